Source: an optimization exercise on an open RTL-to-GDS flow (aim: small area, a short achievable clock period and few clock cycles). Production flows keep margins and buffers that such runs may drop. Where RTL was checked, it was by simulation tests only, not by an equivalence proof against the original. Order is by start time. A run may have started before the one above it ended, and the first run may already hold edits. The series may have gaps, and a smaller design here may also do less where the tests do not look. The RTL of runs 3 to 5, 10, 11, 13, 15, 17, 19, 21, 22 and 29 was laid out without a check of its function. Power is estimated from default activity; no workload was simulated.

==> design.v <==
`timescale 1ns/1ns
module ALU(input[7:0] A, B, input[1:0] ALUOP, output[7:0] out);
    assign out = ALUOP == 2'b00 ? A + B :
          ALUOP == 2'b01 ? A - B :
          ALUOP == 2'b10 ? A & B : 
          ~A;
endmodule
`timescale 1ns/1ns
module ALUReg(input[7:0] inp, input clk, rst, output reg[7:0] out);
    always @(posedge rst, posedge clk) begin
        if (rst)
            out <= 8'b0;
        else 
            out <= inp;
    end
endmodule
`timescale 1ns/1ns
module AReg(input[7:0] inp, input ldA, clk, rst, output reg[7:0] out);
    always @(posedge rst, posedge clk) begin
        if (rst)
            out <= 8'b0;
        else if (ldA)
            out <= inp;
        else
            out <= out;
    end
endmodule
`timescale 1ns/1ns
module BReg(input[7:0] inp, input ldB, clk, rst, output reg[7:0] out);
    always @(posedge rst, posedge clk) begin
        if (rst)
            out <= 8'b0;
        else if (ldB)
            out <= inp;
        else
            out <= out;
    end
endmodule
`timescale 1ns/1ns
module IR(input[7:0] inp, input IRWrite, clk, rst, output reg[7:0] out);
    always @(posedge rst, posedge clk) begin
        if (rst)
            out <= 8'b0;
        else if (IRWrite)
            out <= inp;
        else
            out <= out;
    end
endmodule
`timescale 1ns/1ns
module MDR(input[7:0] inp, input clk, rst, output reg[7:0] out);
    always @(posedge rst, posedge clk) begin
        if (rst)
            out <= 8'b0;
        else
            out <= inp;
    end
endmodule
`timescale 1ns/1ns
module ZReg(input[7:0] inp, input clk, rst, output out);
    assign out = (inp == 8'b0) ? 1'b1 : 1'b0;
endmodule
`timescale 1ns/1ns
module mem(input[4:0] address, input[7:0] writeData, input memRead, memWrite, clk, rst,
           input ld_we, input[4:0] ld_addr, input[7:0] ld_data, output[7:0] out);
    reg[7:0] mem [0:31];
    assign out = mem[address];
    always @(posedge clk) begin
        if (ld_we)
            mem[ld_addr] <= ld_data;
        else if (memWrite)
            mem[address] <= writeData;
    end
endmodule
`timescale 1ns/1ns
module pcReg(input[4:0] in, input write, clk, rst, output reg[4:0] out);
    always @(posedge clk, posedge rst) begin
        if (rst)
            out <= 0;
        else if (write)
            out <= in;
        else
            out <= out;
    end
endmodule
`timescale 1ns/1ns
module stack(input[7:0] din, input push, pop, tos, clk, rst, output reg[7:0] dout);
    reg[7:0] mem [0:31];
    reg[4:0] top;
    always @(posedge clk, posedge rst) begin
        if (rst) begin
            integer i;
            for (i = 0 ; i < 32 ; i = i + 1) begin
              mem[i] <= 0;
            end
            top <= 0;
            dout <= 0;
        end
        else begin
            if (push) begin
                top <= top + 1;
                mem[top] <= din;
            end
            else if (pop) begin
                top <= top - 1;
                dout <= mem[top - 1];
            end
            else if (tos) begin
                dout <= mem[top - 1];
            end
            else begin
              dout <= dout;
            end
        end
    end
endmodule
`timescale 1ns/1ns
module controller (input clk, rst, input [2:0] opcode,  output reg IorD, srcA, srcB, lda, ldb,
                  output reg PCsrc, PCwrite, memRead, IRwrite, tos, pop, push, MtoS, PCwriteCond, memWrite, output reg [1:0] ALUop);
      parameter If = 0, getTop = 1, readFromMem = 2, pushFromMem = 3, popStage = 4, secOprndPop = 5, loadB = 6, jump = 7,
                loadA = 8, branch = 9, ALUfuncNot = 10, ALUfunc = 11, pushRes = 12, writeToMem = 13;
      reg[3:0] ps, ns;
      always @ (posedge rst, posedge clk) begin
        if (rst) ps <= If;
        else ps <= ns;
      end
      always @ (ps, opcode) begin : State_changing_block
        case (ps)
          If: ns <= getTop;
          getTop: ns <= (opcode == 3'b100) ? readFromMem :
                        (opcode == 3'b110) ? jump :
                        (opcode == 3'b111) ? branch :
                        popStage;
          readFromMem: ns <= pushFromMem;
          pushFromMem: ns <= If;
          jump: ns <= If;
          branch: ns <= If;
          popStage: ns <= loadA;
          loadA: ns <= (opcode == 3'b101) ? writeToMem :
                       (opcode == 3'b011) ? ALUfuncNot :
                       secOprndPop;
          writeToMem: ns <= If;
          ALUfuncNot: ns <= pushRes;
          secOprndPop: ns <= loadB;
          loadB: ns <= ALUfunc;
          ALUfunc: ns <= pushRes;
          pushRes: ns <= If;
          default: ns <= If;
        endcase
      end
      always @ (ps) begin
        {IorD, srcA, srcB, lda, ldb, PCsrc, PCwrite, memRead, IRwrite, tos, pop, push, MtoS, PCwriteCond, memWrite, ALUop} = 16'b0;
        case (ps)
          If: begin
            IorD = 0;
            srcA = 1;
            srcB = 1;
            ALUop = 0;
            PCsrc = 0;
            PCwrite = 1;
            memRead = 1;
            IRwrite = 1;
          end
          getTop: begin
            tos = 1;
          end
          readFromMem: begin
            IorD = 1;
            memRead = 1;
          end
          pushFromMem: begin
            MtoS = 1;
            push = 1;
          end
          popStage: begin
            pop = 1;
          end
          secOprndPop: begin
            pop = 1;
          end
          loadB: begin
            ldb = 1;
          end
          jump: begin
            PCsrc = 1;
            PCwrite = 1;
          end
          loadA: begin
            lda = 1;
          end
          branch: begin
            PCwriteCond = 1;
            PCsrc = 1;
          end
          ALUfuncNot: begin
            ALUop = 3;
          end
          ALUfunc: begin
            ALUop = opcode[1:0];
          end
          pushRes: begin
            push = 1;
          end
          writeToMem: begin
            IorD = 1;
            memWrite = 1;
          end
        endcase
      end
endmodule
`timescale 1ns/1ns
module dataPath(input [1:0] ALUOP, input pcWriteUnCond, pcWriteCond, IorD, memRead, memWrite, IRWrite, MtoS, push, pop, tos, ldA, ldB, srcA, srcB, pcSrc, clk, rst,
                input ld_we, input[4:0] ld_addr, input[7:0] ld_data, output[2:0] opc, output[4:0] st_addr, output[7:0] st_data);
    wire pcWrite, zero;
    wire[4:0] pcIn, pcOut, address;
    wire[7:0] AOut, BOut, memOut, MDROut, stackOut, din, ALURegOut, ALUA, ALUB, ALUOut, IROut;
    assign pcWrite = pcWriteUnCond || (pcWriteCond && zero);
    assign pcIn = pcSrc == 1'b0 ? ALUOut[4:0] : IROut[4:0];
    pcReg pcModule(pcIn, pcWrite, clk, rst, pcOut);
    assign address = IorD == 1'b0 ? pcOut : IROut[4:0];
    mem memoryModule(address, AOut, memRead, memWrite, clk, rst, ld_we, ld_addr, ld_data, memOut);
    IR IRModule(memOut, IRWrite, clk, rst, IROut);
    MDR MDRModule(memOut, clk, rst, MDROut);
    assign din = MtoS == 1'b0 ? ALURegOut : MDROut;
    stack stackModule(din, push, pop, tos, clk, rst, stackOut);
    AReg ARegModule(stackOut, ldA, clk, rst, AOut);
    BReg BRegModule(stackOut, ldB, clk, rst, BOut);
    ZReg ZRegModule(stackOut, clk, rst, zero);
    assign ALUA = srcA == 1'b0 ? AOut : {3'b0, pcOut};
    assign ALUB = srcB == 1'b0 ? BOut : 8'b00000001;
    ALU ALUModule(ALUA, ALUB, ALUOP, ALUOut);
    ALUReg ALURegModule(ALUOut, clk, rst, ALURegOut);
    assign opc = IROut[7:5];
    assign st_addr = address;
    assign st_data = AOut;
endmodule
`timescale 1ns/1ns
module CPU (input clk, rst,
            input ld_we, input [4:0] ld_addr, input [7:0] ld_data,
            output st_valid, output [4:0] st_addr, output [7:0] st_data);
  wire [2:0] opc;
  wire [1:0] ALUop;
  wire IorD, srcA, srcB, lda, ldb, PCsrc, PCwrite, memRead, IRwrite, tos, pop, push, MtoS, PCwriteCond, memWrite;
  controller ctrl (clk, rst, opc, IorD, srcA, srcB, lda, ldb, PCsrc, PCwrite, memRead, IRwrite, tos, pop, push, MtoS, PCwriteCond, memWrite, ALUop);
  dataPath DP (ALUop, PCwrite, PCwriteCond, IorD, memRead, memWrite, IRwrite, MtoS, push, pop, tos, lda, ldb, srcA, srcB, PCsrc, clk, rst,
               ld_we, ld_addr, ld_data, opc, st_addr, st_data);
  assign st_valid = memWrite;
endmodule
==> run.sh <==
#!/bin/bash
# synth_recipe.tcl (not shown) runs the flow's synth.tcl, then flattens the netlist and writes it again
# the make line also repeats each setting of config.mk as NAME=value (left out here)
make -C /OpenROAD-flow-scripts/flow DESIGN_CONFIG=/design/flow/config.mk WORK_HOME=/design/flow/orfs CLKGATE_MAP_FILE= SYNTH_SCRIPT=/design/flow/synth_recipe.tcl finish
==> config.mk <==
export PLATFORM = sky130hd
export DESIGN_NAME = CPU
export DESIGN_NICKNAME = CPU
export VERILOG_FILES = /design/flow/design.v
export SDC_FILE = /design/flow/constraint.sdc
export NUM_CORES = 4
export LEC_CHECK = 0
export CAP_MARGIN = 20
export CORE_MARGIN = 2
export CORE_UTILIZATION = 40
export SLEW_MARGIN = 20
==> constraint.sdc <==
create_clock -name core_clock -period 10.0 [get_ports {clk}]
set_input_delay 2.0000 -clock core_clock [delete_from_list [all_inputs] [get_ports {clk}]]
set_output_delay 2.0000 -clock core_clock [all_outputs]
set_load 0.01 [all_outputs]
==> results of run 1 <==
==> metal layers <==
metal / part of all wire / vias to the layer above / GRT usage
met5: 0.00020 / - / 0
met2: 0.45 / 694 / 0.3340
met1: 0.44 / 8960 / 0.3098
li1: - / 8024 / -
met3: 0.082 / 135 / 0.04310
met4: 0.028 / 2 / 0.06202
==> cells by family (layout without fill, tap and decap cells) <==
group | after synthesis | after routing
DFF | 574 | 574
buffers and inverters | 170 | 198
AOI/OAI and AO/OA | 546 | 546
adders and majority gates | 26 | 26
muxes | 270 | 270
and+or+nand+nor | 610 | 610
xor gates and xnor gates | 5 | 5
==> sequential cells by signal (all words and copies together) (netlist names) <==
register,cells
DP.memoryModule.mem,256
DP.stackModule.mem,256
DP.ALURegModule.out,8
DP.ARegModule.out,8
DP.BRegModule.out,8
DP.IRModule.out,8
DP.MDRModule.out,8
DP.stackModule.dout,8
DP.pcModule.out,5
DP.stackModule.top,5
ctrl.ps,4
==> final timing paths <==
| kind | start | to | slack, ps | cells after the start |
|---|---|---|---|---|
| worst max-delay path | ctrl.ps[1] | st_addr[0] | 4550 | 7 |
| worst min-delay path | DP.stackModule.mem[24][1] | DP.stackModule.mem[24][1] | 480 | 2 |
| worst max register to register | ctrl.ps[1] | DP.IRModule.out[5] | 5440 | 11 |
| worst min register to register | DP.stackModule.mem[24][1] | DP.stackModule.mem[24][1] | 480 | 2 |
| max in group asynchronous | rst | DP.stackModule.mem[29][4] | 7240 | 3 |
| min in group asynchronous | rst | DP.stackModule.mem[25][0] | 1960 | 3 |
==> area by class of cell <==
type | instances | area share
Multi-Input combinational cell | 1457 | 0.3261
Tap cell | 846 | 0.03708
Clock buffer | 80 | 0.05619
Inverter | 31 | 0.004207
Clock inverter | 24 | 0.007012
Sequential cell | 574 | 0.5480
Timing Repair Buffer | 63 | 0.02139
==> synthesized netlist by cell type, drive strengths merged, types with 4 or more instances <==
cell type / n / area (sq um)
nand4: 8 / 56.30
dfrtp: 318 / 7958
xnor2: 4 / 35.03
inv: 31 / 116.4
a221oi: 16 / 140.1
a22oi: 33 / 247.7
a222oi: 9 / 90.09
nor3b: 4 / 30.03
a31oi: 25 / 156.4
nand3: 60 / 300.3
nor3: 12 / 70.07
a21oi: 78 / 401.6
o221ai: 4 / 35.03
clkbuf: 100 / 375.4
edfxtp: 256 / 7687
nand3b: 4 / 30.03
mux2i: 224 / 2242
or3: 4 / 25.02
a22o: 14 / 122.6
a211oi: 5 / 37.54
buf: 39 / 230.2
o21ai: 259 / 1296
mux2: 46 / 521.8
nand2b: 7 / 43.79
a32o: 4 / 40.04
nand2: 331 / 1242
o22ai: 52 / 325.3
o211ai: 4 / 30.03
or2: 5 / 31.28
nor4: 16 / 156.4
and2: 6 / 37.54
nor2: 128 / 483.0
nor2b: 11 / 68.82
ha: 24 / 300.3
a32oi: 6 / 52.55
and3: 10 / 62.56
o22a: 5 / 43.79
a21o: 4 / 30.03
==> power by group through the flow <==
stage               Combinational, uW  Sequential, uW  Clock [uW]
floorplan                        2520            3210           0
CTS                              3670            3360        2120
global route                     3980            3420        2210
global placement                 3570            3370           0
finish                           3710            3360        2090
detailed placement               3670            3400           0
==> through the flow <==
step	area (sq um)	worst slack [ps]	power, uW	cells	hold WS [ps]
after CTS	28510	4591	9146	3074	480.6
after floorplan	25480	3761	5725	2201	441.8
after global routing	28550	4414	9615	3075	496.5
after detailed placement	26710	4667	7062	2970	466.9
final	28550	4548	9163	3075	475.8
after global placement	26660	4766	6939	2968	459.3
==> worst reg2reg max path, stage by stage (launching register included) <==
cell	delay (ps)
dfrtp_1	680
inv_2	210
nand4_2	180
inv_2	80
a21oi_4	280
mux2_8	650
buf_4	960
mux2i_1	370
mux2i_1	120
o22ai_1	480
nor4_2	140
mux2_2	290
==> results.toml, run 1 <==
[finish]
mostFrequentLayoutCells = "331 x nand2_1, 318 x dfrtp_1, 258 x o21ai_0, 256 x edfxtp_1, 215 x mux2i_1"
postLayoutCoreUtil = 0.4526
nNetsFinal = 2227
fillCellCount = 5790
drive_above_1_share = 0.09332
multi_input_area_sq_um = 9310
n_antenna_cell = 0
ff_latch_area_sq_um = 15650
syn_to_final_growth_pct = 12.05
final_common_cell = "nand2_1"

[route]
drc = 0
vias = 17820
vias_per_cell = 5.793
dr.first_iter.drc_count = 1924
wire_per_inst_microns = 23.17
ant_nets = 0
routed_wirelength_mm = 71.26
dr.pass1.iters = 6

[worst_setup_path]
cp-start-kind = "flip-flop"
crit_top_cell = "inv_2"
worstSetupPathType = "flip-flop to primary output"
cp_cell_sequence = "inv_2 -> nand4_2 -> inv_2 -> a21oi_4 -> mux2i_1 -> inv_1 -> clkdlybuf4s50_1"
path_buf_inv = 4
cp_top_family = "buffers and inverters"
crit_slowest_cell = "dfrtp_1"
cp.required_ps = 8000
crit_fanout = 13
crit_path_end_kind = "primary output"
cpPeakStageDelay_ps = 680
critPathArrivalTime_ps = 3450

[clock_tree]
cts_setup_buffers = 0
worst_skew_pair.late_latency_ps = 620
numCtsBuffers = 58
cts_max_path_buffers = 3
cts_tree = "built"
cts_resized = 0
ctsHtreeMaxLevel = 2
root_buffer = "clkbuf_16"
cts.hold.buffers_added = 0
cts.sinks = 574
path_clk_slew_ps = 60

[power]
pwr-share-seq = 0.367
power.leakage_uw = 0.01134
clkPwrFrac = 0.228
p_per_area_nw_per_um2 = 321.0
switching_share = 0.4067
p_int_uw = 5436
p_switching_uw = 3727
pwr-share-comb = 0.405
peakVddDrop_uv = 245.4

[placed_design]
hpwl_mm = 46.63
place_congestion = 0.8725
io_buffers = 29

[timing]
clock_skew_ps = 21.01
fmax_mhz = 183.4
maxSlewHeadroom = 0.2110
slew_violations = 0
setup-tns-final_ps = 0
final.period_utilization = 0.5452
worstMarginPinSlew_ps = 1181
setup_viol = 0
period_minus_slack_ps = 5452
hold_viol = 0
rsz0062_at_grt = "false"

[floorplanning]
die-width_microns = 256.4
core_area_sq_um = 63080
pin_count = 30
num_rows = 92
initial_core_util = 0.4039
dieArea_sq_um = 65730
die_h_microns = 256.4

[grt]
overflow = 0
grt_max_degree = 164
antenna_found_initial = 1
grt_pass1_vias = 17440
track_usage = 0.2162
grt_pass1_wl_mm = 109.4

[yosys]
syn_area_sq_um = 25480
yosysWarningCount = 10
yosys.area_share.adder = 0.01336
synthXorXnorAreaFrac = 0.001719
muxShareOfSynthArea = 0.1085
synth_fp_nets = 2243
async_flop_share = 0.5540
synth_cell_types = 70
synth_top_family_by_area = "compound AO/OA/AOI/OAI gates"
synth-seq-cells = 574
synth_compound_area_frac = 0.1292
syn_inst = 2201
synth_simple_gate_area_frac = 0.1049
yosysSeqAreaShare = 0.6141
avgSynthCellArea_sq_um = 11.58
ys.flop_type = "dfrtp_1"
synth_edf_count = 256

[outcome]
status = "finished clean"

[min_path]
holdCritPathClass = "flip-flop to flip-flop"

[job]
cap_violations = 0
Testbench counts, summed over its fixed seeds: cycles 96,597.
==> run 2, diff against run 1 <==
==> design.v (replaced) <==
`timescale 1ns/1ns
module CPU (input clk, rst,
            input ld_we, input [4:0] ld_addr, input [7:0] ld_data,
            output st_valid, output [4:0] st_addr, output [7:0] st_data);
  reg [7:0] mem [0:31];
  reg [7:0] stk [0:31];
  reg [4:0] pc;
  reg [7:0] ir;
  reg       iv;
  wire [2:0] op = ir[7:5];
  wire [4:0] a  = ir[4:0];
  wire e_push = iv & (op == 3'b100);
  wire e_pop  = iv & (op == 3'b101);
  wire e_alu  = iv & ~op[2] & (op[1:0] != 2'b11);
  wire e_not  = iv & (op == 3'b011);
  wire e_jz   = iv & (op == 3'b111);
  wire taken  = e_jz & (stk[0] == 8'd0);
  assign st_valid = e_pop;
  assign st_addr  = a;
  assign st_data  = stk[0];
  always @(posedge clk) begin
    if (ld_we)
      mem[ld_addr] <= ld_data;
    else if (e_pop)
      mem[a] <= stk[0];
  end
  wire [7:0] fm = mem[pc];
  wire [7:0] f  = (e_pop && a == pc) ? stk[0] : fm;
  always @(posedge clk, posedge rst) begin
    if (rst) begin
      pc <= 5'd0;
      ir <= 8'd0;
      iv <= 1'b0;
    end else if (taken) begin
      pc <= a;
      iv <= 1'b0;
    end else begin
      ir <= f;
      iv <= 1'b1;
      pc <= (f[7:5] == 3'b110) ? f[4:0] : pc + 5'd1;
    end
  end
  reg [7:0] top_n;
  always @* begin
    case (op[1:0])
      2'b00:   top_n = stk[0] + stk[1];
      2'b01:   top_n = stk[0] - stk[1];
      default: top_n = stk[0] & stk[1];
    endcase
    if (e_push)     top_n = mem[a];
    else if (e_pop) top_n = stk[1];
    else if (e_not) top_n = ~stk[0];
    else if (!e_alu) top_n = stk[0];
  end
  wire down = e_push;             
  wire up   = e_pop | e_alu;      
  integer k;
  always @(posedge clk, posedge rst) begin
    if (rst) begin
      for (k = 0; k < 32; k = k + 1)
        stk[k] <= 8'd0;
    end else begin
      stk[0] <= top_n;
      for (k = 1; k < 32; k = k + 1)
        if (down)
          stk[k] <= stk[k-1];
        else if (up)
          stk[k] <= stk[(k+1) % 32];
    end
  end
endmodule
==> results.toml, run 2 <==
[yosys]
syn_inst = 1899
yosysWarningCount = 2
synth_cell_types = 61
yosys-top-cells-count = "290 x nand2_1, 270 x dfrtp_1, 257 x mux2i_1, 256 x edfxtp_1, 256 x o21ai_0"
synth_top_cell_area_share = 0.3050
avgSynthCellArea_sq_um = 13.27
yosys.area.top_type = "edfxtp_1"
synth_area_leaders = "edfxtp_1 31%, dfrtp_1 27%, mux4_2 12%"
syn_area_sq_um = 25200
async_flop_share = 0.5133
synth_most_common_cell = "nand2_1"
synth_edf_count = 256
yosysSeqAreaShare = 0.5731
ys.flop_type = "dfrtp_1"
synth-seq-cells = 526
synth_fp_nets = 1926

[worst_setup_path]
cp.required_ps = 8000
crit_path_end_kind = "primary output"
endpoint = "st_valid"
path_buf_inv = 2
crit_slowest_cell = "clkdlybuf4s50_1"
cp_top_family = "buffers and inverters"
ff2ff_setup_slack_ps = 5960
cp_cell_sequence = "nand4b_1 -> inv_1 -> clkdlybuf4s50_1"
cp-start-kind = "flip-flop"
r2r-start = "pc[0]"
worstSetupPathType = "flip-flop to primary output"
startpoint = "ir[6]"
cpPeakStageDelay_ps = 740
r2r_end = "pc[2]"
cp.depth = 3
critPathArrivalTime_ps = 3130
reg2reg_depth = 8
crit_fanout = 21

[timing]
hold_viol = 0
setup-tns-final_ps = 0
maxSlewHeadroom = 0.2698
fin_hold_ws_ps = 484.8
worstMarginPinSlew_ps = 1095
slew_violations = 0
setup_slack_ps = 4869
final.period_utilization = 0.5131
setup_viol = 0
clock_skew_ps = 26.23
fmax_mhz = 194.9
period_minus_slack_ps = 5131
rsz0062_at_grt = "false"

[clock_tree]
cts_resized = 0
root_buffer = "clkbuf_16"
cts.sinks = 526
path_clk_slew_ps = 60
cts_setup_buffers = 0
cts.hold.buffers_added = 0
ctsHtreeMaxLevel = 2
cts_tree = "built"
numCtsBuffers = 55
cts_max_path_buffers = 3
worst_skew_pair.late_latency_ps = 620

[finish]
postLayoutCoreUtil = 0.4474
drive_above_1_share = 0.1512
mostFrequentLayoutCells = "289 x nand2_1, 266 x dfrtp_1, 257 x mux2i_1, 256 x o21ai_0, 256 x edfxtp_1"
nNetsFinal = 1890
final_common_cell = "nand2_1"
n_antenna_cell = 0
fin_cells = 2751
syn_to_final_growth_pct = 11.37
top_regs = "mem (256), stk (256), ir (8)"

[floorplanning]
pin_count = 30
die_h_microns = 255.0
core_area_sq_um = 62740
initial_core_util = 0.4018
die-width_microns = 255.0
dieArea_sq_um = 65040
num_rows = 92

[grt]
antenna_found_initial = 1
grt_max_degree = 155
grt_pass1_wl_mm = 88.96
overflow = 0
grt_pass1_vias = 15000
track_usage = 0.1786

[placed_design]
dp_cells = 2652
hpwl_mm = 36.77
dp_slack_ps = 4847
place_congestion = 0.8598
io_buffers = 29

[power]
p_per_area_nw_per_um2 = 324.0
power.leakage_uw = 0.01151
peakVddDrop_uv = 168.3

[route]
dr.first_iter.drc_count = 1590
ant_nets = 0
vias = 15410
drc = 0
dr.pass1.iters = 8
vias_per_cell = 5.602
wire_per_inst_microns = 20.85
routed_wirelength_mm = 57.35

[job]
cap_violations = 0

[min_path]
holdCritPathClass = "flip-flop to flip-flop"

[outcome]
status = "finished clean"
## run 2: cell types whose count changed in the layout (fill, tap and decap cells not counted), sizes merged, moves of 17 or more
| cell | delta |
|---|---|
| a21oi | -56 |
| a22oi | -22 |
| a31oi | -17 |
| dfrtp | -48 |
| mux2 | -28 |
| mux2i | +35 |
| mux4 | +146 |
| nand2 | -41 |
| nand3 | -46 |
| nor2 | -66 |
| o22ai | -52 |
## run 2: power by group
group	switching, uW	total, uW	internal, uW
Clock	856	2120	1260
Combinational	2010	3650	1640
Sequential	571	3330	2760
## run 2: worst reg2reg max path, delay by kind of cell, from the launching register on
kind	cells	cell delay (ps)
multiplexers	4	1810
flip-flops	1	880
buffers and inverters	1	700
AND/OR/NAND/NOR	3	580
## run 2: layout make-up
cell class / count / area [sq um]
clock buffer: 69 / 1520
inverter: 17 / 71.32
timing repair buffer: 52 / 474.2
sequential: 526 / 14450
multi-input combinational: 1211 / 10120
tap: 846 / 1059
fill: 5528 / 34660
clock inverter: 30 / 374.1
## run 2: metrics by stage
| stage | instance area (sq um) | total power, uW |
|---|---|---|
| after floorplan | 25200 | 6031 |
| after global placement | 26150 | 6916 |
| after detailed placement | 26150 | 7015 |
| after CTS | 28040 | 9150 |
| after global routing | 28070 | 9654 |
| final | 28070 | 9094 |
## run 2: worst min path at each step
| stage | to | cells after the start | startpoint | slack, ps |
|---|---|---|---|---|
| floorplan | stk[31][0] | 2 | stk[31][0] | 450 |
| global placement | stk[31][6] | 2 | stk[31][6] | 460 |
| detailed placement | stk[31][7] | 2 | stk[31][7] | 470 |
| CTS | stk[31][7] | 2 | stk[31][7] | 490 |
| global route | stk[31][6] | 2 | stk[31][6] | 530 |
| finish | stk[31][7] | 2 | stk[31][7] | 480 |
## run 2: logic make-up after synthesis
| logic type | after synthesis | synth area share |
|---|---|---|
| buffers and inverters | 162 | 0.02701 |
| AND/OR/NAND/NOR | 405 | 0.06588 |
| flip-flops | 526 | 0.5731 |
| adder cells (fa/ha/maj) | 11 | 0.005759 |
| multiplexers | 423 | 0.2430 |
| XOR/XNOR | 18 | 0.006255 |
| AO/OA/AOI/OAI | 354 | 0.07903 |
## run 2: metal layers
metal / wire length [microns] / global-route usage / share of wire
met1: 24750 / 0.2515 / 0.43
met2: 26590 / 0.2749 / 0.46
met3: 4005 / 0.03478 / 0.070
met4: 1995 / 0.06800 / 0.035
met5: 9 / 0 / 0.00016
Testbench counts for the RTL of run 2, summed over its fixed seeds: cycles 20,287.
==> run 3, diff against run 2 <==
==> design.v (replaced) <==
`timescale 1ns/1ns
module CPU (input clk, rst,
            input ld_we, input [4:0] ld_addr, input [7:0] ld_data,
            output st_valid, output [4:0] st_addr, output [7:0] st_data);
  reg [7:0] mem [0:31];
  reg [7:0] stk [0:31];
  reg [4:0] pc;
  reg [4:0] a;                  
  reg [1:0] aop;                
  reg       e_push, e_pop, e_alu, e_not, e_jz;
  reg [7:0] sd;                 
  wire taken = e_jz & (stk[0] == 8'd0);
  assign st_valid = e_pop;
  assign st_addr  = a;
  assign st_data  = sd;
  always @(posedge clk) begin
    if (ld_we)
      mem[ld_addr] <= ld_data;
    else if (e_pop)
      mem[a] <= sd;
  end
  wire [7:0] fm = mem[pc];
  wire [7:0] f  = (e_pop && a == pc) ? sd : fm;
  always @(posedge clk, posedge rst) begin
    if (rst) begin
      pc <= 5'd0;
      a <= 5'd0;
      aop <= 2'd0;
      {e_push, e_pop, e_alu, e_not, e_jz} <= 5'd0;
    end else if (taken) begin
      pc <= a;
      {e_push, e_pop, e_alu, e_not, e_jz} <= 5'd0;
    end else begin
      a <= f[4:0];
      aop <= f[6:5];
      e_push <= f[7:5] == 3'b100;
      e_pop  <= f[7:5] == 3'b101;
      e_alu  <= ~f[7] & (f[6:5] != 2'b11);
      e_not  <= f[7:5] == 3'b011;
      e_jz   <= f[7:5] == 3'b111;
      pc <= (f[7:5] == 3'b110) ? f[4:0] : pc + 5'd1;
    end
  end
  reg [7:0] top_n;
  always @* begin
    case (aop)
      2'b00:   top_n = stk[0] + stk[1];
      2'b01:   top_n = stk[0] - stk[1];
      default: top_n = stk[0] & stk[1];
    endcase
    if (e_push)      top_n = mem[a];
    else if (e_pop)  top_n = stk[1];
    else if (e_not)  top_n = ~stk[0];
    else if (!e_alu) top_n = stk[0];
  end
  always @(posedge clk) begin
    if (!taken && f[7:5] == 3'b101)
      sd <= top_n;
  end
  wire down = e_push;             
  wire up   = e_pop | e_alu;      
  integer k;
  always @(posedge clk, posedge rst) begin
    if (rst) begin
      for (k = 0; k < 32; k = k + 1)
        stk[k] <= 8'd0;
    end else begin
      stk[0] <= top_n;
      for (k = 1; k < 32; k = k + 1)
        if (down)
          stk[k] <= stk[k-1];
        else if (up)
          stk[k] <= stk[(k+1) % 32];
    end
  end
endmodule
==> flow/run.sh (new file) <==
#!/bin/bash
# Standard ORFS layout, with repair_timing aiming for a tighter setup slack.
set -e
cp standard.sh logs_standard_sh.txt 2>/dev/null || true
echo "export SETUP_SLACK_MARGIN = ${MARGIN:-7.0}" >> config.mk
bash standard.sh > standard.log 2>&1
==> standard.sh (new file) <==
#!/bin/bash
# synth_recipe.tcl (not shown) runs the flow's synth.tcl, then flattens the netlist and writes it again
# the make line also repeats each setting of config.mk as NAME=value (left out here)
make -C /OpenROAD-flow-scripts/flow DESIGN_CONFIG=/design/flow/config.mk WORK_HOME=/design/flow/orfs CLKGATE_MAP_FILE= SYNTH_SCRIPT=/design/flow/synth_recipe.tcl "${@:-finish}"
--- a/config.mk
+++ b/config.mk
@@ -5,7 +5,9 @@
 export SDC_FILE = /design/flow/constraint.sdc
 export NUM_CORES = 4
 export LEC_CHECK = 0
+export ABC_CLOCK_PERIOD_IN_PS = 2800
 export CAP_MARGIN = 20
 export CORE_MARGIN = 2
 export CORE_UTILIZATION = 40
 export SLEW_MARGIN = 20
+export SETUP_SLACK_MARGIN = 7.0
removed: run.sh
==> results.toml, run 3 <==
[outcome]
status = "finished clean"

[yosys]
synth_top_cell_area_share = 0.3087
syn_inst = 1931
synth_edf_count = 264
yosysWarningCount = 2
yosys-top-cells-count = "317 x nor2_1, 274 x mux2i_1, 273 x a21oi_1, 273 x dfrtp_1, 264 x edfxtp_1"
synth-seq-cells = 537
synth_cell_types = 65
synth_most_common_cell = "nor2_1"
yosys.area.top_type = "edfxtp_1"
synth_area_leaders = "edfxtp_1 31%, dfrtp_1 27%, mux4_2 12%"
async_flop_share = 0.5084
synth_fp_nets = 1958
avgSynthCellArea_sq_um = 13.30
ys.flop_type = "dfrtp_1"
yosysSeqAreaShare = 0.5746
syn_area_sq_um = 25680

[finish]
drive_above_1_share = 0.2277
mostFrequentLayoutCells = "283 x nor2_1, 272 x mux2i_1, 268 x a21oi_1, 264 x edfxtp_1, 259 x dfrtp_1"
n_antenna_cell = 0
fin_cells = 2849
final_common_cell = "nor2_1"
syn_to_final_growth_pct = 17.32
nNetsFinal = 1985
top_regs = "mem (256), stk (256), sd (8)"
postLayoutCoreUtil = 0.4760

[power]
switching_share = 0.3723
pwr-share-seq = 0.340
power.leakage_uw = 0.01012
clkPwrFrac = 0.228
p_per_area_nw_per_um2 = 319.6
p_int_uw = 6045
pwr-share-comb = 0.432
peakVddDrop_uv = 175.9
p_switching_uw = 3586

[worst_setup_path]
r2r_end = "sd[2]"
cp_cell_sequence = "buf_16 -> buf_6"
path_buf_inv = 2
worstSetupPathType = "flip-flop to primary output"
crit_fanout = 2
cp.required_ps = 8000
ff2ff_setup_slack_ps = 7050
r2r-start = "a[1]"
cp-start-kind = "flip-flop"
cpPeakStageDelay_ps = 510
reg2reg_depth = 8
cp.depth = 2
cp_top_family = "flip-flops"
crit_slowest_cell = "dfrtp_4"
critPathArrivalTime_ps = 1390
crit_path_end_kind = "primary output"

[placed_design]
hpwl_mm = 36.19
io_buffers = 29
place_congestion = 0.8417
dp_cells = 2678

[route]
vias_per_cell = 5.670
drc = 0
ant_nets = 0
dr.first_iter.drc_count = 1373
wire_per_inst_microns = 21.62
vias = 16150
dr.pass1.iters = 6
routed_wirelength_mm = 61.58

[clock_tree]
root_buffer = "clkbuf_16"
worst_skew_pair.late_latency_ps = 620
path_clk_slew_ps = 60
cts_max_path_buffers = 3
cts.sinks = 537
cts_tree = "built"
ctsHtreeMaxLevel = 2
numCtsBuffers = 57

[timing]
period_minus_slack_ps = 3386
hold_viol = 0
rsz0062_at_grt = "true"
maxSlewHeadroom = 0.2380
worstMarginPinSlew_ps = 1143
slew_violations = 0
setup-tns-final_ps = 0
final.period_utilization = 0.3386
setup_viol = 0
fmax_mhz = 295.3
clock_skew_ps = 16.02

[floorplanning]
pin_count = 30
die_h_microns = 257.4
initial_core_util = 0.4057
core_area_sq_um = 63310
dieArea_sq_um = 66250
num_rows = 92
die-width_microns = 257.4

[grt]
overflow = 0
grt_pass1_vias = 15670
antenna_found_initial = 0
grt_pass1_wl_mm = 95.25
track_usage = 0.1858
grt_max_degree = 281

[min_path]
hp-start = "stk[31][5]"
holdCritPathClass = "flip-flop to flip-flop"
hold-path-cell-count = 2
min_to = "stk[31][5]"

[job]
cap_violations = 0
[run 3: changes by cell type in the layout (fill, tap and decap cells not counted), sizes merged, moves of 10 or more]
| cell | change |
|---|---|
| clkdlybuf4s50 | -20 |
| mux2i | +15 |
| o21ai | -239 |
| nand2 | -247 |
| a21oi | +253 |
| buf | +70 |
| nor2 | +255 |
| a211oi | +10 |
[run 3: cell families (layout without fill, tap and decap cells)]
logic type	after synthesis	in the layout	synth area share
AOI/OAI and AO/OA	349	349	0.07487
adders and majority gates	11	11	0.005651
and+or+nand+nor	424	425	0.06864
DFF	537	537	0.5746
muxes	435	435	0.2416
xor gates and xnor gates	18	18	0.006138
buffers and inverters	157	228	0.02850
[run 3: tightest hold or removal path, stage by stage (launching register included)]
cell     delay (ps)
dfrtp_1         340
nor2_1           50
a21oi_1         100
[run 3: area by class of cell]
type                    count  area [sq um]
inverters                  10         41.29
flip-flops and latches    537         14790
repair buffers            114          1460
well taps                 846          1059
clock inverters            28         330.3
clock buffers              76          1639
fillers                  5483         33180
multi-input cells        1238         10810
[run 3: per-layer routing]
layer | track usage | vias up | share of wire
met5 | 0 | - | 0
met4 | 0.06856 | 0 | 0.037
met3 | 0.03851 | 128 | 0.076
met2 | 0.2753 | 578 | 0.44
met1 | 0.2702 | 8122 | 0.44
li1 | - | 7326 | -
[run 3: how the worst max path moves through the flow]
stage | start | end | slack (ps)
final | a[1] | st_addr[1] | 6610
after global routing | a[1] | st_addr[1] | 6580
after CTS | a[1] | st_addr[1] | 6570
after detailed placement | ld_we | mem[10][2] | 5400
after global placement | ld_we | mem[6][0] | 5480
after floorplan | rst | a[0] | 4390
[run 3: stage by stage]
step	instance area [sq um]	hold WS [ps]	setup WS, ps	total power, uW
after detailed placement	27010	525.3	5401	6877
after CTS	29810	538.4	6571	9523
after floorplan	26240	494.6	4391	6011
final	30130	529.1	6614	9631
after global routing	30130	567.3	6582	10130
after global placement	27010	512.8	5476	6782
[run 3: repair_timing]
item	4_1_cts	5_1_grt
hold buffers	0	0
pin swaps	10	14
setup buffers	41	17
resized for setup	141	26
gates cloned	7	1
setup endpoints to repair	992	335
[run 3: power groups by stage]
stage | Sequential (uW) | Clock (uW) | Combinational (uW)
4_1_cts | 3270 | 2240 | 4020
3_3_place_gp | 3420 | 0 | 3370
3_5_place_dp | 3430 | 0 | 3440
2_1_floorplan | 3130 | 0 | 2880
6_report | 3270 | 2200 | 4160
5_1_grt | 3330 | 2330 | 4480
==> run 4, diff against run 3 <==
--- a/design.v
+++ b/design.v
@@ -9,18 +9,28 @@
   reg [1:0] aop;                
   reg       e_push, e_pop, e_alu, e_not, e_jz;
   reg [7:0] sd;                 
+  reg [4:0] sa;                 
+  reg       lw;                 
+  reg [4:0] la;
+  reg [7:0] ldv;
   wire taken = e_jz & (stk[0] == 8'd0);
   assign st_valid = e_pop;
-  assign st_addr  = a;
+  assign st_addr  = sa;
   assign st_data  = sd;
   always @(posedge clk) begin
-    if (ld_we)
-      mem[ld_addr] <= ld_data;
-    else if (e_pop)
-      mem[a] <= sd;
+    lw  <= ld_we;
+    la  <= ld_addr;
+    ldv <= ld_data;
+  end
+  wire       wen   = lw | e_pop;
+  wire [4:0] waddr = lw ? la : sa;
+  wire [7:0] wdata = lw ? ldv : sd;
+  always @(posedge clk) begin
+    if (wen)
+      mem[waddr] <= wdata;
   end
   wire [7:0] fm = mem[pc];
-  wire [7:0] f  = (e_pop && a == pc) ? sd : fm;
+  wire [7:0] f  = (wen && waddr == pc) ? wdata : fm;
   always @(posedge clk, posedge rst) begin
     if (rst) begin
       pc <= 5'd0;
@@ -54,8 +64,10 @@
     else if (!e_alu) top_n = stk[0];
   end
   always @(posedge clk) begin
-    if (!taken && f[7:5] == 3'b101)
+    if (!taken && f[7:5] == 3'b101) begin
       sd <= top_n;
+      sa <= f[4:0];
+    end
   end
   wire down = e_push;             
   wire up   = e_pop | e_alu;      
==> results.toml, run 4 <==
[outcome]
status = "finished clean"

[timing]
maxSlewHeadroom = 0.2217
slew_violations = 0
period_minus_slack_ps = 3349
clock_skew_ps = 32.14
hold_viol = 0
setup_slack_ps = 6651
final.period_utilization = 0.3349
setup_viol = 0
setup-tns-final_ps = 0
worstMarginPinSlew_ps = 1163
fmax_mhz = 298.6
fin_hold_ws_ps = 529.6
rsz0062_at_grt = "true"

[floorplanning]
dieArea_sq_um = 67340
die-width_microns = 259.5
num_rows = 93
initial_core_util = 0.4050
core_area_sq_um = 64460
die_h_microns = 259.5
pin_count = 30

[worst_setup_path]
crit_fanout = 2
worstSetupPathType = "flip-flop to primary output"
cp_top_family = "flip-flops"
cp_cell_sequence = "buf_2"
cpPeakStageDelay_ps = 540
ff2ff_setup_slack_ps = 7010
cp-start-kind = "flip-flop"
cp.required_ps = 8000
path_buf_inv = 1
crit_path_end_kind = "primary output"
crit_slowest_cell = "edfxtp_1"
critPathArrivalTime_ps = 1350

[yosys]
synth_top_cell_area_share = 0.3094
yosys.area.top_type = "edfxtp_1"
synth_edf_count = 269
ys.flop_type = "dfrtp_1"
synth_fp_nets = 2008
avgSynthCellArea_sq_um = 13.18
yosysSeqAreaShare = 0.5818
synth-seq-cells = 556
yosys-top-cells-count = "322 x nor2_1, 314 x mux2i_1, 280 x a21oi_1, 273 x dfrtp_1, 269 x edfxtp_1"
syn_area_sq_um = 26110
synth_area_leaders = "edfxtp_1 31%, dfrtp_1 26%, mux2i_1 12%"
yosysWarningCount = 2
synth_most_common_cell = "nor2_1"
async_flop_share = 0.4910
syn_inst = 1981
synth_cell_types = 65

[finish]
final_area_sq_um = 29750
mostFrequentLayoutCells = "318 x nor2_1, 310 x mux2i_1, 277 x a21oi_1, 269 x edfxtp_1, 261 x dfrtp_1"
nNetsFinal = 2019
syn_to_final_growth_pct = 13.94
fin_cells = 2895
top_regs = "mem (256), stk (256)"
final_common_cell = "nor2_1"
drive_above_1_share = 0.1839

[placed_design]
io_buffers = 29
hpwl_mm = 34.66
dp_slack_ps = 5458
place_congestion = 0.8389
dp_cells = 2731
place_area_sq_um = 27000

[route]
ant_nets = 0
drc = 0
wire_per_inst_microns = 20.87
dr.pass1.iters = 6
vias = 16130
routed_wirelength_mm = 60.43
vias_per_cell = 5.572
dr.first_iter.drc_count = 1439

[clock_tree]
worst_skew_pair.late_latency_ps = 630
path_clk_slew_ps = 60
cts_max_path_buffers = 3
cts_tree = "built"
root_buffer = "clkbuf_16"
ctsHtreeMaxLevel = 2
cts.hold.buffers_added = 0
cts.sinks = 556
numCtsBuffers = 58

[power]
power.leakage_uw = 0.01011
peakVddDrop_uv = 328.4
p_per_area_nw_per_um2 = 323.9

[grt]
grt_pass1_vias = 15940
track_usage = 0.1806
antenna_found_initial = 1
grt_pass1_wl_mm = 94.29
overflow = 0
grt_max_degree = 267

[job]
cap_violations = 0

[min_path]
holdCritPathClass = "flip-flop to flip-flop"
==> run 4: cell count changes after synthesis, sizes merged, moves of 6 or more <==
| cell | delta |
|---|---|
| nor3 | -7 |
| inv | +11 |
| nand2b | -7 |
| nand2 | -10 |
| mux4 | -21 |
| a21oi | +6 |
| dfxtp | +14 |
| nor2b | +7 |
| a211oi | -7 |
| mux2i | +43 |
==> run 4: final timing paths <==
check,cells after the start,startpoint,end
max,1,sa[1],st_addr[1]
min,2,stk[31][3],stk[31][3]
max reg2reg,13,aop[0],sd[7]
min reg2reg,2,stk[31][3],stk[31][3]
max in group asynchronous,4,rst,stk[18][6]
min in group asynchronous,3,rst,stk[21][3]
==> run 4: timing repair <==
action | CTS | global route
cloned | 4 | 1
setup endpoints to repair | 329 | 239
buffers inserted | 42 | 8
pin swaps | 9 | 16
gates resized for setup | 102 | 35
==> run 4: per-stage QoR <==
stage | power, uW | util
4_1_cts | 9574 | 0.4578
3_5_place_dp | 7068 | 0.4188
3_3_place_gp | 6969 | 0.4188
5_1_grt | 10180 | 0.4615
2_1_floorplan | 6122 | -
6_report | 9635 | 0.4615
==> run 4: kinds of logic (layout without fill, tap and decap cells) <==
| logic type | count (synthesis) | after routing | synth area share |
|---|---|---|---|
| simple gates | 399 | 400 | 0.06263 |
| other cells | 0 | 1 | 0 |
| buf+inv | 170 | 227 | 0.02789 |
| xor+xnor | 19 | 19 | 0.006373 |
| flops | 556 | 556 | 0.5818 |
| compound gates | 368 | 368 | 0.07840 |
| mux | 458 | 458 | 0.2374 |
| fa+ha+maj | 11 | 11 | 0.005559 |
==> run 4: area by class of cell <==
| type | instances | area [sq um] |
|---|---|---|
| diodes | 1 | 2.502 |
| clock buffers | 76 | 1549 |
| clock inverters | 31 | 366.6 |
| fillers | 5636 | 34710 |
| inverters | 21 | 82.58 |
| multi-input cells | 1256 | 10390 |
| flip-flops and latches | 556 | 15220 |
| well taps | 855 | 1070 |
| repair buffers | 99 | 1065 |
==> run 4: per-layer routing <==
| layer | global-route usage | wire, microns | share of wire | up-vias |
|---|---|---|---|---|
| li1 | - | - | - | 7419 |
| met1 | 0.2520 | 26400 | 0.44 | 8111 |
| met2 | 0.2832 | 28160 | 0.47 | 476 |
| met3 | 0.03144 | 3775 | 0.062 | 125 |
| met4 | 0.06785 | 2095 | 0.035 | 0 |
| met5 | 0 | 0 | 0 | - |
==> run 4: power breakdown <==
group	total, uW	switching (uW)	internal (uW)
logic	3970	2200	1770
registers	3480	475	3010
clock network	2180	906	1270
==> run 5, diff against run 4 <==
--- a/config.mk
+++ b/config.mk
@@ -9,5 +9,8 @@
 export CAP_MARGIN = 20
 export CORE_MARGIN = 2
 export CORE_UTILIZATION = 40
+export CTS_BUF_LIST = sky130_fd_sc_hd__clkbuf_8 sky130_fd_sc_hd__clkbuf_16
+export CTS_CLUSTER_DIAMETER = 60
+export CTS_CLUSTER_SIZE = 30
 export SLEW_MARGIN = 20
 export SETUP_SLACK_MARGIN = 7.0
==> results.toml, run 5 <==
[outcome]
status = "finished clean"

[placed_design]
hpwl_mm = 34.66
io_buffers = 29
place_congestion = 0.8389
dp_cells = 2731
dp_slack_ps = 5458

[grt]
grt_pass1_vias = 15830
overflow = 0
grt_pass1_wl_mm = 93.38
antenna_found_initial = 2
grt_max_degree = 267
track_usage = 0.1791

[yosys]
synth_cell_types = 65
yosys.area.top_type = "edfxtp_1"
yosysWarningCount = 2
ys.flop_type = "dfrtp_1"
syn_inst = 1981
yosysSeqAreaShare = 0.5818
syn_area_sq_um = 26110
yosys-top-cells-count = "322 x nor2_1, 314 x mux2i_1, 280 x a21oi_1, 273 x dfrtp_1, 269 x edfxtp_1"
synth_most_common_cell = "nor2_1"
synth_fp_nets = 2008
avgSynthCellArea_sq_um = 13.18
synth_area_leaders = "edfxtp_1 31%, dfrtp_1 26%, mux2i_1 12%"
synth-seq-cells = 556
synth_edf_count = 269
async_flop_share = 0.4910
synth_top_cell_area_share = 0.3094

[clock_tree]
cts_max_path_buffers = 3
ctsHtreeMaxLevel = 2
worst_skew_pair.late_latency_ps = 610
root_buffer = "clkbuf_16"
cts_tree = "built"
path_clk_slew_ps = 100
cts.sinks = 556
numCtsBuffers = 42

[worst_setup_path]
cp-start-kind = "flip-flop"
crit_fanout = 2
path_buf_inv = 1
crit_path_end_kind = "primary output"
cp.required_ps = 8000
worstSetupPathType = "flip-flop to primary output"
cpPeakStageDelay_ps = 550
startpoint = "sa[3]"
ff2ff_setup_slack_ps = 6950
r2r-start = "aop[0]"
critPathArrivalTime_ps = 1370
crit_slowest_cell = "edfxtp_1"
cp_cell_sequence = "buf_2"
cp_top_family = "flip-flops"

[floorplanning]
num_rows = 93
die-width_microns = 259.5
core_area_sq_um = 64460
dieArea_sq_um = 67340
pin_count = 30
initial_core_util = 0.4050
die_h_microns = 259.5

[power]
pwr-share-seq = 0.373
switching_share = 0.3902
pwr-share-comb = 0.427
p_switching_uw = 3633
power.total_uw = 9308
p_int_uw = 5676
p_per_area_nw_per_um2 = 317.3
peakVddDrop_uv = 296.1
clkPwrFrac = 0.199
power.leakage_uw = 0.009922

[route]
vias_per_cell = 5.565
drc = 0
vias = 15930
dr.pass1.iters = 5
wire_per_inst_microns = 20.85
dr.first_iter.drc_count = 1396
routed_wirelength_mm = 59.68
ant_nets = 0

[timing]
setup_viol = 0
slew_violations = 0
fin_hold_ws_ps = 533.3
fmax_mhz = 296.9
setup_slack_ps = 6632
final.period_utilization = 0.3368
clock_skew_ps = 42.13
setup-tns-final_ps = 0
rsz0062_at_grt = "true"
maxSlewHeadroom = 0.2181
worstMarginPinSlew_ps = 1173
hold_viol = 0
period_minus_slack_ps = 3368

[finish]
drive_above_1_share = 0.1770
syn_to_final_growth_pct = 12.37
ff_latch_area_sq_um = 15220
top_regs = "mem (256), stk (256)"
multi_input_area_sq_um = 10400
fillCellCount = 5677
nNetsFinal = 2000
mostFrequentLayoutCells = "318 x nor2_1, 311 x mux2i_1, 277 x a21oi_1, 269 x edfxtp_1, 261 x dfrtp_1"
fin_cells = 2862
final_common_cell = "nor2_1"

[min_path]
hp-start = "stk[31][3]"
holdCritPathClass = "flip-flop to flip-flop"

[job]
cap_violations = 0
[run 5: cell families (layout without fill, tap and decap cells)]
| family | after synthesis | in the layout | share of synthesized area |
|---|---|---|---|
| flip-flops | 556 | 556 | 0.5818 |
| multiplexers | 458 | 458 | 0.2374 |
| buffers and inverters | 170 | 194 | 0.02789 |
| adder cells (fa/ha/maj) | 11 | 11 | 0.005559 |
| AO/OA/AOI/OAI | 368 | 368 | 0.07840 |
| AND/OR/NAND/NOR | 399 | 400 | 0.06263 |
| XOR/XNOR | 19 | 19 | 0.006373 |
| other | 0 | 1 | 0 |
[run 5: path summary, 6_finish.rpt]
check | cells past startpoint | end
worst max-delay path | 1 | st_addr[3]
worst min-delay path | 2 | stk[31][3]
worst max register to register | 12 | sd[7]
worst min register to register | 2 | stk[31][3]
max in group asynchronous | 4 | stk[18][4]
min in group asynchronous | 3 | stk[27][3]
[run 5: metrics by stage]
stage          instance area (sq um)    util
5_1_grt                        29340  0.4551
3_5_place_dp                   27000  0.4188
6_report                       29340  0.4551
4_1_cts                        29060  0.4509
3_3_place_gp                   27000  0.4188
2_1_floorplan                  26120       -
[run 5: timing repair]
| item | in CTS | in global routing |
|---|---|---|
| gates cloned | 4 | 0 |
| setup endpoints to repair | 340 | 227 |
| hold buffers | 0 | 0 |
| pin swaps | 9 | 19 |
| gates resized for setup | 103 | 43 |
| buffers inserted | 36 | 12 |
[run 5: final cells by class]
| type | count | area share |
|---|---|---|
| sequential | 556 | 0.5187 |
| multi-input combinational | 1256 | 0.3546 |
| clock buffer | 44 | 0.03714 |
| tap | 855 | 0.03646 |
| timing repair buffer | 96 | 0.03569 |
| clock inverter | 33 | 0.01450 |
| inverter | 21 | 0.002815 |
| antenna | 1 | 0.00008529 |
[run 5: layer usage]
metal  global-route usage  routed length (microns)
met1               0.2518                    26210
met2               0.2831                    27730
met3              0.02548                     3555
met4              0.06737                     2184
met5                    0                        0
[run 5: power groups by stage]
stage                     Sequential (uW)  Clock (uW)  Combinational [uW]
after floorplan                      3300           0                2820
after global placement               3610           0                3360
after detailed placement             3630           0                3440
after CTS                            3470        1900                3830
after global routing                 3540        1990                4320
final                                3480        1860                3980
==> run 6, diff against run 5 <==
==> design.v (replaced) <==
`timescale 1ns/1ns
module CPU (input clk, rst,
            input ld_we, input [4:0] ld_addr, input [7:0] ld_data,
            output st_valid, output [4:0] st_addr, output [7:0] st_data);
  reg [7:0] mem [0:31];
  reg [7:0] stk [0:31];
  reg [4:0] pc;
  reg [4:0] a;                  
  reg       e_push, e_pop, e_add, e_sub, e_and, e_not, e_jz;
  reg       e_up;               
  reg       e_keep;             
  reg [7:0] sd;                 
  reg [4:0] sa;                 
  reg       lw;                 
  reg [4:0] la;
  reg [7:0] ldv;
  wire [7:0] s0 = stk[0];
  wire [7:0] s1 = stk[1];
  wire taken = e_jz & (s0 == 8'd0);
  assign st_valid = e_pop;
  assign st_addr  = sa;
  assign st_data  = sd;
  always @(posedge clk) begin
    lw  <= ld_we;
    la  <= ld_addr;
    ldv <= ld_data;
  end
  wire       wen   = lw | e_pop;
  wire [4:0] waddr = lw ? la : a;
  wire [7:0] wdata = lw ? ldv : s0;
  always @(posedge clk) begin
    if (wen)
      mem[waddr] <= wdata;
  end
  wire [7:0] fm = mem[pc];
  wire [7:0] f  = (wen && waddr == pc) ? wdata : fm;
  wire [2:0] fo = f[7:5];
  always @(posedge clk, posedge rst) begin
    if (rst) begin
      pc <= 5'd0;
      a  <= 5'd0;
      {e_push, e_pop, e_add, e_sub, e_and, e_not, e_jz, e_up} <= 8'd0;
      e_keep <= 1'b1;
    end else begin
      a <= f[4:0];
      if (taken) begin
        pc <= a;
        {e_push, e_pop, e_add, e_sub, e_and, e_not, e_jz, e_up} <= 8'd0;
        e_keep <= 1'b1;
      end else begin
        pc <= (fo == 3'b110) ? f[4:0] : pc + 5'd1;
        e_push <= fo == 3'b100;
        e_pop  <= fo == 3'b101;
        e_add  <= fo == 3'b000;
        e_sub  <= fo == 3'b001;
        e_and  <= fo == 3'b010;
        e_not  <= fo == 3'b011;
        e_jz   <= fo == 3'b111;
        e_up   <= (fo == 3'b101) | (~fo[2] & (fo[1:0] != 2'b11));
        e_keep <= fo[2] & fo[1];
      end
    end
  end
  always @(posedge clk) begin
    sa <= f[4:0];
  end
  wire [7:0] md   = mem[a];
  wire [7:0] sum  = s0 + s1;
  wire [7:0] diff = ~(~s0 + s1);           
  wire [7:0] top_n = ({8{e_push}} & md)
                   | ({8{e_pop}}  & s1)
                   | ({8{e_add}}  & sum)
                   | ({8{e_sub}}  & diff)
                   | ({8{e_and}}  & (s0 & s1))
                   | ({8{e_not}}  & ~s0)
                   | ({8{e_keep}} & s0);
  always @(posedge clk) begin
    sd <= top_n;
  end
  integer k;
  always @(posedge clk, posedge rst) begin
    if (rst) begin
      for (k = 0; k < 32; k = k + 1)
        stk[k] <= 8'd0;
    end else begin
      stk[0] <= top_n;
      for (k = 1; k < 32; k = k + 1)
        if (e_push)
          stk[k] <= stk[k-1];
        else if (e_up)
          stk[k] <= stk[(k+1) % 32];
    end
  end
endmodule
==> flow/run.sh (replaced) <==
#!/bin/bash
# Standard ORFS layout (standard.sh, unchanged synthesis), with extra
# settings appended to config.mk: repair_timing aims for a tighter setup slack,
# and the port buffers are plain buffers.
set -e
cat flow/extra.mk >> config.mk
bash standard.sh > standard.log 2>&1
==> flow/extra.mk (new file) <==
export SETUP_SLACK_MARGIN = 7.0
export BUFFER_PORTS_ARGS = -buffer_cell sky130_fd_sc_hd__buf_4
--- a/config.mk
+++ b/config.mk
@@ -14,3 +14,4 @@
 export CTS_CLUSTER_SIZE = 30
 export SLEW_MARGIN = 20
 export SETUP_SLACK_MARGIN = 7.0
+export BUFFER_PORTS_ARGS = -buffer_cell sky130_fd_sc_hd__buf_4
==> results.toml, run 6 <==
[outcome]
status = "finished clean"

[clock_tree]
cts_max_path_buffers = 3
cts_tree = "built"
worst_skew_pair.late_latency_ps = 600
cts.hold.buffers_added = 0
ctsHtreeMaxLevel = 2
root_buffer = "clkbuf_16"
path_clk_slew_ps = 100
cts.sinks = 558
numCtsBuffers = 41

[placed_design]
place_congestion = 0.8279
place_area_sq_um = 26820
hpwl_mm = 36.31
dp_slack_ps = 5815
io_buffers = 29

[yosys]
yosys-top-cells-count = "303 x nand2_1, 283 x mux2i_1, 274 x dfrtp_1, 259 x o21ai_0, 256 x edfxtp_1"
async_flop_share = 0.4928
syn_inst = 1930
synth_edf_count = 256
synth-seq-cells = 558
synth_area_leaders = "edfxtp_1 30%, dfrtp_1 27%, mux4_2 12%"
yosysWarningCount = 2
synth_most_common_cell = "nand2_1"
synth_cell_types = 61
yosysSeqAreaShare = 0.5843
ys.flop_type = "dfrtp_1"
yosys.area.top_type = "edfxtp_1"
avgSynthCellArea_sq_um = 13.40
synth_fp_nets = 1964
synth_top_cell_area_share = 0.2973
syn_area_sq_um = 25860

[timing]
setup_slack_ps = 6765
hold_viol = 0
setup-tns-final_ps = 0
clock_skew_ps = 21.41
worstMarginPinSlew_ps = 1262
fmax_mhz = 309.1
slew_violations = 0
rsz0062_at_grt = "true"
maxSlewHeadroom = 0.1583
final.period_utilization = 0.3235
setup_viol = 0
period_minus_slack_ps = 3235

[floorplanning]
dieArea_sq_um = 66700
num_rows = 93
die-width_microns = 258.3
die_h_microns = 258.3
core_area_sq_um = 64230
initial_core_util = 0.4026
pin_count = 30

[worst_setup_path]
reg2reg_depth = 7
cp.depth = 1
startpoint = "e_pop"
critPathArrivalTime_ps = 1240
cpPeakStageDelay_ps = 500
cp.required_ps = 8000
r2r_end = "stk[0][1]"
worstSetupPathType = "flip-flop to primary output"
cp-start-kind = "flip-flop"
endpoint = "st_valid"
path_buf_inv = 1
r2r-start = "a[0]"
crit_path_end_kind = "primary output"
cp_cell_sequence = "buf_6"
crit_slowest_cell = "dfrtp_4"
crit_fanout = 2
cp_top_family = "flip-flops"
ff2ff_setup_slack_ps = 7090

[min_path]
hold-path-cell-count = 2
holdCritPathClass = "flip-flop to flip-flop"

[grt]
grt_max_degree = 153
antenna_found_initial = 0
overflow = 0
track_usage = 0.1781
grt_pass1_wl_mm = 91.45
grt_pass1_vias = 15040

[finish]
mostFrequentLayoutCells = "303 x nand2_1, 280 x mux2i_1, 266 x dfrtp_1, 256 x edfxtp_1, 255 x o21ai_0"
fillCellCount = 5741
n_antenna_cell = 0
top_regs = "mem (256), stk (256)"
syn_to_final_growth_pct = 11.71
drive_above_1_share = 0.1849
final_common_cell = "nand2_1"
final_area_sq_um = 28890
nNetsFinal = 1953

[route]
vias = 15560
dr.pass1.iters = 6
dr.first_iter.drc_count = 1626
routed_wirelength_mm = 59.53
vias_per_cell = 5.542
drc = 0
ant_nets = 0
wire_per_inst_microns = 21.21

[power]
peakVddDrop_uv = 239.9
power.leakage_uw = 0.01136
p_per_area_nw_per_um2 = 300.3

[job]
cap_violations = 0
[run 6: cells by family after synthesis]
group                      after synthesis  synth area share
buffers and inverters                  160           0.02685
AOI/OAI and AO/OA                      346           0.07456
and+or+nand+nor                        394           0.06130
DFF                                    558            0.5843
adders and majority gates               18          0.009289
xor gates and xnor gates                11          0.003726
muxes                                  443            0.2400
[run 6: layout make-up]
type,count,area (sq um),area share
inverter,23,92.59,0.003205
timing repair buffer,83,907.1,0.03140
tap,855,1070,0.03703
clock inverter,34,481.7,0.01667
multi-input combinational,1212,10120,0.3503
sequential,558,15170,0.5250
clock buffer,42,1051,0.03638
[run 6: through the flow]
step | power (uW) | util | hold WS [ps] | std cells
3_3_place_gp | 6571 | 0.4173 | 487.8 | 2704
2_1_floorplan | 5774 | - | 470.4 | 1930
5_1_grt | 9158 | 0.4498 | 535.5 | 2807
6_report | 8676 | 0.4498 | 499.2 | 2807
4_1_cts | 8657 | 0.4463 | 492.3 | 2790
3_5_place_dp | 6656 | 0.4175 | 493.8 | 2704
[run 6: worst min path at each step]
stage,start,endpoint
final,stk[16][0],stk[17][0]
after global routing,stk[18][2],stk[19][2]
after CTS,stk[16][0],stk[17][0]
after detailed placement,stk[4][5],stk[5][5]
after global placement,stk[15][6],stk[16][6]
after floorplan,stk[22][0],stk[23][0]
[run 6: repair_timing]
item                                   in CTS  in global routing
pin swaps                                   1                  2
gates cloned                                2                  2
resized for setup                          53                 16
buffers inserted                            8                 14
setup endpoints to repair                 494                117
endpoints found under the hold margin       0                  0
[run 6: worst min-delay path: cells and delay by family, from the launching register on]
| family | cells | cell delay, ps |
|---|---|---|
| compound gates | 1 | 60 |
| flops | 1 | 370 |
| simple gates | 1 | 60 |
[run 6: power breakdown]
part	switching, uW	internal [uW]
sequential	487	2980
clock	954	897
combinational	1780	1580
[run 6: layer usage]
layer / vias to the layer above / track usage / routed length (microns)
met5: - / 0 / 0
met2: 501 / 0.2674 / 26460
met4: 0 / 0.05186 / 1725
li1: 7162 / - / -
met3: 91 / 0.04137 / 4675
met1: 7801 / 0.2594 / 26670
Testbench counts for the RTL of run 6, summed over its fixed seeds: cycles 20,287.
==> run 7, diff against run 6 <==
==> flow/extra.mk (replaced) <==
export SETUP_SLACK_MARGIN = 7.2
export TNS_END_PERCENT = 20
export BUFFER_PORTS_ARGS = -buffer_cell sky130_fd_sc_hd__buf_4
--- a/config.mk
+++ b/config.mk
@@ -13,5 +13,6 @@
 export CTS_CLUSTER_DIAMETER = 60
 export CTS_CLUSTER_SIZE = 30
 export SLEW_MARGIN = 20
-export SETUP_SLACK_MARGIN = 7.0
+export SETUP_SLACK_MARGIN = 7.2
+export TNS_END_PERCENT = 20
 export BUFFER_PORTS_ARGS = -buffer_cell sky130_fd_sc_hd__buf_4
==> results.toml, run 7 <==
[outcome]
status = "finished clean"

[timing]
maxSlewHeadroom = 0.2157
fmax_mhz = 309.0
worstMarginPinSlew_ps = 1172
clock_skew_ps = 20.75
slew_violations = 0
final.period_utilization = 0.3237
rsz0062_at_grt = "true"
hold_viol = 0
setup_viol = 0
period_minus_slack_ps = 3237
setup-tns-final_ps = 0

[min_path]
holdCritPathClass = "flip-flop to flip-flop"

[yosys]
yosys-top-cells-count = "303 x nand2_1, 283 x mux2i_1, 274 x dfrtp_1, 259 x o21ai_0, 256 x edfxtp_1"
yosysSeqAreaShare = 0.5843
synth_fp_nets = 1964
yosys.area.top_type = "edfxtp_1"
synth_cell_types = 61
avgSynthCellArea_sq_um = 13.40
ys.flop_type = "dfrtp_1"
yosysWarningCount = 2
syn_area_sq_um = 25860
synth_top_cell_area_share = 0.2973
synth_most_common_cell = "nand2_1"
synth_simple_gate_area_frac = 0.06130
muxShareOfSynthArea = 0.2400
syn_inst = 1930
async_flop_share = 0.4928
yosys.area_share.adder = 0.009289
synth-seq-cells = 558
synth_compound_area_frac = 0.07456
synthXorXnorAreaFrac = 0.003725
synth_edf_count = 256
synth_top_family_by_area = "multiplexers"
synth_area_leaders = "edfxtp_1 30%, dfrtp_1 27%, mux4_2 12%"

[finish]
drive_above_1_share = 0.1896
final_common_cell = "nand2_1"
n_antenna_cell = 0
nNetsFinal = 1958
syn_to_final_growth_pct = 12.50
fillCellCount = 5714
top_regs = "mem (256), stk (256)"
mostFrequentLayoutCells = "303 x nand2_1, 279 x mux2i_1, 265 x dfrtp_1, 256 x edfxtp_1, 255 x o21ai_0"

[clock_tree]
ctsHtreeMaxLevel = 2
cts_tree = "built"
numCtsBuffers = 41
worst_skew_pair.late_latency_ps = 600
path_clk_slew_ps = 90
cts_max_path_buffers = 3
cts.sinks = 558
root_buffer = "clkbuf_16"

[floorplanning]
num_rows = 93
pin_count = 30
core_area_sq_um = 64230
die-width_microns = 258.3
dieArea_sq_um = 66700
initial_core_util = 0.4026
die_h_microns = 258.3

[route]
vias = 15520
wire_per_inst_microns = 21.42
dr.pass1.iters = 5
routed_wirelength_mm = 60.23
vias_per_cell = 5.520
ant_nets = 0
drt-met1-wl_mm = 26.54
wl_met2_mm = 26.51
dr.first_iter.drc_count = 1748
wl_met3_mm = 5.139
drc = 0
highest_layer = "met4"

[grt]
overflow = 0
antenna_found_initial = 0
grt_max_degree = 153
grt_pass1_vias = 15120
track_usage = 0.1794
grt_pass1_wl_mm = 91.90

[job]
cap_violations = 0

[worst_setup_path]
crit_fanout = 2
cp_top_family = "flip-flops"
crit_slowest_cell = "dfrtp_4"
crit_path_end_kind = "primary output"
cp-start-kind = "flip-flop"
cp.required_ps = 8000
cpPeakStageDelay_ps = 500
path_buf_inv = 1
critPathArrivalTime_ps = 1240
worstSetupPathType = "flip-flop to primary output"
cp_cell_sequence = "buf_6"

[power]
p_per_area_nw_per_um2 = 301.4
power.leakage_uw = 0.01143
power.total_uw = 8769
peakVddDrop_uv = 239.5

[placed_design]
hpwl_mm = 36.31
io_buffers = 29
place_congestion = 0.8279
run 7: path summary, 6_finish.rpt:
kind / startpoint / endpoint / slack (ps) / cells after the start
setup reg to reg: stk[0][0] / stk[0][6] / 7260 / 11
min in group asynchronous: rst / e_pop / 1340 / 2
setup / recovery: e_pop / st_valid / 6760 / 1
hold / removal: stk[16][0] / stk[17][0] / 500 / 2
hold reg to reg: stk[16][0] / stk[17][0] / 500 / 2
max in group asynchronous: rst / stk[22][0] / 7320 / 4
run 7: layout make-up:
type / count / area, sq um / area share
inverter: 23 / 95.09 / 0.003268
sequential: 558 / 15170 / 0.5214
clock inverter: 34 / 481.7 / 0.01656
timing repair buffer: 88 / 1085 / 0.03729
multi-input combinational: 1212 / 10140 / 0.3486
clock buffer: 42 / 1051 / 0.03612
tap: 855 / 1070 / 0.03677
run 7: metrics by stage:
step           cell area (sq um)  hold slack (ps)  utilization  cells  worst slack, ps
3_5_place_dp               26820            493.8       0.4175   2704             5815
6_report                   29090            501.4       0.4530   2812             6763
3_3_place_gp               26810            487.8       0.4173   2704             5840
5_1_grt                    29090            535.5       0.4530   2812             6702
4_1_cts                    28730            492.3       0.4473   2795             6710
2_1_floorplan              25860            470.4            -   1930             4363
run 7: metal layers:
metal	GRT usage	vias to the layer above
li1	-	7174
met1	0.2609	7743
met2	0.2659	507
met3	0.04362	97
met4	0.05700	0
met5	0	-
run 7: kinds of logic after synthesis:
family	count (synthesis)
buffers and inverters	160
XOR/XNOR	11
AND/OR/NAND/NOR	394
flip-flops	558
AO/OA/AOI/OAI	346
adder cells (fa/ha/maj)	18
multiplexers	443
run 7: worst register-to-register path, stage by stage (launching register included):
cell and delay [ps]:
dfrtp_1 570, inv_1 130, ha_1 260, fa_1 430
a21oi_1 220, nor2_1 60, nor2_1 190, o21bai_1 100
a21oi_1 220, nor2_1 60, o21ai_0 170, o2111ai_1 180
run 7: timing repair:
item | CTS | global route
pin swaps | 3 | 4
buffers inserted | 11 | 13
endpoints found under the hold margin | 0 | 0
endpoints found under the setup margin | 635 | 299
resized for setup | 38 | 52
cloned | 4 | 3
hold buffers | 0 | 0
run 7: report_power, final:
group          switching (uW)  leakage, uW  internal (uW)  total [uW]
clock network             954     0.000733            897        1850
registers                 492      0.00622           2980        3470
logic                    1820      0.00448           1630        3450
==> run 8, diff against run 7 <==
--- a/design.v
+++ b/design.v
@@ -11,9 +11,9 @@
   reg       e_keep;             
   reg [7:0] sd;                 
   reg [4:0] sa;                 
-  reg       lw;                 
-  reg [4:0] la;
-  reg [7:0] ldv;
+  reg       wen;                
+  reg [4:0] wa;                 
+  reg [7:0] wd;
   wire [7:0] s0 = stk[0];
   wire [7:0] s1 = stk[1];
   wire taken = e_jz & (s0 == 8'd0);
@@ -21,19 +21,11 @@
   assign st_addr  = sa;
   assign st_data  = sd;
   always @(posedge clk) begin
-    lw  <= ld_we;
-    la  <= ld_addr;
-    ldv <= ld_data;
-  end
-  wire       wen   = lw | e_pop;
-  wire [4:0] waddr = lw ? la : a;
-  wire [7:0] wdata = lw ? ldv : s0;
-  always @(posedge clk) begin
     if (wen)
-      mem[waddr] <= wdata;
+      mem[wa] <= wd;
   end
   wire [7:0] fm = mem[pc];
-  wire [7:0] f  = (wen && waddr == pc) ? wdata : fm;
+  wire [7:0] f  = (wen && wa == pc) ? wd : fm;
   wire [2:0] fo = f[7:5];
   always @(posedge clk, posedge rst) begin
     if (rst) begin
@@ -68,7 +60,7 @@
   wire [7:0] sum  = s0 + s1;
   wire [7:0] diff = ~(~s0 + s1);           
   wire [7:0] top_n = ({8{e_push}} & md)
-                   | ({8{e_pop}}  & s1)
+                   | ({8{e_up & ~(e_add | e_sub | e_and)}} & s1)
                    | ({8{e_add}}  & sum)
                    | ({8{e_sub}}  & diff)
                    | ({8{e_and}}  & (s0 & s1))
@@ -76,6 +68,11 @@
                    | ({8{e_keep}} & s0);
   always @(posedge clk) begin
     sd <= top_n;
+  end
+  always @(posedge clk) begin
+    wen <= ld_we | (~rst & ~taken & (fo == 3'b101));
+    wa  <= ld_we ? ld_addr : f[4:0];
+    wd  <= ld_we ? ld_data : top_n;
   end
   integer k;
   always @(posedge clk, posedge rst) begin
--- a/config.mk
+++ b/config.mk
@@ -8,10 +8,11 @@
 export ABC_CLOCK_PERIOD_IN_PS = 2800
 export CAP_MARGIN = 20
 export CORE_MARGIN = 2
-export CORE_UTILIZATION = 40
-export CTS_BUF_LIST = sky130_fd_sc_hd__clkbuf_8 sky130_fd_sc_hd__clkbuf_16
-export CTS_CLUSTER_DIAMETER = 60
-export CTS_CLUSTER_SIZE = 30
+export CORE_UTILIZATION = 60
+export CTS_BUF_LIST = sky130_fd_sc_hd__clkbuf_4 sky130_fd_sc_hd__clkbuf_8
+export CTS_CLUSTER_DIAMETER = 50
+export CTS_CLUSTER_SIZE = 20
+export PLACE_DENSITY = 0.7
 export SLEW_MARGIN = 20
 export SETUP_SLACK_MARGIN = 7.2
 export TNS_END_PERCENT = 20
==> results.toml, run 8 <==
[worst_setup_path]
cp_cell_sequence = "buf_6"
crit_fanout = 1
cpPeakStageDelay_ps = 440
path_buf_inv = 1
crit_path_end_kind = "primary output"
cp.required_ps = 8000
critPathArrivalTime_ps = 1270
cp-start-kind = "flip-flop"
cp_top_family = "flip-flops"
crit_slowest_cell = "dfrtp_1"
worstSetupPathType = "flip-flop to primary output"

[yosys]
synth_most_common_cell = "mux2i_1"
yosysWarningCount = 2
synth_fp_nets = 2011
ys.flop_type = "dfrtp_1"
yosysSeqAreaShare = 0.5828
async_flop_share = 0.4928
avgSynthCellArea_sq_um = 13.12
synth_top_cell_area_share = 0.2965
yosys.area.top_type = "edfxtp_1"
synth_edf_count = 256
synth-seq-cells = 558
synth_area_leaders = "edfxtp_1 30%, dfrtp_1 26%, mux2i_1 12%"
syn_area_sq_um = 25930
synth_cell_types = 58
syn_inst = 1977
yosys-top-cells-count = "316 x mux2i_1, 284 x nand2_1, 274 x dfrtp_1, 264 x o21ai_0, 256 x edfxtp_1"

[placed_design]
place_congestion = 0.8542
hpwl_mm = 34.94
io_buffers = 29
dp_slack_ps = 5735

[finish]
top_regs = "mem (256), stk (256)"
n_antenna_cell = 0
nNetsFinal = 1999
mostFrequentLayoutCells = "315 x mux2i_1, 284 x nand2_1, 266 x dfrtp_1, 263 x o21ai_0, 256 x edfxtp_1"
postLayoutCoreUtil = 0.6620
final_common_cell = "mux2i_1"
drive_above_1_share = 0.1721
syn_to_final_growth_pct = 9.496

[route]
vias_per_cell = 6.190
dr.pass1.iters = 6
ant_nets = 0
routed_wirelength_mm = 58.82
wire_per_inst_microns = 22.71
dr.first_iter.drc_count = 1721
drc = 0
vias = 16030

[floorplanning]
initial_core_util = 0.6046
die-width_microns = 211.9
num_rows = 76
core_area_sq_um = 42890
dieArea_sq_um = 44900
die_h_microns = 211.9
pin_count = 30

[grt]
antenna_found_initial = 1
overflow = 0
grt_pass1_wl_mm = 92.40
grt_pass1_vias = 15950
grt_max_degree = 244
track_usage = 0.2709

[timing]
period_minus_slack_ps = 3270
rsz0062_at_grt = "true"
setup_viol = 0
setup_slack_ps = 6730
fmax_mhz = 305.8
setup-tns-final_ps = 0
worstMarginPinSlew_ps = 1117
clock_skew_ps = 63.62
hold_viol = 0
slew_violations = 0
maxSlewHeadroom = 0.2528
final.period_utilization = 0.3270

[clock_tree]
ctsHtreeMaxLevel = 2
worst_skew_pair.late_latency_ps = 680
path_clk_slew_ps = 120
numCtsBuffers = 48
root_buffer = "clkbuf_8"
cts_tree = "built"
cts.sinks = 558
cts_max_path_buffers = 3

[job]
cap_violations = 0

[power]
peakVddDrop_uv = 187.2
power.leakage_uw = 0.01132
p_per_area_nw_per_um2 = 310.3
power.total_uw = 8811

[outcome]
status = "finished clean"

[min_path]
holdCritPathClass = "flip-flop to flip-flop"
==> run 8: timing repair <==
action                                  4_1_cts  5_1_grt
hold buffers                                  0        0
resized for setup                            52        1
buffers inserted                             25        0
endpoints found under the setup margin      375      171
pin swaps                                     4        0
gates cloned                                  8        1
==> run 8: area by class of cell <==
type | instances | area, sq um
clock buffer | 56 | 739.5
tap | 585 | 732.0
inverter | 17 | 67.56
sequential | 558 | 15140
timing repair inverter | 1 | 7.507
fill | 3114 | 14490
multi-input combinational | 1257 | 10230
clock inverter | 34 | 392.9
timing repair buffer | 82 | 1089
==> run 8: per-layer routing <==
metal / GRT usage / share of wire / up-vias
met5: 0 / 0.00014 / -
met4: 0.1241 / 0.047 / 2
met3: 0.05044 / 0.071 / 146
met2: 0.4280 / 0.47 / 646
met1: 0.3694 / 0.41 / 7914
li1: - / - / 7325
==> run 8: metrics by stage <==
step	std cells	hold WS, ps	cell area, sq um
6_report	2590	489.6	28390
3_3_place_gp	2466	481.0	26490
3_5_place_dp	2466	494.4	26490
4_1_cts	2589	496.9	28360
5_1_grt	2590	529.1	28390
2_1_floorplan	1977	470.4	25930
==> run 8: worst paths after layout <==
check,from,end,slack (ps),cells past startpoint
min in group asynchronous,rst,stk[22][7],1390,2
max,e_pop,st_valid,6730,1
max in group asynchronous,rst,stk[6][6],7330,4
min,stk[2][3],stk[3][3],490,2
max reg2reg,a[0],wd[4],7020,7
min reg2reg,stk[2][3],stk[3][3],490,2
==> run 8: cell families (layout without fill, tap and decap cells) <==
kind of cell / after synthesis / after routing / share of synthesized area
adder cells (fa/ha/maj): 18 / 18 / 0.009265
AO/OA/AOI/OAI: 362 / 362 / 0.07996
flip-flops: 558 / 558 / 0.5828
multiplexers: 456 / 456 / 0.2319
buffers and inverters: 162 / 190 / 0.02572
XOR/XNOR: 17 / 17 / 0.005742
AND/OR/NAND/NOR: 404 / 404 / 0.06471
==> run 8: power by group <==
group	leakage (uW)	internal, uW	total [uW]	switching, uW
sequential	0.00624	3080	3660	578
clock	0.000573	642	1480	843
combinational	0.00451	1720	3670	1950
==> run 8: worst reg2reg max path: stages (launching register included) <==
cell and delay, ps:
dfrtp_4 460, buf_12 160, bufbuf_16 300, mux4_2 490, mux4_2 530, mux2_2 310, a221o_1 360, mux2_2 280
Testbench counts for the RTL of run 8, summed over its fixed seeds: cycles 20,287.
==> run 9, diff against run 8 <==
==> config.mk (replaced) <==
export PLATFORM = sky130hd
export DESIGN_NAME = CPU
export DESIGN_NICKNAME = CPU
export VERILOG_FILES = /design/flow/design.v
export SDC_FILE = /design/flow/constraint.sdc
export NUM_CORES = 4
export LEC_CHECK = 0
export CAP_MARGIN = 20
export CORE_MARGIN = 2
export CORE_UTILIZATION = 60
export CTS_BUF_LIST = sky130_fd_sc_hd__clkbuf_8 sky130_fd_sc_hd__clkbuf_16
export CTS_CLUSTER_DIAMETER = 60
export CTS_CLUSTER_SIZE = 30
export PLACE_DENSITY = 0.7
export SLEW_MARGIN = 20
export SETUP_SLACK_MARGIN = 7.2
export TNS_END_PERCENT = 20
export BUFFER_PORTS_ARGS = -buffer_cell sky130_fd_sc_hd__buf_4
==> results.toml, run 9 <==
[worst_setup_path]
cp_cell_sequence = "buf_6"
cp-start-kind = "flip-flop"
crit_fanout = 1
critPathArrivalTime_ps = 1150
worstSetupPathType = "flip-flop to primary output"
path_buf_inv = 1
cp_top_family = "flip-flops"
cpPeakStageDelay_ps = 430
cp.required_ps = 8000
crit_path_end_kind = "primary output"
crit_slowest_cell = "dfrtp_1"

[grt]
grt_max_degree = 244
antenna_found_initial = 0
overflow = 0
grt_pass1_wl_mm = 92.95
grt_pass1_vias = 15980
track_usage = 0.2725

[timing]
rsz0062_at_grt = "true"
clock_skew_ps = 29.75
maxSlewHeadroom = 0.2372
slew_violations = 0
setup_slack_ps = 6850
final.period_utilization = 0.3150
hold_viol = 0
fmax_mhz = 317.4
worstMarginPinSlew_ps = 1140
setup-tns-final_ps = 0
setup_viol = 0
period_minus_slack_ps = 3150

[floorplanning]
pin_count = 30
initial_core_util = 0.6046
die_h_microns = 211.9
num_rows = 76
die-width_microns = 211.9
dieArea_sq_um = 44900
core_area_sq_um = 42890

[yosys]
async_flop_share = 0.4928
synth_edf_count = 256
yosysSeqAreaShare = 0.5828
syn_inst = 1977
ys.flop_type = "dfrtp_1"
synth_fp_nets = 2011
synth-seq-cells = 558
synth_most_common_cell = "mux2i_1"
syn_area_sq_um = 25930
avgSynthCellArea_sq_um = 13.12
yosysWarningCount = 2
synth_top_cell_area_share = 0.2965
yosys.area.top_type = "edfxtp_1"
synth_area_leaders = "edfxtp_1 30%, dfrtp_1 26%, mux2i_1 12%"
yosys-top-cells-count = "316 x mux2i_1, 284 x nand2_1, 274 x dfrtp_1, 264 x o21ai_0, 256 x edfxtp_1"
synth_cell_types = 58

[placed_design]
dp_slack_ps = 5735
io_buffers = 29
hpwl_mm = 34.94
place_area_sq_um = 26490
place_congestion = 0.8542

[finish]
nNetsFinal = 1995
top_regs = "mem (256), stk (256)"
postLayoutCoreUtil = 0.6734
mostFrequentLayoutCells = "315 x mux2i_1, 283 x nand2_1, 266 x dfrtp_1, 263 x o21ai_0, 256 x edfxtp_1"
final_area_sq_um = 28880
drive_above_1_share = 0.1745
n_antenna_cell = 0
fillCellCount = 3038
syn_to_final_growth_pct = 11.37
final_common_cell = "mux2i_1"

[route]
dr.first_iter.drc_count = 1817
vias = 16120
routed_wirelength_mm = 59.52
vias_per_cell = 6.263
drc = 0
ant_nets = 0
dr.pass1.iters = 6
wire_per_inst_microns = 23.12

[outcome]
status = "finished clean"

[clock_tree]
numCtsBuffers = 39
worst_skew_pair.late_latency_ps = 580
path_clk_slew_ps = 90
cts.sinks = 558
root_buffer = "clkbuf_16"
cts_tree = "built"
ctsHtreeMaxLevel = 2
cts_max_path_buffers = 3

[power]
p_per_area_nw_per_um2 = 318.0
power.leakage_uw = 0.01151
peakVddDrop_uv = 232.6

[min_path]
holdCritPathClass = "flip-flop to flip-flop"

[job]
cap_violations = 0
-- run 9: layout make-up --
type | count | area [sq um] | area share
Timing Repair inverter | 1 | 7.507 | 0.0002600
Inverter | 17 | 67.56 | 0.002340
Sequential cell | 558 | 15160 | 0.5250
Clock inverter | 26 | 306.5 | 0.01062
Timing Repair Buffer | 87 | 1234 | 0.04272
Clock buffer | 43 | 1065 | 0.03687
Multi-Input combinational cell | 1257 | 10310 | 0.3569
Tap cell | 585 | 732.0 | 0.02535
-- run 9: cell families (layout without fill, tap and decap cells) --
group,count (synthesis),count (layout),share of synthesized area
xor+xnor,17,17,0.005742
buf+inv,162,174,0.02572
flops,558,558,0.5828
fa+ha+maj,18,18,0.009265
simple gates,404,404,0.06471
mux,456,456,0.2319
compound gates,362,362,0.07996
-- run 9: worst paths after layout --
kind / start / to / slack (ps) / cells past startpoint
hold / removal: stk[23][3] / stk[24][3] / 500 / 2
min in group asynchronous: rst / stk[22][2] / 1470 / 2
hold reg to reg: stk[23][3] / stk[24][3] / 500 / 2
setup / recovery: e_pop / st_valid / 6850 / 1
setup reg to reg: a[0] / wd[4] / 7000 / 8
max in group asynchronous: rst / stk[30][5] / 7230 / 4
-- run 9: repair_timing --
item,CTS,global route
buffers inserted,24,4
endpoints found under the setup margin,433,104
hold buffers,0,0
resized for setup,56,51
gates cloned,9,2
pin swaps,4,4
-- run 9: per-layer routing --
layer,track usage,vias up,part of all wire
li1,-,7322,-
met1,0.3739,8001,0.41
met2,0.4351,650,0.48
met3,0.04762,148,0.071
met4,0.1144,0,0.044
met5,0,-,0
-- run 9: metrics by stage --
stage / power [uW] / hold WS (ps) / cells
floorplan: 5987 / 470.4 / 1977
global placement: 6837 / 481.0 / 2466
detailed placement: 6927 / 494.4 / 2466
CTS: 9040 / 510.0 / 2568
global route: 9627 / 536.5 / 2574
finish: 9183 / 503.5 / 2574
-- run 9: power by group --
group	total [uW]	switching, uW	leakage, uW	internal [uW]
logic	3800	2000	0.00462	1800
registers	3670	585	0.00624	3090
clock network	1710	851	0.000650	859
total	9180	3440	0.0115	5750
-- run 9: worst register-to-register path, delay by kind of cell (launching register included) --
kind,cells,cell delay (ps)
AOI/OAI and AO/OA,1,390
muxes,4,1580
buffers and inverters,3,430
DFF,1,510
==> run 10, diff against run 9 <==
--- a/design.v
+++ b/design.v
@@ -5,21 +5,18 @@
   reg [7:0] mem [0:31];
   reg [7:0] stk [0:31];
   reg [4:0] pc;
-  reg [4:0] a;                  
   reg       e_push, e_pop, e_add, e_sub, e_and, e_not, e_jz;
   reg       e_up;               
   reg       e_keep;             
-  reg [7:0] sd;                 
-  reg [4:0] sa;                 
   reg       wen;                
   reg [4:0] wa;                 
-  reg [7:0] wd;
+  reg [7:0] wd;                 
   wire [7:0] s0 = stk[0];
   wire [7:0] s1 = stk[1];
   wire taken = e_jz & (s0 == 8'd0);
   assign st_valid = e_pop;
-  assign st_addr  = sa;
-  assign st_data  = sd;
+  assign st_addr  = wa;
+  assign st_data  = wd;
   always @(posedge clk) begin
     if (wen)
       mem[wa] <= wd;
@@ -30,13 +27,11 @@
   always @(posedge clk, posedge rst) begin
     if (rst) begin
       pc <= 5'd0;
-      a  <= 5'd0;
       {e_push, e_pop, e_add, e_sub, e_and, e_not, e_jz, e_up} <= 8'd0;
       e_keep <= 1'b1;
     end else begin
-      a <= f[4:0];
       if (taken) begin
-        pc <= a;
+        pc <= wa;
         {e_push, e_pop, e_add, e_sub, e_and, e_not, e_jz, e_up} <= 8'd0;
         e_keep <= 1'b1;
       end else begin
@@ -53,10 +48,7 @@
       end
     end
   end
-  always @(posedge clk) begin
-    sa <= f[4:0];
-  end
-  wire [7:0] md   = mem[a];
+  wire [7:0] md   = mem[wa];
   wire [7:0] sum  = s0 + s1;
   wire [7:0] diff = ~(~s0 + s1);           
   wire [7:0] top_n = ({8{e_push}} & md)
@@ -66,9 +58,6 @@
                    | ({8{e_and}}  & (s0 & s1))
                    | ({8{e_not}}  & ~s0)
                    | ({8{e_keep}} & s0);
-  always @(posedge clk) begin
-    sd <= top_n;
-  end
   always @(posedge clk) begin
     wen <= ld_we | (~rst & ~taken & (fo == 3'b101));
     wa  <= ld_we ? ld_addr : f[4:0];
--- a/config.mk
+++ b/config.mk
@@ -5,6 +5,7 @@
 export SDC_FILE = /design/flow/constraint.sdc
 export NUM_CORES = 4
 export LEC_CHECK = 0
+export ABC_CLOCK_PERIOD_IN_PS = 2800
 export CAP_MARGIN = 20
 export CORE_MARGIN = 2
 export CORE_UTILIZATION = 60
==> results.toml, run 10 <==
[worst_setup_path]
path_buf_inv = 2
cp_cell_sequence = "buf_16 -> buf_6"
cp.required_ps = 8000
crit_slowest_cell = "dfxtp_4"
r2r-start = "wa[0]"
critPathArrivalTime_ps = 1220
cp-start-kind = "flip-flop"
startpoint = "wa[1]"
crit_fanout = 2
crit_path_end_kind = "primary output"
cp_top_family = "flip-flops"
cpPeakStageDelay_ps = 380
worstSetupPathType = "flip-flop to primary output"

[grt]
track_usage = 0.2818
overflow = 0
grt_pass1_wl_mm = 94.25
use_met2 = 0.4370
use_met3 = 0.05796
grt_util_met1 = 0.3764
antenna_found_initial = 1
busiest_layer = "met2"
grt_max_degree = 147
grt_pass1_vias = 15940

[route]
drc = 0
vias_per_cell = 6.491
ant_nets = 0
dr.pass1.iters = 5
dr.first_iter.drc_count = 1964
wire_per_inst_microns = 24.34
vias = 16380
routed_wirelength_mm = 61.41

[floorplanning]
die_h_microns = 210.4
core_area_sq_um = 41950
initial_core_util = 0.6091
num_rows = 75
die-width_microns = 210.4
dieArea_sq_um = 44250
pin_count = 30

[timing]
hold_viol = 0
maxSlewHeadroom = 0.3015
period_minus_slack_ps = 3215
setup_viol = 0
fin_hold_ws_ps = 505.7
final.period_utilization = 0.3215
setup-tns-final_ps = 0
clock_skew_ps = 29.32
slew_violations = 0
fmax_mhz = 311.0
rsz0062_at_grt = "true"
worstMarginPinSlew_ps = 1048

[finish]
ff_latch_area_sq_um = 14790
final_area_sq_um = 28860
final_common_cell = "mux2i_1"
postLayoutCoreUtil = 0.6880
nNetsFinal = 1987
multi_input_area_sq_um = 10240
top_regs = "mem (256), stk (256), wd (8)"
drive_above_1_share = 0.1947
mostFrequentLayoutCells = "278 x mux2i_1, 271 x nand2_1, 261 x dfrtp_1, 258 x o21ai_0, 256 x edfxtp_1"
syn_to_final_growth_pct = 12.94
fillCellCount = 2862

[yosys]
ys.flop_type = "dfrtp_1"
yosys.area.top_type = "edfxtp_1"
yosysWarningCount = 2
syn_inst = 1925
synth_fp_nets = 1959
yosysSeqAreaShare = 0.5763
yosys-top-cells-count = "278 x mux2i_1, 271 x nand2_1, 269 x dfrtp_1, 264 x o21ai_0, 256 x edfxtp_1"
synth_top_cell_area_share = 0.3009
synth-seq-cells = 540
syn_area_sq_um = 25550
synth_cell_types = 74
synth_most_common_cell = "mux2i_1"
synth_edf_count = 256
async_flop_share = 0.5000
synth_area_leaders = "edfxtp_1 30%, dfrtp_1 26%, mux2i_1 11%"
avgSynthCellArea_sq_um = 13.27

[power]
peakVddDrop_uv = 247.5
power.total_uw = 9231
power.leakage_uw = 0.01157
p_per_area_nw_per_um2 = 319.9

[clock_tree]
cts_tree = "built"
numCtsBuffers = 40
path_clk_slew_ps = 80
cts_max_path_buffers = 3
root_buffer = "clkbuf_16"
worst_skew_pair.late_latency_ps = 600
cts.sinks = 540
cts.hold.buffers_added = 0
ctsHtreeMaxLevel = 2

[min_path]
hp-start = "stk[26][4]"
holdCritPathClass = "flip-flop to flip-flop"

[placed_design]
io_buffers = 29
place_congestion = 0.9624
hpwl_mm = 34.55
place_area_sq_um = 26000

[job]
cap_violations = 0

[outcome]
status = "finished clean"
-- run 10: changes by cell type after synthesis, sizes merged, moves of 6 or more --
| cell | before | now |
|---|---|---|
| nand2 | 284 | 271 |
| a22oi | 16 | 38 |
| mux2 | 27 | 16 |
| dfxtp | 27 | 14 |
| nand4 | 2 | 11 |
| mux4 | 113 | 126 |
| mux2i | 316 | 278 |
| nor2b | 14 | 4 |
| o21ai | 270 | 264 |
| nor2 | 56 | 65 |
| a221o | 13 | 4 |
-- run 10: cell families after synthesis --
| logic type | count (synthesis) | synth area share |
|---|---|---|
| flops | 540 | 0.5763 |
| simple gates | 405 | 0.06763 |
| mux | 420 | 0.2294 |
| compound gates | 368 | 0.08320 |
| buf+inv | 159 | 0.02894 |
| fa+ha+maj | 18 | 0.009402 |
| xor+xnor | 15 | 0.005142 |
-- run 10: routing by layer --
metal | up-vias | part of all wire
met2 | 727 | 0.46
met3 | 199 | 0.084
met4 | 0 | 0.065
li1 | 7285 | -
met1 | 8167 | 0.39
met5 | - | 0
-- run 10: final timing paths --
kind | cells after the start | slack (ps) | endpoint
max | 2 | 6780 | st_addr[1]
min | 2 | 510 | stk[27][4]
max reg2reg | 10 | 7070 | wd[3]
min reg2reg | 2 | 510 | stk[27][4]
max in group asynchronous | 3 | 7360 | stk[14][6]
min in group asynchronous | 2 | 1510 | stk[6][3]
-- run 10: cell type report --
cell class	instances	share of cell area
Sequential cell	540	0.5127
Multi-Input combinational cell	1226	0.3550
Timing Repair Buffer	123	0.05832
Clock buffer	42	0.03603
Tap cell	539	0.02337
Clock inverter	30	0.01106
Inverter	22	0.003512
Antenna cell	1	0.00008672
-- run 10: worst register-to-register path, stage by stage (launching register included) --
cell and delay, ps:
dfxtp_4 390, buf_4 130, buf_8 100, buf_12 140, buf_12 120, mux4_2 480, a22oi_1 540, nand4_1 250
nand2_1 150, o2111ai_1 220, mux2_2 320
-- run 10: power by group --
part	internal [uW]	leakage, uW	switching (uW)
clock network	831	0.000678	871
logic	1940	0.00481	2140
registers	2960	0.00609	485
total	5730	0.0116	3500
-- run 10: repair_timing --
item                                   in CTS  in global routing
setup buffers                              44                 12
gates cloned                               16                  0
pin swaps                                   7                 10
setup endpoints to repair                 606                353
endpoints found under the hold margin       0                  0
resized for setup                          98                 48
-- run 10: stage by stage --
stage	setup slack [ps]	cells
after floorplan	4433	1925
after global placement	6011	2378
after detailed placement	5971	2378
after CTS	6769	2510
after global routing	6767	2522
final	6785	2523
==> run 11, diff against run 10 <==
==> design.v (replaced) <==
`timescale 1ns/1ns
module CPU (input clk, rst,
            input ld_we, input [4:0] ld_addr, input [7:0] ld_data,
            output st_valid, output [4:0] st_addr, output [7:0] st_data);
  reg [7:0] mem [0:31];
  reg [7:0] stk [0:31];
  reg [4:0] pc, pc1;            
  reg       e_pop;              
  reg       e_jz;               
  reg       e_add, e_sub, e_and;
  reg       r_dn, r_up;         
  reg       t_md, t_nmd, t_s1, t_ns1, t_alu, t_nalu, t_ns0, t_s0;   
  reg       u_ns0, u_alu;       
  reg [4:0] ra;                 
  reg       wen;
  reg [4:0] wa;
  reg [7:0] wd;
  wire [7:0] s0 = stk[0];
  wire [7:0] s1 = stk[1];
  wire [7:0] s2 = stk[2];
  wire taken = e_jz & (s0 == 8'd0);
  assign st_valid = e_pop;
  assign st_addr  = wa;
  assign st_data  = wd;
  always @(posedge clk) begin
    if (wen)
      mem[wa] <= wd;
  end
  wire [7:0] f0 = (wen && wa == pc)  ? wd : mem[pc];
  wire [7:0] f1 = (wen && wa == pc1) ? wd : mem[pc1];
  wire [2:0] o0 = f0[7:5];
  wire [2:0] o1 = f1[7:5];
  wire [4:0] a0 = f0[4:0];
  wire [4:0] a1 = f1[4:0];
  wire i0_push = o0 == 3'b100;
  wire i0_pop  = o0 == 3'b101;
  wire i0_not  = o0 == 3'b011;
  wire i0_alu  = ~o0[2] & ~(o0[1] & o0[0]);
  wire i0_jmp  = o0 == 3'b110;
  wire i0_jz   = o0 == 3'b111;
  wire i1_push = o1 == 3'b100;
  wire i1_not  = o1 == 3'b011;
  wire i1_jmp  = o1 == 3'b110;
  wire hz   = i0_pop & (a0 == pc1);           
  wire x0   = i0_pop | i0_alu | i0_not;
  wire p_j  = ~i0_jmp & i1_jmp & ~hz;          
  wire p_p  = x0 & i1_push & ~hz;              
  wire p_n  = (x0 | i0_push) & i1_not & ~hz;   
  wire same = a0 == a1;                        
  always @(posedge clk, posedge rst) begin
    if (rst) begin
      pc  <= 5'd0;
      pc1 <= 5'd1;
      {e_pop, e_jz, r_dn, r_up, u_ns0, u_alu} <= 6'd0;
      {t_md, t_nmd, t_s1, t_ns1, t_alu, t_nalu, t_ns0} <= 7'd0;
      t_s0 <= 1'b1;
    end else if (taken) begin
      pc  <= wa;
      pc1 <= wa + 5'd1;
      {e_pop, e_jz, r_dn, r_up, u_ns0, u_alu} <= 6'd0;
      {t_md, t_nmd, t_s1, t_ns1, t_alu, t_nalu, t_ns0} <= 7'd0;
      t_s0 <= 1'b1;
    end else begin
      if (i0_jmp) begin
        pc  <= a0;
        pc1 <= a0 + 5'd1;
      end else if (p_j) begin
        pc  <= a1;
        pc1 <= a1 + 5'd1;
      end else if (p_p | p_n) begin
        pc  <= pc1 + 5'd1;
        pc1 <= pc1 + 5'd2;
      end else begin
        pc  <= pc1;
        pc1 <= pc1 + 5'd1;
      end
      e_pop  <= i0_pop;
      e_jz   <= i0_jz;
      r_dn   <= i0_push | (i0_not & p_p);
      r_up   <= (i0_pop | i0_alu) & ~p_p;
      u_ns0  <= i0_not & p_p;
      u_alu  <= i0_alu & p_p;
      t_md   <= (i0_push & ~p_n) | (p_p & ~(i0_pop & same));
      t_nmd  <= i0_push & p_n;
      t_s1   <= i0_pop & ~p_p & ~p_n;
      t_ns1  <= i0_pop & p_n;
      t_alu  <= i0_alu & ~p_p & ~p_n;
      t_nalu <= i0_alu & p_n;
      t_ns0  <= i0_not & ~p_p & ~p_n;
      t_s0   <= i0_jmp | i0_jz | (i0_not & p_n) | (p_p & i0_pop & same);
    end
  end
  always @(posedge clk) begin
    e_add <= o0[1:0] == 2'b00;
    e_sub <= o0[1:0] == 2'b01;
    e_and <= o0[1:0] == 2'b10;
    ra    <= p_p ? a1 : a0;
  end
  wire [7:0] md   = mem[ra];
  wire [7:0] sum  = s0 + s1;
  wire [7:0] diff = ~(~s0 + s1);           
  wire [7:0] alu  = ({8{e_add}} & sum) | ({8{e_sub}} & diff) | ({8{e_and}} & (s0 & s1));
  wire [7:0] top_n = ({8{t_md}}   & md)
                   | ({8{t_nmd}}  & ~md)
                   | ({8{t_s1}}   & s1)
                   | ({8{t_ns1}}  & ~s1)
                   | ({8{t_alu}}  & alu)
                   | ({8{t_nalu}} & ~alu)
                   | ({8{t_ns0}}  & ~s0)
                   | ({8{t_s0}}   & s0);
  always @(posedge clk) begin
    wen <= ld_we | (~rst & ~taken & i0_pop);
    wa  <= ld_we ? ld_addr : a0;
    wd  <= ld_we ? ld_data : top_n;
  end
  integer k;
  always @(posedge clk, posedge rst) begin
    if (rst) begin
      for (k = 0; k < 32; k = k + 1)
        stk[k] <= 8'd0;
    end else begin
      stk[0] <= top_n;
      if (r_dn)
        stk[1] <= u_ns0 ? ~s0 : s0;
      else if (r_up)
        stk[1] <= s2;
      else if (u_alu)
        stk[1] <= alu;
      for (k = 2; k < 32; k = k + 1)
        if (r_dn)
          stk[k] <= stk[k-1];
        else if (r_up)
          stk[k] <= stk[(k+1) % 32];
    end
  end
endmodule
==> results.toml, run 11 <==
[yosys]
syn_area_sq_um = 29790
yosys.area.top_type = "edfxtp_1"
synth-seq-cells = 558
yosysWarningCount = 2
syn_inst = 2398
synth_most_common_cell = "mux2i_1"
synth_fp_nets = 2440
synth_area_leaders = "edfxtp_1 26%, dfrtp_1 23%, mux2i_1 14%"
async_flop_share = 0.5018
synth_cell_types = 88
ys.flop_type = "dfrtp_1"
synth_top_cell_area_share = 0.2581
avgSynthCellArea_sq_um = 12.42
yosysSeqAreaShare = 0.5082
synth_edf_count = 256
yosys-top-cells-count = "414 x mux2i_1, 284 x nand2_1, 278 x dfrtp_1, 261 x o21ai_0, 256 x edfxtp_1"

[route]
routed_wirelength_mm = 84.27
ant_nets = 0
wire_per_inst_microns = 26.60
dr.first_iter.drc_count = 2720
vias_per_cell = 6.699
vias = 21220
drc = 0
dr.pass1.iters = 9

[grt]
overflow = 0
antenna_found_initial = 1
track_usage = 0.3245
grt_pass1_wl_mm = 124.0
use_met3 = 0.08578
use_met2 = 0.5019
grt_max_degree = 335
busiest_layer = "met2"
grt_pass1_vias = 20810
grt_util_met1 = 0.4151

[worst_setup_path]
cp-start-kind = "flip-flop"
crit_fanout = 7
worstSetupPathType = "flip-flop to flip-flop"
critPathArrivalTime_ps = 4100
crit_path_end_kind = "flip-flop"
cp.required_ps = 10480

[floorplanning]
initial_core_util = 0.6085
die-width_microns = 226.8
pin_count = 30
core_area_sq_um = 48950
dieArea_sq_um = 51440
num_rows = 81
die_h_microns = 226.8

[timing]
slew_violations = 0
fmax_mhz = 276.3
worstMarginPinSlew_ps = 1308
clock_skew_ps = 17.02
period_minus_slack_ps = 3620
hold_viol = 0
setup-tns-final_ps = 0
setup_viol = 0
final.period_utilization = 0.3620
maxSlewHeadroom = 0.1277
rsz0062_at_grt = "true"

[placed_design]
io_buffers = 29
place_congestion = 0.9752
hpwl_mm = 49.29

[clock_tree]
ctsHtreeMaxLevel = 2
cts_tree = "built"
cts.sinks = 558
cts.hold.buffers_added = 0
cts_max_path_buffers = 3
path_clk_slew_ps = 90
worst_skew_pair.late_latency_ps = 590
root_buffer = "clkbuf_16"
numCtsBuffers = 41

[min_path]
holdCritPathClass = "flip-flop to flip-flop"

[finish]
nNetsFinal = 2515
final_common_cell = "mux2i_1"
fillCellCount = 3256
top_regs = "mem (256), stk (256), wd (8)"
syn_to_final_growth_pct = 16.45
mostFrequentLayoutCells = "396 x mux2i_1, 283 x nand2_1, 264 x dfrtp_1, 257 x o21ai_0, 256 x edfxtp_1"
drive_above_1_share = 0.2517

[outcome]
status = "finished clean"

[job]
cap_violations = 0
-- run 11: cell types whose count changed after synthesis, sizes merged, moves of 10 or more --
| cell | delta |
|---|---|
| mux2i | +136 |
| buf | +47 |
| a21oi | +35 |
| mux4 | +26 |
| nor2 | +26 |
| inv | +25 |
| xnor2 | +22 |
| nand2 | +13 |
| a22oi | +12 |
| o221ai | +11 |
| nor2b | +10 |
| nor3 | +10 |
-- run 11: layer usage --
layer  up-vias  wire [microns]
met5         -              16
met4         2            5951
met3       399            9516
met2      1241           38480
met1     10410           30300
li1       9170               -
-- run 11: final timing paths --
| kind | startpoint | to | slack, ps | depth (start not counted) |
|---|---|---|---|---|
| max reg2reg | pc[0] | pc[2] | 6380 | 12 |
| max in group asynchronous | rst | stk[20][4] | 7380 | 4 |
| min reg2reg | stk[2][4] | stk[3][4] | 510 | 2 |
| min in group asynchronous | rst | pc[0] | 1460 | 2 |
| min | stk[2][4] | stk[3][4] | 510 | 2 |
| max | pc[0] | pc[2] | 6380 | 12 |
-- run 11: cell families (layout without fill, tap and decap cells) --
kind of cell,Yosys count,count (layout),share of synthesized area
adder cells (fa/ha/maj),26,26,0.01143
flip-flops,558,558,0.5082
multiplexers,588,588,0.2624
AO/OA/AOI/OAI,474,474,0.09598
other,0,1,0
AND/OR/NAND/NOR,478,478,0.07053
buffers and inverters,228,333,0.03797
XOR/XNOR,46,46,0.01353
-- run 11: through the flow --
step                hold slack (ps)  instances  instance area, sq um  worst slack [ps]    util
floorplan                     465.2       2398                 29790              4294       -
global route                  528.8       3167                 34680              6355  0.7085
global placement              488.8       2944                 30190              5164  0.6167
CTS                           507.9       3115                 33790              6501  0.6904
detailed placement            495.8       2944                 30200              5155  0.6169
finish                        506.7       3168                 34680              6380  0.7086
-- run 11: worst max-delay path, stage by stage (launching register included) --
cell,delay [ps]
dfrtp_4,580
buf_16,190
mux4_2,550
nor3b_2,180
nor4_1,340
o211ai_1,210
xnor2_1,180
a41o_1,320
and3_4,220
buf_4,150
o21ai_1,230
inv_1,130
a221oi_2,230
-- run 11: layout make-up --
class                   instances  area, sq um  area share
inverters                      47        180.2    0.005195
clock inverters                32        435.4     0.01255
multi-input cells            1612        14320      0.4128
repair inverters                1        5.005   0.0001443
clock buffers                  41         1026     0.02958
well taps                     664        830.8     0.02395
diodes                          1        2.502  0.00007215
repair buffers                212         2684     0.07738
flip-flops and latches        558        15200      0.4383
-- run 11: what timing repair did --
item                       4_1_cts  5_1_grt
pin swaps                       50       30
gates resized for setup        213       83
buffers inserted                82       44
cloned                          16        6
setup endpoints to repair      297      123
Power of run 11 is not shown: the default activity estimate is doubtful for this run.
==> run 12, diff against run 11 <==
==> design.v: back to that of run 8 <==
==> results.toml, run 12 <==
[outcome]
status = "finished clean"

[timing]
clock_skew_ps = 29.75
setup_slack_ps = 6850
fmax_mhz = 317.4
period_minus_slack_ps = 3150
worstMarginPinSlew_ps = 1140
slew_violations = 0
maxSlewHeadroom = 0.2372
hold_viol = 0
setup_viol = 0
rsz0062_at_grt = "true"
fin_hold_ws_ps = 503.5
setup-tns-final_ps = 0
final.period_utilization = 0.3150

[placed_design]
dp_cells = 2466
dp_slack_ps = 5735
place_congestion = 0.8542
io_buffers = 29
hpwl_mm = 34.94

[yosys]
synth_most_common_cell = "mux2i_1"
yosysWarningCount = 2
syn_area_sq_um = 25930
synth_top_cell_area_share = 0.2965
ys.flop_type = "dfrtp_1"
syn_inst = 1977
synth_area_leaders = "edfxtp_1 30%, dfrtp_1 26%, mux2i_1 12%"
yosys-top-cells-count = "316 x mux2i_1, 284 x nand2_1, 274 x dfrtp_1, 264 x o21ai_0, 256 x edfxtp_1"
yosysSeqAreaShare = 0.5828
async_flop_share = 0.4928
synth_edf_count = 256
synth-seq-cells = 558
synth_fp_nets = 2011
synth_cell_types = 58
avgSynthCellArea_sq_um = 13.12
yosys.area.top_type = "edfxtp_1"

[power]
p_per_area_nw_per_um2 = 318.0
p_int_uw = 5748
peakVddDrop_uv = 232.6
p_switching_uw = 3435
switching_share = 0.3741
pwr-share-comb = 0.414
clkPwrFrac = 0.186
pwr-share-seq = 0.400
power.leakage_uw = 0.01151

[worst_setup_path]
cp.required_ps = 8000
cpPeakStageDelay_ps = 430
path_buf_inv = 1
cp_top_family = "flip-flops"
crit_path_end_kind = "primary output"
crit_fanout = 1
cp_cell_sequence = "buf_6"
cp-start-kind = "flip-flop"
worstSetupPathType = "flip-flop to primary output"
ff2ff_setup_slack_ps = 7000
crit_slowest_cell = "dfrtp_1"
critPathArrivalTime_ps = 1150

[route]
vias = 16120
routed_wirelength_mm = 59.52
wire_per_inst_microns = 23.12
dr.pass1.iters = 6
drc = 0
dr.first_iter.drc_count = 1817
ant_nets = 0
vias_per_cell = 6.263

[finish]
nNetsFinal = 1995
fin_cells = 2574
drive_above_1_share = 0.1745
n_antenna_cell = 0
mostFrequentLayoutCells = "315 x mux2i_1, 283 x nand2_1, 266 x dfrtp_1, 263 x o21ai_0, 256 x edfxtp_1"
final_common_cell = "mux2i_1"
postLayoutCoreUtil = 0.6734
syn_to_final_growth_pct = 11.37
top_regs = "mem (256), stk (256)"
fillCellCount = 3038

[floorplanning]
die_h_microns = 211.9
pin_count = 30
die-width_microns = 211.9
dieArea_sq_um = 44900
num_rows = 76
core_area_sq_um = 42890
initial_core_util = 0.6046

[clock_tree]
ctsHtreeMaxLevel = 2
cts.sinks = 558
cts_max_path_buffers = 3
cts_tree = "built"
numCtsBuffers = 39
worst_skew_pair.late_latency_ps = 580
root_buffer = "clkbuf_16"
path_clk_slew_ps = 90

[grt]
overflow = 0
antenna_found_initial = 0
grt_pass1_wl_mm = 92.95
grt_max_degree = 244
grt_pass1_vias = 15980
track_usage = 0.2725

[job]
cap_violations = 0

[min_path]
holdCritPathClass = "flip-flop to flip-flop"
run 12: cell types whose count changed after synthesis, sizes merged, moves of 9 or more:
| cell | before | now |
|---|---|---|
| xnor2 | 31 | 7 |
| nor2 | 91 | 56 |
| o221ai | 11 | 0 |
| a22oi | 50 | 16 |
| mux2i | 414 | 316 |
| mux4 | 152 | 113 |
| a21oi | 58 | 20 |
| buf | 80 | 38 |
| and2 | 11 | 1 |
| a221o | 1 | 13 |
| nor3 | 16 | 7 |
| inv | 46 | 17 |
run 12: path summary, 6_finish.rpt:
path | start | end | depth (start not counted)
max | e_pop | st_valid | 1
min | stk[23][3] | stk[24][3] | 2
max reg2reg | a[0] | wd[4] | 8
min reg2reg | stk[23][3] | stk[24][3] | 2
max in group asynchronous | rst | stk[30][5] | 4
min in group asynchronous | rst | stk[22][2] | 2
run 12: cells by family after synthesis:
| group | synth area share |
|---|---|
| buffers and inverters | 0.02572 |
| AND/OR/NAND/NOR | 0.06471 |
| multiplexers | 0.2319 |
| adder cells (fa/ha/maj) | 0.009265 |
| AO/OA/AOI/OAI | 0.07996 |
| flip-flops | 0.5828 |
| XOR/XNOR | 0.005742 |
run 12: power groups by stage:
stage          sequential [uW]  clock [uW]  combinational, uW
6_report                  3670        1710               3800
5_1_grt                   3740        1830               4060
4_1_cts                   3650        1750               3640
3_5_place_dp              3830           0               3100
3_3_place_gp              3800           0               3040
2_1_floorplan             3450           0               2540
run 12: layout make-up:
cell class              instances  area (sq um)  share of cell area
repair buffers                 87          1234             0.04272
inverters                      17         67.56            0.002340
clock inverters                26         306.5             0.01062
clock buffers                  43          1065             0.03687
multi-input cells            1257         10310              0.3569
repair inverters                1         7.507           0.0002600
flip-flops and latches        558         15160              0.5250
well taps                     585         732.0             0.02535
run 12: repair_timing:
| item | in CTS | in global routing |
|---|---|---|
| cloned | 9 | 2 |
| pin swaps | 4 | 4 |
| endpoints found under the setup margin | 433 | 104 |
| resized for setup | 56 | 51 |
| buffers inserted | 24 | 4 |
| hold buffers | 0 | 0 |
run 12: stage by stage:
stage	power (uW)	area [sq um]
after floorplan	5987	25930
after global placement	6837	26490
after detailed placement	6927	26490
after CTS	9040	28620
after global routing	9627	28880
final	9183	28880
run 12: per-layer routing:
metal  routed length, microns  vias to the layer above  share of wire  global-route usage
met5                        0                        -              0                   0
met4                     2643                        0          0.044              0.1144
met3                     4233                      148          0.071             0.04762
met2                    28520                      650           0.48              0.4351
met1                    24120                     8001           0.41              0.3739
li1                         -                     7322              -                   -
Testbench counts for the RTL of run 12, summed over its fixed seeds: cycles 20,287.
==> run 13, diff against run 12 <==
==> design.v (replaced) <==
`timescale 1ns/1ns
module CPU (input clk, rst,
            input ld_we, input [4:0] ld_addr, input [7:0] ld_data,
            output st_valid, output [4:0] st_addr, output [7:0] st_data);
  reg [7:0] mem [0:31];
  reg [7:0] stk [0:31];
  reg [4:0] pc, pc1;            
  reg       e_pop;              
  reg       e_jz;               
  reg       e_add, e_sub, e_and;
  reg       r_dn, r_up;         
  reg       t_md, t_nmd, t_s1, t_ns1, t_alu, t_nalu, t_ns0, t_s0;   
  reg       u_ns0, u_alu;       
  reg [4:0] ra;                 
  reg       wen;
  reg [4:0] wa;
  reg [7:0] wd;
  wire [7:0] s0 = stk[0];
  wire [7:0] s1 = stk[1];
  wire [7:0] s2 = stk[2];
  wire taken = e_jz & (s0 == 8'd0);
  assign st_valid = e_pop;
  assign st_addr  = wa;
  assign st_data  = wd;
  always @(posedge clk) begin
    if (wen)
      mem[wa] <= wd;
  end
  wire [7:0] f0 = (wen && wa == pc)  ? wd : mem[pc];
  wire [7:0] f1 = (wen && wa == pc1) ? wd : mem[pc1];
  wire [2:0] o0 = f0[7:5];
  wire [2:0] o1 = f1[7:5];
  wire [4:0] a0 = f0[4:0];
  wire [4:0] a1 = f1[4:0];
  wire i0_push = o0 == 3'b100;
  wire i0_pop  = o0 == 3'b101;
  wire i0_not  = o0 == 3'b011;
  wire i0_alu  = ~o0[2] & ~(o0[1] & o0[0]);
  wire i0_jmp  = o0 == 3'b110;
  wire i0_jz   = o0 == 3'b111;
  wire i1_push = o1 == 3'b100;
  wire i1_not  = o1 == 3'b011;
  wire i1_jmp  = o1 == 3'b110;
  wire hz   = i0_pop & (a0[4:3] == pc1[4:3]);
  wire x0   = i0_pop | i0_alu | i0_not;
  wire p_j  = ~i0_jmp & i1_jmp & ~hz;          
  wire p_p  = x0 & i1_push & ~hz;              
  wire p_n  = (x0 | i0_push) & i1_not & ~hz;   
  wire same = a0 == a1;                        
  wire n_a0 = i0_jmp;
  wire n_a1 = p_j;
  wire n_p2 = p_p | p_n;
  wire n_p1 = ~i0_jmp & ~p_j & ~p_p & ~p_n;
  wire [4:0] pc2 = pc1 + 5'd1;
  wire [4:0] pc3 = pc1 + 5'd2;
  wire [4:0] a0i = a0 + 5'd1;
  wire [4:0] a1i = a1 + 5'd1;
  always @(posedge clk, posedge rst) begin
    if (rst) begin
      pc  <= 5'd0;
      pc1 <= 5'd1;
      {e_pop, e_jz, r_dn, r_up, u_ns0, u_alu} <= 6'd0;
      {t_md, t_nmd, t_s1, t_ns1, t_alu, t_nalu, t_ns0} <= 7'd0;
      t_s0 <= 1'b1;
    end else if (taken) begin
      pc  <= wa;
      pc1 <= wa + 5'd1;
      {e_pop, e_jz, r_dn, r_up, u_ns0, u_alu} <= 6'd0;
      {t_md, t_nmd, t_s1, t_ns1, t_alu, t_nalu, t_ns0} <= 7'd0;
      t_s0 <= 1'b1;
    end else begin
      pc  <= ({5{n_a0}} & a0) | ({5{n_a1}} & a1) | ({5{n_p2}} & pc2) | ({5{n_p1}} & pc1);
      pc1 <= ({5{n_a0}} & a0i) | ({5{n_a1}} & a1i) | ({5{n_p2}} & pc3) | ({5{n_p1}} & pc2);
      e_pop  <= i0_pop;
      e_jz   <= i0_jz;
      r_dn   <= i0_push | (i0_not & p_p);
      r_up   <= (i0_pop | i0_alu) & ~p_p;
      u_ns0  <= i0_not & p_p;
      u_alu  <= i0_alu & p_p;
      t_md   <= (i0_push & ~p_n) | (p_p & ~(i0_pop & same));
      t_nmd  <= i0_push & p_n;
      t_s1   <= i0_pop & ~p_p & ~p_n;
      t_ns1  <= i0_pop & p_n;
      t_alu  <= i0_alu & ~p_p & ~p_n;
      t_nalu <= i0_alu & p_n;
      t_ns0  <= i0_not & ~p_p & ~p_n;
      t_s0   <= i0_jmp | i0_jz | (i0_not & p_n) | (p_p & i0_pop & same);
    end
  end
  always @(posedge clk) begin
    e_add <= o0[1:0] == 2'b00;
    e_sub <= o0[1:0] == 2'b01;
    e_and <= o0[1:0] == 2'b10;
    ra    <= p_p ? a1 : a0;
  end
  wire [7:0] md   = mem[ra];
  wire [7:0] sum  = s0 + s1;
  wire [7:0] diff = ~(~s0 + s1);           
  wire [7:0] alu  = ({8{e_add}} & sum) | ({8{e_sub}} & diff) | ({8{e_and}} & (s0 & s1));
  wire [7:0] top_n = ({8{t_md}}   & md)
                   | ({8{t_nmd}}  & ~md)
                   | ({8{t_s1}}   & s1)
                   | ({8{t_ns1}}  & ~s1)
                   | ({8{t_alu}}  & alu)
                   | ({8{t_nalu}} & ~alu)
                   | ({8{t_ns0}}  & ~s0)
                   | ({8{t_s0}}   & s0);
  always @(posedge clk) begin
    wen <= ld_we | (~rst & ~taken & i0_pop);
    wa  <= ld_we ? ld_addr : a0;
    wd  <= ld_we ? ld_data : top_n;
  end
  integer k;
  always @(posedge clk, posedge rst) begin
    if (rst) begin
      for (k = 0; k < 32; k = k + 1)
        stk[k] <= 8'd0;
    end else begin
      stk[0] <= top_n;
      if (r_dn)
        stk[1] <= u_ns0 ? ~s0 : s0;
      else if (r_up)
        stk[1] <= s2;
      else if (u_alu)
        stk[1] <= alu;
      for (k = 2; k < 32; k = k + 1)
        if (r_dn)
          stk[k] <= stk[k-1];
        else if (r_up)
          stk[k] <= stk[(k+1) % 32];
    end
  end
endmodule
==> results.toml, run 13 <==
[finish]
top_regs = "mem (256), stk (256), wd (8)"
nNetsFinal = 2394
mostFrequentLayoutCells = "305 x mux2i_1, 297 x nand2_1, 267 x dfrtp_1, 266 x o21ai_0, 256 x edfxtp_1"
fillCellCount = 3104
final_common_cell = "mux2i_1"
ff_latch_area_sq_um = 15220
multi_input_area_sq_um = 13880
drive_above_1_share = 0.2613
final_area_sq_um = 34190
syn_to_final_growth_pct = 16.97

[timing]
maxSlewHeadroom = 0.2196
clock_skew_ps = 15.69
final.period_utilization = 0.3609
rsz0062_at_grt = "true"
setup-tns-final_ps = 0
setup_viol = 0
fmax_mhz = 277.1
worstMarginPinSlew_ps = 1166
slew_violations = 0
period_minus_slack_ps = 3609
hold_viol = 0

[route]
drc = 0
dr.pass1.iters = 7
vias_per_cell = 6.972
dr.first_iter.drc_count = 3341
wire_per_inst_microns = 28.93
ant_nets = 0
routed_wirelength_mm = 86.89
vias = 20940

[clock_tree]
worst_skew_pair.late_latency_ps = 610
cts.sinks = 558
path_clk_slew_ps = 80
cts_tree = "built"
cts_max_path_buffers = 3
numCtsBuffers = 39
ctsHtreeMaxLevel = 2
root_buffer = "clkbuf_16"

[grt]
grt_util_met1 = 0.4056
use_met2 = 0.5146
use_met3 = 0.1172
antenna_found_initial = 9
grt_pass1_wl_mm = 125.1
track_usage = 0.3402
grt_max_degree = 360
grt_pass1_vias = 19830
overflow = 0
busiest_layer = "met2"

[yosys]
synth-seq-cells = 558
yosys-top-cells-count = "322 x mux2i_1, 299 x nand2_1, 278 x dfrtp_1, 271 x o21ai_0, 256 x edfxtp_1"
synth_top_cell_area_share = 0.2630
synth_area_leaders = "edfxtp_1 26%, dfrtp_1 24%, mux4_2 15%"
synth_top_family_by_area = "multiplexers"
synth_simple_gate_area_frac = 0.07132
synth_edf_count = 256
syn_inst = 2281
ys.flop_type = "dfrtp_1"
synth_fp_nets = 2322
async_flop_share = 0.5018
synthXorXnorAreaFrac = 0.01318
yosysWarningCount = 2
syn_area_sq_um = 29230
muxShareOfSynthArea = 0.2696
synth_compound_area_frac = 0.08514
synth_most_common_cell = "mux2i_1"
synth_cell_types = 80
yosys.area.top_type = "edfxtp_1"
yosysSeqAreaShare = 0.5179
avgSynthCellArea_sq_um = 12.81
yosys.area_share.adder = 0.01122

[worst_setup_path]
critPathArrivalTime_ps = 4100
cp.required_ps = 10490
worstSetupPathType = "flip-flop to flip-flop"
crit_path_end_kind = "flip-flop"
cp-start-kind = "flip-flop"
crit_fanout = 21

[floorplanning]
num_rows = 80
core_area_sq_um = 47950
dieArea_sq_um = 50500
die_h_microns = 224.7
die-width_microns = 224.7
pin_count = 30
initial_core_util = 0.6096

[placed_design]
hpwl_mm = 45.53
io_buffers = 29
place_congestion = 0.9771
place_area_sq_um = 29720

[job]
cap_violations = 0

[outcome]
status = "finished clean"

[min_path]
holdCritPathClass = "flip-flop to flip-flop"
-- run 13: changes by cell type after synthesis, sizes merged, moves of 10 or more --
cell and delta:
nor2 +29, a21oi +22, xnor2 +22, nand4 +11, buf +23, mux2 -13, a221o -11, nand2 +15
nor3 +10, a22oi +14, mux4 +85, inv +15
-- run 13: per-layer routing --
layer,vias to the layer above,share of wire
li1,8773,-
met1,10170,0.33
met2,1464,0.44
met3,525,0.12
met4,4,0.099
met5,-,0.00035
-- run 13: repair_timing --
item	in CTS	in global routing
resized for setup	204	86
setup buffers	76	38
setup endpoints to repair	322	318
pin swaps	27	38
hold buffers	0	0
gates cloned	22	6
-- run 13: cells by family (layout without fill, tap and decap cells) --
family | Yosys count | count (layout)
flops | 558 | 558
mux | 535 | 535
simple gates | 485 | 486
compound gates | 428 | 428
buf+inv | 206 | 308
xor+xnor | 44 | 44
fa+ha+maj | 25 | 25
other cells | 0 | 4
-- run 13: path summary, 6_finish.rpt --
| kind | from | to | slack (ps) | depth (start not counted) |
|---|---|---|---|---|
| worst max-delay path | pc[3] | pc[0] | 6390 | 10 |
| worst min-delay path | stk[21][3] | stk[22][3] | 510 | 2 |
| worst max register to register | pc[3] | pc[0] | 6390 | 10 |
| worst min register to register | stk[21][3] | stk[22][3] | 510 | 2 |
| max in group asynchronous | rst | stk[30][2] | 7280 | 3 |
| min in group asynchronous | rst | stk[10][6] | 1560 | 2 |
-- run 13: layout make-up --
cell class	instances	share of cell area
Antenna cell	4	0.0002928
Clock inverter	31	0.01102
Timing Repair Buffer	203	0.08161
Inverter	33	0.003879
Clock buffer	41	0.02968
Tap cell	615	0.02251
Multi-Input combinational cell	1518	0.4059
Sequential cell	558	0.4451
-- run 13: through the flow --
stage	cells	util	worst slack [ps]	hold slack, ps
6_report	3003	0.7131	6391	508.3
5_1_grt	2999	0.7129	6331	540.7
4_1_cts	2954	0.6948	6593	510.2
3_5_place_dp	2784	0.6199	4966	494.2
3_3_place_gp	2784	0.6199	5003	483.5
2_1_floorplan	2281	-	4294	465.2
-- run 13: worst max-delay path, stage by stage (launching register included) --
cell,delay (ps)
dfrtp_2,810
xnor2_1,200
nand4_1,280
or2_4,380
buf_12,160
nor3_2,420
a211oi_1,120
or2_1,270
nor2b_4,170
a221o_1,320
o32a_1,350
Power of run 13 is not shown: the default activity estimate is doubtful for this run.
==> run 14, diff against run 13 <==
==> design.v: back to that of run 8 <==
--- a/config.mk
+++ b/config.mk
@@ -5,14 +5,13 @@
 export SDC_FILE = /design/flow/constraint.sdc
 export NUM_CORES = 4
 export LEC_CHECK = 0
-export ABC_CLOCK_PERIOD_IN_PS = 2800
 export CAP_MARGIN = 20
 export CORE_MARGIN = 2
-export CORE_UTILIZATION = 60
+export CORE_UTILIZATION = 70
 export CTS_BUF_LIST = sky130_fd_sc_hd__clkbuf_8 sky130_fd_sc_hd__clkbuf_16
 export CTS_CLUSTER_DIAMETER = 60
 export CTS_CLUSTER_SIZE = 30
-export PLACE_DENSITY = 0.7
+export PLACE_DENSITY = 0.8
 export SLEW_MARGIN = 20
 export SETUP_SLACK_MARGIN = 7.2
 export TNS_END_PERCENT = 20
==> results.toml, run 14 <==
[min_path]
min_to = "stk[9][4]"
hold-path-cell-count = 2
holdCritPathClass = "flip-flop to flip-flop"
hp-start = "stk[8][4]"

[clock_tree]
cts_max_path_buffers = 3
root_buffer = "clkbuf_16"
numCtsBuffers = 37
cts_tree = "built"
ctsHtreeMaxLevel = 2
worst_skew_pair.late_latency_ps = 580
path_clk_slew_ps = 90
cts.sinks = 558

[grt]
antenna_found_initial = 0
grt_pass1_vias = 16420
track_usage = 0.3184
overflow = 0
grt_pass1_wl_mm = 93.90
grt_max_degree = 151

[worst_setup_path]
ff2ff_setup_slack_ps = 6970
cp.required_ps = 8000
worstSetupPathType = "flip-flop to primary output"
cp_top_family = "flip-flops"
crit_slowest_cell = "dfrtp_1"
reg2reg_depth = 9
crit_path_end_kind = "primary output"
cpPeakStageDelay_ps = 410
cp_cell_sequence = "buf_6"
path_buf_inv = 1
cp-start-kind = "flip-flop"
critPathArrivalTime_ps = 1120
crit_fanout = 1
r2r_end = "wd[6]"
r2r-start = "a[0]"

[yosys]
synth_fp_nets = 2011
synth_edf_count = 256
avgSynthCellArea_sq_um = 13.12
synth_most_common_cell = "mux2i_1"
ys.flop_type = "dfrtp_1"
yosysWarningCount = 2
syn_inst = 1977
async_flop_share = 0.4928
yosys.area.top_type = "edfxtp_1"
synth_area_leaders = "edfxtp_1 30%, dfrtp_1 26%, mux2i_1 12%"
yosysSeqAreaShare = 0.5828
synth-seq-cells = 558
synth_top_cell_area_share = 0.2965
yosys-top-cells-count = "316 x mux2i_1, 284 x nand2_1, 274 x dfrtp_1, 264 x o21ai_0, 256 x edfxtp_1"
syn_area_sq_um = 25930
synth_cell_types = 58

[floorplanning]
pin_count = 30
initial_core_util = 0.7100
die_h_microns = 196.5
dieArea_sq_um = 38600
die-width_microns = 196.5
num_rows = 70
core_area_sq_um = 36520

[route]
vias_per_cell = 6.743
drc = 0
routed_wirelength_mm = 59.43
dr.pass1.iters = 5
ant_nets = 0
dr.first_iter.drc_count = 1676
wire_per_inst_microns = 24.34
vias = 16470

[power]
p_per_area_nw_per_um2 = 314.4
power.leakage_uw = 0.01133
peakVddDrop_uv = 216.3

[timing]
slew_violations = 0
maxSlewHeadroom = 0.2033
setup_viol = 0
setup-tns-final_ps = 0
rsz0062_at_grt = "true"
final.period_utilization = 0.3120
hold_viol = 0
clock_skew_ps = 38.23
period_minus_slack_ps = 3120
worstMarginPinSlew_ps = 1191
setup_slack_ps = 6880
fin_hold_ws_ps = 502.9
fmax_mhz = 320.5

[placed_design]
dp_slack_ps = 5961
place_area_sq_um = 26320
io_buffers = 29
place_congestion = 0.8835
hpwl_mm = 35.18

[finish]
final_area_sq_um = 28300
nNetsFinal = 1983
syn_to_final_growth_pct = 9.129
fillCellCount = 2190
multi_input_area_sq_um = 10260
mostFrequentLayoutCells = "315 x mux2i_1, 283 x nand2_1, 266 x dfrtp_1, 264 x o21ai_0, 256 x edfxtp_1"
n_antenna_cell = 0
drive_above_1_share = 0.1636
ff_latch_area_sq_um = 15140
final_common_cell = "mux2i_1"
top_regs = "mem (256), stk (256)"

[job]
cap_violations = 0

[outcome]
status = "finished clean"
==> run 14: cell count changes in the layout (fill, tap and decap cells not counted), moves of 14 or more <==
cell / change
buf_12: -21
buf_4: -64
buf_6: -17
dfxtp_1: +14
dfxtp_4: -14
inv_1: -14
mux4_2: -79
nand2_1: -14
nor2_1: -28
xnor2_1: -22
==> run 14: logic make-up (layout without fill, tap and decap cells) <==
| kind of cell | Yosys count | count (layout) | synth area share |
|---|---|---|---|
| AO/OA/AOI/OAI | 362 | 362 | 0.07996 |
| XOR/XNOR | 17 | 17 | 0.005742 |
| adder cells (fa/ha/maj) | 18 | 18 | 0.009265 |
| flip-flops | 558 | 558 | 0.5828 |
| buffers and inverters | 162 | 159 | 0.02572 |
| multiplexers | 456 | 456 | 0.2319 |
| AND/OR/NAND/NOR | 404 | 404 | 0.06471 |
==> run 14: layout make-up <==
type,count,share of cell area
Clock inverter,27,0.01026
Clock buffer,37,0.03272
Multi-Input combinational cell,1257,0.3628
Sequential cell,558,0.5351
Inverter,17,0.002388
Tap cell,468,0.02069
Timing Repair Buffer,78,0.03612
==> run 14: power breakdown <==
| part | switching [uW] | internal (uW) |
|---|---|---|
| Sequential | 654 | 3090 |
| Clock | 817 | 786 |
| Combinational | 1850 | 1700 |
| Total | 3320 | 5570 |
==> run 14: worst max path at each step <==
stage / startpoint / to / slack [ps] / cells after the start
2_1_floorplan: rst / wen / 3490 / 2
3_5_place_dp: pc[1] / pc[3] / 5960 / 9
3_3_place_gp: pc[1] / pc[3] / 6060 / 9
6_report: e_pop / st_valid / 6880 / 1
5_1_grt: e_pop / st_valid / 6850 / 1
4_1_cts: e_pop / st_valid / 6870 / 1
==> run 14: stage by stage <==
stage | total power, uW | util | instances
floorplan | 5987 | - | 1977
global placement | 6741 | 0.7206 | 2347
detailed placement | 6867 | 0.7206 | 2347
CTS | 8840 | 0.7726 | 2439
global route | 9290 | 0.7748 | 2442
finish | 8898 | 0.7748 | 2442
==> run 14: metal layers <==
metal  global-route usage  wire length, microns  part of all wire  vias up
met4               0.1622                  3209             0.054        0
met1               0.4263                 22400              0.38     8176
met2               0.5137                 28970              0.49      800
li1                     -                     -                 -     7282
met3              0.05270                  4849             0.082      209
met5                    0                     0                 0        -
==> run 14: what timing repair did <==
action                     in CTS  in global routing
setup endpoints to repair     440                362
setup buffers                  22                  0
hold buffers                    0                  0
pin swaps                       7                  0
gates resized for setup        58                  5
cloned                          6                  1
Testbench counts for the RTL of run 14, summed over its fixed seeds: cycles 20,287.
==> run 15, diff against run 14 <==
==> design.v (replaced) <==
`timescale 1ns/1ns
module CPU (input clk, rst,
            input ld_we, input [4:0] ld_addr, input [7:0] ld_data,
            output st_valid, output [4:0] st_addr, output [7:0] st_data);
  reg [7:0] mem [0:31];
  reg [7:0] stk [0:31];
  reg [4:0] pc, pc1;            
  reg       e_pop;              
  reg       e_jz;               
  reg       e_add, e_sub, e_and;
  reg       r_dn, r_up;         
  reg       t_md, t_nmd, t_s1, t_ns1, t_alu, t_nalu, t_ns0, t_s0;   
  reg       u_ns0, u_alu;       
  reg [4:0] ra;                 
  reg       wen;
  reg [4:0] wa;
  reg [7:0] wd;
  wire [7:0] s0 = stk[0];
  wire [7:0] s1 = stk[1];
  wire [7:0] s2 = stk[2];
  wire taken = e_jz & (s0 == 8'd0);
  assign st_valid = e_pop;
  assign st_addr  = wa;
  assign st_data  = wd;
  always @(posedge clk) begin
    if (wen)
      mem[wa] <= wd;
  end
  wire [7:0] f0 = mem[pc];
  wire [7:0] f1 = mem[pc1];
  wire hit0 = wen & (wa == pc);
  wire hit1 = wen & (wa == pc1);
  wire [2:0] o0 = f0[7:5];
  wire [2:0] o1 = f1[7:5];
  wire [4:0] a0 = f0[4:0];
  wire [4:0] a1 = f1[4:0];
  wire i0_push = o0 == 3'b100;
  wire i0_pop  = o0 == 3'b101;
  wire i0_not  = o0 == 3'b011;
  wire i0_alu  = ~o0[2] & ~(o0[1] & o0[0]);
  wire i0_jmp  = o0 == 3'b110;
  wire i0_jz   = o0 == 3'b111;
  wire i1_push = o1 == 3'b100;
  wire i1_not  = o1 == 3'b011;
  wire i1_jmp  = o1 == 3'b110;
  wire i1_pop  = o1 == 3'b101;
  wire i1_alu  = ~o1[2] & ~(o1[1] & o1[0]);
  wire hz   = (i0_pop & (a0[4:3] == pc1[4:3])) | hit1;
  wire x0   = i0_pop | i0_alu | i0_not;
  wire p_j  = ~i0_jmp & i1_jmp & ~hz;          
  wire p_p  = x0 & i1_push & ~hz;              
  wire p_n  = (x0 | i0_push) & i1_not & ~hz;   
  wire p_z  = i0_jz & (i1_push | i1_alu | i1_not) & ~hit1;   
  wire same = a0 == a1;                        
  wire n_a0 = i0_jmp;
  wire n_a1 = p_j;
  wire n_p2 = p_p | p_n | p_z;
  wire n_p1 = ~i0_jmp & ~p_j & ~p_p & ~p_n & ~p_z;
  wire [4:0] pc2 = pc1 + 5'd1;
  wire [4:0] pc3 = pc1 + 5'd2;
  wire [4:0] a0i = a0 + 5'd1;
  wire [4:0] a1i = a1 + 5'd1;
  always @(posedge clk, posedge rst) begin
    if (rst) begin
      pc  <= 5'd0;
      pc1 <= 5'd1;
      {e_pop, e_jz, r_dn, r_up, u_ns0, u_alu} <= 6'd0;
      {t_md, t_nmd, t_s1, t_ns1, t_alu, t_nalu, t_ns0} <= 7'd0;
      t_s0 <= 1'b1;
    end else if (taken | hit0) begin
      if (taken) begin
        pc  <= wa;
        pc1 <= wa + 5'd1;
      end
      {e_pop, e_jz, r_dn, r_up, u_ns0, u_alu} <= 6'd0;
      {t_md, t_nmd, t_s1, t_ns1, t_alu, t_nalu, t_ns0} <= 7'd0;
      t_s0 <= 1'b1;
    end else begin
      pc  <= ({5{n_a0}} & a0) | ({5{n_a1}} & a1) | ({5{n_p2}} & pc2) | ({5{n_p1}} & pc1);
      pc1 <= ({5{n_a0}} & a0i) | ({5{n_a1}} & a1i) | ({5{n_p2}} & pc3) | ({5{n_p1}} & pc2);
      e_pop  <= i0_pop;
      e_jz   <= i0_jz;
      if (p_z) begin
        r_dn   <= i1_push;
        r_up   <= i1_alu;
        u_ns0  <= 1'b0;
        u_alu  <= 1'b0;
        t_md   <= i1_push;
        t_nmd  <= 1'b0;
        t_s1   <= 1'b0;
        t_ns1  <= 1'b0;
        t_alu  <= i1_alu;
        t_nalu <= 1'b0;
        t_ns0  <= i1_not;
        t_s0   <= 1'b0;
      end else begin
        r_dn   <= i0_push | (i0_not & p_p);
        r_up   <= (i0_pop | i0_alu) & ~p_p;
        u_ns0  <= i0_not & p_p;
        u_alu  <= i0_alu & p_p;
        t_md   <= (i0_push & ~p_n) | (p_p & ~(i0_pop & same));
        t_nmd  <= i0_push & p_n;
        t_s1   <= i0_pop & ~p_p & ~p_n;
        t_ns1  <= i0_pop & p_n;
        t_alu  <= i0_alu & ~p_p & ~p_n;
        t_nalu <= i0_alu & p_n;
        t_ns0  <= i0_not & ~p_p & ~p_n;
        t_s0   <= i0_jmp | i0_jz | (i0_not & p_n) | (p_p & i0_pop & same);
      end
    end
  end
  always @(posedge clk) begin
    e_add <= (p_z ? o1[1:0] : o0[1:0]) == 2'b00;
    e_sub <= (p_z ? o1[1:0] : o0[1:0]) == 2'b01;
    e_and <= (p_z ? o1[1:0] : o0[1:0]) == 2'b10;
    ra    <= (p_p | p_z) ? a1 : a0;
  end
  wire nt = ~taken;
  wire [7:0] md   = mem[ra];
  wire [7:0] sum  = s0 + s1;
  wire [7:0] diff = ~(~s0 + s1);           
  wire [7:0] alu  = ({8{e_add}} & sum) | ({8{e_sub}} & diff) | ({8{e_and}} & (s0 & s1));
  wire [7:0] top_n = ({8{t_md & nt}}   & md)
                   | ({8{t_nmd & nt}}  & ~md)
                   | ({8{t_s1 & nt}}   & s1)
                   | ({8{t_ns1 & nt}}  & ~s1)
                   | ({8{t_alu & nt}}  & alu)
                   | ({8{t_nalu & nt}} & ~alu)
                   | ({8{t_ns0 & nt}}  & ~s0)
                   | ({8{t_s0 | taken}} & s0);
  always @(posedge clk) begin
    wen <= ld_we | (~rst & ~taken & ~hit0 & i0_pop);
    wa  <= ld_we ? ld_addr : a0;
    wd  <= ld_we ? ld_data : top_n;
  end
  integer k;
  always @(posedge clk, posedge rst) begin
    if (rst) begin
      for (k = 0; k < 32; k = k + 1)
        stk[k] <= 8'd0;
    end else begin
      stk[0] <= top_n;
      if (r_dn & nt)
        stk[1] <= u_ns0 ? ~s0 : s0;
      else if (r_up & nt)
        stk[1] <= s2;
      else if (u_alu)
        stk[1] <= alu;
      for (k = 2; k < 32; k = k + 1)
        if (r_dn & nt)
          stk[k] <= stk[k-1];
        else if (r_up & nt)
          stk[k] <= stk[(k+1) % 32];
    end
  end
endmodule
--- a/config.mk
+++ b/config.mk
@@ -5,6 +5,7 @@
 export SDC_FILE = /design/flow/constraint.sdc
 export NUM_CORES = 4
 export LEC_CHECK = 0
+export ABC_CLOCK_PERIOD_IN_PS = 2800
 export CAP_MARGIN = 20
 export CORE_MARGIN = 2
 export CORE_UTILIZATION = 70
==> results.toml, run 15 <==
[grt]
overflow = 0
antenna_found_initial = 1
grt_pass1_wl_mm = 130.1
grt_max_degree = 227
track_usage = 0.3958
grt_pass1_vias = 22180

[finish]
drive_above_1_share = 0.2371
final_area_sq_um = 33950
top_regs = "mem (256), stk (256), wd (8)"
final_common_cell = "nand2_1"
mostFrequentLayoutCells = "537 x nand2_1, 299 x nor2_1, 269 x dfrtp_1, 256 x edfxtp_1, 246 x a31oi_1"
fin_cells = 3244
nNetsFinal = 2720
syn_to_final_growth_pct = 16.32
fillCellCount = 2152

[route]
highest_layer = "met5"
drt-met1-wl_mm = 30.48
wl_met2_mm = 42.01
drc = 0
ant_nets = 0
routed_wirelength_mm = 94.18
dr.pass1.iters = 10
vias_per_cell = 7.467
wire_per_inst_microns = 29.03
wl_met3_mm = 13.26
vias = 24220
dr.first_iter.drc_count = 4576

[placed_design]
place_area_sq_um = 29540
io_buffers = 29
dp_cells = 2998
place_congestion = 1.027
hpwl_mm = 47.80

[yosys]
yosysWarningCount = 2
yosys.area.top_type = "edfxtp_1"
synth_most_common_cell = "nand2_1"
synth_cell_types = 77
synth_top_cell_area_share = 0.2634
synth-seq-cells = 558
yosys-top-cells-count = "543 x nand2_1, 317 x nor2_1, 278 x dfrtp_1, 256 x edfxtp_1, 246 x a31oi_1"
syn_area_sq_um = 29180
synth_edf_count = 256
ys.flop_type = "dfrtp_1"
avgSynthCellArea_sq_um = 11.22
async_flop_share = 0.5018
synth_fp_nets = 2643
syn_inst = 2602
synth_area_leaders = "edfxtp_1 26%, dfrtp_1 24%, mux4_2 14%"
yosysSeqAreaShare = 0.5187

[outcome]
violations = "capacitance limit, slew limit"
status = "failed layout checks"

[timing]
fmax_mhz = 254.9
worstMarginPinSlew_ps = 1630
period_minus_slack_ps = 3922
slew_violations = 18
final.period_utilization = 0.3922
hold_viol = 0
maxSlewHeadroom = -0.09069
rsz0062_at_grt = "true"
setup-tns-final_ps = 0
setup_viol = 0
clock_skew_ps = 35.22

[clock_tree]
cts_tree = "built"
numCtsBuffers = 37
path_clk_slew_ps = 100
ctsHtreeMaxLevel = 2
worst_skew_pair.late_latency_ps = 620
root_buffer = "clkbuf_16"
cts.hold.buffers_added = 0
cts_max_path_buffers = 3
cts.sinks = 558

[worst_setup_path]
critPathArrivalTime_ps = 4460
crit_slowest_cell = "dfrtp_4"
crit_path_end_kind = "flip-flop"
cpPeakStageDelay_ps = 560
crit_fanout = 6
cp_top_family = "multiplexers"
worstSetupPathType = "flip-flop to flip-flop"
cp_cell_sequence = "buf_12 -> buf_16 -> mux4_2 -> mux4_2 -> mux2i_4 -> buf_6 -> nor2_4 -> or2_4 -> a31oi_4 -> nand2_4 -> buf_4 -> buf_6 -> a21oi_1 -> o21ai_0 -> a21oi_1"
path_buf_inv = 5
cp.required_ps = 10530
cp-start-kind = "flip-flop"

[floorplanning]
dieArea_sq_um = 43340
core_area_sq_um = 41020
die-width_microns = 208.2
initial_core_util = 0.7115
die_h_microns = 208.2
pin_count = 30
num_rows = 74

[job]
cap_violations = 2

[min_path]
holdCritPathClass = "flip-flop to flip-flop"
-- run 15: cell type report --
type | instances | area [sq um] | share of cell area
tap | 532 | 665.6 | 0.01961
clock inverter | 28 | 397.9 | 0.01172
inverter | 34 | 133.9 | 0.003944
multi-input combinational | 1806 | 13660 | 0.4023
antenna | 4 | 10.01 | 0.0002949
timing repair buffer | 242 | 2879 | 0.08481
sequential | 558 | 15200 | 0.4479
clock buffer | 40 | 1001 | 0.02949
-- run 15: final timing paths --
check,start,to,cells after the start,slack (ps)
min in group asynchronous,rst,stk[13][7],2,1350
setup / recovery,pc[1],pc[3],15,6080
max in group asynchronous,rst,stk[21][2],4,7290
setup reg to reg,pc[1],pc[3],15,6080
hold reg to reg,stk[31][5],stk[31][5],2,520
hold / removal,stk[31][5],stk[31][5],2,520
-- run 15: cells by family (layout without fill, tap and decap cells) --
group                    count (synthesis)  in the layout  synth area share
AND/OR/NAND/NOR                        950            953            0.1299
flip-flops                             558            558            0.5187
AO/OA/AOI/OAI                          464            464            0.1049
multiplexers                           319            319            0.1859
buffers and inverters                  241            344           0.03589
XOR/XNOR                                45             45           0.01351
adder cells (fa/ha/maj)                 25             25           0.01123
other                                    0              4                 0
-- run 15: worst min-delay path: cells and delay by family (launching register included) --
family          cells  cell delay, ps
simple gates        1              60
compound gates      1              60
flops               1             370
-- run 15: timing repair --
action / in CTS / in global routing
cloned: 18 / 6
endpoints found under the setup margin: 310 / 434
resized for setup: 180 / 85
buffers inserted: 91 / 58
pin swaps: 38 / 44
-- run 15: per-stage QoR --
| stage | setup WS (ps) | hold WS [ps] | utilization |
|---|---|---|---|
| 6_report | 6078 | 519.3 | 0.8276 |
| 5_1_grt | 6158 | 552.4 | 0.8274 |
| 4_1_cts | 6637 | 501.0 | 0.8037 |
| 3_5_place_dp | 4763 | 473.9 | 0.7203 |
| 3_3_place_gp | 4815 | 473.7 | 0.7196 |
| 2_1_floorplan | 4294 | 449.7 | - |
-- run 15: routing by layer --
layer  vias up  track usage
met5         -            0
met4         2       0.2253
met3       712       0.1111
met2      2128       0.6120
met1     11650       0.5101
li1       9730            -
Power of run 15 is not shown: the default activity estimate is doubtful for this run.
==> run 16, diff against run 15 <==
--- a/design.v
+++ b/design.v
@@ -43,19 +43,16 @@
   wire i1_push = o1 == 3'b100;
   wire i1_not  = o1 == 3'b011;
   wire i1_jmp  = o1 == 3'b110;
-  wire i1_pop  = o1 == 3'b101;
-  wire i1_alu  = ~o1[2] & ~(o1[1] & o1[0]);
   wire hz   = (i0_pop & (a0[4:3] == pc1[4:3])) | hit1;
   wire x0   = i0_pop | i0_alu | i0_not;
   wire p_j  = ~i0_jmp & i1_jmp & ~hz;          
   wire p_p  = x0 & i1_push & ~hz;              
   wire p_n  = (x0 | i0_push) & i1_not & ~hz;   
-  wire p_z  = i0_jz & (i1_push | i1_alu | i1_not) & ~hit1;   
   wire same = a0 == a1;                        
   wire n_a0 = i0_jmp;
   wire n_a1 = p_j;
-  wire n_p2 = p_p | p_n | p_z;
-  wire n_p1 = ~i0_jmp & ~p_j & ~p_p & ~p_n & ~p_z;
+  wire n_p2 = p_p | p_n;
+  wire n_p1 = ~i0_jmp & ~p_j & ~p_p & ~p_n;
   wire [4:0] pc2 = pc1 + 5'd1;
   wire [4:0] pc3 = pc1 + 5'd2;
   wire [4:0] a0i = a0 + 5'd1;
@@ -80,54 +77,38 @@
       pc1 <= ({5{n_a0}} & a0i) | ({5{n_a1}} & a1i) | ({5{n_p2}} & pc3) | ({5{n_p1}} & pc2);
       e_pop  <= i0_pop;
       e_jz   <= i0_jz;
-      if (p_z) begin
-        r_dn   <= i1_push;
-        r_up   <= i1_alu;
-        u_ns0  <= 1'b0;
-        u_alu  <= 1'b0;
-        t_md   <= i1_push;
-        t_nmd  <= 1'b0;
-        t_s1   <= 1'b0;
-        t_ns1  <= 1'b0;
-        t_alu  <= i1_alu;
-        t_nalu <= 1'b0;
-        t_ns0  <= i1_not;
-        t_s0   <= 1'b0;
-      end else begin
-        r_dn   <= i0_push | (i0_not & p_p);
-        r_up   <= (i0_pop | i0_alu) & ~p_p;
-        u_ns0  <= i0_not & p_p;
-        u_alu  <= i0_alu & p_p;
-        t_md   <= (i0_push & ~p_n) | (p_p & ~(i0_pop & same));
-        t_nmd  <= i0_push & p_n;
-        t_s1   <= i0_pop & ~p_p & ~p_n;
-        t_ns1  <= i0_pop & p_n;
-        t_alu  <= i0_alu & ~p_p & ~p_n;
-        t_nalu <= i0_alu & p_n;
-        t_ns0  <= i0_not & ~p_p & ~p_n;
-        t_s0   <= i0_jmp | i0_jz | (i0_not & p_n) | (p_p & i0_pop & same);
-      end
+      r_dn   <= i0_push | (i0_not & p_p);
+      r_up   <= (i0_pop | i0_alu) & ~p_p;
+      u_ns0  <= i0_not & p_p;
+      u_alu  <= i0_alu & p_p;
+      t_md   <= (i0_push & ~p_n) | (p_p & ~(i0_pop & same));
+      t_nmd  <= i0_push & p_n;
+      t_s1   <= i0_pop & ~p_p & ~p_n;
+      t_ns1  <= i0_pop & p_n;
+      t_alu  <= i0_alu & ~p_p & ~p_n;
+      t_nalu <= i0_alu & p_n;
+      t_ns0  <= i0_not & ~p_p & ~p_n;
+      t_s0   <= i0_jmp | i0_jz | (i0_not & p_n) | (p_p & i0_pop & same);
     end
   end
   always @(posedge clk) begin
-    e_add <= (p_z ? o1[1:0] : o0[1:0]) == 2'b00;
-    e_sub <= (p_z ? o1[1:0] : o0[1:0]) == 2'b01;
-    e_and <= (p_z ? o1[1:0] : o0[1:0]) == 2'b10;
-    ra    <= (p_p | p_z) ? a1 : a0;
+    e_add <= o0[1:0] == 2'b00;
+    e_sub <= o0[1:0] == 2'b01;
+    e_and <= o0[1:0] == 2'b10;
+    ra    <= p_p ? a1 : a0;
   end
-  wire nt = ~taken;
   wire [7:0] md   = mem[ra];
   wire [7:0] sum  = s0 + s1;
   wire [7:0] diff = ~(~s0 + s1);           
   wire [7:0] alu  = ({8{e_add}} & sum) | ({8{e_sub}} & diff) | ({8{e_and}} & (s0 & s1));
-  wire [7:0] top_n = ({8{t_md & nt}}   & md)
-                   | ({8{t_nmd & nt}}  & ~md)
-                   | ({8{t_s1 & nt}}   & s1)
-                   | ({8{t_ns1 & nt}}  & ~s1)
-                   | ({8{t_alu & nt}}  & alu)
-                   | ({8{t_nalu & nt}} & ~alu)
-                   | ({8{t_ns0 & nt}}  & ~s0)
-                   | ({8{t_s0 | taken}} & s0);
+  wire [7:0] top_n = ({8{t_md}}   & md)
+                   | ({8{t_nmd}}  & ~md)
+                   | ({8{t_s1}}   & s1)
+                   | ({8{t_ns1}}  & ~s1)
+                   | ({8{t_alu}}  & alu)
+                   | ({8{t_nalu}} & ~alu)
+                   | ({8{t_ns0}}  & ~s0)
+                   | ({8{t_s0}}   & s0);
   always @(posedge clk) begin
     wen <= ld_we | (~rst & ~taken & ~hit0 & i0_pop);
     wa  <= ld_we ? ld_addr : a0;
@@ -140,16 +121,16 @@
         stk[k] <= 8'd0;
     end else begin
       stk[0] <= top_n;
-      if (r_dn & nt)
+      if (r_dn)
         stk[1] <= u_ns0 ? ~s0 : s0;
-      else if (r_up & nt)
+      else if (r_up)
         stk[1] <= s2;
       else if (u_alu)
         stk[1] <= alu;
       for (k = 2; k < 32; k = k + 1)
-        if (r_dn & nt)
+        if (r_dn)
           stk[k] <= stk[k-1];
-        else if (r_up & nt)
+        else if (r_up)
           stk[k] <= stk[(k+1) % 32];
     end
   end
--- a/config.mk
+++ b/config.mk
@@ -8,11 +8,11 @@
 export ABC_CLOCK_PERIOD_IN_PS = 2800
 export CAP_MARGIN = 20
 export CORE_MARGIN = 2
-export CORE_UTILIZATION = 70
+export CORE_UTILIZATION = 60
 export CTS_BUF_LIST = sky130_fd_sc_hd__clkbuf_8 sky130_fd_sc_hd__clkbuf_16
 export CTS_CLUSTER_DIAMETER = 60
 export CTS_CLUSTER_SIZE = 30
-export PLACE_DENSITY = 0.8
+export PLACE_DENSITY = 0.7
 export SLEW_MARGIN = 20
 export SETUP_SLACK_MARGIN = 7.2
 export TNS_END_PERCENT = 20
==> results.toml, run 16 <==
[floorplanning]
initial_core_util = 0.6112
dieArea_sq_um = 50630
die_h_microns = 225.0
num_rows = 80
core_area_sq_um = 47950
die-width_microns = 225.0
pin_count = 30

[timing]
final.period_utilization = 0.3312
maxSlewHeadroom = 0.1752
hold_viol = 0
setup-tns-final_ps = 0
rsz0062_at_grt = "true"
worstMarginPinSlew_ps = 1233
setup_viol = 0
period_minus_slack_ps = 3312
clock_skew_ps = 20.85
slew_violations = 0
fmax_mhz = 302.0

[worst_setup_path]
cp-start-kind = "flip-flop"
startpoint = "pc1[0]"
worstSetupPathType = "flip-flop to flip-flop"
crit_fanout = 5
ff2ff_setup_slack_ps = 6690
crit_path_end_kind = "flip-flop"
cp.required_ps = 10510
reg2reg_depth = 13
r2r_end = "pc[1]"
critPathArrivalTime_ps = 3820
r2r-start = "pc1[0]"

[clock_tree]
numCtsBuffers = 41
ctsHtreeMaxLevel = 2
root_buffer = "clkbuf_16"
path_clk_slew_ps = 90
cts.sinks = 558
worst_skew_pair.late_latency_ps = 620
cts_max_path_buffers = 3
cts_tree = "built"

[grt]
grt_max_degree = 153
grt_pass1_wl_mm = 119.7
overflow = 0
track_usage = 0.3146
antenna_found_initial = 1
grt_pass1_vias = 20080

[yosys]
yosysSeqAreaShare = 0.5165
synth_fp_nets = 2376
yosys.area.top_type = "edfxtp_1"
synth_most_common_cell = "mux2i_1"
synth_top_cell_area_share = 0.2623
synth_area_leaders = "edfxtp_1 26%, dfrtp_1 24%, mux2i_1 14%"
synth_cell_types = 74
syn_inst = 2335
synth_edf_count = 256
yosys-top-cells-count = "406 x mux2i_1, 291 x nand2_1, 278 x dfrtp_1, 277 x o21ai_0, 256 x edfxtp_1"
yosysWarningCount = 2
async_flop_share = 0.5018
syn_area_sq_um = 29310
synth-seq-cells = 558
avgSynthCellArea_sq_um = 12.55
ys.flop_type = "dfrtp_1"

[outcome]
status = "finished clean"

[job]
cap_violations = 0

[route]
dr.pass1.iters = 5
ant_nets = 0
drc = 0
vias_per_cell = 6.709
dr.first_iter.drc_count = 2364
routed_wirelength_mm = 78.18
wire_per_inst_microns = 25.69
vias = 20420

[finish]
syn_to_final_growth_pct = 15.10
fillCellCount = 3257
ff_latch_area_sq_um = 15220
final_common_cell = "mux2i_1"
top_regs = "mem (256), stk (256), wd (8)"
final_area_sq_um = 33730
nNetsFinal = 2436
drive_above_1_share = 0.2323
multi_input_area_sq_um = 13620
n_antenna_cell = 0
mostFrequentLayoutCells = "402 x mux2i_1, 289 x nand2_1, 268 x o21ai_0, 266 x dfrtp_1, 256 x edfxtp_1"

[min_path]
hold-path-cell-count = 2
min_to = "stk[15][1]"
hp-start = "stk[14][1]"
holdCritPathClass = "flip-flop to flip-flop"

[placed_design]
place_area_sq_um = 29770
hpwl_mm = 46.45
io_buffers = 29
place_congestion = 0.9083
## run 16: cell count changes after synthesis, moves of 18 or more
| cell | change |
|---|---|
| clkbuf_1 | -39 |
| a31oi_1 | -241 |
| a22oi_1 | +18 |
| nand2_1 | -252 |
| o21ai_0 | +231 |
| nor2_1 | -225 |
| mux2i_1 | +279 |
## run 16: layer usage
| metal | GRT usage | part of all wire | up-vias |
|---|---|---|---|
| li1 | - | - | 8902 |
| met1 | 0.4151 | 0.38 | 10110 |
| met2 | 0.4994 | 0.47 | 1135 |
| met3 | 0.06532 | 0.095 | 273 |
| met4 | 0.1579 | 0.057 | 2 |
| met5 | 0 | 0.00019 | - |
## run 16: what timing repair did
action | 4_1_cts | 5_1_grt
gates cloned | 21 | 0
setup buffers | 98 | 10
hold buffers | 0 | 0
gates resized for setup | 199 | 22
pin swaps | 37 | 18
endpoints found under the setup margin | 284 | 275
hold endpoints to repair | 0 | 0
## run 16: final cells by class
type	instances	area share
flip-flops and latches	558	0.4512
multi-input cells	1566	0.4038
repair buffers	193	0.07360
clock buffers	41	0.03042
well taps	615	0.02281
clock inverters	35	0.01413
inverters	35	0.004043
## run 16: logic make-up after synthesis
family                   after synthesis  share of synthesized area
AND/OR/NAND/NOR                      465                    0.06861
buffers and inverters                212                    0.03322
adder cells (fa/ha/maj)               25                    0.01119
AO/OA/AOI/OAI                        453                    0.09009
multiplexers                         579                     0.2675
flip-flops                           558                     0.5165
XOR/XNOR                              43                    0.01285
## run 16: worst max-delay path, stage by stage (launching register included)
cell	delay, ps
dfstp_4	700
buf_12	160
mux4_2	500
mux2i_1	160
o211ai_1	180
buf_4	200
buf_4	120
o211ai_1	150
o22ai_2	120
a211o_1	360
buf_4	170
o21ai_1	160
a211oi_2	80
o22ai_1	140
## run 16: through the flow
step           setup WS, ps  hold WS (ps)  instances  utilization
6_report               6688         509.3       3043       0.7035
5_1_grt                6628         531.0       3043       0.7035
4_1_cts                6737         510.4       3033       0.6996
3_5_place_dp           5569         490.0       2838       0.6209
3_3_place_gp           5650         485.5       2836       0.6204
2_1_floorplan          4294         466.8       2335            -
## run 16: worst max-delay path by stage
stage / end / slack (ps) / cells past startpoint
after CTS: st_data[2] / 6740 / 2
final: pc[1] / 6690 / 13
after global placement: pc1[3] / 5650 / 11
after global routing: pc1[3] / 6630 / 11
after detailed placement: pc[2] / 5570 / 11
after floorplan: e_jz / 4290 / 1
Testbench counts for the RTL of run 16, summed over its fixed seeds: cycles 15,319.
Power of run 16 is not shown: the default activity estimate is doubtful for this run.
==> run 17, diff against run 16 <==
==> design.v: back to that of run 15 <==
==> results.toml, run 17 <==
[finish]
n_antenna_cell = 0
top_regs = "mem (256), stk (256), wd (8)"
syn_to_final_growth_pct = 14.91
nNetsFinal = 2686
final_common_cell = "nand2_1"
drive_above_1_share = 0.2161
mostFrequentLayoutCells = "536 x nand2_1, 313 x nor2_1, 269 x dfrtp_1, 256 x edfxtp_1, 245 x a31oi_1"

[floorplanning]
dieArea_sq_um = 50420
core_area_sq_um = 47850
initial_core_util = 0.6099
die-width_microns = 224.5
die_h_microns = 224.5
num_rows = 80
pin_count = 30

[route]
routed_wirelength_mm = 83.06
dr.first_iter.drc_count = 2823
wire_per_inst_microns = 25.22
dr.pass1.iters = 6
vias_per_cell = 6.739
drc = 0
ant_nets = 0
vias = 22200

[worst_setup_path]
cp-start-kind = "flip-flop"
worstSetupPathType = "flip-flop to flip-flop"
crit_fanout = 7
cp.required_ps = 10490
crit_path_end_kind = "flip-flop"
critPathArrivalTime_ps = 3960

[clock_tree]
cts_tree = "built"
ctsHtreeMaxLevel = 2
cts_max_path_buffers = 3
path_clk_slew_ps = 90
root_buffer = "clkbuf_16"
cts.hold.buffers_added = 0
worst_skew_pair.late_latency_ps = 620
cts.sinks = 558
numCtsBuffers = 42

[timing]
setup_viol = 0
maxSlewHeadroom = 0.1738
slew_violations = 0
clock_skew_ps = 38.66
hold_viol = 0
setup-tns-final_ps = 0
final.period_utilization = 0.3468
worstMarginPinSlew_ps = 1235
rsz0062_at_grt = "true"
period_minus_slack_ps = 3468
fmax_mhz = 288.3

[yosys]
synth_area_leaders = "edfxtp_1 26%, dfrtp_1 24%, mux4_2 14%"
syn_inst = 2602
synth_edf_count = 256
synth_compound_area_frac = 0.1049
synth_top_cell_area_share = 0.2634
synthXorXnorAreaFrac = 0.01351
synth_simple_gate_area_frac = 0.1299
yosysWarningCount = 2
synth_fp_nets = 2643
synth_most_common_cell = "nand2_1"
synth_top_family_by_area = "multiplexers"
yosys.area_share.adder = 0.01123
synth-seq-cells = 558
yosys-top-cells-count = "543 x nand2_1, 317 x nor2_1, 278 x dfrtp_1, 256 x edfxtp_1, 246 x a31oi_1"
avgSynthCellArea_sq_um = 11.22
syn_area_sq_um = 29180
yosys.area.top_type = "edfxtp_1"
async_flop_share = 0.5018
muxShareOfSynthArea = 0.1859
yosysSeqAreaShare = 0.5187
ys.flop_type = "dfrtp_1"
synth_cell_types = 77

[grt]
antenna_found_initial = 0
track_usage = 0.3252
grt_pass1_vias = 20990
grt_max_degree = 166
grt_pass1_wl_mm = 124.8
overflow = 0

[placed_design]
io_buffers = 29
hpwl_mm = 48.57
place_congestion = 0.9605

[outcome]
status = "finished clean"

[job]
cap_violations = 0

[min_path]
holdCritPathClass = "flip-flop to flip-flop"
run 17: timing repair:
item,CTS,global route
setup endpoints to repair,543,529
gates cloned,15,10
resized for setup,130,79
pin swaps,26,26
buffers inserted,63,46
run 17: final timing paths:
path	cells past startpoint	slack, ps	to	from
worst max register to register	13	6530	pc[2]	pc[1]
worst min register to register	2	540	stk[31][5]	stk[31][5]
worst min-delay path	2	540	stk[31][5]	stk[31][5]
worst max-delay path	13	6530	pc[2]	pc[1]
max in group asynchronous	4	7420	stk[12][3]	rst
min in group asynchronous	2	1370	stk[15][5]	rst
run 17: final cells by class:
class / count / area, sq um
flip-flops and latches: 558 / 15190
fillers: 3346 / 14310
multi-input cells: 1807 / 13500
repair buffers: 202 / 2499
clock buffers: 42 / 1051
well taps: 615 / 769.5
clock inverters: 36 / 394.1
inverters: 34 / 131.4
run 17: kinds of logic after synthesis:
logic type               Yosys count
flip-flops                       558
multiplexers                     319
XOR/XNOR                          45
AO/OA/AOI/OAI                    464
adder cells (fa/ha/maj)           25
AND/OR/NAND/NOR                  950
buffers and inverters            241
run 17: stage by stage:
| step | instances | setup WS, ps | instance area, sq um | hold slack (ps) | utilization |
|---|---|---|---|---|---|
| after floorplan | 2602 | 4294 | 29190 | 449.7 | - |
| after global placement | 3082 | 5136 | 29630 | 480.3 | 0.6194 |
| after detailed placement | 3082 | 5051 | 29640 | 509.3 | 0.6194 |
| after CTS | 3238 | 6641 | 32630 | 533.6 | 0.6820 |
| after global routing | 3294 | 6475 | 33530 | 560.3 | 0.7009 |
| final | 3294 | 6532 | 33530 | 543.6 | 0.7009 |
run 17: worst max-delay path, cell delays in order, from the launching register on:
cell and delay, ps:
dfrtp_4 520, buf_12 160, buf_12 130, mux4_2 430, mux4_2 550, mux2i_4 290, nand2b_4 230, nor2_4 50
nor3b_4 240, o21ai_4 140, nand2_4 100, nor2_4 70, a2111oi_4 300, o22ai_1 130
run 17: per-layer routing:
layer / vias to the layer above / wire length [microns] / global-route usage / part of all wire
met2: 1258 / 39610 / 0.5214 / 0.48
met4: 0 / 3845 / 0.1414 / 0.046
met3: 240 / 8034 / 0.05408 / 0.097
met1: 11050 / 31570 / 0.4443 / 0.38
met5: - / 0 / 0 / 0
li1: 9648 / - / - / -
Power of run 17 is not shown: the default activity estimate is doubtful for this run.
==> run 18, diff against run 17 <==
==> design.v: back to that of run 16 <==
--- a/config.mk
+++ b/config.mk
@@ -8,11 +8,11 @@
 export ABC_CLOCK_PERIOD_IN_PS = 2800
 export CAP_MARGIN = 20
 export CORE_MARGIN = 2
-export CORE_UTILIZATION = 60
+export CORE_UTILIZATION = 65
 export CTS_BUF_LIST = sky130_fd_sc_hd__clkbuf_8 sky130_fd_sc_hd__clkbuf_16
 export CTS_CLUSTER_DIAMETER = 60
 export CTS_CLUSTER_SIZE = 30
-export PLACE_DENSITY = 0.7
+export PLACE_DENSITY = 0.75
 export SLEW_MARGIN = 20
 export SETUP_SLACK_MARGIN = 7.2
 export TNS_END_PERCENT = 20
==> results.toml, run 18 <==
[route]
drc = 0
dr.first_iter.drc_count = 2563
wire_per_inst_microns = 27.08
dr.pass1.iters = 6
vias_per_cell = 6.840
ant_nets = 0
routed_wirelength_mm = 82.02
vias = 20720

[job]
cap_violations = 0

[floorplanning]
initial_core_util = 0.6613
dieArea_sq_um = 46800
die-width_microns = 216.3
pin_count = 30
die_h_microns = 216.3
num_rows = 77
core_area_sq_um = 44320

[min_path]
holdCritPathClass = "flip-flop to flip-flop"
min_to = "stk[24][4]"
hp-start = "stk[23][4]"
hold-path-cell-count = 2

[finish]
ff_latch_area_sq_um = 15220
multi_input_area_sq_um = 13820
n_antenna_cell = 0
final_common_cell = "mux2i_1"
fillCellCount = 2761
nNetsFinal = 2448
top_regs = "mem (256), stk (256), wd (8)"
syn_to_final_growth_pct = 15.98
mostFrequentLayoutCells = "392 x mux2i_1, 289 x nand2_1, 266 x dfrtp_1, 265 x o21ai_0, 256 x edfxtp_1"
postLayoutCoreUtil = 0.7669
drive_above_1_share = 0.2483

[clock_tree]
path_clk_slew_ps = 80
cts_max_path_buffers = 3
worst_skew_pair.late_latency_ps = 620
ctsHtreeMaxLevel = 2
cts_tree = "built"
numCtsBuffers = 38
root_buffer = "clkbuf_16"
cts.hold.buffers_added = 0
cts.sinks = 558

[worst_setup_path]
crit_top_cell = "buf_6"
cp_top_family = "compound AO/OA/AOI/OAI gates"
cp.required_ps = 10520
r2r_end = "pc1[3]"
crit_fanout = 7
r2r-start = "pc[0]"
ff2ff_setup_slack_ps = 6690
path_buf_inv = 5
critPathArrivalTime_ps = 3830
worstSetupPathType = "flip-flop to flip-flop"
cpPeakStageDelay_ps = 520
crit_path_end_kind = "flip-flop"
cp-start-kind = "flip-flop"
cp_cell_sequence = "buf_6 -> buf_16 -> buf_12 -> mux2i_1 -> a22oi_1 -> a21oi_2 -> nor4_4 -> buf_6 -> xnor2_4 -> a31oi_4 -> nor3b_4 -> buf_4 -> a221oi_2 -> o22ai_1 -> o21bai_1"
crit_slowest_cell = "dfrtp_4"
startpoint = "pc[0]"
reg2reg_depth = 15

[grt]
track_usage = 0.3536
grt_max_degree = 266
antenna_found_initial = 0
grt_pass1_vias = 20410
grt_pass1_wl_mm = 124.4
overflow = 0

[timing]
period_minus_slack_ps = 3314
hold_viol = 0
rsz0062_at_grt = "true"
setup_viol = 0
fmax_mhz = 301.8
fin_hold_ws_ps = 508.1
maxSlewHeadroom = 0.1616
worstMarginPinSlew_ps = 1253
clock_skew_ps = 40.10
slew_violations = 0
setup-tns-final_ps = 0
final.period_utilization = 0.3314

[yosys]
syn_area_sq_um = 29310
synth_top_cell_area_share = 0.2623
yosys.area.top_type = "edfxtp_1"
synth_area_leaders = "edfxtp_1 26%, dfrtp_1 24%, mux2i_1 14%"
synth_fp_nets = 2376
ys.flop_type = "dfrtp_1"
yosysWarningCount = 2
yosys-top-cells-count = "406 x mux2i_1, 291 x nand2_1, 278 x dfrtp_1, 277 x o21ai_0, 256 x edfxtp_1"
synth_most_common_cell = "mux2i_1"
synth_cell_types = 74
synth_edf_count = 256
yosysSeqAreaShare = 0.5165
synth-seq-cells = 558
syn_inst = 2335
avgSynthCellArea_sq_um = 12.55
async_flop_share = 0.5018

[outcome]
status = "finished clean"

[placed_design]
io_buffers = 29
hpwl_mm = 49.12
place_congestion = 0.9711
## run 18: changes by cell type in the layout (fill, tap and decap cells not counted), moves of 11 or more
cell / before / now
a22oi_1: 19 / 32
a31oi_1: 245 / 4
clkbuf_16: 52 / 41
mux2i_1: 119 / 392
mux4_2: 176 / 161
nand2_1: 536 / 289
nand3_1: 23 / 7
nor2_1: 313 / 78
o21ai_0: 41 / 265
## run 18: final cells by class
type / instances / area share
multi-input combinational: 1566 / 0.4067
sequential: 558 / 0.4477
clock inverter: 31 / 0.01174
clock buffer: 39 / 0.02871
inverter: 35 / 0.003976
timing repair buffer: 208 / 0.07937
tap: 592 / 0.02179
## run 18: kinds of logic after synthesis
family,after synthesis,synth area share
compound gates,453,0.09009
xor+xnor,43,0.01285
fa+ha+maj,25,0.01119
buf+inv,212,0.03322
flops,558,0.5165
mux,579,0.2675
simple gates,465,0.06861
## run 18: how the worst max path moves through the flow
| stage | slack [ps] | to | cells past startpoint |
|---|---|---|---|
| after floorplan | 4290 | e_jz | 1 |
| after global placement | 5610 | pc[2] | 11 |
| after detailed placement | 5540 | pc1[2] | 10 |
| after CTS | 6750 | st_data[7] | 2 |
| after global routing | 6660 | pc1[0] | 14 |
| final | 6690 | pc1[3] | 15 |
## run 18: metrics by stage
step / setup slack (ps) / instances / area (sq um)
final: 6686 / 3029 / 33990
after global routing: 6663 / 3029 / 33990
after CTS: 6755 / 3018 / 33730
after detailed placement: 5543 / 2814 / 29760
after global placement: 5609 / 2812 / 29720
after floorplan: 4294 / 2335 / 29310
## run 18: timing repair
item                                    in CTS  in global routing
resized for setup                          239                 38
gates cloned                                24                  2
endpoints found under the setup margin     270                259
setup buffers                              110                  8
pin swaps                                   55                 19
## run 18: worst reg2reg max path, stage by stage, from the launching register on
cell and delay (ps):
dfrtp_4 520, buf_6 150, buf_16 140, buf_12 150, mux2i_1 130, a22oi_1 260, a21oi_2 110, nor4_4 310
buf_6 190, xnor2_4 90, a31oi_4 350, nor3b_4 370, buf_4 180, a221oi_2 60, o22ai_1 110, o21bai_1 140
## run 18: per-layer routing
layer / up-vias / part of all wire / track usage
met3: 354 / 0.096 / 0.08463
met1: 10240 / 0.37 / 0.4563
met2: 1221 / 0.47 / 0.5600
met5: - / 0 / 0
met4: 0 / 0.068 / 0.1904
li1: 8901 / - / -
Testbench counts for the RTL of run 18, summed over its fixed seeds: cycles 15,319.
Power of run 18 is not shown: the default activity estimate is doubtful for this run.
==> run 19, diff against run 18 <==
--- a/design.v
+++ b/design.v
@@ -43,16 +43,20 @@
   wire i1_push = o1 == 3'b100;
   wire i1_not  = o1 == 3'b011;
   wire i1_jmp  = o1 == 3'b110;
+  wire i1_pop  = o1 == 3'b101;
+  wire i1_alu  = ~o1[2] & ~(o1[1] & o1[0]);
   wire hz   = (i0_pop & (a0[4:3] == pc1[4:3])) | hit1;
   wire x0   = i0_pop | i0_alu | i0_not;
   wire p_j  = ~i0_jmp & i1_jmp & ~hz;          
   wire p_p  = x0 & i1_push & ~hz;              
   wire p_n  = (x0 | i0_push) & i1_not & ~hz;   
+  wire p_z  = i0_jz & (i1_push | i1_alu | i1_not) & ~hit1;   
   wire same = a0 == a1;                        
-  wire n_a0 = i0_jmp;
-  wire n_a1 = p_j;
-  wire n_p2 = p_p | p_n;
-  wire n_p1 = ~i0_jmp & ~p_j & ~p_p & ~p_n;
+  wire pairable = ((x0 & i1_push) | ((x0 | i0_push) & i1_not) | (i0_jz & (i1_push | i1_alu | i1_not)));
+  wire [4:0] seq_pc  = i1_jmp ? a1  : pairable ? pc2 : pc1;
+  wire [4:0] seq_pc1 = i1_jmp ? a1i : pairable ? pc3 : pc2;
+  wire [4:0] npc  = i0_jmp ? a0  : hz ? pc1 : seq_pc;
+  wire [4:0] npc1 = i0_jmp ? a0i : hz ? pc2 : seq_pc1;
   wire [4:0] pc2 = pc1 + 5'd1;
   wire [4:0] pc3 = pc1 + 5'd2;
   wire [4:0] a0i = a0 + 5'd1;
@@ -73,42 +77,58 @@
       {t_md, t_nmd, t_s1, t_ns1, t_alu, t_nalu, t_ns0} <= 7'd0;
       t_s0 <= 1'b1;
     end else begin
-      pc  <= ({5{n_a0}} & a0) | ({5{n_a1}} & a1) | ({5{n_p2}} & pc2) | ({5{n_p1}} & pc1);
-      pc1 <= ({5{n_a0}} & a0i) | ({5{n_a1}} & a1i) | ({5{n_p2}} & pc3) | ({5{n_p1}} & pc2);
+      pc  <= npc;
+      pc1 <= npc1;
       e_pop  <= i0_pop;
       e_jz   <= i0_jz;
-      r_dn   <= i0_push | (i0_not & p_p);
-      r_up   <= (i0_pop | i0_alu) & ~p_p;
-      u_ns0  <= i0_not & p_p;
-      u_alu  <= i0_alu & p_p;
-      t_md   <= (i0_push & ~p_n) | (p_p & ~(i0_pop & same));
-      t_nmd  <= i0_push & p_n;
-      t_s1   <= i0_pop & ~p_p & ~p_n;
-      t_ns1  <= i0_pop & p_n;
-      t_alu  <= i0_alu & ~p_p & ~p_n;
-      t_nalu <= i0_alu & p_n;
-      t_ns0  <= i0_not & ~p_p & ~p_n;
-      t_s0   <= i0_jmp | i0_jz | (i0_not & p_n) | (p_p & i0_pop & same);
+      if (p_z) begin
+        r_dn   <= i1_push;
+        r_up   <= i1_alu;
+        u_ns0  <= 1'b0;
+        u_alu  <= 1'b0;
+        t_md   <= i1_push;
+        t_nmd  <= 1'b0;
+        t_s1   <= 1'b0;
+        t_ns1  <= 1'b0;
+        t_alu  <= i1_alu;
+        t_nalu <= 1'b0;
+        t_ns0  <= i1_not;
+        t_s0   <= 1'b0;
+      end else begin
+        r_dn   <= i0_push | (i0_not & p_p);
+        r_up   <= (i0_pop | i0_alu) & ~p_p;
+        u_ns0  <= i0_not & p_p;
+        u_alu  <= i0_alu & p_p;
+        t_md   <= (i0_push & ~p_n) | (p_p & ~(i0_pop & same));
+        t_nmd  <= i0_push & p_n;
+        t_s1   <= i0_pop & ~p_p & ~p_n;
+        t_ns1  <= i0_pop & p_n;
+        t_alu  <= i0_alu & ~p_p & ~p_n;
+        t_nalu <= i0_alu & p_n;
+        t_ns0  <= i0_not & ~p_p & ~p_n;
+        t_s0   <= i0_jmp | i0_jz | (i0_not & p_n) | (p_p & i0_pop & same);
+      end
     end
   end
   always @(posedge clk) begin
-    e_add <= o0[1:0] == 2'b00;
-    e_sub <= o0[1:0] == 2'b01;
-    e_and <= o0[1:0] == 2'b10;
-    ra    <= p_p ? a1 : a0;
+    e_add <= (p_z ? o1[1:0] : o0[1:0]) == 2'b00;
+    e_sub <= (p_z ? o1[1:0] : o0[1:0]) == 2'b01;
+    e_and <= (p_z ? o1[1:0] : o0[1:0]) == 2'b10;
+    ra    <= (p_p | p_z) ? a1 : a0;
   end
+  wire nt = ~taken;
   wire [7:0] md   = mem[ra];
   wire [7:0] sum  = s0 + s1;
   wire [7:0] diff = ~(~s0 + s1);           
   wire [7:0] alu  = ({8{e_add}} & sum) | ({8{e_sub}} & diff) | ({8{e_and}} & (s0 & s1));
-  wire [7:0] top_n = ({8{t_md}}   & md)
-                   | ({8{t_nmd}}  & ~md)
-                   | ({8{t_s1}}   & s1)
-                   | ({8{t_ns1}}  & ~s1)
-                   | ({8{t_alu}}  & alu)
-                   | ({8{t_nalu}} & ~alu)
-                   | ({8{t_ns0}}  & ~s0)
-                   | ({8{t_s0}}   & s0);
+  wire [7:0] top_n = ({8{t_md & nt}}   & md)
+                   | ({8{t_nmd & nt}}  & ~md)
+                   | ({8{t_s1 & nt}}   & s1)
+                   | ({8{t_ns1 & nt}}  & ~s1)
+                   | ({8{t_alu & nt}}  & alu)
+                   | ({8{t_nalu & nt}} & ~alu)
+                   | ({8{t_ns0 & nt}}  & ~s0)
+                   | ({8{t_s0 | taken}} & s0);
   always @(posedge clk) begin
     wen <= ld_we | (~rst & ~taken & ~hit0 & i0_pop);
     wa  <= ld_we ? ld_addr : a0;
@@ -121,16 +141,16 @@
         stk[k] <= 8'd0;
     end else begin
       stk[0] <= top_n;
-      if (r_dn)
+      if (r_dn & nt)
         stk[1] <= u_ns0 ? ~s0 : s0;
-      else if (r_up)
+      else if (r_up & nt)
         stk[1] <= s2;
       else if (u_alu)
         stk[1] <= alu;
       for (k = 2; k < 32; k = k + 1)
-        if (r_dn)
+        if (r_dn & nt)
           stk[k] <= stk[k-1];
-        else if (r_up)
+        else if (r_up & nt)
           stk[k] <= stk[(k+1) % 32];
     end
   end
--- a/config.mk
+++ b/config.mk
@@ -8,11 +8,11 @@
 export ABC_CLOCK_PERIOD_IN_PS = 2800
 export CAP_MARGIN = 20
 export CORE_MARGIN = 2
-export CORE_UTILIZATION = 65
+export CORE_UTILIZATION = 60
 export CTS_BUF_LIST = sky130_fd_sc_hd__clkbuf_8 sky130_fd_sc_hd__clkbuf_16
 export CTS_CLUSTER_DIAMETER = 60
 export CTS_CLUSTER_SIZE = 30
-export PLACE_DENSITY = 0.75
+export PLACE_DENSITY = 0.7
 export SLEW_MARGIN = 20
 export SETUP_SLACK_MARGIN = 7.2
 export TNS_END_PERCENT = 20
==> results.toml, run 19 <==
[clock_tree]
cts_tree = "built"
ctsHtreeMaxLevel = 2
path_clk_slew_ps = 90
cts.sinks = 558
worst_skew_pair.late_latency_ps = 620
numCtsBuffers = 46
root_buffer = "clkbuf_16"
cts_max_path_buffers = 3

[finish]
mostFrequentLayoutCells = "544 x nand2_1, 301 x nor2_1, 273 x dfrtp_1, 256 x edfxtp_1, 248 x a31oi_1"
top_regs = "mem (256), stk (256), wd (8)"
fillCellCount = 3366
syn_to_final_growth_pct = 15.76
drive_above_1_share = 0.2241
n_antenna_cell = 0
nNetsFinal = 2748
final_common_cell = "nand2_1"

[timing]
rsz0062_at_grt = "true"
final.period_utilization = 0.3519
period_minus_slack_ps = 3519
fmax_mhz = 284.2
setup-tns-final_ps = 0
worstMarginPinSlew_ps = 1156
setup_viol = 0
slew_violations = 0
clock_skew_ps = 21.96
hold_viol = 0
maxSlewHeadroom = 0.2265

[floorplanning]
die-width_microns = 225.5
core_area_sq_um = 48650
num_rows = 81
initial_core_util = 0.6050
pin_count = 30
dieArea_sq_um = 50840
die_h_microns = 225.5

[yosys]
synth_fp_nets = 2701
synth_most_common_cell = "nand2_1"
synth_cell_types = 84
avgSynthCellArea_sq_um = 11.07
synth_top_cell_area_share = 0.2612
syn_area_sq_um = 29430
synth-seq-cells = 558
yosys-top-cells-count = "552 x nand2_1, 320 x nor2_1, 278 x dfrtp_1, 256 x edfxtp_1, 249 x a31oi_1"
yosysWarningCount = 2
yosysSeqAreaShare = 0.5143
synth_edf_count = 256
synth_area_leaders = "edfxtp_1 26%, dfrtp_1 24%, mux4_2 13%"
async_flop_share = 0.5018
yosys.area.top_type = "edfxtp_1"
syn_inst = 2659
ys.flop_type = "dfrtp_1"

[worst_setup_path]
cp-start-kind = "flip-flop"
critPathArrivalTime_ps = 4010
reg2reg_depth = 11
crit_fanout = 15
worstSetupPathType = "flip-flop to flip-flop"
cp.required_ps = 10490
crit_path_end_kind = "flip-flop"

[route]
wire_per_inst_microns = 25.52
ant_nets = 0
dr.first_iter.drc_count = 3250
dr.pass1.iters = 6
drc = 0
routed_wirelength_mm = 85.89
vias = 22960
vias_per_cell = 6.821

[placed_design]
place_congestion = 0.9446
io_buffers = 29
hpwl_mm = 50.26

[job]
cap_violations = 0

[min_path]
hold-path-cell-count = 2
holdCritPathClass = "flip-flop to flip-flop"

[grt]
track_usage = 0.3287
overflow = 0
grt_pass1_wl_mm = 127.2
antenna_found_initial = 1
grt_pass1_vias = 21700
grt_max_degree = 123

[outcome]
status = "finished clean"
-- run 19: area by class of cell --
class / count / area (sq um) / area share
Inverter: 31 / 122.6 / 0.003599
Timing Repair inverter: 1 / 5.005 / 0.0001469
Tap cell: 622 / 778.2 / 0.02284
Multi-Input combinational cell: 1868 / 13920 / 0.4086
Clock buffer: 49 / 1226 / 0.03599
Sequential cell: 558 / 15200 / 0.4462
Clock inverter: 37 / 452.9 / 0.01329
Timing Repair Buffer: 200 / 2361 / 0.06930
-- run 19: cells by family (layout without fill, tap and decap cells) --
logic type | after synthesis | count (layout) | synth area share
adders and majority gates | 26 | 26 | 0.01156
and+or+nand+nor | 999 | 1002 | 0.1381
muxes | 317 | 317 | 0.1809
buffers and inverters | 236 | 318 | 0.03448
DFF | 558 | 558 | 0.5143
AOI/OAI and AO/OA | 481 | 481 | 0.1081
xor gates and xnor gates | 42 | 42 | 0.01250
-- run 19: path summary, 6_finish.rpt --
check	from	endpoint	slack, ps
worst min register to register	stk[31][5]	stk[31][5]	490
worst max register to register	pc[4]	pc[4]	6480
worst max-delay path	pc[4]	pc[4]	6480
max in group asynchronous	rst	stk[12][4]	7230
min in group asynchronous	rst	pc1[4]	1470
worst min-delay path	stk[31][5]	stk[31][5]	490
-- run 19: worst max-delay path, cell delays in order, from the launching register on --
cell and delay, ps:
dfrtp_2 620, inv_2 580, mux4_2 620, mux2_4 350, buf_6 150, nand3_4 90
o31ai_4 100, a21o_4 240, buf_6 130, a22o_1 180, a221oi_2 240, o21ai_1 90
-- run 19: per-layer routing --
metal / wire [microns] / global-route usage
met1: 31780 / 0.4312
met2: 40130 / 0.5199
met3: 8940 / 0.06584
met4: 5047 / 0.1782
met5: 0 / 0
-- run 19: per-stage QoR --
step                      hold slack (ps)  instance area (sq um)  std cells  setup slack [ps]  utilization
after floorplan                     449.7                  29430       2659              4294            -
after global placement              471.0                  29880       3146              5095       0.6142
after detailed placement            474.7                  29910       3146              5027       0.6148
after CTS                           494.7                  33200       3313              6590       0.6824
after global routing                519.5                  34070       3366              6475       0.7004
final                               491.4                  34070       3366              6481       0.7004
-- run 19: timing repair --
action / CTS / global route
gates resized for setup: 159 / 80
endpoints found under the setup margin: 501 / 387
pin swaps: 39 / 21
setup buffers: 70 / 42
hold buffers: 0 / 0
gates cloned: 11 / 10
Power of run 19 is not shown: the default activity estimate is doubtful for this run.
==> run 20, diff against run 19 <==
--- a/design.v
+++ b/design.v
@@ -26,8 +26,10 @@
     if (wen)
       mem[wa] <= wd;
   end
-  wire [7:0] f0 = mem[pc];
-  wire [7:0] f1 = mem[pc1];
+  wire [7:0] fe = mem[{pc1[4:1], 1'b0}];
+  wire [7:0] fodd = mem[{pc[4:1], 1'b1}];
+  wire [7:0] f0 = pc[0] ? fodd : fe;
+  wire [7:0] f1 = pc[0] ? fe : fodd;
   wire hit0 = wen & (wa == pc);
   wire hit1 = wen & (wa == pc1);
   wire [2:0] o0 = f0[7:5];
==> results.toml, run 20 <==
[min_path]
hp-start = "stk[31][0]"
min_to = "stk[30][0]"
holdCritPathClass = "flip-flop to flip-flop"
hold-path-cell-count = 2

[floorplanning]
initial_core_util = 0.6085
pin_count = 30
dieArea_sq_um = 47750
die-width_microns = 218.5
die_h_microns = 218.5
core_area_sq_um = 45380
num_rows = 78

[placed_design]
place_congestion = 0.9720
hpwl_mm = 46.99
dp_cells = 3009
io_buffers = 29

[yosys]
avgSynthCellArea_sq_um = 11.01
synth_fp_nets = 2551
yosysSeqAreaShare = 0.5482
synth_cell_types = 81
synth_area_leaders = "edfxtp_1 28%, dfrtp_1 25%, mux4_2 10%"
synth-seq-cells = 558
synth_top_cell_area_share = 0.2784
ys.flop_type = "dfrtp_1"
yosysWarningCount = 2
syn_inst = 2509
yosys-top-cells-count = "539 x nand2_1, 344 x nor2_1, 278 x dfrtp_1, 256 x edfxtp_1, 253 x a31oi_1"
synth_edf_count = 256
yosys.area.top_type = "edfxtp_1"
async_flop_share = 0.5018
syn_area_sq_um = 27610
synth_most_common_cell = "nand2_1"

[grt]
grt_pass1_vias = 20280
antenna_found_initial = 2
grt_pass1_wl_mm = 120.2
overflow = 0
grt_max_degree = 152
track_usage = 0.3346

[finish]
n_antenna_cell = 0
drive_above_1_share = 0.2127
syn_to_final_growth_pct = 15.66
final_common_cell = "nand2_1"
mostFrequentLayoutCells = "534 x nand2_1, 332 x nor2_1, 269 x dfrtp_1, 256 x edfxtp_1, 250 x a31oi_1"
fin_cells = 3204
top_regs = "mem (256), stk (256), wd (8)"
nNetsFinal = 2615

[clock_tree]
cts_max_path_buffers = 3
path_clk_slew_ps = 90
ctsHtreeMaxLevel = 2
cts_tree = "built"
cts.hold.buffers_added = 0
root_buffer = "clkbuf_16"
numCtsBuffers = 40
cts.sinks = 558
worst_skew_pair.late_latency_ps = 610

[timing]
clock_skew_ps = 30.16
rsz0062_at_grt = "true"
maxSlewHeadroom = 0.1857
period_minus_slack_ps = 3431
setup_viol = 0
final.period_utilization = 0.3431
fmax_mhz = 291.4
worstMarginPinSlew_ps = 1217
setup-tns-final_ps = 0
hold_viol = 0
slew_violations = 0

[route]
routed_wirelength_mm = 81.32
drc = 0
ant_nets = 0
vias_per_cell = 6.655
dr.first_iter.drc_count = 3118
wire_per_inst_microns = 25.38
dr.pass1.iters = 6
vias = 21320

[worst_setup_path]
worstSetupPathType = "flip-flop to flip-flop"
cp.required_ps = 10460
r2r_end = "pc1[2]"
cp-start-kind = "flip-flop"
reg2reg_depth = 11
ff2ff_setup_slack_ps = 6570
r2r-start = "pc[4]"
crit_fanout = 24
crit_path_end_kind = "flip-flop"
critPathArrivalTime_ps = 3890

[job]
cap_violations = 0

[outcome]
status = "finished clean"
## run 20: cell types whose count changed after synthesis, sizes merged, moves of 12 or more
cell,previous run,this run
nand2,552,540
mux4,168,123
buf,61,45
a22oi,36,24
nor2,321,344
mux2i,119,88
## run 20: metal layers
layer | wire length (microns) | global-route usage
met5 | 27 | 0
met3 | 7426 | 0.05832
met4 | 5608 | 0.1850
met1 | 29250 | 0.4237
met2 | 39000 | 0.5500
## run 20: how the worst max path moves through the flow
stage                       endpoint  depth (start not counted)   start  slack [ps]
final                         pc1[2]                         11   pc[4]        6570
after detailed placement      pc1[2]                          7   pc[3]        5540
after global routing          pc1[0]                         14  pc1[2]        6540
after global placement        pc1[2]                          7   pc[3]        5580
after floorplan                 e_jz                          1     rst        4290
after CTS                 st_data[1]                          2   wd[1]        6680
## run 20: layout make-up
type	count	area [sq um]
clock buffer	42	1040
clock inverter	31	442.9
fill	3153	13440
inverter	34	138.9
multi-input combinational	1741	12230
sequential	558	15200
tap	600	750.7
timing repair buffer	198	2132
## run 20: metrics by stage
step	hold WS (ps)	setup slack [ps]	utilization	instance area, sq um
final	539.7	6569	0.7038	31940
after floorplan	514.2	4294	-	27620
after CTS	546.5	6684	0.6841	31050
after global placement	516.7	5580	0.6223	28240
after detailed placement	530.6	5544	0.6229	28270
after global routing	563.6	6538	0.7038	31940
## run 20: repair_timing
action                     in CTS  in global routing
pin swaps                      30                 23
hold endpoints to repair        0                  0
setup buffers                  50                 55
gates resized for setup       127                 77
setup endpoints to repair     540                497
gates cloned                   13                  4
## run 20: kinds of logic after synthesis
logic type / share of synthesized area
and+or+nand+nor: 0.1445
DFF: 0.5482
buffers and inverters: 0.03285
adders and majority gates: 0.01233
AOI/OAI and AO/OA: 0.1076
muxes: 0.1424
xor gates and xnor gates: 0.01205
## run 20: worst max-delay path, stage by stage (launching register included)
cell and delay, ps:
dfrtp_1 340, buf_4 360, nor2b_1 420, a22oi_2 150, and3_4 230, or4_4 530, a221oi_4 370, a21oi_4 150
o21a_4 190, mux2i_1 180, nand3_1 160, o311ai_4 180
Testbench counts for the RTL of run 20, summed over its fixed seeds: cycles 14,781.
Power of run 20 is not shown: the default activity estimate is doubtful for this run.
==> run 21, diff against run 20 <==
--- a/design.v
+++ b/design.v
@@ -30,8 +30,7 @@
   wire [7:0] fodd = mem[{pc[4:1], 1'b1}];
   wire [7:0] f0 = pc[0] ? fodd : fe;
   wire [7:0] f1 = pc[0] ? fe : fodd;
-  wire hit0 = wen & (wa == pc);
-  wire hit1 = wen & (wa == pc1);
+  reg  hit0, hit1;              
   wire [2:0] o0 = f0[7:5];
   wire [2:0] o1 = f1[7:5];
   wire [4:0] a0 = f0[4:0];
@@ -54,15 +53,15 @@
   wire p_n  = (x0 | i0_push) & i1_not & ~hz;   
   wire p_z  = i0_jz & (i1_push | i1_alu | i1_not) & ~hit1;   
   wire same = a0 == a1;                        
+  wire [4:0] pc2 = pc1 + 5'd1;
+  wire [4:0] pc3 = pc1 + 5'd2;
+  wire [4:0] a0i = a0 + 5'd1;
+  wire [4:0] a1i = a1 + 5'd1;
   wire pairable = ((x0 & i1_push) | ((x0 | i0_push) & i1_not) | (i0_jz & (i1_push | i1_alu | i1_not)));
   wire [4:0] seq_pc  = i1_jmp ? a1  : pairable ? pc2 : pc1;
   wire [4:0] seq_pc1 = i1_jmp ? a1i : pairable ? pc3 : pc2;
   wire [4:0] npc  = i0_jmp ? a0  : hz ? pc1 : seq_pc;
   wire [4:0] npc1 = i0_jmp ? a0i : hz ? pc2 : seq_pc1;
-  wire [4:0] pc2 = pc1 + 5'd1;
-  wire [4:0] pc3 = pc1 + 5'd2;
-  wire [4:0] a0i = a0 + 5'd1;
-  wire [4:0] a1i = a1 + 5'd1;
   always @(posedge clk, posedge rst) begin
     if (rst) begin
       pc  <= 5'd0;
@@ -131,7 +130,16 @@
                    | ({8{t_nalu & nt}} & ~alu)
                    | ({8{t_ns0 & nt}}  & ~s0)
                    | ({8{t_s0 | taken}} & s0);
+  wire hp1 = a0 == pc1;
+  wire hp2 = a0 == pc2;
+  wire hp3 = a0 == pc3;
+  wire ha1 = a0 == a1;
+  wire ha2 = a0 == a1i;
   always @(posedge clk) begin
+    hit0 <= ld_we ? (ld_addr == 5'd0)
+                  : (~rst & ~taken & ~hit0 & i0_pop & (hz ? hp1 : i1_jmp ? ha1 : pairable ? hp2 : hp1));
+    hit1 <= ld_we ? (ld_addr == 5'd1)
+                  : (~rst & ~taken & ~hit0 & i0_pop & (hz ? hp2 : i1_jmp ? ha2 : pairable ? hp3 : hp2));
     wen <= ld_we | (~rst & ~taken & ~hit0 & i0_pop);
     wa  <= ld_we ? ld_addr : a0;
     wd  <= ld_we ? ld_data : top_n;
==> results.toml, run 21 <==
[finish]
fillCellCount = 3091
drive_above_1_share = 0.2348
top_regs = "mem (256), stk (256), wd (8)"
n_antenna_cell = 0
syn_to_final_growth_pct = 18.92
nNetsFinal = 2738
mostFrequentLayoutCells = "552 x nand2_1, 328 x nor2_1, 269 x dfrtp_1, 256 x edfxtp_1, 250 x a31oi_1"
final_common_cell = "nand2_1"

[route]
wire_per_inst_microns = 25.99
dr.first_iter.drc_count = 2971
vias = 22430
drc = 0
ant_nets = 0
vias_per_cell = 6.722
routed_wirelength_mm = 86.72
dr.pass1.iters = 7

[min_path]
holdCritPathClass = "flip-flop to flip-flop"
hold-path-cell-count = 2
hp-start = "stk[31][3]"

[yosys]
synth_most_common_cell = "nand2_1"
yosysSeqAreaShare = 0.5374
yosys-top-cells-count = "560 x nand2_1, 338 x nor2_1, 278 x dfrtp_1, 256 x edfxtp_1, 254 x a31oi_1"
ys.flop_type = "dfrtp_1"
syn_inst = 2594
synth-seq-cells = 560
syn_area_sq_um = 28240
yosys.area.top_type = "edfxtp_1"
synth_area_leaders = "edfxtp_1 27%, dfrtp_1 25%, mux4_2 11%"
synth_top_cell_area_share = 0.2722
synth_edf_count = 256
synth_fp_nets = 2636
async_flop_share = 0.5000
yosysWarningCount = 2
synth_cell_types = 90
avgSynthCellArea_sq_um = 10.89

[clock_tree]
numCtsBuffers = 43
cts.sinks = 560
worst_skew_pair.late_latency_ps = 620
cts_max_path_buffers = 3
root_buffer = "clkbuf_16"
ctsHtreeMaxLevel = 2
cts_tree = "built"
path_clk_slew_ps = 80

[grt]
grt_pass1_vias = 21500
grt_max_degree = 163
track_usage = 0.3483
overflow = 0
grt_pass1_wl_mm = 130.0
antenna_found_initial = 1

[placed_design]
hpwl_mm = 48.77
place_congestion = 0.9423
io_buffers = 29

[floorplanning]
num_rows = 79
dieArea_sq_um = 48820
initial_core_util = 0.6079
die_h_microns = 221.0
die-width_microns = 221.0
pin_count = 30
core_area_sq_um = 46460

[timing]
hold_viol = 0
maxSlewHeadroom = 0.2399
setup_viol = 0
worstMarginPinSlew_ps = 1139
rsz0062_at_grt = "true"
slew_violations = 0
setup-tns-final_ps = 0
clock_skew_ps = 36.75
final.period_utilization = 0.3459
period_minus_slack_ps = 3459
fmax_mhz = 289.1

[worst_setup_path]
critPathArrivalTime_ps = 3990
startpoint = "pc[3]"
endpoint = "pc1[0]"
crit_path_end_kind = "flip-flop"
cp.depth = 13
cp_top_family = "compound AO/OA/AOI/OAI gates"
cp.required_ps = 10530
crit_top_cell = "nand2_1"
cp_cell_sequence = "buf_8 -> mux4_2 -> mux2i_1 -> mux2_4 -> o211ai_1 -> nand2_1 -> a2111oi_4 -> nand2_2 -> ha_4 -> nand2_1 -> nand4b_1 -> and4_1 -> a211o_1"
r2r-start = "pc[3]"
ff2ff_setup_slack_ps = 6540
path_buf_inv = 1
crit_fanout = 7
crit_slowest_cell = "dfrtp_4"
cpPeakStageDelay_ps = 560
cp-start-kind = "flip-flop"
worstSetupPathType = "flip-flop to flip-flop"
reg2reg_depth = 13
r2r_end = "pc1[0]"

[outcome]
status = "finished clean"

[job]
cap_violations = 0
-- run 21: cell types whose count changed after synthesis, moves of 9 or more --
| cell | delta |
|---|---|
| a211oi_1 | -12 |
| a22oi_1 | -12 |
| clkbuf_1 | +9 |
| inv_1 | +14 |
| mux2_2 | -14 |
| mux4_2 | +18 |
| nand2_1 | +21 |
| o21ai_0 | +23 |
-- run 21: per-layer routing --
layer / GRT usage / vias to the layer above / routed length, microns
met1: 0.4484 / 11100 / 31270
met3: 0.08737 / 370 / 9498
met2: 0.5431 / 1308 / 40140
met4: 0.1985 / 2 / 5793
li1: - / 9651 / -
met5: 0 / - / 17
-- run 21: worst min path at each step --
stage,endpoint,slack [ps]
2_1_floorplan,stk[31][3],450
3_3_place_gp,stk[31][3],470
3_5_place_dp,stk[31][3],480
4_1_cts,stk[31][3],500
5_1_grt,stk[31][3],520
6_report,stk[31][3],500
-- run 21: worst reg2reg max path, cell delays in order, from the launching register on --
cell and delay, ps:
dfrtp_4 560, buf_8 180, mux4_2 380, mux2i_1 90
mux2_4 310, o211ai_1 320, nand2_1 180, a2111oi_4 510
nand2_2 160, ha_4 180, nand2_1 50, nand4b_1 100
and4_1 160, a211o_1 220
-- run 21: cells by family (layout without fill, tap and decap cells) --
kind of cell | count (synthesis) | after routing | synth area share
and+or+nand+nor | 1024 | 1028 | 0.1477
DFF | 560 | 560 | 0.5374
xor gates and xnor gates | 45 | 45 | 0.01396
AOI/OAI and AO/OA | 469 | 470 | 0.1085
muxes | 232 | 232 | 0.1449
buffers and inverters | 238 | 369 | 0.03553
adders and majority gates | 26 | 26 | 0.01205
-- run 21: metrics by stage --
| step | util | setup WS (ps) | cells | hold WS (ps) | area [sq um] |
|---|---|---|---|---|---|
| final | 0.7229 | 6541 | 3337 | 496.2 | 33580 |
| after global routing | 0.7229 | 6488 | 3337 | 522.3 | 33580 |
| after CTS | 0.7054 | 6564 | 3291 | 500.9 | 32770 |
| after detailed placement | 0.6212 | 5058 | 3094 | 483.5 | 28860 |
| after global placement | 0.6212 | 5121 | 3094 | 472.1 | 28860 |
| after floorplan | - | 2992 | 2594 | 449.7 | 28250 |
-- run 21: timing repair --
action / in CTS / in global routing
cloned: 14 / 3
endpoints found under the setup margin: 474 / 294
pin swaps: 28 / 36
hold buffers: 0 / 0
resized for setup: 225 / 87
setup buffers: 104 / 42
-- run 21: layout make-up --
cell class              count  area (sq um)  share of cell area
flip-flops and latches    560         15250              0.4540
multi-input cells        1801         13000              0.3869
repair buffers            241          2708             0.08062
clock buffers              45          1126             0.03353
well taps                 607         759.5             0.02261
clock inverters            34         544.3             0.01621
inverters                  49         203.9            0.006073
Power of run 21 is not shown: the default activity estimate is doubtful for this run.
==> run 22, diff against run 21 <==
--- a/design.v
+++ b/design.v
@@ -144,24 +144,45 @@
     wa  <= ld_we ? ld_addr : a0;
     wd  <= ld_we ? ld_data : top_n;
   end
-  integer k;
+  reg [5:0] vb;
+  reg [4:0] vu;
+  reg       vall;
+  wire dn = r_dn & nt;
+  wire up = r_up & nt;
+  wire [5:0] vb_n = dn ? vb + 6'd1 : (up && vb != 6'd2) ? vb - 6'd1 : vb;
+  wire [4:0] vu_n = (dn && vu != 5'd0) ? vu - 5'd1 : up ? vu + 5'd1 : vu;
+  wire v2 = vall | (vb >= 6'd3);
   always @(posedge clk, posedge rst) begin
     if (rst) begin
-      for (k = 0; k < 32; k = k + 1)
-        stk[k] <= 8'd0;
+      vb <= 6'd2;
+      vu <= 5'd0;
+      vall <= 1'b0;
+    end else if (!vall) begin
+      vb <= vb_n;
+      vu <= vu_n;
+      vall <= ({1'b0, vb_n} + {2'b0, vu_n}) >= 7'd32;
+    end
+  end
+  always @(posedge clk, posedge rst) begin
+    if (rst) begin
+      stk[0] <= 8'd0;
+      stk[1] <= 8'd0;
     end else begin
       stk[0] <= top_n;
-      if (r_dn & nt)
+      if (dn)
         stk[1] <= u_ns0 ? ~s0 : s0;
-      else if (r_up & nt)
-        stk[1] <= s2;
+      else if (up)
+        stk[1] <= v2 ? s2 : 8'd0;
       else if (u_alu)
         stk[1] <= alu;
-      for (k = 2; k < 32; k = k + 1)
-        if (r_dn & nt)
-          stk[k] <= stk[k-1];
-        else if (r_up & nt)
-          stk[k] <= stk[(k+1) % 32];
     end
   end
+  integer k;
+  always @(posedge clk) begin
+    for (k = 2; k < 32; k = k + 1)
+      if (dn)
+        stk[k] <= stk[k-1];
+      else if (up)
+        stk[k] <= stk[(k+1) % 32];
+  end
 endmodule
==> results.toml, run 22 <==
[route]
dr.first_iter.drc_count = 2675
vias_per_cell = 6.466
wire_per_inst_microns = 25.42
dr.pass1.iters = 8
ant_nets = 0
routed_wirelength_mm = 80.20
drc = 0
vias = 20400

[timing]
slew_violations = 0
setup_viol = 0
rsz0062_at_grt = "true"
final.period_utilization = 0.3571
maxSlewHeadroom = 0.1504
worstMarginPinSlew_ps = 1270
hold_viol = 0
setup-tns-final_ps = 0
setup_slack_ps = 6429
fmax_mhz = 280.0
period_minus_slack_ps = 3571
clock_skew_ps = 37.59

[yosys]
synth-seq-cells = 572
yosys-top-cells-count = "792 x nand2_1, 496 x edfxtp_1, 114 x mux4_2, 96 x nor2_1, 89 x mux2i_1"
yosysSeqAreaShare = 0.5863
synth_most_common_cell = "nand2_1"
synth_cell_types = 86
ys.flop_type = "edfxtp_1"
syn_inst = 2366
synth_edf_count = 496
avgSynthCellArea_sq_um = 12.02
synth_top_cell_area_share = 0.5235
synth_fp_nets = 2419
yosysWarningCount = 2
synth_area_leaders = "edfxtp_1 52%, nand2_1 10%, mux4_2 9.0%"
syn_area_sq_um = 28450
yosys.area.top_type = "edfxtp_1"
async_flop_share = 0.09091

[finish]
n_antenna_cell = 0
fillCellCount = 3035
nNetsFinal = 2565
mostFrequentLayoutCells = "782 x nand2_1, 496 x edfxtp_1, 150 x buf_4, 117 x mux4_2, 78 x nor2_1"
syn_to_final_growth_pct = 19.02
fin_cells = 3155
top_regs = "mem (256), stk (256), wd (8)"
final_common_cell = "nand2_1"
drive_above_1_share = 0.2594
postLayoutCoreUtil = 0.7258

[clock_tree]
worst_skew_pair.late_latency_ps = 630
cts.hold.buffers_added = 0
cts.sinks = 572
numCtsBuffers = 44
cts_max_path_buffers = 3
cts_tree = "built"
ctsHtreeMaxLevel = 2
root_buffer = "clkbuf_16"
path_clk_slew_ps = 90

[worst_setup_path]
cp_top_family = "simple AND/OR/NAND/NOR gates"
cp-start-kind = "flip-flop"
critPathArrivalTime_ps = 4100
cpPeakStageDelay_ps = 610
cp.required_ps = 10530
path_buf_inv = 2
cp_cell_sequence = "buf_12 -> mux4_1 -> a22oi_2 -> nand3_2 -> o31ai_4 -> nor3_4 -> nand2b_4 -> a221oi_4 -> ha_2 -> inv_2 -> o2111ai_1 -> or4b_1 -> nand3b_1"
crit_slowest_cell = "mux4_1"
crit_path_end_kind = "flip-flop"
worstSetupPathType = "flip-flop to flip-flop"
crit_fanout = 8

[floorplanning]
core_area_sq_um = 46650
num_rows = 79
die_h_microns = 221.8
die-width_microns = 221.8
dieArea_sq_um = 49170
initial_core_util = 0.6098
pin_count = 30

[grt]
grt_pass1_vias = 19810
track_usage = 0.3158
grt_pass1_wl_mm = 117.6
antenna_found_initial = 0
grt_max_degree = 116
overflow = 0

[placed_design]
hpwl_mm = 47.73
dp_slack_ps = 5427
io_buffers = 29
place_congestion = 0.9951
dp_cells = 2888

[min_path]
holdCritPathClass = "flip-flop to flip-flop"

[job]
cap_violations = 0

[outcome]
status = "finished clean"
-- run 22: per-stage QoR --
stage               instance area (sq um)  hold WS [ps]
finish                              33860         509.8
global route                        33860         539.2
CTS                                 32360         511.9
detailed placement                  29000         500.5
global placement                    28980         497.8
floorplan                           28480         490.7
-- run 22: path summary, 6_finish.rpt --
check | from | endpoint | slack [ps] | cells after the start
min in group asynchronous | rst | pc[3] | 1630 | 3
max reg2reg | pc1[1] | pc1[0] | 6430 | 13
min reg2reg | stk[31][3] | stk[30][3] | 510 | 2
min | stk[31][3] | stk[30][3] | 510 | 2
max in group asynchronous | rst | stk[0][6] | 7740 | 3
max | pc1[1] | pc1[0] | 6430 | 13
-- run 22: routing by layer --
layer | vias to the layer above | track usage | routed length [microns]
met1 | 10070 | 0.4035 | 29690
met5 | - | 0.008798 | 54
li1 | 8889 | - | -
met3 | 293 | 0.05818 | 7227
met2 | 1146 | 0.5295 | 38960
met4 | 2 | 0.1419 | 4259
-- run 22: final cells by class --
cell class                      instances  area, sq um  area share
Clock inverter                         36        476.7     0.01408
Inverter                               40        161.4    0.004767
Timing Repair inverter                  2        12.51   0.0003695
Sequential cell                       572        16760      0.4951
Clock buffer                           46         1151     0.03400
Multi-Input combinational cell       1617        11910      0.3516
Tap cell                              607        759.5     0.02243
Timing Repair Buffer                  235         2629     0.07764
-- run 22: cell families after synthesis --
logic type | after synthesis | share of synthesized area
AO/OA/AOI/OAI | 256 | 0.06214
XOR/XNOR | 57 | 0.01781
adder cells (fa/ha/maj) | 37 | 0.01706
buffers and inverters | 179 | 0.02938
flip-flops | 572 | 0.5863
multiplexers | 236 | 0.1404
AND/OR/NAND/NOR | 1029 | 0.1469
-- run 22: tightest hold or removal path: stages (launching register included) --
cell	delay (ps)
edfxtp_1	320
nand2_1	40
nand2_1	50
-- run 22: timing repair --
action | CTS | global route
pin swaps | 42 | 57
cloned | 10 | 11
setup endpoints to repair | 561 | 342
gates resized for setup | 178 | 146
buffers inserted | 84 | 80
Power of run 22 is not shown: the default activity estimate is doubtful for this run.
==> run 23, diff against run 22 <==
==> design.v: back to that of run 20 <==
==> flow/extra.mk (replaced) <==
export SETUP_SLACK_MARGIN = 7.2
export TNS_END_PERCENT = 5
export BUFFER_PORTS_ARGS = -buffer_cell sky130_fd_sc_hd__buf_4
--- a/config.mk
+++ b/config.mk
@@ -15,5 +15,5 @@
 export PLACE_DENSITY = 0.7
 export SLEW_MARGIN = 20
 export SETUP_SLACK_MARGIN = 7.2
-export TNS_END_PERCENT = 20
+export TNS_END_PERCENT = 5
 export BUFFER_PORTS_ARGS = -buffer_cell sky130_fd_sc_hd__buf_4
==> results.toml, run 23 <==
[outcome]
status = "finished clean"

[timing]
worstMarginPinSlew_ps = 1226
setup_viol = 0
fmax_mhz = 294.9
rsz0062_at_grt = "true"
clock_skew_ps = 26.80
slew_violations = 0
setup-tns-final_ps = 0
maxSlewHeadroom = 0.1797
hold_viol = 0
final.period_utilization = 0.3391
period_minus_slack_ps = 3391

[min_path]
holdCritPathClass = "flip-flop to flip-flop"

[yosys]
synth_fp_nets = 2551
yosysSeqAreaShare = 0.5482
avgSynthCellArea_sq_um = 11.01
synth-seq-cells = 558
yosys.area.top_type = "edfxtp_1"
async_flop_share = 0.5018
synth_edf_count = 256
yosysWarningCount = 2
synth_most_common_cell = "nand2_1"
synth_area_leaders = "edfxtp_1 28%, dfrtp_1 25%, mux4_2 10%"
syn_area_sq_um = 27610
ys.flop_type = "dfrtp_1"
syn_inst = 2509
yosys-top-cells-count = "539 x nand2_1, 344 x nor2_1, 278 x dfrtp_1, 256 x edfxtp_1, 253 x a31oi_1"
synth_cell_types = 81
synth_top_cell_area_share = 0.2784

[worst_setup_path]
worstSetupPathType = "flip-flop to flip-flop"
cp_top_family = "compound AO/OA/AOI/OAI gates"
crit_slowest_cell = "or4_4"
path_buf_inv = 3
cpPeakStageDelay_ps = 530
cp_cell_sequence = "buf_12 -> buf_16 -> buf_4 -> mux2i_2 -> a22oi_2 -> and3_4 -> or4_4 -> a221oi_4 -> a21oi_4 -> o21a_4 -> mux2i_1 -> nand3_1 -> o311ai_4"
cp.required_ps = 10450
crit_path_end_kind = "flip-flop"
critPathArrivalTime_ps = 3840
cp-start-kind = "flip-flop"
crit_fanout = 5

[clock_tree]
root_buffer = "clkbuf_16"
path_clk_slew_ps = 90
ctsHtreeMaxLevel = 2
worst_skew_pair.late_latency_ps = 610
cts_max_path_buffers = 3
cts_tree = "built"
cts.sinks = 558
numCtsBuffers = 40

[route]
dr.first_iter.drc_count = 2969
drc = 0
vias = 21010
routed_wirelength_mm = 79.20
vias_per_cell = 6.637
ant_nets = 0
wire_per_inst_microns = 25.02
dr.pass1.iters = 5

[finish]
drive_above_1_share = 0.2011
final_common_cell = "nand2_1"
syn_to_final_growth_pct = 14.08
fin_cells = 3166
postLayoutCoreUtil = 0.6942
mostFrequentLayoutCells = "533 x nand2_1, 331 x nor2_1, 269 x dfrtp_1, 256 x edfxtp_1, 250 x a31oi_1"
nNetsFinal = 2577
top_regs = "mem (256), stk (256), wd (8)"
fillCellCount = 3189
n_antenna_cell = 0

[floorplanning]
initial_core_util = 0.6085
die-width_microns = 218.5
core_area_sq_um = 45380
die_h_microns = 218.5
num_rows = 78
pin_count = 30
dieArea_sq_um = 47750

[grt]
antenna_found_initial = 2
grt_pass1_wl_mm = 119.8
grt_max_degree = 152
grt_pass1_vias = 20260
overflow = 0
track_usage = 0.3334

[job]
cap_violations = 0

[placed_design]
io_buffers = 29
hpwl_mm = 46.99
place_congestion = 0.9720
dp_cells = 3009
[run 23: changes by cell type after synthesis, moves of 11 or more]
cell and change:
o21ai_0 -23, dfrtp_1 +229, a221oi_1 -11, a21oi_1 -16, clkbuf_1 +48, xnor2_1 -11, nor2_1 +248, a31oi_1 +240
edfxtp_1 -240, nand2_1 -253, nand3_1 -11, a211oi_1 +11
[run 23: final timing paths]
| path | from | to | slack (ps) | cells after the start |
|---|---|---|---|---|
| worst max-delay path | pc[3] | pc1[2] | 6610 | 13 |
| worst min-delay path | stk[31][0] | stk[30][0] | 540 | 2 |
| worst max register to register | pc[3] | pc1[2] | 6610 | 13 |
| worst min register to register | stk[31][0] | stk[30][0] | 540 | 2 |
| max in group asynchronous | rst | stk[20][0] | 7160 | 4 |
| min in group asynchronous | rst | e_pop | 1570 | 3 |
[run 23: cells by family after synthesis]
group,count (synthesis),synth area share
DFF,558,0.5482
and+or+nand+nor,994,0.1445
muxes,235,0.1424
xor gates and xnor gates,38,0.01205
AOI/OAI and AO/OA,443,0.1076
buffers and inverters,215,0.03285
adders and majority gates,26,0.01233
[run 23: repair_timing]
item / 4_1_cts / 5_1_grt
gates resized for setup: 125 / 66
hold buffers: 0 / 0
pin swaps: 30 / 23
buffers inserted: 48 / 23
setup endpoints to repair: 540 / 497
gates cloned: 13 / 0
hold endpoints to repair: 0 / 0
[run 23: through the flow]
stage / hold WS (ps) / cell area (sq um) / setup WS (ps)
2_1_floorplan: 514.2 / 27620 / 4294
6_report: 538.4 / 31500 / 6609
5_1_grt: 563.6 / 31500 / 6523
3_3_place_gp: 516.7 / 28240 / 5580
4_1_cts: 546.5 / 31030 / 6684
3_5_place_dp: 530.6 / 28270 / 5544
[run 23: layout make-up]
| class | count | area [sq um] | share of cell area |
|---|---|---|---|
| clock inverter | 31 | 442.9 | 0.01406 |
| clock buffer | 42 | 1040 | 0.03301 |
| sequential | 558 | 15190 | 0.4822 |
| inverter | 34 | 138.9 | 0.004409 |
| timing repair buffer | 160 | 1708 | 0.05422 |
| multi-input combinational | 1741 | 12230 | 0.3883 |
| tap | 600 | 750.7 | 0.02383 |
[run 23: worst min-delay path: cells and delay by family, from the launching register on]
family           cells  cell delay, ps
flip-flops           1             380
AO/OA/AOI/OAI        1              70
AND/OR/NAND/NOR      1              60
[run 23: per-layer routing]
layer  track usage  routed length, microns
met1        0.4225                   29260
met2        0.5466                   38240
met5             0                      27
met4        0.1855                    5004
met3       0.05873                    6667
Testbench counts for the RTL of run 23, summed over its fixed seeds: cycles 14,781.
Power of run 23 is not shown: the default activity estimate is doubtful for this run.
==> run 24, diff against run 23 <==
==> flow/extra.mk (replaced) <==
export SETUP_SLACK_MARGIN = 6.0
export TNS_END_PERCENT = 20
export BUFFER_PORTS_ARGS = -buffer_cell sky130_fd_sc_hd__buf_4
--- a/config.mk
+++ b/config.mk
@@ -14,6 +14,6 @@
 export CTS_CLUSTER_SIZE = 30
 export PLACE_DENSITY = 0.7
 export SLEW_MARGIN = 20
-export SETUP_SLACK_MARGIN = 7.2
-export TNS_END_PERCENT = 5
+export SETUP_SLACK_MARGIN = 6.0
+export TNS_END_PERCENT = 20
 export BUFFER_PORTS_ARGS = -buffer_cell sky130_fd_sc_hd__buf_4
==> results.toml, run 24 <==
[grt]
overflow = 0
track_usage = 0.3089
grt_pass1_wl_mm = 112.0
antenna_found_initial = 1
grt_max_degree = 283
grt_pass1_vias = 19290

[worst_setup_path]
critPathArrivalTime_ps = 1880
worstSetupPathType = "flip-flop to primary output"
cp-start-kind = "flip-flop"
path_buf_inv = 1
cp.required_ps = 8000
r2r-start = "pc1[2]"
crit_fanout = 33
crit_slowest_cell = "dfxtp_1"
crit_path_end_kind = "primary output"
startpoint = "wd[0]"
cp_top_family = "flip-flops"
cp_cell_sequence = "buf_4"
cpPeakStageDelay_ps = 1030

[clock_tree]
ctsHtreeMaxLevel = 2
cts.sinks = 558
cts_tree = "built"
path_clk_slew_ps = 80
numCtsBuffers = 40
cts.hold.buffers_added = 0
worst_skew_pair.late_latency_ps = 600
root_buffer = "clkbuf_16"
cts_max_path_buffers = 3

[yosys]
synth_top_cell_area_share = 0.2784
yosys.area.top_type = "edfxtp_1"
synth_most_common_cell = "nand2_1"
syn_area_sq_um = 27610
synth_fp_nets = 2551
ys.flop_type = "dfrtp_1"
syn_inst = 2509
synth_edf_count = 256
avgSynthCellArea_sq_um = 11.01
yosys-top-cells-count = "539 x nand2_1, 344 x nor2_1, 278 x dfrtp_1, 256 x edfxtp_1, 253 x a31oi_1"
synth_cell_types = 81
yosysWarningCount = 2
async_flop_share = 0.5018
synth-seq-cells = 558
yosysSeqAreaShare = 0.5482
synth_area_leaders = "edfxtp_1 28%, dfrtp_1 25%, mux4_2 10%"

[timing]
slew_violations = 0
fmax_mhz = 258.0
clock_skew_ps = 23.40
setup_viol = 0
final.period_utilization = 0.3876
hold_viol = 0
worstMarginPinSlew_ps = 1177
setup-tns-final_ps = 0
period_minus_slack_ps = 3876
rsz0062_at_grt = "false"
maxSlewHeadroom = 0.2123

[finish]
nNetsFinal = 2501
drive_above_1_share = 0.1442
postLayoutCoreUtil = 0.6591
top_regs = "mem (256), stk (256), wd (8)"
n_antenna_cell = 0
syn_to_final_growth_pct = 8.315
final_common_cell = "nand2_1"
mostFrequentLayoutCells = "537 x nand2_1, 335 x nor2_1, 276 x dfrtp_1, 256 x edfxtp_1, 253 x a31oi_1"

[route]
wire_per_inst_microns = 23.51
ant_nets = 0
dr.pass1.iters = 6
dr.first_iter.drc_count = 2597
routed_wirelength_mm = 72.64
drc = 0
vias_per_cell = 6.516
vias = 20140

[min_path]
holdCritPathClass = "flip-flop to flip-flop"
hp-start = "stk[31][0]"

[floorplanning]
dieArea_sq_um = 47750
die_h_microns = 218.5
die-width_microns = 218.5
pin_count = 30
num_rows = 78
core_area_sq_um = 45380
initial_core_util = 0.6085

[placed_design]
hpwl_mm = 46.99
place_congestion = 0.9720
io_buffers = 29

[job]
cap_violations = 0

[outcome]
status = "finished clean"
-- run 24: worst paths after layout --
check | endpoint | slack, ps | cells past startpoint
min in group asynchronous | e_pop | 1670 | 3
worst max register to register | flip-flop | 6160 | 10
worst min register to register | stk[30][0] | 540 | 2
worst min-delay path | stk[30][0] | 540 | 2
max in group asynchronous | stk[20][1] | 6880 | 4
worst max-delay path | st_data[0] | 6120 | 1
-- run 24: final cells by class --
| class | count | area [sq um] |
|---|---|---|
| Multi-Input combinational cell | 1738 | 11670 |
| Inverter | 34 | 131.4 |
| Sequential cell | 558 | 15150 |
| Clock buffer | 42 | 1040 |
| Fill cell | 3401 | 15470 |
| Timing Repair Buffer | 87 | 725.7 |
| Clock inverter | 31 | 442.9 |
| Tap cell | 600 | 750.7 |
-- run 24: logic make-up after synthesis --
family	count (synthesis)	share of synthesized area
simple gates	994	0.1445
mux	235	0.1424
xor+xnor	38	0.01205
fa+ha+maj	26	0.01233
buf+inv	215	0.03285
flops	558	0.5482
compound gates	443	0.1076
-- run 24: stage by stage --
step	setup slack, ps	hold slack (ps)	instance area [sq um]	std cells
global placement	5580	516.7	28240	3008
detailed placement	5544	530.6	28270	3009
finish	6124	539.5	29910	3090
floorplan	4294	514.2	27620	2509
global route	6006	560.9	29910	3090
CTS	5941	546.5	29820	3087
-- run 24: layer usage --
layer,global-route usage,up-vias,wire [microns]
li1,-,9015,-
met1,0.3937,10050,27480
met2,0.5136,858,35340
met3,0.05498,212,5917
met4,0.1478,4,3836
met5,0.007292,-,63
-- run 24: timing repair --
item / CTS / global route
cloned: 2 / 0
gates resized for setup: 5 / 8
hold endpoints to repair: 0 / 0
setup buffers: 3 / 0
setup endpoints to repair: 135 / 25
pin swaps: 2 / 0
Power of run 24 is not shown: the default activity estimate is doubtful for this run.
==> run 25, diff against run 24 <==
==> flow/extra.mk (replaced) <==
export SETUP_SLACK_MARGIN = 6.5
export TNS_END_PERCENT = 20
export BUFFER_PORTS_ARGS = -buffer_cell sky130_fd_sc_hd__buf_4
--- a/config.mk
+++ b/config.mk
@@ -14,6 +14,6 @@
 export CTS_CLUSTER_SIZE = 30
 export PLACE_DENSITY = 0.7
 export SLEW_MARGIN = 20
-export SETUP_SLACK_MARGIN = 6.0
+export SETUP_SLACK_MARGIN = 6.5
 export TNS_END_PERCENT = 20
 export BUFFER_PORTS_ARGS = -buffer_cell sky130_fd_sc_hd__buf_4
==> results.toml, run 25 <==
[route]
vias_per_cell = 6.531
ant_nets = 0
wire_per_inst_microns = 23.86
wl_met3_mm = 6.089
drt-met1-wl_mm = 28.36
routed_wirelength_mm = 74.38
dr.pass1.iters = 6
dr.first_iter.drc_count = 2847
highest_layer = "met5"
drc = 0
wl_met2_mm = 36.09
vias = 20360

[yosys]
yosysSeqAreaShare = 0.5482
synth-seq-cells = 558
synth_edf_count = 256
yosysWarningCount = 2
ys.flop_type = "dfrtp_1"
async_flop_share = 0.5018
yosys-top-cells-count = "539 x nand2_1, 344 x nor2_1, 278 x dfrtp_1, 256 x edfxtp_1, 253 x a31oi_1"
avgSynthCellArea_sq_um = 11.01
synth_cell_types = 81
synth_top_cell_area_share = 0.2784
syn_area_sq_um = 27610
synth_most_common_cell = "nand2_1"
yosys.area.top_type = "edfxtp_1"
synth_fp_nets = 2551
syn_inst = 2509
synth_area_leaders = "edfxtp_1 28%, dfrtp_1 25%, mux4_2 10%"

[grt]
grt_max_degree = 283
overflow = 0
track_usage = 0.3117
antenna_found_initial = 1
grt_pass1_vias = 19400
grt_pass1_wl_mm = 113.1

[worst_setup_path]
cp_top_family = "flip-flops"
critPathArrivalTime_ps = 1610
cp-start-kind = "flip-flop"
crit_path_end_kind = "primary output"
reg2reg_depth = 13
crit_fanout = 14
cpPeakStageDelay_ps = 780
cp.required_ps = 8000
crit_slowest_cell = "dfxtp_1"
r2r-start = "pc1[2]"
r2r_end = "pc1[0]"
ff2ff_setup_slack_ps = 6460
cp_cell_sequence = "buf_4"
worstSetupPathType = "flip-flop to primary output"
path_buf_inv = 1

[floorplanning]
dieArea_sq_um = 47750
die_h_microns = 218.5
pin_count = 30
num_rows = 78
die-width_microns = 218.5
core_area_sq_um = 45380
initial_core_util = 0.6085

[timing]
slew_violations = 0
period_minus_slack_ps = 3609
worstMarginPinSlew_ps = 1087
clock_skew_ps = 27.62
setup_viol = 0
fmax_mhz = 277.1
rsz0062_at_grt = "true"
setup-tns-final_ps = 0
hold_viol = 0
final.period_utilization = 0.3609
maxSlewHeadroom = 0.2727

[clock_tree]
numCtsBuffers = 40
cts_tree = "built"
worst_skew_pair.late_latency_ps = 610
path_clk_slew_ps = 90
cts_max_path_buffers = 3
cts.sinks = 558
cts.hold.buffers_added = 0
root_buffer = "clkbuf_16"
ctsHtreeMaxLevel = 2

[min_path]
hp-start = "stk[31][0]"
hold-path-cell-count = 2
holdCritPathClass = "flip-flop to flip-flop"
min_to = "stk[30][0]"

[placed_design]
place_congestion = 0.9720
hpwl_mm = 46.99
io_buffers = 29
place_area_sq_um = 28270

[finish]
n_antenna_cell = 0
drive_above_1_share = 0.1608
final_common_cell = "nand2_1"
mostFrequentLayoutCells = "536 x nand2_1, 334 x nor2_1, 275 x dfrtp_1, 256 x edfxtp_1, 252 x a31oi_1"
syn_to_final_growth_pct = 10.01
top_regs = "mem (256), stk (256), wd (8)"
nNetsFinal = 2529
final_area_sq_um = 30380

[outcome]
status = "finished clean"

[job]
cap_violations = 0
## run 25: cell counts after synthesis
No cell type changed its count.
## run 25: logic make-up (layout without fill, tap and decap cells)
group	Yosys count	count (layout)	share of synthesized area
simple gates	994	997	0.1445
flops	558	558	0.5482
compound gates	443	444	0.1076
mux	235	235	0.1424
buf+inv	215	220	0.03285
xor+xnor	38	38	0.01205
fa+ha+maj	26	26	0.01233
## run 25: per-layer routing
metal,vias up,track usage
met1,10150,0.3995
met4,4,0.1476
met3,213,0.05331
met5,-,0.007292
met2,931,0.5185
li1,9067,-
## run 25: final cells by class
type / instances / area [sq um]
clock inverter: 31 / 442.9
multi-input combinational: 1740 / 11800
inverter: 34 / 138.9
fill: 3355 / 15010
sequential: 558 / 15150
clock buffer: 42 / 1040
tap: 600 / 750.7
timing repair buffer: 113 / 1050
## run 25: how the worst max path moves through the flow
stage	startpoint	end	slack [ps]	depth (start not counted)
2_1_floorplan	rst	e_jz	4290	1
3_3_place_gp	pc[3]	pc1[2]	5580	7
3_5_place_dp	pc[3]	pc1[2]	5540	7
4_1_cts	pc1[3]	pc1[2]	6370	8
5_1_grt	flip-flop	wd[4]	6340	8
6_report	wa[3]	st_addr[3]	6390	1
## run 25: repair_timing
action | in CTS | in global routing
buffers inserted | 13 | 14
resized for setup | 26 | 32
pin swaps | 6 | 3
hold endpoints to repair | 0 | 0
cloned | 3 | 3
endpoints found under the setup margin | 293 | 32
## run 25: stage by stage
stage,cells,hold slack [ps],util,worst slack (ps)
finish,3118,540.6,0.6693,6391
global route,3118,560.9,0.6693,6335
CTS,3098,546.5,0.6613,6372
detailed placement,3009,530.6,0.6229,5544
global placement,3008,516.7,0.6223,5580
floorplan,2509,514.2,-,4294
Power of run 25 is not shown: the default activity estimate is doubtful for this run.
==> run 26, diff against run 25 <==
==> flow/extra.mk (replaced) <==
export SETUP_SLACK_MARGIN = 7.0
export TNS_END_PERCENT = 20
export BUFFER_PORTS_ARGS = -buffer_cell sky130_fd_sc_hd__buf_4
--- a/config.mk
+++ b/config.mk
@@ -14,6 +14,6 @@
 export CTS_CLUSTER_SIZE = 30
 export PLACE_DENSITY = 0.7
 export SLEW_MARGIN = 20
-export SETUP_SLACK_MARGIN = 6.5
+export SETUP_SLACK_MARGIN = 7.0
 export TNS_END_PERCENT = 20
 export BUFFER_PORTS_ARGS = -buffer_cell sky130_fd_sc_hd__buf_4
==> results.toml, run 26 <==
[clock_tree]
numCtsBuffers = 40
worst_skew_pair.late_latency_ps = 610
ctsHtreeMaxLevel = 2
root_buffer = "clkbuf_16"
cts_tree = "built"
cts.sinks = 558
cts_max_path_buffers = 3
path_clk_slew_ps = 90

[finish]
top_regs = "mem (256), stk (256), wd (8)"
final_common_cell = "nand2_1"
fillCellCount = 3192
drive_above_1_share = 0.1989
syn_to_final_growth_pct = 13.98
mostFrequentLayoutCells = "534 x nand2_1, 331 x nor2_1, 271 x dfrtp_1, 256 x edfxtp_1, 250 x a31oi_1"
n_antenna_cell = 0
nNetsFinal = 2580

[floorplanning]
core_area_sq_um = 45380
pin_count = 30
die-width_microns = 218.5
die_h_microns = 218.5
dieArea_sq_um = 47750
initial_core_util = 0.6085
num_rows = 78

[grt]
grt_pass1_vias = 20080
track_usage = 0.3316
antenna_found_initial = 1
overflow = 0
grt_pass1_wl_mm = 119.1
grt_max_degree = 283

[timing]
slew_violations = 0
fmax_mhz = 294.3
hold_viol = 0
rsz0062_at_grt = "true"
maxSlewHeadroom = 0.2017
worstMarginPinSlew_ps = 1193
setup-tns-final_ps = 0
setup_viol = 0
final.period_utilization = 0.3398
setup_slack_ps = 6602
clock_skew_ps = 26.43
period_minus_slack_ps = 3398

[route]
wire_per_inst_microns = 25.02
routed_wirelength_mm = 79.29
vias_per_cell = 6.655
drc = 0
dr.first_iter.drc_count = 2924
vias = 21090
ant_nets = 0
dr.pass1.iters = 5

[placed_design]
place_congestion = 0.9720
io_buffers = 29
hpwl_mm = 46.99
dp_slack_ps = 5544

[worst_setup_path]
worstSetupPathType = "flip-flop to flip-flop"
cp.required_ps = 10450
cp-start-kind = "flip-flop"
critPathArrivalTime_ps = 3850
crit_fanout = 8
crit_path_end_kind = "flip-flop"

[yosys]
syn_inst = 2509
syn_area_sq_um = 27610
avgSynthCellArea_sq_um = 11.01
synth_edf_count = 256
ys.flop_type = "dfrtp_1"
async_flop_share = 0.5018
yosysWarningCount = 2
synth_cell_types = 81
yosysSeqAreaShare = 0.5482
synth_area_leaders = "edfxtp_1 28%, dfrtp_1 25%, mux4_2 10%"
yosys.area.top_type = "edfxtp_1"
synth_fp_nets = 2551
synth_most_common_cell = "nand2_1"
synth_top_cell_area_share = 0.2784
synth-seq-cells = 558
yosys-top-cells-count = "539 x nand2_1, 344 x nor2_1, 278 x dfrtp_1, 256 x edfxtp_1, 253 x a31oi_1"

[job]
cap_violations = 0

[min_path]
holdCritPathClass = "flip-flop to flip-flop"

[outcome]
status = "finished clean"
run 26: area by class of cell:
| type | instances | area (sq um) | area share |
|---|---|---|---|
| well taps | 600 | 750.7 | 0.02385 |
| inverters | 34 | 138.9 | 0.004413 |
| flip-flops and latches | 558 | 15190 | 0.4826 |
| repair buffers | 163 | 1733 | 0.05506 |
| clock buffers | 42 | 1040 | 0.03304 |
| clock inverters | 31 | 442.9 | 0.01407 |
| multi-input cells | 1741 | 12180 | 0.3869 |
run 26: metrics by stage:
step / cell area (sq um) / instances / util / hold slack (ps)
after global routing: 31470 / 3169 / 0.6935 / 563.6
after detailed placement: 28270 / 3009 / 0.6229 / 530.6
after CTS: 30950 / 3142 / 0.6820 / 546.5
after global placement: 28240 / 3008 / 0.6223 / 516.7
final: 31470 / 3169 / 0.6935 / 541.6
after floorplan: 27620 / 2509 / - / 514.2
run 26: critical path: stages (launching register included):
cell and delay, ps:
dfrtp_2 440, buf_12 150, buf_12 160, mux4_2 510, mux2i_1 250, mux2_4 260
o221a_2 310, nand2_1 140, a31oi_2 260, o21a_4 210, mux2i_1 230, nand3_1 160
o311ai_4 170
run 26: per-layer routing:
layer	global-route usage	wire, microns	up-vias
li1	-	-	9189
met1	0.4217	29040	10460
met2	0.5414	38000	1149
met3	0.05971	7134	288
met4	0.1839	5090	2
met5	0	13	-
run 26: logic make-up (layout without fill, tap and decap cells):
logic type / after synthesis / in the layout / synth area share
flip-flops: 558 / 558 / 0.5482
AO/OA/AOI/OAI: 443 / 444 / 0.1076
multiplexers: 235 / 235 / 0.1424
adder cells (fa/ha/maj): 26 / 26 / 0.01233
AND/OR/NAND/NOR: 994 / 998 / 0.1445
XOR/XNOR: 38 / 38 / 0.01205
buffers and inverters: 215 / 270 / 0.03285
run 26: final timing paths:
path / slack (ps) / depth (start not counted) / from / to
worst min register to register: 540 / 2 / stk[31][0] / stk[30][0]
worst max register to register: 6600 / 12 / pc[3] / pc1[2]
worst max-delay path: 6600 / 12 / pc[3] / pc1[2]
min in group asynchronous: 1680 / 3 / rst / pc1[2]
max in group asynchronous: 6960 / 4 / rst / stk[18][0]
worst min-delay path: 540 / 2 / stk[31][0] / stk[30][0]
run 26: repair_timing:
item,CTS,global route
setup buffers,48,25
hold buffers,0,0
cloned,12,1
resized for setup,115,62
setup endpoints to repair,477,413
pin swaps,22,22
Power of run 26 is not shown: the default activity estimate is doubtful for this run.
==> run 27, diff against run 26 <==
==> flow/extra.mk (replaced) <==
export SETUP_SLACK_MARGIN = 6.8
export TNS_END_PERCENT = 20
export BUFFER_PORTS_ARGS = -buffer_cell sky130_fd_sc_hd__buf_4
--- a/config.mk
+++ b/config.mk
@@ -14,6 +14,6 @@
 export CTS_CLUSTER_SIZE = 30
 export PLACE_DENSITY = 0.7
 export SLEW_MARGIN = 20
-export SETUP_SLACK_MARGIN = 7.0
+export SETUP_SLACK_MARGIN = 6.8
 export TNS_END_PERCENT = 20
 export BUFFER_PORTS_ARGS = -buffer_cell sky130_fd_sc_hd__buf_4
==> results.toml, run 27 <==
[worst_setup_path]
startpoint = "pc[3]"
critPathArrivalTime_ps = 3840
reg2reg_depth = 13
cp.required_ps = 10450
crit_path_end_kind = "flip-flop"
r2r-start = "pc[3]"
cp-start-kind = "flip-flop"
worstSetupPathType = "flip-flop to flip-flop"
crit_fanout = 5

[yosys]
async_flop_share = 0.5018
synth_fp_nets = 2551
avgSynthCellArea_sq_um = 11.01
synth_most_common_cell = "nand2_1"
syn_inst = 2509
syn_area_sq_um = 27610
synth_top_cell_area_share = 0.2784
ys.flop_type = "dfrtp_1"
synth_edf_count = 256
yosys-top-cells-count = "539 x nand2_1, 344 x nor2_1, 278 x dfrtp_1, 256 x edfxtp_1, 253 x a31oi_1"
synth_cell_types = 81
synth-seq-cells = 558
synth_area_leaders = "edfxtp_1 28%, dfrtp_1 25%, mux4_2 10%"
yosys.area.top_type = "edfxtp_1"
yosysSeqAreaShare = 0.5482
yosysWarningCount = 2

[placed_design]
hpwl_mm = 46.99
place_congestion = 0.9720
io_buffers = 29
place_area_sq_um = 28270

[min_path]
hold-path-cell-count = 2
hp-start = "stk[31][0]"
holdCritPathClass = "flip-flop to flip-flop"

[clock_tree]
numCtsBuffers = 40
cts.hold.buffers_added = 0
cts_max_path_buffers = 3
worst_skew_pair.late_latency_ps = 610
ctsHtreeMaxLevel = 2
cts.sinks = 558
path_clk_slew_ps = 90
root_buffer = "clkbuf_16"
cts_tree = "built"

[floorplanning]
initial_core_util = 0.6085
dieArea_sq_um = 47750
core_area_sq_um = 45380
die_h_microns = 218.5
num_rows = 78
die-width_microns = 218.5
pin_count = 30

[grt]
overflow = 0
grt_pass1_vias = 20030
antenna_found_initial = 1
grt_max_degree = 283
grt_pass1_wl_mm = 118.6
track_usage = 0.3294

[route]
dr.first_iter.drc_count = 2780
drc = 0
wire_per_inst_microns = 24.84
ant_nets = 0
routed_wirelength_mm = 78.50
dr.pass1.iters = 6
vias_per_cell = 6.654
vias = 21030

[finish]
top_regs = "mem (256), stk (256), wd (8)"
fillCellCount = 3189
ff_latch_area_sq_um = 15180
final_common_cell = "nand2_1"
syn_to_final_growth_pct = 13.43
drive_above_1_share = 0.1891
postLayoutCoreUtil = 0.6902
mostFrequentLayoutCells = "535 x nand2_1, 331 x nor2_1, 275 x dfrtp_1, 256 x edfxtp_1, 250 x a31oi_1"
nNetsFinal = 2571
multi_input_area_sq_um = 12130
final_area_sq_um = 31320
n_antenna_cell = 0

[timing]
worstMarginPinSlew_ps = 1203
final.period_utilization = 0.3385
setup-tns-final_ps = 0
period_minus_slack_ps = 3385
clock_skew_ps = 28.20
slew_violations = 0
fmax_mhz = 295.4
fin_hold_ws_ps = 539.6
hold_viol = 0
setup_viol = 0
rsz0062_at_grt = "true"
maxSlewHeadroom = 0.1953

[outcome]
status = "finished clean"

[job]
cap_violations = 0
-- run 27: changes by cell type in the layout (fill, tap and decap cells not counted), sizes merged --
cell | previous run | this run
buf | 158 | 148
bufbuf | 4 | 5
-- run 27: stage by stage --
stage | setup slack, ps | std cells
floorplan | 4294 | 2509
global placement | 5580 | 3008
detailed placement | 5544 | 3009
CTS | 6678 | 3135
global route | 6537 | 3160
finish | 6615 | 3160
-- run 27: worst max-delay path, cell delays in order (launching register included) --
cell      delay, ps
dfrtp_2         460
buf_12          150
buf_16          140
buf_4           150
mux2i_2         230
a22oi_2         120
and3_4          220
or4_4           530
a221oi_4        390
a21oi_4         150
o21a_4          190
mux2i_1         180
nand3_1         150
o311ai_4        170
-- run 27: path summary, 6_finish.rpt --
kind | to | slack (ps)
setup / recovery | pc1[2] | 6610
hold / removal | stk[30][0] | 540
setup reg to reg | pc1[2] | 6610
hold reg to reg | stk[30][0] | 540
max in group asynchronous | stk[20][1] | 6890
min in group asynchronous | e_pop | 1670
-- run 27: per-layer routing --
metal  GRT usage  up-vias  part of all wire
met5           0        -           0.00017
met4      0.1776        2             0.061
met3     0.05177      282             0.084
met2      0.5407     1089              0.48
met1      0.4235    10490              0.37
li1            -     9168                 -
-- run 27: cell families (layout without fill, tap and decap cells) --
logic type / after synthesis / after routing / share of synthesized area
AOI/OAI and AO/OA: 443 / 444 / 0.1076
xor gates and xnor gates: 38 / 38 / 0.01205
DFF: 558 / 558 / 0.5482
adders and majority gates: 26 / 26 / 0.01233
muxes: 235 / 235 / 0.1424
buffers and inverters: 215 / 261 / 0.03285
and+or+nand+nor: 994 / 998 / 0.1445
-- run 27: area by class of cell --
| cell class | count | share of cell area |
|---|---|---|
| Multi-Input combinational cell | 1741 | 0.3873 |
| Sequential cell | 558 | 0.4847 |
| Clock buffer | 42 | 0.03319 |
| Inverter | 34 | 0.004434 |
| Tap cell | 600 | 0.02397 |
| Timing Repair Buffer | 154 | 0.05229 |
| Clock inverter | 31 | 0.01414 |
-- run 27: what timing repair did --
item,4_1_cts,5_1_grt
resized for setup,103,49
buffers inserted,41,23
pin swaps,19,23
setup endpoints to repair,307,268
cloned,12,1
Power of run 27 is not shown: the default activity estimate is doubtful for this run.
==> run 28, diff against run 27 <==
==> flow/extra.mk (replaced) <==
export SETUP_SLACK_MARGIN = 6.8
export TNS_END_PERCENT = 5
export BUFFER_PORTS_ARGS = -buffer_cell sky130_fd_sc_hd__buf_4
--- a/config.mk
+++ b/config.mk
@@ -9,11 +9,11 @@
 export CAP_MARGIN = 20
 export CORE_MARGIN = 2
 export CORE_UTILIZATION = 60
-export CTS_BUF_LIST = sky130_fd_sc_hd__clkbuf_8 sky130_fd_sc_hd__clkbuf_16
-export CTS_CLUSTER_DIAMETER = 60
-export CTS_CLUSTER_SIZE = 30
+export CTS_BUF_LIST = sky130_fd_sc_hd__clkbuf_4 sky130_fd_sc_hd__clkbuf_8
+export CTS_CLUSTER_DIAMETER = 50
+export CTS_CLUSTER_SIZE = 20
 export PLACE_DENSITY = 0.7
 export SLEW_MARGIN = 20
 export SETUP_SLACK_MARGIN = 6.8
-export TNS_END_PERCENT = 20
+export TNS_END_PERCENT = 5
 export BUFFER_PORTS_ARGS = -buffer_cell sky130_fd_sc_hd__buf_4
==> results.toml, run 28 <==
[finish]
final_common_cell = "nand2_1"
drive_above_1_share = 0.2008
fillCellCount = 3256
nNetsFinal = 2591
n_antenna_cell = 0
postLayoutCoreUtil = 0.6870
multi_input_area_sq_um = 12160
syn_to_final_growth_pct = 12.91
mostFrequentLayoutCells = "534 x nand2_1, 329 x nor2_1, 275 x dfrtp_1, 256 x edfxtp_1, 250 x a31oi_1"
top_regs = "mem (256), stk (256), wd (8)"
ff_latch_area_sq_um = 15200
final_area_sq_um = 31180

[timing]
period_minus_slack_ps = 3367
hold_viol = 0
clock_skew_ps = 51.57
slew_violations = 0
rsz0062_at_grt = "true"
maxSlewHeadroom = 0.3916
setup_viol = 0
final.period_utilization = 0.3367
fmax_mhz = 297.0
worstMarginPinSlew_ps = 912.6
setup-tns-final_ps = 0

[yosys]
synth_most_common_cell = "nand2_1"
syn_inst = 2509
synth_top_cell_area_share = 0.2784
yosys-top-cells-count = "539 x nand2_1, 344 x nor2_1, 278 x dfrtp_1, 256 x edfxtp_1, 253 x a31oi_1"
synth_edf_count = 256
syn_area_sq_um = 27610
ys.flop_type = "dfrtp_1"
yosysWarningCount = 2
synth_area_leaders = "edfxtp_1 28%, dfrtp_1 25%, mux4_2 10%"
yosysSeqAreaShare = 0.5482
synth_cell_types = 81
async_flop_share = 0.5018
synth_fp_nets = 2551
avgSynthCellArea_sq_um = 11.01
yosys.area.top_type = "edfxtp_1"
synth-seq-cells = 558

[floorplanning]
die-width_microns = 218.5
initial_core_util = 0.6085
dieArea_sq_um = 47750
die_h_microns = 218.5
num_rows = 78
pin_count = 30
core_area_sq_um = 45380

[grt]
antenna_found_initial = 2
grt_pass1_vias = 20060
grt_max_degree = 283
overflow = 0
track_usage = 0.3307
grt_pass1_wl_mm = 118.6

[job]
cap_violations = 0

[placed_design]
place_area_sq_um = 28270
hpwl_mm = 46.99
place_congestion = 0.9720
io_buffers = 29

[min_path]
hp-start = "stk[31][1]"
holdCritPathClass = "flip-flop to flip-flop"
min_to = "stk[30][1]"
hold-path-cell-count = 2

[outcome]
status = "finished clean"

[clock_tree]
root_buffer = "clkbuf_8"
cts_max_path_buffers = 3
cts.hold.buffers_added = 0
path_clk_slew_ps = 110
cts.sinks = 558
ctsHtreeMaxLevel = 2
cts_tree = "built"
worst_skew_pair.late_latency_ps = 710
numCtsBuffers = 49

[worst_setup_path]
crit_path_end_kind = "flip-flop"
reg2reg_depth = 14
r2r-start = "pc[3]"
r2r_end = "pc1[2]"
cp-start-kind = "flip-flop"
cp.required_ps = 10540
critPathArrivalTime_ps = 3900
crit_fanout = 8
ff2ff_setup_slack_ps = 6630
worstSetupPathType = "flip-flop to flip-flop"

[route]
vias = 21040
routed_wirelength_mm = 79.47
wire_per_inst_microns = 24.92
ant_nets = 0
drc = 0
dr.first_iter.drc_count = 3000
vias_per_cell = 6.596
dr.pass1.iters = 8
[run 28: cell counts after synthesis]
No cell type changed its count.
[run 28: worst max-delay path, stage by stage (launching register included)]
cell and delay, ps:
dfrtp_2 460, buf_4 160, buf_12 120, buf_16 150
buf_4 160, mux2i_1 260, a22oi_1 200, a32oi_1 340
o21a_1 190, o21ai_2 130, a21oi_4 280, o21a_4 230
mux2i_1 210, nand3_1 110, o311ai_2 190
[run 28: area by class of cell]
| cell class | instances | share of cell area |
|---|---|---|
| clock inverters | 38 | 0.01561 |
| multi-input cells | 1741 | 0.3899 |
| flip-flops and latches | 558 | 0.4874 |
| clock buffers | 53 | 0.02320 |
| inverters | 34 | 0.004455 |
| well taps | 600 | 0.02408 |
| repair buffers | 165 | 0.05538 |
[run 28: worst max path at each step]
| stage | startpoint | endpoint | slack (ps) | cells past startpoint |
|---|---|---|---|---|
| after floorplan | rst | e_jz | 4290 | 1 |
| after global placement | pc[3] | pc1[2] | 5580 | 7 |
| after detailed placement | pc[3] | pc1[2] | 5540 | 7 |
| after CTS | flip-flop | wd[2] | 6650 | 8 |
| after global routing | pc[3] | pc[3] | 6540 | 14 |
| final | pc[3] | pc1[2] | 6630 | 14 |
[run 28: logic make-up (layout without fill, tap and decap cells)]
| kind of cell | count (synthesis) | in the layout | synth area share |
|---|---|---|---|
| multiplexers | 235 | 235 | 0.1424 |
| adder cells (fa/ha/maj) | 26 | 26 | 0.01233 |
| AND/OR/NAND/NOR | 994 | 998 | 0.1445 |
| flip-flops | 558 | 558 | 0.5482 |
| XOR/XNOR | 38 | 38 | 0.01205 |
| buffers and inverters | 215 | 290 | 0.03285 |
| AO/OA/AOI/OAI | 443 | 444 | 0.1076 |
[run 28: timing repair]
| item | 4_1_cts | 5_1_grt |
|---|---|---|
| gates cloned | 12 | 1 |
| gates resized for setup | 111 | 52 |
| pin swaps | 15 | 17 |
| buffers inserted | 51 | 23 |
| endpoints found under the hold margin | 0 | 0 |
| endpoints found under the setup margin | 308 | 235 |
[run 28: stage by stage]
stage | cells | hold slack [ps] | setup slack [ps]
6_report | 3189 | 526.4 | 6633
5_1_grt | 3189 | 564.0 | 6543
4_1_cts | 3163 | 539.6 | 6647
3_5_place_dp | 3009 | 530.6 | 5544
3_3_place_gp | 3008 | 516.7 | 5580
2_1_floorplan | 2509 | 514.2 | 4294
[run 28: layer usage]
| layer | wire, microns | up-vias | track usage |
|---|---|---|---|
| met5 | 11 | - | 0 |
| li1 | - | 9212 | - |
| met1 | 29170 | 10460 | 0.4221 |
| met2 | 37950 | 1064 | 0.5348 |
| met4 | 5090 | 2 | 0.1855 |
| met3 | 7249 | 296 | 0.06263 |
Power of run 28 is not shown: the default activity estimate is doubtful for this run.
==> run 29, diff against run 28 <==
--- a/design.v
+++ b/design.v
@@ -5,6 +5,7 @@
   reg [7:0] mem [0:31];
   reg [7:0] stk [0:31];
   reg [4:0] pc, pc1;            
+  reg       nj;                 
   reg       e_pop;              
   reg       e_jz;               
   reg       e_add, e_sub, e_and;
@@ -47,33 +48,37 @@
   wire i1_jmp  = o1 == 3'b110;
   wire i1_pop  = o1 == 3'b101;
   wire i1_alu  = ~o1[2] & ~(o1[1] & o1[0]);
-  wire hz   = (i0_pop & (a0[4:3] == pc1[4:3])) | hit1;
+  wire hz   = (i0_pop & (a0[4:3] == pc1[4:3])) | hit1 | nj;
   wire x0   = i0_pop | i0_alu | i0_not;
   wire p_j  = ~i0_jmp & i1_jmp & ~hz;          
   wire p_p  = x0 & i1_push & ~hz;              
   wire p_n  = (x0 | i0_push) & i1_not & ~hz;   
-  wire p_z  = i0_jz & (i1_push | i1_alu | i1_not) & ~hit1;   
+  wire p_z  = i0_jz & (i1_push | i1_alu | i1_not) & ~hit1 & ~nj;   
   wire same = a0 == a1;                        
   wire pairable = ((x0 & i1_push) | ((x0 | i0_push) & i1_not) | (i0_jz & (i1_push | i1_alu | i1_not)));
-  wire [4:0] seq_pc  = i1_jmp ? a1  : pairable ? pc2 : pc1;
-  wire [4:0] seq_pc1 = i1_jmp ? a1i : pairable ? pc3 : pc2;
-  wire [4:0] npc  = i0_jmp ? a0  : hz ? pc1 : seq_pc;
-  wire [4:0] npc1 = i0_jmp ? a0i : hz ? pc2 : seq_pc1;
   wire [4:0] pc2 = pc1 + 5'd1;
   wire [4:0] pc3 = pc1 + 5'd2;
-  wire [4:0] a0i = a0 + 5'd1;
-  wire [4:0] a1i = a1 + 5'd1;
+  wire [3:0] ph  = pc[4:1] + 4'd1;              
+  wire [4:0] p1n = nj ? {ph, 1'b0} : pc1;       
+  wire [4:0] p2n = nj ? {ph, 1'b1} : pc2;       
+  wire [4:0] seq_pc  = i1_jmp ? a1 : pairable ? pc2 : pc1;
+  wire [4:0] seq_pc1 = i1_jmp ? {a1[4:1], 1'b1} : pairable ? pc3 : pc2;
+  wire [4:0] npc  = i0_jmp ? a0 : hz ? p1n : seq_pc;
+  wire [4:0] npc1 = i0_jmp ? {a0[4:1], 1'b1} : hz ? p2n : seq_pc1;
+  wire       nnj  = i0_jmp ? a0[0] : ~hz & i1_jmp & a1[0];
   always @(posedge clk, posedge rst) begin
     if (rst) begin
       pc  <= 5'd0;
       pc1 <= 5'd1;
+      nj  <= 1'b0;
       {e_pop, e_jz, r_dn, r_up, u_ns0, u_alu} <= 6'd0;
       {t_md, t_nmd, t_s1, t_ns1, t_alu, t_nalu, t_ns0} <= 7'd0;
       t_s0 <= 1'b1;
     end else if (taken | hit0) begin
       if (taken) begin
         pc  <= wa;
-        pc1 <= wa + 5'd1;
+        pc1 <= {wa[4:1], 1'b1};
+        nj  <= wa[0];
       end
       {e_pop, e_jz, r_dn, r_up, u_ns0, u_alu} <= 6'd0;
       {t_md, t_nmd, t_s1, t_ns1, t_alu, t_nalu, t_ns0} <= 7'd0;
@@ -81,6 +86,7 @@
     end else begin
       pc  <= npc;
       pc1 <= npc1;
+      nj  <= nnj;
       e_pop  <= i0_pop;
       e_jz   <= i0_jz;
       if (p_z) begin
--- a/config.mk
+++ b/config.mk
@@ -9,9 +9,9 @@
 export CAP_MARGIN = 20
 export CORE_MARGIN = 2
 export CORE_UTILIZATION = 60
-export CTS_BUF_LIST = sky130_fd_sc_hd__clkbuf_4 sky130_fd_sc_hd__clkbuf_8
-export CTS_CLUSTER_DIAMETER = 50
-export CTS_CLUSTER_SIZE = 20
+export CTS_BUF_LIST = sky130_fd_sc_hd__clkbuf_8 sky130_fd_sc_hd__clkbuf_16
+export CTS_CLUSTER_DIAMETER = 60
+export CTS_CLUSTER_SIZE = 30
 export PLACE_DENSITY = 0.7
 export SLEW_MARGIN = 20
 export SETUP_SLACK_MARGIN = 6.8
==> results.toml, run 29 <==
[outcome]
status = "finished clean"

[floorplanning]
core_area_sq_um = 46360
pin_count = 30
die-width_microns = 220.4
dieArea_sq_um = 48580
initial_core_util = 0.6061
num_rows = 79
die_h_microns = 220.4

[worst_setup_path]
cp-start-kind = "flip-flop"
cp_cell_sequence = "clkbuf_16 -> buf_4 -> mux2_2 -> o22ai_4 -> or2_4 -> o22ai_4 -> o2bb2ai_2 -> o22ai_4 -> a21oi_4 -> ha_4 -> and2b_1 -> mux2_4 -> nand3_2 -> a22oi_2"
cp.depth = 14
r2r_end = "pc[0]"
cp.required_ps = 10470
cpPeakStageDelay_ps = 520
crit_path_end_kind = "flip-flop"
crit_slowest_cell = "dfrtp_2"
path_buf_inv = 2
worstSetupPathType = "flip-flop to flip-flop"
reg2reg_depth = 14
endpoint = "pc[0]"
ff2ff_setup_slack_ps = 6580
cp_top_family = "compound AO/OA/AOI/OAI gates"
crit_top_cell = "o22ai_4"
crit_fanout = 5
startpoint = "pc1[2]"
critPathArrivalTime_ps = 3890
r2r-start = "pc1[2]"

[timing]
hold_viol = 0
period_minus_slack_ps = 3423
maxSlewHeadroom = 0.1832
fmax_mhz = 292.1
setup-tns-final_ps = 0
final.period_utilization = 0.3423
worstMarginPinSlew_ps = 1221
rsz0062_at_grt = "true"
slew_violations = 0
setup_viol = 0
clock_skew_ps = 33.27

[placed_design]
hpwl_mm = 46.77
io_buffers = 29
place_congestion = 0.9649

[yosys]
synth-seq-cells = 559
synth_fp_nets = 2607
synth_edf_count = 256
synthXorXnorAreaFrac = 0.01002
syn_area_sq_um = 28100
yosys-top-cells-count = "544 x nand2_1, 341 x nor2_1, 279 x dfrtp_1, 256 x edfxtp_1, 253 x a31oi_1"
synth_area_leaders = "edfxtp_1 27%, dfrtp_1 25%, mux4_2 9.0%"
yosysSeqAreaShare = 0.5396
yosys.area_share.adder = 0.009886
avgSynthCellArea_sq_um = 10.93
synth_cell_types = 95
synth_compound_area_frac = 0.1171
ys.flop_type = "dfrtp_1"
async_flop_share = 0.5027
yosysWarningCount = 2
synth_top_cell_area_share = 0.2736
muxShareOfSynthArea = 0.1388
synth_most_common_cell = "nand2_1"
synth_simple_gate_area_frac = 0.1491
synth_top_family_by_area = "simple AND/OR/NAND/NOR gates"
syn_inst = 2570
yosys.area.top_type = "edfxtp_1"

[grt]
grt_pass1_wl_mm = 116.8
grt_max_degree = 307
antenna_found_initial = 0
overflow = 0
grt_pass1_vias = 20070
track_usage = 0.3157

[clock_tree]
root_buffer = "clkbuf_16"
cts_tree = "built"
cts.hold.buffers_added = 0
worst_skew_pair.late_latency_ps = 620
path_clk_slew_ps = 90
ctsHtreeMaxLevel = 2
numCtsBuffers = 41
cts.sinks = 559
cts_max_path_buffers = 3

[job]
cap_violations = 0

[min_path]
holdCritPathClass = "flip-flop to flip-flop"

[finish]
n_antenna_cell = 0
ff_latch_area_sq_um = 15210
nNetsFinal = 2600
mostFrequentLayoutCells = "540 x nand2_1, 334 x nor2_1, 273 x dfrtp_1, 256 x edfxtp_1, 251 x a31oi_1"
drive_above_1_share = 0.1896
final_common_cell = "nand2_1"
multi_input_area_sq_um = 12480
fillCellCount = 3317
top_regs = "mem (256), stk (256), wd (8)"
syn_to_final_growth_pct = 13.19

[route]
dr.first_iter.drc_count = 2805
dr.pass1.iters = 6
vias = 21220
vias_per_cell = 6.628
routed_wirelength_mm = 76.44
wire_per_inst_microns = 23.87
ant_nets = 0
drc = 0
run 29: cell count changes after synthesis, sizes merged, moves of 8 or more:
cell / previous run / this run
o22a: 1 / 9
o21ai: 31 / 45
nand2b: 4 / 12
mux2: 24 / 37
xnor2: 20 / 11
mux2i: 88 / 96
buf: 45 / 53
mux4: 123 / 112
o22ai: 9 / 18
run 29: metal layers:
metal	track usage	share of wire
met1	0.4222	0.39
met2	0.4932	0.46
met3	0.06254	0.089
met4	0.1655	0.059
met5	0	0
run 29: repair_timing:
action	4_1_cts	5_1_grt
pin swaps	33	11
gates cloned	15	2
resized for setup	150	29
buffers inserted	50	14
setup endpoints to repair	179	188
run 29: worst reg2reg max path: stages, from the launching register on:
cell and delay, ps:
dfrtp_2 520, clkbuf_16 210, buf_4 130, mux2_2 370, o22ai_4 210, or2_4 210, o22ai_4 90, o2bb2ai_2 360
o22ai_4 170, a21oi_4 210, ha_4 210, and2b_1 150, mux2_4 270, nand3_2 90, a22oi_2 80
run 29: final cells by class:
cell class / count / area share
clock inverter: 32 / 0.01511
multi-input combinational: 1793 / 0.3925
timing repair buffer: 140 / 0.05284
inverter: 27 / 0.003580
clock buffer: 43 / 0.03384
timing repair inverter: 1 / 0.0001574
tap: 607 / 0.02388
sequential: 559 / 0.4781
run 29: how the worst min path moves through the flow:
stage	endpoint	depth (start not counted)	from	slack, ps
CTS	stk[31][3]	2	stk[31][3]	500
global placement	stk[31][3]	2	stk[31][3]	470
floorplan	stk[31][3]	2	stk[31][3]	450
detailed placement	stk[31][3]	2	stk[31][3]	480
finish	stk[31][3]	2	stk[31][3]	500
global route	stk[31][3]	2	stk[31][3]	560
run 29: logic make-up after synthesis:
family,count (synthesis)
compound gates,483
xor+xnor,30
fa+ha+maj,21
buf+inv,218
flops,559
mux,245
simple gates,1014
run 29: metrics by stage:
step	hold WS (ps)	std cells	utilization	cell area (sq um)	worst slack [ps]
final	496.5	3202	0.6860	31800	6577
after global routing	555.4	3202	0.6860	31800	6507
after CTS	499.5	3185	0.6790	31480	6671
after detailed placement	479.1	3045	0.6137	28450	5472
after global placement	474.4	3045	0.6136	28450	5578
after floorplan	449.7	2570	-	28100	4280
Power of run 29 is not shown: the default activity estimate is doubtful for this run.
==> run 30, diff against run 29 <==
==> design.v: back to that of run 20 <==
==> results.toml, run 30 <==
[outcome]
status = "finished clean"

[grt]
grt_max_degree = 283
grt_pass1_vias = 19970
overflow = 0
track_usage = 0.3281
grt_pass1_wl_mm = 118.2
antenna_found_initial = 0

[job]
cap_violations = 0

[route]
wire_per_inst_microns = 24.86
dr.pass1.iters = 6
dr.first_iter.drc_count = 2767
vias_per_cell = 6.634
drc = 0
vias = 20900
ant_nets = 0
routed_wirelength_mm = 78.34

[finish]
top_regs = "mem (256), stk (256), wd (8)"
postLayoutCoreUtil = 0.6877
fin_cells = 3151
nNetsFinal = 2562
n_antenna_cell = 0
mostFrequentLayoutCells = "534 x nand2_1, 332 x nor2_1, 275 x dfrtp_1, 256 x edfxtp_1, 250 x a31oi_1"
final_common_cell = "nand2_1"
drive_above_1_share = 0.1878
syn_to_final_growth_pct = 13.02
fillCellCount = 3216

[timing]
final.period_utilization = 0.3371
fmax_mhz = 296.7
maxSlewHeadroom = 0.1898
hold_viol = 0
setup-tns-final_ps = 0
clock_skew_ps = 28.72
slew_violations = 0
rsz0062_at_grt = "true"
setup_viol = 0
worstMarginPinSlew_ps = 1211
period_minus_slack_ps = 3371

[floorplanning]
dieArea_sq_um = 47750
core_area_sq_um = 45380
num_rows = 78
die_h_microns = 218.5
die-width_microns = 218.5
initial_core_util = 0.6085
pin_count = 30

[min_path]
holdCritPathClass = "flip-flop to flip-flop"
hp-start = "stk[31][0]"

[yosys]
synth_edf_count = 256
async_flop_share = 0.5018
avgSynthCellArea_sq_um = 11.01
yosysWarningCount = 2
yosys-top-cells-count = "539 x nand2_1, 344 x nor2_1, 278 x dfrtp_1, 256 x edfxtp_1, 253 x a31oi_1"
yosysSeqAreaShare = 0.5482
synth_top_cell_area_share = 0.2784
ys.flop_type = "dfrtp_1"
synth_most_common_cell = "nand2_1"
synth_cell_types = 81
syn_area_sq_um = 27610
synth_fp_nets = 2551
synth_area_leaders = "edfxtp_1 28%, dfrtp_1 25%, mux4_2 10%"
syn_inst = 2509
yosys.area.top_type = "edfxtp_1"
synth-seq-cells = 558

[worst_setup_path]
crit_path_end_kind = "flip-flop"
cp.required_ps = 10430
r2r-start = "pc[3]"
ff2ff_setup_slack_ps = 6630
reg2reg_depth = 13
startpoint = "pc[3]"
crit_fanout = 5
cp-start-kind = "flip-flop"
endpoint = "pc1[2]"
r2r_end = "pc1[2]"
critPathArrivalTime_ps = 3800
worstSetupPathType = "flip-flop to flip-flop"

[clock_tree]
worst_skew_pair.late_latency_ps = 610
root_buffer = "clkbuf_16"
cts.sinks = 558
ctsHtreeMaxLevel = 2
cts_tree = "built"
path_clk_slew_ps = 90
cts.hold.buffers_added = 0
cts_max_path_buffers = 3
numCtsBuffers = 40

[placed_design]
place_congestion = 0.9720
dp_cells = 3009
hpwl_mm = 46.99
io_buffers = 29
## run 30: cell count changes after synthesis, moves of 8 or more
cell	before	now
o21ai_0	45	27
mux4_2	112	122
xnor2_1	10	20
a22oi_1	15	24
buf_2	13	22
mux2_2	32	23
mux2i_1	96	87
nand2b_1	12	4
## run 30: logic make-up (layout without fill, tap and decap cells)
group,count (synthesis),in the layout,share of synthesized area
buffers and inverters,215,252,0.03285
adders and majority gates,26,26,0.01233
AOI/OAI and AO/OA,443,444,0.1076
DFF,558,558,0.5482
muxes,235,235,0.1424
xor gates and xnor gates,38,38,0.01205
and+or+nand+nor,994,998,0.1445
## run 30: timing repair
action,4_1_cts,5_1_grt
endpoints found under the setup margin,307,253
gates resized for setup,102,50
gates cloned,11,1
setup buffers,40,16
pin swaps,19,16
## run 30: area by class of cell
cell class | instances | area (sq um) | area share
inverters | 34 | 138.9 | 0.004450
well taps | 600 | 750.7 | 0.02406
flip-flops and latches | 558 | 15180 | 0.4865
repair buffers | 145 | 1538 | 0.04927
clock inverters | 31 | 442.9 | 0.01419
multi-input cells | 1741 | 12120 | 0.3882
clock buffers | 42 | 1040 | 0.03332
## run 30: metrics by stage
step | cell area (sq um) | hold WS [ps] | setup WS, ps
after global placement | 28240 | 516.7 | 5580
after CTS | 30790 | 546.5 | 6678
after floorplan | 27620 | 514.2 | 4294
final | 31210 | 539.3 | 6629
after global routing | 31210 | 563.6 | 6556
after detailed placement | 28270 | 530.6 | 5544
## run 30: worst min-delay path by stage
stage | to | slack, ps | cells after the start
after CTS | stk[30][2] | 550 | 2
after detailed placement | pc[3] | 530 | 2
after global placement | pc[3] | 520 | 2
final | stk[30][0] | 540 | 2
after global routing | stk[30][1] | 560 | 2
after floorplan | stk[30][0] | 510 | 2
## run 30: critical path, stage by stage (launching register included)
cell and delay [ps]:
dfrtp_2 460, buf_12 150, buf_16 140, buf_4 150, mux2i_2 240, a22oi_2 120, and3_4 220, or4_4 530
a221oi_4 370, a21oi_4 150, o21a_4 190, mux2i_1 180, nand3_1 120, o311ai_2 180
## run 30: routing by layer
| metal | vias to the layer above | share of wire | global-route usage |
|---|---|---|---|
| li1 | 9154 | - | - |
| met1 | 10390 | 0.37 | 0.4231 |
| met2 | 1101 | 0.48 | 0.5372 |
| met3 | 259 | 0.088 | 0.05289 |
| met4 | 0 | 0.060 | 0.1744 |
| met5 | - | 0 | 0 |
Testbench counts for the RTL of run 30, summed over its fixed seeds: cycles 14,781.
Power of run 30 is not shown: the default activity estimate is doubtful for this run.
==> run 31, diff against run 30 <==
--- a/config.mk
+++ b/config.mk
@@ -8,11 +8,11 @@
 export ABC_CLOCK_PERIOD_IN_PS = 2800
 export CAP_MARGIN = 20
 export CORE_MARGIN = 2
-export CORE_UTILIZATION = 60
+export CORE_UTILIZATION = 55
 export CTS_BUF_LIST = sky130_fd_sc_hd__clkbuf_8 sky130_fd_sc_hd__clkbuf_16
 export CTS_CLUSTER_DIAMETER = 60
 export CTS_CLUSTER_SIZE = 30
-export PLACE_DENSITY = 0.7
+export PLACE_DENSITY = 0.65
 export SLEW_MARGIN = 20
 export SETUP_SLACK_MARGIN = 6.8
 export TNS_END_PERCENT = 5
==> results.toml, run 31 <==
[outcome]
status = "finished clean"

[floorplanning]
die_h_microns = 228.1
num_rows = 82
pin_count = 30
dieArea_sq_um = 52010
die-width_microns = 228.1
initial_core_util = 0.5538
core_area_sq_um = 49860

[yosys]
syn_inst = 2509
synthXorXnorAreaFrac = 0.01205
syn_area_sq_um = 27610
synth_edf_count = 256
synth-seq-cells = 558
synth_compound_area_frac = 0.1076
ys.flop_type = "dfrtp_1"
synth_simple_gate_area_frac = 0.1445
avgSynthCellArea_sq_um = 11.01
yosysWarningCount = 2
synth_fp_nets = 2551
synth_cell_types = 81
yosysSeqAreaShare = 0.5482
synth_most_common_cell = "nand2_1"
yosys-top-cells-count = "539 x nand2_1, 344 x nor2_1, 278 x dfrtp_1, 256 x edfxtp_1, 253 x a31oi_1"
yosys.area_share.adder = 0.01232
synth_area_leaders = "edfxtp_1 28%, dfrtp_1 25%, mux4_2 10%"
muxShareOfSynthArea = 0.1424
async_flop_share = 0.5018
synth_top_family_by_area = "simple AND/OR/NAND/NOR gates"
synth_top_cell_area_share = 0.2784
yosys.area.top_type = "edfxtp_1"

[worst_setup_path]
ff2ff_setup_slack_ps = 6640
cp-start-kind = "flip-flop"
cp_top_family = "flip-flops"
critPathArrivalTime_ps = 1380
crit_path_end_kind = "primary output"
crit_fanout = 14
crit_slowest_cell = "dfxtp_2"
cp_cell_sequence = "buf_4"
worstSetupPathType = "flip-flop to primary output"
path_buf_inv = 1
cpPeakStageDelay_ps = 580
cp.required_ps = 8000

[placed_design]
hpwl_mm = 47.34
io_buffers = 29
dp_cells = 3081
place_congestion = 0.9394

[timing]
fin_hold_ws_ps = 542.9
hold_viol = 0
slew_violations = 0
clock_skew_ps = 35.91
final.period_utilization = 0.3380
fmax_mhz = 295.9
worstMarginPinSlew_ps = 1174
maxSlewHeadroom = 0.2146
period_minus_slack_ps = 3380
setup-tns-final_ps = 0
rsz0062_at_grt = "true"
setup_viol = 0

[clock_tree]
cts.sinks = 558
numCtsBuffers = 45
cts_max_path_buffers = 3
path_clk_slew_ps = 80
root_buffer = "clkbuf_16"
ctsHtreeMaxLevel = 2
cts_tree = "built"
worst_skew_pair.late_latency_ps = 610

[grt]
grt_pass1_vias = 19640
grt_pass1_wl_mm = 114.5
antenna_found_initial = 0
grt_max_degree = 251
overflow = 0
track_usage = 0.2845

[route]
routed_wirelength_mm = 76.05
vias_per_cell = 6.354
vias = 20640
dr.pass1.iters = 5
drc = 0
dr.first_iter.drc_count = 2607
wire_per_inst_microns = 23.41
ant_nets = 0

[finish]
fin_cells = 3249
nNetsFinal = 2584
final_common_cell = "nand2_1"
syn_to_final_growth_pct = 14.43
top_regs = "mem (256), stk (256), wd (8)"
n_antenna_cell = 0
mostFrequentLayoutCells = "534 x nand2_1, 332 x nor2_1, 270 x dfrtp_1, 256 x edfxtp_1, 249 x a31oi_1"
drive_above_1_share = 0.1991

[min_path]
holdCritPathClass = "flip-flop to flip-flop"

[job]
cap_violations = 0
[run 31: worst paths after layout]
kind,startpoint,end,cells after the start
min in group asynchronous,rst,e_pop,3
min,stk[31][5],stk[31][5],2
max,wa[3],st_addr[3],1
min reg2reg,stk[31][5],stk[31][5],2
max reg2reg,pc[3],pc1[0],14
max in group asynchronous,rst,stk[0][2],4
[run 31: logic make-up (layout without fill, tap and decap cells)]
| kind of cell | after synthesis | in the layout |
|---|---|---|
| adders and majority gates | 26 | 26 |
| buffers and inverters | 215 | 282 |
| xor gates and xnor gates | 38 | 38 |
| and+or+nand+nor | 994 | 994 |
| muxes | 235 | 235 |
| DFF | 558 | 558 |
| AOI/OAI and AO/OA | 443 | 444 |
[run 31: through the flow]
stage                     worst slack (ps)  area (sq um)  utilization
final                                 6620         31600       0.6337
after global routing                  6554         31600       0.6337
after CTS                             6592         30600       0.6136
after detailed placement              5464         28360       0.5687
after global placement                5493         28340       0.5683
after floorplan                       4294         27620            -
[run 31: final cells by class]
cell class                      instances  area (sq um)
Inverter                               34         138.9
Fill cell                            3897         18270
Clock inverter                         32         414.1
Sequential cell                       558         15190
Clock buffer                           50          1206
Timing Repair Buffer                  166          1692
Tap cell                              672         840.8
Multi-Input combinational cell       1737         12120
[run 31: timing repair]
item | 4_1_cts | 5_1_grt
hold endpoints to repair | 0 | 0
gates resized for setup | 69 | 109
hold buffers | 0 | 0
endpoints found under the setup margin | 68 | 428
pin swaps | 9 | 22
gates cloned | 4 | 6
setup buffers | 25 | 50
[run 31: metal layers]
layer  routed length (microns)  vias to the layer above  share of wire  global-route usage
met5                         0                        -              0                   0
met4                      3223                        0          0.042              0.1270
met3                      5816                      188          0.076             0.04738
met2                     37730                      905           0.50              0.4781
met1                     29290                    10360           0.39              0.3657
li1                          -                     9196              -                   -
Power of run 31 is not shown: the default activity estimate is doubtful for this run.
==> run 32, diff against run 31 <==
--- a/config.mk
+++ b/config.mk
@@ -5,14 +5,14 @@
 export SDC_FILE = /design/flow/constraint.sdc
 export NUM_CORES = 4
 export LEC_CHECK = 0
-export ABC_CLOCK_PERIOD_IN_PS = 2800
+export ABC_AREA = 1
 export CAP_MARGIN = 20
 export CORE_MARGIN = 2
-export CORE_UTILIZATION = 55
+export CORE_UTILIZATION = 60
 export CTS_BUF_LIST = sky130_fd_sc_hd__clkbuf_8 sky130_fd_sc_hd__clkbuf_16
 export CTS_CLUSTER_DIAMETER = 60
 export CTS_CLUSTER_SIZE = 30
-export PLACE_DENSITY = 0.65
+export PLACE_DENSITY = 0.7
 export SLEW_MARGIN = 20
 export SETUP_SLACK_MARGIN = 6.8
 export TNS_END_PERCENT = 5
==> results.toml, run 32 <==
[grt]
antenna_found_initial = 0
grt_max_degree = 169
use_met3 = 0.06321
busiest_layer = "met2"
use_met2 = 0.5633
grt_pass1_vias = 23480
grt_util_met1 = 0.4448
grt_pass1_wl_mm = 135.0
overflow = 0
track_usage = 0.3535

[job]
cap_violations = 0

[worst_setup_path]
crit_fanout = 16
ff2ff_setup_slack_ps = 6630
crit_path_end_kind = "flip-flop"
cp.required_ps = 10470
critPathArrivalTime_ps = 3850
worstSetupPathType = "flip-flop to flip-flop"
cp-start-kind = "flip-flop"

[route]
dr.first_iter.drc_count = 3166
vias = 25170
drc = 0
dr.pass1.iters = 8
wire_per_inst_microns = 23.32
routed_wirelength_mm = 92.52
vias_per_cell = 6.344
ant_nets = 0

[yosys]
synth_area_leaders = "edfxtp_1 27%, dfrtp_1 24%, o21ai_0 16%"
synth-seq-cells = 558
synth_cell_types = 55
ys.flop_type = "dfrtp_1"
synth_top_cell_area_share = 0.2679
avgSynthCellArea_sq_um = 8.495
synth_edf_count = 256
synth_fp_nets = 3420
async_flop_share = 0.5018
yosysSeqAreaShare = 0.5275
syn_inst = 3378
yosys.area.top_type = "edfxtp_1"
yosysWarningCount = 2
yosys-top-cells-count = "911 x o21ai_0, 460 x nand2_1, 343 x inv_1, 288 x nor2_1, 278 x dfrtp_1"
synth_most_common_cell = "o21ai_0"
syn_area_sq_um = 28700

[clock_tree]
numCtsBuffers = 42
path_clk_slew_ps = 90
ctsHtreeMaxLevel = 2
cts.sinks = 558
worst_skew_pair.late_latency_ps = 610
cts_tree = "built"
cts.hold.buffers_added = 0
cts_max_path_buffers = 3
root_buffer = "clkbuf_16"

[finish]
final_common_cell = "o21ai_0"
nNetsFinal = 3361
fin_cells = 3967
syn_to_final_growth_pct = 11.17
mostFrequentLayoutCells = "908 x o21ai_0, 455 x nand2_1, 340 x inv_1, 282 x nor2_1, 273 x dfrtp_1"
n_antenna_cell = 0
top_regs = "mem (256), stk (256), wd (8)"
fillCellCount = 3803
postLayoutCoreUtil = 0.6723
drive_above_1_share = 0.1005

[floorplanning]
die-width_microns = 222.7
initial_core_util = 0.6048
core_area_sq_um = 47450
pin_count = 30
dieArea_sq_um = 49590
num_rows = 80
die_h_microns = 222.7

[timing]
fmax_mhz = 296.4
setup_viol = 0
final.period_utilization = 0.3374
slew_violations = 0
setup_slack_ps = 6626
period_minus_slack_ps = 3374
rsz0062_at_grt = "true"
maxSlewHeadroom = 0.1782
worstMarginPinSlew_ps = 1228
setup-tns-final_ps = 0
hold_viol = 0
clock_skew_ps = 29.48

[placed_design]
dp_cells = 3829
hpwl_mm = 52.75
place_congestion = 0.9383
dp_slack_ps = 5574
io_buffers = 29

[outcome]
status = "finished clean"

[min_path]
holdCritPathClass = "flip-flop to flip-flop"
## run 32: final timing paths
| kind | start | end | cells after the start |
|---|---|---|---|
| setup / recovery | pc[1] | pc1[2] | 17 |
| hold / removal | stk[31][6] | stk[31][6] | 2 |
| setup reg to reg | pc[1] | pc1[2] | 17 |
| hold reg to reg | stk[31][6] | stk[31][6] | 2 |
| max in group asynchronous | rst | pc1[3] | 3 |
| min in group asynchronous | rst | stk[23][7] | 2 |
## run 32: cell type report
type	count	area (sq um)	area share
clock buffers	43	1076	0.03373
clock inverters	34	370.4	0.01161
inverters	367	1540	0.04828
multi-input cells	2231	11350	0.3558
flip-flops and latches	558	15190	0.4762
well taps	615	769.5	0.02412
repair buffers	114	1568	0.04915
repair inverters	5	37.54	0.001177
## run 32: cells by family (layout without fill, tap and decap cells)
family / Yosys count / count (layout) / share of synthesized area
and+or+nand+nor: 990 / 993 / 0.1488
adders and majority gates: 26 / 26 / 0.01186
xor gates and xnor gates: 18 / 18 / 0.005494
AOI/OAI and AO/OA: 1194 / 1194 / 0.2226
DFF: 558 / 558 / 0.5275
buffers and inverters: 592 / 563 / 0.08367
## run 32: worst max-delay path: stages, from the launching register on
cell and delay [ps]:
dfrtp_2 390, buf_12 180, inv_6 80, clkbuf_16 210, nor2_1 100, nor2_1 40
o21ai_0 150, o211ai_1 390, nand3_2 230, nand2_1 140, o21ai_4 240, inv_1 70
ha_1 230, or2_2 320, a31oi_1 200, nand2_1 110, nand2_1 80, nand2_1 50
## run 32: layer usage
layer  wire length [microns]  up-vias
li1                        -    11400
met1                   34780    12110
met2                   42920     1342
met3                    8268      324
met4                    6549        0
met5                       0        -
## run 32: timing repair
action                     CTS  global route
setup endpoints to repair  302           453
buffers inserted             9            26
resized for setup           83            91
gates cloned                 8            17
pin swaps                    2            11
## run 32: metrics by stage
stage	cell area, sq um	hold slack (ps)
finish	31900	490.0
global route	31900	513.0
CTS	30960	492.1
detailed placement	28960	467.4
global placement	28960	457.3
floorplan	28700	444.0
Power of run 32 is not shown: the default activity estimate is doubtful for this run.
==> run 33, diff against run 32 <==
--- a/config.mk
+++ b/config.mk
@@ -5,7 +5,7 @@
 export SDC_FILE = /design/flow/constraint.sdc
 export NUM_CORES = 4
 export LEC_CHECK = 0
-export ABC_AREA = 1
+export ABC_CLOCK_PERIOD_IN_PS = 1500
 export CAP_MARGIN = 20
 export CORE_MARGIN = 2
 export CORE_UTILIZATION = 60
==> results.toml, run 33 <==
[yosys]
syn_area_sq_um = 27610
synth_most_common_cell = "nand2_1"
yosys.area.top_type = "edfxtp_1"
synth_fp_nets = 2551
synth_edf_count = 256
syn_inst = 2509
yosysWarningCount = 2
synth_area_leaders = "edfxtp_1 28%, dfrtp_1 25%, mux4_2 10%"
synth_top_cell_area_share = 0.2784
ys.flop_type = "dfrtp_1"
synth_cell_types = 81
yosys-top-cells-count = "539 x nand2_1, 344 x nor2_1, 278 x dfrtp_1, 256 x edfxtp_1, 253 x a31oi_1"
async_flop_share = 0.5018
yosysSeqAreaShare = 0.5482
synth-seq-cells = 558
avgSynthCellArea_sq_um = 11.01

[grt]
busiest_layer = "met2"
track_usage = 0.3281
grt_util_met1 = 0.4231
use_met2 = 0.5372
grt_pass1_vias = 19970
use_met3 = 0.05289
grt_max_degree = 283
overflow = 0
grt_pass1_wl_mm = 118.2
antenna_found_initial = 0

[timing]
setup_viol = 0
maxSlewHeadroom = 0.1898
fin_hold_ws_ps = 539.3
setup-tns-final_ps = 0
hold_viol = 0
worstMarginPinSlew_ps = 1211
final.period_utilization = 0.3371
period_minus_slack_ps = 3371
slew_violations = 0
fmax_mhz = 296.7
rsz0062_at_grt = "true"
clock_skew_ps = 28.72

[worst_setup_path]
worstSetupPathType = "flip-flop to flip-flop"
startpoint = "pc[3]"
cp-start-kind = "flip-flop"
crit_path_end_kind = "flip-flop"
crit_fanout = 5
r2r-start = "pc[3]"
critPathArrivalTime_ps = 3800
cp.required_ps = 10430

[placed_design]
dp_cells = 3009
hpwl_mm = 46.99
io_buffers = 29
place_congestion = 0.9720

[finish]
final_common_cell = "nand2_1"
mostFrequentLayoutCells = "534 x nand2_1, 332 x nor2_1, 275 x dfrtp_1, 256 x edfxtp_1, 250 x a31oi_1"
syn_to_final_growth_pct = 13.02
postLayoutCoreUtil = 0.6877
nNetsFinal = 2562
fillCellCount = 3216
drive_above_1_share = 0.1878
fin_cells = 3151
n_antenna_cell = 0
ff_latch_area_sq_um = 15180
multi_input_area_sq_um = 12120
top_regs = "mem (256), stk (256), wd (8)"

[floorplanning]
die_h_microns = 218.5
die-width_microns = 218.5
pin_count = 30
dieArea_sq_um = 47750
initial_core_util = 0.6085
num_rows = 78
core_area_sq_um = 45380

[clock_tree]
root_buffer = "clkbuf_16"
path_clk_slew_ps = 90
numCtsBuffers = 40
ctsHtreeMaxLevel = 2
cts_max_path_buffers = 3
cts_tree = "built"
cts.sinks = 558
worst_skew_pair.late_latency_ps = 610

[route]
ant_nets = 0
routed_wirelength_mm = 78.34
dr.first_iter.drc_count = 2767
wire_per_inst_microns = 24.86
vias_per_cell = 6.634
vias = 20900
drc = 0
dr.pass1.iters = 6

[job]
cap_violations = 0

[min_path]
holdCritPathClass = "flip-flop to flip-flop"
hp-start = "stk[31][0]"

[outcome]
status = "finished clean"
run 33: changes by cell type after synthesis, sizes merged, moves of 47 or more:
cell and change:
mux2i +88, a21oi -63, mux4 +123, nand2 +47, a31oi +238, inv -331
o21ai -918, nand3 -147, nor2 +47
run 33: through the flow:
| step | setup WS (ps) | area (sq um) |
|---|---|---|
| after floorplan | 4294 | 27620 |
| after global placement | 5580 | 28240 |
| after detailed placement | 5544 | 28270 |
| after CTS | 6678 | 30790 |
| after global routing | 6556 | 31210 |
| final | 6629 | 31210 |
run 33: logic make-up (layout without fill, tap and decap cells):
group,Yosys count,in the layout,share of synthesized area
xor+xnor,38,38,0.01205
fa+ha+maj,26,26,0.01233
simple gates,994,998,0.1445
flops,558,558,0.5482
buf+inv,215,252,0.03285
mux,235,235,0.1424
compound gates,443,444,0.1076
run 33: path summary, 6_finish.rpt:
path / end / depth (start not counted) / slack [ps]
setup / recovery: pc1[2] / 13 / 6630
hold / removal: stk[30][0] / 2 / 540
setup reg to reg: pc1[2] / 13 / 6630
hold reg to reg: stk[30][0] / 2 / 540
max in group asynchronous: stk[20][1] / 4 / 6890
min in group asynchronous: e_pop / 3 / 1670
run 33: layer usage:
layer	up-vias	part of all wire
li1	9154	-
met1	10390	0.37
met2	1101	0.48
met3	259	0.088
met4	0	0.060
met5	-	0
run 33: what timing repair did:
| action | 4_1_cts | 5_1_grt |
|---|---|---|
| cloned | 11 | 1 |
| pin swaps | 19 | 16 |
| buffers inserted | 40 | 16 |
| gates resized for setup | 102 | 50 |
| hold buffers | 0 | 0 |
| endpoints found under the setup margin | 307 | 253 |
run 33: layout make-up:
cell class,instances,share of cell area
Sequential cell,558,0.4865
Timing Repair Buffer,145,0.04927
Multi-Input combinational cell,1741,0.3882
Tap cell,600,0.02406
Clock inverter,31,0.01419
Clock buffer,42,0.03332
Inverter,34,0.004450
run 33: critical path, stage by stage, from the launching register on:
cell and delay (ps):
dfrtp_2 460, buf_12 150, buf_16 140, buf_4 150, mux2i_2 240, a22oi_2 120
and3_4 220, or4_4 530, a221oi_4 370, a21oi_4 150, o21a_4 190, mux2i_1 180
nand3_1 120, o311ai_2 180
Power of run 33 is not shown: the default activity estimate is doubtful for this run.
==> run 34, diff against run 33 <==
--- a/config.mk
+++ b/config.mk
@@ -5,14 +5,14 @@
 export SDC_FILE = /design/flow/constraint.sdc
 export NUM_CORES = 4
 export LEC_CHECK = 0
-export ABC_CLOCK_PERIOD_IN_PS = 1500
+export ABC_CLOCK_PERIOD_IN_PS = 2800
 export CAP_MARGIN = 20
 export CORE_MARGIN = 2
 export CORE_UTILIZATION = 60
 export CTS_BUF_LIST = sky130_fd_sc_hd__clkbuf_8 sky130_fd_sc_hd__clkbuf_16
 export CTS_CLUSTER_DIAMETER = 60
 export CTS_CLUSTER_SIZE = 30
-export PLACE_DENSITY = 0.7
+export PLACE_DENSITY = 0.62
 export SLEW_MARGIN = 20
 export SETUP_SLACK_MARGIN = 6.8
 export TNS_END_PERCENT = 5
==> results.toml, run 34 <==
[floorplanning]
initial_core_util = 0.6085
num_rows = 78
die_h_microns = 218.5
die-width_microns = 218.5
pin_count = 30
core_area_sq_um = 45380
dieArea_sq_um = 47750

[yosys]
syn_inst = 2509
yosys.area.top_type = "edfxtp_1"
yosysWarningCount = 2
synth_cell_types = 81
avgSynthCellArea_sq_um = 11.01
synth_most_common_cell = "nand2_1"
synth_fp_nets = 2551
yosys-top-cells-count = "539 x nand2_1, 344 x nor2_1, 278 x dfrtp_1, 256 x edfxtp_1, 253 x a31oi_1"
synth_area_leaders = "edfxtp_1 28%, dfrtp_1 25%, mux4_2 10%"
yosysSeqAreaShare = 0.5482
synth_edf_count = 256
syn_area_sq_um = 27610
async_flop_share = 0.5018
synth-seq-cells = 558
synth_top_cell_area_share = 0.2784
ys.flop_type = "dfrtp_1"

[min_path]
holdCritPathClass = "flip-flop to flip-flop"

[clock_tree]
root_buffer = "clkbuf_16"
cts.hold.buffers_added = 0
cts_tree = "built"
cts_max_path_buffers = 3
worst_skew_pair.late_latency_ps = 620
numCtsBuffers = 42
path_clk_slew_ps = 80
cts.sinks = 558
ctsHtreeMaxLevel = 2

[route]
ant_nets = 0
highest_layer = "met4"
drc = 0
vias_per_cell = 6.579
wl_met2_mm = 37.21
routed_wirelength_mm = 77.83
drt-met1-wl_mm = 29.11
dr.pass1.iters = 8
wl_met3_mm = 6.112
wire_per_inst_microns = 24.73
dr.first_iter.drc_count = 2544
vias = 20700

[grt]
overflow = 0
grt_pass1_vias = 19780
track_usage = 0.3265
grt_pass1_wl_mm = 117.5
antenna_found_initial = 0
grt_max_degree = 287

[worst_setup_path]
cp_cell_sequence = "buf_12 -> mux4_2 -> mux2_2 -> mux2i_4 -> o221a_4 -> o211ai_2 -> a21oi_4 -> or2_1 -> inv_1 -> ha_1 -> nor3_1 -> nor2_1 -> nor3_2 -> a211oi_2"
cp.required_ps = 10510
critPathArrivalTime_ps = 3880
worstSetupPathType = "flip-flop to flip-flop"
cpPeakStageDelay_ps = 490
crit_path_end_kind = "flip-flop"
cp-start-kind = "flip-flop"
crit_fanout = 8
crit_slowest_cell = "mux4_2"

[finish]
syn_to_final_growth_pct = 12.40
nNetsFinal = 2556
drive_above_1_share = 0.1786
final_area_sq_um = 31040
postLayoutCoreUtil = 0.6839
final_common_cell = "nand2_1"
mostFrequentLayoutCells = "535 x nand2_1, 336 x nor2_1, 274 x dfrtp_1, 256 x edfxtp_1, 251 x a31oi_1"
fin_cells = 3147
top_regs = "mem (256), stk (256), wd (8)"
n_antenna_cell = 0

[timing]
maxSlewHeadroom = 0.2906
setup_viol = 0
clock_skew_ps = 45.55
slew_violations = 0
rsz0062_at_grt = "true"
period_minus_slack_ps = 3377
fmax_mhz = 296.1
hold_viol = 0
worstMarginPinSlew_ps = 1063
final.period_utilization = 0.3377
setup-tns-final_ps = 0

[job]
cap_violations = 0

[placed_design]
hpwl_mm = 48.88
dp_cells = 3018
io_buffers = 29
place_congestion = 0.9179
place_area_sq_um = 28330

[outcome]
status = "finished clean"
-- run 34: final timing paths --
path                       startpoint          to  slack [ps]  cells past startpoint
setup / recovery                pc[3]      pc1[0]        6620                     14
hold / removal             stk[31][5]  stk[30][5]         540                      2
setup reg to reg                pc[3]      pc1[0]        6620                     14
hold reg to reg            stk[31][5]  stk[30][5]         540                      2
max in group asynchronous         rst  stk[29][3]        6900                      4
min in group asynchronous         rst       e_pop        1630                      3
-- run 34: what timing repair did --
item,4_1_cts,5_1_grt
pin swaps,12,6
resized for setup,92,23
buffers inserted,36,7
endpoints found under the setup margin,65,292
gates cloned,7,1
-- run 34: cell families after synthesis --
group	count (synthesis)	synth area share
compound gates	443	0.1076
simple gates	994	0.1445
xor+xnor	38	0.01205
fa+ha+maj	26	0.01233
flops	558	0.5482
mux	235	0.1424
buf+inv	215	0.03285
-- run 34: worst max-delay path: cells and delay by family (launching register included) --
kind | cells | cell delay [ps]
AOI/OAI and AO/OA | 4 | 720
adders and majority gates | 1 | 180
buffers and inverters | 2 | 210
DFF | 1 | 430
muxes | 3 | 1130
and+or+nand+nor | 4 | 600
-- run 34: layout make-up --
cell class,instances,area (sq um)
clock buffers,44,1090
clock inverters,33,436.7
fillers,3332,14340
inverters,34,138.9
multi-input cells,1737,11910
flip-flops and latches,558,15170
well taps,600,750.7
repair buffers,141,1549
-- run 34: per-stage QoR --
step	hold WS (ps)	setup WS, ps
2_1_floorplan	514.2	4294
3_3_place_gp	525.1	5833
3_5_place_dp	531.3	5879
4_1_cts	542.0	6649
5_1_grt	563.5	6547
6_report	540.2	6623
-- run 34: metal layers --
layer,track usage,vias to the layer above
met1,0.4080,10330
li1,-,9130
met3,0.06235,309
met5,0,-
met4,0.1930,0
met2,0.5324,939
Power of run 34 is not shown: the default activity estimate is doubtful for this run.
==> run 35, diff against run 34 <==
--- a/config.mk
+++ b/config.mk
@@ -12,7 +12,7 @@
 export CTS_BUF_LIST = sky130_fd_sc_hd__clkbuf_8 sky130_fd_sc_hd__clkbuf_16
 export CTS_CLUSTER_DIAMETER = 60
 export CTS_CLUSTER_SIZE = 30
-export PLACE_DENSITY = 0.62
+export PLACE_DENSITY = 0.8
 export SLEW_MARGIN = 20
 export SETUP_SLACK_MARGIN = 6.8
 export TNS_END_PERCENT = 5
==> results.toml, run 35 <==
[worst_setup_path]
cp.required_ps = 10470
critPathArrivalTime_ps = 4000
cp-start-kind = "flip-flop"
crit_path_end_kind = "flip-flop"
worstSetupPathType = "flip-flop to flip-flop"
crit_fanout = 8

[timing]
slew_violations = 0
setup-tns-final_ps = 0
period_minus_slack_ps = 3531
rsz0062_at_grt = "true"
setup_viol = 0
maxSlewHeadroom = 0.1888
final.period_utilization = 0.3531
fmax_mhz = 283.2
clock_skew_ps = 48.46
hold_viol = 0
worstMarginPinSlew_ps = 1212

[yosys]
yosys-top-cells-count = "539 x nand2_1, 344 x nor2_1, 278 x dfrtp_1, 256 x edfxtp_1, 253 x a31oi_1"
yosys.area.top_type = "edfxtp_1"
synth_top_cell_area_share = 0.2784
yosysSeqAreaShare = 0.5482
synth_cell_types = 81
synth_fp_nets = 2551
avgSynthCellArea_sq_um = 11.01
ys.flop_type = "dfrtp_1"
syn_inst = 2509
synth-seq-cells = 558
synth_area_leaders = "edfxtp_1 28%, dfrtp_1 25%, mux4_2 10%"
synth_most_common_cell = "nand2_1"
synth_edf_count = 256
yosysWarningCount = 2
async_flop_share = 0.5018
syn_area_sq_um = 27610

[finish]
n_antenna_cell = 0
final_area_sq_um = 31020
top_regs = "mem (256), stk (256), wd (8)"
mostFrequentLayoutCells = "533 x nand2_1, 316 x nor2_1, 273 x dfrtp_1, 256 x edfxtp_1, 251 x a31oi_1"
final_common_cell = "nand2_1"
nNetsFinal = 2535
syn_to_final_growth_pct = 12.36
drive_above_1_share = 0.1854
fin_cells = 3119

[clock_tree]
numCtsBuffers = 36
cts_tree = "built"
worst_skew_pair.late_latency_ps = 620
cts.sinks = 558
ctsHtreeMaxLevel = 2
path_clk_slew_ps = 90
cts_max_path_buffers = 3
root_buffer = "clkbuf_16"

[grt]
antenna_found_initial = 0
overflow = 0
track_usage = 0.3466
grt_pass1_wl_mm = 123.6
grt_pass1_vias = 21000
grt_max_degree = 177

[route]
routed_wirelength_mm = 82.55
vias = 21610
ant_nets = 0
vias_per_cell = 6.929
wire_per_inst_microns = 26.47
dr.pass1.iters = 9
drc = 0
dr.first_iter.drc_count = 3447

[min_path]
holdCritPathClass = "flip-flop to flip-flop"

[placed_design]
io_buffers = 29
place_congestion = 0.9848
place_area_sq_um = 28170
dp_cells = 2996
hpwl_mm = 47.75

[floorplanning]
dieArea_sq_um = 47750
pin_count = 30
die-width_microns = 218.5
initial_core_util = 0.6085
die_h_microns = 218.5
num_rows = 78
core_area_sq_um = 45380

[job]
cap_violations = 0

[outcome]
status = "finished clean"
-- run 35: cell counts after synthesis --
Identical to the previous run, type by type.
-- run 35: worst paths after layout --
| path | from | to | slack [ps] | cells after the start |
|---|---|---|---|---|
| hold reg to reg | stk[31][5] | stk[30][5] | 540 | 2 |
| setup reg to reg | pc[3] | flip-flop | 6470 | 12 |
| setup / recovery | pc[3] | flip-flop | 6470 | 12 |
| min in group asynchronous | rst | pc1[2] | 1570 | 3 |
| max in group asynchronous | rst | stk[20][6] | 6950 | 4 |
| hold / removal | stk[31][5] | stk[30][5] | 540 | 2 |
-- run 35: final cells by class --
type / count / area, sq um
clock buffers: 37 / 925.9
clock inverters: 27 / 349.1
fillers: 3086 / 14360
inverters: 34 / 138.9
multi-input cells: 1738 / 12080
flip-flops and latches: 558 / 15200
well taps: 600 / 750.7
repair buffers: 125 / 1584
-- run 35: layer usage --
layer  up-vias  part of all wire  global-route usage
met4         0             0.072              0.2020
met3       427              0.12              0.1040
met1     10600              0.34              0.4208
li1       9075                 -                   -
met5         -                 0                   0
met2      1509              0.47              0.5516
-- run 35: timing repair --
action	CTS	global route
pin swaps	14	8
resized for setup	129	44
buffers inserted	34	11
hold buffers	0	0
gates cloned	12	2
endpoints found under the setup margin	185	286
-- run 35: cell families (layout without fill, tap and decap cells) --
group	after synthesis	count (layout)	share of synthesized area
buffers and inverters	215	223	0.03285
XOR/XNOR	38	38	0.01205
multiplexers	235	235	0.1424
AND/OR/NAND/NOR	994	995	0.1445
adder cells (fa/ha/maj)	26	26	0.01233
AO/OA/AOI/OAI	443	444	0.1076
flip-flops	558	558	0.5482
-- run 35: worst max-delay path, cell delays in order (launching register included) --
cell       delay, ps
dfrtp_2          520
clkbuf_16        240
buf_12           110
mux4_2           510
mux2i_1          230
mux2_4           300
a221o_1          270
buf_6            140
a221oi_4          50
a21oi_4          360
nand3_4          190
nand2_4          150
mux2_2           340
-- run 35: per-stage QoR --
| step | hold slack (ps) | utilization | worst slack, ps |
|---|---|---|---|
| after floorplan | 514.2 | - | 4294 |
| final | 536.0 | 0.6837 | 6469 |
| after global placement | 525.1 | 0.6199 | 5906 |
| after detailed placement | 532.2 | 0.6208 | 5808 |
| after global routing | 545.6 | 0.6837 | 6452 |
| after CTS | 539.2 | 0.6759 | 6709 |
Power of run 35 is not shown: the default activity estimate is doubtful for this run.

## separate check: timing with driven ports
The flow's constraints put no driver on any port. The routed layouts listed below were extracted and timed again, unchanged, in two steps. Step 1: set_driving_cell puts a clkbuf_16 on clk and a buf_2 on each other input, an assumption about the parent block. Step 2 times the ports against the registers' clock, not the clock port: input delays grow and output delays shrink by t, the midpoint of the rising clock arrivals with the driver on. Three values: ideal, step 1, step 2; two values: the first two.
run	shift t [ns]	setup WS [ns]	hold slack, ns	worst slew at a driven data input, ns	pins driven straight from the clock port
run 1	0.675	4.548 / 4.485 / 4.893	0.476 / 0.476 / 0.476	0.04	1
run 2	0.667	4.869 / 4.807 / 4.797	0.485 / 0.485 / 0.485	0.05	1
run 3	0.666	6.614 / 6.554 / 6.325	0.529 / 0.529 / 0.529	0.12	1
run 4	0.675	6.651 / 6.587 / 6.591	0.530 / 0.530 / 0.530	0.03	1
run 5	0.656	6.632 / 6.569 / 6.593	0.533 / 0.533 / 0.533	0.03	1
run 6	0.655	6.765 / 6.705 / 6.696	0.499 / 0.499 / 0.499	0.05	1
run 7	0.657	6.763 / 6.704 / 6.693	0.501 / 0.501 / 0.501	0.05	1
run 8	0.702	6.730 / 6.680 / 6.654	0.490 / 0.490 / 0.490	0.05	1
run 9	0.625	6.850 / 6.794 / 6.631	0.504 / 0.504 / 0.504	0.05	1
run 10	0.643	6.785 / 6.725 / 6.735	0.506 / 0.506 / 0.506	0.04	1
run 11	0.637	6.380 / 6.380 / 6.380	0.507 / 0.507 / 0.507	0.04	1
run 12	0.625	6.850 / 6.794 / 6.631	0.504 / 0.504 / 0.504	0.05	1
run 13	0.663	6.391 / 6.391 / 6.391	0.508 / 0.508 / 0.508	0.05	1
run 14	0.613	6.880 / 6.826 / 6.884	0.503 / 0.503 / 0.503	0.04	1
run 15	0.668	6.078 / 6.078 / 6.078	0.519 / 0.519 / 0.519	0.07	1
run 16	0.665	6.688 / 6.688 / 6.460	0.509 / 0.509 / 0.509	0.04	1
run 17	0.659	6.532 / 6.532 / 6.532	0.544 / 0.544 / 0.544	0.09	1
run 18	0.665	6.686 / 6.686 / 6.547	0.508 / 0.508 / 0.508	0.04	1
run 19	0.665	6.481 / 6.481 / 6.481	0.491 / 0.491 / 0.491	0.05	1
run 20	0.661	6.569 / 6.569 / 6.500	0.540 / 0.540 / 0.540	0.05	1
run 21	0.661	6.541 / 6.541 / 6.470	0.496 / 0.496 / 0.496	0.05	1
run 22	0.667	6.429 / 6.429 / 6.429	0.510 / 0.510 / 0.510	0.05	1
run 23	0.653	6.609 / 6.609 / 6.538	0.538 / 0.538 / 0.538	0.05	1
run 24	0.650	6.124 / 6.064 / 6.162	0.540 / 0.540 / 0.540	0.05	1
run 25	0.652	6.391 / 6.330 / 6.258	0.541 / 0.541 / 0.541	0.04	1
run 26	0.655	6.602 / 6.602 / 6.336	0.542 / 0.542 / 0.542	0.05	1
run 27	0.654	6.615 / 6.615 / 6.269	0.540 / 0.540 / 0.540	0.04	1
run 28	0.739	6.633 / 6.613 / 6.251	0.526 / 0.526 / 0.526	0.05	1
run 29	0.651	6.577 / 6.577 / 6.447	0.497 / 0.497 / 0.497	0.05	1
run 30	0.655	6.629 / 6.626 / 6.268	0.539 / 0.539 / 0.539	0.05	1
run 31	0.660	6.620 / 6.555 / 6.321	0.543 / 0.543 / 0.543	0.06	1
run 32	0.652	6.626 / 6.626 / 6.446	0.490 / 0.490 / 0.490	0.07	1
run 33	0.655	6.629 / 6.626 / 6.268	0.539 / 0.539 / 0.539	0.05	1
run 34	0.661	6.623 / 6.601 / 6.269	0.540 / 0.540 / 0.540	0.04	1
run 35	0.657	6.469 / 6.469 / 6.301	0.536 / 0.536 / 0.536	0.06	1
The setup slack of run 28, which loses most, moves by -0.020 ns with the drivers and by -0.382 ns with both steps. Setup slack includes reset recovery checks.
